This design comes from an exercise in tuning for small area, a short achievable clock period and few clock cycles on the open sky130 flow, not from production work.
At most, simulation tests tie the RTL to the original design; equivalence was not proved.
Order is by start time. A run may have started before the one above it ended, and the first run may already hold edits.
Some runs may be left out. An edit can pass the tests and still lose a function that they never use.
Function not checked in runs 1 to 13, 22 to 24, 26 to 34, 36, 45 and 48: the RTL went through the layout flow alone.
Power and IR drop assume default switching activity.

## design.v

```verilog
module fir_single_chan (
  input clk,
  input rst,
  output logic [15:0] data_addr_rd_o,
  output logic [15:0] data_addr_wr_o,
  input  logic [15:0] data_din_i,
  output logic [15:0] data_dout_o,
  output logic        data_we_o,
  output logic        done_intr
);
logic [15:0] w[0:7];
always_ff @(posedge clk) begin
  w[0] <= data_din_i;
  for (int i = 1; i < 8; i++) w[i] <= w[i-1];
end
logic [16:0] pa, pb, pc, pd;
always_ff @(posedge clk) begin
  pa <= {w[0][15], w[0]} + {w[7][15], w[7]};
  pb <= {w[1][15], w[1]} + {w[6][15], w[6]};
  pc <= {w[2][15], w[2]} + {w[5][15], w[5]};
  pd <= {w[3][15], w[3]} + {w[4][15], w[4]};
end
logic [23:0] ea, eb, ec, ed, sum;
assign ea = {{7{pa[16]}}, pa};
assign eb = {{7{pb[16]}}, pb};
assign ec = {{7{pc[16]}}, pc};
assign ed = {{7{pd[16]}}, pd};
assign sum = (ea << 3) - ea + (eb << 4) + (eb << 3)
           + (ec << 5) + (ec << 3) + (ec << 1) + ec
           + (ed << 6) - (ed << 3) - ed;
always_ff @(posedge clk) data_dout_o <= sum[23:8];
logic start;
assign start = (data_addr_rd_o == 16'd11);
always_ff @(posedge clk) begin
  if (rst) begin
    data_addr_rd_o <= 16'd1;
    data_addr_wr_o <= 16'hffff;
    data_we_o <= 1'b0;
    done_intr <= 1'b0;
  end else begin
    data_addr_rd_o <= data_addr_rd_o + 16'd1;
    if (done_intr) begin
      data_we_o <= 1'b0;
    end else if (data_we_o | start) begin
      data_we_o <= 1'b1;
      data_addr_wr_o <= data_addr_wr_o + 16'd1;
      if (data_addr_wr_o == 16'hfffe) done_intr <= 1'b1;
    end
  end
end
endmodule
```

## run.sh

```bash
#!/bin/bash
# synth_recipe.tcl (not shown) runs the flow's synth.tcl, then flattens the netlist and writes it again
# the make line also repeats each setting of config.mk as NAME=value (left out here)
make -C /OpenROAD-flow-scripts/flow DESIGN_CONFIG=/design/flow/config.mk WORK_HOME=/design/flow/orfs CLKGATE_MAP_FILE= SYNTH_SCRIPT=/design/flow/synth_recipe.tcl finish
```

## config.mk

```make
export PLATFORM = sky130hd
export DESIGN_NAME = fir_single_chan
export DESIGN_NICKNAME = fir_single_chan
export VERILOG_FILES = /design/flow/design.v
export SDC_FILE = /design/flow/constraint.sdc
export NUM_CORES = 4
export LEC_CHECK = 0
export CAP_MARGIN = 20
export CORE_MARGIN = 2
export CORE_UTILIZATION = 40
export PLACE_DENSITY = 0.6
export SLEW_MARGIN = 20
```

## constraint.sdc

```tcl
create_clock -name core_clock -period 5.5 [get_ports {clk}]
set_input_delay 1.1000 -clock core_clock [delete_from_list [all_inputs] [get_ports {clk}]]
set_output_delay 1.1000 -clock core_clock [all_outputs]
set_load 0.01 [all_outputs]
```

==> metrics list, run 1 <==
- Post-Syn Area per Cell: 11.1 um2
* Worst-Margin Slew: 0.587 ns
- Antenna diode instance count: 0
- Minimum setup slack among reg-to-reg paths: 0.51 ns
* Count of pins over their slew limit: 0
* Proportion of layout cells with a drive suffix above 1: 4.37%
- Dominant register cell in the synthesized netlist: sky130_fd_sc_hd__dfxtp_1
- At the end of routability-driven placement, the weighted congestion stood at 0.841.
- Die footprint: 34800 um2
* Highest fanout seen on the critical path: 9
- In this design, the stage delay of the slowest critical-path cell is 0.63 ns.
- STA classifies the critical path endpoint as a register.
* Area growth from synthesis to layout: 15.2%
- The clock passes through at most 3 buffers.
- Count of buffers from port buffering: 67
- The count of nets left with antenna violations once routing finished came out at 0.
- Min Hold Slack: 0.352 ns
- The clock arrives with 0.0124 ns of skew.
- The number of global-route vias before repair is 8879.
- Max-cap violations in this run came to 0.
- Entering global routing, the biggest net connects 35 pins.
- Buffers added to address setup during post-CTS repair amount to 0.
- Walking the worst path, the cells encountered are inv_1 > fa_1 > inv_1 > fa_1 > inv_1 > fa_1 > fa_1 > inv_1 > fa_1 > inv_1 > ha_1 > and3_1 > a21oi_1 > o32ai_2 > nand4_1 > o211ai_1 > xnor2_1.
- Minimum clock period after layout: 4.99 ns
- Detail Placement HPWL: 20200 um
- Summed over its instances, the top area cell type makes up 37.0% of the synthesized netlist area.
- Hold violation total from the final report: 0
- After clock tree synthesis, the clock-pin slew on the worst setup and hold paths is 0.06 ns.
* Number of synthesized flops with an enable pin: 0
* Floorplan row count: 66
* Final WL: 24800 um
* First element of the critical path: pd[16]
- CTS H-tree lvls: 1
- Count of vias placed by the detailed router: 8227
- Counting every net in the synthesized netlist gives 1481.
- RSZ-0062 raised after global routing: false
- The run finished with no timing, DRC or antenna violations.
* CTS tree: yes
- Setup TNS: 0 ns
- The number of antenna violations at the first check in global routing came to 0.
* Cell with the largest stage delay on the worst path: sky130_fd_sc_hd__dfxtp_1
* Combined global-route utilization of all metal layers: 14.8%
- Post-DR wirelength/cell: 14.2 um
* Total global routing overflow: 0
- The final layout contains 1568 nets.
- Setup violations remaining at the end of the flow were counted as 0.
* CTS Hold Buffers Added: 0
- Placeable Area: 32700 um2
- Derived from the worst setup path, the maximum achievable clock frequency is 201 MHz.
- Number of clock sinks: 246
- After synthesis the cells add up to 13300 um2.
- Post-CTS repair changed the size of 0 cells.
- Cell taking the most area after synthesis: sky130_fd_sc_hd__dfxtp_1
* Data required time at the worst endpoint: 5.95 ns
- Clock buffers created by TritonCTS: 26
- The number of different library cells used by synthesis comes to 63.
* Yosys warning count: 2
* Drt initial violations: 279
* Clock latency on the worst-skew pair: 0.52 ns
- In this run the horizontal extent of the chip is 186 um.
* Most numerous cell types in the synthesized netlist: sky130_fd_sc_hd__dfxtp_1, sky130_fd_sc_hd__inv_1, sky130_fd_sc_hd__fa_1
* Most area-consuming cells after synthesis: sky130_fd_sc_hd__dfxtp_1, sky130_fd_sc_hd__fa_1, sky130_fd_sc_hd__ha_1
* Worst hold start: w[0][7]
- Clk Tree Root Cell: sky130_fd_sc_hd__clkbuf_16
- Detailed-route DRC error count: 0
- In this run the worst hold path is classified as register to register.
- For the worst setup path, the data arrival time is 5.43 ns.
* Count leader, synth: sky130_fd_sc_hd__dfxtp_1
- Synthesis handed over a netlist of 1201 instances.
- Via-to-Cell Ratio: 4.71
- Synthesis-stage register bit count: 246
- Slew HR: 60.8%
- Number of I/O pins: 68
- Fillcell total: 3047
* Wire length of the first global-routing pass: 42700 um
- Sequential elements use 37.0% of the synthesized area.
- STA classifies the critical path startpoint as a register.
- The first detailed-routing pass took 5 iterations.
- Share of flip-flops with an asynchronous set or reset: 0%
* Initial core utilization: 40.7%
* Launch instance of the worst register-to-register path: pd[16]
- By startpoint and endpoint, the worst setup path is classified as register to register.
- In the finished design, the share of the clock period the worst path needs comes to 90.6%.
* Die extent in y: 186 um
cell usage in the layout, fill, tap and decap left out, types with 8 or more instances in the layout:
cell | Yosys | layout
sky130_fd_sc_hd__xor2_1 | 28 | 28
sky130_fd_sc_hd__ha_1 | 106 | 106
sky130_fd_sc_hd__o21bai_1 | 11 | 11
sky130_fd_sc_hd__fa_1 | 156 | 156
sky130_fd_sc_hd__o211ai_1 | 8 | 8
sky130_fd_sc_hd__a21o_1 | 20 | 20
sky130_fd_sc_hd__nand2b_1 | 25 | 25
sky130_fd_sc_hd__nor2_1 | 53 | 53
sky130_fd_sc_hd__a21oi_1 | 62 | 62
sky130_fd_sc_hd__nor3_1 | 12 | 12
sky130_fd_sc_hd__a211oi_1 | 11 | 11
sky130_fd_sc_hd__inv_1 | 187 | 187
sky130_fd_sc_hd__and3_1 | 15 | 15
sky130_fd_sc_hd__o21a_1 | 10 | 10
sky130_fd_sc_hd__dfxtp_1 | 246 | 246
sky130_fd_sc_hd__xnor2_1 | 58 | 58
sky130_fd_sc_hd__o21ai_0 | 18 | 18
sky130_fd_sc_hd__nor2b_1 | 10 | 10
sky130_fd_sc_hd__or3_1 | 9 | 9
sky130_fd_sc_hd__nand3_1 | 25 | 25
sky130_fd_sc_hd__clkdlybuf4s50_1 | 0 | 66
sky130_fd_sc_hd__nand2_1 | 30 | 30
sky130_fd_sc_hd__o21ai_1 | 13 | 13
sky130_fd_sc_hd__clkbuf_16 | 0 | 27
sky130_fd_sc_hd__nand4_1 | 13 | 13
worst paths after layout:
check | to | depth (start not counted)
worst min-delay path | w[1][7] | 0
worst max-delay path | data_dout_o[15] | 17
worst max register to register | data_dout_o[15] | 17
worst min register to register | w[1][7] | 0
through the flow:
stage,instances,utilization [%],instance area (um2),setup WS [ns]
floorplan,1201,-,13300,0.592
global placement,1702,44.4,14500,0.637
detailed placement,1702,44.4,14500,0.489
CTS,1747,46.9,15400,0.488
global route,1747,46.9,15300,0.180
finish,1747,46.9,15300,0.515
worst max-delay path: cells and delay by family (launching register included):
kind                       cells  cell delay, ns
AOI/OAI and AO/OA              3            0.49
and+or+nand+nor                2            0.33
DFF                            1            0.63
xor gates and xnor gates       1            0.14
buffers and inverters          5            0.36
adders and majority gates      6            2.97
cell type report:
cell class                      instances  area (um2)  share of cell area [%]
Multi-Input combinational cell        759        7650                    49.8
Tap cell                              442         553                    3.60
Sequential cell                       246        4920                    32.1
Inverter                              187         702                    4.57
Clock inverter                          8        92.6                   0.603
Timing Repair Buffer                   68         673                    4.39
Clock buffer                           37         753                    4.91
sequential cells by signal, indices dropped and copies added (netlist names):
register / flops
data_we_o: 1
data_addr_rd_o: 16
w: 128
data_addr_wr_o: 16
pc: 17
data_dout_o: 16
pb: 17
pd: 17
pa: 17
done_intr: 1
logic make-up (layout without fill, tap and decap cells):
kind of cell / count (synthesis) / count (layout) / synth area share [%]
adder cells (fa/ha/maj): 262 / 262 / 33.4
flip-flops: 246 / 246 / 37.0
AND/OR/NAND/NOR: 216 / 216 / 8.71
buffers and inverters: 196 / 300 / 5.62
AO/OA/AOI/OAI: 194 / 194 / 9.58
XOR/XNOR: 86 / 86 / 5.65
multiplexers: 1 / 1 / 0.0751
layer usage:
metal | track usage (%) | part of all wire, %
met1 | 20.7 | 50
met2 | 23.8 | 44
met3 | 2.73 | 4.3
met4 | 3.51 | 1.6
met5 | 0 | 0
Power of run 1 is not shown: default switching activity piles up to over one toggle a cycle in this logic, so the estimate is an artifact.
==> inputs of run 2 (changes only) <==
--- a/design.v
+++ b/design.v
@@ -27,8 +27,11 @@
 assign ed = {{7{pd[16]}}, pd};
-assign sum = (ea << 3) - ea + (eb << 4) + (eb << 3)
-           + (ec << 5) + (ec << 3) + (ec << 1) + ec
-           + (ed << 6) - (ed << 3) - ed;
+logic [23:0] p, q;
+always_ff @(posedge clk) begin
+  p <= (ea << 3) - ea + (eb << 4) + (eb << 3);
+  q <= (ec << 5) + (ec << 3) + (ec << 1) + ec + (ed << 6) - (ed << 3) - ed;
+end
+assign sum = p + q;
 always_ff @(posedge clk) data_dout_o <= sum[23:8];
 logic start;
-assign start = (data_addr_rd_o == 16'd11);
+assign start = (data_addr_rd_o == 16'd12);
 always_ff @(posedge clk) begin
==> run 2 against run 1 <==
- still clean
- global-route usage is 0.81 points higher
- count of clock-buffer cells in the layout rose by 12
- non-clock buffer count unchanged
- worst setup slack improved by 0.13 ns
==> metrics list, run 2 <==
- Die footprint: 40400 um2 (was 34800 um2)
- Fillcell total: 3613 (was 3047)
- Net count, final: 1913 (was 1568)
* Share of flip-flops with an asynchronous set or reset: 0% (unchanged)
- Total global routing overflow: 0 (unchanged)
* MaxCap Viol Count: 0 (unchanged)
- Count of unique library cells instantiated by Yosys: 72 (was 63)
- Instance area at placement: 16800 um2 (was 14500 um2)
- The number of warning messages in the yosys log came to 2 (unchanged).
- Share of Yosys cell area claimed by the top area cell type: 37.8% (was 37.0%)
- Run status: finished clean (unchanged)
- The overall die height was 201 um (was 186 um).
- Sequential element share of the synthesized area: 37.8% (was 37.0%)
- The total length of routed wires came to 30700 um (was 24800 um).
- RSZ-0062 raised after global routing: false (unchanged)
* Post-DR wirelength/cell: 14.1 um (was 14.2 um)
- Width of the chip: 201 um (was 186 um)
* Most numerous cell types in the synthesized netlist: sky130_fd_sc_hd__dfxtp_1, sky130_fd_sc_hd__inv_1, sky130_fd_sc_hd__ha_1 (was sky130_fd_sc_hd__dfxtp_1, sky130_fd_sc_hd__inv_1, sky130_fd_sc_hd__fa_1)
* Number of flip-flops in the largest register: 128 (unchanged)
- Sort of element at the end of the critical path: register (unchanged)
* Area growth from synthesis to layout: 16.3% (was 15.2%)
- The largest family of logic cells by synthesized area is adder cells (unchanged).
- The slew at the pin closest to its max-slew limit is 0.719 ns (was 0.587 ns).
* Maximum clock frequency: 206 MHz (was 201 MHz)
- Post-Synthesis Net Count: 1819 (was 1481)
- Routed met1 length: 15200 um (was 12400 um)
- Synthesis-stage register bit count: 293 (was 246)
* Min Hold Slack: 0.351 ns (was 0.352 ns)
- Biggest registers after layout: w (128), q (24), p (23)
* Minimum clock period after layout: 4.85 ns (was 4.99 ns)
* Clock skew: 0.0315 ns (was 0.0124 ns)
- CTS tree: yes (unchanged)
- Leading cell type in the layout, fill and taps excluded: sky130_fd_sc_hd__dfxtp_1 (unchanged)
- The clock latency of the later-clocked register in the worst-skew pair is 0.53 ns (was 0.52 ns).
* Floorplan row count: 72 (was 66)
- The via count came to 10.5k (was 8227).
- Count of buffers from port buffering: 67 (unchanged)
- Synthesized-area fraction occupied by adder cells: 27.0% (was 33.4%)
- The category of the critical setup timing path is register to register (unchanged).
- The final count of pins violating max slew is 0 (unchanged).
- The count of flip-flops with a built-in enable after synthesis was 0 (unchanged).
- The post-cts gate resize count came to 0 (unchanged).
- Maximum number of pins on one net before global-route repair: 35 (unchanged)
- The average footprint of a synthesized cell is 10.1 um2 (was 11.1 um2).
- The starting density of the core came to 40.4% (was 40.7%).
- Combined global-route utilization of all metal layers: 15.6% (was 14.8%)
- Multiplexer area fraction after synthesis: 0.129% (was 0.0751%)
- The post-synthesis xor/xnor area fraction came to 6.65% (was 5.65%).
- Detailed-route DRC error count: 0 (unchanged)
- The post-route setup TNS is 0 ns (unchanged).
- The placeable core area was 38500 um2 (was 32700 um2).
- Proportion of layout cells with a drive suffix above 1: 4.41% (was 4.37%)
- Clk Tree Root Cell: sky130_fd_sc_hd__clkbuf_16 (unchanged)
- The iteration count of the initial detailed-routing pass is 5 (unchanged).
- Share of the core filled with cells: 47.0% (was 46.9%)
* Sort of element at the start of the critical path: register (unchanged)
- Number of clock sinks: 293 (was 246)
* Worst setup slack after layout: 0.649 ns (was 0.515 ns)
* Cell taking the most area after synthesis: sky130_fd_sc_hd__dfxtp_1 (unchanged)
* Initial antenna violation count: 3 (was 0)
- The number of setup buffers added after CTS came to 0 (unchanged).
- Count leader, synth: sky130_fd_sc_hd__dfxtp_1 (unchanged)
- The non-filler instance count after layout was 2172 (was 1747).
- The number of DRC markers in iteration 0 is 465 (was 279).
* Post-placement worst setup slack: 0.641 ns (was 0.489 ns)
- The share of the clock period used by the worst path was 88.2% (was 90.6%).
- The antenna violation net count after detailed routing came to 0 (unchanged).
* Final weighted congestion of routability-driven global placement: 0.847 (was 0.841)
- The quantity of hold-fixing buffers added after cts is 0 (unchanged).
* Number of buffers on the longest clock path: 3 (unchanged)
- Top Layer Used: met4 (unchanged)
-- run 2: cell count changes in the layout (fill, tap and decap cells not counted), sizes merged, moves of 10 or more --
cell / before / now
clkbuf: 37 / 49
o21ai: 33 / 55
nor3: 12 / 25
xnor2: 58 / 73
nor2: 54 / 85
xor2: 28 / 45
a21oi: 66 / 76
fa: 156 / 114
dfxtp: 246 / 293
nand2: 30 / 57
ha: 106 / 153
inv: 187 / 258
o21a: 10 / 20
a21o: 20 / 41
-- run 2: worst max-delay path, stage by stage (launching register included) --
cell	delay, ns
sky130_fd_sc_hd__dfxtp_1	0.33
sky130_fd_sc_hd__inv_1	0.10
sky130_fd_sc_hd__fa_1	0.54
sky130_fd_sc_hd__inv_1	0.05
sky130_fd_sc_hd__fa_1	0.53
sky130_fd_sc_hd__inv_1	0.05
sky130_fd_sc_hd__fa_1	0.53
sky130_fd_sc_hd__inv_1	0.04
sky130_fd_sc_hd__ha_1	0.27
sky130_fd_sc_hd__ha_1	0.16
sky130_fd_sc_hd__inv_1	0.05
sky130_fd_sc_hd__fa_1	0.39
sky130_fd_sc_hd__nor2b_1	0.18
sky130_fd_sc_hd__o31a_1	0.16
sky130_fd_sc_hd__o21ai_0	0.18
sky130_fd_sc_hd__a2111oi_2	0.51
sky130_fd_sc_hd__nor3_1	0.14
sky130_fd_sc_hd__o41ai_1	0.41
sky130_fd_sc_hd__xor2_1	0.10
-- run 2: worst paths after layout --
path	start	endpoint	slack, ns	depth (start not counted)
min	w[6][0]	w[7][0]	0.35	0
min reg2reg	w[6][0]	w[7][0]	0.35	0
max	pc[1]	q[22]	0.65	18
max reg2reg	pc[1]	q[22]	0.65	18
-- run 2: logic make-up after synthesis --
kind of cell             after synthesis
AO/OA/AOI/OAI                        296
XOR/XNOR                             118
adder cells (fa/ha/maj)              267
buffers and inverters                268
flip-flops                           293
multiplexers                           2
AND/OR/NAND/NOR                      290
-- run 2: final cells by class --
class	instances	area, um2	area share (%)
clock inverter	14	219	1.21
clock buffer	49	1030	5.70
tap	518	648	3.59
multi-input combinational	973	8660	48.0
sequential	293	5870	32.5
inverter	257	965	5.34
timing repair buffer	68	673	3.73
-- run 2: per-layer routing --
metal  vias to the layer above  track usage (%)
met4                         0             5.13
met5                         -                0
met2                       181             25.3
met1                      4918             21.2
met3                        58             2.50
li1                       5294                -
Power of run 2 is left out for the same reason.
==> inputs of run 3 (changes only) <==
--- a/config.mk
+++ b/config.mk
@@ -7,2 +7,3 @@
 export LEC_CHECK = 0
+export ABC_CLOCK_PERIOD_IN_PS = 2000
 export CAP_MARGIN = 20
@@ -11,2 +12,3 @@
 export PLACE_DENSITY = 0.6
+export SETUP_SLACK_MARGIN = 3.0
 export SLEW_MARGIN = 20
==> run 3 against run 2 <==
- maximum frequency increased by 13%
- design area increased by 7.2%
- area after synthesis is the same
- first-iteration DRC count is 4.9% lower
- flip-flop and latch count unchanged
- non-clock buffer count increased by 57
- register-to-register slack better by 0.55 ns
- worst setup slack better by 0.55 ns
- critical path depth shrank 2
- final cell count increased by 2.4%
- via count rose by 2.3%
- clock skew down 0.019 ns
- largest cell class unchanged
==> metrics list, run 3 <==
* Run status: finished clean (unchanged)
- The logic depth of the worst register-to-register path is 16 (was 18).
- Wire length of the first global-routing pass: 53000 um (was 51500 um)
* Stage delay of the slowest cell on the critical path: 0.55 ns (was 0.54 ns)
* Post-Syn Area per Cell: 10.1 um2 (unchanged)
- The number of warning messages in the yosys log is 2 (unchanged).
- The cell with the largest stage delay on the worst path is sky130_fd_sc_hd__fa_1 (unchanged).
* Maximum clock frequency: 233 MHz (was 206 MHz)
* MaxCap Viol Count: 0 (unchanged)
* Highest fanout seen on the critical path: 4 (was 3)
- The synthesized instance count came to 1534 (unchanged).
- The number of levels the H-tree was split into came to 2 (unchanged).
* Cell type group with the largest total delay on the critical path: adder cells (unchanged)
- The library cell occupying the most area in the post-synthesis netlist is sky130_fd_sc_hd__dfxtp_1 (unchanged).
* Post-DR wirelength/cell: 14.7 um (was 14.1 um)
- The port buffer count came to 67 (unchanged).
* Floorplan row count: 72 (unchanged)
- The critical hold path startpoint was w[1][3] (was w[6][0]).
* Levels on crit path: 16 (was 18)
- First element of the critical path: pc[6] (was pc[1])
- Die footprint: 40400 um2 (unchanged)
- Number of buffers and inverters on the critical path: 4 (was 5)
- Sort of element at the start of the critical path: register (unchanged)
- The endpoint type of the worst setup path was a register (unchanged).
- The clock tree buffer depth is 3 (unchanged).
- The count of flip-flops with a built-in enable after synthesis is 0 (unchanged).
- The flop-to-flop setup slack was 1.20 ns (was 0.65 ns).
- Path class of the lowest-slack min-delay path: register to register (unchanged)
- Proportion of layout cells with a drive suffix above 1: 19.3% (was 4.41%)
* Detailed-route DRC error count: 0 (unchanged)
- Share of Yosys cell area claimed by the top area cell type: 37.8% (unchanged)
- The number of buffers created by CTS is 34 (was 35).
- Crit-path cells: inv_2 > fa_1 > inv_2 > fa_1 > inv_1 > fa_2 > fa_1 > inv_2 > ha_4 > o21a_1 > o31a_1 > o21ai_4 > a2111oi_4 > nor3_2 > o41ai_2 > xor2_1 (was inv_1 > fa_1 > inv_1 > fa_1 > inv_1 > fa_1 > inv_1 > ha_1 > ha_1 > inv_1 > fa_1 > nor2b_1 > o31a_1 > o21ai_0 > a2111oi_2 > nor3_1 > o41ai_1 > xor2_1).
- Vias in the first global route: 11.0k (was 10.7k)
- The mean number of vias per cell came to 4.81 (about the same).
* Maximum number of pins on one net before global-route repair: 35 (unchanged)
* RSZ-0062 raised after global routing: true (was false)
- The worst path required time is 5.95 ns (was 5.89 ns).
- The commonest non-fill, non-tap cell in the layout is sky130_fd_sc_hd__dfxtp_1 (unchanged).
- The count of boundary I/O pins is 68 (unchanged).
- Fillcell total: 3494 (was 3613)
- The most repeated cell in the gate-level netlist after synthesis is sky130_fd_sc_hd__dfxtp_1 (unchanged).
* Critical path start-end classification: register to register (unchanged)
- The final critical delay including setup and external delays is 4.30 ns (was 4.85 ns).
- Combined global-route utilization of all metal layers: 16.1% (was 15.6%)
* Initial antenna violation count: 0 (was 3)
* Endpoint of the worst-slack reg-to-reg timing path: q[22] (unchanged)
* Worst Setup EP: q[22] (unchanged)
* Count of vias placed by the detailed router: 10.7k (was 10.5k)
* Area growth from synthesis to layout: 24.6% (was 16.3%)
- Post-Synthesis Net Count: 1819 (unchanged)
- Antenna diode instance count: 0 (unchanged)
- The worst flop-to-flop path startpoint was pc[6] (was pc[1]).
* Sequential element share of the synthesized area: 37.8% (unchanged)
* Setup-violating endpoint count in the final report: 0 (unchanged)
* Worst-Margin Slew: 0.629 ns (was 0.719 ns)
- Die extent in y: 201 um (unchanged)
- The setup clock skew after layout was 0.0122 ns (was 0.0315 ns).
* Clk Tree Root Cell: sky130_fd_sc_hd__clkbuf_16 (unchanged)
* Clock-pin transition on the worst setup and hold timing paths: 0.06 ns (about the same)
* Net count, final: 1969 (was 1913)
* Count of unique library cells instantiated by Yosys: 72 (unchanged)
- Initial core utilization: 40.4% (unchanged)
* Final WL: 32600 um (was 30700 um)
* Total global routing overflow: 0 (unchanged)
* Final weighted congestion of routability-driven global placement: 0.834 (was 0.847)
* Slew HR: 58.0% (was 51.8%)
* CTS Hold Buffers Added: 0 (unchanged)
- The final count of pins violating max slew is 0 (unchanged).
* Endpoint arrival time on the critical path: 4.74 ns (was 5.24 ns)
* Share of flip-flops with an asynchronous set or reset: 0% (unchanged)
run 3: cell counts after synthesis:
No cell type changed its count.
run 3: metrics by stage:
step	hold WS, ns	std cells	area [um2]	worst slack, ns	util (%)
final	0.351	2224	19400	1.20	50.3
after CTS	0.349	2200	18900	1.20	49.1
after floorplan	0.331	1534	15900	1.33	-
after global placement	0.340	2108	17200	1.16	44.7
after detailed placement	0.342	2108	17200	1.08	44.7
after global routing	0.354	2224	19400	1.04	50.3
run 3: layout make-up:
type | count | area [um2] | share of cell area [%]
flip-flops and latches | 293 | 5940 | 30.7
multi-input cells | 973 | 9590 | 49.5
clock inverters | 13 | 144 | 0.743
well taps | 518 | 648 | 3.35
inverters | 257 | 975 | 5.03
clock buffers | 45 | 973 | 5.03
repair buffers | 125 | 1100 | 5.67
run 3: worst min path at each step:
stage	endpoint	slack, ns	cells after the start
3_5_place_dp	w[7][15]	0.34	0
4_1_cts	w[4][0]	0.35	0
5_1_grt	w[4][0]	0.35	0
6_report	w[2][3]	0.35	0
2_1_floorplan	p[0]	0.33	0
3_3_place_gp	w[1][11]	0.34	0
run 3: layer usage:
| layer | part of all wire, % | GRT usage, % | vias up |
|---|---|---|---|
| met3 | 3.2 | 2.47 | 61 |
| met2 | 46 | 27.2 | 168 |
| li1 | - | - | 5402 |
| met5 | 0 | 0 | - |
| met1 | 48 | 20.9 | 5057 |
| met4 | 2.9 | 5.71 | 0 |
run 3: logic make-up (layout without fill, tap and decap cells):
kind of cell / after synthesis / after routing / synth area share (%)
flip-flops: 293 / 293 / 37.8
AND/OR/NAND/NOR: 290 / 290 / 9.24
buffers and inverters: 268 / 440 / 6.48
multiplexers: 2 / 2 / 0.129
AO/OA/AOI/OAI: 296 / 296 / 12.7
XOR/XNOR: 118 / 118 / 6.65
adder cells (fa/ha/maj): 267 / 267 / 27.0
run 3: what timing repair did:
item,CTS,global route
endpoints found under the setup margin,84,61
buffers inserted,34,24
cloned,0,0
pin swaps,63,62
endpoints found under the hold margin,0,0
gates resized for setup,133,77
Power of run 3 is left out for the same reason.
==> inputs of run 4 (changes only) <==
--- a/design.v
+++ b/design.v
@@ -27,11 +27,8 @@
 assign ed = {{7{pd[16]}}, pd};
-logic [23:0] p, q;
-always_ff @(posedge clk) begin
-  p <= (ea << 3) - ea + (eb << 4) + (eb << 3);
-  q <= (ec << 5) + (ec << 3) + (ec << 1) + ec + (ed << 6) - (ed << 3) - ed;
-end
-assign sum = p + q;
+assign sum = (ea << 3) - ea + (eb << 4) + (eb << 3)
+           + (ec << 5) + (ec << 3) + (ec << 1) + ec
+           + (ed << 6) - (ed << 3) - ed;
 always_ff @(posedge clk) data_dout_o <= sum[23:8];
 logic start;
-assign start = (data_addr_rd_o == 16'd12);
+assign start = (data_addr_rd_o == 16'd11);
 always_ff @(posedge clk) begin
==> run 4 against run 3 <==
- routed wire length down 20%
- die area down 14%
- clock skew up 0.0072 ns
- area after synthesis down 14%
- still clean
- hold slack worse by 0.0038 ns
- flip-flop and latch count down 47
- utilization down 1.2 points
- non-clock buffer count down 30
- final cell count down 20%
- sequential share of layout area up 0.51 points
==> metrics list, run 4 <==
- The hold violation total from the final report came to 0 (unchanged).
* Clock-pin transition on the worst setup and hold timing paths: 0.06 ns (about the same)
* Share of Yosys cell area claimed by the top area cell type: 37.0% (was 37.8%)
- The number of nets in the finished design came to 1596 (was 1969).
- Clock buffers created by TritonCTS: 27 (was 34)
- The clock tree buffer depth came to 3 (unchanged).
- The average footprint of a synthesized cell was 11.1 um2 (was 10.1 um2).
- The async set or reset register ratio after synthesis is 0% (unchanged).
* Register ranked first by flip-flop count: w (unchanged)
* Maximum number of pins on one net before global-route repair: 35 (unchanged)
* Proportion of layout cells with a drive suffix above 1: 15.4% (was 19.3%)
- Clock skew: 0.0194 ns (was 0.0122 ns)
- CTS H-tree lvls: 1 (was 2)
* Sequential element share of the synthesized area: 37.0% (was 37.8%)
* Total global routing overflow: 0 (unchanged)
* Final weighted congestion of routability-driven global placement: 0.821 (was 0.834)
- The number of antenna violations at the first check in global routing was 0 (unchanged).
- Run status: finished clean (unchanged)
- The tightest hold margin came to 0.347 ns (was 0.351 ns).
- Crit-path cells: inv_4 > fa_1 > inv_2 > fa_1 > fa_1 > fa_1 > fa_1 > ha_4 > buf_4 > a21o_1 > a211o_1 > a221oi_2 > o21bai_1 > a21oi_2 > xnor2_1 (was inv_2 > fa_1 > inv_2 > fa_1 > inv_1 > fa_2 > fa_1 > inv_2 > ha_4 > o21a_1 > o31a_1 > o21ai_4 > a2111oi_4 > nor3_2 > o41ai_2 > xor2_1).
- The final count of pins violating max slew was 0 (unchanged).
- The mean number of vias per cell is 4.72 (was 4.81).
* Endpoint arrival time on the critical path: 5.02 ns (was 4.74 ns)
* Post-Synthesis Net Count: 1481 (was 1819)
- Highest fanout seen on the critical path: 3 (was 4)
- Data required time at the worst endpoint: 5.96 ns (was 5.95 ns)
- Area growth from synthesis to layout: 20.5% (was 24.6%)
- Multiplexer area fraction after synthesis: 0.0751% (was 0.129%)
* Fillcell total: 2995 (was 3494)
- The aggregate global-route resource usage is 15.3% (was 16.1%).
* Drt initial violations: 362 (was 442)
* Dominant register cell in the synthesized netlist: sky130_fd_sc_hd__dfxtp_1 (unchanged)
* Final antenna-violating net count: 0 (unchanged)
* CTS tree: yes (unchanged)
* Count of vias placed by the detailed router: 8370 (was 10.7k)
- The estimated wirelength of the detail-placed design is 20600 um (was 25000 um).
* Number of optimization iterations in the first detailed-route pass: 6 (was 5)
- The placeable core area was 32700 um2 (was 38500 um2).
* Cell taking the most area after synthesis: sky130_fd_sc_hd__dfxtp_1 (unchanged)
* Vias in the first global route: 8964 (was 11.0k)
- The slew at the pin closest to its max-slew limit was 0.542 ns (was 0.629 ns).
- Floorplan row count: 66 (was 72)
- Most frequent cells in the layout: sky130_fd_sc_hd__dfxtp_1, sky130_fd_sc_hd__inv_1, sky130_fd_sc_hd__fa_1 (was sky130_fd_sc_hd__dfxtp_1, sky130_fd_sc_hd__inv_1, sky130_fd_sc_hd__ha_1).
* Path class of the lowest-slack min-delay path: register to register (unchanged)
- Xor-xnor portion of the synthesized cell area: 5.65% (was 6.65%)
- The number of flip-flops in the largest register came to 128 (unchanged).
- The worst slew slack as a fraction of its limit was 63.9% (was 58.0%).
- Most numerous cell types in the synthesized netlist: sky130_fd_sc_hd__dfxtp_1, sky130_fd_sc_hd__inv_1, sky130_fd_sc_hd__fa_1 (was sky130_fd_sc_hd__dfxtp_1, sky130_fd_sc_hd__inv_1, sky130_fd_sc_hd__ha_1).
* Antenna diode instance count: 0 (unchanged)
[run 4: cell count changes after synthesis, moves of 13 or more]
cell	before	now
sky130_fd_sc_hd__ha_1	153	106
sky130_fd_sc_hd__a21o_1	39	20
sky130_fd_sc_hd__fa_1	114	156
sky130_fd_sc_hd__nor2_1	84	53
sky130_fd_sc_hd__dfxtp_1	293	246
sky130_fd_sc_hd__xnor2_1	73	58
sky130_fd_sc_hd__o21ai_0	55	18
sky130_fd_sc_hd__nand2_1	57	30
sky130_fd_sc_hd__o21ai_1	0	13
sky130_fd_sc_hd__xor2_1	45	28
sky130_fd_sc_hd__a21oi_1	76	62
sky130_fd_sc_hd__inv_1	257	187
sky130_fd_sc_hd__nor3_1	25	12
[run 4: timing repair]
item | in CTS | in global routing
hold buffers | 0 | 0
buffers inserted | 18 | 10
resized for setup | 99 | 49
pin swaps | 41 | 35
endpoints found under the setup margin | 66 | 35
[run 4: per-stage QoR]
step	util [%]	setup WS [ns]	instances	cell area, um2
2_1_floorplan	-	1.05	1201	13500
3_3_place_gp	44.8	0.897	1701	14600
3_5_place_dp	44.8	0.858	1701	14600
4_1_cts	48.4	0.934	1765	15800
5_1_grt	49.1	0.723	1775	16100
6_report	49.1	0.931	1775	16100
[run 4: final cells by class]
class	instances	area, um2	share of cell area (%)
well taps	442	553	3.44
inverters	187	704	4.39
repair buffers	95	863	5.38
multi-input cells	759	7960	49.6
clock buffers	34	763	4.75
flip-flops and latches	246	5000	31.2
clock inverters	12	203	1.26
[run 4: worst paths after layout]
check | depth (start not counted) | end | slack, ns | start
worst max-delay path | 15 | data_dout_o[8] | 0.93 | pa[7]
worst min-delay path | 0 | w[2][8] | 0.35 | w[1][8]
worst max register to register | 15 | data_dout_o[8] | 0.93 | pa[7]
worst min register to register | 0 | w[2][8] | 0.35 | w[1][8]
[run 4: metal layers]
layer	up-vias	share of wire [%]	track usage, %
met2	148	45	25.3
met3	35	4.0	2.82
met5	-	0	0
li1	4181	-	-
met1	4006	49	21.0
met4	0	1.7	3.42
Power of run 4 is left out for the same reason.
==> inputs of run 5 (changes only) <==
==> design.v (replaced) <==
module fir_single_chan (
  input clk,
  input rst,
  output logic [15:0] data_addr_rd_o,
  output logic [15:0] data_addr_wr_o,
  input  logic [15:0] data_din_i,
  output logic [15:0] data_dout_o,
  output logic        data_we_o,
  output logic        done_intr
);
logic [23:0] xs;
assign xs = {{8{data_din_i[15]}}, data_din_i};
logic [17:0] m3;
logic [18:0] m5, m7;
always_ff @(posedge clk) begin
  m3 <= 18'(xs + (xs << 1));
  m5 <= 19'(xs + (xs << 2));
  m7 <= 19'((xs << 3) - xs);
end
logic [23:0] e3, e5, e7, t7, t24, t43, t55;
assign e3 = {{6{m3[17]}}, m3};
assign e5 = {{5{m5[18]}}, m5};
assign e7 = {{5{m7[18]}}, m7};
assign t7  = e7;
assign t24 = e3 << 3;
assign t43 = (e5 << 3) + e3;
assign t55 = (e3 << 4) + e7;
logic [18:0] q7;
logic [20:0] q6;
logic [22:0] q5;
logic [23:0] q4, q3, q2, q1;
always_ff @(posedge clk) begin
  q7 <= m7;
  q6 <= 21'({{5{q7[18]}}, q7} + t24);
  q5 <= 23'({{3{q6[20]}}, q6} + t43);
  q4 <= {q5[22], q5} + t55;
  q3 <= q4 + t55;
  q2 <= q3 + t43;
  q1 <= q2 + t24;
end
logic [23:0] sum;
assign sum = q1 + t7;
always_ff @(posedge clk) data_dout_o <= sum[23:8];
logic start;
assign start = (data_addr_rd_o == 16'd10);
always_ff @(posedge clk) begin
  if (rst) begin
    data_addr_rd_o <= 16'd1;
    data_addr_wr_o <= 16'hffff;
    data_we_o <= 1'b0;
    done_intr <= 1'b0;
  end else begin
    data_addr_rd_o <= data_addr_rd_o + 16'd1;
    if (done_intr) begin
      data_we_o <= 1'b0;
    end else if (data_we_o | start) begin
      data_we_o <= 1'b1;
      data_addr_wr_o <= data_addr_wr_o + 16'd1;
      if (data_addr_wr_o == 16'hfffe) done_intr <= 1'b1;
    end
  end
end
endmodule
==> run 5 against run 4 <==
- design area up 43%
- still clean
- die area up 22%
- non-clock buffer count up 159
- first-iteration DRC count up 110%
- area after synthesis up 22%
- clock skew down 0.0018 ns
- routed wire length up 75%
- count of clock-buffer cells in the layout up 14
==> metrics list, run 5 <==
- The share of the clock period used by the worst path came to 70.0% (was 83.1%).
- Most numerous cell types in the synthesized netlist: sky130_fd_sc_hd__dfxtp_1, sky130_fd_sc_hd__ha_1, sky130_fd_sc_hd__a21oi_1 (was sky130_fd_sc_hd__dfxtp_1, sky130_fd_sc_hd__inv_1, sky130_fd_sc_hd__fa_1).
* Die extent in y: 206 um (was 186 um)
- Number of I/O pins: 68 (unchanged)
- The family of cells with the greatest summed delay on the critical path is compound AO/OA/AOI/OAI gates (was adder cells).
* Clock-pin transition on the worst setup and hold timing paths: 0.06 ns (about the same)
- The logic depth of the worst register-to-register path came to 15 (unchanged).
* Path class of the lowest-slack min-delay path: register to register (unchanged)
- RSZ-0062 raised after global routing: true (unchanged).
- The aggregate global-route resource usage was 20.9% (was 15.3%).
- Setup TNS: 0 ns (unchanged)
- The fraction of post-synthesis cell area in the top cell type by area was 32.1% (was 37.0%).
- The area occupied by registers was 5270 um2 (was 5000 um2).
- The number of antenna cells inserted is 0 (unchanged).
- Initial antenna violation count: 1 (was 0)
- The category of the critical setup timing path is register to register (unchanged).
- The number of synthesized register bits was 261 (was 246).
- Most frequent cells in the layout: sky130_fd_sc_hd__dfxtp_1, sky130_fd_sc_hd__ha_1, sky130_fd_sc_hd__buf_4 (was sky130_fd_sc_hd__dfxtp_1, sky130_fd_sc_hd__inv_1, sky130_fd_sc_hd__fa_1).
* Clk Tree Root Cell: sky130_fd_sc_hd__clkbuf_16 (unchanged)
* Net count, final: 2329 (was 1596)
- The die width was 206 um (was 186 um).
* Count of vias placed by the detailed router: 14.1k (was 8370)
- Dominant combinational cell family by area after synthesis: compound AO/OA/AOI/OAI gates (was adder cells)
* Levels on crit path: 15 (unchanged)
- Clock latency on the worst-skew pair: 0.55 ns (was 0.54 ns)
- Run status: finished clean (unchanged)
- The antenna violation net count after detailed routing came to 0 (unchanged).
- Hold violation total from the final report: 0 (unchanged)
- The portion of netlist area occupied by mux cells came to 0.246% (was 0.0751%).
- Synthesized-area fraction occupied by adder cells: 19.4% (was 33.4%)
- The post-synthesis compound-gate area fraction is 20.3% (was 9.58%).
- Detail Placement HPWL: 31000 um (was 20600 um)
* Dominant register cell in the synthesized netlist: sky130_fd_sc_hd__dfxtp_1 (unchanged)
- CTS Hold Buffers Added: 0 (unchanged)
- Detailed-route DRC error count: 0 (unchanged)
- The data arrival time of the critical path was 4.32 ns (was 5.02 ns).
- Leading cell type in the layout, fill and taps excluded: sky130_fd_sc_hd__dfxtp_1 (unchanged)
- Setup-violating endpoint count in the final report: 0 (unchanged)
- Worst-Margin Slew: 0.697 ns (was 0.542 ns)
- Wire length of the first global-routing pass: 71000 um (was 43800 um)
* Minimum clock period after layout: 3.85 ns (was 4.57 ns)
- The starting density of the core came to 40.7% (about the same).
- The post-synthesis xor/xnor area fraction is 10.7% (was 5.65%).
* CTS tree: yes (unchanged)
- The share of post-route cells with drive strength above 1 came to 33.3% (was 15.4%).
* Most area-consuming cells after synthesis: sky130_fd_sc_hd__dfxtp_1, sky130_fd_sc_hd__ha_1, sky130_fd_sc_hd__xnor2_1 (was sky130_fd_sc_hd__dfxtp_1, sky130_fd_sc_hd__fa_1, sky130_fd_sc_hd__ha_1)
- The tightest hold margin came to 0.325 ns (was 0.347 ns).
- Number of buffers on the longest clock path: 3 (unchanged)
* Number of synthesized flops with an enable pin: 0 (unchanged)
-- run 5: layout make-up --
class | instances | area share, %
multi-input combinational | 1420 | 57.7
sequential | 261 | 22.9
timing repair buffer | 254 | 9.65
clock buffer | 48 | 4.41
tap | 525 | 2.86
inverter | 93 | 1.58
clock inverter | 14 | 0.844
-- run 5: per-stage QoR --
stage	instance area [um2]	worst slack (ns)	utilization, %
after floorplan	16600	1.84	-
after global placement	17900	1.47	44.8
after detailed placement	17900	1.38	44.8
after CTS	21800	1.71	54.4
after global routing	23000	1.50	57.4
final	23000	1.65	57.4
-- run 5: cell families (layout without fill, tap and decap cells) --
family	Yosys count	in the layout
AOI/OAI and AO/OA	488	488
DFF	261	261
xor gates and xnor gates	198	198
buffers and inverters	104	409
and+or+nand+nor	483	483
adders and majority gates	247	247
muxes	4	4
-- run 5: path summary, 6_finish.rpt --
kind / slack, ns / endpoint / start
worst min-delay path: 0.32 / q1[1] / q2[1]
worst max-delay path: 1.65 / q4[23] / m7[8]
worst min register to register: 0.32 / q1[1] / q2[1]
worst max register to register: 1.65 / q4[23] / m7[8]
-- run 5: repair_timing --
| item | 4_1_cts | 5_1_grt |
|---|---|---|
| gates cloned | 0 | 0 |
| gates resized for setup | 422 | 162 |
| pin swaps | 235 | 184 |
| setup buffers | 127 | 60 |
| setup endpoints to repair | 163 | 123 |
-- run 5: routing by layer --
| metal | vias up | routed length (um) | GRT usage (%) | share of wire (%) |
|---|---|---|---|---|
| met1 | 6769 | 20900 | 26.4 | 46 |
| met2 | 289 | 21800 | 36.9 | 48 |
| met5 | - | 10 | 0 | 0.022 |
| met3 | 87 | 1620 | 2.61 | 3.6 |
| li1 | 6981 | - | - | - |
| met4 | 2 | 1230 | 6.48 | 2.7 |
Power of run 5 is not shown: the default activity estimate is doubtful for this run.
==> inputs of run 6 (changes only) <==
--- a/config.mk
+++ b/config.mk
@@ -7,3 +7,3 @@
 export LEC_CHECK = 0
-export ABC_CLOCK_PERIOD_IN_PS = 2000
+export ABC_CLOCK_PERIOD_IN_PS = 1500
 export CAP_MARGIN = 20
@@ -12,3 +12,3 @@
 export PLACE_DENSITY = 0.6
-export SETUP_SLACK_MARGIN = 3.0
+export SETUP_SLACK_MARGIN = 3.2
 export SLEW_MARGIN = 20
==> run 6 against run 5 <==
- global-route usage increased by 0.12 points
- die area unchanged
- count of clock-buffer cells in the layout fell by 9
- non-clock buffer count is 36 higher
- register-to-register slack got worse by 0.04 ns
- worst setup slack worse by 0.041 ns
- utilization up 1.2 points
- critical path depth increased by 2
- final cell count rose by 1.1%
- synthesized cell count stayed put
- via count rose by 0.61%
- highest routed layer is now met4
==> metrics list, run 6 <==
- The category of the critical setup timing path was register to register (unchanged).
* Endpoint arrival time on the critical path: 4.39 ns (was 4.32 ns)
- The total standard cell area after synthesis was 16300 um2 (unchanged).
* Most area-consuming cells after synthesis: sky130_fd_sc_hd__dfxtp_1, sky130_fd_sc_hd__ha_1, sky130_fd_sc_hd__xnor2_1 (unchanged)
- Cell taking the most area after synthesis: sky130_fd_sc_hd__dfxtp_1 (unchanged)
- Cell type group with the largest total delay on the critical path: compound AO/OA/AOI/OAI gates (unchanged)
- Count of pins over their slew limit: 0 (unchanged)
- The final setup violation count came to 0 (unchanged).
- Number of cells on the worst reg-to-reg path: 17 (was 15)
* Post-Syn Area per Cell: 9.13 um2 (unchanged)
- The share of the clock period used by the worst path is 70.8% (was 70.0%).
- Post-synthesis compound-gate area fraction: 20.3% (unchanged)
- The adder and majority cell fraction of the synthesized area is 19.4% (unchanged).
- The combined buffer and inverter count along the critical path is 0 (unchanged).
- Maximum clock frequency: 257 MHz (was 260 MHz)
- The kind of path behind the tightest hold check is register to register (unchanged).
- Cell with the largest stage delay on the worst path: sky130_fd_sc_hd__or4b_1 (unchanged)
- Initial antenna violation count: 0 (was 1)
- Via-to-Cell Ratio: 5.38 (was 5.40)
- Area used by multi-input combinational logic: 13400 um2 (was 13300 um2)
- The post-detailed-route wirelength per cell came to 17.4 um (about the same).
* Share of Yosys cell area claimed by the top area cell type: 32.1% (unchanged)
- The setup clock skew after layout is 0.0150 ns (was 0.0176 ns).
- Final weighted congestion of routability-driven global placement: 0.896 (was 0.847)
- The slew at the pin closest to its max-slew limit was 0.695 ns (was 0.697 ns).
- MaxCap Viol Count: 0 (unchanged)
- The commonest non-fill, non-tap cell in the layout is sky130_fd_sc_hd__dfxtp_1 (unchanged).
* Run status: finished clean (unchanged)
* Drt initial violations: 739 (was 752)
- The worst path required time is 6.00 ns (was 5.97 ns).
- Sort of element at the start of the critical path: register (unchanged)
- The clock latency of the later-clocked register in the worst-skew pair is 0.58 ns (was 0.55 ns).
- Wire length of the first global-routing pass: 71900 um (was 71000 um)
* Total global routing overflow: 0 (unchanged)
- Combined global-route utilization of all metal layers: 21.0% (was 20.9%)
* Count of vias placed by the detailed router: 14.2k (was 14.1k)
* Final antenna-violating net count: 0 (unchanged)
- Dominant combinational cell family by area after synthesis: compound AO/OA/AOI/OAI gates (unchanged)
- The floorplan die area is 42400 um2 (unchanged).
- The TritonCTS clock tree is yes (unchanged).
- Number of cells produced by synthesis: 1785 (unchanged)
- The number of sinks driven by the clock tree came to 261 (unchanged).
- CTS H-tree lvls: 1 (was 2)
- Most frequent cells in the layout: sky130_fd_sc_hd__dfxtp_1, sky130_fd_sc_hd__ha_1, sky130_fd_sc_hd__buf_4 (unchanged).
- Detail Placement HPWL: 30800 um (was 31000 um)
- Number of stages on the worst hold path: 0 (unchanged)
* Slew HR: 53.3% (was 53.1%)
- Proportion of layout cells with a drive suffix above 1: 36.7% (was 33.3%)
- The die width was 206 um (unchanged).
* Count of buffers from port buffering: 67 (unchanged)
- Setup TNS: 0 ns (unchanged)
- RSZ-0062 raised after global routing: true (unchanged)
- Number of optimization iterations in the first detailed-route pass: 5 (was 7)
- Antenna diode instance count: 0 (unchanged)
- The count of boundary I/O pins came to 68 (unchanged).
- Synthesis-stage register bit count: 261 (unchanged)
- The portion of netlist area occupied by mux cells is 0.246% (unchanged).
- Crit-path cells: ha_4 > a21o_1 > a21oi_2 > or2_4 > a21boi_4 > o21a_4 > o31ai_4 > nor2b_4 > xnor2_2 > ha_4 > and3_4 > and3_4 > and3_4 > a22oi_2 > a2111oi_2 > or4b_1 > o21ai_1 (was ha_4 > a2111oi_4 > a21boi_2 > o21a_2 > o31ai_4 > nor2b_4 > xnor2_2 > ha_4 > and3_4 > and3_4 > and3_4 > a22oi_2 > a2111oi_2 > or4b_1 > o21ai_1)
- The placeable core area came to 40000 um2 (unchanged).
- Sequential element share of the synthesized area: 32.1% (unchanged)
- Most used cell, CP: sky130_fd_sc_hd__and3_4 (unchanged)
- The starting density of the core was 40.7% (unchanged).
- The number of placement rows was 73 (unchanged).
- Most numerous cell types in the synthesized netlist: sky130_fd_sc_hd__dfxtp_1, sky130_fd_sc_hd__ha_1, sky130_fd_sc_hd__a21oi_1 (unchanged)
* Stage delay of the slowest cell on the critical path: 0.49 ns (was 0.47 ns)
* Post-Synth Simple-Gate Area: 14.9% (unchanged)
- The count of unresolved DRC violations after routing came to 0 (unchanged).
- The number of warning messages in the yosys log was 1 (unchanged).
- Hold violation total from the final report: 0 (unchanged)
- The endpoint type of the worst setup path is a register (unchanged).
- The post-synth net total came to 2050 (unchanged).
[run 6: cell counts after synthesis]
No cell type changed its count.
[run 6: worst paths after layout]
path / startpoint / endpoint / slack (ns)
max: m7[1] / q4[23] / 1.61
min: q2[0] / q1[0] / 0.33
max reg2reg: m7[1] / q4[23] / 1.61
min reg2reg: q2[0] / q1[0] / 0.33
[run 6: area by class of cell]
| type | count | area share [%] |
|---|---|---|
| clock buffer | 39 | 3.69 |
| clock inverter | 16 | 1.13 |
| inverter | 93 | 1.55 |
| multi-input combinational | 1420 | 57.0 |
| sequential | 261 | 22.7 |
| tap | 525 | 2.80 |
| timing repair buffer | 290 | 11.1 |
[run 6: repair_timing]
action                                 in CTS  in global routing
gates resized for setup                   535                203
pin swaps                                 256                193
buffers inserted                          158                 65
setup endpoints to repair                 189                176
endpoints found under the hold margin       0                  0
[run 6: cells by family after synthesis]
logic type | Yosys count
compound gates | 488
mux | 4
simple gates | 483
buf+inv | 104
xor+xnor | 198
fa+ha+maj | 247
flops | 261
[run 6: metrics by stage]
stage | utilization (%) | instance area, um2 | hold slack [ns] | cells | setup WS, ns
floorplan | - | 16700 | 0.310 | 1785 | 1.84
global placement | 44.9 | 17900 | 0.311 | 2366 | 1.46
detailed placement | 44.9 | 17900 | 0.315 | 2366 | 1.41
CTS | 55.2 | 22100 | 0.329 | 2579 | 1.70
global route | 58.6 | 23500 | 0.334 | 2644 | 1.41
finish | 58.6 | 23500 | 0.326 | 2644 | 1.61
[run 6: routing by layer]
| metal | global-route usage, % | up-vias | share of wire [%] |
|---|---|---|---|
| met5 | 0 | - | 0 |
| met4 | 6.35 | 0 | 2.5 |
| met3 | 2.17 | 80 | 3.3 |
| met2 | 36.8 | 281 | 48 |
| met1 | 27.2 | 6799 | 46 |
| li1 | - | 7054 | - |
Power of run 6 is not shown: the default activity estimate is doubtful for this run.
==> run 7: too many edits to list; what changed since run 6 <==
design.v: 63 -> 667 lines; modules unchanged: 0
  fir_single_chan: edited, 63 -> 667 lines, not shown
--- a/config.mk
+++ b/config.mk
@@ -7,3 +7,2 @@
 export LEC_CHECK = 0
-export ABC_CLOCK_PERIOD_IN_PS = 1500
 export CAP_MARGIN = 20
@@ -12,3 +11,2 @@
 export PLACE_DENSITY = 0.6
-export SETUP_SLACK_MARGIN = 3.2
 export SLEW_MARGIN = 20
==> run 7 against run 6 <==
- still clean on timing, DRC and antenna
- flip-flop and latch count grew 54
- register-to-register slack gained 1.0 ns
- area after synthesis shrank 9.3%
- routed wire length shrank 39%
- worst setup slack gained 1.0 ns
- global-route usage shrank 5.9 points
- clock skew grew 0.015 ns
- design area shrank 27%
- critical endpoint is now data_dout_o[15]
- synthesized cell count shrank 26%
- largest cell class unchanged
- die area shrank 9.2%
- critical path depth shrank 9
==> metrics list, run 7 <==
* Dominant register cell in the synthesized netlist: sky130_fd_sc_hd__dfxtp_1 (unchanged)
- Min Hold Slack: 0.353 ns (was 0.326 ns)
- Yosys warning count: 2 (was 1)
* Leading cell type in the layout, fill and taps excluded: sky130_fd_sc_hd__dfxtp_1 (unchanged)
- Maximum number of pins on one net before global-route repair: 35 (unchanged)
- Area used by sequential logic in the layout: 6310 um2 (was 5330 um2)
* Period utilisation layout: 52.3% (was 70.8%)
- CTS Hold Buffers Added: 0 (unchanged)
* Synthesis-stage register bit count: 315 (was 261)
* MaxCap Viol Count: 0 (unchanged)
* CTS tree: yes (unchanged)
- Data required time at the worst endpoint: 5.90 ns (was 6.00 ns)
- The post-synthesis xor/xnor area fraction is 5.04% (was 10.7%).
* Number of cells on the worst reg-to-reg path: 8 (was 17)
- The clock tree buffer depth is 3 (unchanged).
- Sort of element at the start of the critical path: register (unchanged)
* Final weighted congestion of routability-driven global placement: 0.911 (was 0.896)
* Synthesized-area fraction occupied by adder cells: 28.7% (was 19.4%)
- Combined global-route utilization of all metal layers: 15.1% (was 21.0%)
- Worst setup slack after layout: 2.62 ns (was 1.61 ns)
- Count of pins over their slew limit: 0 (unchanged)
- The largest family of logic cells by synthesized area is adder cells (was compound AO/OA/AOI/OAI gates).
* Initial antenna violation count: 0 (unchanged)
- The overall die height is 196 um (was 206 um).
- Layout clock buffer count: 42 (was 39)
- The sequential portion of the cell area came to 36.6% (was 22.7%).
- The portion of netlist area occupied by mux cells was 0.136% (was 0.246%).
- Multi-input combinational cell count: 779 (was 1420)
- The iteration count of the initial detailed-routing pass came to 5 (unchanged).
- Drt initial violations: 339 (was 739)
- The count of flip-flops with a built-in enable after synthesis is 0 (unchanged).
- The footprint of the multi-input gates came to 7620 um2 (was 13400 um2).
- Clock latency on the worst-skew pair: 0.52 ns (was 0.58 ns)
* Cell type group with the largest total delay on the critical path: adder cells (was compound AO/OA/AOI/OAI gates)
- Cell taking the most area after synthesis: sky130_fd_sc_hd__dfxtp_1 (unchanged)
- The endpoint type of the worst setup path was a register (unchanged).
- Slew HR: 63.1% (was 53.3%)
- The number of tapcells was 468 (was 525).
- The largest cell class by area was multi-input gates (unchanged).
- Routed length on met3: 1090 um (was 1520 um)
- Run status: finished clean (unchanged).
- The worst flop-to-flop path startpoint was r316 (was m7[1]).
* Final antenna-violating net count: 0 (unchanged)
* Post-Synth Simple-Gate Area: 8.22% (was 14.9%)
* Most area-consuming cells after synthesis: sky130_fd_sc_hd__dfxtp_1, sky130_fd_sc_hd__fa_1, sky130_fd_sc_hd__ha_1 (was sky130_fd_sc_hd__dfxtp_1, sky130_fd_sc_hd__ha_1, sky130_fd_sc_hd__xnor2_1)
- Top Layer Used: met4 (unchanged)
* Minimum setup slack among reg-to-reg paths: 2.62 ns (was 1.61 ns)
- The final setup violation count was 0 (unchanged).
- Path class of the lowest-slack min-delay path: register to register (unchanged)
-- run 7: cell types whose count changed after synthesis, moves of 28 or more --
cell                      delta
sky130_fd_sc_hd__a21o_1     -44
sky130_fd_sc_hd__a21oi_1    -88
sky130_fd_sc_hd__dfxtp_1    +54
sky130_fd_sc_hd__fa_1      +135
sky130_fd_sc_hd__ha_1      -130
sky130_fd_sc_hd__inv_1     +116
sky130_fd_sc_hd__nand2_1    -42
sky130_fd_sc_hd__nor2_1     -87
sky130_fd_sc_hd__nor3_1     -32
sky130_fd_sc_hd__o21ai_0    -28
sky130_fd_sc_hd__xnor2_1    -87
-- run 7: how the worst max path moves through the flow --
stage	cells past startpoint	from	end	slack [ns]
final	8	r316	data_dout_o[15]	2.62
after global routing	8	r316	data_dout_o[15]	2.41
after CTS	8	r319	data_dout_o[15]	2.61
after detailed placement	8	r319	data_dout_o[15]	2.63
after global placement	8	r319	data_dout_o[15]	2.67
after floorplan	7	A[6]	r292	2.93
-- run 7: kinds of logic (layout without fill, tap and decap cells) --
logic type      after synthesis  count (layout)
flops                       315             315
fa+ha+maj                   252             252
simple gates                231             231
xor+xnor                     85              85
compound gates              209             209
buf+inv                     222             336
mux                           2               2
-- run 7: metal layers --
metal | up-vias | global-route usage, %
met5 | - | 0
met4 | 0 | 4.60
met1 | 4266 | 20.4
li1 | 4497 | -
met3 | 40 | 2.25
met2 | 191 | 25.1
-- run 7: power by group --
| group | total (mW) | internal [mW] | switching [mW] | leakage (nW) |
|---|---|---|---|---|
| Combinational | 5.13 | 2.29 | 2.84 | 4.50 |
| Clock | 2.55 | 1.62 | 0.929 | 0.613 |
| Sequential | 3.18 | 2.89 | 0.296 | 2.65 |
-- run 7: worst register-to-register path, stage by stage (launching register included) --
cell	delay [ns]
sky130_fd_sc_hd__dfxtp_1	0.32
sky130_fd_sc_hd__fa_1	0.47
sky130_fd_sc_hd__ha_1	0.48
sky130_fd_sc_hd__nand4_1	0.17
sky130_fd_sc_hd__nor4_1	0.38
sky130_fd_sc_hd__o211ai_1	0.29
sky130_fd_sc_hd__a21oi_1	0.32
sky130_fd_sc_hd__o221ai_1	0.19
sky130_fd_sc_hd__xnor2_1	0.16
==> inputs of run 8 (changes only) <==
--- a/config.mk
+++ b/config.mk
@@ -11,2 +11,3 @@
 export PLACE_DENSITY = 0.6
+export SETUP_SLACK_MARGIN = 2.5
 export SLEW_MARGIN = 20
==> run 8 against run 7 <==
- final cell count unchanged
- worst setup slack better by 0.078 ns
- flip-flop and latch count unchanged
- power increased by 0.21%
- first-iteration DRC count decreased by 2.9%
- clock power about the same
- sequential power barely moved
- synthesized cell count unchanged
- die area unchanged
- sequential share of layout area barely moved
- critical path depth unchanged
- largest power group unchanged
- highest routed layer unchanged
==> metrics list, run 8 <==
- The number of nets in the finished design was 1677 (unchanged).
- The synthesized instance count was 1316 (unchanged).
- Detail Placement HPWL: 22500 um (unchanged)
* Sequential element share of the synthesized area: 42.7% (unchanged)
- Number of synthesized flops with an enable pin: 0 (unchanged)
- Most area-consuming cells after synthesis: sky130_fd_sc_hd__dfxtp_1, sky130_fd_sc_hd__fa_1, sky130_fd_sc_hd__ha_1 (unchanged)
- Die footprint: 38500 um2 (unchanged)
- CTS tree: yes (unchanged)
- The clock edge transition at the registers on the reported setup and hold paths is 0.06 ns (about the same).
* Count of vias placed by the detailed router: 9020 (was 8994)
- The biggest fanout along the worst timing path came to 10 (unchanged).
- The kind of path behind the tightest hold check was register to register (unchanged).
* Met3 Resource Use GR: 2.25% (unchanged)
* Critical path start-end classification: register to register (unchanged)
- Routed length on met3: 1090 um (about the same)
- Synthesized-area fraction occupied by adder cells: 28.7% (unchanged)
- Synthesis-stage register bit count: 315 (unchanged)
- Met2 wire len: 12900 um (about the same)
* Psw: 4.08 mW (was 4.07 mW)
- The number of global-route vias before repair was 9256 (unchanged).
- Area used by sequential logic in the layout: 6310 um2 (unchanged)
- The die width is 196 um (unchanged).
- Non-clock buffer count: 67 (unchanged)
* Sort of element at the end of the critical path: register (unchanged)
- Detailed-route DRC error count: 0 (unchanged)
- Hold violation total from the final report: 0 (unchanged)
* Post-Synthesis Net Count: 1586 (unchanged)
* Internal portion of total power: 6.80 mW (was 6.79 mW)
- Run status: finished clean (unchanged)
- The worst path required time is 5.92 ns (was 5.90 ns).
- The post-synthesis xor/xnor area fraction came to 5.04% (unchanged).
- The met2 demand-to-capacity share in global routing came to 25.1% (unchanged).
- RSZ-0062 raised after global routing: false (unchanged).
- The depth of the worst hold-timing path is 0 (unchanged).
* Initial core utilization: 40.4% (unchanged)
- The most flop-heavy register was w (unchanged).
- The antenna violation net count after detailed routing was 0 (unchanged).
- The number of antenna violations at the first check in global routing is 0 (unchanged).
- Endpoint of the worst-slack reg-to-reg timing path: data_dout_o[13] (was data_dout_o[15])
* Sort of element at the start of the critical path: register (unchanged)
* Setup Fix Bufs, Post-CTS: 0 (unchanged)
- The most repeated cell in the gate-level netlist after synthesis is sky130_fd_sc_hd__dfxtp_1 (unchanged).
- Final WL: 28300 um (was 28200 um)
* Leading cell type in the layout, fill and taps excluded: sky130_fd_sc_hd__dfxtp_1 (unchanged)
* Worst hold start: w[1][15] (unchanged)
- Tap cells: 468 (unchanged)
* Cell taking the most area after synthesis: sky130_fd_sc_hd__dfxtp_1 (unchanged)
- The worst flop-to-flop path startpoint was r316 (unchanged).
- The final critical delay including setup and external delays was 2.80 ns (was 2.88 ns).
- The number of fill cells came to 3309 (was 3313).
- Worst-Margin Slew: 0.553 ns (was 0.540 ns)
- Min Hold Slack: 0.353 ns (about the same)
- Setup-violating endpoint count in the final report: 0 (unchanged)
- Clock buffers and inverters, area share: 7.39% (was 7.40%)
- The switching portion of total power was 37.5% (about the same).
* Post-Synth Simple-Gate Area: 8.22% (unchanged)
- The logic depth of the worst register-to-register path came to 8 (unchanged).
* Worst hold path endpoint: w[2][15] (unchanged)
* Number of flip-flops in the largest register: 128 (unchanged)
- The number of maximum-capacitance violations is 0 (unchanged).
- The largest family of logic cells by synthesized area was adder cells (unchanged).
- Setup TNS: 0 ns (unchanged)
* Area growth from synthesis to layout: 16.8% (was 16.7%)
- The count of boundary I/O pins is 68 (unchanged).
- Clock buffers created by TritonCTS: 35 (unchanged)
- The async set or reset register ratio after synthesis is 0% (unchanged).
- Busiest layer in global routing: met2 (unchanged)
- Most numerous cell types in the synthesized netlist: sky130_fd_sc_hd__dfxtp_1, sky130_fd_sc_hd__inv_1, sky130_fd_sc_hd__fa_1 (unchanged)
- The number of levels the H-tree was split into came to 2 (unchanged).
* Non-Clock Buffer Area Fraction: 3.86% (about the same)
- The prevailing post-synth register cell is sky130_fd_sc_hd__dfxtp_1 (unchanged).
==> run 8: cell counts after synthesis <==
Identical to the previous run, type by type.
==> run 8: timing repair <==
item                       in CTS  in global routing
hold buffers                    0                  0
gates resized for setup         0                  3
setup endpoints to repair       0                  3
==> run 8: per-stage QoR <==
| step | util, % | std cells | setup WS (ns) | cell area, um2 |
|---|---|---|---|---|
| 5_1_grt | 47.2 | 1898 | 2.51 | 17200 |
| 3_5_place_dp | 43.7 | 1838 | 2.63 | 16000 |
| 3_3_place_gp | 43.7 | 1838 | 2.67 | 16000 |
| 4_1_cts | 47.2 | 1898 | 2.61 | 17200 |
| 2_1_floorplan | - | 1316 | 2.93 | 14800 |
| 6_report | 47.2 | 1898 | 2.70 | 17200 |
==> run 8: logic make-up (layout without fill, tap and decap cells) <==
family / Yosys count / in the layout
flops: 315 / 315
fa+ha+maj: 252 / 252
simple gates: 231 / 231
buf+inv: 222 / 336
compound gates: 209 / 209
xor+xnor: 85 / 85
mux: 2 / 2
==> run 8: power by group through the flow <==
stage          Combinational [mW]  Sequential [mW]  Clock (mW)
2_1_floorplan                3.95             3.19           0
3_3_place_gp                 5.10             3.23           0
3_5_place_dp                 5.22             3.25           0
4_1_cts                      5.23             3.20        2.61
5_1_grt                      6.09             3.24        2.70
6_report                     5.15             3.18        2.55
==> run 8: worst max-delay path: stages (launching register included) <==
cell and delay (ns):
sky130_fd_sc_hd__dfxtp_1 0.32, sky130_fd_sc_hd__fa_1 0.54, sky130_fd_sc_hd__ha_2 0.33, sky130_fd_sc_hd__a2111oi_0 0.45, sky130_fd_sc_hd__a2111oi_1 0.14, sky130_fd_sc_hd__a21oi_2 0.24
sky130_fd_sc_hd__a21boi_1 0.12, sky130_fd_sc_hd__or4b_1 0.48, sky130_fd_sc_hd__o311ai_1 0.09
==> run 8: worst max-delay path by stage <==
| stage | start | endpoint | slack [ns] | cells after the start |
|---|---|---|---|---|
| 6_report | r316 | data_dout_o[13] | 2.70 | 8 |
| 5_1_grt | r316 | data_dout_o[13] | 2.51 | 8 |
| 4_1_cts | r319 | data_dout_o[15] | 2.61 | 8 |
| 3_5_place_dp | r319 | data_dout_o[15] | 2.63 | 8 |
| 3_3_place_gp | r319 | data_dout_o[15] | 2.67 | 8 |
| 2_1_floorplan | A[6] | r292 | 2.93 | 7 |
==> inputs of run 9 (changes only) <==
==> flow/run.sh (new file) <==
#!/bin/bash
# Own layout flow: the standard ORFS flow (standard.sh, standard synthesis), with the
# ports buffered by plain buffers instead of the delay cells buffer_ports picks by default,
# and sizing not held to the cells' footprints. Each tool's output goes to a log here.
set -uo pipefail
bash standard.sh \
  'BUFFER_PORTS_ARGS=-buffer_cell sky130_fd_sc_hd__buf_4' \
  MATCH_CELL_FOOTPRINT=0 \
  finish > flow_make.log 2>&1
status=$?
cp -r orfs/logs flow_logs 2>/dev/null || true
exit $status
==> standard.sh (new file) <==
#!/bin/bash
# synth_recipe.tcl (not shown) runs the flow's synth.tcl, then flattens the netlist and writes it again
# the make line also repeats each setting of config.mk as NAME=value (left out here)
make -C /OpenROAD-flow-scripts/flow DESIGN_CONFIG=/design/flow/config.mk WORK_HOME=/design/flow/orfs CLKGATE_MAP_FILE= SYNTH_SCRIPT=/design/flow/synth_recipe.tcl "${@:-finish}"
--- a/config.mk
+++ b/config.mk
@@ -11,3 +11,2 @@
 export PLACE_DENSITY = 0.6
-export SETUP_SLACK_MARGIN = 2.5
 export SLEW_MARGIN = 20
removed: run.sh
==> run 9 against run 8 <==
- non-clock buffer count unchanged
- design area down 1.5%
- final cell count up 0.21%
- utilization down 0.69 points
- critical endpoint is now data_dout_o[15]
- highest routed layer unchanged
==> metrics list, run 9 <==
* Run status: finished clean (unchanged)
- Net count, final: 1677 (unchanged)
- The TritonCTS clock tree is yes (unchanged).
- The number of buffers created by CTS came to 35 (unchanged).
- Floorplan row count: 70 (unchanged)
- Leading cell type in the layout, fill and taps excluded: sky130_fd_sc_hd__dfxtp_1 (unchanged)
* Count of unique library cells instantiated by Yosys: 66 (unchanged)
- MaxCap Viol Count: 0 (unchanged)
- The estimated wirelength of the detail-placed design is 22700 um (was 22500 um).
* Number of I/O pins: 68 (unchanged)
- Count leader, synth: sky130_fd_sc_hd__dfxtp_1 (unchanged)
* Placeable Area: 36500 um2 (unchanged)
- RSZ-0062 raised after global routing: false (unchanged)
- The number of global-route vias before repair came to 9431 (was 9256).
- Slew HR: 64.1% (was 63.0%)
* Minimum clock period after layout: 2.85 ns (was 2.80 ns)
* Count of buffers from port buffering: 67 (unchanged)
- The cell total after placement came to 1838 (unchanged).
* Worst setup slack after layout: 2.65 ns (was 2.70 ns)
- PostCTS Resize Cnt: 0 (unchanged)
- Setup Fix Bufs, Post-CTS: 0 (unchanged)
- The count of flip-flops with a built-in enable after synthesis came to 0 (unchanged).
- Min Hold Slack: 0.353 ns (about the same)
- The clock tree buffer depth was 3 (unchanged).
- The part of the power in combinational logic was 48.2% (was 47.3%).
* Cell taking the most area after synthesis: sky130_fd_sc_hd__dfxtp_1 (unchanged)
* Maximum clock frequency: 351 MHz (was 357 MHz)
- Psw: 4.12 mW (was 4.08 mW)
- The delay of the slowest critical-path stage came to 0.49 ns (was 0.54 ns).
- The sequential share of power is 29.8% (was 29.2%).
* Filler-free cell count of the finished design: 1902 (was 1898)
* Die footprint: 38500 um2 (unchanged)
- The quantity of hold-fixing buffers added after cts is 0 (unchanged).
- The via count is 8999 (was 9020).
- Most numerous cell types in the synthesized netlist: sky130_fd_sc_hd__dfxtp_1, sky130_fd_sc_hd__inv_1, sky130_fd_sc_hd__fa_1 (unchanged)
- The synthesized instance count was 1316 (unchanged).
- The number of synthesized register bits came to 315 (unchanged).
* Critical path start-end classification: register to register (unchanged)
- The share of the clock period used by the worst path was 51.9% (was 50.9%).
- The post-synth net total was 1586 (unchanged).
* Maximum number of pins on one net before global-route repair: 35 (unchanged)
* Wire length of the first global-routing pass: 47300 um (was 46600 um)
- Antenna diode instance count: 0 (unchanged)
* Drt initial violations: 376 (was 329)
- CTS H-tree lvls: 2 (unchanged)
- The async set or reset register ratio after synthesis is 0% (unchanged).
* Detailed-route DRC error count: 0 (unchanged)
* Number of clock sinks: 315 (unchanged)
* Hold violation total from the final report: 0 (unchanged)
- The total standard cell area after synthesis came to 14800 um2 (unchanged).
- Sort of element at the end of the critical path: register (unchanged)
- The total grt overflow was 0 (unchanged).
- Final WL: 28600 um (was 28300 um)
* Clock skew: 0.0283 ns (was 0.0296 ns)
* Initial core utilization: 40.4% (unchanged)
* Setup TNS: 0 ns (unchanged)
* Yosys warning count: 2 (unchanged)
- Clock-pin transition on the worst setup and hold timing paths: 0.06 ns (about the same)
* Setup-violating endpoint count in the final report: 0 (unchanged)
- Number of optimization iterations in the first detailed-route pass: 5 (unchanged)
- The clock latency of the later-clocked register in the worst-skew pair came to 0.53 ns (was 0.52 ns).
- Proportion of layout cells with a drive suffix above 1: 10.5% (was 5.73%)
- The data arrival time of the critical path is 3.26 ns (was 3.22 ns).
* Internal portion of total power: 6.56 mW (was 6.80 mW)
* Worst-Margin Slew: 0.525 ns (was 0.553 ns)
- Most frequent cells in the layout: sky130_fd_sc_hd__dfxtp_1, sky130_fd_sc_hd__inv_1, sky130_fd_sc_hd__fa_1 (unchanged).
- Register ranked first by flip-flop count: w (unchanged)
- The post-detailed-route wirelength per cell was 15.1 um (was 14.9 um).
* Share of total power in the clock network: 22.0% (was 23.4%)
- Crit-path cells: fa_1 > ha_1 > nand4_1 > nor4_1 > o211ai_1 > a21oi_1 > o221ai_1 > xnor2_1 (was fa_1 > ha_2 > a2111oi_0 > a2111oi_1 > a21oi_2 > a21boi_1 > or4b_1 > o311ai_1)
- Via-to-Cell Ratio: 4.73 (was 4.75)
-- run 9: metrics by stage --
step / instance area, um2 / util [%]
finish: 17000 / 46.5
global route: 17000 / 46.5
CTS: 17000 / 46.5
detailed placement: 15800 / 43.3
global placement: 15800 / 43.3
floorplan: 14800 / -
-- run 9: critical path, delay by kind of cell, from the launching register on --
family	cells	cell delay (ns)
AOI/OAI and AO/OA	3	0.77
xor gates and xnor gates	1	0.14
adders and majority gates	2	0.96
DFF	1	0.31
and+or+nand+nor	2	0.56
-- run 9: final cells by class --
cell class	instances	area, um2
Clock buffer	47	1040
Clock inverter	17	154
Fill cell	3311	19500
Inverter	209	785
Multi-Input combinational cell	779	7620
Sequential cell	315	6310
Tap cell	468	586
Timing Repair Buffer	67	503
-- run 9: cells by family (layout without fill, tap and decap cells) --
logic type | after synthesis | after routing | share of synthesized area, %
flops | 315 | 315 | 42.7
fa+ha+maj | 252 | 252 | 28.7
xor+xnor | 85 | 85 | 5.04
mux | 2 | 2 | 0.136
simple gates | 231 | 231 | 8.22
buf+inv | 222 | 340 | 5.70
compound gates | 209 | 209 | 9.49
-- run 9: final timing paths --
path              depth (start not counted)     from  slack, ns               to
hold reg to reg                           0  w[1][6]       0.35          w[2][6]
hold / removal                            0  w[1][6]       0.35          w[2][6]
setup / recovery                          8     r319       2.65  data_dout_o[15]
setup reg to reg                          8     r319       2.65  data_dout_o[15]
-- run 9: routing by layer --
| layer | wire length (um) | GRT usage (%) |
|---|---|---|
| met1 | 14000 | 20.8 |
| met2 | 12700 | 25.1 |
| met3 | 1130 | 2.30 |
| met4 | 825 | 5.27 |
| met5 | 0 | 0 |
-- run 9: power by group through the flow --
stage / sequential, mW / combinational, mW / clock [mW]
2_1_floorplan: 3.19 / 3.95 / 0
3_3_place_gp: 3.23 / 5.08 / 0
3_5_place_dp: 3.24 / 5.23 / 0
4_1_cts: 3.19 / 5.23 / 2.41
5_1_grt: 3.24 / 6.05 / 2.50
6_report: 3.18 / 5.15 / 2.35
==> inputs of run 10 (changes only) <==
--- a/config.mk
+++ b/config.mk
@@ -11,2 +11,3 @@
 export PLACE_DENSITY = 0.6
+export SETUP_SLACK_MARGIN = 3.3
 export SLEW_MARGIN = 20
==> run 10 against run 9 <==
- still clean on timing, DRC and antenna
- final cell count rose by 1.7%
- utilization rose by 2.7 points
- die area did not move
- design area rose by 5.8%
- hold slack got worse by 0.00054 ns
- flip-flop and latch count did not move
- via count rose by 2.0%
- first-iteration DRC count fell by 19%
- synthesized cell count did not move
- critical path type unchanged
==> metrics list, run 10 <==
* Run status: finished clean (unchanged)
* Post-Synthesis Net Count: 1586 (unchanged)
- The final count of pins violating max slew is 0 (unchanged).
- CTS H-tree lvls: 2 (unchanged)
- The via count is 9178 (was 8999).
- The area overhead of the layout relative to synthesis came to 21.8% (was 15.1%).
* Worst Setup EP: data_dout_o[15] (unchanged)
- The library cell occupying the most area in the post-synthesis netlist is sky130_fd_sc_hd__dfxtp_1 (unchanged).
- Final WL: 29600 um (was 28600 um)
- RSZ-0062 raised after global routing: true (was false).
- Synthesis-stage register bit count: 315 (unchanged)
- The commonest non-fill, non-tap cell in the layout was sky130_fd_sc_hd__dfxtp_1 (unchanged).
* Post-DR wirelength/cell: 15.3 um (was 15.1 um)
* Number of cells on the worst reg-to-reg path: 9 (was 8)
- Wire length of the first global-routing pass: 48700 um (was 47300 um)
- The fraction of post-synthesis cell area in the top cell type by area is 42.7% (unchanged).
* Most numerous cell types in the synthesized netlist: sky130_fd_sc_hd__dfxtp_1, sky130_fd_sc_hd__inv_1, sky130_fd_sc_hd__fa_1 (unchanged)
- The count of distinct cell types in the synthesized netlist came to 66 (unchanged).
- Total global routing overflow: 0 (unchanged)
- The biggest fanout along the worst timing path came to 7 (was 9).
- The post-placement setup slack is 2.61 ns (was 2.65 ns).
- Proportion of layout cells with a drive suffix above 1: 25.8% (was 10.5%)
- Path class of the lowest-slack min-delay path: register to register (unchanged)
- The data arrival time of the critical path was 3.09 ns (was 3.26 ns).
- Endpoint of the worst-slack reg-to-reg timing path: data_dout_o[15] (unchanged)
- Launch instance of the worst register-to-register path: r322 (was r319)
- Most frequent cells in the layout: sky130_fd_sc_hd__dfxtp_1, sky130_fd_sc_hd__inv_1, sky130_fd_sc_hd__fa_1 (unchanged).
* Worst setup slack after layout: 2.80 ns (was 2.65 ns)
- Sort of element at the start of the critical path: register (unchanged)
* Post-Syn Area per Cell: 11.2 um2 (unchanged)
- The share of the core filled with cells in the final layout was 49.2% (was 46.5%).
- Detailed-route DRC error count: 0 (unchanged)
* Register ranked first by flip-flop count: w (unchanged)
- The number of antenna cells inserted came to 0 (unchanged).
- Die extent in y: 196 um (unchanged)
- The slew at the pin closest to its max-slew limit was 0.540 ns (was 0.525 ns).
- The clock latency of the later-clocked register in the worst-skew pair came to 0.52 ns (was 0.53 ns).
- The hold violation total from the final report came to 0 (unchanged).
- The setup clock skew after layout came to 0.0275 ns (was 0.0283 ns).
- Placeable Area: 36500 um2 (unchanged)
* Number of flip-flops in the largest register: 128 (unchanged)
* Most area-consuming cells after synthesis: sky130_fd_sc_hd__dfxtp_1, sky130_fd_sc_hd__fa_1, sky130_fd_sc_hd__ha_1 (unchanged)
- First element of the critical path: r322 (was r319)
- The category of the critical setup timing path is register to register (unchanged).
- The number of antenna violations at the first check in global routing came to 0 (unchanged).
- The clock tree buffer depth came to 3 (unchanged).
- The most repeated cell in the gate-level netlist after synthesis is sky130_fd_sc_hd__dfxtp_1 (unchanged).
- The share of the clock period used by the worst path came to 49.0% (was 51.9%).
* Final weighted congestion of routability-driven global placement: 0.871 (was 0.894)
- The number of nets in the finished design is 1710 (was 1677).
- Maximum number of pins on one net before global-route repair: 35 (unchanged)
- The port buffer count was 67 (unchanged).
* Dominant register cell in the synthesized netlist: sky130_fd_sc_hd__dfxtp_1 (unchanged)
- Mapped cell area: 14800 um2 (unchanged)
- The root buffer cell is sky130_fd_sc_hd__clkbuf_16 (unchanged).
- The post-route setup TNS was 0 ns (unchanged).
- The post-place instance area is 16000 um2 (was 15800 um2).
- The number of global-route vias before repair is 9731 (was 9431).
- The post-route cell area is 18000 um2 (was 17000 um2).
- The floorplan die area was 38500 um2 (unchanged).
* Minimum setup slack among reg-to-reg paths: 2.80 ns (was 2.65 ns)
- The TritonCTS clock tree is yes (unchanged).
- The die width is 196 um (unchanged).
* Combined global-route utilization of all metal layers: 15.8% (was 15.3%)
- The number of placement rows was 70 (unchanged).
* Drt initial violations: 303 (was 376)
* Number of cells produced by synthesis: 1316 (unchanged)
- The worst slew slack as a fraction of its limit was 63.1% (was 64.1%).
* Number of synthesized flops with an enable pin: 0 (unchanged)
- The estimated wirelength of the detail-placed design was 22900 um (was 22700 um).
- Setup-violating endpoint count in the final report: 0 (unchanged)
[run 10: cell counts after synthesis]
Identical to the previous run, type by type.
[run 10: final cells by class]
| type | instances | area (um2) |
|---|---|---|
| fillers | 3252 | 18500 |
| multi-input cells | 779 | 8210 |
| flip-flops and latches | 315 | 6430 |
| clock buffers | 49 | 1000 |
| inverters | 209 | 787 |
| repair buffers | 99 | 751 |
| well taps | 468 | 586 |
| clock inverters | 16 | 230 |
[run 10: what timing repair did]
item / in CTS / in global routing
hold buffers: 0 / 0
setup endpoints to repair: 76 / 90
setup buffers: 23 / 9
resized for setup: 97 / 65
pin swaps: 64 / 50
[run 10: cell families after synthesis]
logic type / share of synthesized area [%]
multiplexers: 0.136
buffers and inverters: 5.70
AO/OA/AOI/OAI: 9.49
XOR/XNOR: 5.04
AND/OR/NAND/NOR: 8.22
adder cells (fa/ha/maj): 28.7
flip-flops: 42.7
[run 10: worst min path at each step]
stage          startpoint       end  depth (start not counted)  slack, ns
2_1_floorplan       D[16]      r340                          0       0.33
3_3_place_gp      w[4][0]   w[5][0]                          0       0.34
6_report         w[0][10]  w[1][10]                          0       0.35
4_1_cts          w[0][10]  w[1][10]                          0       0.36
5_1_grt           w[6][7]   w[7][7]                          0       0.36
3_5_place_dp      w[2][5]   w[3][5]                          0       0.34
[run 10: stage by stage]
| step | hold WS [ns] | cells |
|---|---|---|
| after floorplan | 0.331 | 1316 |
| after global placement | 0.340 | 1838 |
| after detailed placement | 0.343 | 1838 |
| after CTS | 0.356 | 1926 |
| after global routing | 0.360 | 1935 |
| final | 0.352 | 1935 |
[run 10: critical path, cell delays in order (launching register included)]
cell and delay [ns]:
sky130_fd_sc_hd__dfxtp_1 0.31, sky130_fd_sc_hd__fa_1 0.48, sky130_fd_sc_hd__ha_2 0.42, sky130_fd_sc_hd__nand4_1 0.14
sky130_fd_sc_hd__nor4_2 0.31, sky130_fd_sc_hd__o211ai_1 0.25, sky130_fd_sc_hd__buf_4 0.21, sky130_fd_sc_hd__a21oi_2 0.15
sky130_fd_sc_hd__o221ai_1 0.16, sky130_fd_sc_hd__xnor2_1 0.15
[run 10: layer usage]
metal	vias to the layer above	wire length, um	GRT usage, %
met4	0	630	4.69
met2	174	13800	26.5
li1	4560	-	-
met1	4403	14200	21.2
met3	41	958	2.25
met5	-	0	0
Power of run 10 is not shown: the default activity estimate is doubtful for this run.
--- run 11: outline of the changes from run 10 ---
design.v: 667 -> 385 lines; modules unchanged: 0
  fir_single_chan: edited, 667 -> 385 lines, shown in part
==> module fir_single_chan, changes in run 11, first 65 of 992 lines <==
@@ -10,641 +10,359 @@
 );
-logic [15:0] w[0:7];
+logic [15:0] x1;
+logic [16:0] s0, s1, s2;
 always_ff @(posedge clk) begin
-  w[0] <= data_din_i;
-  for (int i = 1; i < 8; i++) w[i] <= w[i-1];
+  x1 <= data_din_i;
+  s0 <= {data_din_i[15], data_din_i} + {x1[15], x1};
+  s1 <= s0;
+  s2 <= s1;
 end
-logic [16:0] A, B, C, D;
+logic [18:0] v[0:4];
 always_ff @(posedge clk) begin
-  A <= {w[0][15], w[0]} + {w[7][15], w[7]};
-  B <= {w[1][15], w[1]} + {w[6][15], w[6]};
-  C <= {w[2][15], w[2]} + {w[5][15], w[5]};
-  D <= {w[3][15], w[3]} + {w[4][15], w[4]};
+  v[0] <= {{2{s0[16]}}, s0} + {{2{s1[16]}}, s1} + {{2{s2[16]}}, s2};
+  for (int i = 1; i < 5; i++) v[i] <= v[i-1];
 end
-logic s1, c2;
-logic s3, c4;
-logic s5, c6;
-logic s7, c8;
-logic s9, c10;
-logic s11, c12;
-logic s13, c14;
-logic s15, c16;
-logic s17, c18;
-logic s19, c20;
-logic s21, c22;
-logic s23, c24;
-logic s25, c26;
-logic s27, c28;
-logic s29, c30;
-logic s31, c32;
-logic s33, c34;
-logic s35, c36;
-logic s37, c38;
-logic s39, c40;
-logic s41, c42;
-logic s43, c44;
-logic s45, c46;
-logic s47, c48;
-logic s49, c50;
-logic s51, c52;
-logic s53, c54;
-logic s55, c56;
-logic s57, c58;
-logic s59, c60;
-logic s61, c62;
-logic s63, c64;
-logic s65, c66;
-logic s67, c68;
-logic s69, c70;
-logic s71, c72;
-logic s73, c74;
-logic s75, c76;
-logic s77, c78;
-logic s79, c80;
-logic s81, c82;
-logic s83, c84;
--- a/config.mk
+++ b/config.mk
@@ -11,3 +11,2 @@
 export PLACE_DENSITY = 0.6
-export SETUP_SLACK_MARGIN = 3.3
 export SLEW_MARGIN = 20
==> run 11 against run 10 <==
- still clean
- design area is 17% lower
- first-iteration DRC count is 27% lower
- hold slack worse by 0.029 ns
- register-to-register slack worse by 0.31 ns
- die area is 13% lower
- area after synthesis is 13% lower
- critical path type unchanged
- critical endpoint is now v[0][18]
==> metrics list, run 11 <==
- Sort of element at the end of the critical path: register (unchanged)
- The setup clock skew after layout was 0.00795 ns (was 0.0275 ns).
- Vias in the first global route: 7678 (was 9731)
- Count of buffers from port buffering: 67 (unchanged)
- RSZ-0062 raised after global routing: false (was true)
- Endpoint arrival time on the critical path: 3.46 ns (was 3.09 ns)
- CTS tree: yes (unchanged)
- Antenna diode instance count: 0 (unchanged)
- The number of warning messages in the yosys log came to 2 (unchanged).
- The biggest fanout along the worst timing path is 3 (was 7).
- The count of boundary I/O pins came to 68 (unchanged).
- The number of DRC markers in iteration 0 is 221 (was 303).
- Cell with the largest stage delay on the worst path: sky130_fd_sc_hd__fa_1 (unchanged)
* Count of pins over their slew limit: 0 (unchanged)
* Floorplan row count: 65 (was 70)
- The worst slew slack as a fraction of its limit was 62.9% (was 63.1%).
- The most repeated cell in the gate-level netlist after synthesis is sky130_fd_sc_hd__dfxtp_1 (unchanged).
- CTS Hold Buffers Added: 0 (unchanged)
* Width of the chip: 183 um (was 196 um)
- The number of antenna violations at the first check in global routing was 0 (unchanged).
* Final WL: 20400 um (was 29600 um)
* Detail Placement HPWL: 15500 um (was 22900 um)
* Number of cells produced by synthesis: 1138 (was 1316)
* Fillcell total: 2886 (was 3252)
* Area growth from synthesis to layout: 16.2% (was 21.8%)
- Placeable Area: 31600 um2 (was 36500 um2)
- Clock-pin transition on the worst setup and hold timing paths: 0.06 ns (about the same)
- Critical path start-end classification: register to register (unchanged)
* Number of buffers and inverters on the critical path: 0 (was 1)
- Crit-path cells: fa_1 > ha_1 > a211o_1 > a21oi_2 > o21ai_2 > a221oi_2 > a21oi_1 > o41a_1 > a221oi_2 (was fa_1 > ha_2 > nand4_1 > nor4_2 > o211ai_1 > buf_4 > a21oi_2 > o221ai_1 > xnor2_1).
- MaxCap Viol Count: 0 (unchanged)
* Met3 Resource Use GR: 2.24% (was 2.25%)
- Most frequent cells in the layout: sky130_fd_sc_hd__dfxtp_1, sky130_fd_sc_hd__inv_1, sky130_fd_sc_hd__ha_1 (was sky130_fd_sc_hd__dfxtp_1, sky130_fd_sc_hd__inv_1, sky130_fd_sc_hd__fa_1)
- Count of unique library cells instantiated by Yosys: 64 (was 66)
- The global-route track usage on met1 was 17.3% (was 21.2%).
- Combined global-route utilization of all metal layers: 12.5% (was 15.8%)
- Biggest registers after layout: v (95), pa (20), pb (20)
- Worst-Margin Slew: 0.553 ns (was 0.540 ns)
* Number of synthesized flops with an enable pin: 0 (unchanged)
- The worst path required time was 5.96 ns (was 5.89 ns).
* Cell taking the most area after synthesis: sky130_fd_sc_hd__dfxtp_1 (unchanged)
- The commonest non-fill, non-tap cell in the layout is sky130_fd_sc_hd__dfxtp_1 (unchanged).
- The number of levels the H-tree was split into is 1 (was 2).
- Share of Yosys cell area claimed by the top area cell type: 46.5% (was 42.7%)
* Setup-violating endpoint count in the final report: 0 (unchanged)
* Post-Syn Area per Cell: 11.3 um2 (was 11.2 um2)
* Minimum setup slack among reg-to-reg paths: 2.49 ns (was 2.80 ns)
- The post-synth net total was 1352 (was 1586).
- The clock tree buffer depth was 3 (unchanged).
- Most used cell, CP: sky130_fd_sc_hd__a221oi_2
- Proportion of layout cells with a drive suffix above 1: 10.7% (was 25.8%)
* Busiest layer in global routing: met2 (unchanged)
- The iteration count of the initial detailed-routing pass is 4 (unchanged).
- Minimum clock period after layout: 3.01 ns (was 2.70 ns)
- Share of flip-flops with an asynchronous set or reset: 0% (unchanged)
- The met2 demand-to-capacity share in global routing is 20.1% (was 26.5%).
- Run status: finished clean (unchanged)
- The hold violation total from the final report was 0 (unchanged).
- Period utilisation layout: 54.7% (was 49.0%)
- The final RePlAce weighted congestion was 0.833 (was 0.871).
- The family of cells with the greatest summed delay on the critical path is compound AO/OA/AOI/OAI gates (was adder cells).
- The number of flip-flops in the largest register is 95 (was 128).
* Placed Cells incl. Taps: 1600 (was 1838)
- The number of sinks driven by the clock tree came to 299 (was 315).
- Sort of element at the start of the critical path: register (unchanged)
- Setup TNS: 0 ns (unchanged)
* Die extent in y: 183 um (was 196 um)
- Detailed-route DRC error count: 0 (unchanged)
- Setup Fix Bufs, Post-CTS: 0 (was 23)
- Count of vias placed by the detailed router: 7759 (was 9178)
- The number of synthesized register bits is 299 (was 315).
==> run 11: cell types whose count changed after synthesis, sizes merged, moves of 8 or more <==
cell	change
nand4	-8
inv	-79
fa	-53
o21a	+10
dfxtp	-16
nor2	+13
nand2	-10
==> run 11: worst paths after layout <==
check / start / cells after the start / to
worst min register to register: v[2][8] / 0 / v[3][8]
worst max-delay path: s0[2] / 9 / v[0][18]
worst max register to register: s0[2] / 9 / v[0][18]
worst min-delay path: v[2][8] / 0 / v[3][8]
==> run 11: logic make-up after synthesis <==
kind of cell	synth area share (%)
xor+xnor	6.39
simple gates	8.10
buf+inv	4.00
compound gates	10.5
fa+ha+maj	24.4
flops	46.5
mux	0.0777
==> run 11: per-layer routing <==
metal  vias up  part of all wire, %
met5         -                    0
met4         0                  2.4
li1       4011                    -
met2       114                   43
met3        31                  3.8
met1      3603                   51
==> run 11: per-stage QoR <==
| stage | hold WS, ns | util (%) | area [um2] | setup slack [ns] |
|---|---|---|---|---|
| after global routing | 0.328 | 47.3 | 15000 | 2.31 |
| after CTS | 0.321 | 47.3 | 15000 | 2.47 |
| after detailed placement | 0.312 | 43.8 | 13900 | 1.98 |
| after global placement | 0.310 | 43.8 | 13900 | 1.99 |
| after floorplan | 0.310 | - | 12900 | 2.38 |
| final | 0.324 | 47.3 | 15000 | 2.49 |
==> run 11: final cells by class <==
type | count | area (um2) | area share [%]
Tap cell | 402 | 503 | 3.36
Clock buffer | 43 | 921 | 6.15
Inverter | 130 | 488 | 3.26
Timing Repair Buffer | 67 | 503 | 3.36
Sequential cell | 299 | 5990 | 40.0
Multi-Input combinational cell | 702 | 6370 | 42.6
Clock inverter | 15 | 193 | 1.29
Power of run 11 is not shown: the default activity estimate is doubtful for this run.
==> inputs of run 12 (changes only) <==
--- a/config.mk
+++ b/config.mk
@@ -11,2 +11,3 @@
 export PLACE_DENSITY = 0.6
+export SETUP_SLACK_MARGIN = 3.0
 export SLEW_MARGIN = 20
==> run 12 against run 11 <==
- still clean
- first-iteration DRC count increased by 32%
- flip-flop and latch count unchanged
- global-route usage rose by 0.64 points
- worst setup slack improved by 0.16 ns
- via count increased by 1.3%
- critical path depth stayed put
- register-to-register slack better by 0.16 ns
- final cell count is 1.1% higher
- maximum frequency increased by 5.6%
- hold slack improved by 0.00063 ns
- critical path type unchanged
- largest cell class unchanged
==> metrics list, run 12 <==
- Critical path start-end classification: register to register (unchanged)
* Count of vias placed by the detailed router: 7862 (was 7759)
* Number of I/O pins: 68 (unchanged)
- Sort of element at the start of the critical path: register (unchanged)
- Setup TNS: 0 ns (unchanged)
- The cell with the largest stage delay on the worst path is sky130_fd_sc_hd__fa_2 (was sky130_fd_sc_hd__fa_1).
- The share of post-route cells with drive strength above 1 was 16.5% (was 10.7%).
- Share of the core filled with cells: 48.9% (was 47.3%)
* Final weighted congestion of routability-driven global placement: 0.783 (was 0.833)
- Count of unique library cells instantiated by Yosys: 64 (unchanged)
- Endpoint arrival time on the critical path: 3.25 ns (was 3.46 ns)
- Total global routing overflow: 0 (unchanged)
- Number of synthesized flops with an enable pin: 0 (unchanged)
* Share of flip-flops with an asynchronous set or reset: 0% (unchanged)
* Run status: finished clean (unchanged)
- The area overhead of the layout relative to synthesis was 20.1% (was 16.2%).
- Post-DR wirelength/cell: 12.8 um (was 12.3 um)
* Number of buffers on the longest clock path: 3 (unchanged)
- The delay of the slowest critical-path stage is 0.60 ns (was 0.54 ns).
* Maximum number of pins on one net before global-route repair: 35 (unchanged)
- Min Hold Slack: 0.324 ns (about the same)
* Leading cell type in the layout, fill and taps excluded: sky130_fd_sc_hd__dfxtp_1 (unchanged)
- The port buffer count was 67 (unchanged).
* Setup-violating endpoint count in the final report: 0 (unchanged)
- CTS H-tree lvls: 2 (was 1)
- Share of Yosys cell area claimed by the top area cell type: 46.5% (unchanged)
- Clock buffers created by TritonCTS: 34 (was 31)
* Period utilisation layout: 51.7% (was 54.7%)
* Path class of the lowest-slack min-delay path: register to register (unchanged)
- Clock latency on the worst-skew pair: 0.52 ns (was 0.55 ns)
* Detail Placement HPWL: 15900 um (was 15500 um)
- Biggest registers after layout: v (95), pa (20), pb (20) (unchanged)
- The number of DRC markers in iteration 0 is 291 (was 221).
- Most area-consuming cells after synthesis: sky130_fd_sc_hd__dfxtp_1, sky130_fd_sc_hd__fa_1, sky130_fd_sc_hd__ha_1 (unchanged).
- Final WL: 21400 um (was 20400 um)
- The peak clock frequency supported by timing was 351 MHz (was 333 MHz).
- Minimum clock period after layout: 2.85 ns (was 3.01 ns)
- The endpoint type of the worst setup path is a register (unchanged).
- Fillcell total: 2842 (was 2886)
* Hold violation total from the final report: 0 (unchanged)
* Initial core utilization: 40.7% (unchanged)
- The number of nets in the finished design came to 1464 (was 1445).
- The placeable core area is 31600 um2 (unchanged).
- The average footprint of a synthesized cell is 11.3 um2 (unchanged).
- Combined global-route utilization of all metal layers: 13.1% (was 12.5%)
* Count of pins over their slew limit: 0 (unchanged)
- The TritonCTS clock tree was yes (unchanged).
* Worst setup slack after layout: 2.65 ns (was 2.49 ns)
- Clock skew: 0.0280 ns (was 0.00795 ns)
* Mapped cell area: 12900 um2 (unchanged)
- The library cell occupying the most area in the post-synthesis netlist was sky130_fd_sc_hd__dfxtp_1 (unchanged).
- The number of maximum-capacitance violations came to 0 (unchanged).
- Die footprint: 33600 um2 (unchanged)
- The worst path required time came to 5.91 ns (was 5.96 ns).
- The prevailing post-synth register cell is sky130_fd_sc_hd__dfxtp_1 (unchanged).
- Slew HR: 66.9% (was 62.9%)
- Worst-Margin Slew: 0.493 ns (was 0.553 ns)
- Number of cells produced by synthesis: 1138 (unchanged)
- Count leader, synth: sky130_fd_sc_hd__dfxtp_1 (unchanged)
* RSZ-0062 raised after global routing: true (was false)
- Via-to-Cell Ratio: 4.69 (was 4.68)
- The number of global-route vias before repair was 7913 (was 7678).
* Register ranked first by flip-flop count: v (unchanged)
- Floorplan row count: 65 (unchanged)
- The quantity of hold-fixing buffers added after cts was 0 (unchanged).
- Clk Tree Root Cell: sky130_fd_sc_hd__clkbuf_16 (unchanged)
- Most frequent cells in the layout: sky130_fd_sc_hd__dfxtp_1, sky130_fd_sc_hd__inv_1, sky130_fd_sc_hd__ha_1 (unchanged)
- Most numerous cell types in the synthesized netlist: sky130_fd_sc_hd__dfxtp_1, sky130_fd_sc_hd__inv_1, sky130_fd_sc_hd__ha_1 (unchanged)
- Post-placement worst setup slack: 2.30 ns (was 1.98 ns)
- The sequential element share of the synthesized area was 46.5% (unchanged).
* Number of flip-flops in the largest register: 95 (unchanged)
==> run 12: cell count changes in the layout (fill, tap and decap cells not counted), sizes merged <==
cell	before	now
inv	132	130
clkinv	5	10
bufinv	4	3
buf	67	83
clkbuf	43	44
clkinvlp	4	3
==> run 12: path summary, 6_finish.rpt <==
path | slack [ns] | from | cells past startpoint | end
worst max-delay path | 2.65 | s2[2] | 9 | v[0][18]
worst min-delay path | 0.32 | v[2][13] | 0 | v[3][13]
worst max register to register | 2.65 | s2[2] | 9 | v[0][18]
worst min register to register | 0.32 | v[2][13] | 0 | v[3][13]
==> run 12: cells by family after synthesis <==
group | count (synthesis) | share of synthesized area (%)
compound gates | 204 | 10.5
mux | 1 | 0.0777
flops | 299 | 46.5
xor+xnor | 94 | 6.39
fa+ha+maj | 196 | 24.4
simple gates | 207 | 8.10
buf+inv | 137 | 4.00
==> run 12: layout make-up <==
cell class	instances	area, um2	area share (%)
Clock buffer	44	970	6.27
Clock inverter	16	189	1.22
Inverter	130	488	3.16
Multi-Input combinational cell	702	6680	43.2
Sequential cell	299	6000	38.8
Tap cell	402	503	3.25
Timing Repair Buffer	83	631	4.08
==> run 12: per-stage QoR <==
step,area (um2),std cells
after floorplan,13000,1138
after global placement,14000,1600
after detailed placement,14000,1600
after CTS,15300,1668
after global routing,15500,1676
final,15500,1676
==> run 12: metal layers <==
layer / share of wire [%] / wire length (um) / vias to the layer above / track usage, %
li1: - / - / 4054 / -
met1: 49 / 10500 / 3649 / 17.9
met2: 45 / 9550 / 116 / 21.1
met3: 4.0 / 860 / 43 / 2.46
met4: 2.4 / 512 / 0 / 4.22
met5: 0 / 0 / - / 0
==> run 12: repair_timing <==
action	in CTS	in global routing
endpoints found under the setup margin	13	23
endpoints found under the hold margin	0	0
pin swaps	19	20
gates resized for setup	23	25
setup buffers	8	8
gates cloned	0	0
==> run 12: worst max-delay path: cells and delay by family (launching register included) <==
family	cells	cell delay (ns)
AO/OA/AOI/OAI	7	1.62
flip-flops	1	0.32
adder cells (fa/ha/maj)	2	0.80
Power of run 12 is not shown: default switching activity piles up to over one toggle a cycle in this logic, so the estimate is an artifact.
==> inputs of run 13 (changes only) <==
--- a/config.mk
+++ b/config.mk
@@ -11,3 +11,3 @@
 export PLACE_DENSITY = 0.6
-export SETUP_SLACK_MARGIN = 3.0
+export SETUP_SLACK_MARGIN = 3.2
 export SLEW_MARGIN = 20
==> run 13 against run 12 <==
- critical endpoint unchanged
- still clean
- count of clock-buffer cells in the layout up 1
- area after synthesis unchanged
- maximum frequency down 2.8%
- worst setup slack worse by 0.083 ns
- final cell count up 1.8%
- highest routed layer unchanged
- utilization up 1.8 points
==> metrics list, run 13 <==
* Final weighted congestion of routability-driven global placement: 0.805 (was 0.783)
- The synthesized instance count is 1138 (unchanged).
- Share of Yosys cell area claimed by the top area cell type: 46.5% (unchanged)
- Vias in the first global route: 8223 (was 7913)
- Maximum number of pins on one net before global-route repair: 35 (unchanged)
* Number of synthesized flops with an enable pin: 0 (unchanged)
- Proportion of layout cells with a drive suffix above 1: 20.9% (was 16.5%)
- The hold violation total from the final report was 0 (unchanged).
- The async set or reset register ratio after synthesis was 0% (unchanged).
- Drt initial violations: 308 (was 291)
* Setup TNS: 0 ns (unchanged)
* Count leader, synth: sky130_fd_sc_hd__dfxtp_1 (unchanged)
* Number of clock sinks: 299 (unchanged)
- Count of unique library cells instantiated by Yosys: 64 (unchanged)
- The prevailing post-synth register cell is sky130_fd_sc_hd__dfxtp_1 (unchanged).
- Most numerous cell types in the synthesized netlist: sky130_fd_sc_hd__dfxtp_1, sky130_fd_sc_hd__inv_1, sky130_fd_sc_hd__ha_1 (unchanged).
- Run status: finished clean (unchanged)
* Initial antenna violation count: 0 (unchanged)
- Worst-Margin Slew: 0.480 ns (was 0.493 ns)
- Final WL: 22300 um (was 21400 um)
* Number of I/O pins: 68 (unchanged)
- Endpoint arrival time on the critical path: 3.34 ns (was 3.25 ns)
* Post-Synthesis Net Count: 1352 (unchanged)
- The floorplan die area is 33600 um2 (unchanged).
- The die width was 183 um (unchanged).
- Mapped cell area: 12900 um2 (unchanged)
- Via-to-Cell Ratio: 4.70 (was 4.69)
- The number of synthesized register bits came to 299 (unchanged).
- Clock latency on the worst-skew pair: 0.51 ns (was 0.52 ns)
* Sequential element share of the synthesized area: 46.5% (unchanged)
- The TritonCTS clock tree is yes (unchanged).
* Total global routing overflow: 0 (unchanged)
- Cell with the largest stage delay on the worst path: sky130_fd_sc_hd__fa_1 (was sky130_fd_sc_hd__fa_2)
- Cell taking the most area after synthesis: sky130_fd_sc_hd__dfxtp_1 (unchanged)
* RSZ-0062 raised after global routing: true (unchanged)
- Most area-consuming cells after synthesis: sky130_fd_sc_hd__dfxtp_1, sky130_fd_sc_hd__fa_1, sky130_fd_sc_hd__ha_1 (unchanged)
* Stage delay of the slowest cell on the critical path: 0.52 ns (was 0.60 ns)
- Highest fanout seen on the critical path: 2 (unchanged)
* Number of optimization iterations in the first detailed-route pass: 4 (unchanged)
* Leading cell type in the layout, fill and taps excluded: sky130_fd_sc_hd__dfxtp_1 (unchanged)
- Floorplan row count: 65 (unchanged)
- The number of flip-flops in the largest register came to 95 (unchanged).
- The worst slew slack as a fraction of its limit came to 67.7% (was 66.9%).
- Clock-pin transition on the worst setup and hold timing paths: 0.06 ns (about the same)
- Critical path start-end classification: register to register (unchanged)
* Most frequent cells in the layout: sky130_fd_sc_hd__dfxtp_1, sky130_fd_sc_hd__inv_1, sky130_fd_sc_hd__buf_4 (was sky130_fd_sc_hd__dfxtp_1, sky130_fd_sc_hd__inv_1, sky130_fd_sc_hd__ha_1)
- Net count, final: 1492 (was 1464)
- Detail Placement HPWL: 15800 um (was 15900 um)
- The root buffer cell is sky130_fd_sc_hd__clkbuf_16 (unchanged).
- Minimum clock period after layout: 2.93 ns (was 2.85 ns)
- The final setup violation count was 0 (unchanged).
* Yosys warning count: 2 (unchanged)
* Number of buffers on the longest clock path: 3 (unchanged)
* Sort of element at the end of the critical path: register (unchanged)
* CTS H-tree lvls: 2 (unchanged)
- Share of the core filled with cells: 50.6% (was 48.9%)
- Post-DR wirelength/cell: 13.1 um (was 12.8 um)
- Path class of the lowest-slack min-delay path: register to register (unchanged)
* Register ranked first by flip-flop count: v (unchanged)
* Die extent in y: 183 um (unchanged)
* Detailed-route DRC error count: 0 (unchanged)
* Number of buffers and inverters on the critical path: 0 (unchanged)
- Sort of element at the start of the critical path: register (unchanged)
- The number of fill cells was 2775 (was 2842).
- The number of buffers created by CTS was 34 (unchanged).
* MaxCap Viol Count: 0 (unchanged)
- CTS Hold Buffers Added: 0 (unchanged)
- Biggest registers after layout: v (95), pa (20), pb (20) (unchanged).
- Placeable Area: 31600 um2 (unchanged)
* Maximum clock frequency: 341 MHz (was 351 MHz)
- Final antenna-violating net count: 0 (unchanged)
-- run 13: cell counts after synthesis --
Identical to the previous run, type by type.
-- run 13: timing repair --
item | 4_1_cts | 5_1_grt
setup buffers | 22 | 22
setup endpoints to repair | 29 | 47
hold endpoints to repair | 0 | 0
resized for setup | 35 | 65
pin swaps | 34 | 58
-- run 13: kinds of logic after synthesis --
group | Yosys count | share of synthesized area [%]
muxes | 1 | 0.0777
buffers and inverters | 137 | 4.00
adders and majority gates | 196 | 24.4
xor gates and xnor gates | 94 | 6.39
DFF | 299 | 46.5
AOI/OAI and AO/OA | 204 | 10.5
and+or+nand+nor | 207 | 8.10
-- run 13: stage by stage --
step | cell area (um2) | hold slack, ns | setup slack, ns | instances
6_report | 16000 | 0.312 | 2.57 | 1706
4_1_cts | 15500 | 0.309 | 2.60 | 1684
3_5_place_dp | 14000 | 0.312 | 2.33 | 1600
5_1_grt | 16000 | 0.327 | 2.52 | 1706
3_3_place_gp | 14000 | 0.311 | 2.32 | 1600
2_1_floorplan | 13000 | 0.310 | 2.61 | 1138
-- run 13: final timing paths --
kind	startpoint	to	slack [ns]	cells past startpoint
worst max-delay path	s2[2]	v[0][18]	2.57	9
worst min-delay path	v[2][13]	v[3][13]	0.31	0
worst max register to register	s2[2]	v[0][18]	2.57	9
worst min register to register	v[2][13]	v[3][13]	0.31	0
-- run 13: worst register-to-register path: cells and delay by family, from the launching register on --
| family | cells | cell delay, ns |
|---|---|---|
| AOI/OAI and AO/OA | 7 | 1.67 |
| adders and majority gates | 2 | 0.85 |
| DFF | 1 | 0.32 |
-- run 13: metal layers --
| layer | GRT usage (%) | routed length [um] |
|---|---|---|
| met1 | 17.6 | 10700 |
| met2 | 22.5 | 10300 |
| met4 | 3.97 | 377 |
| met5 | 0 | 0 |
| met3 | 2.64 | 880 |
-- run 13: cell type report --
| cell class | instances | area [um2] | share of cell area (%) |
|---|---|---|---|
| Clock buffer | 45 | 963 | 6.01 |
| Timing Repair Buffer | 111 | 882 | 5.51 |
| Sequential cell | 299 | 6010 | 37.5 |
| Clock inverter | 17 | 244 | 1.52 |
| Multi-Input combinational cell | 702 | 6930 | 43.3 |
| Tap cell | 402 | 503 | 3.14 |
| Inverter | 130 | 488 | 3.05 |
Power of run 13 is left out for the same reason.
==> inputs of run 14 (changes only) <==
--- a/design.v
+++ b/design.v
@@ -10,13 +10,15 @@
 );
-logic [15:0] x1;
-logic [16:0] s0, s1, s2;
+logic [15:0] x0, x1;
+logic [16:0] s0, s1;
 always_ff @(posedge clk) begin
-  x1 <= data_din_i;
-  s0 <= {data_din_i[15], data_din_i} + {x1[15], x1};
+  x0 <= data_din_i;
+  x1 <= x0;
+  s0 <= {x0[15], x0} + {x1[15], x1};
   s1 <= s0;
-  s2 <= s1;
 end
+logic [17:0] p;
 logic [18:0] v[0:4];
 always_ff @(posedge clk) begin
-  v[0] <= {{2{s0[16]}}, s0} + {{2{s1[16]}}, s1} + {{2{s2[16]}}, s2};
+  p <= {s0[16], s0} + {s1[16], s1};
+  v[0] <= {{2{s0[16]}}, s0} + {p[17], p};
   for (int i = 1; i < 5; i++) v[i] <= v[i-1];
@@ -366,3 +368,3 @@
 logic start;
-assign start = (data_addr_rd_o == 16'd13);
+assign start = (data_addr_rd_o == 16'd14);
 always_ff @(posedge clk) begin
--- a/config.mk
+++ b/config.mk
@@ -11,3 +11,3 @@
 export PLACE_DENSITY = 0.6
-export SETUP_SLACK_MARGIN = 3.2
+export SETUP_SLACK_MARGIN = 3.0
 export SLEW_MARGIN = 20
==> run 14 against run 13 <==
- final cell count rose by 10%
- die area rose by 8.4%
- synthesized cell count rose by 15%
- register-to-register slack improved by 0.47 ns
- still clean on timing, DRC and antenna
- routed wire length rose by 4.2%
- critical path depth fell by 1
- maximum frequency rose by 19%
==> metrics list, run 14 <==
- Biggest registers after layout: v (95), pa (20), pb (20) (unchanged)
- The post-detailed-route wirelength per cell came to 12.3 um (was 13.1 um).
- Die footprint: 36500 um2 (was 33600 um2)
- The setup clock skew after layout is 0.0201 ns (was 0.0254 ns).
- The area overhead of the layout relative to synthesis came to 17.0% (was 24.5%).
* Minimum setup slack among reg-to-reg paths: 3.04 ns (was 2.57 ns)
- PostCTS Resize Cnt: 2 (was 35)
* Path class of the lowest-slack min-delay path: register to register (unchanged)
- Worst hold path endpoint: v[3][5] (was v[3][13])
* Via-to-Cell Ratio: 4.68 (was 4.70)
- RSZ-0062 raised after global routing: true (unchanged).
- The slew at the pin closest to its max-slew limit came to 0.570 ns (was 0.480 ns).
- The placeable core area was 34500 um2 (was 31600 um2).
- Initial core utilization: 40.6% (was 40.7%)
- Maximum number of pins on one net before global-route repair: 35 (unchanged)
- The count of unresolved DRC violations after routing came to 0 (unchanged).
- The number of levels the H-tree was split into came to 2 (unchanged).
* Busiest layer in global routing: met2 (unchanged)
* Stage delay of the slowest cell on the critical path: 0.51 ns (was 0.52 ns)
- Dominant register cell in the synthesized netlist: sky130_fd_sc_hd__dfxtp_1 (unchanged)
- The total grt overflow is 0 (unchanged).
* Most frequent cells in the layout: sky130_fd_sc_hd__dfxtp_1, sky130_fd_sc_hd__inv_1, sky130_fd_sc_hd__ha_1 (was sky130_fd_sc_hd__dfxtp_1, sky130_fd_sc_hd__inv_1, sky130_fd_sc_hd__buf_4)
- The number of warning messages in the yosys log was 2 (unchanged).
- Final antenna-violating net count: 0 (unchanged)
- Crit-path cells: ha_1 > a21o_1 > a21oi_2 > o21ai_0 > a31oi_2 > o21ai_0 > mux2i_1 > or4_1 (was fa_1 > ha_1 > a211o_1 > a21oi_2 > o21ai_2 > a221oi_2 > a21oi_2 > o41a_1 > a221oi_2)
- The sum of routed wire segments on met1 was 11400 um (was 10700 um).
- Most numerous cell types in the synthesized netlist: sky130_fd_sc_hd__dfxtp_1, sky130_fd_sc_hd__inv_1, sky130_fd_sc_hd__ha_1 (unchanged)
- Period utilisation layout: 44.7% (was 53.2%)
- Cell taking the most area after synthesis: sky130_fd_sc_hd__dfxtp_1 (unchanged)
- The number of synthesized register bits was 316 (was 299).
- The overall die height came to 191 um (was 183 um).
* Hold violation total from the final report: 0 (unchanged)
- Minimum clock period after layout: 2.46 ns (was 2.93 ns)
* Clock-pin transition on the worst setup and hold timing paths: 0.06 ns (about the same)
* Net count, final: 1616 (was 1492)
- Most used cell, CP: sky130_fd_sc_hd__o21ai_0
* MaxCap Viol Count: 0 (unchanged)
- The critical hold path startpoint is v[2][5] (was v[2][13]).
- The clock latency of the later-clocked register in the worst-skew pair came to 0.53 ns (was 0.51 ns).
* Run status: finished clean (unchanged)
- Count of vias placed by the detailed router: 8796 (was 8016)
- Proportion of layout cells with a drive suffix above 1: 11.6% (was 20.9%)
- Count leader, synth: sky130_fd_sc_hd__dfxtp_1 (unchanged)
* Sort of element at the end of the critical path: register (unchanged)
- The number of antenna violations at the first check in global routing came to 0 (unchanged).
* Mapped cell area: 14000 um2 (was 12900 um2)
- The worst flop-to-flop path startpoint is v[3][1] (was s2[2]).
* Vias in the first global route: 8808 (was 8223)
- Number of buffers on the longest clock path: 3 (unchanged)
run 14: cell types whose count changed after synthesis, moves of 16 or more:
| cell | previous run | this run |
|---|---|---|
| sky130_fd_sc_hd__o21ai_0 | 18 | 54 |
| sky130_fd_sc_hd__inv_1 | 129 | 160 |
| sky130_fd_sc_hd__o21ai_1 | 20 | 1 |
| sky130_fd_sc_hd__ha_1 | 104 | 122 |
| sky130_fd_sc_hd__dfxtp_1 | 299 | 316 |
| sky130_fd_sc_hd__fa_1 | 92 | 76 |
run 14: stage by stage:
step | cell area, um2 | setup slack (ns) | util, % | std cells | hold slack, ns
after global placement | 15000 | 2.85 | 43.5 | 1814 | 0.310
after floorplan | 14000 | 3.15 | - | 1304 | 0.310
after CTS | 16300 | 2.93 | 47.2 | 1879 | 0.325
after detailed placement | 15000 | 2.80 | 43.5 | 1814 | 0.312
after global routing | 16400 | 2.90 | 47.5 | 1881 | 0.327
final | 16400 | 3.04 | 47.5 | 1881 | 0.325
run 14: cells by family (layout without fill, tap and decap cells):
group / after synthesis / count (layout) / synth area share (%)
AOI/OAI and AO/OA: 258 / 258 / 12.1
xor gates and xnor gates: 108 / 108 / 6.77
buffers and inverters: 172 / 294 / 4.67
DFF: 316 / 316 / 45.2
and+or+nand+nor: 249 / 249 / 9.24
muxes: 3 / 3 / 0.215
adders and majority gates: 198 / 198 / 21.8
run 14: worst max-delay path by stage:
stage                        end  cells after the start  startpoint
after floorplan           pb[15]                      8     v[3][1]
after global placement    pb[15]                      8     v[3][1]
after detailed placement  pb[15]                      8     v[3][1]
after CTS                 pb[15]                      8     v[3][1]
after global routing      pb[15]                      8     v[3][1]
final                     pb[15]                      8     v[3][1]
run 14: critical path, delay by kind of cell (launching register included):
family          cells  cell delay [ns]
fa+ha+maj           1             0.29
compound gates      5             1.04
mux                 1             0.14
simple gates        1             0.51
flops               1             0.35
run 14: final cells by class:
| type | count | area, um2 | area share [%] |
|---|---|---|---|
| clock buffers | 49 | 1050 | 6.44 |
| clock inverters | 16 | 190 | 1.16 |
| inverters | 160 | 601 | 3.67 |
| multi-input cells | 816 | 7090 | 43.4 |
| flip-flops and latches | 316 | 6330 | 38.7 |
| well taps | 455 | 569 | 3.48 |
| repair buffers | 69 | 518 | 3.17 |
Testbench counts for the RTL of run 14, summed over its fixed seeds: cycles 262,200.
Power of run 14 is not shown: the default activity estimate is doubtful for this run.
==> inputs of run 15 (changes only) <==
--- a/config.mk
+++ b/config.mk
@@ -11,3 +11,3 @@
 export PLACE_DENSITY = 0.6
-export SETUP_SLACK_MARGIN = 3.0
+export SETUP_SLACK_MARGIN = 3.2
 export SLEW_MARGIN = 20
==> run 15 against run 14 <==
- die area is the same
- via count grew 0.82%
- non-clock buffer count grew 18
==> metrics list, run 15 <==
* Endpoint of the worst-slack reg-to-reg timing path: cs_r192 (was pb[15])
- The root buffer cell is sky130_fd_sc_hd__clkbuf_16 (unchanged).
- Most frequent cells in the layout: sky130_fd_sc_hd__dfxtp_1, sky130_fd_sc_hd__inv_1, sky130_fd_sc_hd__ha_1 (unchanged).
- The endpoint type of the worst setup path was a register (unchanged).
- RSZ-0062 raised after global routing: true (unchanged)
- Final WL: 23500 um (was 23200 um)
- The uppermost metal layer occupied by signal nets is met4 (unchanged).
- The number of antenna violations at the first check in global routing came to 0 (unchanged).
- Fillcell total: 3132 (was 3192)
- The clock edge transition at the registers on the reported setup and hold paths came to 0.06 ns (about the same).
* Clock skew: 0.00787 ns (was 0.0201 ns)
* CTS H-tree lvls: 2 (unchanged)
- Area used by multi-input combinational logic: 7290 um2 (was 7090 um2)
- The type of origin of the critical path is a register (unchanged).
* Worst-Margin Slew: 0.389 ns (was 0.570 ns)
* Routed met1 length: 11500 um (was 11400 um)
- The count of unresolved DRC violations after routing came to 0 (unchanged).
* Area used by sequential logic in the layout: 6340 um2 (was 6330 um2)
- The count of distinct cell types in the synthesized netlist is 63 (unchanged).
- The depth of the worst hold-timing path came to 0 (unchanged).
- Share of Yosys cell area claimed by the top area cell type: 45.2% (unchanged)
- The cell repeated most along the worst path is sky130_fd_sc_hd__fa_1 (was sky130_fd_sc_hd__o21ai_0).
* Number of flip-flops in the largest register: 95 (unchanged)
- Post-Syn Area per Cell: 10.7 um2 (unchanged)
- Post-DR wirelength/cell: 12.4 um (was 12.3 um)
* Run status: finished clean (unchanged)
* Area growth from synthesis to layout: 18.9% (was 17.0%)
- The clock tree buffer depth came to 3 (unchanged).
- Slew HR: 73.4% (was 61.6%)
- Most numerous cell types in the synthesized netlist: sky130_fd_sc_hd__dfxtp_1, sky130_fd_sc_hd__inv_1, sky130_fd_sc_hd__ha_1 (unchanged)
* Setup TNS: 0 ns (unchanged)
- Critical path start-end classification: register to register (unchanged)
- The global-route wire length before repair came to 39600 um (was 39500 um).
* Proportion of layout cells with a drive suffix above 1: 15.3% (was 11.6%)
- The TritonCTS clock tree was yes (unchanged).
- The worst setup path endpoint is cs_r192 (was pb[15]).
* Crit-path cells: inv_4 > ha_4 > inv_1 > fa_1 > inv_2 > fa_1 > fa_1 (was ha_1 > a21o_1 > a21oi_2 > o21ai_0 > a31oi_2 > o21ai_0 > mux2i_1 > or4_1)
* Count of pins over their slew limit: 0 (unchanged)
- Busiest layer in global routing: met2 (unchanged)
- Cell taking the most area after synthesis: sky130_fd_sc_hd__dfxtp_1 (unchanged)
* Detail Placement HPWL: 17400 um (about the same)
- Worst hold start: v[2][13] (was v[2][5])
- Post-Synthesis Net Count: 1520 (unchanged)
* Levels on crit path: 7 (was 8)
- Clock latency on the worst-skew pair: 0.50 ns (was 0.53 ns)
* Dominant register cell in the synthesized netlist: sky130_fd_sc_hd__dfxtp_1 (unchanged)
- The count of flip-flops with a built-in enable after synthesis was 0 (unchanged).
- The peak clock frequency supported by timing was 441 MHz (was 407 MHz).
- Path class of the lowest-slack min-delay path: register to register (unchanged)
- Stage delay of the slowest cell on the critical path: 0.54 ns (was 0.51 ns)
- Number of cells produced by synthesis: 1304 (unchanged)
- The quantity of hold-fixing buffers added after cts came to 0 (unchanged).
- Clock buffers created by TritonCTS: 35 (was 37)
- The met2 demand-to-capacity share in global routing is 21.5% (was 21.2%).
- Synthesis-stage register bit count: 316 (unchanged)
- The final critical delay including setup and external delays was 2.27 ns (was 2.46 ns).
- Highest fanout seen on the critical path: 2 (was 5)
- Mapped cell area: 14000 um2 (unchanged)
- Hold violation total from the final report: 0 (unchanged)
- Number of clock sinks: 316 (unchanged)
- Count leader, synth: sky130_fd_sc_hd__dfxtp_1 (unchanged)
* Share of flip-flops with an asynchronous set or reset: 0% (unchanged)
- Launch instance of the worst register-to-register path: pa[18] (was v[3][1])
* Worst hold path endpoint: v[3][13] (was v[3][5])
* Die extent in y: 191 um (unchanged)
- Minimum setup slack among reg-to-reg paths: 3.23 ns (was 3.04 ns)
* Register ranked first by flip-flop count: v (unchanged)
- Biggest registers after layout: v (95), pa (20), pb (20) (unchanged).
- Final antenna-violating net count: 0 (unchanged)
* Number of cells on the worst reg-to-reg path: 7 (was 8)
- Total global routing overflow: 0 (unchanged)
==> run 15: changes by cell type in the layout (fill, tap and decap cells not counted), moves of 4 or more <==
cell,change
sky130_fd_sc_hd__clkbuf_8,+5
sky130_fd_sc_hd__a21oi_1,-4
sky130_fd_sc_hd__buf_4,+18
sky130_fd_sc_hd__ha_4,+5
sky130_fd_sc_hd__dfxtp_2,+7
sky130_fd_sc_hd__dfxtp_1,-8
sky130_fd_sc_hd__ha_1,-6
sky130_fd_sc_hd__o21ai_0,-7
sky130_fd_sc_hd__o21ai_1,+5
sky130_fd_sc_hd__a21oi_2,+4
==> run 15: logic make-up (layout without fill, tap and decap cells) <==
kind of cell | count (synthesis) | count (layout) | share of synthesized area [%]
buffers and inverters | 172 | 309 | 4.67
muxes | 3 | 3 | 0.215
xor gates and xnor gates | 108 | 108 | 6.77
adders and majority gates | 198 | 198 | 21.8
DFF | 316 | 316 | 45.2
and+or+nand+nor | 249 | 249 | 9.24
AOI/OAI and AO/OA | 258 | 258 | 12.1
==> run 15: stage by stage <==
stage	util, %	setup WS (ns)	cells	hold WS, ns	instance area, um2
after floorplan	-	3.23	1304	0.310	14000
after global placement	43.6	3.01	1814	0.310	15000
after detailed placement	43.6	2.94	1814	0.312	15000
after CTS	47.3	3.16	1881	0.326	16300
after global routing	48.2	3.12	1896	0.329	16600
final	48.2	3.23	1896	0.325	16600
==> run 15: cell type report <==
class	count	share of cell area (%)
Clock inverter	8	0.542
Multi-Input combinational cell	816	43.9
Inverter	160	3.63
Timing Repair Buffer	87	3.93
Sequential cell	316	38.1
Clock buffer	54	6.49
Tap cell	455	3.42
==> run 15: timing repair <==
item	in CTS	in global routing
setup endpoints to repair	35	45
pin swaps	11	37
buffers inserted	5	15
resized for setup	27	55
==> run 15: worst register-to-register path, stage by stage (launching register included) <==
cell and delay, ns:
sky130_fd_sc_hd__dfxtp_2 0.34, sky130_fd_sc_hd__inv_4 0.05, sky130_fd_sc_hd__ha_4 0.25, sky130_fd_sc_hd__inv_1 0.04, sky130_fd_sc_hd__fa_1 0.49, sky130_fd_sc_hd__inv_2 0.04, sky130_fd_sc_hd__fa_1 0.54, sky130_fd_sc_hd__fa_1 0.40
Power of run 15 is not shown: the default activity estimate is doubtful for this run.
==> inputs of run 16 (changes only) <==
--- a/config.mk
+++ b/config.mk
@@ -10,2 +10,5 @@
 export CORE_UTILIZATION = 40
+export CTS_BUF_LIST = sky130_fd_sc_hd__clkbuf_16
+export CTS_CLUSTER_DIAMETER = 120
+export CTS_CLUSTER_SIZE = 30
 export PLACE_DENSITY = 0.6
==> run 16 against run 15 <==
- register-to-register slack worse by 0.04 ns
- via count fell by 2.1%
- non-clock buffer count increased by 4
- maximum frequency is 1.6% lower
- first-iteration DRC count is 26% lower
- flip-flop and latch count did not move
- sequential share of layout area grew 1.7 points
- die area stayed put
- worst setup slack got worse by 0.036 ns
- global-route usage down 0.34 points
- routed wire length is 2.2% lower
- critical path depth is the same
==> metrics list, run 16 <==
- Run status: finished clean (unchanged).
* Clock-pin transition on the worst setup and hold timing paths: 0.11 ns (was 0.06 ns)
- The type of origin of the critical path is a register (unchanged).
* Maximum clock frequency: 434 MHz (was 441 MHz)
* Leading cell type in the layout, fill and taps excluded: sky130_fd_sc_hd__dfxtp_1 (unchanged)
- The number of flip-flops in the largest register was 95 (unchanged).
- Hold violation total from the final report: 0 (unchanged)
- The total length of routed wires is 23000 um (was 23500 um).
- Data required time at the worst endpoint: 5.88 ns (was 5.87 ns)
* CTS tree: yes (unchanged)
- Filler-free cell count of the finished design: 1855 (was 1896)
- Sequential element share of the synthesized area: 45.2% (unchanged)
- The post-route setup TNS is 0 ns (unchanged).
- The kind of path behind the tightest hold check is register to register (unchanged).
- The worst slew slack as a fraction of its limit was 73.2% (was 73.4%).
- Share of Yosys cell area claimed by the top area cell type: 45.2% (unchanged)
- Count of unique library cells instantiated by Yosys: 63 (unchanged)
- The slew at the pin closest to its max-slew limit came to 0.391 ns (was 0.389 ns).
- The data arrival time of the critical path was 2.68 ns (was 2.64 ns).
* Cell with the largest stage delay on the worst path: sky130_fd_sc_hd__fa_1 (unchanged)
- MaxCap Viol Count: 0 (unchanged)
- The final RePlAce weighted congestion is 0.806 (unchanged).
- The post-detailed-route wirelength per cell is 12.4 um (about the same).
* Fillcell total: 3205 (was 3132)
- The count of flip-flops with a built-in enable after synthesis came to 0 (unchanged).
- Highest fanout seen on the critical path: 2 (unchanged)
* Wire length of the first global-routing pass: 38800 um (was 39600 um)
- Critical path start-end classification: register to register (unchanged)
- The final count of pins violating max slew was 0 (unchanged).
- The number of nets in the finished design was 1615 (was 1632).
- Dominant register cell in the synthesized netlist: sky130_fd_sc_hd__dfxtp_1 (unchanged)
- Initial core utilization: 40.6% (unchanged)
- The endpoint type of the worst setup path is a register (unchanged).
- Most area-consuming cells after synthesis: sky130_fd_sc_hd__dfxtp_1, sky130_fd_sc_hd__ha_1, sky130_fd_sc_hd__fa_1 (unchanged).
* Die extent in y: 191 um (unchanged)
* Stage delay of the slowest cell on the critical path: 0.54 ns (about the same)
- Share of the core filled with cells: 46.3% (was 48.2%)
- The die width came to 191 um (unchanged).
- Post-Synthesis Net Count: 1520 (unchanged)
- The aggregate global-route resource usage is 12.7% (was 13.0%).
- Maximum number of pins on one net before global-route repair: 35 (unchanged)
* Placed Cells incl. Taps: 1814 (unchanged)
* Most used cell, CP: sky130_fd_sc_hd__fa_1 (unchanged)
* Clock skew: 0.0200 ns (was 0.00787 ns)
- Post-Syn Area per Cell: 10.7 um2 (unchanged)
* Die footprint: 36500 um2 (unchanged)
* Number of I/O pins: 68 (unchanged)
* Detailed-route DRC error count: 0 (unchanged)
* Min Hold Slack: 0.333 ns (was 0.325 ns)
- Biggest registers after layout: v (95), pa (20), pb (20) (unchanged).
* Area growth from synthesis to layout: 14.0% (was 18.9%)
* Number of buffers on the longest clock path: 3 (unchanged)
- Yosys warning count: 2 (unchanged)
* Via-to-Cell Ratio: 4.68 (about the same)
* CTS H-tree lvls: 1 (was 2)
- The share of the clock period used by the worst path was 41.9% (was 41.2%).
* Clock buffers created by TritonCTS: 14 (was 35)
- The share of post-route cells with drive strength above 1 is 14.0% (was 15.3%).
* Antenna diode instance count: 0 (unchanged)
- Most numerous cell types in the synthesized netlist: sky130_fd_sc_hd__dfxtp_1, sky130_fd_sc_hd__inv_1, sky130_fd_sc_hd__ha_1 (unchanged).
- The root buffer cell was sky130_fd_sc_hd__clkbuf_16 (unchanged).
- Count of buffers from port buffering: 67 (unchanged)
* Number of cells produced by synthesis: 1304 (unchanged)
* Count of vias placed by the detailed router: 8678 (was 8868)
- The most repeated cell in the gate-level netlist after synthesis is sky130_fd_sc_hd__dfxtp_1 (unchanged).
* Synthesis-stage register bit count: 316 (unchanged)
- Final antenna-violating net count: 0 (unchanged)
- Drt initial violations: 303 (was 412)
* Detail Placement HPWL: 17400 um (unchanged)
- The number of sinks driven by the clock tree is 316 (unchanged).
- The number of global-route vias before repair was 8556 (was 8787).
run 16: path summary, 6_finish.rpt:
kind         startpoint        to  slack, ns  cells past startpoint
min reg2reg    v[2][12]  v[3][12]       0.33                      0
max reg2reg      pa[18]   cs_r192       3.20                      7
max              pa[18]   cs_r192       3.20                      7
min            v[2][12]  v[3][12]       0.33                      0
run 16: kinds of logic after synthesis:
kind of cell               share of synthesized area (%)
muxes                                              0.215
buffers and inverters                               4.67
and+or+nand+nor                                     9.24
DFF                                                 45.2
AOI/OAI and AO/OA                                   12.1
xor gates and xnor gates                            6.77
adders and majority gates                           21.8
run 16: worst max-delay path, delay by kind of cell (launching register included):
kind	cells	cell delay, ns
adder cells (fa/ha/maj)	4	1.71
buffers and inverters	3	0.13
flip-flops	1	0.35
run 16: layout make-up:
cell class,instances,area [um2],area share (%)
Clock inverter,2,41.3,0.259
Timing Repair Buffer,91,683,4.29
Multi-Input combinational cell,816,7320,45.9
Sequential cell,316,6350,39.9
Tap cell,455,569,3.57
Inverter,160,603,3.78
Clock buffer,15,375,2.35
run 16: per-stage QoR:
stage / area, um2 / worst slack [ns]
final: 15900 / 3.20
after global placement: 15000 / 3.01
after global routing: 15900 / 3.12
after detailed placement: 15000 / 2.94
after CTS: 15600 / 3.16
after floorplan: 14000 / 3.23
run 16: routing by layer:
metal  global-route usage, %  vias up  routed length [um]
met1                    17.3     3965               11600
li1                        -     4580                   -
met3                    1.89       24                 692
met5                       0        -                   0
met2                    21.3      109               10300
met4                    3.04        0                 368
run 16: what timing repair did:
item	4_1_cts	5_1_grt
pin swaps	11	41
setup endpoints to repair	36	48
buffers inserted	6	18
hold buffers	0	0
gates resized for setup	30	71
Power of run 16 is not shown: the default activity estimate is doubtful for this run.
==> inputs of run 17 (changes only) <==
--- a/config.mk
+++ b/config.mk
@@ -11,4 +11,4 @@
 export CTS_BUF_LIST = sky130_fd_sc_hd__clkbuf_16
-export CTS_CLUSTER_DIAMETER = 120
-export CTS_CLUSTER_SIZE = 30
+export CTS_CLUSTER_DIAMETER = 100
+export CTS_CLUSTER_SIZE = 22
 export PLACE_DENSITY = 0.6
==> run 17 against run 16 <==
- register-to-register slack improved by 0.04 ns
- largest cell class unchanged
- hold slack got worse by 0.0091 ns
- non-clock buffer count shrank 1
- critical path type is now register to output port
- design area up 0.15%
- die area did not move
- worst setup slack improved by 0.028 ns
- maximum frequency up 1.2%
- critical endpoint is now data_addr_rd_o[4]
- global-route usage hardly changed
==> metrics list, run 17 <==
- The largest net degree at the start of global routing is 35 (unchanged).
* Final weighted congestion of routability-driven global placement: 0.806 (unchanged)
- The total length of routed wires came to 23100 um (was 23000 um).
- Clock latency on the worst-skew pair: 0.51 ns (about the same)
* Wire length of the first global-routing pass: 38800 um (about the same)
* Via-to-Cell Ratio: 4.69 (was 4.68)
- The total standard cell area after synthesis is 14000 um2 (unchanged).
* Detail Placement HPWL: 17400 um (unchanged)
* Hold violation total from the final report: 0 (unchanged)
- The starting density of the core came to 40.6% (unchanged).
* Number of clock sinks: 316 (unchanged)
- The family of cells with the greatest summed delay on the critical path is flip-flops (was adder cells).
- The count of flip-flops with a built-in enable after synthesis came to 0 (unchanged).
- The library cell occupying the most area in the post-synthesis netlist was sky130_fd_sc_hd__dfxtp_1 (unchanged).
* Placeable Area: 34500 um2 (unchanged)
- Most numerous cell types in the synthesized netlist: sky130_fd_sc_hd__dfxtp_1, sky130_fd_sc_hd__inv_1, sky130_fd_sc_hd__ha_1 (unchanged)
- Highest fanout seen on the critical path: 7 (was 2)
* Count of pins over their slew limit: 0 (unchanged)
* Share of flip-flops with an asynchronous set or reset: 0% (unchanged)
* Area growth from synthesis to layout: 14.2% (was 14.0%)
* Number of optimization iterations in the first detailed-route pass: 4 (unchanged)
* Die footprint: 36500 um2 (unchanged)
* Count of vias placed by the detailed router: 8703 (was 8678)
* Period utilisation layout: 41.4% (was 41.9%)
- Post-Syn Area per Cell: 10.7 um2 (unchanged)
- Stage delay of the slowest cell on the critical path: 0.49 ns (was 0.54 ns)
* Met2 wire len: 10300 um (about the same)
- The most repeated cell in the gate-level netlist after synthesis was sky130_fd_sc_hd__dfxtp_1 (unchanged).
- The antenna violation net count after detailed routing came to 0 (unchanged).
- Vias in the first global route: 8580 (was 8556)
- Top Layer Used: met4 (unchanged)
* Drt initial violations: 346 (was 303)
- Critical path start-end classification: register to output port (was register to register)
- Count of buffers from port buffering: 67 (unchanged)
* Setup-violating endpoint count in the final report: 0 (unchanged)
* Number of cells produced by synthesis: 1304 (unchanged)
- The worst path required time came to 4.40 ns (was 5.88 ns).
* Total global routing overflow: 0 (unchanged)
- The quantity of hold-fixing buffers added after cts came to 0 (unchanged).
- The aggregate global-route resource usage was 12.7% (about the same).
* Number of buffers and inverters on the critical path: 1 (was 3)
- Most frequent cells in the layout: sky130_fd_sc_hd__dfxtp_1, sky130_fd_sc_hd__inv_1, sky130_fd_sc_hd__ha_1 (unchanged).
- The root buffer cell was sky130_fd_sc_hd__clkbuf_16 (unchanged).
- The TritonCTS clock tree is yes (unchanged).
* Count of unique library cells instantiated by Yosys: 63 (unchanged)
- The final critical delay including setup and external delays is 2.27 ns (was 2.30 ns).
- Floorplan row count: 68 (unchanged)
* Yosys warning count: 2 (unchanged)
- The cell with the largest stage delay on the worst path was sky130_fd_sc_hd__dfxtp_1 (was sky130_fd_sc_hd__fa_1).
- Setup TNS: 0 ns (unchanged)
* Routed length on met3: 605 um (was 692 um)
- Slew HR: 73.2% (about the same)
* Proportion of layout cells with a drive suffix above 1: 13.8% (was 14.0%)
* RSZ-0062 raised after global routing: true (unchanged)
- Crit-path cells: buf_4 (was inv_4 > ha_4 > inv_1 > fa_2 > inv_2 > fa_1 > fa_1)
- Sort of element at the start of the critical path: register (unchanged)
- Run status: finished clean (unchanged)
- The number of buffers created by CTS is 18 (was 14).
- Maximum clock frequency: 440 MHz (was 434 MHz)
- The slew at the pin closest to its max-slew limit came to 0.391 ns (about the same).
- Number of I/O pins: 68 (unchanged)
- Fillcell total: 3189 (was 3205)
- Antenna diode instance count: 0 (unchanged)
- Leading cell type in the layout, fill and taps excluded: sky130_fd_sc_hd__dfxtp_1 (unchanged)
- Synthesis-stage register bit count: 316 (unchanged)
- Most area-consuming cells after synthesis: sky130_fd_sc_hd__dfxtp_1, sky130_fd_sc_hd__ha_1, sky130_fd_sc_hd__fa_1 (unchanged)
* Post-Synthesis Net Count: 1520 (unchanged)
- The number of levels the H-tree was split into came to 1 (unchanged).
* Number of buffers on the longest clock path: 3 (unchanged)
* Width of the chip: 191 um (unchanged)
- Sort of element at the end of the critical path: output port (was register)
==> run 17: per-layer routing <==
| layer | vias to the layer above | track usage (%) |
|---|---|---|
| met4 | 0 | 3.25 |
| met2 | 109 | 21.4 |
| met1 | 3981 | 17.1 |
| met5 | - | 0 |
| met3 | 31 | 1.71 |
| li1 | 4582 | - |
==> run 17: layout make-up <==
type	count	area, um2	share of cell area (%)
multi-input combinational	816	7280	45.6
sequential	316	6340	39.7
timing repair buffer	90	676	4.23
inverter	160	603	3.78
tap	455	569	3.57
clock buffer	19	475	2.98
clock inverter	1	16.3	0.102
==> run 17: repair_timing <==
action,4_1_cts,5_1_grt
endpoints found under the setup margin,35,47
pin swaps,11,43
resized for setup,29,62
setup buffers,5,18
==> run 17: through the flow <==
step	util [%]	std cells	instance area, um2	worst slack, ns	hold slack (ns)
global route	46.3	1857	16000	3.11	0.334
detailed placement	43.6	1814	15000	2.94	0.312
global placement	43.6	1814	15000	3.01	0.310
CTS	45.4	1839	15600	3.16	0.332
floorplan	-	1304	14000	3.23	0.310
finish	46.3	1857	16000	3.23	0.324
==> run 17: logic make-up after synthesis <==
logic type                 after synthesis  synth area share [%]
DFF                                    316                  45.2
AOI/OAI and AO/OA                      258                  12.1
and+or+nand+nor                        249                  9.24
adders and majority gates              198                  21.8
buffers and inverters                  172                  4.67
xor gates and xnor gates               108                  6.77
muxes                                    3                 0.215
==> run 17: path summary, 6_finish.rpt <==
| kind | cells past startpoint | to | slack (ns) | start |
|---|---|---|---|---|
| setup / recovery | 1 | data_addr_rd_o[4] | 3.23 | data_addr_rd_o[4] |
| hold / removal | 0 | v[3][15] | 0.32 | v[2][15] |
| setup reg to reg | 7 | cs_r192 | 3.24 | pa[18] |
| hold reg to reg | 0 | v[3][15] | 0.32 | v[2][15] |
Power of run 17 is not shown: the default activity estimate is doubtful for this run.
==> inputs of run 18 (changes only) <==
--- a/config.mk
+++ b/config.mk
@@ -14,3 +14,3 @@
 export PLACE_DENSITY = 0.6
-export SETUP_SLACK_MARGIN = 3.2
+export SETUP_SLACK_MARGIN = 3.4
 export SLEW_MARGIN = 20
==> run 18 against run 17 <==
- synthesized cell count unchanged
- first-iteration DRC count increased by 7.5%
- maximum frequency increased by 0.42%
- die area unchanged
- clock skew decreased by 0.0049 ns
- via count increased by 5.3%
==> metrics list, run 18 <==
- Slew HR: 73.6% (was 73.2%)
- The worst path required time came to 5.89 ns (was 4.40 ns).
- The prevailing post-synth register cell is sky130_fd_sc_hd__dfxtp_1 (unchanged).
- Routed met1 length: 11900 um (was 11600 um)
- Sort of element at the end of the critical path: register (was output port)
- Yosys warning count: 2 (unchanged)
- Routed length on met3: 754 um (was 605 um)
* Total global routing overflow: 0 (unchanged)
- The count of unresolved DRC violations after routing came to 0 (unchanged).
* Count leader, synth: sky130_fd_sc_hd__dfxtp_1 (unchanged)
- The post-route setup TNS is 0 ns (unchanged).
- Endpoint arrival time on the critical path: 2.65 ns (was 1.17 ns)
* Combined global-route utilization of all metal layers: 13.8% (was 12.7%)
* Maximum number of pins on one net before global-route repair: 35 (unchanged)
- The starting density of the core is 40.6% (unchanged).
- The worst flop-to-flop path startpoint was pa[18] (unchanged).
* MaxCap Viol Count: 0 (unchanged)
- The setup clock skew after layout was 0.0170 ns (was 0.0219 ns).
- Number of optimization iterations in the first detailed-route pass: 5 (was 4)
- The met2 routed wirelength came to 12000 um (was 10300 um).
- Number of I/O pins: 68 (unchanged)
- The post-detailed-route wirelength per cell was 13.0 um (was 12.4 um).
- The kind of path behind the tightest hold check is register to register (unchanged).
* Most numerous cell types in the synthesized netlist: sky130_fd_sc_hd__dfxtp_1, sky130_fd_sc_hd__inv_1, sky130_fd_sc_hd__ha_1 (unchanged)
* Setup-violating endpoint count in the final report: 0 (unchanged)
- Met1 Track Usage GR: 18.4% (was 17.1%)
* Endpoint of the worst-slack reg-to-reg timing path: cs_r192 (unchanged)
- Run status: finished clean (unchanged).
- Most area-consuming cells after synthesis: sky130_fd_sc_hd__dfxtp_1, sky130_fd_sc_hd__ha_1, sky130_fd_sc_hd__fa_1 (unchanged).
- Minimum setup slack among reg-to-reg paths: 3.23 ns (was 3.24 ns)
* Worst Setup EP: cs_r192 (was data_addr_rd_o[4])
- Number of cells on the worst reg-to-reg path: 7 (unchanged)
- The number of nets in the finished design came to 1695 (was 1618).
- The number of sinks driven by the clock tree was 316 (unchanged).
- The share of the clock period used by the worst path came to 41.2% (was 41.4%).
* Floorplan row count: 68 (unchanged)
* Busiest layer in global routing: met2 (unchanged)
- Number of cells produced by synthesis: 1304 (unchanged)
* GRT met2 Usage: 23.6% (was 21.4%)
* RSZ-0062 raised after global routing: true (unchanged)
- Synthesis-stage register bit count: 316 (unchanged)
* Number of buffers on the longest clock path: 3 (unchanged)
* Proportion of layout cells with a drive suffix above 1: 29.7% (was 13.8%)
- The global-route wire length before repair came to 41900 um (was 38800 um).
- The clock edge transition at the registers on the reported setup and hold paths was 0.09 ns (was 0.08 ns).
- Initial antenna violation count: 0 (unchanged)
- Number of synthesized flops with an enable pin: 0 (unchanged)
* Clock latency on the worst-skew pair: 0.51 ns (about the same)
- The hold violation total from the final report is 0 (unchanged).
* CTS tree: yes (unchanged)
- The uppermost metal layer occupied by signal nets was met4 (unchanged).
* Leading cell type in the layout, fill and taps excluded: sky130_fd_sc_hd__dfxtp_1 (unchanged)
* Most frequent cells in the layout: sky130_fd_sc_hd__dfxtp_1, sky130_fd_sc_hd__inv_1, sky130_fd_sc_hd__buf_4 (was sky130_fd_sc_hd__dfxtp_1, sky130_fd_sc_hd__inv_1, sky130_fd_sc_hd__ha_1)
* Area growth from synthesis to layout: 24.6% (was 14.2%)
- The total standard cell area after synthesis was 14000 um2 (unchanged).
- The root buffer cell was sky130_fd_sc_hd__clkbuf_16 (unchanged).
- Count of vias placed by the detailed router: 9168 (was 8703)
* Count of unique library cells instantiated by Yosys: 63 (unchanged)
* Via-to-Cell Ratio: 4.74 (was 4.69)
- Antenna diode instance count: 0 (unchanged)
* Clock buffers created by TritonCTS: 18 (unchanged)
* Post-Synthesis Net Count: 1520 (unchanged)
- The startpoint of the most critical setup path was pa[18] (was data_addr_rd_o[4]).
- The final count of pins violating max slew was 0 (unchanged).
* Sort of element at the start of the critical path: register (unchanged)
- The total length of routed wires is 25200 um (was 23100 um).
- Biggest registers after layout: v (95), pa (20), pb (20) (unchanged)
- Maximum clock frequency: 441 MHz (was 440 MHz)
- The overall die height was 191 um (unchanged).
- The sequential element share of the synthesized area is 45.2% (unchanged).
* Width of the chip: 191 um (unchanged)
[run 18: cell counts after synthesis]
Identical to the previous run, type by type.
[run 18: area by class of cell]
cell class	count	area (um2)	area share [%]
timing repair buffer	167	1440	8.25
clock buffer	19	475	2.73
inverter	160	601	3.45
tap	455	569	3.27
sequential	316	6530	37.5
multi-input combinational	816	7790	44.7
clock inverter	2	21.3	0.122
[run 18: worst max-delay path, cell delays in order, from the launching register on]
cell,delay (ns)
sky130_fd_sc_hd__dfxtp_2,0.33
sky130_fd_sc_hd__inv_2,0.05
sky130_fd_sc_hd__ha_4,0.25
sky130_fd_sc_hd__inv_2,0.03
sky130_fd_sc_hd__fa_2,0.52
sky130_fd_sc_hd__inv_2,0.04
sky130_fd_sc_hd__fa_2,0.52
sky130_fd_sc_hd__fa_2,0.42
[run 18: worst min-delay path by stage]
stage	start	to	slack (ns)	depth (start not counted)
floorplan	v[2][1]	v[3][1]	0.31	0
global placement	v[2][17]	v[3][17]	0.31	0
detailed placement	v[2][13]	v[3][13]	0.31	0
CTS	v[2][2]	v[3][2]	0.33	0
global route	v[2][2]	v[3][2]	0.32	0
finish	v[2][2]	v[3][2]	0.33	0
[run 18: cells by family (layout without fill, tap and decap cells)]
group | count (synthesis) | after routing | synth area share [%]
DFF | 316 | 316 | 45.2
AOI/OAI and AO/OA | 258 | 258 | 12.1
buffers and inverters | 172 | 348 | 4.67
muxes | 3 | 3 | 0.215
xor gates and xnor gates | 108 | 108 | 6.77
and+or+nand+nor | 249 | 249 | 9.24
adders and majority gates | 198 | 198 | 21.8
[run 18: metrics by stage]
| step | setup slack, ns | instance area [um2] | hold slack (ns) | util (%) | cells |
|---|---|---|---|---|---|
| floorplan | 3.33 | 14000 | 0.310 | - | 1304 |
| global placement | 2.98 | 15100 | 0.310 | 43.7 | 1814 |
| detailed placement | 2.95 | 15100 | 0.312 | 43.7 | 1814 |
| CTS | 3.28 | 16800 | 0.328 | 48.6 | 1910 |
| global route | 3.18 | 17400 | 0.325 | 50.6 | 1935 |
| finish | 3.23 | 17400 | 0.328 | 50.6 | 1935 |
[run 18: repair_timing]
item                       4_1_cts  5_1_grt
setup endpoints to repair      111      101
pin swaps                       77       93
resized for setup              221      128
buffers inserted                75       25
Power of run 18 is not shown: the default activity estimate is doubtful for this run.
==> inputs of run 19 (changes only) <==
--- a/config.mk
+++ b/config.mk
@@ -14,3 +14,3 @@
 export PLACE_DENSITY = 0.6
-export SETUP_SLACK_MARGIN = 3.4
+export SETUP_SLACK_MARGIN = 3.6
 export SLEW_MARGIN = 20
==> run 19 against run 18 <==
- die area is the same
- maximum frequency shrank 0.98%
- critical path depth is the same
- critical endpoint unchanged
==> metrics list, run 19 <==
- Initial antenna violation count: 1 (was 0)
- The post-route cell area is 18500 um2 (was 17400 um2).
- The estimated wirelength of the detail-placed design came to 17800 um (was 17700 um).
- The count of flip-flops with a built-in enable after synthesis is 0 (unchanged).
- The final RePlAce weighted congestion was 0.784 (was 0.798).
- Endpoint arrival time on the critical path: 2.68 ns (was 2.65 ns)
- The slew at the pin closest to its max-slew limit was 0.485 ns (was 0.387 ns).
- Clock buffers created by TritonCTS: 18 (unchanged)
- The clock edge transition at the registers on the reported setup and hold paths is 0.09 ns (about the same).
* Met3 Resource Use GR: 1.84% (was 1.89%)
* Clock skew: 0.0122 ns (was 0.0170 ns)
- The kind of path behind the tightest hold check was register to register (unchanged).
- The number of warning messages in the yosys log is 2 (unchanged).
* Floorplan row count: 68 (unchanged)
* Share of Yosys cell area claimed by the top area cell type: 45.2% (unchanged)
- Filler-free cell count of the finished design: 1977 (was 1935)
- The hold violation total from the final report was 0 (unchanged).
* Number of flip-flops in the largest register: 95 (unchanged)
- The number of synthesized register bits was 316 (unchanged).
* Number of buffers on the longest clock path: 3 (unchanged)
* Final WL: 26300 um (was 25200 um)
- Combined global-route utilization of all metal layers: 14.3% (was 13.8%)
- Wire length of the first global-routing pass: 43200 um (was 41900 um)
- Die footprint: 36500 um2 (unchanged)
- Cell with the largest stage delay on the worst path: sky130_fd_sc_hd__fa_2 (unchanged)
- Number of cells produced by synthesis: 1304 (unchanged)
- Cell taking the most area after synthesis: sky130_fd_sc_hd__dfxtp_1 (unchanged)
* Period utilisation layout: 41.6% (was 41.2%)
- The endpoint type of the worst setup path is a register (unchanged).
- Final antenna-violating net count: 0 (unchanged)
- Number of optimization iterations in the first detailed-route pass: 4 (was 5)
* Most numerous cell types in the synthesized netlist: sky130_fd_sc_hd__dfxtp_1, sky130_fd_sc_hd__inv_1, sky130_fd_sc_hd__ha_1 (unchanged)
- The commonest non-fill, non-tap cell in the layout was sky130_fd_sc_hd__dfxtp_1 (unchanged).
* Post-DR wirelength/cell: 13.3 um (was 13.0 um)
* Mapped cell area: 14000 um2 (unchanged)
- The number of levels the H-tree was split into was 1 (unchanged).
* Vias in the first global route: 9401 (was 9088)
- Clk Tree Root Cell: sky130_fd_sc_hd__clkbuf_16 (unchanged)
* Data required time at the worst endpoint: 5.90 ns (was 5.89 ns)
- Register ranked first by flip-flop count: v (unchanged)
- The cell total after placement was 1814 (unchanged).
* Count of unique library cells instantiated by Yosys: 63 (unchanged)
* Count of vias placed by the detailed router: 9373 (was 9168)
- Area growth from synthesis to layout: 32.4% (was 24.6%)
- Via-to-Cell Ratio: 4.74 (about the same)
- The post-synth net total came to 1520 (unchanged).
* Busiest layer in global routing: met2 (unchanged)
- Most area-consuming cells after synthesis: sky130_fd_sc_hd__dfxtp_1, sky130_fd_sc_hd__ha_1, sky130_fd_sc_hd__fa_1 (unchanged).
- The number of antenna cells inserted was 0 (unchanged).
- The count of unresolved DRC violations after routing is 0 (unchanged).
* Number of clock sinks: 316 (unchanged)
- Count leader, synth: sky130_fd_sc_hd__dfxtp_1 (unchanged)
- Run status: finished clean (unchanged).
- MaxCap Viol Count: 0 (unchanged)
* Number of I/O pins: 68 (unchanged)
- Placeable Area: 34500 um2 (unchanged)
- The category of the critical setup timing path was register to register (unchanged).
- The type of origin of the critical path is a register (unchanged).
* Most used cell, CP: sky130_fd_sc_hd__fa_2
- Share of flip-flops with an asynchronous set or reset: 0% (unchanged)
- Proportion of layout cells with a drive suffix above 1: 39.2% (was 29.7%)
- Min Hold Slack: 0.322 ns (was 0.328 ns)
- The worst slew slack as a fraction of its limit came to 66.8% (was 73.6%).
- Highest fanout seen on the critical path: 2 (unchanged)
* Fillcell total: 2961 (was 3122)
* Post-Syn Area per Cell: 10.7 um2 (unchanged)
- The peak clock frequency supported by timing came to 437 MHz (was 441 MHz).
* Drt initial violations: 334 (was 372)
* RSZ-0062 raised after global routing: true (unchanged)
* Count of buffers from port buffering: 67 (unchanged)
- The delay of the slowest critical-path stage is 0.52 ns (about the same).
[run 19: cell counts after synthesis]
Identical to the previous run, type by type.
[run 19: final timing paths]
check                               from        to  slack, ns  cells after the start
worst min register to register  v[2][18]  v[3][18]       0.32                      0
worst max register to register    pa[18]   cs_r192       3.21                      7
worst min-delay path            v[2][18]  v[3][18]       0.32                      0
worst max-delay path              pa[18]   cs_r192       3.21                      7
[run 19: final cells by class]
type                    count  area [um2]  area share [%]
inverters                 160         606            3.27
multi-input cells         816        8320            44.9
repair buffers            208        1920            10.4
clock inverters             3        23.8           0.128
flip-flops and latches    316        6600            35.7
clock buffers              19         475            2.57
well taps                 455         569            3.07
[run 19: kinds of logic (layout without fill, tap and decap cells)]
logic type | count (synthesis) | count (layout) | share of synthesized area [%]
simple gates | 249 | 249 | 9.24
fa+ha+maj | 198 | 198 | 21.8
flops | 316 | 316 | 45.2
mux | 3 | 3 | 0.215
compound gates | 258 | 258 | 12.1
xor+xnor | 108 | 108 | 6.77
buf+inv | 172 | 390 | 4.67
[run 19: stage by stage]
step,utilization [%],worst slack (ns)
floorplan,-,3.33
global placement,44.6,3.14
detailed placement,44.6,3.13
CTS,50.9,3.26
global route,53.7,3.14
finish,53.7,3.21
[run 19: metal layers]
layer,routed length [um],vias up
met5,12,-
met2,12800,116
met1,12300,4409
li1,-,4806
met4,573,2
met3,691,40
[run 19: worst max-delay path: cells and delay by family, from the launching register on]
| family | cells | cell delay, ns |
|---|---|---|
| flip-flops | 1 | 0.35 |
| buffers and inverters | 3 | 0.11 |
| adder cells (fa/ha/maj) | 4 | 1.71 |
[run 19: what timing repair did]
| action | 4_1_cts | 5_1_grt |
|---|---|---|
| resized for setup | 259 | 168 |
| buffers inserted | 105 | 36 |
| endpoints found under the setup margin | 147 | 161 |
| pin swaps | 117 | 107 |
Power of run 19 is not shown: the default activity estimate is doubtful for this run.
==> inputs of run 20 (changes only) <==
--- a/config.mk
+++ b/config.mk
@@ -14,3 +14,4 @@
 export PLACE_DENSITY = 0.6
-export SETUP_SLACK_MARGIN = 3.6
+export SETUP_SLACK_MARGIN = 3.3
 export SLEW_MARGIN = 20
+export TNS_END_PERCENT = 0
==> run 20 against run 19 <==
- still clean on timing, DRC and antenna
- register-to-register slack improved by 0.04 ns
- synthesized cell count did not move
- sequential share of layout area rose by 4.3 points
- maximum frequency is 1.9% higher
- utilization is 7.7 points lower
- hold slack better by 0.0057 ns
- die area unchanged
- first-iteration DRC count is 6.3% higher
- critical path depth shrank 1
- global-route usage fell by 1.3 points
- non-clock buffer count decreased by 126
- critical path type unchanged
==> metrics list, run 20 <==
- The family of cells with the greatest summed delay on the critical path is adder cells (unchanged).
- Final weighted congestion of routability-driven global placement: 0.800 (was 0.784)
- The count of flip-flops with a built-in enable after synthesis was 0 (unchanged).
* Biggest registers after layout: v (95), pa (20), pb (20) (unchanged)
- The number of global-route vias before repair came to 8584 (was 9401).
- The number of antenna cells inserted was 0 (unchanged).
- Mapped cell area: 14000 um2 (unchanged)
* Post-Syn Area per Cell: 10.7 um2 (unchanged)
* Floorplan row count: 68 (unchanged)
* Count of unique library cells instantiated by Yosys: 63 (unchanged)
* Final WL: 23000 um (was 26300 um)
- Routed length on met3: 665 um (was 691 um)
- Min Hold Slack: 0.328 ns (was 0.322 ns)
* Maximum number of pins on one net before global-route repair: 35 (unchanged)
- The estimated wirelength of the detail-placed design is 17700 um (was 17800 um).
- Area growth from synthesis to layout: 13.5% (was 32.4%)
* Worst hold start: v[2][8] (was v[2][18])
- Register ranked first by flip-flop count: v (unchanged)
- The post-synth net total is 1520 (unchanged).
* Count of buffers from port buffering: 67 (unchanged)
- The placeable core area was 34500 um2 (unchanged).
- The number of DRC markers in iteration 0 is 355 (was 334).
- MaxCap Viol Count: 0 (unchanged)
- Number of buffers and inverters on the critical path: 3 (unchanged)
- Minimum clock period after layout: 2.25 ns (was 2.29 ns)
* Post-DR wirelength/cell: 12.5 um (was 13.3 um)
- The endpoint type of the worst setup path was a register (unchanged).
* Number of flip-flops in the largest register: 95 (unchanged)
- Sort of element at the start of the critical path: register (unchanged)
- The worst flop-to-flop path startpoint is pa[12] (was pa[18]).
- Maximum clock frequency: 445 MHz (was 437 MHz)
* Cell with the largest stage delay on the worst path: sky130_fd_sc_hd__fa_1 (was sky130_fd_sc_hd__fa_2)
- Setup-violating endpoint count in the final report: 0 (unchanged)
- Clock buffers created by TritonCTS: 18 (unchanged)
- Count leader, synth: sky130_fd_sc_hd__dfxtp_1 (unchanged)
* Count of vias placed by the detailed router: 8745 (was 9373)
* Width of the chip: 191 um (unchanged)
- The iteration count of the initial detailed-routing pass is 4 (unchanged).
- The biggest fanout along the worst timing path is 2 (unchanged).
- The sequential element share of the synthesized area was 45.2% (unchanged).
- The setup clock skew after layout came to 0.0147 ns (was 0.0122 ns).
- The clock tree buffer depth was 3 (unchanged).
- Run status: finished clean (unchanged).
- The TritonCTS clock tree is yes (unchanged).
* Final antenna-violating net count: 0 (unchanged)
- CTS H-tree lvls: 1 (unchanged)
- The sum of routed wire segments on met1 came to 11300 um (was 12300 um).
- Initial antenna violation count: 0 (was 1)
- Dominant register cell in the synthesized netlist: sky130_fd_sc_hd__dfxtp_1 (unchanged)
- Worst-Margin Slew: 0.544 ns (was 0.485 ns)
- Most frequent cells in the layout: sky130_fd_sc_hd__dfxtp_1, sky130_fd_sc_hd__inv_1, sky130_fd_sc_hd__ha_1 (was sky130_fd_sc_hd__dfxtp_1, sky130_fd_sc_hd__inv_1, sky130_fd_sc_hd__buf_4).
- The clock edge transition at the registers on the reported setup and hold paths came to 0.09 ns (about the same).
- Slew HR: 62.8% (was 66.8%)
- Initial core utilization: 40.6% (unchanged)
- The category of the critical setup timing path is register to register (unchanged).
- Path class of the lowest-slack min-delay path: register to register (unchanged)
- The global-route wire length before repair was 39300 um (was 43200 um).
- The share of post-route cells with drive strength above 1 was 12.6% (was 39.2%).
* Net count, final: 1610 (was 1736)
- The number of sinks driven by the clock tree is 316 (unchanged).
- Hold violation total from the final report: 0 (unchanged)
- The met2 routed wirelength was 10500 um (was 12800 um).
- Die footprint: 36500 um2 (unchanged)
- The root buffer cell is sky130_fd_sc_hd__clkbuf_16 (unchanged).
- The overall die height is 191 um (unchanged).
- Number of cells produced by synthesis: 1304 (unchanged)
* Most numerous cell types in the synthesized netlist: sky130_fd_sc_hd__dfxtp_1, sky130_fd_sc_hd__inv_1, sky130_fd_sc_hd__ha_1 (unchanged)
- Data required time at the worst endpoint: 5.89 ns (was 5.90 ns)
* RSZ-0062 raised after global routing: true (unchanged)
- Detailed-route DRC error count: 0 (unchanged)
* Period utilisation layout: 40.8% (was 41.6%)
-- run 20: changes by cell type in the layout (fill, tap and decap cells not counted), moves of 26 or more --
cell	previous run	this run
sky130_fd_sc_hd__buf_4	117	82
sky130_fd_sc_hd__buf_6	89	0
sky130_fd_sc_hd__dfxtp_1	195	305
sky130_fd_sc_hd__dfxtp_2	71	10
sky130_fd_sc_hd__dfxtp_4	50	1
sky130_fd_sc_hd__ha_1	84	117
sky130_fd_sc_hd__ha_4	28	2
sky130_fd_sc_hd__inv_1	125	159
sky130_fd_sc_hd__inv_2	35	1
-- run 20: layout make-up --
type	instances	area, um2
Fill cell	3261	18600
Multi-Input combinational cell	816	7240
Clock inverter	1	16.3
Tap cell	455	569
Sequential cell	316	6340
Clock buffer	19	475
Inverter	160	601
Timing Repair Buffer	82	616
-- run 20: final timing paths --
check | endpoint | slack, ns | cells past startpoint
setup / recovery | cs_r180 | 3.25 | 6
hold / removal | v[3][8] | 0.33 | 0
setup reg to reg | cs_r180 | 3.25 | 6
hold reg to reg | v[3][8] | 0.33 | 0
-- run 20: logic make-up after synthesis --
kind of cell,share of synthesized area (%)
xor+xnor,6.77
mux,0.215
buf+inv,4.67
fa+ha+maj,21.8
simple gates,9.24
compound gates,12.1
flops,45.2
-- run 20: through the flow --
stage	utilization, %	cell area [um2]	cells	setup WS (ns)
finish	46.0	15900	1849	3.25
global route	46.0	15900	1849	3.15
CTS	45.4	15600	1838	3.19
detailed placement	43.6	15000	1814	2.98
global placement	43.6	15000	1814	3.02
floorplan	-	14000	1304	3.28
-- run 20: repair_timing --
| item | CTS | global route |
|---|---|---|
| pin swaps | 9 | 33 |
| buffers inserted | 4 | 11 |
| setup endpoints to repair | 64 | 99 |
| gates resized for setup | 23 | 52 |
| hold buffers | 0 | 0 |
-- run 20: metal layers --
metal  vias up  global-route usage, %
met2       111                   21.7
met3        33                   1.84
met4         0                   3.28
met1      4034                   17.5
met5         -                      0
li1       4567                      -
Power of run 20 is left out: the tool's default activity adds up to more than one toggle a clock period on the data nets, which glitch-free logic cannot reach.
==> inputs of run 21 (changes only) <==
--- a/config.mk
+++ b/config.mk
@@ -14,3 +14,3 @@
 export PLACE_DENSITY = 0.6
-export SETUP_SLACK_MARGIN = 3.3
+export SETUP_SLACK_MARGIN = 3.5
 export SLEW_MARGIN = 20
==> run 21 against run 20 <==
- final cell count rose by 0.32%
- area after synthesis did not move
- utilization rose by 0.20 points
- flip-flop and latch count did not move
- sequential share of layout area fell by 0.089 points
- still clean
- worst setup slack got worse by 0.0061 ns
- via count fell by 0.14%
- synthesized cell count did not move
- design area rose by 0.44%
==> metrics list, run 21 <==
- The count of distinct cell types in the synthesized netlist came to 63 (unchanged).
* Drt initial violations: 359 (was 355)
- The port buffer count is 67 (unchanged).
- Count of vias placed by the detailed router: 8733 (was 8745)
- Clock-pin transition on the worst setup and hold timing paths: 0.09 ns (about the same)
- Cell area after layout: 15900 um2 (about the same)
* Count of pins over their slew limit: 0 (unchanged)
- Number of synthesized flops with an enable pin: 0 (unchanged)
- The number of placement rows came to 68 (unchanged).
- The worst path required time came to 5.90 ns (was 5.89 ns).
* Width of the chip: 191 um (unchanged)
* Fillcell total: 3229 (was 3261)
- The setup clock skew after layout was 0.0189 ns (was 0.0147 ns).
- The sequential element share of the synthesized area is 45.2% (unchanged).
- The largest net degree at the start of global routing is 35 (unchanged).
- Sort of element at the end of the critical path: register (unchanged)
- The total standard cell area after synthesis came to 14000 um2 (unchanged).
- The number of antenna cells inserted came to 0 (unchanged).
- The starting density of the core came to 40.6% (unchanged).
* Dominant combinational cell family by area after synthesis: adder cells (unchanged)
- The final RePlAce weighted congestion was 0.801 (was 0.800).
- The adder and majority cell fraction of the synthesized area is 21.8% (unchanged).
- Setup-violating endpoint count in the final report: 0 (unchanged)
- The quantity of hold-fixing buffers added after cts was 0 (unchanged).
* Biggest registers after layout: v (95), pa (20), pb (20) (unchanged)
- The number of flip-flops in the largest register came to 95 (unchanged).
- The number of warning messages in the yosys log came to 2 (unchanged).
* Maximum clock frequency: 444 MHz (was 445 MHz)
* Multiplexer area fraction after synthesis: 0.215% (unchanged)
* Number of clock sinks: 316 (unchanged)
- Post-Synth Simple-Gate Area: 9.24% (unchanged)
- RSZ-0062 raised after global routing: true (unchanged).
* Run status: finished clean (unchanged)
* Proportion of layout cells with a drive suffix above 1: 13.6% (was 12.6%)
- The most flop-heavy register was v (unchanged).
* Count leader, synth: sky130_fd_sc_hd__dfxtp_1 (unchanged)
- The root buffer cell was sky130_fd_sc_hd__clkbuf_16 (unchanged).
* Combined global-route utilization of all metal layers: 13.0% (was 12.9%)
- Period utilisation layout: 40.9% (was 40.8%)
- Vias in the first global route: 8614 (was 8584)
- The final critical delay including setup and external delays came to 2.25 ns (about the same).
- Post-DR wirelength/cell: 12.6 um (was 12.5 um)
- The antenna violation net count after detailed routing came to 0 (unchanged).
- CTS H-tree lvls: 1 (unchanged)
- The floorplan die area came to 36500 um2 (unchanged).
- Number of cells produced by synthesis: 1304 (unchanged)
* Final WL: 23400 um (was 23000 um)
- Detailed-route DRC error count: 0 (unchanged)
* Clock buffers created by TritonCTS: 18 (unchanged)
- Share of flip-flops with an asynchronous set or reset: 0% (unchanged)
- The count of boundary I/O pins is 68 (unchanged).
- The tightest hold margin is 0.328 ns (about the same).
- Synthesis-stage register bit count: 316 (unchanged)
- Detail Placement HPWL: 17500 um (was 17700 um)
* MaxCap Viol Count: 0 (unchanged)
- Critical path start-end classification: register to register (unchanged)
* Post-Synthesis Net Count: 1520 (unchanged)
- Wire length of the first global-routing pass: 39400 um (was 39300 um)
- Most area-consuming cells after synthesis: sky130_fd_sc_hd__dfxtp_1, sky130_fd_sc_hd__ha_1, sky130_fd_sc_hd__fa_1 (unchanged).
- Area growth from synthesis to layout: 14.0% (was 13.5%)
- The flop-to-flop setup slack is 3.25 ns (about the same).
* Placeable Area: 34500 um2 (unchanged)
- Die extent in y: 191 um (unchanged)
* Number of buffers on the longest clock path: 3 (unchanged)
- Share of Yosys cell area claimed by the top area cell type: 45.2% (unchanged)
- Most frequent cells in the layout: sky130_fd_sc_hd__dfxtp_1, sky130_fd_sc_hd__inv_1, sky130_fd_sc_hd__ha_1 (unchanged)
* Cell taking the most area after synthesis: sky130_fd_sc_hd__dfxtp_1 (unchanged)
- The hold violation total from the final report is 0 (unchanged).
* Path class of the lowest-slack min-delay path: register to register (unchanged)
- The post-place instance area was 15000 um2 (about the same).
* CTS tree: yes (unchanged)
==> run 21: path summary, 6_finish.rpt <==
| path | end | cells past startpoint | start |
|---|---|---|---|
| hold reg to reg | v[3][5] | 0 | v[2][5] |
| setup reg to reg | v[0][16] | 10 | s0[0] |
| hold / removal | v[3][5] | 0 | v[2][5] |
| setup / recovery | v[0][16] | 10 | s0[0] |
==> run 21: cell type report <==
type | instances | area (um2) | area share (%)
repair buffers | 88 | 661 | 4.15
well taps | 455 | 569 | 3.57
clock inverters | 1 | 16.3 | 0.102
clock buffers | 19 | 475 | 2.98
flip-flops and latches | 316 | 6360 | 39.9
inverters | 160 | 601 | 3.77
multi-input cells | 816 | 7250 | 45.5
==> run 21: through the flow <==
stage	util (%)	worst slack, ns	instances
after floorplan	-	3.33	1304
after global placement	43.6	3.00	1814
after detailed placement	43.6	2.99	1814
after CTS	45.8	3.26	1849
after global routing	46.2	3.15	1855
final	46.2	3.25	1855
==> run 21: logic make-up (layout without fill, tap and decap cells) <==
family,Yosys count,count (layout)
AOI/OAI and AO/OA,258,258
and+or+nand+nor,249,249
buffers and inverters,172,268
adders and majority gates,198,198
xor gates and xnor gates,108,108
muxes,3,3
DFF,316,316
==> run 21: worst max-delay path, stage by stage (launching register included) <==
cell	delay [ns]
sky130_fd_sc_hd__dfxtp_4	0.37
sky130_fd_sc_hd__ha_4	0.13
sky130_fd_sc_hd__inv_2	0.04
sky130_fd_sc_hd__fa_2	0.39
sky130_fd_sc_hd__nor2b_4	0.16
sky130_fd_sc_hd__o31ai_4	0.09
sky130_fd_sc_hd__a211oi_2	0.28
sky130_fd_sc_hd__o31a_1	0.29
sky130_fd_sc_hd__a41o_1	0.21
sky130_fd_sc_hd__a21oi_2	0.06
sky130_fd_sc_hd__xnor2_1	0.12
==> run 21: timing repair <==
| action | CTS | global route |
|---|---|---|
| resized for setup | 40 | 35 |
| pin swaps | 17 | 26 |
| endpoints found under the setup margin | 150 | 160 |
| buffers inserted | 15 | 6 |
==> run 21: per-layer routing <==
| layer | wire length (um) | vias to the layer above | track usage [%] |
|---|---|---|---|
| met1 | 11500 | 4010 | 17.8 |
| met2 | 10600 | 113 | 21.3 |
| met3 | 697 | 33 | 1.87 |
| li1 | - | 4577 | - |
| met5 | 0 | - | 0 |
| met4 | 530 | 0 | 3.55 |
Power of run 21 is not shown: the default activity estimate is doubtful for this run.
--- run 22: outline of the changes from run 21 ---
design.v: 387 -> 1978 lines; modules unchanged: 0
  fir_single_chan: edited, 387 -> 1978 lines, not shown
--- a/config.mk
+++ b/config.mk
@@ -14,4 +14,3 @@
 export PLACE_DENSITY = 0.6
-export SETUP_SLACK_MARGIN = 3.5
+export SETUP_SLACK_MARGIN = 3.2
 export SLEW_MARGIN = 20
-export TNS_END_PERCENT = 0
==> run 22 against run 21 <==
- sequential share of layout area up 0.18 points
- utilization down 0.18 points
- area after synthesis down 0.75%
==> metrics list, run 22 <==
* Biggest registers after layout: v (95), ra (24), rb (23) (was v (95), pa (20), pb (20))
* Run status: finished clean (unchanged)
* Met1 Track Usage GR: 17.1% (was 17.8%)
- Sort of element at the end of the critical path: register (unchanged)
- Setup TNS: 0 ns (unchanged)
- The hold violation total from the final report came to 0 (unchanged).
- The final count of pins violating max slew came to 0 (unchanged).
- The post-placement setup slack came to 2.88 ns (was 2.99 ns).
* Share of flip-flops with an asynchronous set or reset: 0% (unchanged)
- CTS H-tree lvls: 1 (unchanged)
- Count of buffers from port buffering: 67 (unchanged)
- Wire length of the first global-routing pass: 38900 um (was 39400 um)
- Net count, final: 1605 (was 1616)
* MaxCap Viol Count: 0 (unchanged)
* Number of clock sinks: 316 (unchanged)
- Count of unique library cells instantiated by Yosys: 71 (was 63)
- The number of global-route vias before repair is 8495 (was 8614).
- Most frequent cells in the layout: sky130_fd_sc_hd__dfxtp_1, sky130_fd_sc_hd__inv_1, sky130_fd_sc_hd__ha_1 (unchanged).
- The minimum setup slack in the final design is 3.05 ns (was 3.25 ns).
* Number of optimization iterations in the first detailed-route pass: 5 (was 4)
- The kind of path behind the tightest hold check was register to register (unchanged).
- The share of post-route cells with drive strength above 1 came to 13.1% (was 13.6%).
- The estimated wirelength of the detail-placed design is 17300 um (was 17500 um).
- The most flop-heavy register is v (unchanged).
- The number of antenna violations at the first check in global routing came to 0 (unchanged).
* Data required time at the worst endpoint: 5.90 ns (about the same)
- Sequential element share of the synthesized area: 45.6% (was 45.2%)
- The worst slew slack as a fraction of its limit is 70.9% (was 70.8%).
* Via-to-Cell Ratio: 4.76 (was 4.71)
- The final setup violation count is 0 (unchanged).
* Cell taking the most area after synthesis: sky130_fd_sc_hd__dfxtp_1 (unchanged)
* Endpoint arrival time on the critical path: 2.85 ns (was 2.65 ns)
- The final critical delay including setup and external delays came to 2.45 ns (was 2.25 ns).
- The share of the clock period used by the worst path was 44.5% (was 40.9%).
* Sort of element at the start of the critical path: register (unchanged)
* Post-Syn Area per Cell: 10.8 um2 (was 10.7 um2)
* Number of I/O pins: 68 (unchanged)
- Number of flip-flops in the largest register: 95 (unchanged)
- Share of the core filled with cells: 46.1% (was 46.2%)
- Final weighted congestion of routability-driven global placement: 0.825 (was 0.801)
- Maximum clock frequency: 409 MHz (was 444 MHz)
- The starting density of the core came to 40.4% (was 40.6%).
- Most numerous cell types in the synthesized netlist: sky130_fd_sc_hd__dfxtp_1, sky130_fd_sc_hd__inv_1, sky130_fd_sc_hd__ha_1 (unchanged).
* Post-Synthesis Net Count: 1503 (was 1520)
- The biggest fanout along the worst timing path is 4 (unchanged).
- The clock tree buffer depth is 3 (unchanged).
* Area growth from synthesis to layout: 14.1% (was 14.0%)
* Count of vias placed by the detailed router: 8779 (was 8733)
* Dominant register cell in the synthesized netlist: sky130_fd_sc_hd__dfxtp_1 (unchanged)
- Met3 Resource Use GR: 1.73% (was 1.87%)
- Clock latency on the worst-skew pair: 0.51 ns (about the same)
* Clock buffers created by TritonCTS: 18 (unchanged)
* Post-DR wirelength/cell: 12.4 um (was 12.6 um)
- Worst-Margin Slew: 0.425 ns (was 0.434 ns)
- The number of fill cells was 3241 (was 3229).
* Maximum number of pins on one net before global-route repair: 35 (unchanged)
- Placeable Area: 34400 um2 (was 34500 um2)
* RSZ-0062 raised after global routing: true (unchanged)
- The count of flip-flops with a built-in enable after synthesis came to 0 (unchanged).
* Clk Tree Root Cell: sky130_fd_sc_hd__clkbuf_16 (unchanged)
- The tightest hold margin came to 0.323 ns (was 0.328 ns).
- The overall die height came to 190 um (was 191 um).
- The number of antenna cells inserted came to 0 (unchanged).
- Final WL: 23000 um (was 23400 um)
* Share of Yosys cell area claimed by the top area cell type: 45.6% (was 45.2%)
* Total global routing overflow: 0 (unchanged)
- Busiest layer in global routing: met2 (unchanged)
- The category of the critical setup timing path is register to register (unchanged).
- The number of DRC markers in iteration 0 was 370 (was 359).
* Mapped cell area: 13900 um2 (was 14000 um2)
- The count of unresolved DRC violations after routing was 0 (unchanged).
==> run 22: area by class of cell <==
class | instances | area share (%)
clock buffers | 19 | 3.00
clock inverters | 2 | 0.134
inverters | 155 | 3.68
multi-input cells | 810 | 45.3
flip-flops and latches | 316 | 40.1
well taps | 455 | 3.60
repair buffers | 88 | 4.17
==> run 22: kinds of logic (layout without fill, tap and decap cells) <==
logic type,Yosys count,after routing,share of synthesized area [%]
AO/OA/AOI/OAI,235,235,11.2
AND/OR/NAND/NOR,266,266,9.82
flip-flops,316,316,45.6
buffers and inverters,161,264,4.36
adder cells (fa/ha/maj),198,198,22.0
multiplexers,2,2,0.153
XOR/XNOR,109,109,6.88
==> run 22: metal layers <==
layer	vias to the layer above	wire [um]	part of all wire, %
li1	4543	-	-
met1	4078	11300	49
met2	128	10400	45
met3	30	683	3.0
met4	0	557	2.4
met5	-	0	0
==> run 22: worst paths after layout <==
path              depth (start not counted)  startpoint  slack [ns]  endpoint
setup / recovery                          9     v[1][0]        3.05    pb[16]
setup reg to reg                          9     v[1][0]        3.05    pb[16]
hold / removal                            0     v[2][1]        0.32   v[3][1]
hold reg to reg                           0     v[2][1]        0.32   v[3][1]
==> run 22: metrics by stage <==
stage | cell area, um2 | cells
floorplan | 13900 | 1287
CTS | 15600 | 1832
finish | 15800 | 1845
detailed placement | 14900 | 1803
global route | 15800 | 1845
global placement | 14900 | 1803
==> run 22: what timing repair did <==
| item | in CTS | in global routing |
|---|---|---|
| resized for setup | 33 | 32 |
| hold buffers | 0 | 0 |
| endpoints found under the setup margin | 23 | 33 |
| buffers inserted | 8 | 13 |
| pin swaps | 25 | 37 |
| endpoints found under the hold margin | 0 | 0 |
==> run 22: worst max-delay path, cell delays in order (launching register included) <==
cell and delay, ns:
sky130_fd_sc_hd__dfxtp_2 0.34, sky130_fd_sc_hd__ha_4 0.17, sky130_fd_sc_hd__fa_2 0.36, sky130_fd_sc_hd__a21o_1 0.20, sky130_fd_sc_hd__a221o_1 0.37, sky130_fd_sc_hd__o221ai_2 0.28, sky130_fd_sc_hd__a21oi_2 0.10, sky130_fd_sc_hd__o211ai_1 0.30
sky130_fd_sc_hd__buf_4 0.18, sky130_fd_sc_hd__xnor2_2 0.05
Power of run 22 is not shown: the default activity estimate is doubtful for this run.
--- run 23: outline of the changes from run 22 ---
design.v: 1978 -> 1477 lines; modules unchanged: 0
  fir_single_chan: edited, 1978 -> 1477 lines, not shown
==> run 23 against run 22 <==
- worst setup slack worse by 0.078 ns
- register-to-register slack got worse by 0.08 ns
- critical endpoint is now pa[16]
- flip-flop and latch count unchanged
- largest cell class unchanged
- critical path depth rose by 3
- routed wire length decreased by 12%
- hold slack gained 0.0073 ns
- highest routed layer unchanged
- first-iteration DRC count is 51% lower
- design area increased by 0.12%
- still clean on timing, DRC and antenna
==> metrics list, run 23 <==
- Worst Setup EP: pa[16] (was pb[16])
- The count of plain and timing-repair buffers in the layout was 126 (was 88).
* Share of Yosys cell area claimed by the top area cell type: 48.2% (was 45.6%)
- The worst flop-to-flop path startpoint is v[0][0] (was v[1][0]).
- The port buffer count was 67 (unchanged).
- Cell class with the largest area share: multi-input gates (unchanged)
- Fraction of standard cell area in multi-input logic: 42.2% (was 45.3%)
* Initial core utilization: 40.5% (was 40.4%)
- Seq_cells: 316 (unchanged)
- Critical path start-end classification: register to register (unchanged)
- Proportion of layout cells with a drive suffix above 1: 21.9% (was 13.1%)
- Biggest registers after layout: v (95), ra (24), rb (23) (unchanged)
- The total grt overflow is 0 (unchanged).
* Count leader, synth: sky130_fd_sc_hd__dfxtp_1 (unchanged)
- First element of the critical path: v[0][0] (was v[1][0])
- Clock latency on the worst-skew pair: 0.50 ns (was 0.51 ns)
- The footprint of the multi-input gates is 6690 um2 (was 7180 um2).
- Most area-consuming cells after synthesis: sky130_fd_sc_hd__dfxtp_1, sky130_fd_sc_hd__fa_1, sky130_fd_sc_hd__ha_1 (was sky130_fd_sc_hd__dfxtp_1, sky130_fd_sc_hd__ha_1, sky130_fd_sc_hd__fa_1)
- The total standard cell area after synthesis was 13100 um2 (was 13900 um2).
- Worst hold path endpoint: v[3][7] (was v[3][1])
- The prevailing post-synth register cell is sky130_fd_sc_hd__dfxtp_1 (unchanged).
- Endpoint arrival time on the critical path: 2.93 ns (was 2.85 ns)
- The iteration count of the initial detailed-routing pass came to 4 (was 5).
- The average footprint of a synthesized cell is 11.4 um2 (was 10.8 um2).
- The commonest non-fill, non-tap cell in the layout is sky130_fd_sc_hd__dfxtp_1 (unchanged).
* Detailed-route DRC error count: 0 (unchanged)
- Layout clock buffer count: 19 (unchanged)
* Share of flip-flops with an asynchronous set or reset: 0% (unchanged)
* CTS tree: yes (unchanged)
- Die extent in y: 185 um (was 190 um)
* Clock-pin transition on the worst setup and hold timing paths: 0.08 ns (was 0.09 ns)
- CTS H-tree lvls: 1 (unchanged)
- Most numerous cell types in the synthesized netlist: sky130_fd_sc_hd__dfxtp_1, sky130_fd_sc_hd__inv_1, sky130_fd_sc_hd__ha_1 (unchanged)
- The layout buffering overhead excluding clock cells came to 6.18% (was 4.17%).
- Setup-violating endpoint count in the final report: 0 (unchanged)
- The peak clock frequency supported by timing was 396 MHz (was 409 MHz).
- Number of clock sinks: 316 (unchanged)
- Maximum number of pins on one net before global-route repair: 35 (unchanged)
* Number of non-clock inverters: 204 (was 155)
* Number of flip-flops in the largest register: 95 (unchanged)
* Count of vias placed by the detailed router: 7639 (was 8779)
* Post-DR wirelength/cell: 11.6 um (was 12.4 um)
- Tap cells: 442 (was 455)
- Number of buffers on the longest clock path: 3 (unchanged)
- Setup TNS: 0 ns (unchanged)
- Fillcell total: 2917 (was 3241)
- Worst-Margin Slew: 0.495 ns (was 0.425 ns)
- Number of cells produced by synthesis: 1151 (was 1287)
- Register ranked first by flip-flop count: v (unchanged)
- Die footprint: 34300 um2 (was 36200 um2)
- Run status: finished clean (unchanged)
* Hold violation total from the final report: 0 (unchanged)
- Width of the chip: 185 um (was 190 um)
- Net count, final: 1525 (was 1605)
- The number of maximum-capacitance violations came to 0 (unchanged).
- Sort of element at the start of the critical path: register (unchanged)
* Detail Placement HPWL: 14500 um (was 17300 um)
- Highest fanout seen on the critical path: 3 (was 4)
* Combined global-route utilization of all metal layers: 12.0% (was 12.8%)
- Wire length of the first global-routing pass: 34300 um (was 38900 um)
- Yosys warning count: 2 (unchanged)
- Number of synthesized flops with an enable pin: 0 (unchanged)
* Slew HR: 66.7% (was 70.9%)
* Clock skew: 0.00981 ns (was 0.0108 ns)
* Path class of the lowest-slack min-delay path: register to register (unchanged)
* Synthesis-stage register bit count: 316 (unchanged)
- The post-synth net total came to 1383 (was 1503).
* Sort of element at the end of the critical path: register (unchanged)
- The antenna violation net count after detailed routing came to 0 (unchanged).
- Count of pins over their slew limit: 0 (unchanged)
* Clock buffers and inverters, area share: 3.13% (was 3.14%)
## run 23: cell types whose count changed after synthesis, moves of 9 or more
cell,before,now
sky130_fd_sc_hd__o21ai_0,49,31
sky130_fd_sc_hd__inv_1,155,204
sky130_fd_sc_hd__xnor2_1,72,50
sky130_fd_sc_hd__nor3_1,25,9
sky130_fd_sc_hd__nor2_1,73,53
sky130_fd_sc_hd__o21bai_1,18,9
sky130_fd_sc_hd__a21oi_1,67,39
sky130_fd_sc_hd__fa_1,76,98
## run 23: worst max-delay path, stage by stage (launching register included)
cell                      delay, ns
sky130_fd_sc_hd__dfxtp_2       0.36
sky130_fd_sc_hd__ha_4          0.13
sky130_fd_sc_hd__inv_2         0.03
sky130_fd_sc_hd__fa_2          0.36
sky130_fd_sc_hd__nor2b_2       0.14
sky130_fd_sc_hd__o211a_1       0.18
sky130_fd_sc_hd__o21ai_2       0.07
sky130_fd_sc_hd__o21ai_2       0.17
sky130_fd_sc_hd__nand2_2       0.08
sky130_fd_sc_hd__o31ai_4       0.31
sky130_fd_sc_hd__nor2_2        0.06
sky130_fd_sc_hd__fa_2          0.51
sky130_fd_sc_hd__inv_1         0.03
## run 23: routing by layer
layer | up-vias | wire length, um | global-route usage [%]
li1 | 3955 | - | -
met1 | 3554 | 9800 | 16.0
met2 | 101 | 9160 | 20.3
met3 | 29 | 797 | 2.14
met4 | 0 | 434 | 3.02
met5 | - | 0 | 0
## run 23: metrics by stage
stage	area, um2	setup WS [ns]	util, %	hold slack (ns)	cells
final	15800	2.98	48.8	0.330	1737
after global routing	15800	2.86	48.8	0.334	1737
after CTS	15300	2.85	47.2	0.329	1715
after detailed placement	14300	2.71	44.1	0.312	1656
after global placement	14300	2.78	44.1	0.311	1656
after floorplan	13300	3.00	-	0.310	1151
## run 23: logic make-up (layout without fill, tap and decap cells)
kind of cell             Yosys count  in the layout  share of synthesized area (%)
AO/OA/AOI/OAI                    136            136                           6.79
XOR/XNOR                          87             87                           5.80
adder cells (fa/ha/maj)          214            214                           26.0
buffers and inverters            208            352                           5.96
flip-flops                       316            316                           48.2
AND/OR/NAND/NOR                  190            190                           7.26
## run 23: repair_timing
item | in CTS | in global routing
gates resized for setup | 62 | 73
pin swaps | 45 | 49
hold buffers | 0 | 0
setup endpoints to repair | 44 | 47
setup buffers | 37 | 22
Power of run 23 is not shown: the default activity estimate is doubtful for this run.
==> inputs of run 24 (changes only) <==
==> design.v (replaced) <==
module fir_single_chan (
  input clk,
  input rst,
  output logic [15:0] data_addr_rd_o,
  output logic [15:0] data_addr_wr_o,
  input  logic [15:0] data_din_i,
  output logic [15:0] data_dout_o,
  output logic        data_we_o,
  output logic        done_intr
);
logic [15:0] x1;
logic [16:0] s0, s1;
always_ff @(posedge clk) begin
  x1 <= data_din_i;
  s0 <= {data_din_i[15], data_din_i} + {x1[15], x1};
  s1 <= s0;
end
logic [17:0] p;
logic [18:0] v[0:4];
always_ff @(posedge clk) begin
  p <= {s0[16], s0} + {s1[16], s1};
  v[0] <= {{2{s0[16]}}, s0} + {p[17], p};
  for (int i = 1; i < 5; i++) v[i] <= v[i-1];
end
logic [19:0] pa, pb;
logic [18:0] pc;
always_ff @(posedge clk) begin
  pa <= {v[0][18], v[0]} + {v[4][18], v[4]};
  pb <= {v[1][18], v[1]} + {v[3][18], v[3]};
end
assign pc = v[3];   
logic cs_s1, cs_c2;
logic cs_s3, cs_c4;
logic cs_s5, cs_c6;
logic cs_s7, cs_c8;
logic cs_s9, cs_c10;
logic cs_s11, cs_c12;
logic cs_s13, cs_c14;
logic cs_s15, cs_c16;
logic cs_s17, cs_c18;
logic cs_s19, cs_c20;
logic cs_s21, cs_c22;
logic cs_s23, cs_c24;
logic cs_s25, cs_c26;
logic cs_s27, cs_c28;
logic cs_s29, cs_c30;
logic cs_s31, cs_c32;
logic cs_s33, cs_c34;
logic cs_s35, cs_c36;
logic cs_s37, cs_c38;
logic cs_s39, cs_c40;
logic cs_s41, cs_c42;
logic cs_s43, cs_c44;
logic cs_s45, cs_c46;
logic cs_s47, cs_c48;
logic cs_s49, cs_c50;
logic cs_s51, cs_c52;
logic cs_s53, cs_c54;
logic cs_s55, cs_c56;
logic cs_s57, cs_c58;
logic cs_s59, cs_c60;
logic cs_s61, cs_c62;
logic cs_s63, cs_c64;
logic cs_s65, cs_c66;
logic cs_s67, cs_c68;
logic cs_s69, cs_c70;
logic cs_s71, cs_c72;
logic cs_s73, cs_c74;
logic cs_s75, cs_c76;
logic cs_s77, cs_c78;
logic cs_s79, cs_c80;
logic cs_s81, cs_c82;
logic cs_s83, cs_c84;
logic cs_s85, cs_c86;
logic cs_s87, cs_c88;
logic cs_s89, cs_c90;
logic cs_s91, cs_c92;
logic cs_s93, cs_c94;
logic cs_s95, cs_c96;
logic cs_s97, cs_c98;
logic cs_s99, cs_c100;
logic cs_s101, cs_c102;
logic cs_s103, cs_c104;
logic cs_s105, cs_c106;
logic cs_s107, cs_c108;
logic cs_s109, cs_c110;
logic cs_s111, cs_c112;
logic cs_s113, cs_c114;
logic cs_s115, cs_c116;
logic cs_s117, cs_c118;
logic cs_s119, cs_c120;
logic cs_s121, cs_c122;
logic cs_s123, cs_c124;
logic cs_s125, cs_c126;
logic cs_s127, cs_c128;
logic cs_s129, cs_c130;
logic cs_s131, cs_c132;
logic cs_s133, cs_c134;
logic cs_s135, cs_c136;
logic cs_s137, cs_c138;
logic cs_s139, cs_c140;
logic cs_s141, cs_c142;
logic cs_s143, cs_c144;
logic cs_s145, cs_c146;
logic cs_s147, cs_c148;
logic cs_s149, cs_c150;
logic cs_s151, cs_c152;
logic cs_s153, cs_c154;
logic cs_s155, cs_c156;
logic cs_r157;
logic cs_r158;
logic cs_r159;
logic cs_r160;
logic cs_r161;
logic cs_r162;
logic cs_r163;
logic cs_r164;
logic cs_r165;
logic cs_r166;
logic cs_r167;
logic cs_r168;
logic cs_r169;
logic cs_r170;
logic cs_r171;
logic cs_r172;
logic cs_r173;
logic cs_r174;
logic cs_r175;
logic cs_r176;
logic cs_r177;
logic cs_r178;
logic cs_r179;
logic cs_r180;
logic cs_r181;
logic cs_r182;
logic cs_r183;
logic cs_r184;
logic cs_r185;
logic cs_r186;
logic cs_r187;
logic cs_r188;
logic cs_r189;
logic cs_r190;
logic cs_r191;
logic cs_r192;
logic cs_r193;
logic cs_r194;
logic cs_r195;
logic cs_r196;
logic cs_r197;
logic cs_r198;
logic cs_r199;
logic cs_r200;
logic cs_r201;
logic cs_r202;
logic cs_r203;
assign cs_s1 = pa[15] ^ ~pa[18];
assign cs_c2 = pa[15] & ~pa[18];
assign cs_s3 = pa[0] ^ ~pa[3] ^ pb[0];
assign cs_c4 = (pa[0] & ~pa[3]) | (pa[0] & pb[0]) | (~pa[3] & pb[0]);
assign cs_s5 = pa[1] ^ ~pa[4] ^ pb[1];
assign cs_c6 = (pa[1] & ~pa[4]) | (pa[1] & pb[1]) | (~pa[4] & pb[1]);
assign cs_s7 = pb[3] ^ pc[1];
assign cs_c8 = pb[3] & pc[1];
assign cs_s9 = pa[2] ^ ~pa[5] ^ pb[2];
assign cs_c10 = (pa[2] & ~pa[5]) | (pa[2] & pb[2]) | (~pa[5] & pb[2]);
assign cs_s11 = pb[4] ^ pc[2] ^ pc[5];
assign cs_c12 = (pb[4] & pc[2]) | (pb[4] & pc[5]) | (pc[2] & pc[5]);
assign cs_s13 = pa[3] ^ ~pa[6] ^ pb[3];
assign cs_c14 = (pa[3] & ~pa[6]) | (pa[3] & pb[3]) | (~pa[6] & pb[3]);
assign cs_s15 = pb[5] ^ pc[3] ^ pc[6];
assign cs_c16 = (pb[5] & pc[3]) | (pb[5] & pc[6]) | (pc[3] & pc[6]);
assign cs_s17 = pa[4] ^ ~pa[7] ^ pb[4];
assign cs_c18 = (pa[4] & ~pa[7]) | (pa[4] & pb[4]) | (~pa[7] & pb[4]);
assign cs_s19 = pb[6] ^ pc[4] ^ pc[7];
assign cs_c20 = (pb[6] & pc[4]) | (pb[6] & pc[7]) | (pc[4] & pc[7]);
assign cs_s21 = pa[5] ^ ~pa[8] ^ pb[5];
assign cs_c22 = (pa[5] & ~pa[8]) | (pa[5] & pb[5]) | (~pa[8] & pb[5]);
assign cs_s23 = pb[7] ^ pc[5] ^ pc[8];
assign cs_c24 = (pb[7] & pc[5]) | (pb[7] & pc[8]) | (pc[5] & pc[8]);
assign cs_s25 = pa[6] ^ ~pa[9] ^ pb[6];
assign cs_c26 = (pa[6] & ~pa[9]) | (pa[6] & pb[6]) | (~pa[9] & pb[6]);
assign cs_s27 = pb[8] ^ pc[6] ^ pc[9];
assign cs_c28 = (pb[8] & pc[6]) | (pb[8] & pc[9]) | (pc[6] & pc[9]);
assign cs_s29 = pa[7] ^ ~pa[10] ^ pb[7];
assign cs_c30 = (pa[7] & ~pa[10]) | (pa[7] & pb[7]) | (~pa[10] & pb[7]);
assign cs_s31 = pb[9] ^ pc[7] ^ pc[10];
assign cs_c32 = (pb[9] & pc[7]) | (pb[9] & pc[10]) | (pc[7] & pc[10]);
assign cs_s33 = pa[8] ^ ~pa[11] ^ pb[8];
assign cs_c34 = (pa[8] & ~pa[11]) | (pa[8] & pb[8]) | (~pa[11] & pb[8]);
assign cs_s35 = pb[10] ^ pc[8] ^ pc[11];
assign cs_c36 = (pb[10] & pc[8]) | (pb[10] & pc[11]) | (pc[8] & pc[11]);
assign cs_s37 = pa[9] ^ ~pa[12] ^ pb[9];
assign cs_c38 = (pa[9] & ~pa[12]) | (pa[9] & pb[9]) | (~pa[12] & pb[9]);
assign cs_s39 = pb[11] ^ pc[9] ^ pc[12];
assign cs_c40 = (pb[11] & pc[9]) | (pb[11] & pc[12]) | (pc[9] & pc[12]);
assign cs_s41 = pa[10] ^ ~pa[13] ^ pb[10];
assign cs_c42 = (pa[10] & ~pa[13]) | (pa[10] & pb[10]) | (~pa[13] & pb[10]);
assign cs_s43 = pb[12] ^ pc[10] ^ pc[13];
assign cs_c44 = (pb[12] & pc[10]) | (pb[12] & pc[13]) | (pc[10] & pc[13]);
assign cs_s45 = pa[11] ^ ~pa[14] ^ pb[11];
assign cs_c46 = (pa[11] & ~pa[14]) | (pa[11] & pb[11]) | (~pa[14] & pb[11]);
assign cs_s47 = pb[13] ^ pc[11] ^ pc[14];
assign cs_c48 = (pb[13] & pc[11]) | (pb[13] & pc[14]) | (pc[11] & pc[14]);
assign cs_s49 = pa[12] ^ ~pa[15] ^ pb[12];
assign cs_c50 = (pa[12] & ~pa[15]) | (pa[12] & pb[12]) | (~pa[15] & pb[12]);
assign cs_s51 = pb[14] ^ pc[12] ^ pc[15];
assign cs_c52 = (pb[14] & pc[12]) | (pb[14] & pc[15]) | (pc[12] & pc[15]);
assign cs_s53 = pa[13] ^ ~pa[16] ^ pb[13];
assign cs_c54 = (pa[13] & ~pa[16]) | (pa[13] & pb[13]) | (~pa[16] & pb[13]);
assign cs_s55 = pb[15] ^ pc[13] ^ pc[16];
assign cs_c56 = (pb[15] & pc[13]) | (pb[15] & pc[16]) | (pc[13] & pc[16]);
assign cs_s57 = pa[14] ^ ~pa[17] ^ pb[14];
assign cs_c58 = (pa[14] & ~pa[17]) | (pa[14] & pb[14]) | (~pa[17] & pb[14]);
assign cs_s59 = pb[16] ^ pc[14] ^ pc[17];
assign cs_c60 = (pb[16] & pc[14]) | (pb[16] & pc[17]) | (pc[14] & pc[17]);
assign cs_s61 = cs_s1 ^ pb[15] ^ pb[17];
assign cs_c62 = (cs_s1 & pb[15]) | (cs_s1 & pb[17]) | (pb[15] & pb[17]);
assign cs_s63 = pc[15] ^ ~pc[18] ^ 1'b1;
assign cs_c64 = (pc[15] & ~pc[18]) | (pc[15] & 1'b1) | (~pc[18] & 1'b1);
assign cs_s65 = pa[16] ^ pa[19] ^ pb[16];
assign cs_c66 = (pa[16] & pa[19]) | (pa[16] & pb[16]) | (pa[19] & pb[16]);
assign cs_s67 = pb[18] ^ pc[16] ^ cs_c2;
assign cs_c68 = (pb[18] & pc[16]) | (pb[18] & cs_c2) | (pc[16] & cs_c2);
assign cs_s69 = pa[17] ^ pb[17] ^ ~pb[19];
assign cs_c70 = (pa[17] & pb[17]) | (pa[17] & ~pb[19]) | (pb[17] & ~pb[19]);
assign cs_s71 = cs_s3 ^ pb[2];
assign cs_c72 = cs_s3 & pb[2];
assign cs_s73 = cs_s5 ^ cs_s7 ^ pc[4];
assign cs_c74 = (cs_s5 & cs_s7) | (cs_s5 & pc[4]) | (cs_s7 & pc[4]);
assign cs_s75 = cs_s9 ^ cs_s11 ^ cs_c6;
assign cs_c76 = (cs_s9 & cs_s11) | (cs_s9 & cs_c6) | (cs_s11 & cs_c6);
assign cs_s77 = cs_s13 ^ cs_s15 ^ cs_c10;
assign cs_c78 = (cs_s13 & cs_s15) | (cs_s13 & cs_c10) | (cs_s15 & cs_c10);
assign cs_s79 = cs_s17 ^ cs_s19 ^ cs_c14;
assign cs_c80 = (cs_s17 & cs_s19) | (cs_s17 & cs_c14) | (cs_s19 & cs_c14);
assign cs_s81 = cs_s21 ^ cs_s23 ^ cs_c18;
assign cs_c82 = (cs_s21 & cs_s23) | (cs_s21 & cs_c18) | (cs_s23 & cs_c18);
assign cs_s83 = cs_s25 ^ cs_s27 ^ cs_c22;
assign cs_c84 = (cs_s25 & cs_s27) | (cs_s25 & cs_c22) | (cs_s27 & cs_c22);
assign cs_s85 = cs_s29 ^ cs_s31 ^ cs_c26;
assign cs_c86 = (cs_s29 & cs_s31) | (cs_s29 & cs_c26) | (cs_s31 & cs_c26);
assign cs_s87 = cs_s33 ^ cs_s35 ^ cs_c30;
assign cs_c88 = (cs_s33 & cs_s35) | (cs_s33 & cs_c30) | (cs_s35 & cs_c30);
assign cs_s89 = cs_s37 ^ cs_s39 ^ cs_c34;
assign cs_c90 = (cs_s37 & cs_s39) | (cs_s37 & cs_c34) | (cs_s39 & cs_c34);
assign cs_s91 = cs_s41 ^ cs_s43 ^ cs_c38;
assign cs_c92 = (cs_s41 & cs_s43) | (cs_s41 & cs_c38) | (cs_s43 & cs_c38);
assign cs_s93 = cs_s45 ^ cs_s47 ^ cs_c42;
assign cs_c94 = (cs_s45 & cs_s47) | (cs_s45 & cs_c42) | (cs_s47 & cs_c42);
assign cs_s95 = cs_s49 ^ cs_s51 ^ cs_c46;
assign cs_c96 = (cs_s49 & cs_s51) | (cs_s49 & cs_c46) | (cs_s51 & cs_c46);
assign cs_s97 = cs_s53 ^ cs_s55 ^ cs_c50;
assign cs_c98 = (cs_s53 & cs_s55) | (cs_s53 & cs_c50) | (cs_s55 & cs_c50);
assign cs_s99 = cs_s57 ^ cs_s59 ^ cs_c54;
assign cs_c100 = (cs_s57 & cs_s59) | (cs_s57 & cs_c54) | (cs_s59 & cs_c54);
assign cs_s101 = cs_s61 ^ cs_s63 ^ cs_c58;
assign cs_c102 = (cs_s61 & cs_s63) | (cs_s61 & cs_c58) | (cs_s63 & cs_c58);
assign cs_s103 = cs_s65 ^ cs_s67 ^ cs_c62;
assign cs_c104 = (cs_s65 & cs_s67) | (cs_s65 & cs_c62) | (cs_s67 & cs_c62);
assign cs_s105 = cs_s69 ^ pc[17] ^ cs_c66;
assign cs_c106 = (cs_s69 & pc[17]) | (cs_s69 & cs_c66) | (pc[17] & cs_c66);
assign cs_s107 = pa[18] ^ pb[18] ^ ~pc[18];
assign cs_c108 = (pa[18] & pb[18]) | (pa[18] & ~pc[18]) | (pb[18] & ~pc[18]);
assign cs_s109 = ~pa[19] ^ ~pb[19];
assign cs_c110 = ~pa[19] & ~pb[19];
assign cs_s111 = ~pa[0] ^ pc[0];
assign cs_c112 = ~pa[0] & pc[0];
assign cs_s113 = ~pa[1] ^ pb[0] ^ pc[1];
assign cs_c114 = (~pa[1] & pb[0]) | (~pa[1] & pc[1]) | (pb[0] & pc[1]);
assign cs_s115 = ~pa[2] ^ pb[1] ^ pc[2];
assign cs_c116 = (~pa[2] & pb[1]) | (~pa[2] & pc[2]) | (pb[1] & pc[2]);
assign cs_s117 = cs_s71 ^ pc[0] ^ pc[3];
assign cs_c118 = (cs_s71 & pc[0]) | (cs_s71 & pc[3]) | (pc[0] & pc[3]);
assign cs_s119 = cs_s73 ^ cs_c4 ^ cs_c72;
assign cs_c120 = (cs_s73 & cs_c4) | (cs_s73 & cs_c72) | (cs_c4 & cs_c72);
assign cs_s121 = cs_s75 ^ cs_c8 ^ cs_c74;
assign cs_c122 = (cs_s75 & cs_c8) | (cs_s75 & cs_c74) | (cs_c8 & cs_c74);
assign cs_s123 = cs_s77 ^ cs_c12 ^ cs_c76;
assign cs_c124 = (cs_s77 & cs_c12) | (cs_s77 & cs_c76) | (cs_c12 & cs_c76);
assign cs_s125 = cs_s79 ^ cs_c16 ^ cs_c78;
assign cs_c126 = (cs_s79 & cs_c16) | (cs_s79 & cs_c78) | (cs_c16 & cs_c78);
assign cs_s127 = cs_s81 ^ cs_c20 ^ cs_c80;
assign cs_c128 = (cs_s81 & cs_c20) | (cs_s81 & cs_c80) | (cs_c20 & cs_c80);
assign cs_s129 = cs_s83 ^ cs_c24 ^ cs_c82;
assign cs_c130 = (cs_s83 & cs_c24) | (cs_s83 & cs_c82) | (cs_c24 & cs_c82);
assign cs_s131 = cs_s85 ^ cs_c28 ^ cs_c84;
assign cs_c132 = (cs_s85 & cs_c28) | (cs_s85 & cs_c84) | (cs_c28 & cs_c84);
assign cs_s133 = cs_s87 ^ cs_c32 ^ cs_c86;
assign cs_c134 = (cs_s87 & cs_c32) | (cs_s87 & cs_c86) | (cs_c32 & cs_c86);
assign cs_s135 = cs_s89 ^ cs_c36 ^ cs_c88;
assign cs_c136 = (cs_s89 & cs_c36) | (cs_s89 & cs_c88) | (cs_c36 & cs_c88);
assign cs_s137 = cs_s91 ^ cs_c40 ^ cs_c90;
assign cs_c138 = (cs_s91 & cs_c40) | (cs_s91 & cs_c90) | (cs_c40 & cs_c90);
assign cs_s139 = cs_s93 ^ cs_c44 ^ cs_c92;
assign cs_c140 = (cs_s93 & cs_c44) | (cs_s93 & cs_c92) | (cs_c44 & cs_c92);
assign cs_s141 = cs_s95 ^ cs_c48 ^ cs_c94;
assign cs_c142 = (cs_s95 & cs_c48) | (cs_s95 & cs_c94) | (cs_c48 & cs_c94);
assign cs_s143 = cs_s97 ^ cs_c52 ^ cs_c96;
assign cs_c144 = (cs_s97 & cs_c52) | (cs_s97 & cs_c96) | (cs_c52 & cs_c96);
assign cs_s145 = cs_s99 ^ cs_c56 ^ cs_c98;
assign cs_c146 = (cs_s99 & cs_c56) | (cs_s99 & cs_c98) | (cs_c56 & cs_c98);
assign cs_s147 = cs_s101 ^ cs_c60 ^ cs_c100;
assign cs_c148 = (cs_s101 & cs_c60) | (cs_s101 & cs_c100) | (cs_c60 & cs_c100);
assign cs_s149 = cs_s103 ^ cs_c64 ^ cs_c102;
assign cs_c150 = (cs_s103 & cs_c64) | (cs_s103 & cs_c102) | (cs_c64 & cs_c102);
assign cs_s151 = cs_s105 ^ cs_c68 ^ cs_c104;
assign cs_c152 = (cs_s105 & cs_c68) | (cs_s105 & cs_c104) | (cs_c68 & cs_c104);
assign cs_s153 = cs_s107 ^ cs_c70 ^ cs_c106;
assign cs_c154 = (cs_s107 & cs_c70) | (cs_s107 & cs_c106) | (cs_c70 & cs_c106);
assign cs_s155 = cs_s109 ^ 1'b1 ^ cs_c108;
assign cs_c156 = (cs_s109 & 1'b1) | (cs_s109 & cs_c108) | (1'b1 & cs_c108);
always_ff @(posedge clk) begin
  cs_r157 <= cs_s111;
  cs_r158 <= cs_s113;
  cs_r159 <= cs_c112;
  cs_r160 <= cs_s115;
  cs_r161 <= cs_c114;
  cs_r162 <= cs_s117;
  cs_r163 <= cs_c116;
  cs_r164 <= cs_s119;
  cs_r165 <= cs_c118;
  cs_r166 <= cs_s121;
  cs_r167 <= cs_c120;
  cs_r168 <= cs_s123;
  cs_r169 <= cs_c122;
  cs_r170 <= cs_s125;
  cs_r171 <= cs_c124;
  cs_r172 <= cs_s127;
  cs_r173 <= cs_c126;
  cs_r174 <= cs_s129;
  cs_r175 <= cs_c128;
  cs_r176 <= cs_s131;
  cs_r177 <= cs_c130;
  cs_r178 <= cs_s133;
  cs_r179 <= cs_c132;
  cs_r180 <= cs_s135;
  cs_r181 <= cs_c134;
  cs_r182 <= cs_s137;
  cs_r183 <= cs_c136;
  cs_r184 <= cs_s139;
  cs_r185 <= cs_c138;
  cs_r186 <= cs_s141;
  cs_r187 <= cs_c140;
  cs_r188 <= cs_s143;
  cs_r189 <= cs_c142;
  cs_r190 <= cs_s145;
  cs_r191 <= cs_c144;
  cs_r192 <= cs_s147;
  cs_r193 <= cs_c146;
  cs_r194 <= cs_s149;
  cs_r195 <= cs_c148;
  cs_r196 <= cs_s151;
  cs_r197 <= cs_c150;
  cs_r198 <= cs_s153;
  cs_r199 <= cs_c152;
  cs_r200 <= cs_s155;
  cs_r201 <= cs_c154;
  cs_r202 <= cs_c110;
  cs_r203 <= cs_c156;
end
logic [23:0] sum_a, sum_b, sum;
assign sum_a = {cs_r202, cs_r200, cs_r198, cs_r196, cs_r194, cs_r192, cs_r190, cs_r188, cs_r186, cs_r184, cs_r182, cs_r180, cs_r178, cs_r176, cs_r174, cs_r172, cs_r170, cs_r168, cs_r166, cs_r164, cs_r162, cs_r160, cs_r158, cs_r157};
assign sum_b = {cs_r203, cs_r201, cs_r199, cs_r197, cs_r195, cs_r193, cs_r191, cs_r189, cs_r187, cs_r185, cs_r183, cs_r181, cs_r179, cs_r177, cs_r175, cs_r173, cs_r171, cs_r169, cs_r167, cs_r165, cs_r163, cs_r161, cs_r159, 1'b1};
assign sum = sum_a + sum_b;
always_ff @(posedge clk) data_dout_o <= sum[23:8];
logic start;
assign start = (data_addr_rd_o == 16'd13);
always_ff @(posedge clk) begin
  if (rst) begin
    data_addr_rd_o <= 16'd1;
    data_addr_wr_o <= 16'hffff;
    data_we_o <= 1'b0;
    done_intr <= 1'b0;
  end else begin
    data_addr_rd_o <= data_addr_rd_o + 16'd1;
    if (done_intr) begin
      data_we_o <= 1'b0;
    end else if (data_we_o | start) begin
      data_we_o <= 1'b1;
      data_addr_wr_o <= data_addr_wr_o + 16'd1;
      if (data_addr_wr_o == 16'hfffe) done_intr <= 1'b1;
    end
  end
end
endmodule
==> run 24 against run 23 <==
- via count up 15%
- area after synthesis up 3.9%
- routed wire length up 16%
- clock skew up 0.0047 ns
- first-iteration DRC count up 120%
- non-clock buffer count down 23
- still clean
- synthesized cell count up 12%
- critical path type unchanged
- design area up 0.15%
==> metrics list, run 24 <==
* Share of flip-flops with an asynchronous set or reset: 0% (unchanged)
* Count of unique library cells instantiated by Yosys: 57 (was 53)
- Initial antenna violation count: 0 (unchanged)
* Highest fanout seen on the critical path: 2 (was 3)
* Slew HR: 69.9% (was 66.7%)
- CTS Hold Buffers Added: 0 (unchanged)
- The kind of path behind the tightest hold check is register to register (unchanged).
- The data arrival time of the critical path was 2.90 ns (was 2.93 ns).
- Biggest registers after layout: v (95), pa (20), pb (20) (was v (95), ra (24), rb (23))
- The floorplan die area was 35600 um2 (was 34300 um2).
- Post-DR wirelength/cell: 12.6 um (was 11.6 um)
* Clk Tree Root Cell: sky130_fd_sc_hd__clkbuf_16 (unchanged)
* Number of clock sinks: 300 (was 316)
- The TritonCTS clock tree was yes (unchanged).
- Most area-consuming cells after synthesis: sky130_fd_sc_hd__dfxtp_1, sky130_fd_sc_hd__ha_1, sky130_fd_sc_hd__fa_1 (was sky130_fd_sc_hd__dfxtp_1, sky130_fd_sc_hd__fa_1, sky130_fd_sc_hd__ha_1).
* Initial core utilization: 40.7% (was 40.5%)
- Most frequent cells in the layout: sky130_fd_sc_hd__dfxtp_1, sky130_fd_sc_hd__inv_1, sky130_fd_sc_hd__ha_1 (was sky130_fd_sc_hd__dfxtp_1, sky130_fd_sc_hd__inv_1, sky130_fd_sc_hd__buf_4).
- Critical path start-end classification: register to register (unchanged)
- Drt initial violations: 411 (was 183)
- Net count, final: 1620 (was 1525)
* Sequential element share of the synthesized area: 44.0% (was 48.2%)
- The share of the core filled with cells in the final layout is 47.3% (was 48.8%).
- The total length of routed wires is 23400 um (was 20200 um).
* Run status: finished clean (unchanged)
- The endpoint type of the worst setup path was a register (unchanged).
- The final RePlAce weighted congestion is 0.841 (was 0.788).
- Count of pins over their slew limit: 0 (unchanged)
- Number of cells produced by synthesis: 1292 (was 1151)
- Total global routing overflow: 0 (unchanged)
* Clock latency on the worst-skew pair: 0.50 ns (about the same)
* CTS H-tree lvls: 1 (unchanged)
- The aggregate global-route resource usage is 13.0% (was 12.0%).
- The number of warning messages in the yosys log came to 2 (unchanged).
* Clock skew: 0.0145 ns (was 0.00981 ns)
- Final antenna-violating net count: 0 (unchanged)
- The count of flip-flops with a built-in enable after synthesis came to 0 (unchanged).
- The post-cts gate resize count came to 30 (was 62).
* Maximum clock frequency: 407 MHz (was 396 MHz)
- Setup-violating endpoint count in the final report: 0 (unchanged)
- Worst-Margin Slew: 0.449 ns (was 0.495 ns)
* Via-to-Cell Ratio: 4.75 (was 4.40)
* Floorplan row count: 67 (was 66)
- Post-Syn Area per Cell: 10.6 um2 (was 11.4 um2)
* Clock-pin transition on the worst setup and hold timing paths: 0.09 ns (was 0.08 ns)
* Minimum clock period after layout: 2.46 ns (was 2.52 ns)
* Detail Placement HPWL: 17300 um (was 14500 um)
- The most repeated cell in the gate-level netlist after synthesis is sky130_fd_sc_hd__dfxtp_1 (unchanged).
- Number of optimization iterations in the first detailed-route pass: 5 (was 4)
- Share of Yosys cell area claimed by the top area cell type: 44.0% (was 48.2%)
- The number of maximum-capacitance violations is 0 (unchanged).
* Mapped cell area: 13600 um2 (was 13100 um2)
* Leading cell type in the layout, fill and taps excluded: sky130_fd_sc_hd__dfxtp_1 (unchanged)
- Number of I/O pins: 68 (unchanged)
- Setup Fix Bufs, Post-CTS: 26 (was 37)
* Cell taking the most area after synthesis: sky130_fd_sc_hd__dfxtp_1 (unchanged)
- Register ranked first by flip-flop count: v (unchanged)
- The clock tree buffer depth was 3 (unchanged).
- Width of the chip: 189 um (was 185 um)
- Dominant register cell in the synthesized netlist: sky130_fd_sc_hd__dfxtp_1 (unchanged)
- Synthesis-stage register bit count: 300 (was 316)
- The post-synth net total was 1508 (was 1383).
- Die extent in y: 189 um (was 185 um)
* Count of vias placed by the detailed router: 8792 (was 7639)
- Maximum number of pins on one net before global-route repair: 35 (unchanged)
- The worst path required time is 5.94 ns (was 5.90 ns).
* Proportion of layout cells with a drive suffix above 1: 16.2% (was 21.9%)
- Area growth from synthesis to layout: 16.4% (was 20.7%)
- The hold violation total from the final report was 0 (unchanged).
* Most numerous cell types in the synthesized netlist: sky130_fd_sc_hd__dfxtp_1, sky130_fd_sc_hd__inv_1, sky130_fd_sc_hd__ha_1 (unchanged)
- The number of global-route vias before repair came to 8623 (was 7723).
- Detailed-route DRC error count: 0 (unchanged)
## run 24: kinds of logic after synthesis
group	after synthesis	share of synthesized area [%]
buf+inv	167	4.60
mux	2	0.147
simple gates	242	8.89
xor+xnor	106	6.81
compound gates	277	13.2
flops	300	44.0
fa+ha+maj	198	22.3
## run 24: path summary, 6_finish.rpt
kind                            slack (ns)  cells after the start    start  endpoint
worst max register to register        3.04                     16  v[3][0]     pb[6]
worst max-delay path                  3.04                     16  v[3][0]     pb[6]
worst min register to register        0.32                      0  v[2][9]   v[3][9]
worst min-delay path                  0.32                      0  v[2][9]   v[3][9]
## run 24: worst max-delay path, cell delays in order (launching register included)
cell and delay, ns:
sky130_fd_sc_hd__dfxtp_4 0.36, sky130_fd_sc_hd__ha_4 0.16, sky130_fd_sc_hd__fa_2 0.39, sky130_fd_sc_hd__a211oi_2 0.24, sky130_fd_sc_hd__buf_4 0.16, sky130_fd_sc_hd__buf_6 0.08
sky130_fd_sc_hd__buf_6 0.08, sky130_fd_sc_hd__buf_4 0.09, sky130_fd_sc_hd__buf_4 0.09, sky130_fd_sc_hd__buf_4 0.09, sky130_fd_sc_hd__buf_6 0.08, sky130_fd_sc_hd__buf_6 0.08
sky130_fd_sc_hd__buf_6 0.08, sky130_fd_sc_hd__buf_6 0.08, sky130_fd_sc_hd__o21bai_4 0.07, sky130_fd_sc_hd__a21oi_2 0.15, sky130_fd_sc_hd__xnor2_1 0.12
## run 24: stage by stage
stage	hold WS (ns)	instance area (um2)	setup slack, ns	std cells
final	0.321	15900	3.04	1852
after detailed placement	0.312	14800	2.35	1797
after global routing	0.338	15900	2.97	1852
after global placement	0.310	14800	2.37	1797
after CTS	0.325	15500	2.99	1842
after floorplan	0.310	13800	2.65	1292
## run 24: area by class of cell
cell class,instances,area (um2)
fillers,3124,17700
multi-input cells,825,7450
flip-flops and latches,300,6030
repair buffers,103,803
inverters,157,589
well taps,448,561
clock buffers,17,425
clock inverters,2,12.5
## run 24: metal layers
layer / track usage (%) / vias to the layer above / wire [um]
met4: 3.31 / 0 / 510
met1: 17.3 / 4077 / 11400
met5: 0 / - / 0
met2: 22.3 / 113 / 10800
met3: 1.64 / 31 / 620
li1: - / 4571 / -
Power of run 24 is not shown: the default activity estimate is doubtful for this run.
==> inputs of run 25 (changes only) <==
--- a/design.v
+++ b/design.v
@@ -10,7 +10,8 @@
 );
-logic [15:0] x1;
+logic [15:0] x0, x1;
 logic [16:0] s0, s1;
 always_ff @(posedge clk) begin
-  x1 <= data_din_i;
-  s0 <= {data_din_i[15], data_din_i} + {x1[15], x1};
+  x0 <= data_din_i;
+  x1 <= x0;
+  s0 <= {x0[15], x0} + {x1[15], x1};
   s1 <= s0;
@@ -367,3 +368,3 @@
 logic start;
-assign start = (data_addr_rd_o == 16'd13);
+assign start = (data_addr_rd_o == 16'd14);
 always_ff @(posedge clk) begin
--- a/config.mk
+++ b/config.mk
@@ -9,3 +9,3 @@
 export CORE_MARGIN = 2
-export CORE_UTILIZATION = 40
+export CORE_UTILIZATION = 60
 export CTS_BUF_LIST = sky130_fd_sc_hd__clkbuf_16
@@ -13,3 +13,3 @@
 export CTS_CLUSTER_SIZE = 22
-export PLACE_DENSITY = 0.6
+export PLACE_DENSITY = 0.75
 export SETUP_SLACK_MARGIN = 3.2
==> run 25 against run 24 <==
- first-iteration DRC count increased by 2.9%
- global-route usage up 5.8 points
- largest cell class unchanged
- still clean on timing, DRC and antenna
- critical endpoint is now data_dout_o[15]
- critical path depth is 8 lower
==> metrics list, run 25 <==
* Crit-path cells: ha_1 > a211oi_2 > o21a_1 > nor3_4 > o41ai_4 > o221ai_2 > a31oi_2 > xnor2_1 (was ha_4 > fa_2 > a211oi_2 > buf_4 > buf_6 > buf_6 > buf_4 > buf_4 > buf_4 > buf_6 > buf_6 > buf_6 > buf_6 > o21bai_4 > a21oi_2 > xnor2_1)
- The most flop-heavy register is v (unchanged).
- Setup TNS: 0 ns (unchanged)
* Count of pins over their slew limit: 0 (unchanged)
* Number of clock sinks: 316 (was 300)
* Number of flip-flops in the largest register: 95 (unchanged)
* Sort of element at the end of the critical path: register (unchanged)
- Yosys warning count: 2 (unchanged)
* Synthesis-stage register bit count: 316 (was 300)
- The number of placement rows was 55 (was 67).
- RSZ-0062 raised after global routing: true (unchanged)
- CTS tree: yes (unchanged)
- Drt initial violations: 423 (was 411)
- The area overhead of the layout relative to synthesis was 12.9% (was 16.4%).
* Cell taking the most area after synthesis: sky130_fd_sc_hd__dfxtp_1 (unchanged)
- The biggest fanout along the worst timing path came to 4 (was 2).
* Number of buffers and inverters on the critical path: 0 (was 10)
- Die extent in y: 157 um (was 189 um)
- The aggregate global-route resource usage is 18.8% (was 13.0%).
- Cell with the largest stage delay on the worst path: sky130_fd_sc_hd__o41ai_4 (was sky130_fd_sc_hd__fa_2)
* Number of synthesized flops with an enable pin: 0 (unchanged)
- Placeable Area: 22800 um2 (was 33500 um2)
- The final setup violation count came to 0 (unchanged).
- Proportion of layout cells with a drive suffix above 1: 13.5% (was 16.2%)
- The area occupied by registers came to 6350 um2 (was 6030 um2).
* Worst-Margin Slew: 0.633 ns (was 0.449 ns)
- Number of cells produced by synthesis: 1304 (was 1292)
- The number of buffers created by CTS is 18 (was 17).
- Endpoint arrival time on the critical path: 2.71 ns (was 2.90 ns)
- Sequential element share of the synthesized area: 45.2% (was 44.0%)
* Detailed-route DRC error count: 0 (unchanged)
* Slew HR: 57.4% (was 69.9%)
* Endpoint of the worst-slack reg-to-reg timing path: data_dout_o[15] (was pb[6])
* Number of cells on the worst reg-to-reg path: 8 (was 16)
- The average footprint of a synthesized cell is 10.7 um2 (was 10.6 um2).
- The clock edge transition at the registers on the reported setup and hold paths was 0.08 ns (was 0.09 ns).
- Detail Placement HPWL: 17000 um (was 17300 um)
* Vias in the first global route: 8803 (was 8623)
* Clock skew: 0.0149 ns (was 0.0145 ns)
* Stage delay of the slowest cell on the critical path: 0.50 ns (was 0.39 ns)
- The most repeated cell in the gate-level netlist after synthesis is sky130_fd_sc_hd__dfxtp_1 (unchanged).
- Run status: finished clean (unchanged)
* Number of stages on the worst hold path: 0 (unchanged)
- Cell type group with the largest total delay on the critical path: compound AO/OA/AOI/OAI gates (was buffers and inverters)
- The final RePlAce weighted congestion was 0.860 (was 0.841).
* Critical path start-end classification: register to register (unchanged)
* Fillcell total: 1643 (was 3124)
* Minimum clock period after layout: 2.28 ns (was 2.46 ns)
- Total global routing overflow: 0 (unchanged)
- The startpoint of the most critical setup path is cs_r158 (was v[3][0]).
- The async set or reset register ratio after synthesis came to 0% (unchanged).
* Via-to-Cell Ratio: 5.24 (was 4.75)
- The total standard cell area after synthesis was 14000 um2 (was 13600 um2).
- The type of origin of the critical path was a register (unchanged).
* Maximum clock frequency: 438 MHz (was 407 MHz)
- Antenna diode instance count: 0 (unchanged)
- Initial antenna violation count: 0 (unchanged)
- The commonest non-fill, non-tap cell in the layout is sky130_fd_sc_hd__dfxtp_1 (unchanged).
- The total stage count of the critical path was 8 (was 16).
- Clock latency on the worst-skew pair: 0.51 ns (was 0.50 ns)
- The post-detailed-route wirelength per cell was 13.4 um (was 12.6 um).
- The via count is 8991 (was 8792).
- Minimum setup slack among reg-to-reg paths: 3.22 ns (was 3.04 ns)
- Count of buffers from port buffering: 67 (unchanged)
* Path class of the lowest-slack min-delay path: register to register (unchanged)
- Post-Synthesis Net Count: 1520 (was 1508)
- MaxCap Viol Count: 0 (unchanged)
- Final antenna-violating net count: 0 (unchanged)
* Launch instance of the worst register-to-register path: cs_r158 (was v[3][0])
* Most area-consuming cells after synthesis: sky130_fd_sc_hd__dfxtp_1, sky130_fd_sc_hd__ha_1, sky130_fd_sc_hd__fa_1 (unchanged)
* Number of optimization iterations in the first detailed-route pass: 4 (was 5)
-- run 25: changes by cell type in the layout (fill, tap and decap cells not counted), sizes merged, moves of 9 or more --
cell    delta
buf       -12
a21oi     -21
dfxtp     +16
a211oi     -9
nor2      -13
-- run 25: what timing repair did --
item,4_1_cts,5_1_grt
setup buffers,8,16
resized for setup,29,59
setup endpoints to repair,34,46
pin swaps,14,36
-- run 25: cell families after synthesis --
| logic type | count (synthesis) | synth area share, % |
|---|---|---|
| and+or+nand+nor | 249 | 9.24 |
| muxes | 3 | 0.215 |
| buffers and inverters | 172 | 4.67 |
| AOI/OAI and AO/OA | 258 | 12.1 |
| adders and majority gates | 198 | 21.8 |
| xor gates and xnor gates | 108 | 6.77 |
| DFF | 316 | 45.2 |
-- run 25: routing by layer --
layer	up-vias	global-route usage [%]	routed length, um
met4	0	4.94	473
met5	-	0	0
li1	4586	-	-
met1	4255	23.5	10600
met2	114	34.3	11400
met3	36	2.19	569
-- run 25: worst min path at each step --
stage / from / endpoint / slack, ns
floorplan: v[2][0] / v[3][0] / 0.31
global placement: v[2][3] / v[3][3] / 0.31
detailed placement: v[2][6] / v[3][6] / 0.31
CTS: v[2][7] / v[3][7] / 0.33
global route: v[2][7] / v[3][7] / 0.33
finish: v[2][14] / v[3][14] / 0.33
-- run 25: area by class of cell --
| cell class | count | area share [%] |
|---|---|---|
| inverter | 160 | 3.80 |
| sequential | 316 | 40.2 |
| timing repair buffer | 91 | 4.33 |
| multi-input combinational | 816 | 46.1 |
| tap | 313 | 2.48 |
| clock buffer | 19 | 3.01 |
| clock inverter | 1 | 0.103 |
-- run 25: stage by stage --
step / hold WS, ns / util, % / std cells / cell area, um2 / setup WS, ns
after floorplan: 0.310 / - / 1304 / 14000 / 3.23
after global placement: 0.310 / 65.1 / 1672 / 14800 / 3.01
after detailed placement: 0.312 / 65.1 / 1672 / 14800 / 2.90
after CTS: 0.332 / 68.0 / 1700 / 15500 / 3.15
after global routing: 0.333 / 69.3 / 1716 / 15800 / 3.13
final: 0.329 / 69.3 / 1716 / 15800 / 3.22
Testbench counts for the RTL of run 25, summed over its fixed seeds: cycles 262,200.
Power of run 25 is not shown: default switching activity piles up to over one toggle a cycle in this logic, so the estimate is an artifact.
==> inputs of run 26 (changes only) <==
--- a/design.v
+++ b/design.v
@@ -368,3 +368,3 @@
 logic start;
-assign start = (data_addr_rd_o == 16'd14);
+assign start = (data_addr_rd_o[3:0] == 4'd14);
 always_ff @(posedge clk) begin
@@ -372,3 +372,3 @@
     data_addr_rd_o <= 16'd1;
-    data_addr_wr_o <= 16'hffff;
+    data_addr_wr_o <= 16'hfff2;
     data_we_o <= 1'b0;
@@ -377,2 +377,3 @@
     data_addr_rd_o <= data_addr_rd_o + 16'd1;
+    data_addr_wr_o <= data_addr_wr_o + 16'd1;
     if (done_intr) begin
@@ -381,4 +382,3 @@
       data_we_o <= 1'b1;
-      data_addr_wr_o <= data_addr_wr_o + 16'd1;
-      if (data_addr_wr_o == 16'hfffe) done_intr <= 1'b1;
+      if (data_we_o && data_addr_wr_o == 16'hfffe) done_intr <= 1'b1;
     end
--- a/config.mk
+++ b/config.mk
@@ -9,3 +9,3 @@
 export CORE_MARGIN = 2
-export CORE_UTILIZATION = 60
+export CORE_UTILIZATION = 40
 export CTS_BUF_LIST = sky130_fd_sc_hd__clkbuf_16
@@ -13,3 +13,3 @@
 export CTS_CLUSTER_SIZE = 22
-export PLACE_DENSITY = 0.75
+export PLACE_DENSITY = 0.6
 export SETUP_SLACK_MARGIN = 3.2
==> run 26 against run 25 <==
- still clean
- register-to-register slack worse by 0.05 ns
- critical path depth did not move
- final cell count up 7.2%
- synthesized cell count fell by 2.1%
- hold slack lost 0.0021 ns
- global-route usage decreased by 5.8 points
- die area up 47%
- largest cell class unchanged
==> metrics list, run 26 <==
* Number of synthesized flops with an enable pin: 0 (unchanged)
- The category of the critical setup timing path was register to register (unchanged).
- The post-synth net total was 1493 (was 1520).
- The TritonCTS clock tree was yes (unchanged).
* Share of flip-flops with an asynchronous set or reset: 0% (unchanged)
- Sort of element at the end of the critical path: register (unchanged)
- The estimated wirelength of the detail-placed design is 17300 um (was 17000 um).
- Yosys warning count: 2 (unchanged)
* Total global routing overflow: 0 (unchanged)
- Highest fanout seen on the critical path: 4 (unchanged)
- Period utilisation layout: 42.4% (was 41.5%)
- The delay of the slowest critical-path stage is 0.53 ns (was 0.50 ns).
- The largest net degree at the start of global routing was 35 (unchanged).
- Most area-consuming cells after synthesis: sky130_fd_sc_hd__dfxtp_1, sky130_fd_sc_hd__ha_1, sky130_fd_sc_hd__fa_1 (unchanged).
* Minimum clock period after layout: 2.33 ns (was 2.28 ns)
* Dominant register cell in the synthesized netlist: sky130_fd_sc_hd__dfxtp_1 (unchanged)
- Number of flip-flops in the largest register: 95 (unchanged)
- The root buffer cell was sky130_fd_sc_hd__clkbuf_16 (unchanged).
- Count of buffers from port buffering: 67 (unchanged)
* Busiest layer in global routing: met2 (unchanged)
- Run status: finished clean (unchanged)
* Number of clock sinks: 316 (unchanged)
- The type of origin of the critical path is a register (unchanged).
- The clock tree buffer depth was 3 (unchanged).
* Cell taking the most area after synthesis: sky130_fd_sc_hd__dfxtp_1 (unchanged)
- The global routing usage on met3 was 2.14% (was 2.19%).
- Worst-Margin Slew: 0.483 ns (was 0.633 ns)
- Initial antenna violation count: 0 (unchanged)
* Slew HR: 67.0% (was 57.4%)
- Setup-violating endpoint count in the final report: 0 (unchanged)
* GRT met2 Usage: 21.1% (was 34.3%)
- The number of placement rows was 68 (was 55).
* CTS H-tree lvls: 1 (unchanged)
- The minimum setup slack in the final design came to 3.17 ns (was 3.22 ns).
- Die extent in y: 190 um (was 157 um)
- RSZ-0062 raised after global routing: true (unchanged).
* Clock buffers created by TritonCTS: 18 (unchanged)
* Maximum clock frequency: 429 MHz (was 438 MHz)
- The global-route track usage on met1 came to 18.0% (was 23.5%).
- The number of antenna cells inserted came to 0 (unchanged).
* Vias in the first global route: 8537 (was 8803)
* Die footprint: 36100 um2 (was 24500 um2)
- The iteration count of the initial detailed-routing pass is 5 (was 4).
- The post-placement setup slack came to 2.76 ns (was 2.90 ns).
- The area occupied by registers came to 6360 um2 (was 6350 um2).
* Net count, final: 1600 (was 1619)
* Detailed-route DRC error count: 0 (unchanged)
- The starting density of the core is 40.4% (was 61.4%).
- Path class of the lowest-slack min-delay path: register to register (unchanged)
* Count leader, synth: sky130_fd_sc_hd__dfxtp_1 (unchanged)
* Wire length of the first global-routing pass: 39400 um (was 38300 um)
- Width of the chip: 190 um (was 157 um)
- Area growth from synthesis to layout: 15.5% (was 12.9%)
- Leading cell type in the layout, fill and taps excluded: sky130_fd_sc_hd__dfxtp_1 (unchanged)
- Biggest registers after layout: v (95), pa (20), pb (20) (unchanged).
- Sequential element share of the synthesized area: 45.7% (was 45.2%)
- Mapped cell area: 13800 um2 (was 14000 um2)
- The synthesized instance count was 1277 (was 1304).
* Clock skew: 0.0107 ns (was 0.0149 ns)
* Final antenna-violating net count: 0 (unchanged)
* Placeable Area: 34300 um2 (was 22800 um2)
- Hold violation total from the final report: 0 (unchanged)
- Synthesis-stage register bit count: 316 (unchanged)
* Fillcell total: 3208 (was 1643)
- Crit-path cells: ha_4 > or4_4 > o2111ai_4 > nor3_2 > or3_4 > a41o_4 > a221oi_4 > xnor2_1 (was ha_1 > a211oi_2 > o21a_1 > nor3_4 > o41ai_4 > o221ai_2 > a31oi_2 > xnor2_1).
* Count of unique library cells instantiated by Yosys: 62 (was 63)
* Setup TNS: 0 ns (unchanged)
- Endpoint arrival time on the critical path: 2.78 ns (was 2.71 ns)
- The footprint of the multi-input gates was 7300 um2 (was 7270 um2).
* Combined global-route utilization of all metal layers: 13.0% (was 18.8%)
* Drt initial violations: 374 (was 423)
-- run 26: cell type report --
class	instances	share of cell area (%)
multi-input cells	802	45.6
flip-flops and latches	316	39.7
clock buffers	19	2.97
repair buffers	93	4.39
well taps	455	3.56
clock inverters	2	0.133
inverters	153	3.59
-- run 26: cell families (layout without fill, tap and decap cells) --
logic type	Yosys count	after routing	share of synthesized area, %
compound gates	244	244	11.8
flops	316	316	45.7
fa+ha+maj	198	198	22.0
mux	2	2	0.145
simple gates	250	250	9.24
buf+inv	159	267	4.31
xor+xnor	108	108	6.83
-- run 26: what timing repair did --
item / CTS / global route
hold endpoints to repair: 0 / 0
hold buffers: 0 / 0
setup buffers: 17 / 9
pin swaps: 31 / 45
endpoints found under the setup margin: 35 / 37
gates resized for setup: 54 / 53
-- run 26: worst paths after layout --
path	end	cells after the start	slack, ns	start
min reg2reg	v[3][7]	0	0.33	v[2][7]
min	v[3][7]	0	0.33	v[2][7]
max	data_dout_o[15]	8	3.17	cs_r168
max reg2reg	data_dout_o[15]	8	3.17	cs_r168
-- run 26: routing by layer --
metal / vias up / wire (um)
met2: 135 / 10400
met1: 4034 / 11500
met4: 0 / 519
li1: 4513 / -
met5: - / 0
met3: 39 / 804
-- run 26: stage by stage --
stage	util, %	hold WS (ns)	area, um2	std cells
floorplan	-	0.310	13900	1277
global placement	43.6	0.310	14900	1793
detailed placement	43.6	0.312	14900	1793
CTS	45.9	0.332	15700	1831
global route	46.7	0.330	16000	1840
finish	46.7	0.327	16000	1840
-- run 26: critical path, delay by kind of cell, from the launching register on --
| family | cells | cell delay (ns) |
|---|---|---|
| AOI/OAI and AO/OA | 3 | 0.62 |
| xor gates and xnor gates | 1 | 0.13 |
| DFF | 1 | 0.34 |
| and+or+nand+nor | 3 | 1.00 |
| adders and majority gates | 1 | 0.17 |
Power of run 26 is left out for the same reason.
==> inputs of run 27 (changes only) <==
==> design.v (replaced) <==
module fir_single_chan (
  input clk,
  input rst,
  output logic [15:0] data_addr_rd_o,
  output logic [15:0] data_addr_wr_o,
  input  logic [15:0] data_din_i,
  output logic [15:0] data_dout_o,
  output logic        data_we_o,
  output logic        done_intr
);
logic [15:0] x0, x1;
logic [16:0] s0, s1;
always_ff @(posedge clk) begin
  x0 <= data_din_i;
  x1 <= x0;
  s0 <= {x0[15], x0} + {x1[15], x1};
  s1 <= s0;
end
logic [17:0] p;
logic [18:0] v[0:4];
always_ff @(posedge clk) begin
  p <= {s0[16], s0} + {s1[16], s1};
  v[0] <= {{2{s0[16]}}, s0} + {p[17], p};
  for (int i = 1; i < 5; i++) v[i] <= v[i-1];
end
logic [19:0] pa, pb;
logic [18:0] pc;
always_ff @(posedge clk) begin
  pa <= {v[0][18], v[0]} + {v[4][18], v[4]};
  pb <= {v[1][18], v[1]} + {v[3][18], v[3]};
end
assign pc = v[3];   
logic cs_s1, cs_c2;
logic cs_s3, cs_c4;
logic cs_s5, cs_c6;
logic cs_s7, cs_c8;
logic cs_s9, cs_c10;
logic cs_s11, cs_c12;
logic cs_s13, cs_c14;
logic cs_s15, cs_c16;
logic cs_s17, cs_c18;
logic cs_s19, cs_c20;
logic cs_s21, cs_c22;
logic cs_s23, cs_c24;
logic cs_s25, cs_c26;
logic cs_s27, cs_c28;
logic cs_s29, cs_c30;
logic cs_s31, cs_c32;
logic cs_s33, cs_c34;
logic cs_s35, cs_c36;
logic cs_s37, cs_c38;
logic cs_s39, cs_c40;
logic cs_s41, cs_c42;
logic cs_s43, cs_c44;
logic cs_s45, cs_c46;
logic cs_s47, cs_c48;
logic cs_s49, cs_c50;
logic cs_s51, cs_c52;
logic cs_s53, cs_c54;
logic cs_s55, cs_c56;
logic cs_s57, cs_c58;
logic cs_s59, cs_c60;
logic cs_s61, cs_c62;
logic cs_s63, cs_c64;
logic cs_s65, cs_c66;
logic cs_s67, cs_c68;
logic cs_s69, cs_c70;
logic cs_s71, cs_c72;
logic cs_s73, cs_c74;
logic cs_s75, cs_c76;
logic cs_s77, cs_c78;
logic cs_s79, cs_c80;
logic cs_s81, cs_c82;
logic cs_s83, cs_c84;
logic cs_s85, cs_c86;
logic cs_s87, cs_c88;
logic cs_s89, cs_c90;
logic cs_s91, cs_c92;
logic cs_s93, cs_c94;
logic cs_s95, cs_c96;
logic cs_s97, cs_c98;
logic cs_s99, cs_c100;
logic cs_s101, cs_c102;
logic cs_s103, cs_c104;
logic cs_s105, cs_c106;
logic cs_s107, cs_c108;
logic cs_s109, cs_c110;
logic cs_s111, cs_c112;
logic cs_s113, cs_c114;
logic cs_s115, cs_c116;
logic cs_s117, cs_c118;
logic cs_s119, cs_c120;
logic cs_s121, cs_c122;
logic cs_s123, cs_c124;
logic cs_s125, cs_c126;
logic cs_s127, cs_c128;
logic cs_s129, cs_c130;
logic cs_s131, cs_c132;
logic cs_s133, cs_c134;
logic cs_s135, cs_c136;
logic cs_s137, cs_c138;
logic cs_s139, cs_c140;
logic cs_s141, cs_c142;
logic cs_s143, cs_c144;
logic cs_s145, cs_c146;
logic cs_s147, cs_c148;
logic cs_s149, cs_c150;
logic cs_s151, cs_c152;
logic cs_s153, cs_c154;
logic cs_r155;
logic cs_r156;
logic cs_r157;
logic cs_r158;
logic cs_r159;
logic cs_r160;
logic cs_r161;
logic cs_r162;
logic cs_r163;
logic cs_r164;
logic cs_r165;
logic cs_r166;
logic cs_r167;
logic cs_r168;
logic cs_r169;
logic cs_r170;
logic cs_r171;
logic cs_r172;
logic cs_r173;
logic cs_r174;
logic cs_r175;
logic cs_r176;
logic cs_r177;
logic cs_r178;
logic cs_r179;
logic cs_r180;
logic cs_r181;
logic cs_r182;
logic cs_r183;
logic cs_r184;
logic cs_r185;
logic cs_r186;
logic cs_r187;
logic cs_r188;
logic cs_r189;
logic cs_r190;
logic cs_r191;
logic cs_r192;
logic cs_r193;
logic cs_r194;
logic cs_r195;
logic cs_r196;
logic cs_r197;
logic cs_r198;
logic cs_r199;
logic cs_r200;
logic cs_r201;
assign cs_s1 = pa[0] ^ ~pa[3] ^ pb[0];
assign cs_c2 = (pa[0] & ~pa[3]) | (pa[0] & pb[0]) | (~pa[3] & pb[0]);
assign cs_s3 = pa[1] ^ ~pa[4] ^ pb[1];
assign cs_c4 = (pa[1] & ~pa[4]) | (pa[1] & pb[1]) | (~pa[4] & pb[1]);
assign cs_s5 = pb[3] ^ pc[1];
assign cs_c6 = pb[3] & pc[1];
assign cs_s7 = pa[2] ^ ~pa[5] ^ pb[2];
assign cs_c8 = (pa[2] & ~pa[5]) | (pa[2] & pb[2]) | (~pa[5] & pb[2]);
assign cs_s9 = pb[4] ^ pc[2] ^ pc[5];
assign cs_c10 = (pb[4] & pc[2]) | (pb[4] & pc[5]) | (pc[2] & pc[5]);
assign cs_s11 = pa[3] ^ ~pa[6] ^ pb[3];
assign cs_c12 = (pa[3] & ~pa[6]) | (pa[3] & pb[3]) | (~pa[6] & pb[3]);
assign cs_s13 = pb[5] ^ pc[3] ^ pc[6];
assign cs_c14 = (pb[5] & pc[3]) | (pb[5] & pc[6]) | (pc[3] & pc[6]);
assign cs_s15 = pa[4] ^ ~pa[7] ^ pb[4];
assign cs_c16 = (pa[4] & ~pa[7]) | (pa[4] & pb[4]) | (~pa[7] & pb[4]);
assign cs_s17 = pb[6] ^ pc[4] ^ pc[7];
assign cs_c18 = (pb[6] & pc[4]) | (pb[6] & pc[7]) | (pc[4] & pc[7]);
assign cs_s19 = pa[5] ^ ~pa[8] ^ pb[5];
assign cs_c20 = (pa[5] & ~pa[8]) | (pa[5] & pb[5]) | (~pa[8] & pb[5]);
assign cs_s21 = pb[7] ^ pc[5] ^ pc[8];
assign cs_c22 = (pb[7] & pc[5]) | (pb[7] & pc[8]) | (pc[5] & pc[8]);
assign cs_s23 = pa[6] ^ ~pa[9] ^ pb[6];
assign cs_c24 = (pa[6] & ~pa[9]) | (pa[6] & pb[6]) | (~pa[9] & pb[6]);
assign cs_s25 = pb[8] ^ pc[6] ^ pc[9];
assign cs_c26 = (pb[8] & pc[6]) | (pb[8] & pc[9]) | (pc[6] & pc[9]);
assign cs_s27 = pa[7] ^ ~pa[10] ^ pb[7];
assign cs_c28 = (pa[7] & ~pa[10]) | (pa[7] & pb[7]) | (~pa[10] & pb[7]);
assign cs_s29 = pb[9] ^ pc[7] ^ pc[10];
assign cs_c30 = (pb[9] & pc[7]) | (pb[9] & pc[10]) | (pc[7] & pc[10]);
assign cs_s31 = pa[8] ^ ~pa[11] ^ pb[8];
assign cs_c32 = (pa[8] & ~pa[11]) | (pa[8] & pb[8]) | (~pa[11] & pb[8]);
assign cs_s33 = pb[10] ^ pc[8] ^ pc[11];
assign cs_c34 = (pb[10] & pc[8]) | (pb[10] & pc[11]) | (pc[8] & pc[11]);
assign cs_s35 = pa[9] ^ ~pa[12] ^ pb[9];
assign cs_c36 = (pa[9] & ~pa[12]) | (pa[9] & pb[9]) | (~pa[12] & pb[9]);
assign cs_s37 = pb[11] ^ pc[9] ^ pc[12];
assign cs_c38 = (pb[11] & pc[9]) | (pb[11] & pc[12]) | (pc[9] & pc[12]);
assign cs_s39 = pa[10] ^ ~pa[13] ^ pb[10];
assign cs_c40 = (pa[10] & ~pa[13]) | (pa[10] & pb[10]) | (~pa[13] & pb[10]);
assign cs_s41 = pb[12] ^ pc[10] ^ pc[13];
assign cs_c42 = (pb[12] & pc[10]) | (pb[12] & pc[13]) | (pc[10] & pc[13]);
assign cs_s43 = pa[11] ^ ~pa[14] ^ pb[11];
assign cs_c44 = (pa[11] & ~pa[14]) | (pa[11] & pb[11]) | (~pa[14] & pb[11]);
assign cs_s45 = pb[13] ^ pc[11] ^ pc[14];
assign cs_c46 = (pb[13] & pc[11]) | (pb[13] & pc[14]) | (pc[11] & pc[14]);
assign cs_s47 = pa[12] ^ ~pa[15] ^ pb[12];
assign cs_c48 = (pa[12] & ~pa[15]) | (pa[12] & pb[12]) | (~pa[15] & pb[12]);
assign cs_s49 = pb[14] ^ pc[12] ^ pc[15];
assign cs_c50 = (pb[14] & pc[12]) | (pb[14] & pc[15]) | (pc[12] & pc[15]);
assign cs_s51 = pa[13] ^ ~pa[16] ^ pb[13];
assign cs_c52 = (pa[13] & ~pa[16]) | (pa[13] & pb[13]) | (~pa[16] & pb[13]);
assign cs_s53 = pb[15] ^ pc[13] ^ pc[16];
assign cs_c54 = (pb[15] & pc[13]) | (pb[15] & pc[16]) | (pc[13] & pc[16]);
assign cs_s55 = pa[14] ^ ~pa[17] ^ pb[14];
assign cs_c56 = (pa[14] & ~pa[17]) | (pa[14] & pb[14]) | (~pa[17] & pb[14]);
assign cs_s57 = pb[16] ^ pc[14] ^ pc[17];
assign cs_c58 = (pb[16] & pc[14]) | (pb[16] & pc[17]) | (pc[14] & pc[17]);
assign cs_s59 = pa[15] ^ ~pa[18] ^ pb[15];
assign cs_c60 = (pa[15] & ~pa[18]) | (pa[15] & pb[15]) | (~pa[18] & pb[15]);
assign cs_s61 = pb[17] ^ pc[15] ^ pc[18];
assign cs_c62 = (pb[17] & pc[15]) | (pb[17] & pc[18]) | (pc[15] & pc[18]);
assign cs_s63 = pa[16] ^ pa[19] ^ pb[16];
assign cs_c64 = (pa[16] & pa[19]) | (pa[16] & pb[16]) | (pa[19] & pb[16]);
assign cs_s65 = pb[18] ^ pc[16] ^ ~pc[18];
assign cs_c66 = (pb[18] & pc[16]) | (pb[18] & ~pc[18]) | (pc[16] & ~pc[18]);
assign cs_s67 = pa[17] ^ pb[17] ^ ~pb[19];
assign cs_c68 = (pa[17] & pb[17]) | (pa[17] & ~pb[19]) | (pb[17] & ~pb[19]);
assign cs_s69 = cs_s1 ^ pb[2];
assign cs_c70 = cs_s1 & pb[2];
assign cs_s71 = cs_s3 ^ cs_s5 ^ pc[4];
assign cs_c72 = (cs_s3 & cs_s5) | (cs_s3 & pc[4]) | (cs_s5 & pc[4]);
assign cs_s73 = cs_s7 ^ cs_s9 ^ cs_c4;
assign cs_c74 = (cs_s7 & cs_s9) | (cs_s7 & cs_c4) | (cs_s9 & cs_c4);
assign cs_s75 = cs_s11 ^ cs_s13 ^ cs_c8;
assign cs_c76 = (cs_s11 & cs_s13) | (cs_s11 & cs_c8) | (cs_s13 & cs_c8);
assign cs_s77 = cs_s15 ^ cs_s17 ^ cs_c12;
assign cs_c78 = (cs_s15 & cs_s17) | (cs_s15 & cs_c12) | (cs_s17 & cs_c12);
assign cs_s79 = cs_s19 ^ cs_s21 ^ cs_c16;
assign cs_c80 = (cs_s19 & cs_s21) | (cs_s19 & cs_c16) | (cs_s21 & cs_c16);
assign cs_s81 = cs_s23 ^ cs_s25 ^ cs_c20;
assign cs_c82 = (cs_s23 & cs_s25) | (cs_s23 & cs_c20) | (cs_s25 & cs_c20);
assign cs_s83 = cs_s27 ^ cs_s29 ^ cs_c24;
assign cs_c84 = (cs_s27 & cs_s29) | (cs_s27 & cs_c24) | (cs_s29 & cs_c24);
assign cs_s85 = cs_s31 ^ cs_s33 ^ cs_c28;
assign cs_c86 = (cs_s31 & cs_s33) | (cs_s31 & cs_c28) | (cs_s33 & cs_c28);
assign cs_s87 = cs_s35 ^ cs_s37 ^ cs_c32;
assign cs_c88 = (cs_s35 & cs_s37) | (cs_s35 & cs_c32) | (cs_s37 & cs_c32);
assign cs_s89 = cs_s39 ^ cs_s41 ^ cs_c36;
assign cs_c90 = (cs_s39 & cs_s41) | (cs_s39 & cs_c36) | (cs_s41 & cs_c36);
assign cs_s91 = cs_s43 ^ cs_s45 ^ cs_c40;
assign cs_c92 = (cs_s43 & cs_s45) | (cs_s43 & cs_c40) | (cs_s45 & cs_c40);
assign cs_s93 = cs_s47 ^ cs_s49 ^ cs_c44;
assign cs_c94 = (cs_s47 & cs_s49) | (cs_s47 & cs_c44) | (cs_s49 & cs_c44);
assign cs_s95 = cs_s51 ^ cs_s53 ^ cs_c48;
assign cs_c96 = (cs_s51 & cs_s53) | (cs_s51 & cs_c48) | (cs_s53 & cs_c48);
assign cs_s97 = cs_s55 ^ cs_s57 ^ cs_c52;
assign cs_c98 = (cs_s55 & cs_s57) | (cs_s55 & cs_c52) | (cs_s57 & cs_c52);
assign cs_s99 = cs_s59 ^ cs_s61 ^ cs_c56;
assign cs_c100 = (cs_s59 & cs_s61) | (cs_s59 & cs_c56) | (cs_s61 & cs_c56);
assign cs_s101 = cs_s63 ^ cs_s65 ^ cs_c60;
assign cs_c102 = (cs_s63 & cs_s65) | (cs_s63 & cs_c60) | (cs_s65 & cs_c60);
assign cs_s103 = cs_s67 ^ pc[17] ^ cs_c64;
assign cs_c104 = (cs_s67 & pc[17]) | (cs_s67 & cs_c64) | (pc[17] & cs_c64);
assign cs_s105 = pa[18] ^ pb[18] ^ ~pc[18];
assign cs_c106 = (pa[18] & pb[18]) | (pa[18] & ~pc[18]) | (pb[18] & ~pc[18]);
assign cs_s107 = ~pa[19] ^ ~pb[19];
assign cs_c108 = ~pa[19] & ~pb[19];
assign cs_s109 = ~pa[0] ^ pc[0];
assign cs_c110 = ~pa[0] & pc[0];
assign cs_s111 = ~pa[1] ^ pb[0] ^ pc[1];
assign cs_c112 = (~pa[1] & pb[0]) | (~pa[1] & pc[1]) | (pb[0] & pc[1]);
assign cs_s113 = ~pa[2] ^ pb[1] ^ pc[2];
assign cs_c114 = (~pa[2] & pb[1]) | (~pa[2] & pc[2]) | (pb[1] & pc[2]);
assign cs_s115 = cs_s69 ^ pc[0] ^ pc[3];
assign cs_c116 = (cs_s69 & pc[0]) | (cs_s69 & pc[3]) | (pc[0] & pc[3]);
assign cs_s117 = cs_s71 ^ cs_c2 ^ cs_c70;
assign cs_c118 = (cs_s71 & cs_c2) | (cs_s71 & cs_c70) | (cs_c2 & cs_c70);
assign cs_s119 = cs_s73 ^ cs_c6 ^ cs_c72;
assign cs_c120 = (cs_s73 & cs_c6) | (cs_s73 & cs_c72) | (cs_c6 & cs_c72);
assign cs_s121 = cs_s75 ^ cs_c10 ^ cs_c74;
assign cs_c122 = (cs_s75 & cs_c10) | (cs_s75 & cs_c74) | (cs_c10 & cs_c74);
assign cs_s123 = cs_s77 ^ cs_c14 ^ cs_c76;
assign cs_c124 = (cs_s77 & cs_c14) | (cs_s77 & cs_c76) | (cs_c14 & cs_c76);
assign cs_s125 = cs_s79 ^ cs_c18 ^ cs_c78;
assign cs_c126 = (cs_s79 & cs_c18) | (cs_s79 & cs_c78) | (cs_c18 & cs_c78);
assign cs_s127 = cs_s81 ^ cs_c22 ^ cs_c80;
assign cs_c128 = (cs_s81 & cs_c22) | (cs_s81 & cs_c80) | (cs_c22 & cs_c80);
assign cs_s129 = cs_s83 ^ cs_c26 ^ cs_c82;
assign cs_c130 = (cs_s83 & cs_c26) | (cs_s83 & cs_c82) | (cs_c26 & cs_c82);
assign cs_s131 = cs_s85 ^ cs_c30 ^ cs_c84;
assign cs_c132 = (cs_s85 & cs_c30) | (cs_s85 & cs_c84) | (cs_c30 & cs_c84);
assign cs_s133 = cs_s87 ^ cs_c34 ^ cs_c86;
assign cs_c134 = (cs_s87 & cs_c34) | (cs_s87 & cs_c86) | (cs_c34 & cs_c86);
assign cs_s135 = cs_s89 ^ cs_c38 ^ cs_c88;
assign cs_c136 = (cs_s89 & cs_c38) | (cs_s89 & cs_c88) | (cs_c38 & cs_c88);
assign cs_s137 = cs_s91 ^ cs_c42 ^ cs_c90;
assign cs_c138 = (cs_s91 & cs_c42) | (cs_s91 & cs_c90) | (cs_c42 & cs_c90);
assign cs_s139 = cs_s93 ^ cs_c46 ^ cs_c92;
assign cs_c140 = (cs_s93 & cs_c46) | (cs_s93 & cs_c92) | (cs_c46 & cs_c92);
assign cs_s141 = cs_s95 ^ cs_c50 ^ cs_c94;
assign cs_c142 = (cs_s95 & cs_c50) | (cs_s95 & cs_c94) | (cs_c50 & cs_c94);
assign cs_s143 = cs_s97 ^ cs_c54 ^ cs_c96;
assign cs_c144 = (cs_s97 & cs_c54) | (cs_s97 & cs_c96) | (cs_c54 & cs_c96);
assign cs_s145 = cs_s99 ^ cs_c58 ^ cs_c98;
assign cs_c146 = (cs_s99 & cs_c58) | (cs_s99 & cs_c98) | (cs_c58 & cs_c98);
assign cs_s147 = cs_s101 ^ cs_c62 ^ cs_c100;
assign cs_c148 = (cs_s101 & cs_c62) | (cs_s101 & cs_c100) | (cs_c62 & cs_c100);
assign cs_s149 = cs_s103 ^ cs_c66 ^ cs_c102;
assign cs_c150 = (cs_s103 & cs_c66) | (cs_s103 & cs_c102) | (cs_c66 & cs_c102);
assign cs_s151 = cs_s105 ^ cs_c68 ^ cs_c104;
assign cs_c152 = (cs_s105 & cs_c68) | (cs_s105 & cs_c104) | (cs_c68 & cs_c104);
assign cs_s153 = cs_s107 ^ 1'b1 ^ cs_c106;
assign cs_c154 = (cs_s107 & 1'b1) | (cs_s107 & cs_c106) | (1'b1 & cs_c106);
always_ff @(posedge clk) begin
  cs_r155 <= cs_s109;
  cs_r156 <= cs_s111;
  cs_r157 <= cs_c110;
  cs_r158 <= cs_s113;
  cs_r159 <= cs_c112;
  cs_r160 <= cs_s115;
  cs_r161 <= cs_c114;
  cs_r162 <= cs_s117;
  cs_r163 <= cs_c116;
  cs_r164 <= cs_s119;
  cs_r165 <= cs_c118;
  cs_r166 <= cs_s121;
  cs_r167 <= cs_c120;
  cs_r168 <= cs_s123;
  cs_r169 <= cs_c122;
  cs_r170 <= cs_s125;
  cs_r171 <= cs_c124;
  cs_r172 <= cs_s127;
  cs_r173 <= cs_c126;
  cs_r174 <= cs_s129;
  cs_r175 <= cs_c128;
  cs_r176 <= cs_s131;
  cs_r177 <= cs_c130;
  cs_r178 <= cs_s133;
  cs_r179 <= cs_c132;
  cs_r180 <= cs_s135;
  cs_r181 <= cs_c134;
  cs_r182 <= cs_s137;
  cs_r183 <= cs_c136;
  cs_r184 <= cs_s139;
  cs_r185 <= cs_c138;
  cs_r186 <= cs_s141;
  cs_r187 <= cs_c140;
  cs_r188 <= cs_s143;
  cs_r189 <= cs_c142;
  cs_r190 <= cs_s145;
  cs_r191 <= cs_c144;
  cs_r192 <= cs_s147;
  cs_r193 <= cs_c146;
  cs_r194 <= cs_s149;
  cs_r195 <= cs_c148;
  cs_r196 <= cs_s151;
  cs_r197 <= cs_c150;
  cs_r198 <= cs_s153;
  cs_r199 <= cs_c152;
  cs_r200 <= cs_c108;
  cs_r201 <= cs_c154;
end
logic [23:0] sum_a, sum_b, sum;
assign sum_a = {cs_r200, cs_r198, cs_r196, cs_r194, cs_r192, cs_r190, cs_r188, cs_r186, cs_r184, cs_r182, cs_r180, cs_r178, cs_r176, cs_r174, cs_r172, cs_r170, cs_r168, cs_r166, cs_r164, cs_r162, cs_r160, cs_r158, cs_r156, cs_r155};
assign sum_b = {cs_r201, cs_r199, cs_r197, cs_r195, cs_r193, cs_r191, cs_r189, cs_r187, cs_r185, cs_r183, cs_r181, cs_r179, cs_r177, cs_r175, cs_r173, cs_r171, cs_r169, cs_r167, cs_r165, cs_r163, cs_r161, cs_r159, cs_r157, 1'b1};
assign sum = sum_a + sum_b;
always_ff @(posedge clk) data_dout_o <= sum[23:8];
logic start;
assign start = (data_addr_rd_o[3:0] == 4'd14);
always_ff @(posedge clk) begin
  if (rst) begin
    data_addr_rd_o <= 16'd1;
    data_addr_wr_o <= 16'hfff2;
    data_we_o <= 1'b0;
    done_intr <= 1'b0;
  end else begin
    data_addr_rd_o <= data_addr_rd_o + 16'd1;
    data_addr_wr_o <= data_addr_wr_o + 16'd1;
    if (done_intr) begin
      data_we_o <= 1'b0;
    end else if (data_we_o | start) begin
      data_we_o <= 1'b1;
      if (data_we_o && data_addr_wr_o == 16'hfffe) done_intr <= 1'b1;
    end
  end
end
endmodule
==> run 27 against run 26 <==
- critical path type unchanged
- count of clock-buffer cells in the layout is the same
- design area decreased by 0.32%
- critical path depth up 1
- still clean on timing, DRC and antenna
- sequential share of layout area increased by 0.073 points
- global-route usage decreased by 0.11 points
==> metrics list, run 27 <==
- The number of antenna violations at the first check in global routing was 0 (unchanged).
- Mapped cell area: 13900 um2 (was 13800 um2)
* Run status: finished clean (unchanged)
- The most repeated cell in the gate-level netlist after synthesis is sky130_fd_sc_hd__dfxtp_1 (unchanged).
* CTS Hold Buffers Added: 0 (unchanged)
* Net count, final: 1612 (was 1600)
- Min Hold Slack: 0.329 ns (was 0.327 ns)
- CTS tree: yes (unchanged)
- The total grt overflow is 0 (unchanged).
- The estimated wirelength of the detail-placed design is 17500 um (was 17300 um).
* Clk Tree Root Cell: sky130_fd_sc_hd__clkbuf_16 (unchanged)
* Endpoint arrival time on the critical path: 2.74 ns (was 2.78 ns)
* Number of cells produced by synthesis: 1295 (was 1277)
* Detailed-route DRC error count: 0 (unchanged)
* Wire length of the first global-routing pass: 39200 um (was 39400 um)
* Post-Synthesis Net Count: 1510 (was 1493)
* Count of vias placed by the detailed router: 8792 (was 8721)
* Placeable Area: 34400 um2 (was 34300 um2)
- Filler-free cell count of the finished design: 1853 (was 1840)
* Cell taking the most area after synthesis: sky130_fd_sc_hd__dfxtp_1 (unchanged)
* Die footprint: 36300 um2 (was 36100 um2)
- Critical path start-end classification: register to register (unchanged)
- Area growth from synthesis to layout: 14.6% (was 15.5%)
- Most area-consuming cells after synthesis: sky130_fd_sc_hd__dfxtp_1, sky130_fd_sc_hd__fa_1, sky130_fd_sc_hd__ha_1 (was sky130_fd_sc_hd__dfxtp_1, sky130_fd_sc_hd__ha_1, sky130_fd_sc_hd__fa_1).
- Worst setup slack after layout: 3.18 ns (was 3.17 ns)
- Initial core utilization: 40.5% (was 40.4%)
- Synthesis-stage register bit count: 316 (unchanged)
* Final weighted congestion of routability-driven global placement: 0.836 (was 0.832)
- Final WL: 23300 um (about the same)
* Via-to-Cell Ratio: 4.74 (about the same)
* Biggest registers after layout: v (95), pa (20), pb (20) (unchanged)
- The share of post-route cells with drive strength above 1 came to 13.9% (was 15.9%).
* Share of Yosys cell area claimed by the top area cell type: 45.5% (was 45.7%)
- The clock edge transition at the registers on the reported setup and hold paths is 0.09 ns (about the same).
- The count of flip-flops with a built-in enable after synthesis came to 0 (unchanged).
- Count of unique library cells instantiated by Yosys: 66 (was 62)
- The post-route setup TNS is 0 ns (unchanged).
- The count of boundary I/O pins came to 68 (unchanged).
* CTS H-tree lvls: 1 (unchanged)
* Antenna diode instance count: 0 (unchanged)
- The number of buffers created by CTS is 18 (unchanged).
- The final setup violation count is 0 (unchanged).
* Sequential element share of the synthesized area: 45.5% (was 45.7%)
- Post-placement worst setup slack: 2.89 ns (was 2.76 ns)
* Count of buffers from port buffering: 67 (unchanged)
* Final antenna-violating net count: 0 (unchanged)
- The iteration count of the initial detailed-routing pass was 5 (unchanged).
- The final count of pins violating max slew came to 0 (unchanged).
- The setup clock skew after layout is 0.0213 ns (was 0.0107 ns).
- The number of flip-flops in the largest register came to 95 (unchanged).
* Number of buffers on the longest clock path: 3 (unchanged)
* Highest fanout seen on the critical path: 3 (was 4)
- The final critical delay including setup and external delays came to 2.32 ns (was 2.33 ns).
- Maximum clock frequency: 432 MHz (was 429 MHz)
- Most numerous cell types in the synthesized netlist: sky130_fd_sc_hd__dfxtp_1, sky130_fd_sc_hd__inv_1, sky130_fd_sc_hd__ha_1 (unchanged)
* Leading cell type in the layout, fill and taps excluded: sky130_fd_sc_hd__dfxtp_1 (unchanged)
- The hold violation total from the final report is 0 (unchanged).
* Vias in the first global route: 8596 (was 8537)
- The die width was 191 um (was 190 um).
- Fillcell total: 3259 (was 3208)
* Sort of element at the end of the critical path: register (unchanged)
- Combined global-route utilization of all metal layers: 12.9% (was 13.0%)
* Drt initial violations: 305 (was 374)
* Post-Syn Area per Cell: 10.7 um2 (was 10.8 um2)
* Post-DR wirelength/cell: 12.6 um (about the same)
* Die extent in y: 191 um (was 190 um)
* Yosys warning count: 2 (unchanged)
* Share of flip-flops with an asynchronous set or reset: 0% (unchanged)
* Floorplan row count: 68 (unchanged)
* Worst-Margin Slew: 0.544 ns (was 0.483 ns)
- Sort of element at the start of the critical path: register (unchanged)
[run 27: cell families after synthesis]
group	Yosys count	share of synthesized area, %
XOR/XNOR	108	6.80
AO/OA/AOI/OAI	271	13.1
buffers and inverters	172	4.64
flip-flops	316	45.5
adder cells (fa/ha/maj)	197	21.9
AND/OR/NAND/NOR	231	8.11
[run 27: repair_timing]
action / 4_1_cts / 5_1_grt
buffers inserted: 8 / 15
gates resized for setup: 34 / 49
cloned: 0 / 0
pin swaps: 16 / 40
endpoints found under the setup margin: 26 / 34
[run 27: critical path, stage by stage (launching register included)]
cell and delay, ns:
sky130_fd_sc_hd__dfxtp_2 0.33, sky130_fd_sc_hd__ha_2 0.20, sky130_fd_sc_hd__fa_2 0.40, sky130_fd_sc_hd__a211oi_4 0.29, sky130_fd_sc_hd__o21ai_2 0.12, sky130_fd_sc_hd__a31oi_4 0.26, sky130_fd_sc_hd__o21ai_2 0.09, sky130_fd_sc_hd__a31o_2 0.28
sky130_fd_sc_hd__a21oi_2 0.14, sky130_fd_sc_hd__xnor2_1 0.13
[run 27: metal layers]
layer	vias up	global-route usage, %	part of all wire (%)
li1	4545	-	-
met1	4079	17.2	49
met2	135	21.7	45
met3	33	2.01	3.4
met4	0	3.19	2.3
met5	-	0	0
[run 27: layout make-up]
cell class                 count  area [um2]  area share, %
timing repair buffer          90         676           4.24
clock inverter                 2        20.0          0.126
sequential                   316        6350           39.8
tap                          455         569           3.57
clock buffer                  19         475           2.98
multi-input combinational    807        7240           45.4
inverter                     164         616           3.86
[run 27: worst paths after layout]
kind	startpoint	slack, ns	cells after the start	end
setup / recovery	v[0][0]	3.18	9	pa[16]
hold / removal	v[2][13]	0.33	0	v[3][13]
hold reg to reg	v[2][13]	0.33	0	v[3][13]
setup reg to reg	v[0][0]	3.18	9	pa[16]
[run 27: per-stage QoR]
step / utilization, % / instance area, um2
2_1_floorplan: - / 13900
3_3_place_gp: 43.6 / 15000
3_5_place_dp: 43.6 / 15000
4_1_cts: 45.5 / 15600
5_1_grt: 46.4 / 15900
6_report: 46.4 / 15900
Power of run 27 is left out for the same reason.
==> inputs of run 28 (changes only) <==
--- a/config.mk
+++ b/config.mk
@@ -14,3 +14,3 @@
 export PLACE_DENSITY = 0.6
-export SETUP_SLACK_MARGIN = 3.2
+export SETUP_SLACK_MARGIN = 3.4
 export SLEW_MARGIN = 20
==> run 28 against run 27 <==
- largest cell class unchanged
- via count is 3.8% higher
- routed wire length is 6.6% higher
- sequential share of layout area is 1.9 points lower
- area after synthesis stayed put
- synthesized cell count stayed put
- critical endpoint is now s0[4]
- worst setup slack better by 0.074 ns
- count of clock-buffer cells in the layout stayed put
==> metrics list, run 28 <==
- Critical path start-end classification: register to register (unchanged)
* Synthesis-stage register bit count: 316 (unchanged)
* Met2 wire len: 11500 um (was 10500 um)
* Period utilisation layout: 40.8% (was 42.1%)
- Yosys warning count: 2 (unchanged)
- The number of global-route vias before repair was 9052 (was 8596).
* Most area-consuming cells after synthesis: sky130_fd_sc_hd__dfxtp_1, sky130_fd_sc_hd__fa_1, sky130_fd_sc_hd__ha_1 (unchanged)
* Clk Tree Root Cell: sky130_fd_sc_hd__clkbuf_16 (unchanged)
* Sort of element at the start of the critical path: register (unchanged)
- The final critical delay including setup and external delays came to 2.24 ns (was 2.32 ns).
- The number of DRC markers in iteration 0 came to 354 (was 305).
- Cell type group with the largest total delay on the critical path: buffers and inverters (was compound AO/OA/AOI/OAI gates)
- The number of maximum-capacitance violations came to 0 (unchanged).
* Most frequent cells in the layout: sky130_fd_sc_hd__dfxtp_1, sky130_fd_sc_hd__inv_1, sky130_fd_sc_hd__buf_4 (was sky130_fd_sc_hd__dfxtp_1, sky130_fd_sc_hd__inv_1, sky130_fd_sc_hd__ha_1)
* Worst-Margin Slew: 0.604 ns (was 0.544 ns)
- Final WL: 24800 um (was 23300 um)
* Routed met1 length: 11900 um (was 11400 um)
* CTS Hold Buffers Added: 0 (unchanged)
- The startpoint of the most critical setup path is x0[0] (was v[0][0]).
* Clock-pin transition on the worst setup and hold timing paths: 0.08 ns (was 0.09 ns)
- The count of boundary I/O pins was 68 (unchanged).
- The aggregate global-route resource usage was 13.5% (was 12.9%).
- Die footprint: 36300 um2 (unchanged)
- The antenna violation net count after detailed routing was 0 (unchanged).
- The async set or reset register ratio after synthesis came to 0% (unchanged).
- Leading cell type in the layout, fill and taps excluded: sky130_fd_sc_hd__dfxtp_1 (unchanged)
* Clock latency on the worst-skew pair: 0.51 ns (was 0.52 ns)
- The die width came to 191 um (unchanged).
- Hold violation total from the final report: 0 (unchanged)
* Launch instance of the worst register-to-register path: x0[0] (was v[0][0])
* Proportion of layout cells with a drive suffix above 1: 28.7% (was 13.9%)
- Area used by sequential logic in the layout: 6510 um2 (was 6350 um2)
* Run status: finished clean (unchanged)
- The kind of path behind the tightest hold check is register to register (unchanged).
* Clock buffers created by TritonCTS: 18 (unchanged)
- Count of pins over their slew limit: 0 (unchanged)
- The peak clock frequency supported by timing was 446 MHz (was 432 MHz).
- The sequential element share of the synthesized area came to 45.5% (unchanged).
- Slew HR: 58.7% (was 62.8%)
- Top Layer Used: met4 (unchanged)
- The count of distinct cell types in the synthesized netlist was 66 (unchanged).
* Most numerous cell types in the synthesized netlist: sky130_fd_sc_hd__dfxtp_1, sky130_fd_sc_hd__inv_1, sky130_fd_sc_hd__ha_1 (unchanged)
- The count of unresolved DRC violations after routing was 0 (unchanged).
- Area growth from synthesis to layout: 23.5% (was 14.6%)
- Levels on crit path: 15 (was 9)
- The endpoint type of the worst setup path is a register (unchanged).
- The placeable core area is 34400 um2 (unchanged).
* Detail Placement HPWL: 17700 um (was 17500 um)
- Cell taking the most area after synthesis: sky130_fd_sc_hd__dfxtp_1 (unchanged)
- Cell with the largest stage delay on the worst path: sky130_fd_sc_hd__dfxtp_2 (was sky130_fd_sc_hd__fa_2)
- Maximum number of pins on one net before global-route repair: 35 (unchanged)
- Clock skew: 0.0166 ns (was 0.0213 ns)
* Minimum setup slack among reg-to-reg paths: 3.26 ns (was 3.18 ns)
* Biggest registers after layout: v (95), pa (20), pb (20) (unchanged)
* Setup-violating endpoint count in the final report: 0 (unchanged)
* Worst hold start: v[2][8] (was v[2][13])
- Count of buffers from port buffering: 67 (unchanged)
- The number of nets in the finished design is 1681 (was 1612).
- Die extent in y: 191 um (unchanged)
- The number of antenna violations at the first check in global routing came to 0 (unchanged).
- Register ranked first by flip-flop count: v (unchanged)
* Post-DR wirelength/cell: 12.9 um (was 12.6 um)
- The biggest fanout along the worst timing path is 2 (was 3).
* Post-Syn Area per Cell: 10.7 um2 (unchanged)
- Number of buffers and inverters on the critical path: 10 (was 0)
- Crit-path cells: ha_4 > fa_2 > a21o_1 > a21oi_2 > buf_4 > buf_4 > buf_4 > buf_4 > buf_4 > buf_6 > buf_6 > buf_6 > buf_6 > buf_6 > xnor2_2 (was ha_2 > fa_2 > a211oi_4 > o21ai_2 > a31oi_4 > o21ai_2 > a31o_2 > a21oi_2 > xnor2_1)
- Number of optimization iterations in the first detailed-route pass: 5 (unchanged)
- Initial core utilization: 40.5% (unchanged)
- Post-Synthesis Net Count: 1510 (unchanged)
- Mapped cell area: 13900 um2 (unchanged)
* Antenna diode instance count: 0 (unchanged)
==> run 28: layout make-up <==
cell class                      count  share of cell area (%)
Multi-Input combinational cell    807                    44.4
Timing Repair Buffer              159                    7.92
Inverter                          164                    3.58
Clock buffer                       19                    2.77
Tap cell                          455                    3.31
Sequential cell                   316                    37.9
Clock inverter                      2                   0.117
==> run 28: metrics by stage <==
| stage | hold WS, ns | cell area [um2] | setup WS, ns | util [%] | std cells |
|---|---|---|---|---|---|
| 4_1_cts | 0.330 | 16500 | 3.19 | 48.0 | 1896 |
| 3_3_place_gp | 0.310 | 15000 | 3.11 | 43.8 | 1809 |
| 3_5_place_dp | 0.312 | 15000 | 3.02 | 43.8 | 1809 |
| 2_1_floorplan | 0.310 | 14000 | 3.30 | - | 1295 |
| 6_report | 0.327 | 17200 | 3.26 | 50.0 | 1922 |
| 5_1_grt | 0.334 | 17200 | 3.15 | 50.0 | 1922 |
==> run 28: kinds of logic (layout without fill, tap and decap cells) <==
| logic type | Yosys count | in the layout | synth area share, % |
|---|---|---|---|
| and+or+nand+nor | 231 | 231 | 8.11 |
| xor gates and xnor gates | 108 | 108 | 6.80 |
| DFF | 316 | 316 | 45.5 |
| adders and majority gates | 197 | 197 | 21.9 |
| AOI/OAI and AO/OA | 271 | 271 | 13.1 |
| buffers and inverters | 172 | 344 | 4.64 |
==> run 28: worst min-delay path by stage <==
stage | endpoint | cells after the start
after floorplan | v[3][0] | 0
after global placement | v[3][1] | 0
after detailed placement | v[3][0] | 0
after CTS | v[3][0] | 0
after global routing | v[3][10] | 0
final | v[3][8] | 0
==> run 28: routing by layer <==
metal	GRT usage, %	vias up
met5	0	-
met4	3.97	0
met3	1.69	45
met2	23.0	126
met1	17.8	4253
li1	-	4705
==> run 28: what timing repair did <==
| action | CTS | global route |
|---|---|---|
| setup endpoints to repair | 104 | 100 |
| pin swaps | 65 | 72 |
| setup buffers | 66 | 26 |
| gates resized for setup | 190 | 116 |
| gates cloned | 0 | 0 |
Power of run 28 is not shown: the default activity estimate is doubtful for this run.
--- run 29: outline of the changes from run 28 ---
design.v: 384 -> 1975 lines; modules unchanged: 0
  fir_single_chan: edited, 384 -> 1975 lines, not shown
--- a/config.mk
+++ b/config.mk
@@ -14,3 +14,4 @@
 export PLACE_DENSITY = 0.6
-export SETUP_SLACK_MARGIN = 3.4
+export SETUP_SLACK_MARGIN = 3.5
 export SLEW_MARGIN = 20
+export TNS_END_PERCENT = 0
==> run 29 against run 28 <==
- hold slack about the same
- first-iteration DRC count decreased by 24%
- design area decreased by 9.8%
- critical endpoint is now pa[18]
- largest cell class unchanged
- still clean
==> metrics list, run 29 <==
- The number of levels the H-tree was split into was 1 (unchanged).
- The layout buffering overhead excluding clock cells is 3.44% (was 7.92%).
* Share of flip-flops with an asynchronous set or reset: 0% (unchanged)
- Count of buffers from port buffering: 67 (unchanged)
- Crit-path cells: ha_4 > fa_2 > a211o_4 > a2111oi_4 > o31ai_4 > a21oi_2 > a311oi_1 > xor2_1 (was ha_4 > fa_2 > a21o_1 > a21oi_2 > buf_4 > buf_4 > buf_4 > buf_4 > buf_4 > buf_6 > buf_6 > buf_6 > buf_6 > buf_6 > xnor2_2).
- Biggest registers after layout: v (95), ra (24), rb (23) (was v (95), pa (20), pb (20)).
- Post-Syn Area per Cell: 10.9 um2 (was 10.7 um2)
* Wire length of the first global-routing pass: 37600 um (was 40800 um)
* Placed Cells incl. Taps: 1782 (was 1809)
* Initial core utilization: 40.4% (was 40.5%)
- Filler-free cell count of the finished design: 1807 (was 1922)
- Placeable Area: 34300 um2 (was 34400 um2)
- Total global routing overflow: 0 (unchanged)
- Yosys warning count: 2 (unchanged)
- The total standard cell area after synthesis is 13800 um2 (was 13900 um2).
- The critical hold path startpoint is v[2][12] (was v[2][8]).
- The number of synthesized register bits is 316 (unchanged).
- The most flop-heavy register is v (unchanged).
* Number of optimization iterations in the first detailed-route pass: 6 (was 5)
- Number of buffers on the longest clock path: 3 (unchanged)
- Antenna diode instance count: 0 (unchanged)
- Sequential element share of the synthesized area: 45.7% (was 45.5%)
- Period utilisation layout: 44.2% (was 40.8%)
* Path class of the lowest-slack min-delay path: register to register (unchanged)
- The prevailing post-synth register cell is sky130_fd_sc_hd__dfxtp_1 (unchanged).
- Non-clock buffer count: 71 (was 159)
- The area overhead of the layout relative to synthesis was 12.0% (was 23.5%).
- Share of Yosys cell area claimed by the top area cell type: 45.7% (was 45.5%)
- Run status: finished clean (unchanged).
- Detailed-route DRC error count: 0 (unchanged)
* Maximum number of pins on one net before global-route repair: 35 (unchanged)
* Area used by multi-input combinational logic: 7000 um2 (was 7630 um2)
- The share of post-route cells with drive strength above 1 is 10.4% (was 28.7%).
* Drt initial violations: 268 (was 354)
- The synthesized instance count was 1268 (was 1295).
- Most numerous cell types in the synthesized netlist: sky130_fd_sc_hd__dfxtp_1, sky130_fd_sc_hd__inv_1, sky130_fd_sc_hd__ha_1 (unchanged).
- RSZ-0062 raised after global routing: true (unchanged).
- The category of the critical setup timing path is register to register (unchanged).
- Die extent in y: 190 um (was 191 um)
- Fraction of standard cell area in multi-input logic: 45.2% (was 44.4%)
- Final weighted congestion of routability-driven global placement: 0.789 (was 0.884)
- The family of cells with the greatest summed delay on the critical path was compound AO/OA/AOI/OAI gates (was buffers and inverters).
- Clock latency on the worst-skew pair: 0.51 ns (about the same)
- Die footprint: 36100 um2 (was 36300 um2)
- Final antenna-violating net count: 0 (unchanged)
* Post-Synthesis Net Count: 1483 (was 1510)
- The count of distinct cell types in the synthesized netlist is 74 (was 66).
* CTS tree: yes (unchanged)
- First element of the critical path: v[4][0] (was x0[0])
* Tap cells: 455 (unchanged)
- The worst slew slack as a fraction of its limit was 65.5% (was 58.7%).
- The root buffer cell is sky130_fd_sc_hd__clkbuf_16 (unchanged).
- Floorplan row count: 68 (unchanged)
- Sort of element at the end of the critical path: register (unchanged)
- Combined global-route utilization of all metal layers: 12.4% (was 13.5%)
- Clock buffers created by TritonCTS: 18 (unchanged)
* Hold violation total from the final report: 0 (unchanged)
- The number of global-route vias before repair was 8227 (was 9052).
- The setup clock skew after layout came to 0.00915 ns (was 0.0166 ns).
- The minimum setup slack in the final design is 3.07 ns (was 3.26 ns).
- The count of flip-flops with a built-in enable after synthesis is 0 (unchanged).
* Highest fanout seen on the critical path: 3 (was 2)
* Cell with the largest stage delay on the worst path: sky130_fd_sc_hd__a2111oi_4 (was sky130_fd_sc_hd__dfxtp_2)
- Area used by sequential logic in the layout: 6330 um2 (was 6510 um2)
- The count of clock-net buffers in the final layout came to 19 (unchanged).
* Final WL: 22000 um (was 24800 um)
- Most frequent cells in the layout: sky130_fd_sc_hd__dfxtp_1, sky130_fd_sc_hd__inv_1, sky130_fd_sc_hd__ha_1 (was sky130_fd_sc_hd__dfxtp_1, sky130_fd_sc_hd__inv_1, sky130_fd_sc_hd__buf_4)
* Number of non-clock inverters: 152 (was 164)
- Post-placement worst setup slack: 2.94 ns (was 3.02 ns)
* Post-DR wirelength/cell: 12.2 um (was 12.9 um)
- The via count is 8448 (was 9129).
-- run 29: cell types whose count changed after synthesis, moves of 5 or more --
| cell | change |
|---|---|
| sky130_fd_sc_hd__a21oi_1 | -19 |
| sky130_fd_sc_hd__inv_1 | -12 |
| sky130_fd_sc_hd__nor3_1 | +10 |
| sky130_fd_sc_hd__a211oi_1 | +6 |
| sky130_fd_sc_hd__a31oi_1 | +6 |
| sky130_fd_sc_hd__nor2b_1 | -6 |
| sky130_fd_sc_hd__o211ai_1 | -6 |
| sky130_fd_sc_hd__o31ai_1 | -6 |
| sky130_fd_sc_hd__xor2_1 | +6 |
| sky130_fd_sc_hd__a2111oi_0 | -5 |
| sky130_fd_sc_hd__and3_1 | +5 |
| sky130_fd_sc_hd__nand2b_1 | -5 |
| sky130_fd_sc_hd__o21ai_0 | -5 |
| sky130_fd_sc_hd__or3_1 | +5 |
-- run 29: what timing repair did --
item	CTS	global route
resized for setup	11	12
hold endpoints to repair	0	0
pin swaps	3	9
hold buffers	0	0
setup buffers	2	2
setup endpoints to repair	133	146
cloned	0	0
-- run 29: per-layer routing --
| layer | up-vias | GRT usage [%] | wire length (um) |
|---|---|---|---|
| met1 | 3892 | 17.1 | 11100 |
| met2 | 92 | 20.5 | 9830 |
| met3 | 30 | 1.62 | 623 |
| met5 | - | 0 | 0 |
| li1 | 4434 | - | - |
| met4 | 0 | 3.37 | 470 |
-- run 29: worst paths after layout --
check             depth (start not counted)  slack [ns]       end
setup / recovery                          8        3.07    pa[18]
hold / removal                            0        0.33  v[3][12]
setup reg to reg                          8        3.07    pa[18]
hold reg to reg                           0        0.33  v[3][12]
-- run 29: logic make-up after synthesis --
kind of cell	share of synthesized area [%]
and+or+nand+nor	8.45
AOI/OAI and AO/OA	12.3
buffers and inverters	4.47
adders and majority gates	22.0
xor gates and xnor gates	7.03
muxes	0.0814
DFF	45.7
-- run 29: per-stage QoR --
stage / hold slack, ns / instance area, um2
finish: 0.327 / 15500
global route: 0.334 / 15500
CTS: 0.326 / 15400
detailed placement: 0.312 / 14900
global placement: 0.310 / 14900
floorplan: 0.310 / 13900
Power of run 29 is not shown: default switching activity piles up to over one toggle a cycle in this logic, so the estimate is an artifact.
## Run 30: large edit since run 29, in outline
design.v: 1975 -> 1474 lines; modules unchanged: 0
  fir_single_chan: edited, 1975 -> 1474 lines, not shown
==> run 30 against run 29 <==
- still clean
- die area down 5.1%
- final cell count down 6.9%
- flip-flop and latch count unchanged
- first-iteration DRC count down 26%
- synthesized cell count down 9.6%
- global-route usage down 0.77 points
- sequential share of layout area up 1.7 points
- worst setup slack worse by 0.17 ns
- critical path type unchanged
- highest routed layer unchanged
==> metrics list, run 30 <==
- The category of the critical setup timing path was register to register (unchanged).
- Crit-path cells: ha_1 > inv_1 > fa_2 > nor2b_1 > o21ai_1 > a211o_1 > nand2_2 > o21ai_2 > a2111oi_4 > or3_1 > fa_2 (was ha_4 > fa_2 > a211o_4 > a2111oi_4 > o31ai_4 > a21oi_2 > a311oi_1 > xor2_1)
* Run status: finished clean (unchanged)
- Stage delay of the slowest cell on the critical path: 0.42 ns (about the same)
- The antenna violation net count after detailed routing was 0 (unchanged).
* Sort of element at the start of the critical path: register (unchanged)
* Mapped cell area: 13100 um2 (was 13800 um2)
* Data required time at the worst endpoint: 5.88 ns (was 5.89 ns)
- The number of buffers created by CTS came to 18 (unchanged).
- Count of vias placed by the detailed router: 7251 (was 8448)
- The count of boundary I/O pins was 68 (unchanged).
- Count of unique library cells instantiated by Yosys: 53 (was 74)
- The kind of path behind the tightest hold check is register to register (unchanged).
* Count of pins over their slew limit: 0 (unchanged)
- The die width was 185 um (was 190 um).
- The data arrival time of the critical path is 2.99 ns (was 2.82 ns).
- The floorplan die area was 34300 um2 (was 36100 um2).
- The number of antenna violations at the first check in global routing was 0 (unchanged).
* Count leader, synth: sky130_fd_sc_hd__dfxtp_1 (unchanged)
* Setup-violating endpoint count in the final report: 0 (unchanged)
- The mean number of vias per cell is 4.31 (was 4.68).
- The combined buffer and inverter count along the critical path was 1 (was 0).
- Period utilisation layout: 47.4% (was 44.2%)
- Cell taking the most area after synthesis: sky130_fd_sc_hd__dfxtp_1 (unchanged)
- Cell type group with the largest total delay on the critical path: adder cells (was compound AO/OA/AOI/OAI gates)
- The starting density of the core is 40.4% (about the same).
* Clock latency on the worst-skew pair: 0.51 ns (about the same)
- Most frequent cells in the layout: sky130_fd_sc_hd__dfxtp_1, sky130_fd_sc_hd__inv_1, sky130_fd_sc_hd__ha_1 (unchanged).
- The endpoint type of the worst setup path is a register (unchanged).
* Setup TNS: 0 ns (unchanged)
- RSZ-0062 raised after global routing: true (unchanged).
- Cell with the largest stage delay on the worst path: sky130_fd_sc_hd__fa_2 (was sky130_fd_sc_hd__a2111oi_4)
- The root buffer cell is sky130_fd_sc_hd__clkbuf_16 (unchanged).
- The biggest fanout along the worst timing path is 3 (unchanged).
- The commonest non-fill, non-tap cell in the layout was sky130_fd_sc_hd__dfxtp_1 (unchanged).
- The total length of routed wires is 19000 um (was 22000 um).
- Vias in the first global route: 7373 (was 8227)
* Most numerous cell types in the synthesized netlist: sky130_fd_sc_hd__dfxtp_1, sky130_fd_sc_hd__inv_1, sky130_fd_sc_hd__ha_1 (unchanged)
- Combined global-route utilization of all metal layers: 11.6% (was 12.4%)
- Total global routing overflow: 0 (unchanged)
* Most area-consuming cells after synthesis: sky130_fd_sc_hd__dfxtp_1, sky130_fd_sc_hd__fa_1, sky130_fd_sc_hd__ha_1 (unchanged)
- The met3 layer wire length in the routed design came to 776 um (was 623 um).
- Antenna diode instance count: 0 (unchanged)
* Dominant register cell in the synthesized netlist: sky130_fd_sc_hd__dfxtp_1 (unchanged)
- Met2 wire len: 8250 um (was 9830 um)
- Floorplan row count: 66 (was 68)
- The number of maximum-capacitance violations is 0 (unchanged).
* Net count, final: 1469 (was 1566)
- Share of flip-flops with an asynchronous set or reset: 0% (unchanged)
* Minimum clock period after layout: 2.61 ns (was 2.43 ns)
- Sequential element share of the synthesized area: 48.2% (was 45.7%)
- Biggest registers after layout: v (95), ra (24), rb (23) (unchanged).
* Yosys warning count: 2 (unchanged)
- The number of fill cells was 3001 (was 3195).
- The sum of routed wire segments on met1 is 9570 um (was 11100 um).
* Hold violation total from the final report: 0 (unchanged)
- Die extent in y: 185 um (was 190 um)
- Number of cells produced by synthesis: 1146 (was 1268)
- Most used cell, CP: sky130_fd_sc_hd__fa_2
- Final weighted congestion of routability-driven global placement: 0.778 (was 0.789)
- The number of sinks driven by the clock tree came to 316 (unchanged).
* Maximum number of pins on one net before global-route repair: 35 (unchanged)
* Area growth from synthesis to layout: 13.5% (was 12.0%)
* Share of Yosys cell area claimed by the top area cell type: 48.2% (was 45.7%)
* CTS tree: yes (unchanged)
- The port buffer count was 67 (unchanged).
- Placeable Area: 32500 um2 (was 34300 um2)
* CTS Hold Buffers Added: 0 (unchanged)
- The setup clock skew after layout is 0.0140 ns (was 0.00915 ns).
- Maximum clock frequency: 384 MHz (was 411 MHz)
* Post-Syn Area per Cell: 11.4 um2 (was 10.9 um2)
==> run 30: metrics by stage <==
| step | cell area (um2) | hold WS (ns) | util (%) | instances | setup WS [ns] |
|---|---|---|---|---|---|
| finish | 14900 | 0.323 | 45.9 | 1682 | 2.89 |
| global route | 14900 | 0.334 | 45.9 | 1682 | 2.73 |
| CTS | 14900 | 0.331 | 45.8 | 1680 | 2.89 |
| detailed placement | 14200 | 0.312 | 43.8 | 1652 | 2.61 |
| global placement | 14200 | 0.310 | 43.8 | 1652 | 2.68 |
| floorplan | 13200 | 0.310 | - | 1146 | 2.98 |
==> run 30: cell families after synthesis <==
family	share of synthesized area [%]
xor gates and xnor gates	5.68
AOI/OAI and AO/OA	7.14
and+or+nand+nor	7.03
muxes	0.0763
adders and majority gates	26.0
DFF	48.2
buffers and inverters	5.87
==> run 30: cell type report <==
cell class / count / area [um2] / share of cell area, %
clock buffers: 19 / 475 / 3.19
clock inverters: 3 / 20.0 / 0.134
inverters: 202 / 758 / 5.09
multi-input cells: 625 / 6190 / 41.6
flip-flops and latches: 316 / 6330 / 42.5
well taps: 442 / 553 / 3.71
repair buffers: 75 / 563 / 3.78
==> run 30: path summary, 6_finish.rpt <==
check | endpoint | slack, ns | cells past startpoint | startpoint
worst min register to register | v[3][7] | 0.32 | 0 | v[2][7]
worst max register to register | v[0][16] | 2.89 | 11 | s0[0]
worst max-delay path | v[0][16] | 2.89 | 11 | s0[0]
worst min-delay path | v[3][7] | 0.32 | 0 | v[2][7]
==> run 30: metal layers <==
layer / track usage [%] / vias up
li1: - / 3824
met3: 2.36 / 23
met5: 0 / -
met1: 15.6 / 3316
met2: 19.3 / 88
met4: 2.79 / 0
==> run 30: what timing repair did <==
action,4_1_cts,5_1_grt
gates cloned,0,0
pin swaps,20,8
endpoints found under the setup margin,145,162
gates resized for setup,25,5
setup buffers,6,2
Power of run 30 is not shown: the default activity estimate is doubtful for this run.
==> inputs of run 31 (changes only) <==
==> design.v: back to that of run 29 <==
--- a/config.mk
+++ b/config.mk
@@ -14,4 +14,3 @@
 export PLACE_DENSITY = 0.6
-export SETUP_SLACK_MARGIN = 3.5
+export SETUP_SLACK_MARGIN = 3.3
 export SLEW_MARGIN = 20
-export TNS_END_PERCENT = 0
==> run 31 against run 30 <==
- utilization increased by 1.3 points
- critical path depth decreased by 3
- area after synthesis increased by 5.5%
- register-to-register slack improved by 0.22 ns
- via count increased by 19%
- design area increased by 8.7%
- first-iteration DRC count increased by 53%
- worst setup slack improved by 0.22 ns
- final cell count increased by 9.1%
- clock skew about the same
- critical path type unchanged
- critical endpoint is now pa[18]
==> metrics list, run 31 <==
- Run status: finished clean (unchanged).
- Post-Synthesis Net Count: 1483 (was 1377)
* Post-Syn Area per Cell: 10.9 um2 (was 11.4 um2)
* Number of cells produced by synthesis: 1268 (was 1146)
* Die footprint: 36100 um2 (was 34300 um2)
- The iteration count of the initial detailed-routing pass was 4 (unchanged).
* Critical path start-end classification: register to register (unchanged)
- The async set or reset register ratio after synthesis came to 0% (unchanged).
- RSZ-0062 raised after global routing: true (unchanged).
- The port buffer count came to 67 (unchanged).
- Path class of the lowest-slack min-delay path: register to register (unchanged)
- The worst slew slack as a fraction of its limit was 68.0% (was 59.2%).
* Instance area at placement: 14900 um2 (was 14200 um2)
- Number of cells on the worst reg-to-reg path: 8 (was 11)
* Final WL: 23200 um (was 19000 um)
- The global-route wire length before repair is 38900 um (was 33200 um).
* Setup TNS: 0 ns (unchanged)
- The post-placement setup slack came to 2.91 ns (was 2.61 ns).
- The final setup violation count was 0 (unchanged).
- Drt initial violations: 305 (was 199)
- The root buffer cell is sky130_fd_sc_hd__clkbuf_16 (unchanged).
* Crit-path cells: ha_4 > fa_2 > a211o_4 > a2111oi_4 > o31ai_4 > a21oi_2 > a311oi_2 > xor2_1 (was ha_1 > inv_1 > fa_2 > nor2b_1 > o21ai_1 > a211o_1 > nand2_2 > o21ai_2 > a2111oi_4 > or3_1 > fa_2)
* Number of clock sinks: 316 (unchanged)
* Most frequent cells in the layout: sky130_fd_sc_hd__dfxtp_1, sky130_fd_sc_hd__inv_1, sky130_fd_sc_hd__ha_1 (unchanged)
* Most numerous cell types in the synthesized netlist: sky130_fd_sc_hd__dfxtp_1, sky130_fd_sc_hd__inv_1, sky130_fd_sc_hd__ha_1 (unchanged)
* Combined global-route utilization of all metal layers: 12.8% (was 11.6%)
- Biggest registers after layout: v (95), ra (24), rb (23) (unchanged)
- Number of synthesized flops with an enable pin: 0 (unchanged)
- The count of unresolved DRC violations after routing was 0 (unchanged).
- The fraction of post-synthesis cell area in the top cell type by area was 45.7% (was 48.2%).
* Area growth from synthesis to layout: 17.0% (was 13.5%)
* Number of buffers on the longest clock path: 3 (unchanged)
- CTS tree: yes (unchanged)
- The flop-to-flop setup slack is 3.12 ns (was 2.89 ns).
- The type of origin of the critical path was a register (unchanged).
- Maximum clock frequency: 420 MHz (was 384 MHz)
- Width of the chip: 190 um (was 185 um)
* Detail Placement HPWL: 17100 um (was 14700 um)
- The most repeated cell in the gate-level netlist after synthesis was sky130_fd_sc_hd__dfxtp_1 (unchanged).
- The tightest hold margin is 0.326 ns (was 0.323 ns).
* Most area-consuming cells after synthesis: sky130_fd_sc_hd__dfxtp_1, sky130_fd_sc_hd__fa_1, sky130_fd_sc_hd__ha_1 (unchanged)
- CTS Hold Buffers Added: 0 (unchanged)
- The number of fill cells is 3146 (was 3001).
* Clock skew: 0.0141 ns (was 0.0140 ns)
- Clock latency on the worst-skew pair: 0.51 ns (about the same)
- Antenna diode instance count: 0 (unchanged)
* Placeable Area: 34300 um2 (was 32500 um2)
- The total stage count of the critical path came to 8 (was 11).
- Stage delay of the slowest cell on the critical path: 0.45 ns (was 0.42 ns)
* Number of buffers and inverters on the critical path: 0 (was 1)
- Worst-Margin Slew: 0.475 ns (was 0.597 ns)
* Data required time at the worst endpoint: 5.90 ns (was 5.88 ns)
- Cell with the largest stage delay on the worst path: sky130_fd_sc_hd__a2111oi_4 (was sky130_fd_sc_hd__fa_2)
- The biggest fanout along the worst timing path came to 3 (unchanged).
* Cell type group with the largest total delay on the critical path: compound AO/OA/AOI/OAI gates (was adder cells)
* MaxCap Viol Count: 0 (unchanged)
- Sort of element at the end of the critical path: register (unchanged)
* Minimum clock period after layout: 2.38 ns (was 2.61 ns)
- Worst setup slack after layout: 3.12 ns (was 2.89 ns)
* Sequential element share of the synthesized area: 45.7% (was 48.2%)
- Count of vias placed by the detailed router: 8660 (was 7251)
* Number of I/O pins: 68 (unchanged)
- The post-detailed-route wirelength per cell is 12.7 um (was 11.3 um).
- The most flop-heavy register is v (unchanged).
- The final count of pins violating max slew came to 0 (unchanged).
* Final antenna-violating net count: 0 (unchanged)
- The share of post-route cells with drive strength above 1 was 18.6% (was 11.1%).
- Share of the core filled with cells: 47.2% (was 45.9%)
- The number of warning messages in the yosys log was 2 (unchanged).
- Synthesis-stage register bit count: 316 (unchanged)
- The footprint of the multi-input gates was 7410 um2 (was 6190 um2).
[run 31: cell types whose count changed in the layout (fill, tap and decap cells not counted), moves of 10 or more]
| cell | before | now |
|---|---|---|
| sky130_fd_sc_hd__a21oi_2 | 2 | 15 |
| sky130_fd_sc_hd__dfxtp_2 | 4 | 37 |
| sky130_fd_sc_hd__a21o_1 | 21 | 34 |
| sky130_fd_sc_hd__xnor2_1 | 48 | 64 |
| sky130_fd_sc_hd__buf_4 | 75 | 96 |
| sky130_fd_sc_hd__ha_4 | 0 | 12 |
| sky130_fd_sc_hd__nor3_1 | 10 | 24 |
| sky130_fd_sc_hd__a21oi_1 | 32 | 50 |
| sky130_fd_sc_hd__nand2_1 | 33 | 44 |
| sky130_fd_sc_hd__o21bai_1 | 8 | 18 |
| sky130_fd_sc_hd__inv_1 | 203 | 151 |
| sky130_fd_sc_hd__dfxtp_1 | 312 | 272 |
| sky130_fd_sc_hd__and3_1 | 7 | 17 |
| sky130_fd_sc_hd__fa_1 | 92 | 72 |
[run 31: per-layer routing]
metal	track usage (%)	up-vias	share of wire, %
met5	0	-	0
met4	3.25	0	1.9
met2	21.5	87	46
li1	-	4483	-
met3	1.73	25	2.4
met1	17.4	4065	50
[run 31: logic make-up after synthesis]
logic type	Yosys count	synth area share (%)
AOI/OAI and AO/OA	247	12.3
xor gates and xnor gates	111	7.03
adders and majority gates	197	22.0
buffers and inverters	160	4.47
DFF	316	45.7
muxes	1	0.0814
and+or+nand+nor	236	8.45
[run 31: final timing paths]
check / start / end
setup / recovery: v[0][0] / pa[18]
hold / removal: v[2][1] / v[3][1]
setup reg to reg: v[0][0] / pa[18]
hold reg to reg: v[2][1] / v[3][1]
[run 31: area by class of cell]
cell class                 count  area share, %
clock buffer                  19           2.94
clock inverter                 3          0.124
inverter                     152           3.53
multi-input combinational    792           45.8
sequential                   316           39.5
tap                          455           3.52
timing repair buffer          98           4.59
[run 31: repair_timing]
action	CTS	global route
pin swaps	29	41
cloned	0	0
endpoints found under the setup margin	55	57
gates resized for setup	68	76
buffers inserted	24	7
Power of run 31 is left out: the tool's default activity adds up to more than one toggle a clock period on the data nets, which glitch-free logic cannot reach.
==> inputs of run 32 (changes only) <==
--- a/config.mk
+++ b/config.mk
@@ -14,3 +14,4 @@
 export PLACE_DENSITY = 0.6
-export SETUP_SLACK_MARGIN = 3.3
+export SETUP_SLACK_MARGIN = 3.4
 export SLEW_MARGIN = 20
+export TNS_END_PERCENT = 40
==> run 32 against run 31 <==
- still clean
- via count up 1.9%
- design area increased by 2.2%
- non-clock buffer count increased by 18
- routed wire length up 1.9%
- critical path depth unchanged
- worst setup slack better by 0.033 ns
- first-iteration DRC count is 23% higher
- global-route usage up 0.13 points
- critical endpoint unchanged
==> metrics list, run 32 <==
- Total global routing overflow: 0 (unchanged)
* Dominant register cell in the synthesized netlist: sky130_fd_sc_hd__dfxtp_1 (unchanged)
* Instance area at placement: 14900 um2 (about the same)
- Biggest registers after layout: v (95), ra (24), rb (23) (unchanged).
- The category of the critical setup timing path is register to register (unchanged).
- The iteration count of the initial detailed-routing pass came to 4 (unchanged).
* Most area-consuming cells after synthesis: sky130_fd_sc_hd__dfxtp_1, sky130_fd_sc_hd__fa_1, sky130_fd_sc_hd__ha_1 (unchanged)
- The setup clock skew after layout is 0.0121 ns (was 0.0141 ns).
- Most frequent cells in the layout: sky130_fd_sc_hd__dfxtp_1, sky130_fd_sc_hd__inv_1, sky130_fd_sc_hd__ha_1 (unchanged).
* Wire length of the first global-routing pass: 39100 um (was 38900 um)
- GRT met2 Usage: 21.8% (was 21.5%)
* Area growth from synthesis to layout: 19.5% (was 17.0%)
* Register ranked first by flip-flop count: v (unchanged)
- The number of sinks driven by the clock tree came to 316 (unchanged).
- The worst path required time is 5.89 ns (was 5.90 ns).
- Clock-pin transition on the worst setup and hold timing paths: 0.08 ns (was 0.09 ns)
- The flop-to-flop setup slack is 3.15 ns (was 3.12 ns).
- Share of Yosys cell area claimed by the top area cell type: 45.7% (unchanged)
* Sort of element at the end of the critical path: register (unchanged)
- Count of vias placed by the detailed router: 8823 (was 8660)
* Post-Syn Area per Cell: 10.9 um2 (unchanged)
* Worst hold start: v[2][7] (was v[2][1])
- The largest net degree at the start of global routing was 35 (unchanged).
- The type of origin of the critical path is a register (unchanged).
* Highest fanout seen on the critical path: 3 (unchanged)
- Yosys warning count: 2 (unchanged)
* Synthesis-stage register bit count: 316 (unchanged)
- The mean number of vias per cell came to 4.76 (was 4.72).
- The slew at the pin closest to its max-slew limit is 0.536 ns (was 0.475 ns).
- The number of flip-flops in the largest register is 95 (unchanged).
- Path class of the lowest-slack min-delay path: register to register (unchanged)
- Most numerous cell types in the synthesized netlist: sky130_fd_sc_hd__dfxtp_1, sky130_fd_sc_hd__inv_1, sky130_fd_sc_hd__ha_1 (unchanged)
- The share of post-route cells with drive strength above 1 came to 20.4% (was 18.6%).
- Busiest layer in global routing: met2 (unchanged)
- The port buffer count is 67 (unchanged).
* CTS H-tree lvls: 1 (unchanged)
* First element of the critical path: v[0][0] (unchanged)
- The global-route track usage on met1 came to 17.4% (about the same).
- The most repeated cell in the gate-level netlist after synthesis is sky130_fd_sc_hd__dfxtp_1 (unchanged).
- The aggregate global-route resource usage was 12.9% (was 12.8%).
* Number of cells produced by synthesis: 1268 (unchanged)
- Number of synthesized flops with an enable pin: 0 (unchanged)
* Worst Setup EP: pa[18] (unchanged)
- RSZ-0062 raised after global routing: true (unchanged).
- Launch instance of the worst register-to-register path: v[0][0] (unchanged)
- Count of pins over their slew limit: 0 (unchanged)
- The commonest non-fill, non-tap cell in the layout is sky130_fd_sc_hd__dfxtp_1 (unchanged).
- MaxCap Viol Count: 0 (unchanged)
- Placed Cells incl. Taps: 1782 (unchanged)
* Placeable Area: 34300 um2 (unchanged)
- Cell area after layout: 16500 um2 (was 16200 um2)
- Post-DR wirelength/cell: 12.8 um (was 12.7 um)
* Final antenna-violating net count: 0 (unchanged)
- Minimum clock period after layout: 2.35 ns (was 2.38 ns)
* Drt initial violations: 374 (was 305)
* Initial antenna violation count: 0 (unchanged)
- The estimated wirelength of the detail-placed design came to 17100 um (about the same).
* Detailed-route DRC error count: 0 (unchanged)
- Die extent in y: 190 um (unchanged)
* Period utilisation layout: 42.7% (was 43.3%)
* Vias in the first global route: 8586 (was 8521)
- Run status: finished clean (unchanged)
* Post-Synthesis Net Count: 1483 (unchanged)
- The count of distinct cell types in the synthesized netlist was 74 (unchanged).
- Net count, final: 1611 (was 1593)
* Clock buffers created by TritonCTS: 18 (unchanged)
- The worst slew slack as a fraction of its limit is 63.9% (was 68.0%).
* Antenna diode instance count: 0 (unchanged)
- The total standard cell area after synthesis is 13800 um2 (unchanged).
* Number of cells on the worst reg-to-reg path: 8 (unchanged)
* Maximum clock frequency: 426 MHz (was 420 MHz)
[run 32: cell counts after synthesis]
No cell type changed its count.
[run 32: metrics by stage]
stage | hold slack (ns) | worst slack [ns] | util, %
2_1_floorplan | 0.310 | 3.29 | -
6_report | 0.326 | 3.15 | 48.2
5_1_grt | 0.331 | 3.08 | 48.2
3_3_place_gp | 0.310 | 2.95 | 43.5
3_5_place_dp | 0.313 | 2.88 | 43.5
4_1_cts | 0.327 | 3.16 | 46.8
[run 32: worst min-delay path by stage]
stage               endpoint  slack, ns  depth (start not counted)
CTS                  v[3][7]       0.33                          0
global placement     v[3][7]       0.31                          0
floorplan            v[3][0]       0.31                          0
global route         v[3][1]       0.33                          0
finish               v[3][7]       0.33                          0
detailed placement  v[3][11]       0.31                          0
[run 32: routing by layer]
| metal | wire length [um] | part of all wire, % |
|---|---|---|
| met5 | 0 | 0 |
| met4 | 641 | 2.7 |
| met3 | 606 | 2.6 |
| met2 | 11000 | 46 |
| met1 | 11500 | 48 |
[run 32: kinds of logic after synthesis]
kind of cell / Yosys count / synth area share (%)
DFF: 316 / 45.7
AOI/OAI and AO/OA: 247 / 12.3
and+or+nand+nor: 236 / 8.45
adders and majority gates: 197 / 22.0
buffers and inverters: 160 / 4.47
xor gates and xnor gates: 111 / 7.03
muxes: 1 / 0.0814
[run 32: layout make-up]
cell class | instances | area, um2
fillers | 3114 | 17800
multi-input cells | 792 | 7510
flip-flops and latches | 316 | 6430
repair buffers | 116 | 935
inverters | 152 | 571
well taps | 455 | 569
clock buffers | 19 | 475
clock inverters | 2 | 41.3
[run 32: what timing repair did]
action / CTS / global route
gates resized for setup: 99 / 83
hold buffers: 0 / 0
pin swaps: 48 / 52
setup buffers: 23 / 26
setup endpoints to repair: 88 / 101
[run 32: worst max-delay path, cell delays in order (launching register included)]
cell and delay [ns]:
sky130_fd_sc_hd__dfxtp_2 0.34, sky130_fd_sc_hd__ha_4 0.16, sky130_fd_sc_hd__fa_2 0.35, sky130_fd_sc_hd__a211o_4 0.35
sky130_fd_sc_hd__a2111oi_4 0.39, sky130_fd_sc_hd__o31ai_4 0.12, sky130_fd_sc_hd__a21oi_2 0.22, sky130_fd_sc_hd__a311oi_2 0.13
sky130_fd_sc_hd__xor2_1 0.17
Power of run 32 is left out for the same reason.
==> inputs of run 33 (changes only) <==
==> design.v: back to that of run 27 <==
==> flow/run.sh (replaced) <==
#!/bin/bash
# Own layout flow: the standard ORFS flow (standard.sh, standard synthesis), with the
# ports buffered by plain buffers (buf_2 on inputs, buf_4 on outputs) instead of the delay
# cells buffer_ports picks by default, and sizing not held to the cells' footprints.
# Each tool's output goes to a log here.
set -uo pipefail
here=$(pwd)
bash standard.sh \
  "PRE_GLOBAL_PLACE_TCL=$here/flow/pre_gpl.tcl" \
  'BUFFER_PORTS_ARGS=-outputs -buffer_cell sky130_fd_sc_hd__buf_4' \
  MATCH_CELL_FOOTPRINT=0 \
  finish > flow_make.log 2>&1
status=$?
cp -r orfs/logs flow_logs 2>/dev/null || true
exit $status
==> flow/pre_gpl.tcl (new file) <==
# Buffer the input ports with small buffers before the standard buffer_ports call,
# which BUFFER_PORTS_ARGS limits to the outputs.
buffer_ports -inputs -buffer_cell sky130_fd_sc_hd__buf_2
--- a/config.mk
+++ b/config.mk
@@ -14,4 +14,3 @@
 export PLACE_DENSITY = 0.6
-export SETUP_SLACK_MARGIN = 3.4
+export SETUP_SLACK_MARGIN = 3.2
 export SLEW_MARGIN = 20
-export TNS_END_PERCENT = 40
==> run 33 against run 32 <==
- via count shrank 0.24%
- hold slack lost 0.0089 ns
- utilization shrank 2.2 points
- clock skew grew 0.0019 ns
- non-clock buffer count shrank 42
- maximum frequency grew 0.22%
- design area shrank 4.3%
- synthesized cell count grew 2.1%
==> metrics list, run 33 <==
- The TritonCTS clock tree was yes (unchanged).
- The global-route wire length before repair is 40000 um (was 39100 um).
* Synthesis-stage register bit count: 316 (unchanged)
- The number of antenna violations at the first check in global routing came to 0 (unchanged).
- The most repeated cell in the gate-level netlist after synthesis is sky130_fd_sc_hd__dfxtp_1 (unchanged).
* Net count, final: 1596 (was 1611)
* Dominant register cell in the synthesized netlist: sky130_fd_sc_hd__dfxtp_1 (unchanged)
* Maximum number of pins on one net before global-route repair: 35 (unchanged)
- Worst hold start: v[2][16] (was v[2][7])
* Filler-free cell count of the finished design: 1837 (was 1852)
* Die footprint: 36300 um2 (was 36100 um2)
* Most numerous cell types in the synthesized netlist: sky130_fd_sc_hd__dfxtp_1, sky130_fd_sc_hd__inv_1, sky130_fd_sc_hd__ha_1 (unchanged)
- Biggest registers after layout: v (95), pa (20), pb (20) (was v (95), ra (24), rb (23))
- Initial core utilization: 40.5% (was 40.4%)
* Detailed-route DRC error count: 0 (unchanged)
* CTS H-tree lvls: 1 (unchanged)
- Setup-violating endpoint count in the final report: 0 (unchanged)
* Maximum clock frequency: 427 MHz (was 426 MHz)
- Via-to-Cell Ratio: 4.79 (was 4.76)
- Placed Cells incl. Taps: 1792 (was 1782)
- Total global routing overflow: 0 (unchanged)
- Number of I/O pins: 68 (unchanged)
* Worst hold path endpoint: v[3][16] (was v[3][7])
* Die extent in y: 191 um (was 190 um)
- Endpoint arrival time on the critical path: 2.77 ns (was 2.74 ns)
- Sequential element share of the synthesized area: 45.5% (was 45.7%)
* MaxCap Viol Count: 0 (unchanged)
- The synthesized instance count is 1295 (was 1268).
- The area occupied by registers is 6340 um2 (was 6430 um2).
- The category of the critical setup timing path is register to register (unchanged).
- Share of flip-flops with an asynchronous set or reset: 0% (unchanged)
* Setup TNS: 0 ns (unchanged)
- Post-Syn Area per Cell: 10.7 um2 (was 10.9 um2)
- The delay of the slowest critical-path stage was 0.42 ns (was 0.39 ns).
- The antenna violation net count after detailed routing came to 0 (unchanged).
- The number of sinks driven by the clock tree came to 316 (unchanged).
* Worst-Margin Slew: 0.537 ns (was 0.536 ns)
- The share of the clock period used by the worst path came to 42.6% (was 42.7%).
- The count of flip-flops with a built-in enable after synthesis is 0 (unchanged).
- The number of fill cells is 3238 (was 3114).
- Most area-consuming cells after synthesis: sky130_fd_sc_hd__dfxtp_1, sky130_fd_sc_hd__fa_1, sky130_fd_sc_hd__ha_1 (unchanged).
- Vias in the first global route: 8664 (was 8586)
- Count of vias placed by the detailed router: 8802 (was 8823)
* Sort of element at the start of the critical path: register (unchanged)
- The number of warning messages in the yosys log is 2 (unchanged).
- Leading cell type in the layout, fill and taps excluded: sky130_fd_sc_hd__dfxtp_1 (unchanged)
* Slew HR: 63.3% (was 63.9%)
- Proportion of layout cells with a drive suffix above 1: 13.0% (was 20.4%)
- Number of buffers on the longest clock path: 3 (unchanged)
- The worst flop-to-flop path startpoint is x0[0] (was v[0][0]).
- Hold violation total from the final report: 0 (unchanged)
- Highest fanout seen on the critical path: 2 (was 3)
- Antenna diode instance count: 0 (unchanged)
- Combined global-route utilization of all metal layers: 13.2% (was 12.9%)
- The combined buffer and inverter count along the critical path came to 0 (unchanged).
* Number of optimization iterations in the first detailed-route pass: 5 (was 4)
* Post-DR wirelength/cell: 12.8 um (about the same)
* Count of pins over their slew limit: 0 (unchanged)
- Most frequent cells in the layout: sky130_fd_sc_hd__dfxtp_1, sky130_fd_sc_hd__inv_1, sky130_fd_sc_hd__ha_1 (unchanged)
- Run status: finished clean (unchanged)
- Clock buffers created by TritonCTS: 18 (unchanged)
- The number of placement rows is 68 (unchanged).
- The clock edge transition at the registers on the reported setup and hold paths is 0.09 ns (was 0.08 ns).
- The clock latency of the later-clocked register in the worst-skew pair was 0.51 ns (about the same).
* Count of buffers from port buffering: 67 (unchanged)
- Path class of the lowest-slack min-delay path: register to register (unchanged)
- Cell taking the most area after synthesis: sky130_fd_sc_hd__dfxtp_1 (unchanged)
- Width of the chip: 191 um (was 190 um)
- Area used by multi-input combinational logic: 7240 um2 (was 7510 um2)
* Register ranked first by flip-flop count: v (unchanged)
- Data required time at the worst endpoint: 5.92 ns (was 5.89 ns)
## run 33: worst max-delay path by stage
| stage | end | cells after the start |
|---|---|---|
| 2_1_floorplan | s0[14] | 9 |
| 3_3_place_gp | pa[16] | 9 |
| 3_5_place_dp | pa[16] | 9 |
| 4_1_cts | pa[16] | 9 |
| 5_1_grt | p[14] | 10 |
| 6_report | s0[14] | 9 |
## run 33: cells by family (layout without fill, tap and decap cells)
logic type      after synthesis  after routing  share of synthesized area, %
flops                       316            316                          45.5
xor+xnor                    108            108                          6.80
fa+ha+maj                   197            197                          21.9
buf+inv                     172            259                          4.64
simple gates                231            231                          8.11
compound gates              271            271                          13.1
## run 33: what timing repair did
action                     CTS  global route
setup endpoints to repair   25            32
pin swaps                   23            45
buffers inserted            13            11
hold buffers                 0             0
resized for setup           33            46
hold endpoints to repair     0             0
## run 33: final cells by class
cell class / instances / share of cell area [%]
Multi-Input combinational cell: 807 / 45.8
Timing Repair Buffer: 74 / 3.51
Inverter: 164 / 3.89
Clock inverter: 2 / 0.119
Clock buffer: 19 / 3.00
Sequential cell: 316 / 40.1
Tap cell: 455 / 3.60
## run 33: metal layers
layer	GRT usage, %	vias up	part of all wire (%)
li1	-	4536	-
met1	17.9	4096	49
met2	22.2	135	45
met3	1.86	35	3.1
met4	3.19	0	2.3
met5	0	-	0
## run 33: per-stage QoR
| stage | hold WS [ns] | area (um2) | worst slack, ns | utilization (%) |
|---|---|---|---|---|
| after floorplan | 0.310 | 13900 | 3.21 | - |
| after global placement | 0.310 | 14800 | 2.94 | 43.2 |
| after detailed placement | 0.312 | 14800 | 2.91 | 43.2 |
| after CTS | 0.320 | 15500 | 3.16 | 45.2 |
| after global routing | 0.317 | 15800 | 3.05 | 46.0 |
| final | 0.317 | 15800 | 3.16 | 46.0 |
Power of run 33 is left out for the same reason.
==> inputs of run 34 (changes only) <==
==> flow/run.sh (replaced) <==
#!/bin/bash
# Own layout flow: the standard ORFS flow (standard.sh, standard synthesis), with the
# ports buffered by plain buffers instead of the delay cells buffer_ports picks by default,
# and sizing not held to the cells' footprints. Each tool's output goes to a log here.
set -uo pipefail
bash standard.sh \
  'BUFFER_PORTS_ARGS=-buffer_cell sky130_fd_sc_hd__buf_4' \
  MATCH_CELL_FOOTPRINT=0 \
  finish > flow_make.log 2>&1
status=$?
cp -r orfs/logs flow_logs 2>/dev/null || true
exit $status
--- a/config.mk
+++ b/config.mk
@@ -10,5 +10,5 @@
 export CORE_UTILIZATION = 40
-export CTS_BUF_LIST = sky130_fd_sc_hd__clkbuf_16
-export CTS_CLUSTER_DIAMETER = 100
-export CTS_CLUSTER_SIZE = 22
+export CTS_BUF_LIST = sky130_fd_sc_hd__clkbuf_8
+export CTS_CLUSTER_DIAMETER = 80
+export CTS_CLUSTER_SIZE = 16
 export PLACE_DENSITY = 0.6
removed: flow/pre_gpl.tcl
==> run 34 against run 33 <==
- worst setup slack improved by 0.035 ns
- flip-flop and latch count did not move
- utilization barely moved
- hold slack gained 0.014 ns
- design area hardly changed
- maximum frequency increased by 1.5%
- via count grew 0.35%
- non-clock buffer count increased by 16
- critical path type unchanged
- largest cell class unchanged
==> metrics list, run 34 <==
* Number of clock sinks: 316 (unchanged)
* Data required time at the worst endpoint: 5.98 ns (was 5.92 ns)
- Most numerous cell types in the synthesized netlist: sky130_fd_sc_hd__dfxtp_1, sky130_fd_sc_hd__inv_1, sky130_fd_sc_hd__ha_1 (unchanged)
- The setup clock skew after layout is 0.0317 ns (was 0.0139 ns).
- The depth of the worst hold-timing path was 0 (unchanged).
* Clock-pin transition on the worst setup and hold timing paths: 0.10 ns (was 0.09 ns)
- Run status: finished clean (unchanged).
- The number of warning messages in the yosys log came to 2 (unchanged).
- The family of cells with the greatest summed delay on the critical path was compound AO/OA/AOI/OAI gates (unchanged).
- Number of cells produced by synthesis: 1295 (unchanged)
* Final weighted congestion of routability-driven global placement: 0.836 (was 0.839)
- Floorplan row count: 68 (unchanged)
- Clock buffers created by TritonCTS: 23 (was 18)
- The portion of netlist area occupied by mux cells was 0% (unchanged).
- Detailed-route DRC error count: 0 (unchanged)
- Maximum number of pins on one net before global-route repair: 35 (unchanged)
* Clk Tree Root Cell: sky130_fd_sc_hd__clkbuf_8 (was sky130_fd_sc_hd__clkbuf_16)
* Slew HR: 61.6% (was 63.3%)
- Die footprint: 36300 um2 (unchanged)
- The number of global-route vias before repair came to 8607 (was 8664).
- The die width was 191 um (unchanged).
- Biggest registers after layout: v (95), pa (20), pb (20) (unchanged).
- Most area-consuming cells after synthesis: sky130_fd_sc_hd__dfxtp_1, sky130_fd_sc_hd__fa_1, sky130_fd_sc_hd__ha_1 (unchanged)
- Crit-path cells: ha_2 > fa_2 > a211oi_4 > o21ai_2 > a31oi_4 > o21ai_2 > a31o_2 > a21oi_2 > xnor2_1 (was ha_4 > fa_2 > a21o_1 > a21oi_2 > o21bai_2 > a2111oi_4 > nor2_2 > a221oi_2 > xnor2_1)
* Clock latency on the worst-skew pair: 0.57 ns (was 0.51 ns)
- Final antenna-violating net count: 0 (unchanged)
- Mapped cell area: 13900 um2 (unchanged)
- Placeable Area: 34400 um2 (unchanged)
- The TritonCTS clock tree was yes (unchanged).
- The number of antenna cells inserted came to 0 (unchanged).
* Count of buffers from port buffering: 67 (unchanged)
- The count of flip-flops with a built-in enable after synthesis came to 0 (unchanged).
- The cell with the largest stage delay on the worst path is sky130_fd_sc_hd__fa_2 (was sky130_fd_sc_hd__a2111oi_4).
* Wire length of the first global-routing pass: 39400 um (was 40000 um)
- The sequential element share of the synthesized area came to 45.5% (unchanged).
* Count of vias placed by the detailed router: 8833 (was 8802)
* Post-Syn Area per Cell: 10.7 um2 (unchanged)
* Count of pins over their slew limit: 0 (unchanged)
* Register ranked first by flip-flop count: v (unchanged)
* Number of optimization iterations in the first detailed-route pass: 4 (was 5)
* Sort of element at the end of the critical path: register (unchanged)
* Drt initial violations: 351 (was 334)
* Initial antenna violation count: 0 (unchanged)
* Sort of element at the start of the critical path: register (unchanged)
* MaxCap Viol Count: 0 (unchanged)
- Total global routing overflow: 0 (unchanged)
* Final WL: 23400 um (was 23500 um)
* Most used cell, CP: sky130_fd_sc_hd__o21ai_2
- Levels on crit path: 9 (unchanged)
* Leading cell type in the layout, fill and taps excluded: sky130_fd_sc_hd__dfxtp_1 (unchanged)
- Net count, final: 1617 (was 1596)
* RSZ-0062 raised after global routing: true (unchanged)
- Synthesis-stage register bit count: 316 (unchanged)
- Most frequent cells in the layout: sky130_fd_sc_hd__dfxtp_1, sky130_fd_sc_hd__inv_1, sky130_fd_sc_hd__ha_1 (unchanged).
- The footprint of the multi-input gates came to 7250 um2 (was 7240 um2).
* Post-synthesis compound-gate area fraction: 13.1% (unchanged)
- The overall die height was 191 um (unchanged).
- The area occupied by registers was 6360 um2 (was 6340 um2).
- Setup TNS: 0 ns (unchanged)
- The final setup violation count came to 0 (unchanged).
- Dominant register cell in the synthesized netlist: sky130_fd_sc_hd__dfxtp_1 (unchanged)
- The peak clock frequency supported by timing is 433 MHz (was 427 MHz).
* Number of flip-flops in the largest register: 95 (unchanged)
- The quantity of hold-fixing buffers added after cts was 0 (unchanged).
- The data arrival time of the critical path came to 2.79 ns (was 2.77 ns).
- Fillcell total: 3282 (was 3238)
- The post-synthesis xor/xnor area fraction came to 6.80% (unchanged).
* Worst-Margin Slew: 0.561 ns (was 0.537 ns)
- The estimated wirelength of the detail-placed design came to 17500 um (about the same).
- The most repeated cell in the gate-level netlist after synthesis is sky130_fd_sc_hd__dfxtp_1 (unchanged).
* Share of flip-flops with an asynchronous set or reset: 0% (unchanged)
[run 34: kinds of logic after synthesis]
logic type               Yosys count
XOR/XNOR                         108
flip-flops                       316
adder cells (fa/ha/maj)          197
AND/OR/NAND/NOR                  231
AO/OA/AOI/OAI                    271
buffers and inverters            172
[run 34: area by class of cell]
class | count | share of cell area [%]
Sequential cell | 316 | 40.3
Clock buffer | 24 | 2.09
Timing Repair Buffer | 90 | 4.27
Inverter | 164 | 3.89
Tap cell | 455 | 3.60
Clock inverter | 2 | 0.0475
Multi-Input combinational cell | 807 | 45.8
[run 34: per-stage QoR]
step	util [%]	instances	hold slack [ns]	instance area (um2)	setup slack [ns]
floorplan	-	1295	0.310	13900	3.21
global placement	43.6	1809	0.310	15000	2.94
detailed placement	43.6	1809	0.312	15000	2.89
CTS	45.1	1843	0.332	15500	3.13
global route	46.0	1858	0.338	15800	3.06
finish	46.0	1858	0.331	15800	3.19
[run 34: path summary, 6_finish.rpt]
kind              startpoint        to  slack (ns)
setup / recovery     v[0][0]    pa[16]        3.19
hold / removal      v[2][10]  v[3][10]        0.33
hold reg to reg     v[2][10]  v[3][10]        0.33
setup reg to reg     v[0][0]    pa[16]        3.19
[run 34: timing repair]
action,CTS,global route
setup buffers,8,15
setup endpoints to repair,36,37
pin swaps,17,37
gates resized for setup,48,49
[run 34: worst reg2reg max path: cells and delay by family, from the launching register on]
| kind | cells | cell delay (ns) |
|---|---|---|
| flip-flops | 1 | 0.34 |
| XOR/XNOR | 1 | 0.12 |
| adder cells (fa/ha/maj) | 2 | 0.60 |
| AO/OA/AOI/OAI | 6 | 1.17 |
[run 34: routing by layer]
layer / GRT usage (%) / routed length, um / share of wire [%] / vias to the layer above
met5: 0 / 0 / 0 / -
met4: 3.61 / 598 / 2.6 / 0
met3: 2.08 / 819 / 3.5 / 38
met2: 21.6 / 10600 / 45 / 132
met1: 17.4 / 11500 / 49 / 4109
li1: - / - / - / 4554
Power of run 34 is left out for the same reason.
==> inputs of run 35 (changes only) <==
==> design.v: back to that of run 14 <==
--- a/config.mk
+++ b/config.mk
@@ -10,5 +10,6 @@
 export CORE_UTILIZATION = 40
-export CTS_BUF_LIST = sky130_fd_sc_hd__clkbuf_8
-export CTS_CLUSTER_DIAMETER = 80
-export CTS_CLUSTER_SIZE = 16
+export CTS_BUF_LIST = sky130_fd_sc_hd__clkbuf_16
+export CTS_CLUSTER_DIAMETER = 100
+export CTS_CLUSTER_SIZE = 22
+export GPL_TIMING_DRIVEN = 1
 export PLACE_DENSITY = 0.6
==> run 35 against run 34 <==
- synthesized cell count increased by 0.69%
- worst setup slack improved by 0.033 ns
- count of clock-buffer cells in the layout decreased by 5
- non-clock buffer count unchanged
- critical path depth decreased by 8
- design area increased by 0.98%
- sequential share of layout area decreased by 0.52 points
- still clean on timing, DRC and antenna
==> metrics list, run 35 <==
* Number of optimization iterations in the first detailed-route pass: 4 (unchanged)
- The number of flip-flops in the largest register came to 95 (unchanged).
* Die extent in y: 191 um (about the same)
* Number of stages on the worst hold path: 0 (unchanged)
* Mapped cell area: 14000 um2 (was 13900 um2)
* Maximum clock frequency: 440 MHz (was 433 MHz)
- The category of the critical setup timing path is register to output port (was register to register).
* Share of the core filled with cells: 46.3% (was 46.0%)
* Clock skew: 0.0219 ns (was 0.0317 ns)
- Slew HR: 73.2% (was 61.6%)
* Drt initial violations: 346 (was 351)
* Stage delay of the slowest cell on the critical path: 0.49 ns (was 0.40 ns)
* Detail Placement HPWL: 17400 um (was 17500 um)
- The endpoint type of the worst setup path is an output port (was register).
- Wire length of the first global-routing pass: 38800 um (was 39400 um)
- Net count, final: 1618 (was 1617)
- Number of buffers and inverters on the critical path: 1 (was 0)
* Clock latency on the worst-skew pair: 0.51 ns (was 0.57 ns)
- Cell taking the most area after synthesis: sky130_fd_sc_hd__dfxtp_1 (unchanged)
* Path class of the lowest-slack min-delay path: register to register (unchanged)
- The slew at the pin closest to its max-slew limit came to 0.391 ns (was 0.561 ns).
* Die footprint: 36500 um2 (was 36300 um2)
- The type of origin of the critical path is a register (unchanged).
- Number of clock sinks: 316 (unchanged)
* Levels on crit path: 1 (was 9)
* Worst setup slack after layout: 3.23 ns (was 3.19 ns)
- Count of pins over their slew limit: 0 (unchanged)
- The port buffer count is 67 (unchanged).
- The hold violation total from the final report came to 0 (unchanged).
- Vias in the first global route: 8580 (was 8607)
- The aggregate global-route resource usage is 12.7% (was 13.0%).
- Area growth from synthesis to layout: 14.2% (was 13.6%)
- The number of maximum-capacitance violations was 0 (unchanged).
- Count of vias placed by the detailed router: 8703 (was 8833)
* Count of unique library cells instantiated by Yosys: 63 (was 66)
- Maximum number of pins on one net before global-route repair: 35 (unchanged)
- The placeable core area was 34500 um2 (was 34400 um2).
- The logic depth of the worst register-to-register path was 7 (was 9).
* Post-DR wirelength/cell: 12.4 um (was 12.6 um)
- Share of Yosys cell area claimed by the top area cell type: 45.2% (was 45.5%)
- The synthesized instance count is 1304 (was 1295).
- The total length of routed wires came to 23100 um (was 23400 um).
- RSZ-0062 raised after global routing: true (unchanged)
* Proportion of layout cells with a drive suffix above 1: 13.8% (was 15.3%)
- The number of antenna violations at the first check in global routing was 0 (unchanged).
* Setup TNS: 0 ns (unchanged)
* Number of I/O pins: 68 (unchanged)
- The antenna violation net count after detailed routing was 0 (unchanged).
- The commonest non-fill, non-tap cell in the layout was sky130_fd_sc_hd__dfxtp_1 (unchanged).
- The post-route cell area was 16000 um2 (was 15800 um2).
- Most numerous cell types in the synthesized netlist: sky130_fd_sc_hd__dfxtp_1, sky130_fd_sc_hd__inv_1, sky130_fd_sc_hd__ha_1 (unchanged).
- The tightest hold margin is 0.324 ns (was 0.331 ns).
* Antenna diode instance count: 0 (unchanged)
- The number of placement rows was 68 (unchanged).
- The async set or reset register ratio after synthesis came to 0% (unchanged).
- Number of synthesized flops with an enable pin: 0 (unchanged)
- Sequential element share of the synthesized area: 45.2% (was 45.5%)
* Crit-path cells: buf_4 (was ha_2 > fa_2 > a211oi_4 > o21ai_2 > a31oi_4 > o21ai_2 > a31o_2 > a21oi_2 > xnor2_1)
* Synthesis-stage register bit count: 316 (unchanged)
- The number of warning messages in the yosys log came to 2 (unchanged).
* Clock-pin transition on the worst setup and hold timing paths: 0.08 ns (was 0.10 ns)
- The TritonCTS clock tree is yes (unchanged).
* CTS H-tree lvls: 1 (unchanged)
* Run status: finished clean (unchanged)
- Most frequent cells in the layout: sky130_fd_sc_hd__dfxtp_1, sky130_fd_sc_hd__inv_1, sky130_fd_sc_hd__ha_1 (unchanged)
- Dominant register cell in the synthesized netlist: sky130_fd_sc_hd__dfxtp_1 (unchanged)
- Via-to-Cell Ratio: 4.69 (was 4.75)
- The cell total after placement came to 1814 (was 1809).
- Initial core utilization: 40.6% (was 40.5%)
- Period utilisation layout: 41.4% (was 42.0%)
* Post-Synthesis Net Count: 1520 (was 1510)
run 35: changes by cell type after synthesis, moves of 5 or more:
cell                       delta
sky130_fd_sc_hd__a21o_1       +5
sky130_fd_sc_hd__a21oi_1     -17
sky130_fd_sc_hd__a31oi_1      +7
sky130_fd_sc_hd__nand2_1      -5
sky130_fd_sc_hd__nor2_1       -5
sky130_fd_sc_hd__nor3_1       +8
sky130_fd_sc_hd__o21a_1      +12
sky130_fd_sc_hd__o21ai_0     +12
sky130_fd_sc_hd__o21ai_1      -5
sky130_fd_sc_hd__o21bai_1     -7
sky130_fd_sc_hd__or3_1        +7
run 35: repair_timing:
action,CTS,global route
pin swaps,11,43
resized for setup,29,62
endpoints found under the setup margin,35,47
setup buffers,5,18
run 35: layer usage:
| metal | vias to the layer above | track usage [%] | share of wire [%] |
|---|---|---|---|
| li1 | 4582 | - | - |
| met1 | 3981 | 17.1 | 50 |
| met2 | 109 | 21.4 | 45 |
| met3 | 31 | 1.71 | 2.6 |
| met4 | 0 | 3.25 | 2.3 |
| met5 | - | 0 | 0 |
run 35: worst paths after layout:
kind / slack [ns] / end / startpoint
max: 3.23 / data_addr_rd_o[4] / data_addr_rd_o[4]
min reg2reg: 0.32 / v[3][15] / v[2][15]
max reg2reg: 3.24 / cs_r192 / pa[18]
min: 0.32 / v[3][15] / v[2][15]
run 35: layout make-up:
| class | instances | area, um2 |
|---|---|---|
| fill | 3189 | 18500 |
| multi-input combinational | 816 | 7280 |
| clock buffer | 19 | 475 |
| clock inverter | 1 | 16.3 |
| timing repair buffer | 90 | 676 |
| sequential | 316 | 6340 |
| inverter | 160 | 603 |
| tap | 455 | 569 |
run 35: logic make-up (layout without fill, tap and decap cells):
logic type / Yosys count / after routing / share of synthesized area (%)
flops: 316 / 316 / 45.2
compound gates: 258 / 258 / 12.1
simple gates: 249 / 249 / 9.24
fa+ha+maj: 198 / 198 / 21.8
buf+inv: 172 / 270 / 4.67
xor+xnor: 108 / 108 / 6.77
mux: 3 / 3 / 0.215
Testbench counts for the RTL of run 35, summed over its fixed seeds: cycles 262,200.
Power of run 35 is not shown: the default activity estimate is doubtful for this run.
==> inputs of run 36 (changes only) <==
==> design.v: back to that of run 27 <==
--- a/config.mk
+++ b/config.mk
@@ -10,5 +10,5 @@
 export CORE_UTILIZATION = 40
-export CTS_BUF_LIST = sky130_fd_sc_hd__clkbuf_16
-export CTS_CLUSTER_DIAMETER = 100
-export CTS_CLUSTER_SIZE = 22
+export CTS_BUF_LIST = sky130_fd_sc_hd__clkbuf_8
+export CTS_CLUSTER_DIAMETER = 80
+export CTS_CLUSTER_SIZE = 16
 export GPL_TIMING_DRIVEN = 1
==> run 36 against run 35 <==
- still clean on timing, DRC and antenna
- sequential share of layout area up 0.52 points
- count of clock-buffer cells in the layout is 5 higher
- maximum frequency shrank 1.4%
- critical path depth up 8
- global-route usage grew 0.26 points
- routed wire length is 1.5% higher
- utilization down 0.34 points
- via count rose by 1.5%
- final cell count is essentially flat
- critical path type is now register to register
- critical endpoint is now pa[16]
- highest routed layer unchanged
==> metrics list, run 36 <==
- Run status: finished clean (unchanged)
- The commonest non-fill, non-tap cell in the layout is sky130_fd_sc_hd__dfxtp_1 (unchanged).
- Final antenna-violating net count: 0 (unchanged)
- Count of unique library cells instantiated by Yosys: 66 (was 63)
- The most repeated cell in the gate-level netlist after synthesis was sky130_fd_sc_hd__dfxtp_1 (unchanged).
- The number of synthesized register bits came to 316 (unchanged).
- Clk Tree Root Cell: sky130_fd_sc_hd__clkbuf_8 (was sky130_fd_sc_hd__clkbuf_16)
- Sort of element at the start of the critical path: register (unchanged)
- Vias in the first global route: 8607 (was 8580)
- Width of the chip: 191 um (about the same)
- The iteration count of the initial detailed-routing pass was 4 (unchanged).
- The slew at the pin closest to its max-slew limit was 0.561 ns (was 0.391 ns).
- The number of placement rows came to 68 (unchanged).
- The floorplan die area came to 36300 um2 (was 36500 um2).
* Number of clock sinks: 316 (unchanged)
* Initial core utilization: 40.5% (was 40.6%)
- CTS tree: yes (unchanged)
* Number of I/O pins: 68 (unchanged)
- The category of the critical setup timing path was register to register (was register to output port).
* CTS H-tree lvls: 1 (unchanged)
- The final RePlAce weighted congestion is 0.836 (was 0.806).
- The prevailing post-synth register cell is sky130_fd_sc_hd__dfxtp_1 (unchanged).
- Placeable Area: 34400 um2 (was 34500 um2)
* Maximum number of pins on one net before global-route repair: 35 (unchanged)
- The number of antenna violations at the first check in global routing is 0 (unchanged).
- Post-Syn Area per Cell: 10.7 um2 (about the same)
* Worst Setup EP: pa[16] (was data_addr_rd_o[4])
* Wire length of the first global-routing pass: 39400 um (was 38800 um)
- Share of Yosys cell area claimed by the top area cell type: 45.5% (was 45.2%)
- RSZ-0062 raised after global routing: true (unchanged)
- The share of post-route cells with drive strength above 1 came to 15.3% (was 13.8%).
- The post-detailed-route wirelength per cell is 12.6 um (was 12.4 um).
- MaxCap Viol Count: 0 (unchanged)
- The terminus of the critical flop-to-flop path is pa[16] (was cs_r192).
- The count of unresolved DRC violations after routing came to 0 (unchanged).
- Detail Placement HPWL: 17500 um (was 17400 um)
- Post-Synthesis Net Count: 1510 (was 1520)
- Minimum setup slack among reg-to-reg paths: 3.19 ns (was 3.24 ns)
* Slew HR: 61.6% (was 73.2%)
- CTS Hold Buffers Added: 0 (unchanged)
- Path class of the lowest-slack min-delay path: register to register (unchanged)
* Drt initial violations: 351 (was 346)
- Biggest registers after layout: v (95), pa (20), pb (20) (unchanged).
- The biggest fanout along the worst timing path came to 3 (was 7).
- The number of warning messages in the yosys log is 2 (unchanged).
* Net count, final: 1617 (was 1618)
* Area growth from synthesis to layout: 13.6% (was 14.2%)
- The endpoint type of the worst setup path was a register (was output port).
- The footprint of the multi-input gates came to 7250 um2 (was 7280 um2).
- Mapped cell area: 13900 um2 (was 14000 um2)
- The cell total after placement came to 1809 (was 1814).
- The combined buffer and inverter count along the critical path is 0 (was 1).
- Count of buffers from port buffering: 67 (unchanged)
- Count of pins over their slew limit: 0 (unchanged)
* Combined global-route utilization of all metal layers: 13.0% (was 12.7%)
* Minimum clock period after layout: 2.31 ns (was 2.27 ns)
- Crit-path cells: ha_2 > fa_2 > a211oi_4 > o21ai_2 > a31oi_4 > o21ai_2 > a31o_2 > a21oi_2 > xnor2_1 (was buf_4)
* Launch instance of the worst register-to-register path: v[0][0] (was pa[18])
- Most numerous cell types in the synthesized netlist: sky130_fd_sc_hd__dfxtp_1, sky130_fd_sc_hd__inv_1, sky130_fd_sc_hd__ha_1 (unchanged).
- Clock buffers created by TritonCTS: 23 (was 18)
* Cell with the largest stage delay on the worst path: sky130_fd_sc_hd__fa_2 (was sky130_fd_sc_hd__dfxtp_1)
* Clock latency on the worst-skew pair: 0.57 ns (was 0.51 ns)
* Count of vias placed by the detailed router: 8833 (was 8703)
- The final setup violation count is 0 (unchanged).
- The area occupied by registers was 6360 um2 (was 6340 um2).
- The share of the core filled with cells in the final layout is 46.0% (was 46.3%).
- The sequential element share of the synthesized area is 45.5% (was 45.2%).
* Share of flip-flops with an asynchronous set or reset: 0% (unchanged)
- Period utilisation layout: 42.0% (was 41.4%)
- The total stage count of the critical path came to 9 (was 1).
- The library cell occupying the most area in the post-synthesis netlist is sky130_fd_sc_hd__dfxtp_1 (unchanged).
-- run 36: cell types whose count changed after synthesis, sizes merged, moves of 5 or more --
cell and delta:
o21ai -6, nor3 -8, a31oi -6, o21bai +7, o21a -12, a2111oi +5, or3 -7, a21oi +20
-- run 36: worst register-to-register path: cells and delay by family, from the launching register on --
| family | cells | cell delay [ns] |
|---|---|---|
| flops | 1 | 0.34 |
| compound gates | 6 | 1.17 |
| fa+ha+maj | 2 | 0.60 |
| xor+xnor | 1 | 0.12 |
-- run 36: layout make-up --
cell class	count	share of cell area (%)
Sequential cell	316	40.3
Inverter	164	3.89
Tap cell	455	3.60
Timing Repair Buffer	90	4.27
Multi-Input combinational cell	807	45.8
Clock inverter	2	0.0475
Clock buffer	24	2.09
-- run 36: what timing repair did --
action | CTS | global route
pin swaps | 17 | 37
resized for setup | 48 | 49
cloned | 0 | 0
buffers inserted | 8 | 15
setup endpoints to repair | 36 | 37
-- run 36: cells by family after synthesis --
group	share of synthesized area (%)
AOI/OAI and AO/OA	13.1
xor gates and xnor gates	6.80
adders and majority gates	21.9
buffers and inverters	4.64
DFF	45.5
and+or+nand+nor	8.11
-- run 36: through the flow --
step	hold WS [ns]	setup WS [ns]	instance area, um2
floorplan	0.310	3.21	13900
global placement	0.310	2.94	15000
detailed placement	0.312	2.89	15000
CTS	0.332	3.13	15500
global route	0.338	3.06	15800
finish	0.331	3.19	15800
-- run 36: worst min-delay path by stage --
stage / from / end / slack [ns]
6_report: v[2][10] / v[3][10] / 0.33
5_1_grt: v[2][10] / v[3][10] / 0.34
4_1_cts: v[2][1] / v[3][1] / 0.33
3_5_place_dp: v[2][18] / v[3][18] / 0.31
3_3_place_gp: v[2][1] / v[3][1] / 0.31
2_1_floorplan: v[2][0] / v[3][0] / 0.31
-- run 36: per-layer routing --
metal | GRT usage (%) | share of wire, % | vias to the layer above
met5 | 0 | 0 | -
met1 | 17.4 | 49 | 4109
met3 | 2.08 | 3.5 | 38
met4 | 3.61 | 2.6 | 0
met2 | 21.6 | 45 | 132
li1 | - | - | 4554
Power of run 36 is left out: the tool's default activity adds up to more than one toggle a clock period on the data nets, which glitch-free logic cannot reach.
==> run 37: too many edits to list; what changed since run 36 <==
design.v: 384 -> 390 lines; modules unchanged: 0
  fir_single_chan: edited, 384 -> 390 lines, not shown
--- a/config.mk
+++ b/config.mk
@@ -13,3 +13,2 @@
 export CTS_CLUSTER_SIZE = 16
-export GPL_TIMING_DRIVEN = 1
 export PLACE_DENSITY = 0.6
==> run 37 against run 36 <==
- register-to-register slack better by 0.04 ns
- via count shrank 12%
- non-clock buffer count decreased by 12
- critical path depth unchanged
- hold slack hardly changed
- worst setup slack gained 0.036 ns
- final cell count shrank 9.3%
- clock skew fell by 0.0098 ns
- synthesized cell count fell by 12%
- critical path type unchanged
- highest routed layer unchanged
==> metrics list, run 37 <==
- The global-route track usage on met1 came to 16.8% (was 17.4%).
* Drt initial violations: 229 (was 351)
* Count of pins over their slew limit: 0 (unchanged)
- The port buffer count is 67 (unchanged).
- The number of nets in the finished design is 1455 (was 1617).
* Data required time at the worst endpoint: 6.01 ns (was 5.98 ns)
* Run status: finished clean (unchanged)
* Register ranked first by flip-flop count: v (unchanged)
- Sort of element at the start of the critical path: register (unchanged)
- The terminus of the critical flop-to-flop path is pb[16] (was pa[16]).
- The area overhead of the layout relative to synthesis was 13.5% (was 13.6%).
- The placeable core area came to 32400 um2 (was 34400 um2).
* Number of synthesized flops with an enable pin: 0 (unchanged)
* Clock latency on the worst-skew pair: 0.56 ns (was 0.57 ns)
- The number of sinks driven by the clock tree was 315 (was 316).
- The async set or reset register ratio after synthesis is 0% (unchanged).
* Met3 Resource Use GR: 2.50% (was 2.08%)
* Proportion of layout cells with a drive suffix above 1: 14.3% (was 15.3%)
- Share of Yosys cell area claimed by the top area cell type: 48.2% (was 45.5%)
- Vias in the first global route: 8030 (was 8607)
- Number of cells produced by synthesis: 1146 (was 1295)
- RSZ-0062 raised after global routing: true (unchanged)
- Cell taking the most area after synthesis: sky130_fd_sc_hd__dfxtp_1 (unchanged)
* MaxCap Viol Count: 0 (unchanged)
- The biggest fanout along the worst timing path was 4 (was 3).
- Most numerous cell types in the synthesized netlist: sky130_fd_sc_hd__dfxtp_1, sky130_fd_sc_hd__inv_1, sky130_fd_sc_hd__fa_1 (was sky130_fd_sc_hd__dfxtp_1, sky130_fd_sc_hd__inv_1, sky130_fd_sc_hd__ha_1).
* Sequential element share of the synthesized area: 48.2% (was 45.5%)
- Sort of element at the end of the critical path: register (unchanged)
- Placed Cells incl. Taps: 1649 (was 1809)
* Die extent in y: 185 um (was 191 um)
* Clock-pin transition on the worst setup and hold timing paths: 0.10 ns (about the same)
* First element of the critical path: v[3][0] (was v[0][0])
- Maximum number of pins on one net before global-route repair: 35 (unchanged)
- Number of buffers on the longest clock path: 3 (unchanged)
* Clock skew: 0.0219 ns (was 0.0317 ns)
- The total standard cell area after synthesis was 13100 um2 (was 13900 um2).
- The flop-to-flop setup slack was 3.23 ns (was 3.19 ns).
- The final RePlAce weighted congestion was 0.874 (was 0.836).
- Width of the chip: 185 um (was 191 um)
* Detail Placement HPWL: 16400 um (was 17500 um)
- Critical path start-end classification: register to register (unchanged)
- The root buffer cell is sky130_fd_sc_hd__clkbuf_8 (unchanged).
- Leading cell type in the layout, fill and taps excluded: sky130_fd_sc_hd__dfxtp_1 (unchanged)
- The post-route setup TNS is 0 ns (unchanged).
- The number of antenna cells inserted was 0 (unchanged).
* Minimum clock period after layout: 2.27 ns (was 2.31 ns)
- CTS H-tree lvls: 1 (unchanged)
- The mean number of vias per cell came to 4.59 (was 4.75).
* Path class of the lowest-slack min-delay path: register to register (unchanged)
- Detailed-route DRC error count: 0 (unchanged)
* Maximum clock frequency: 440 MHz (was 433 MHz)
* Total global routing overflow: 0 (unchanged)
* Combined global-route utilization of all metal layers: 13.0% (about the same)
- Dominant register cell in the synthesized netlist: sky130_fd_sc_hd__dfxtp_1 (unchanged)
- Worst-Margin Slew: 0.618 ns (was 0.561 ns)
- The logic depth of the worst register-to-register path is 9 (unchanged).
* Count of unique library cells instantiated by Yosys: 67 (was 66)
- Die footprint: 34200 um2 (was 36300 um2)
* Synthesis-stage register bit count: 315 (was 316)
- Number of I/O pins: 68 (unchanged)
* Count leader, synth: sky130_fd_sc_hd__dfxtp_1 (unchanged)
* Worst Setup EP: pb[16] (was pa[16])
- Biggest registers after layout: v (95), ra (24), rb (23) (was v (95), pa (20), pb (20)).
- Final WL: 21700 um (was 23400 um)
- The number of warning messages in the yosys log came to 2 (unchanged).
- Post-DR wirelength/cell: 12.9 um (was 12.6 um)
- The worst flop-to-flop path startpoint is v[3][0] (was v[0][0]).
* Routed length on met3: 924 um (was 819 um)
- The most used routing layer in global routing was met2 (unchanged).
* Hold violation total from the final report: 0 (unchanged)
- GRT met2 Usage: 22.3% (was 21.6%)
[run 37: what timing repair did]
action / 4_1_cts / 5_1_grt
hold buffers: 0 / 0
setup buffers: 4 / 7
setup endpoints to repair: 25 / 33
pin swaps: 6 / 21
endpoints found under the hold margin: 0 / 0
gates resized for setup: 27 / 48
[run 37: cell type report]
class,count,area [um2]
clock buffer,24,330
clock inverter,2,12.5
fill,3033,17500
inverter,158,593
multi-input combinational,667,6440
sequential,315,6330
tap,442,553
timing repair buffer,78,589
[run 37: cells by family (layout without fill, tap and decap cells)]
logic type               count (synthesis)  after routing  share of synthesized area [%]
AO/OA/AOI/OAI                          193            193                           9.74
AND/OR/NAND/NOR                        201            201                           7.58
flip-flops                             315            315                           48.2
multiplexers                             1              1                         0.0765
buffers and inverters                  164            262                           4.71
XOR/XNOR                                78             78                           5.22
adder cells (fa/ha/maj)                194            194                           24.5
[run 37: metrics by stage]
stage	hold slack, ns	setup WS, ns	util, %	cell area (um2)
after floorplan	0.310	3.22	-	13100
after global placement	0.310	3.03	43.6	14100
after detailed placement	0.312	2.97	43.6	14100
after CTS	0.334	3.17	45.1	14600
after global routing	0.338	3.14	45.9	14800
final	0.332	3.23	45.9	14800
[run 37: worst min path at each step]
| stage | startpoint | to | slack [ns] | cells after the start |
|---|---|---|---|---|
| after detailed placement | v[2][12] | v[3][12] | 0.31 | 0 |
| after global placement | v[2][10] | v[3][10] | 0.31 | 0 |
| final | v[2][1] | v[3][1] | 0.33 | 0 |
| after CTS | v[2][12] | v[3][12] | 0.33 | 0 |
| after floorplan | v[2][0] | v[3][0] | 0.31 | 0 |
| after global routing | v[2][15] | v[3][15] | 0.34 | 0 |
[run 37: critical path: stages, from the launching register on]
cell and delay (ns):
sky130_fd_sc_hd__dfxtp_2 0.36, sky130_fd_sc_hd__ha_2 0.21, sky130_fd_sc_hd__fa_2 0.35, sky130_fd_sc_hd__a21o_1 0.19
sky130_fd_sc_hd__a21oi_2 0.16, sky130_fd_sc_hd__nand2b_4 0.16, sky130_fd_sc_hd__a21bo_4 0.15, sky130_fd_sc_hd__a31oi_4 0.11
sky130_fd_sc_hd__or4_1 0.43, sky130_fd_sc_hd__nand4_1 0.09
Testbench counts for the RTL of run 37, summed over its fixed seeds: cycles 262,196.
Power of run 37 is not shown: the default activity estimate is doubtful for this run.
==> inputs of run 38 (changes only) <==
--- a/config.mk
+++ b/config.mk
@@ -10,5 +10,5 @@
 export CORE_UTILIZATION = 40
-export CTS_BUF_LIST = sky130_fd_sc_hd__clkbuf_8
-export CTS_CLUSTER_DIAMETER = 80
-export CTS_CLUSTER_SIZE = 16
+export CTS_BUF_LIST = sky130_fd_sc_hd__clkbuf_16
+export CTS_CLUSTER_DIAMETER = 100
+export CTS_CLUSTER_SIZE = 22
 export PLACE_DENSITY = 0.6
==> run 38 against run 37 <==
- area after synthesis unchanged
- flip-flop and latch count unchanged
- first-iteration DRC count increased by 18%
- highest routed layer unchanged
- worst setup slack improved by 0.0078 ns
- register-to-register slack about the same
- count of clock-buffer cells in the layout decreased by 5
==> metrics list, run 38 <==
* Mapped cell area: 13100 um2 (unchanged)
- The area overhead of the layout relative to synthesis is 14.7% (was 13.5%).
- The fraction of post-synthesis cell area in the top cell type by area was 48.2% (unchanged).
* Floorplan row count: 66 (unchanged)
* CTS Hold Buffers Added: 0 (unchanged)
- Clock buffers created by TritonCTS: 18 (was 23)
* Setup-violating endpoint count in the final report: 0 (unchanged)
- Most frequent cells in the layout: sky130_fd_sc_hd__dfxtp_1, sky130_fd_sc_hd__inv_1, sky130_fd_sc_hd__fa_1 (unchanged)
- Net count, final: 1450 (was 1455)
- The data arrival time of the critical path came to 2.71 ns (was 2.78 ns).
- The count of unresolved DRC violations after routing came to 0 (unchanged).
- The sequential element share of the synthesized area is 48.2% (unchanged).
* Hold violation total from the final report: 0 (unchanged)
- Minimum setup slack among reg-to-reg paths: 3.24 ns (was 3.23 ns)
- The count of distinct cell types in the synthesized netlist came to 67 (unchanged).
- Levels on crit path: 9 (unchanged)
* Register ranked first by flip-flop count: v (unchanged)
* Multiplexer area fraction after synthesis: 0.0765% (unchanged)
- The type of origin of the critical path is a register (unchanged).
- Number of I/O pins: 68 (unchanged)
* Vias in the first global route: 7977 (was 8030)
- The family of cells with the greatest summed delay on the critical path is simple AND/OR/NAND/NOR gates (unchanged).
- Die footprint: 34200 um2 (unchanged)
- Crit-path cells: ha_2 > fa_2 > a21o_1 > a21oi_2 > nand2b_4 > a21bo_4 > a31oi_4 > or4_1 > nand4_1 (unchanged).
* Post-Syn Area per Cell: 11.4 um2 (unchanged)
- The startpoint of the most critical setup path is v[3][0] (unchanged).
- Leading cell type in the layout, fill and taps excluded: sky130_fd_sc_hd__dfxtp_1 (unchanged)
- Worst Setup EP: pb[16] (unchanged)
- Post-placement worst setup slack: 2.97 ns (unchanged)
- Routed length on met3: 1010 um (was 924 um)
- Dominant combinational cell family by area after synthesis: adder cells (unchanged)
- The cell total after placement was 1649 (unchanged).
- The delay of the slowest critical-path stage was 0.43 ns (about the same).
- Count of buffers from port buffering: 67 (unchanged)
* Clk Tree Root Cell: sky130_fd_sc_hd__clkbuf_16 (was sky130_fd_sc_hd__clkbuf_8)
* Period utilisation layout: 41.2% (was 41.3%)
- Fillcell total: 3013 (was 3033)
- The met2 routed wirelength is 9900 um (was 10000 um).
- The async set or reset register ratio after synthesis is 0% (unchanged).
* Count of vias placed by the detailed router: 7720 (was 7746)
* Endpoint of the worst-slack reg-to-reg timing path: pb[16] (unchanged)
- The worst path required time came to 5.95 ns (was 6.01 ns).
- Highest fanout seen on the critical path: 4 (unchanged)
* Final WL: 21500 um (was 21700 um)
- The share of post-route cells with drive strength above 1 was 13.2% (was 14.3%).
- The number of flip-flops in the largest register was 95 (unchanged).
* CTS tree: yes (unchanged)
- Cell with the largest stage delay on the worst path: sky130_fd_sc_hd__or4_1 (unchanged)
* Worst setup slack after layout: 3.24 ns (was 3.23 ns)
- The logic depth of the worst register-to-register path was 9 (unchanged).
* Xor-xnor portion of the synthesized cell area: 5.22% (unchanged)
- The iteration count of the initial detailed-routing pass was 4 (unchanged).
- The clock tree buffer depth is 3 (unchanged).
- The setup clock skew after layout was 0.0156 ns (was 0.0219 ns).
* Most numerous cell types in the synthesized netlist: sky130_fd_sc_hd__dfxtp_1, sky130_fd_sc_hd__inv_1, sky130_fd_sc_hd__fa_1 (unchanged)
- Routed met1 length: 10200 um (about the same)
- The worst flop-to-flop path startpoint is v[3][0] (unchanged).
* Critical path start-end classification: register to register (unchanged)
* RSZ-0062 raised after global routing: true (unchanged)
* Post-Synthesis Net Count: 1358 (unchanged)
- Wire length of the first global-routing pass: 36700 um (was 36800 um)
* Width of the chip: 185 um (unchanged)
- Setup TNS: 0 ns (unchanged)
* Final antenna-violating net count: 0 (unchanged)
- The endpoint type of the worst setup path is a register (unchanged).
- The number of synthesized register bits is 315 (unchanged).
- Count of pins over their slew limit: 0 (unchanged)
* Slew HR: 60.7% (was 58.7%)
- The aggregate global-route resource usage is 13.0% (about the same).
- Final weighted congestion of routability-driven global placement: 0.874 (unchanged)
- Run status: finished clean (unchanged)
## run 38: cell counts after synthesis
Identical to the previous run, type by type.
## run 38: logic make-up (layout without fill, tap and decap cells)
logic type / after synthesis / count (layout)
and+or+nand+nor: 201 / 201
xor gates and xnor gates: 78 / 78
muxes: 1 / 1
DFF: 315 / 315
adders and majority gates: 194 / 194
buffers and inverters: 164 / 256
AOI/OAI and AO/OA: 193 / 193
## run 38: per-stage QoR
step / util [%] / area (um2)
global route: 46.4 / 15000
detailed placement: 43.6 / 14100
finish: 46.4 / 15000
CTS: 45.5 / 14700
global placement: 43.6 / 14100
floorplan: - / 13100
## run 38: per-layer routing
| layer | GRT usage, % | up-vias |
|---|---|---|
| li1 | - | 3932 |
| met1 | 16.9 | 3637 |
| met2 | 22.2 | 122 |
| met3 | 2.71 | 29 |
| met4 | 3.05 | 0 |
| met5 | 0 | - |
## run 38: worst min-delay path by stage
stage	startpoint	endpoint	slack [ns]	cells after the start
floorplan	v[2][0]	v[3][0]	0.31	0
global placement	v[2][10]	v[3][10]	0.31	0
detailed placement	v[2][12]	v[3][12]	0.31	0
CTS	v[2][11]	v[3][11]	0.33	0
global route	v[2][11]	v[3][11]	0.33	0
finish	v[2][11]	v[3][11]	0.33	0
## run 38: cell type report
cell class	count	share of cell area [%]
clock buffers	19	3.17
clock inverters	1	0.108
inverters	158	3.95
multi-input cells	667	43.0
flip-flops and latches	315	42.1
well taps	442	3.68
repair buffers	78	3.93
## run 38: worst reg2reg max path: cells and delay by family, from the launching register on
kind	cells	cell delay, ns
DFF	1	0.35
adders and majority gates	2	0.56
AOI/OAI and AO/OA	4	0.61
and+or+nand+nor	3	0.68
## run 38: repair_timing
action                                  CTS  global route
gates resized for setup                  22            43
buffers inserted                          4             7
pin swaps                                 6            20
hold endpoints to repair                  0             0
endpoints found under the setup margin   21            28
Power of run 38 is not shown: the default activity estimate is doubtful for this run.
==> inputs of run 39 (changes only) <==
--- a/config.mk
+++ b/config.mk
@@ -14,3 +14,3 @@
 export PLACE_DENSITY = 0.6
-export SETUP_SLACK_MARGIN = 3.2
+export SETUP_SLACK_MARGIN = 3.3
 export SLEW_MARGIN = 20
==> run 39 against run 38 <==
- still clean on timing, DRC and antenna
- utilization up 0.83 points
- hold slack worse by 0.0034 ns
- sequential share of layout area down 0.38 points
- final cell count up 1.0%
- critical path depth unchanged
- maximum frequency up 1.7%
- via count up 0.83%
- die area unchanged
- non-clock buffer count up 17
- flip-flop and latch count unchanged
- critical path type unchanged
- critical endpoint is now pa[18]
==> metrics list, run 39 <==
* Detailed-route DRC error count: 0 (unchanged)
* Area used by sequential logic in the layout: 6380 um2 (was 6320 um2)
* Vias in the first global route: 7989 (was 7977)
- The mean number of vias per cell is 4.59 (was 4.60).
- Die extent in y: 185 um (unchanged)
- Data required time at the worst endpoint: 5.88 ns (was 5.95 ns)
* Combined global-route utilization of all metal layers: 13.3% (was 13.0%)
- Post-Synthesis Net Count: 1358 (unchanged)
* Initial core utilization: 40.4% (unchanged)
* Drt initial violations: 239 (was 270)
- The peak clock frequency supported by timing is 449 MHz (was 442 MHz).
- Clock skew: 0.0114 ns (was 0.0156 ns)
* Worst hold start: v[2][17] (was v[2][11])
* Share of Yosys cell area claimed by the top area cell type: 48.2% (unchanged)
* Yosys warning count: 2 (unchanged)
* Share of flip-flops with an asynchronous set or reset: 0% (unchanged)
- The global-route track usage on met1 came to 17.8% (was 16.9%).
* Wire length of the first global-routing pass: 37600 um (was 36700 um)
- The antenna violation net count after detailed routing is 0 (unchanged).
* Number of cells produced by synthesis: 1146 (unchanged)
- Busiest layer in global routing: met2 (unchanged)
- The flop-to-flop setup slack came to 3.27 ns (was 3.24 ns).
- Count leader, synth: sky130_fd_sc_hd__dfxtp_1 (unchanged)
* Total global routing overflow: 0 (unchanged)
* CTS tree: yes (unchanged)
* Most numerous cell types in the synthesized netlist: sky130_fd_sc_hd__dfxtp_1, sky130_fd_sc_hd__inv_1, sky130_fd_sc_hd__fa_1 (unchanged)
- The final count of pins violating max slew is 0 (unchanged).
* Highest fanout seen on the critical path: 4 (unchanged)
* Area used by multi-input combinational logic: 6550 um2 (was 6460 um2)
* Area growth from synthesis to layout: 16.8% (was 14.7%)
- Count of buffers from port buffering: 67 (unchanged)
* Slew HR: 59.2% (was 60.7%)
- The number of maximum-capacitance violations was 0 (unchanged).
- Run status: finished clean (unchanged)
* Most frequent cells in the layout: sky130_fd_sc_hd__dfxtp_1, sky130_fd_sc_hd__inv_1, sky130_fd_sc_hd__fa_1 (unchanged)
- Number of optimization iterations in the first detailed-route pass: 5 (was 4)
- The clock tree buffer depth came to 3 (unchanged).
- The estimated wirelength of the detail-placed design came to 16300 um (was 16400 um).
* Register ranked first by flip-flop count: v (unchanged)
- The library cell occupying the most area in the post-synthesis netlist is sky130_fd_sc_hd__dfxtp_1 (unchanged).
- The post-detailed-route wirelength per cell is 13.0 um (was 12.8 um).
- Count of unique library cells instantiated by Yosys: 67 (unchanged)
* Met3 Resource Use GR: 2.38% (was 2.71%)
- Final weighted congestion of routability-driven global placement: 0.865 (was 0.874)
- The type of origin of the critical path is a register (unchanged).
- Most area-consuming cells after synthesis: sky130_fd_sc_hd__dfxtp_1, sky130_fd_sc_hd__fa_1, sky130_fd_sc_hd__ha_1 (unchanged).
- The number of flip-flops in the largest register is 95 (unchanged).
- Worst-Margin Slew: 0.610 ns (was 0.588 ns)
- Biggest registers after layout: v (95), ra (24), rb (23) (unchanged)
- Number of I/O pins: 68 (unchanged)
- The post-route setup TNS came to 0 ns (unchanged).
- The number of sinks driven by the clock tree was 315 (unchanged).
- Clock buffers created by TritonCTS: 18 (unchanged)
* Fillcell total: 2970 (was 3013)
* Endpoint arrival time on the critical path: 2.61 ns (was 2.71 ns)
- The total standard cell area after synthesis was 13100 um2 (unchanged).
- Net count, final: 1467 (was 1450)
- The via count came to 7784 (was 7720).
- The hold violation total from the final report was 0 (unchanged).
- Period utilisation layout: 40.5% (was 41.2%)
- The placeable core area came to 32400 um2 (unchanged).
- RSZ-0062 raised after global routing: true (unchanged).
- GRT met2 Usage: 22.4% (was 22.2%)
- The number of placement rows came to 66 (unchanged).
- Antenna diode instance count: 0 (unchanged)
- Maximum number of pins on one net before global-route repair: 35 (unchanged)
* Path class of the lowest-slack min-delay path: register to register (unchanged)
- Width of the chip: 185 um (unchanged)
- The final setup violation count was 0 (unchanged).
- The sequential element share of the synthesized area is 48.2% (unchanged).
- The endpoint type of the worst setup path was a register (unchanged).
-- run 39: what timing repair did --
action | 4_1_cts | 5_1_grt
hold buffers | 0 | 0
setup endpoints to repair | 39 | 64
gates resized for setup | 57 | 66
setup buffers | 18 | 10
endpoints found under the hold margin | 0 | 0
pin swaps | 35 | 35
-- run 39: critical path: stages, from the launching register on --
cell	delay [ns]
sky130_fd_sc_hd__dfxtp_2	0.34
sky130_fd_sc_hd__ha_4	0.16
sky130_fd_sc_hd__fa_2	0.36
sky130_fd_sc_hd__a21o_1	0.17
sky130_fd_sc_hd__a21oi_2	0.16
sky130_fd_sc_hd__o21ai_2	0.10
sky130_fd_sc_hd__a31o_4	0.26
sky130_fd_sc_hd__o211ai_1	0.25
sky130_fd_sc_hd__a31oi_1	0.15
sky130_fd_sc_hd__xor2_1	0.17
-- run 39: metal layers --
layer | part of all wire (%) | up-vias
met4 | 2.1 | 0
met2 | 46 | 134
met1 | 48 | 3660
met3 | 4.3 | 26
met5 | 0 | -
li1 | - | 3964
-- run 39: cells by family (layout without fill, tap and decap cells) --
| group | after synthesis | in the layout | synth area share [%] |
|---|---|---|---|
| AOI/OAI and AO/OA | 193 | 193 | 9.74 |
| DFF | 315 | 315 | 48.2 |
| adders and majority gates | 194 | 194 | 24.5 |
| and+or+nand+nor | 201 | 201 | 7.58 |
| buffers and inverters | 164 | 273 | 4.71 |
| xor gates and xnor gates | 78 | 78 | 5.22 |
| muxes | 1 | 1 | 0.0765 |
-- run 39: worst paths after layout --
path         endpoint  depth (start not counted)
min reg2reg  v[3][17]                          0
min          v[3][17]                          0
max reg2reg    pa[18]                          9
max            pa[18]                          9
-- run 39: layout make-up --
| class | instances | area share (%) |
|---|---|---|
| multi-input combinational | 667 | 42.8 |
| inverter | 158 | 3.91 |
| clock inverter | 1 | 0.106 |
| tap | 442 | 3.62 |
| timing repair buffer | 95 | 4.67 |
| clock buffer | 19 | 3.11 |
| sequential | 315 | 41.7 |
-- run 39: through the flow --
step                cells  util, %  worst slack (ns)  hold WS, ns  area, um2
floorplan            1146        -              3.28        0.310      13100
global placement     1649     43.7              3.05        0.310      14100
detailed placement   1649     43.7              3.00        0.312      14100
CTS                  1687     46.3              3.24        0.327      15000
global route         1697     47.2              3.18        0.333      15300
finish               1697     47.2              3.27        0.322      15300
Power of run 39 is not shown: the default activity estimate is doubtful for this run.
==> inputs of run 40 (changes only) <==
--- a/config.mk
+++ b/config.mk
@@ -14,3 +14,3 @@
 export PLACE_DENSITY = 0.6
-export SETUP_SLACK_MARGIN = 3.3
+export SETUP_SLACK_MARGIN = 3.5
 export SLEW_MARGIN = 20
==> run 40 against run 39 <==
- routed wire length up 6.9%
- worst setup slack better by 0.00077 ns
- utilization up 4.1 points
- clock skew down 0.0016 ns
- largest cell class unchanged
- via count up 5.1%
- first-iteration DRC count up 67%
- highest routed layer unchanged
- critical path depth unchanged
- die area unchanged
- global-route usage up 0.42 points
==> metrics list, run 40 <==
- Share of the core filled with cells: 51.3% (was 47.2%)
- The endpoint type of the worst setup path was a register (unchanged).
- Critical path start-end classification: register to register (unchanged)
- The average footprint of a synthesized cell was 11.4 um2 (unchanged).
- Count of vias placed by the detailed router: 8178 (was 7784)
- The antenna violation net count after detailed routing was 0 (unchanged).
- The count of boundary I/O pins was 68 (unchanged).
* Post-placement worst setup slack: 3.10 ns (was 3.00 ns)
- Detailed-route DRC error count: 0 (unchanged)
- The number of DRC markers in iteration 0 is 399 (was 239).
- Most frequent cells in the layout: sky130_fd_sc_hd__dfxtp_1, sky130_fd_sc_hd__inv_1, sky130_fd_sc_hd__buf_4 (was sky130_fd_sc_hd__dfxtp_1, sky130_fd_sc_hd__inv_1, sky130_fd_sc_hd__fa_1)
- The logic depth of the worst register-to-register path is 9 (unchanged).
* Clock-pin transition on the worst setup and hold timing paths: 0.09 ns (about the same)
- Floorplan row count: 66 (unchanged)
- Worst setup slack after layout: 3.28 ns (was 3.27 ns)
- Number of stages on the worst hold path: 0 (unchanged)
- The number of antenna violations at the first check in global routing was 0 (unchanged).
- Post-Synthesis Net Count: 1358 (unchanged)
- Slew HR: 61.4% (was 59.2%)
- Post-synthesis compound-gate area fraction: 9.74% (unchanged)
- CTS Hold Buffers Added: 0 (unchanged)
- The setup clock skew after layout was 0.00986 ns (was 0.0114 ns).
- Most area-consuming cells after synthesis: sky130_fd_sc_hd__dfxtp_1, sky130_fd_sc_hd__fa_1, sky130_fd_sc_hd__ha_1 (unchanged).
- Post-DR wirelength/cell: 13.3 um (was 13.0 um)
- The hold violation total from the final report came to 0 (unchanged).
- The terminating pin of the worst hold path was v[3][6] (was v[3][17]).
- Cell area after layout: 16600 um2 (was 15300 um2)
* Placed Cells incl. Taps: 1649 (unchanged)
- Biggest registers after layout: v (95), ra (24), rb (23) (unchanged).
- Initial core utilization: 40.4% (unchanged)
- The aggregate global-route resource usage came to 13.7% (was 13.3%).
- The peak clock frequency supported by timing was 449 MHz (about the same).
- Dominant combinational cell family by area after synthesis: adder cells (unchanged)
- The synthesized instance count came to 1146 (unchanged).
- Number of optimization iterations in the first detailed-route pass: 4 (was 5)
* Met1 Track Usage GR: 18.8% (was 17.8%)
- Routed length on met3: 777 um (was 936 um)
* GRT met2 Usage: 22.9% (was 22.4%)
- The number of sinks driven by the clock tree is 315 (unchanged).
* Clk Tree Root Cell: sky130_fd_sc_hd__clkbuf_16 (unchanged)
- The async set or reset register ratio after synthesis came to 0% (unchanged).
- Net count, final: 1540 (was 1467)
- Endpoint of the worst-slack reg-to-reg timing path: pa[16] (was pa[18])
- CTS tree: yes (unchanged)
- The uppermost metal layer occupied by signal nets is met4 (unchanged).
* Via-to-Cell Ratio: 4.62 (was 4.59)
* Multiplexer area fraction after synthesis: 0.0765% (unchanged)
- The prevailing post-synth register cell was sky130_fd_sc_hd__dfxtp_1 (unchanged).
- The count of flip-flops with a built-in enable after synthesis is 0 (unchanged).
* Synthesized-area fraction occupied by adder cells: 24.5% (unchanged)
- Count of pins over their slew limit: 0 (unchanged)
- Width of the chip: 185 um (unchanged)
- Share of Yosys cell area claimed by the top area cell type: 48.2% (unchanged)
- Endpoint arrival time on the critical path: 2.65 ns (was 2.61 ns)
- Run status: finished clean (unchanged)
- The area overhead of the layout relative to synthesis was 26.9% (was 16.8%).
- The number of levels the H-tree was split into came to 1 (unchanged).
- The share of the clock period used by the worst path is 40.5% (about the same).
- Met2 wire len: 10900 um (was 10000 um)
- Path class of the lowest-slack min-delay path: register to register (unchanged)
- Die footprint: 34200 um2 (unchanged)
* Clock latency on the worst-skew pair: 0.51 ns (was 0.50 ns)
- The share of post-route cells with drive strength above 1 is 34.5% (was 19.2%).
- Maximum number of pins on one net before global-route repair: 35 (unchanged)
- The estimated wirelength of the detail-placed design is 16200 um (was 16300 um).
* Synthesis-stage register bit count: 315 (unchanged)
- The sequential element share of the synthesized area is 48.2% (unchanged).
* Clock buffers created by TritonCTS: 18 (unchanged)
- Count of buffers from port buffering: 67 (unchanged)
- Post-Synth Simple-Gate Area: 7.58% (unchanged)
- RSZ-0062 raised after global routing: true (unchanged).
## run 40: changes by cell type in the layout (fill, tap and decap cells not counted), moves of 8 or more
| cell | change |
|---|---|
| sky130_fd_sc_hd__inv_1 | -18 |
| sky130_fd_sc_hd__o21ai_2 | +8 |
| sky130_fd_sc_hd__ha_1 | -8 |
| sky130_fd_sc_hd__fa_2 | +22 |
| sky130_fd_sc_hd__fa_1 | -22 |
| sky130_fd_sc_hd__dfxtp_2 | +38 |
| sky130_fd_sc_hd__o21ai_0 | -9 |
| sky130_fd_sc_hd__dfxtp_1 | -62 |
| sky130_fd_sc_hd__a21oi_1 | -10 |
| sky130_fd_sc_hd__inv_2 | +19 |
| sky130_fd_sc_hd__buf_6 | +67 |
| sky130_fd_sc_hd__dfxtp_4 | +24 |
## run 40: logic make-up (layout without fill, tap and decap cells)
logic type,count (synthesis),in the layout
AOI/OAI and AO/OA,193,193
xor gates and xnor gates,78,78
adders and majority gates,194,194
buffers and inverters,164,348
DFF,315,315
muxes,1,1
and+or+nand+nor,201,201
## run 40: area by class of cell
class,instances,area (um2),area share (%)
Clock buffer,19,475,2.86
Clock inverter,3,22.5,0.136
Inverter,158,598,3.60
Multi-Input combinational cell,667,6920,41.7
Sequential cell,315,6510,39.2
Tap cell,442,553,3.33
Timing Repair Buffer,168,1510,9.11
## run 40: what timing repair did
action | in CTS | in global routing
setup endpoints to repair | 123 | 119
pin swaps | 112 | 74
buffers inserted | 76 | 25
gates resized for setup | 217 | 87
## run 40: worst max path at each step
stage,cells past startpoint,endpoint,start
after floorplan,5,va[15],data_din_i[15]
after global placement,6,va[15],data_din_i[15]
after detailed placement,6,va[15],data_din_i[15]
after CTS,9,pb[16],v[3][0]
after global routing,9,pa[16],v[4][0]
final,9,pa[16],v[0][0]
## run 40: critical path, cell delays in order, from the launching register on
cell                      delay [ns]
sky130_fd_sc_hd__dfxtp_2        0.34
sky130_fd_sc_hd__ha_4           0.17
sky130_fd_sc_hd__fa_2           0.36
sky130_fd_sc_hd__a21o_1         0.17
sky130_fd_sc_hd__a21oi_2        0.16
sky130_fd_sc_hd__o21ai_2        0.10
sky130_fd_sc_hd__a31o_4         0.26
sky130_fd_sc_hd__a221o_1        0.32
sky130_fd_sc_hd__a21oi_2        0.15
sky130_fd_sc_hd__xnor2_1        0.12
Power of run 40 is not shown: the default activity estimate is doubtful for this run.
==> inputs of run 41 (changes only) <==
==> flow/run.sh (replaced) <==
#!/bin/bash
# Own layout flow: the standard ORFS flow (standard.sh, standard synthesis), with the
# ports buffered by plain buffers (buf_1 on inputs, buf_2 on outputs) instead of the delay
# cells buffer_ports picks by default, and sizing not held to the cells' footprints.
# Each tool's output goes to a log here.
set -uo pipefail
here=$(pwd)
bash standard.sh \
  "PRE_GLOBAL_PLACE_TCL=$here/flow/pre_gpl.tcl" \
  'BUFFER_PORTS_ARGS=-outputs -buffer_cell sky130_fd_sc_hd__buf_2' \
  MATCH_CELL_FOOTPRINT=0 \
  finish > flow_make.log 2>&1
status=$?
cp -r orfs/logs flow_logs 2>/dev/null || true
exit $status
==> flow/pre_gpl.tcl (new file) <==
# Buffer the input ports with small buffers before the standard buffer_ports call,
# which BUFFER_PORTS_ARGS limits to the outputs.
buffer_ports -inputs -buffer_cell sky130_fd_sc_hd__buf_1
--- a/config.mk
+++ b/config.mk
@@ -10,7 +10,7 @@
 export CORE_UTILIZATION = 40
-export CTS_BUF_LIST = sky130_fd_sc_hd__clkbuf_16
-export CTS_CLUSTER_DIAMETER = 100
-export CTS_CLUSTER_SIZE = 22
+export CTS_BUF_LIST = sky130_fd_sc_hd__clkbuf_8
+export CTS_CLUSTER_DIAMETER = 80
+export CTS_CLUSTER_SIZE = 16
 export PLACE_DENSITY = 0.6
-export SETUP_SLACK_MARGIN = 3.5
+export SETUP_SLACK_MARGIN = 3.2
 export SLEW_MARGIN = 20
==> run 41 against run 40 <==
- non-clock buffer count is 108 lower
- clock skew is 0.0064 ns higher
- count of clock-buffer cells in the layout is 4 higher
- via count is 6.5% lower
- critical path type unchanged
- utilization is 6.6 points lower
==> metrics list, run 41 <==
- The iteration count of the initial detailed-routing pass was 4 (unchanged).
* PostCTS Resize Cnt: 24 (was 217)
* Endpoint arrival time on the critical path: 2.68 ns (was 2.65 ns)
* Setup TNS: 0 ns (unchanged)
- The total length of routed wires came to 21300 um (was 23500 um).
- Count of unique library cells instantiated by Yosys: 67 (unchanged)
* Count of vias placed by the detailed router: 7648 (was 8178)
- The clock tree buffer depth is 3 (unchanged).
- The hold violation total from the final report was 0 (unchanged).
- The total grt overflow came to 0 (unchanged).
- Count of pins over their slew limit: 0 (unchanged)
- Sort of element at the start of the critical path: register (unchanged)
- MaxCap Viol Count: 0 (unchanged)
- Wire length of the first global-routing pass: 36100 um (was 38500 um)
* Biggest registers after layout: v (95), ra (24), rb (23) (unchanged)
* Die footprint: 34200 um2 (unchanged)
- The number of warning messages in the yosys log is 2 (unchanged).
- Net count, final: 1437 (was 1540)
* Worst-Margin Slew: 0.578 ns (about the same)
- The mean number of vias per cell came to 4.59 (was 4.62).
* Number of I/O pins: 68 (unchanged)
* Detail Placement HPWL: 16100 um (was 16200 um)
* Highest fanout seen on the critical path: 4 (unchanged)
- Most frequent cells in the layout: sky130_fd_sc_hd__dfxtp_1, sky130_fd_sc_hd__inv_1, sky130_fd_sc_hd__fa_1 (was sky130_fd_sc_hd__dfxtp_1, sky130_fd_sc_hd__inv_1, sky130_fd_sc_hd__buf_4).
* CTS tree: yes (unchanged)
* Setup Fix Bufs, Post-CTS: 7 (was 76)
- The final critical delay including setup and external delays came to 2.25 ns (was 2.22 ns).
* Endpoint of the worst-slack reg-to-reg timing path: pb[19] (was pa[16])
- The prevailing post-synth register cell was sky130_fd_sc_hd__dfxtp_1 (unchanged).
* Drt initial violations: 261 (was 399)
* Post-Synthesis Net Count: 1358 (unchanged)
* Filler-free cell count of the finished design: 1666 (was 1772)
- RSZ-0062 raised after global routing: true (unchanged)
- The cell total after placement is 1632 (was 1649).
- Number of flip-flops in the largest register: 95 (unchanged)
- Most area-consuming cells after synthesis: sky130_fd_sc_hd__dfxtp_1, sky130_fd_sc_hd__fa_1, sky130_fd_sc_hd__ha_1 (unchanged).
- Most numerous cell types in the synthesized netlist: sky130_fd_sc_hd__dfxtp_1, sky130_fd_sc_hd__inv_1, sky130_fd_sc_hd__fa_1 (unchanged).
- The number of sinks driven by the clock tree was 315 (unchanged).
* Clock latency on the worst-skew pair: 0.55 ns (was 0.51 ns)
- The flop-to-flop setup slack came to 3.25 ns (was 3.28 ns).
- Clk Tree Root Cell: sky130_fd_sc_hd__clkbuf_8 (was sky130_fd_sc_hd__clkbuf_16)
- The sequential element share of the synthesized area is 48.2% (unchanged).
- The quantity of hold-fixing buffers added after cts was 0 (unchanged).
- The share of post-route cells with drive strength above 1 came to 11.7% (was 34.5%).
- Share of Yosys cell area claimed by the top area cell type: 48.2% (unchanged)
- The peak clock frequency supported by timing was 443 MHz (was 449 MHz).
- Share of flip-flops with an asynchronous set or reset: 0% (unchanged)
* Number of cells on the worst reg-to-reg path: 8 (was 9)
- Share of the core filled with cells: 44.7% (was 51.3%)
* Vias in the first global route: 7718 (was 8227)
* First element of the critical path: v[3][4] (was v[0][0])
- The endpoint type of the worst setup path is a register (unchanged).
- Number of cells produced by synthesis: 1146 (unchanged)
- Die extent in y: 185 um (unchanged)
- Data required time at the worst endpoint: 5.92 ns (was 5.93 ns)
* Leading cell type in the layout, fill and taps excluded: sky130_fd_sc_hd__dfxtp_1 (unchanged)
- Register ranked first by flip-flop count: v (unchanged)
- Instance area at placement: 13900 um2 (was 14300 um2)
- Number of synthesized flops with an enable pin: 0 (unchanged)
- Path class of the lowest-slack min-delay path: register to register (unchanged)
* Combined global-route utilization of all metal layers: 12.9% (was 13.7%)
- Slew HR: 61.4% (about the same)
- Maximum number of pins on one net before global-route repair: 35 (unchanged)
- Cell taking the most area after synthesis: sky130_fd_sc_hd__dfxtp_1 (unchanged)
- Antenna diode instance count: 0 (unchanged)
- The count of unresolved DRC violations after routing came to 0 (unchanged).
- Area growth from synthesis to layout: 10.7% (was 26.9%)
* Post-DR wirelength/cell: 12.8 um (was 13.3 um)
- Width of the chip: 185 um (unchanged)
* Floorplan row count: 66 (unchanged)
* Run status: finished clean (unchanged)
[run 41: cell count changes in the layout (fill, tap and decap cells not counted), moves of 50 or more]
cell                      delta
sky130_fd_sc_hd__dfxtp_1   +101
sky130_fd_sc_hd__buf_2      +50
sky130_fd_sc_hd__buf_4      -91
sky130_fd_sc_hd__buf_6      -67
sky130_fd_sc_hd__dfxtp_2    -75
[run 41: area by class of cell]
class | instances | area (um2)
Fill cell | 3022 | 17900
Clock inverter | 1 | 7.51
Sequential cell | 315 | 6320
Clock buffer | 23 | 317
Timing Repair Buffer | 60 | 325
Inverter | 158 | 593
Tap cell | 442 | 553
Multi-Input combinational cell | 667 | 6360
[run 41: logic make-up (layout without fill, tap and decap cells)]
group | after synthesis | in the layout | share of synthesized area (%)
AOI/OAI and AO/OA | 193 | 193 | 9.74
xor gates and xnor gates | 78 | 78 | 5.22
adders and majority gates | 194 | 194 | 24.5
buffers and inverters | 164 | 242 | 4.71
DFF | 315 | 315 | 48.2
muxes | 1 | 1 | 0.0765
and+or+nand+nor | 201 | 201 | 7.58
[run 41: per-layer routing]
metal	GRT usage, %	wire [um]	vias to the layer above	share of wire (%)
met5	0	0	-	0
met4	2.98	447	0	2.1
met3	3.03	1130	25	5.3
met2	21.6	9500	139	45
met1	16.8	10200	3571	48
li1	-	-	3913	-
[run 41: worst min path at each step]
stage	endpoint	slack [ns]	cells past startpoint
3_5_place_dp	v[3][0]	0.31	0
5_1_grt	v[3][6]	0.33	0
2_1_floorplan	v[3][0]	0.31	0
6_report	v[3][6]	0.33	0
4_1_cts	v[3][6]	0.31	0
3_3_place_gp	v[3][18]	0.31	0
[run 41: critical path, cell delays in order, from the launching register on]
cell and delay (ns):
sky130_fd_sc_hd__dfxtp_1 0.40, sky130_fd_sc_hd__ha_1 0.44, sky130_fd_sc_hd__o21ai_0 0.15, sky130_fd_sc_hd__a21oi_1 0.22, sky130_fd_sc_hd__nand2_1 0.14, sky130_fd_sc_hd__o21ai_2 0.18
sky130_fd_sc_hd__a21oi_1 0.14, sky130_fd_sc_hd__nor4_2 0.32, sky130_fd_sc_hd__o22ai_1 0.12
[run 41: per-stage QoR]
stage	hold WS, ns	setup WS (ns)
global placement	0.310	3.03
CTS	0.313	3.16
detailed placement	0.312	2.95
finish	0.328	3.25
global route	0.329	3.11
floorplan	0.310	3.22
Power of run 41 is not shown: default switching activity piles up to over one toggle a cycle in this logic, so the estimate is an artifact.
==> inputs of run 42 (changes only) <==
==> flow/run.sh (replaced) <==
#!/bin/bash
# Own layout flow: the standard ORFS flow (standard.sh, standard synthesis), with the
# ports buffered by plain buffers instead of the delay cells buffer_ports picks by default,
# and sizing not held to the cells' footprints. Each tool's output goes to a log here.
set -uo pipefail
bash standard.sh \
  'BUFFER_PORTS_ARGS=-buffer_cell sky130_fd_sc_hd__buf_4' \
  MATCH_CELL_FOOTPRINT=0 \
  finish > flow_make.log 2>&1
status=$?
cp -r orfs/logs flow_logs 2>/dev/null || true
exit $status
--- a/config.mk
+++ b/config.mk
@@ -9,7 +9,7 @@
 export CORE_MARGIN = 2
-export CORE_UTILIZATION = 40
-export CTS_BUF_LIST = sky130_fd_sc_hd__clkbuf_8
-export CTS_CLUSTER_DIAMETER = 80
-export CTS_CLUSTER_SIZE = 16
-export PLACE_DENSITY = 0.6
+export CORE_UTILIZATION = 55
+export CTS_BUF_LIST = sky130_fd_sc_hd__clkbuf_16
+export CTS_CLUSTER_DIAMETER = 100
+export CTS_CLUSTER_SIZE = 22
+export PLACE_DENSITY = 0.7
 export SETUP_SLACK_MARGIN = 3.2
removed: flow/pre_gpl.tcl
==> run 42 against run 41 <==
- clock skew up 0.00056 ns
- worst setup slack worse by 0.047 ns
- count of clock-buffer cells in the layout down 4
- critical path depth up 2
- hold slack better by 0.0010 ns
- utilization up 19 points
- global-route usage up 4.8 points
- area after synthesis unchanged
- design area up 3.1%
- final cell count down 6.2%
- critical path type unchanged
==> metrics list, run 42 <==
- Run status: finished clean (unchanged)
* Count of unique library cells instantiated by Yosys: 67 (unchanged)
- The post-synthesis compound-gate area fraction came to 9.74% (unchanged).
* Final antenna-violating net count: 0 (unchanged)
- Post-Synthesis Net Count: 1358 (unchanged)
- The share of post-route cells with drive strength above 1 is 14.2% (was 11.7%).
* Number of cells produced by synthesis: 1146 (unchanged)
* Synthesis-stage register bit count: 315 (unchanged)
- The post-synthesis xor/xnor area fraction was 5.22% (unchanged).
* Number of buffers on the longest clock path: 3 (unchanged)
* Clock latency on the worst-skew pair: 0.51 ns (was 0.55 ns)
- The number of placement rows was 56 (was 66).
- Final WL: 21500 um (was 21300 um)
- Sequential element share of the synthesized area: 48.2% (unchanged)
* Cell taking the most area after synthesis: sky130_fd_sc_hd__dfxtp_1 (unchanged)
- Setup TNS: 0 ns (unchanged)
* Maximum number of pins on one net before global-route repair: 35 (unchanged)
* Number of stages on the worst hold path: 0 (unchanged)
* Number of cells on the worst reg-to-reg path: 10 (was 8)
- Critical path start-end classification: register to register (unchanged)
* Vias in the first global route: 7950 (was 7718)
- Sort of element at the end of the critical path: register (unchanged)
* Initial core utilization: 55.9% (was 40.4%)
- The number of fill cells is 1902 (was 3022).
- CTS Hold Buffers Added: 0 (unchanged)
- The final setup violation count came to 0 (unchanged).
- The iteration count of the initial detailed-routing pass is 4 (unchanged).
- Most numerous cell types in the synthesized netlist: sky130_fd_sc_hd__dfxtp_1, sky130_fd_sc_hd__inv_1, sky130_fd_sc_hd__fa_1 (unchanged)
* Post-Syn Area per Cell: 11.4 um2 (unchanged)
- The delay of the slowest critical-path stage was 0.36 ns (was 0.44 ns).
* Count of buffers from port buffering: 67 (unchanged)
* Yosys warning count: 2 (unchanged)
- Period utilisation layout: 41.8% (was 41.0%)
- Antenna diode instance count: 0 (unchanged)
* Placeable Area: 23400 um2 (was 32400 um2)
* Minimum clock period after layout: 2.30 ns (was 2.25 ns)
- The fraction of post-synthesis cell area in the top cell type by area came to 48.2% (unchanged).
* Die footprint: 25000 um2 (was 34200 um2)
- The area overhead of the layout relative to synthesis was 14.1% (was 10.7%).
- The root buffer cell is sky130_fd_sc_hd__clkbuf_16 (was sky130_fd_sc_hd__clkbuf_8).
- The biggest fanout along the worst timing path came to 3 (was 4).
- Hold violation total from the final report: 0 (unchanged)
* Detailed-route DRC error count: 0 (unchanged)
- Clock buffers created by TritonCTS: 18 (was 23)
- Area used by multi-input combinational logic: 6480 um2 (was 6360 um2)
- Number of flip-flops in the largest register: 95 (unchanged)
- The setup clock skew after layout was 0.0168 ns (was 0.0163 ns).
* Number of I/O pins: 68 (unchanged)
* Sort of element at the start of the critical path: register (unchanged)
- Die extent in y: 158 um (was 185 um)
- Path class of the lowest-slack min-delay path: register to register (unchanged)
- The prevailing post-synth register cell is sky130_fd_sc_hd__dfxtp_1 (unchanged).
- Most area-consuming cells after synthesis: sky130_fd_sc_hd__dfxtp_1, sky130_fd_sc_hd__fa_1, sky130_fd_sc_hd__ha_1 (unchanged).
- The area share of and/or/nand/nor cells after synthesis came to 7.58% (unchanged).
- Slew HR: 57.8% (was 61.4%)
- Filler-free cell count of the finished design: 1562 (was 1666)
- The minimum setup slack in the final design came to 3.20 ns (was 3.25 ns).
- RSZ-0062 raised after global routing: true (unchanged)
* MaxCap Viol Count: 0 (unchanged)
- The number of DRC markers in iteration 0 was 315 (was 261).
- The slew at the pin closest to its max-slew limit was 0.631 ns (was 0.578 ns).
- The die width is 158 um (was 185 um).
* Count leader, synth: sky130_fd_sc_hd__dfxtp_1 (unchanged)
* CTS H-tree lvls: 1 (unchanged)
- Most frequent cells in the layout: sky130_fd_sc_hd__dfxtp_1, sky130_fd_sc_hd__inv_1, sky130_fd_sc_hd__fa_1 (unchanged)
* Biggest registers after layout: v (95), ra (24), rb (23) (unchanged)
- The number of antenna violations at the first check in global routing was 0 (unchanged).
- The tightest hold margin is 0.330 ns (was 0.328 ns).
- Wire length of the first global-routing pass: 36000 um (was 36100 um)
* Area used by sequential logic in the layout: 6320 um2 (unchanged)
- Synthesized-area fraction occupied by adder cells: 24.5% (unchanged)
-- run 42: cell counts after synthesis --
No cell type changed its count.
-- run 42: layer usage --
layer | vias up | GRT usage [%] | part of all wire, %
li1 | 3943 | - | -
met1 | 3752 | 23.8 | 47
met2 | 125 | 29.9 | 47
met3 | 39 | 2.44 | 3.1
met4 | 0 | 5.19 | 2.6
met5 | - | 0 | 0
-- run 42: metrics by stage --
step	area, um2	util, %
finish	14900	63.8
global route	14900	63.8
CTS	14600	62.3
detailed placement	14000	59.7
global placement	14000	59.7
floorplan	13100	-
-- run 42: final timing paths --
| path | startpoint | to | slack, ns |
|---|---|---|---|
| min | v[2][0] | v[3][0] | 0.33 |
| min reg2reg | v[2][0] | v[3][0] | 0.33 |
| max reg2reg | v[0][0] | pa[18] | 3.20 |
| max | v[0][0] | pa[18] | 3.20 |
-- run 42: cells by family (layout without fill, tap and decap cells) --
kind of cell	count (synthesis)	count (layout)
DFF	315	315
buffers and inverters	164	261
and+or+nand+nor	201	201
AOI/OAI and AO/OA	193	193
muxes	1	1
adders and majority gates	194	194
xor gates and xnor gates	78	78
-- run 42: layout make-up --
cell class              count  area share, %
repair buffers             83           4.23
inverters                 158           3.97
multi-input cells         667           43.5
clock buffers              19           3.19
flip-flops and latches    315           42.4
well taps                 319           2.68
clock inverters             1          0.109
-- run 42: worst max-delay path: cells and delay by family, from the launching register on --
kind            cells  cell delay (ns)
buf+inv             1             0.12
fa+ha+maj           2             0.52
xor+xnor            1             0.17
compound gates      6             1.04
flops               1             0.34
-- run 42: timing repair --
item                                    CTS  global route
endpoints found under the setup margin   22            32
buffers inserted                          7             9
resized for setup                        19            55
pin swaps                                 5            35
Power of run 42 is left out for the same reason.
==> inputs of run 43 (changes only) <==
--- a/flow/run.sh
+++ b/flow/run.sh
@@ -6,3 +6,3 @@
 bash standard.sh \
-  'BUFFER_PORTS_ARGS=-buffer_cell sky130_fd_sc_hd__buf_4' \
+  'BUFFER_PORTS_ARGS=-buffer_cell sky130_fd_sc_hd__buf_2' \
   MATCH_CELL_FOOTPRINT=0 \
--- a/config.mk
+++ b/config.mk
@@ -9,3 +9,3 @@
 export CORE_MARGIN = 2
-export CORE_UTILIZATION = 55
+export CORE_UTILIZATION = 40
 export CTS_BUF_LIST = sky130_fd_sc_hd__clkbuf_16
@@ -13,3 +13,3 @@
 export CTS_CLUSTER_SIZE = 22
-export PLACE_DENSITY = 0.7
+export PLACE_DENSITY = 0.6
 export SETUP_SLACK_MARGIN = 3.2
==> run 43 against run 42 <==
- utilization decreased by 18 points
- critical path depth down 1
- via count fell by 1.3%
- flip-flop and latch count stayed put
- highest routed layer unchanged
- critical endpoint is now pb[16]
- count of clock-buffer cells in the layout shrank 1
- die area is 36% higher
- still clean on timing, DRC and antenna
- hold slack worse by 0.0014 ns
- non-clock buffer count fell by 4
==> metrics list, run 43 <==
- Most numerous cell types in the synthesized netlist: sky130_fd_sc_hd__dfxtp_1, sky130_fd_sc_hd__inv_1, sky130_fd_sc_hd__fa_1 (unchanged)
- The peak clock frequency supported by timing came to 446 MHz (was 434 MHz).
* Number of cells on the worst reg-to-reg path: 9 (was 10)
- Antenna diode instance count: 0 (unchanged)
* Sequential element share of the synthesized area: 48.2% (unchanged)
- Critical path start-end classification: register to register (unchanged)
- Number of clock sinks: 315 (unchanged)
* Launch instance of the worst register-to-register path: v[3][0] (was v[0][0])
- MaxCap Viol Count: 0 (unchanged)
* Setup TNS: 0 ns (unchanged)
- The post-place instance area came to 13900 um2 (was 14000 um2).
* Number of I/O pins: 68 (unchanged)
* Clock skew: 0.0182 ns (was 0.0168 ns)
- The kind of path behind the tightest hold check is register to register (unchanged).
- The estimated wirelength of the detail-placed design came to 16300 um (was 15900 um).
- Most area-consuming cells after synthesis: sky130_fd_sc_hd__dfxtp_1, sky130_fd_sc_hd__fa_1, sky130_fd_sc_hd__ha_1 (unchanged)
* Count leader, synth: sky130_fd_sc_hd__dfxtp_1 (unchanged)
- The number of DRC markers in iteration 0 came to 217 (was 315).
- Share of flip-flops with an asynchronous set or reset: 0% (unchanged)
- The number of antenna violations at the first check in global routing came to 0 (unchanged).
* Data required time at the worst endpoint: 5.94 ns (was 5.91 ns)
- Minimum clock period after layout: 2.24 ns (was 2.30 ns)
- Placeable Area: 32400 um2 (was 23400 um2)
* Share of the core filled with cells: 45.8% (was 63.8%)
* Endpoint arrival time on the critical path: 2.69 ns (was 2.71 ns)
- The TritonCTS clock tree is yes (unchanged).
- Total global routing overflow: 0 (unchanged)
- The number of nets in the finished design came to 1451 (was 1455).
* Number of cells produced by synthesis: 1146 (unchanged)
- Combined global-route utilization of all metal layers: 13.1% (was 17.7%)
* Minimum setup slack among reg-to-reg paths: 3.26 ns (was 3.20 ns)
- Number of synthesized flops with an enable pin: 0 (unchanged)
- Post-Synthesis Net Count: 1358 (unchanged)
- The post-detailed-route wirelength per cell was 12.8 um (was 13.7 um).
- The most flop-heavy register was v (unchanged).
* Sort of element at the start of the critical path: register (unchanged)
- Count of unique library cells instantiated by Yosys: 67 (unchanged)
- The number of flip-flops in the largest register is 95 (unchanged).
- Proportion of layout cells with a drive suffix above 1: 14.0% (was 14.2%)
- Clock latency on the worst-skew pair: 0.52 ns (was 0.51 ns)
* Worst hold start: x3[0] (was v[2][0])
- The number of buffers created by CTS is 18 (unchanged).
- The fraction of post-synthesis cell area in the top cell type by area was 48.2% (unchanged).
* Worst setup slack after layout: 3.26 ns (was 3.20 ns)
* Count of pins over their slew limit: 0 (unchanged)
* Run status: finished clean (unchanged)
- Width of the chip: 185 um (was 158 um)
- The final setup violation count is 0 (unchanged).
- The clock edge transition at the registers on the reported setup and hold paths is 0.09 ns (was 0.08 ns).
* Final weighted congestion of routability-driven global placement: 0.859 (was 0.856)
* Initial core utilization: 40.4% (was 55.9%)
* CTS Hold Buffers Added: 0 (unchanged)
- The hold violation total from the final report was 0 (unchanged).
- Vias in the first global route: 7816 (was 7950)
- The cell total after placement is 1649 (was 1526).
- The total length of routed wires is 21400 um (was 21500 um).
- The root buffer cell was sky130_fd_sc_hd__clkbuf_16 (unchanged).
* Worst-Margin Slew: 0.562 ns (was 0.631 ns)
* Highest fanout seen on the critical path: 4 (was 3)
- The area overhead of the layout relative to synthesis came to 13.3% (was 14.1%).
* Cell area after layout: 14800 um2 (was 14900 um2)
* Synthesis-stage register bit count: 315 (unchanged)
- Wire length of the first global-routing pass: 36900 um (was 36000 um)
- RSZ-0062 raised after global routing: true (unchanged).
- The depth of the worst hold-timing path came to 0 (unchanged).
- Filler-free cell count of the finished design: 1681 (was 1562)
* Cell taking the most area after synthesis: sky130_fd_sc_hd__dfxtp_1 (unchanged)
* Die extent in y: 185 um (was 158 um)
* Period utilisation layout: 40.8% (was 41.8%)
- The clock tree buffer depth came to 3 (unchanged).
- The total standard cell area after synthesis came to 13100 um2 (unchanged).
## run 43: cell counts after synthesis
Identical to the previous run, type by type.
## run 43: worst max-delay path by stage
stage / slack (ns) / cells after the start / startpoint / to
2_1_floorplan: 3.22 / 9 / v[0][0] / pa[16]
3_3_place_gp: 3.03 / 9 / v[3][0] / pb[16]
3_5_place_dp: 2.99 / 9 / v[3][0] / pb[16]
4_1_cts: 3.18 / 5 / v[3][13] / pb[16]
5_1_grt: 3.15 / 10 / x1[0] / v[0][16]
6_report: 3.26 / 9 / v[3][0] / pb[16]
## run 43: logic make-up after synthesis
| logic type | share of synthesized area [%] |
|---|---|
| AOI/OAI and AO/OA | 9.74 |
| xor gates and xnor gates | 5.22 |
| adders and majority gates | 24.5 |
| buffers and inverters | 4.71 |
| DFF | 48.2 |
| muxes | 0.0765 |
| and+or+nand+nor | 7.58 |
## run 43: critical path, cell delays in order (launching register included)
cell	delay (ns)
sky130_fd_sc_hd__dfxtp_4	0.36
sky130_fd_sc_hd__ha_4	0.17
sky130_fd_sc_hd__fa_2	0.35
sky130_fd_sc_hd__a21o_1	0.18
sky130_fd_sc_hd__a21oi_2	0.14
sky130_fd_sc_hd__nand2b_4	0.16
sky130_fd_sc_hd__a21bo_4	0.15
sky130_fd_sc_hd__a31oi_4	0.11
sky130_fd_sc_hd__or4_1	0.49
sky130_fd_sc_hd__nand4_1	0.08
## run 43: layer usage
layer  wire length, um  share of wire [%]  GRT usage [%]  vias to the layer above
met3               901                4.2           2.34                       28
met1             10400                 48           17.7                     3646
met5                 0                  0              0                        -
met4               491                2.3           3.52                        0
li1                  -                  -              -                     3942
met2              9700                 45           21.7                      138
## run 43: what timing repair did
action,4_1_cts,5_1_grt
gates resized for setup,23,47
hold endpoints to repair,0,0
pin swaps,6,31
setup buffers,2,10
setup endpoints to repair,20,30
## run 43: area by class of cell
cell class / instances / area [um2]
Clock buffer: 18 / 450
Timing Repair Buffer: 79 / 425
Sequential cell: 315 / 6330
Fill cell: 3047 / 17500
Clock inverter: 2 / 32.5
Tap cell: 442 / 553
Inverter: 158 / 593
Multi-Input combinational cell: 667 / 6440
Power of run 43 is not shown: the default activity estimate is doubtful for this run.
==> inputs of run 44 (changes only) <==
--- a/config.mk
+++ b/config.mk
@@ -10,5 +10,5 @@
 export CORE_UTILIZATION = 40
-export CTS_BUF_LIST = sky130_fd_sc_hd__clkbuf_16
-export CTS_CLUSTER_DIAMETER = 100
-export CTS_CLUSTER_SIZE = 22
+export CTS_BUF_LIST = sky130_fd_sc_hd__clkbuf_8
+export CTS_CLUSTER_DIAMETER = 80
+export CTS_CLUSTER_SIZE = 16
 export PLACE_DENSITY = 0.6
==> run 44 against run 43 <==
- final cell count rose by 0.48%
- sequential share of layout area rose by 0.26 points
- via count about the same
- maximum frequency increased by 0.87%
- critical path type unchanged
==> metrics list, run 44 <==
- Run status: finished clean (unchanged).
* Wire length of the first global-routing pass: 37000 um (was 36900 um)
* Width of the chip: 185 um (unchanged)
* Initial antenna violation count: 0 (unchanged)
* Most area-consuming cells after synthesis: sky130_fd_sc_hd__dfxtp_1, sky130_fd_sc_hd__fa_1, sky130_fd_sc_hd__ha_1 (unchanged)
- Sequential element share of the synthesized area: 48.2% (unchanged)
- Maximum clock frequency: 450 MHz (was 446 MHz)
- The starting density of the core came to 40.4% (unchanged).
- The combined buffer and inverter count along the critical path came to 0 (unchanged).
* Worst hold path endpoint: v[3][1] (was vb[0])
- Period utilisation layout: 40.4% (was 40.8%)
- The setup clock skew after layout was 0.0175 ns (was 0.0182 ns).
- Net count, final: 1458 (was 1451)
* Minimum clock period after layout: 2.22 ns (was 2.24 ns)
* Cell with the largest stage delay on the worst path: sky130_fd_sc_hd__or4_1 (unchanged)
* Post-Syn Area per Cell: 11.4 um2 (unchanged)
- The largest net degree at the start of global routing was 35 (unchanged).
- Endpoint arrival time on the critical path: 2.72 ns (was 2.69 ns)
* Total global routing overflow: 0 (unchanged)
- Min Hold Slack: 0.331 ns (was 0.328 ns)
- Launch instance of the worst register-to-register path: v[3][0] (unchanged)
* Minimum setup slack among reg-to-reg paths: 3.28 ns (was 3.26 ns)
- The number of buffers created by CTS was 23 (was 18).
- Clk Tree Root Cell: sky130_fd_sc_hd__clkbuf_8 (was sky130_fd_sc_hd__clkbuf_16)
* Synthesis-stage register bit count: 315 (unchanged)
- The number of antenna cells inserted is 0 (unchanged).
- Sort of element at the end of the critical path: register (unchanged)
- Hold violation total from the final report: 0 (unchanged)
- The count of boundary I/O pins came to 68 (unchanged).
* Cell type group with the largest total delay on the critical path: simple AND/OR/NAND/NOR gates (unchanged)
- The area overhead of the layout relative to synthesis was 12.9% (was 13.3%).
- The post-detailed-route wirelength per cell is 12.8 um (about the same).
- Number of synthesized flops with an enable pin: 0 (unchanged)
- The number of global-route vias before repair is 7835 (was 7816).
- The final count of pins violating max slew was 0 (unchanged).
- The prevailing post-synth register cell is sky130_fd_sc_hd__dfxtp_1 (unchanged).
- Share of flip-flops with an asynchronous set or reset: 0% (unchanged)
- The number of maximum-capacitance violations is 0 (unchanged).
- The logic depth of the worst register-to-register path is 9 (unchanged).
- The area occupied by registers was 6340 um2 (was 6330 um2).
- Critical path start-end classification: register to register (unchanged)
- Detail Placement HPWL: 16300 um (unchanged)
- The type of origin of the critical path was a register (unchanged).
* First element of the critical path: v[3][0] (unchanged)
* Biggest registers after layout: v (95), ra (24), rb (23) (unchanged)
* Number of cells produced by synthesis: 1146 (unchanged)
* CTS tree: yes (unchanged)
- Clock-pin transition on the worst setup and hold timing paths: 0.10 ns (was 0.09 ns)
- Leading cell type in the layout, fill and taps excluded: sky130_fd_sc_hd__dfxtp_1 (unchanged)
* Area used by multi-input combinational logic: 6480 um2 (was 6440 um2)
* Final antenna-violating net count: 0 (unchanged)
- The floorplan die area was 34200 um2 (unchanged).
- The non-filler instance count after layout came to 1689 (was 1681).
- The mean number of vias per cell is 4.59 (was 4.61).
* Stage delay of the slowest cell on the critical path: 0.41 ns (was 0.49 ns)
- The overall die height came to 185 um (unchanged).
* Number of optimization iterations in the first detailed-route pass: 4 (unchanged)
- Crit-path cells: ha_4 > fa_2 > a21o_1 > a21oi_2 > nand2b_4 > a21bo_4 > a31oi_4 > or4_1 > nand4_1 (unchanged)
- The depth of the worst hold-timing path was 0 (unchanged).
- The aggregate global-route resource usage came to 13.1% (about the same).
- The final setup violation count is 0 (unchanged).
- The worst slew slack as a fraction of its limit is 62.3% (was 62.1%).
* Yosys warning count: 2 (unchanged)
- Count of vias placed by the detailed router: 7757 (was 7754)
- Most numerous cell types in the synthesized netlist: sky130_fd_sc_hd__dfxtp_1, sky130_fd_sc_hd__inv_1, sky130_fd_sc_hd__fa_1 (unchanged)
* Drt initial violations: 212 (was 217)
- The worst path required time was 6.00 ns (was 5.94 ns).
* Detailed-route DRC error count: 0 (unchanged)
- The critical hold path startpoint is v[2][1] (was x3[0]).
* Placeable Area: 32400 um2 (unchanged)
- The clock latency of the later-clocked register in the worst-skew pair came to 0.55 ns (was 0.52 ns).
[run 44: stage by stage]
step	worst slack (ns)	area, um2
floorplan	3.22	13100
global placement	3.03	13900
detailed placement	2.99	13900
CTS	3.18	14500
global route	3.18	14800
finish	3.28	14800
[run 44: final cells by class]
class	count	share of cell area, %
multi-input cells	667	43.9
flip-flops and latches	315	43.0
inverters	158	4.02
well taps	442	3.74
repair buffers	81	2.98
clock buffers	23	2.14
clock inverters	3	0.280
[run 44: layer usage]
| metal | global-route usage [%] | wire (um) | vias to the layer above | part of all wire (%) |
|---|---|---|---|---|
| met4 | 3.40 | 470 | 0 | 2.2 |
| met3 | 2.54 | 950 | 35 | 4.4 |
| met5 | 0 | 0 | - | 0 |
| met1 | 17.7 | 10400 | 3631 | 48 |
| met2 | 21.6 | 9770 | 136 | 45 |
| li1 | - | - | 3955 | - |
[run 44: logic make-up after synthesis]
| logic type | Yosys count | synth area share [%] |
|---|---|---|
| adders and majority gates | 194 | 24.5 |
| DFF | 315 | 48.2 |
| and+or+nand+nor | 201 | 7.58 |
| muxes | 1 | 0.0765 |
| xor gates and xnor gates | 78 | 5.22 |
| AOI/OAI and AO/OA | 193 | 9.74 |
| buffers and inverters | 164 | 4.71 |
[run 44: what timing repair did]
| action | 4_1_cts | 5_1_grt |
|---|---|---|
| pin swaps | 8 | 29 |
| endpoints found under the setup margin | 24 | 42 |
| buffers inserted | 3 | 11 |
| gates resized for setup | 26 | 59 |
| hold endpoints to repair | 0 | 0 |
[run 44: worst max path at each step]
stage | to | slack [ns] | depth (start not counted)
6_report | pb[16] | 3.28 | 9
5_1_grt | v[0][16] | 3.18 | 10
4_1_cts | pb[16] | 3.18 | 9
3_5_place_dp | pb[16] | 2.99 | 9
3_3_place_gp | pb[16] | 3.03 | 9
2_1_floorplan | pa[16] | 3.22 | 9
Power of run 44 is not shown: the default activity estimate is doubtful for this run.
--- run 45: outline of the changes from run 44 ---
design.v: 390 -> 1129 lines; modules unchanged: 0
  fir_single_chan: edited, 390 -> 1129 lines, not shown
==> run 45 against run 44 <==
- still clean on timing, DRC and antenna
- first-iteration DRC count shrank 8.0%
- final cell count fell by 11%
- design area fell by 2.9%
- utilization is 0.15 points higher
- sequential share of layout area increased by 1.3 points
- register-to-register slack worse by 0.18 ns
- global-route usage shrank 1.4 points
==> metrics list, run 45 <==
* Period utilisation layout: 43.7% (was 40.4%)
- The category of the critical setup timing path was register to register (unchanged).
* Placeable Area: 31300 um2 (was 32400 um2)
* Count of buffers from port buffering: 67 (unchanged)
* Detailed-route DRC error count: 0 (unchanged)
- Most area-consuming cells after synthesis: sky130_fd_sc_hd__dfxtp_1, sky130_fd_sc_hd__fa_1, sky130_fd_sc_hd__ha_1 (unchanged)
* Combined global-route utilization of all metal layers: 11.7% (was 13.1%)
- The most repeated cell in the gate-level netlist after synthesis was sky130_fd_sc_hd__dfxtp_1 (unchanged).
* Worst-Margin Slew: 0.552 ns (was 0.560 ns)
- The starting density of the core was 40.3% (was 40.4%).
* Post-Syn Area per Cell: 12.8 um2 (was 11.4 um2)
- Share of Yosys cell area claimed by the top area cell type: 50.0% (was 48.2%)
- Initial antenna violation count: 0 (unchanged)
- Final WL: 18400 um (was 21600 um)
- Run status: finished clean (unchanged)
- Multiplexer area fraction after synthesis: 0% (was 0.0765%)
* Post-DR wirelength/cell: 12.2 um (was 12.8 um)
* Minimum clock period after layout: 2.40 ns (was 2.22 ns)
* Dominant register cell in the synthesized netlist: sky130_fd_sc_hd__dfxtp_1 (unchanged)
- The endpoint type of the worst setup path was a register (unchanged).
* Leading cell type in the layout, fill and taps excluded: sky130_fd_sc_hd__dfxtp_1 (unchanged)
* Setup-violating endpoint count in the final report: 0 (unchanged)
* Most frequent cells in the layout: sky130_fd_sc_hd__dfxtp_1, sky130_fd_sc_hd__inv_1, sky130_fd_sc_hd__fa_1 (unchanged)
- Register ranked first by flip-flop count: v (unchanged)
- The number of fill cells is 2786 (was 3073).
- The clock latency of the later-clocked register in the worst-skew pair is 0.55 ns (about the same).
* Clock-pin transition on the worst setup and hold timing paths: 0.10 ns (about the same)
- Number of clock sinks: 315 (unchanged)
- The number of global-route vias before repair came to 7071 (was 7835).
- Setup TNS: 0 ns (unchanged)
* Post-synthesis compound-gate area fraction: 5.13% (was 9.74%)
- Synthesized-area fraction occupied by adder cells: 30.5% (was 24.5%)
- Die footprint: 33000 um2 (was 34200 um2)
- The mean number of vias per cell came to 4.38 (was 4.59).
- Antenna diode instance count: 0 (unchanged)
* Final antenna-violating net count: 0 (unchanged)
- MaxCap Viol Count: 0 (unchanged)
- Width of the chip: 182 um (was 185 um)
- The hold violation total from the final report is 0 (unchanged).
- Final weighted congestion of routability-driven global placement: 0.784 (was 0.859)
- The number of DRC markers in iteration 0 was 195 (was 212).
* Clock skew: 0.0141 ns (was 0.0175 ns)
- Yosys warning count: 2 (unchanged)
* Placed Cells incl. Taps: 1453 (was 1649)
- The count of boundary I/O pins came to 68 (unchanged).
- Highest fanout seen on the critical path: 4 (unchanged)
- CTS H-tree lvls: 1 (unchanged)
* Count of unique library cells instantiated by Yosys: 51 (was 67)
- Endpoint arrival time on the critical path: 2.83 ns (was 2.72 ns)
- Post-Synthesis Net Count: 1230 (was 1358)
* Total global routing overflow: 0 (unchanged)
- The post-synthesis xor/xnor area fraction was 3.54% (was 5.22%).
- Synthesis-stage register bit count: 315 (unchanged)
- Number of synthesized flops with an enable pin: 0 (unchanged)
- The type of origin of the critical path is a register (unchanged).
- Wire length of the first global-routing pass: 32500 um (was 37000 um)
- Clock buffers created by TritonCTS: 23 (unchanged)
- The post-place instance area was 13500 um2 (was 13900 um2).
- The cell with the largest stage delay on the worst path is sky130_fd_sc_hd__fa_1 (was sky130_fd_sc_hd__or4_1).
- The post-route cell area came to 14300 um2 (was 14800 um2).
- Die extent in y: 182 um (was 185 um)
* Cell taking the most area after synthesis: sky130_fd_sc_hd__dfxtp_1 (unchanged)
* Path class of the lowest-slack min-delay path: register to register (unchanged)
* Cell type group with the largest total delay on the critical path: adder cells (was simple AND/OR/NAND/NOR gates)
* Area used by multi-input combinational logic: 6030 um2 (was 6480 um2)
- Number of buffers and inverters on the critical path: 1 (was 0)
- RSZ-0062 raised after global routing: true (unchanged).
- The non-filler instance count after layout came to 1500 (was 1689).
- Floorplan row count: 65 (was 66)
* Clk Tree Root Cell: sky130_fd_sc_hd__clkbuf_8 (unchanged)
* Crit-path cells: ha_4 > inv_2 > fa_2 > nor2b_4 > a221oi_4 > o31a_1 > nand3b_4 > o311ai_4 > fa_1 (was ha_4 > fa_2 > a21o_1 > a21oi_2 > nand2b_4 > a21bo_4 > a31oi_4 > or4_1 > nand4_1)
## run 45: cell count changes in the layout (fill, tap and decap cells not counted), sizes merged, moves of 10 or more
| cell | before | now |
|---|---|---|
| and3 | 12 | 2 |
| a21oi | 65 | 32 |
| nand3 | 26 | 10 |
| xnor2 | 41 | 17 |
| a21o | 18 | 7 |
| fa | 103 | 139 |
| o21ai | 44 | 27 |
| nor2 | 58 | 32 |
## run 45: through the flow
step,utilization [%],worst slack [ns],hold slack (ns)
after detailed placement,43.0,2.86,0.312
after CTS,45.1,3.01,0.328
after floorplan,-,3.18,0.310
after global routing,45.8,3.00,0.336
after global placement,43.0,2.92,0.310
final,45.8,3.10,0.327
## run 45: path summary, 6_finish.rpt
path | start | end | cells after the start
max reg2reg | v[0][0] | pa[14] | 9
max | v[0][0] | pa[14] | 9
min | v[2][4] | v[3][4] | 0
min reg2reg | v[2][4] | v[3][4] | 0
## run 45: repair_timing
action                                 in CTS  in global routing
cloned                                      0                  0
buffers inserted                           13                  9
endpoints found under the hold margin       0                  0
hold buffers                                0                  0
resized for setup                          64                 42
pin swaps                                  32                 23
setup endpoints to repair                  35                 43
## run 45: layout make-up
cell class	instances	area share [%]
clock buffer	23	2.21
inverter	160	4.19
tap	402	3.51
multi-input combinational	509	42.1
clock inverter	2	0.105
sequential	315	44.3
timing repair buffer	89	3.60
## run 45: cell families after synthesis
group	count (synthesis)
AND/OR/NAND/NOR	136
XOR/XNOR	51
AO/OA/AOI/OAI	98
buffers and inverters	164
adder cells (fa/ha/maj)	224
flip-flops	315
## run 45: metal layers
| metal | global-route usage [%] | wire length (um) | vias up |
|---|---|---|---|
| met3 | 2.63 | 1020 | 23 |
| met5 | 0 | 0 | - |
| met1 | 16.1 | 8970 | 3123 |
| met4 | 2.93 | 289 | 0 |
| li1 | - | - | 3326 |
| met2 | 18.9 | 8080 | 102 |
Power of run 45 is not shown: the default activity estimate is doubtful for this run.
## Run 46: large edit since run 45, in outline
design.v: 1129 -> 1591 lines; modules unchanged: 0
  fir_single_chan: edited, 1129 -> 1591 lines, not shown
==> run 46 against run 45 <==
- via count up 11%
- flip-flop and latch count unchanged
- synthesized cell count up 12%
- non-clock buffer count down 7
- sequential share of layout area down 0.076 points
- utilization shrank 0.33 points
- design area about the same
- hold slack got worse by 0.025 ns
- die area increased by 1.6%
- clock skew rose by 0.027 ns
- maximum frequency up 8.4%
- critical path type is now register to output port
==> metrics list, run 46 <==
- Path class of the lowest-slack min-delay path: register to register (unchanged)
* Minimum setup slack among reg-to-reg paths: 3.29 ns (was 3.10 ns)
- Count leader, synth: sky130_fd_sc_hd__dfxtp_1 (unchanged)
- Area used by multi-input combinational logic: 6100 um2 (was 6030 um2)
* MaxCap Viol Count: 0 (unchanged)
- The cell total after placement is 1570 (was 1453).
- The hold violation total from the final report was 0 (unchanged).
* Multiplexer area fraction after synthesis: 0% (unchanged)
- The number of antenna cells inserted was 0 (unchanged).
- The critical hold path startpoint is v[2][7] (was v[2][4]).
* Sequential element share of the synthesized area: 49.2% (was 50.0%)
- Setup-violating endpoint count in the final report: 0 (unchanged)
- Number of buffers on the longest clock path: 3 (unchanged)
- The via count is 7275 (was 6574).
- Final antenna-violating net count: 0 (unchanged)
- The most flop-heavy register was v (unchanged).
- Stage delay of the slowest cell on the critical path: 0.41 ns (was 0.44 ns)
* Maximum clock frequency: 451 MHz (was 416 MHz)
* Worst hold path endpoint: v[3][7] (was v[3][4])
- The count of flip-flops with a built-in enable after synthesis was 0 (unchanged).
- Post-Synth Simple-Gate Area: 6.48% (was 5.94%)
- Clock latency on the worst-skew pair: 0.57 ns (was 0.55 ns)
- The largest family of logic cells by synthesized area was adder cells (unchanged).
* Post-Syn Area per Cell: 11.6 um2 (was 12.8 um2)
- The endpoint type of the worst setup path is an output port (was register).
- Clock buffers created by TritonCTS: 23 (unchanged)
* Vias in the first global route: 7399 (was 7071)
- Initial antenna violation count: 0 (unchanged)
- Most area-consuming cells after synthesis: sky130_fd_sc_hd__dfxtp_1, sky130_fd_sc_hd__fa_1, sky130_fd_sc_hd__ha_1 (unchanged).
- The total grt overflow came to 0 (unchanged).
* Number of clock sinks: 315 (unchanged)
* Most frequent cells in the layout: sky130_fd_sc_hd__dfxtp_1, sky130_fd_sc_hd__inv_1, sky130_fd_sc_hd__fa_1 (unchanged)
- Net count, final: 1420 (was 1340)
- Detail Placement HPWL: 15200 um (was 14000 um)
* Cell with the largest stage delay on the worst path: sky130_fd_sc_hd__dfxtp_1 (was sky130_fd_sc_hd__fa_1)
- The tightest hold margin came to 0.302 ns (was 0.327 ns).
- Slew HR: 62.2% (was 63.2%)
- The global-route wire length before repair was 34200 um (was 32500 um).
* Clock skew: 0.0407 ns (was 0.0141 ns)
- Number of optimization iterations in the first detailed-route pass: 4 (unchanged)
* Biggest registers after layout: v (95), ra (24), rb (23) (unchanged)
- The terminus of the critical flop-to-flop path is pb[17] (was pa[14]).
* Leading cell type in the layout, fill and taps excluded: sky130_fd_sc_hd__dfxtp_1 (unchanged)
* Post-DR wirelength/cell: 12.4 um (was 12.2 um)
- CTS H-tree lvls: 1 (unchanged)
* Number of cells on the worst reg-to-reg path: 9 (unchanged)
* Run status: finished clean (unchanged)
- Detailed-route DRC error count: 0 (unchanged)
- Share of Yosys cell area claimed by the top area cell type: 49.2% (was 50.0%)
* Die extent in y: 183 um (was 182 um)
* Count of pins over their slew limit: 0 (unchanged)
- Number of flip-flops in the largest register: 95 (unchanged)
* Minimum clock period after layout: 2.22 ns (was 2.40 ns)
- The post-route setup TNS came to 0 ns (unchanged).
* Floorplan row count: 65 (unchanged)
- Fillcell total: 2990 (was 2786)
- The worst path required time was 4.40 ns (was 5.93 ns).
- Post-synthesis compound-gate area fraction: 8.33% (was 5.13%)
- Most numerous cell types in the synthesized netlist: sky130_fd_sc_hd__dfxtp_1, sky130_fd_sc_hd__inv_1, sky130_fd_sc_hd__fa_1 (unchanged).
- Filler-free cell count of the finished design: 1611 (was 1500)
* Sort of element at the start of the critical path: register (unchanged)
- The area occupied by registers came to 6340 um2 (was 6350 um2).
- The number of warning messages in the yosys log came to 2 (unchanged).
- Final WL: 20000 um (was 18400 um)
- Post-Synthesis Net Count: 1318 (was 1230)
* Worst-Margin Slew: 0.563 ns (was 0.552 ns)
* Xor-xnor portion of the synthesized cell area: 6.08% (was 3.54%)
* Area growth from synthesis to layout: 11.9% (was 13.6%)
* Synthesis-stage register bit count: 315 (unchanged)
- Period utilisation layout: 40.3% (was 43.7%)
- The family of cells with the greatest summed delay on the critical path is flip-flops (was adder cells).
## run 46: cell types whose count changed in the layout (fill, tap and decap cells not counted), moves of 15 or more
cell / before / now
sky130_fd_sc_hd__fa_1: 123 / 100
sky130_fd_sc_hd__a21oi_1: 27 / 47
sky130_fd_sc_hd__a21o_1: 7 / 27
sky130_fd_sc_hd__nand3_1: 10 / 25
sky130_fd_sc_hd__xnor2_1: 16 / 53
## run 46: worst max path at each step
stage                  startpoint            endpoint  slack (ns)  cells after the start
5_1_grt                   v[1][0]              pb[18]        3.14                     10
3_5_place_dp                ra[1]     data_dout_o[11]        2.90                      9
6_report       data_addr_wr_o[10]  data_addr_wr_o[10]        3.28                      1
3_3_place_gp              v[3][0]              pb[18]        2.95                     10
4_1_cts                   v[3][0]              pb[18]        3.18                     10
2_1_floorplan             v[3][0]              pb[18]        3.21                     10
## run 46: logic make-up after synthesis
kind of cell	after synthesis
flip-flops	315
adder cells (fa/ha/maj)	194
AO/OA/AOI/OAI	171
buffers and inverters	167
XOR/XNOR	89
AND/OR/NAND/NOR	170
## run 46: what timing repair did
item                                    CTS  global route
endpoints found under the setup margin   18            28
buffers inserted                          6             9
gates cloned                              0             0
resized for setup                        31            44
hold buffers                              0             0
pin swaps                                15            29
## run 46: stage by stage
step / area [um2] / utilization [%]
after floorplan: 12800 / -
after global placement: 13600 / 43.2
after global routing: 14300 / 45.5
after detailed placement: 13600 / 43.2
final: 14300 / 45.5
after CTS: 14100 / 44.7
## run 46: final cells by class
cell class / instances / share of cell area, %
Clock buffer: 24 / 2.30
Clock inverter: 2 / 0.0872
Inverter: 162 / 4.24
Multi-Input combinational cell: 624 / 42.5
Sequential cell: 315 / 44.2
Tap cell: 402 / 3.51
Timing Repair Buffer: 82 / 3.12
## run 46: layer usage
metal / global-route usage, % / up-vias / wire length [um]
li1: - / 3754 / -
met1: 17.9 / 3369 / 10200
met2: 19.1 / 121 / 8460
met3: 2.12 / 31 / 955
met4: 3.17 / 0 / 403
met5: 0 / - / 0
Testbench counts for the RTL of run 46, summed over its fixed seeds: cycles 262,196.
Power of run 46 is not shown: default switching activity piles up to over one toggle a cycle in this logic, so the estimate is an artifact.
==> inputs of run 47 (changes only) <==
--- a/config.mk
+++ b/config.mk
@@ -14,3 +14,3 @@
 export PLACE_DENSITY = 0.6
-export SETUP_SLACK_MARGIN = 3.2
+export SETUP_SLACK_MARGIN = 3.3
 export SLEW_MARGIN = 20
==> run 47 against run 46 <==
- non-clock buffer count grew 30
- final cell count grew 1.9%
- routed wire length grew 3.4%
- synthesized cell count is the same
- clock skew shrank 0.026 ns
- worst setup slack gained 0.0086 ns
- area after synthesis is the same
- die area is the same
- sequential share of layout area shrank 0.81 points
==> metrics list, run 47 <==
- The clock edge transition at the registers on the reported setup and hold paths was 0.10 ns (about the same).
* Detailed-route DRC error count: 0 (unchanged)
- Sort of element at the start of the critical path: register (unchanged)
* Width of the chip: 183 um (unchanged)
- Clock latency on the worst-skew pair: 0.55 ns (was 0.57 ns)
* Cell area after layout: 14800 um2 (was 14300 um2)
* Clock skew: 0.0148 ns (was 0.0407 ns)
* Fillcell total: 2928 (was 2990)
* Most frequent cells in the layout: sky130_fd_sc_hd__dfxtp_1, sky130_fd_sc_hd__inv_1, sky130_fd_sc_hd__fa_1 (unchanged)
* Most area-consuming cells after synthesis: sky130_fd_sc_hd__dfxtp_1, sky130_fd_sc_hd__fa_1, sky130_fd_sc_hd__ha_1 (unchanged)
- The area overhead of the layout relative to synthesis was 15.5% (was 11.9%).
- Minimum clock period after layout: 2.21 ns (was 2.22 ns)
* Instance area at placement: 13700 um2 (was 13600 um2)
- The count of distinct cell types in the synthesized netlist was 47 (unchanged).
- Maximum number of pins on one net before global-route repair: 35 (unchanged)
- The TritonCTS clock tree is yes (unchanged).
* Endpoint arrival time on the critical path: 2.66 ns (was 1.12 ns)
- Total global routing overflow: 0 (unchanged)
- Cell taking the most area after synthesis: sky130_fd_sc_hd__dfxtp_1 (unchanged)
- The final count of pins violating max slew was 0 (unchanged).
- The average footprint of a synthesized cell came to 11.6 um2 (unchanged).
* Critical path start-end classification: register to register (was register to output port)
- The port buffer count came to 67 (unchanged).
- The number of synthesized register bits is 315 (unchanged).
* Register ranked first by flip-flop count: v (unchanged)
- The slew at the pin closest to its max-slew limit is 0.595 ns (was 0.563 ns).
* Detail Placement HPWL: 15300 um (was 15200 um)
- Die extent in y: 183 um (unchanged)
- Wire length of the first global-routing pass: 35100 um (was 34200 um)
- Minimum setup slack among reg-to-reg paths: 3.29 ns (about the same)
- Number of optimization iterations in the first detailed-route pass: 4 (unchanged)
* Drt initial violations: 216 (was 264)
- The number of sinks driven by the clock tree came to 315 (unchanged).
* Leading cell type in the layout, fill and taps excluded: sky130_fd_sc_hd__dfxtp_1 (unchanged)
- Post-DR wirelength/cell: 12.6 um (was 12.4 um)
- Number of buffers on the longest clock path: 3 (unchanged)
* Number of buffers and inverters on the critical path: 0 (was 1)
- Clock buffers created by TritonCTS: 23 (unchanged)
* Floorplan row count: 65 (unchanged)
- The startpoint of the most critical setup path is v[3][0] (was data_addr_wr_o[10]).
- Initial core utilization: 40.6% (unchanged)
- The number of antenna cells inserted was 0 (unchanged).
- The async set or reset register ratio after synthesis came to 0% (unchanged).
* Post-Synthesis Net Count: 1318 (unchanged)
- The number of antenna violations at the first check in global routing is 0 (unchanged).
- The endpoint type of the worst setup path is a register (was output port).
- Final weighted congestion of routability-driven global placement: 0.796 (was 0.824)
* Setup-violating endpoint count in the final report: 0 (unchanged)
- Number of flip-flops in the largest register: 95 (unchanged)
- The quantity of hold-fixing buffers added after cts came to 0 (unchanged).
- The family of cells with the greatest summed delay on the critical path is compound AO/OA/AOI/OAI gates (was flip-flops).
- The share of post-route cells with drive strength above 1 was 21.5% (was 15.1%).
- Number of I/O pins: 68 (unchanged)
- The share of the clock period used by the worst path is 40.1% (was 40.3%).
- The total length of routed wires was 20700 um (was 20000 um).
- Filler-free cell count of the finished design: 1642 (was 1611)
* Placed Cells incl. Taps: 1570 (unchanged)
- Most numerous cell types in the synthesized netlist: sky130_fd_sc_hd__dfxtp_1, sky130_fd_sc_hd__inv_1, sky130_fd_sc_hd__fa_1 (unchanged).
- Stage delay of the slowest cell on the critical path: 0.36 ns (was 0.41 ns)
* Maximum clock frequency: 453 MHz (was 451 MHz)
- The worst slew slack as a fraction of its limit came to 60.0% (was 62.2%).
- Die footprint: 33500 um2 (unchanged)
- The prevailing post-synth register cell was sky130_fd_sc_hd__dfxtp_1 (unchanged).
- Sequential element share of the synthesized area: 49.2% (unchanged)
* Worst Setup EP: pb[18] (was data_addr_wr_o[10])
* Final antenna-violating net count: 0 (unchanged)
- Path class of the lowest-slack min-delay path: register to register (unchanged)
- The depth of the worst hold-timing path was 0 (unchanged).
- The total stage count of the critical path is 10 (was 1).
* Run status: finished clean (unchanged)
- Placeable Area: 31600 um2 (unchanged)
[run 47: cell counts after synthesis]
Identical to the previous run, type by type.
[run 47: cell type report]
cell class	count	area (um2)	area share, %
Tap cell	402	503	3.40
Inverter	162	613	4.14
Multi-Input combinational cell	624	6200	41.9
Clock buffer	24	330	2.23
Timing Repair Buffer	112	709	4.79
Clock inverter	3	16.3	0.110
Sequential cell	315	6420	43.4
[run 47: kinds of logic (layout without fill, tap and decap cells)]
kind of cell	Yosys count	count (layout)	synth area share, %
flip-flops	315	315	49.2
adder cells (fa/ha/maj)	194	194	25.0
AO/OA/AOI/OAI	171	171	8.33
AND/OR/NAND/NOR	170	170	6.48
buffers and inverters	167	301	4.95
XOR/XNOR	89	89	6.08
[run 47: routing by layer]
| metal | GRT usage (%) | part of all wire (%) | wire length [um] | vias to the layer above |
|---|---|---|---|---|
| li1 | - | - | - | 3821 |
| met1 | 18.0 | 51 | 10600 | 3450 |
| met2 | 20.0 | 43 | 8870 | 87 |
| met3 | 2.10 | 3.4 | 707 | 31 |
| met4 | 3.26 | 2.3 | 476 | 0 |
| met5 | 0 | 0 | 0 | - |
[run 47: worst min path at each step]
| stage | end | slack [ns] | startpoint |
|---|---|---|---|
| 2_1_floorplan | v[3][8] | 0.31 | v[2][8] |
| 3_3_place_gp | v[3][3] | 0.31 | v[2][3] |
| 3_5_place_dp | v[3][8] | 0.31 | v[2][8] |
| 4_1_cts | v[3][7] | 0.32 | v[2][7] |
| 5_1_grt | v[3][6] | 0.33 | v[2][6] |
| 6_report | v[3][7] | 0.32 | v[2][7] |
[run 47: repair_timing]
item	4_1_cts	5_1_grt
setup buffers	28	17
pin swaps	26	38
gates resized for setup	86	62
setup endpoints to repair	57	44
hold endpoints to repair	0	0
[run 47: through the flow]
stage | hold WS (ns) | util [%] | setup WS (ns)
2_1_floorplan | 0.309 | - | 3.26
3_3_place_gp | 0.311 | 43.4 | 3.01
3_5_place_dp | 0.312 | 43.4 | 2.94
4_1_cts | 0.321 | 45.8 | 3.21
5_1_grt | 0.326 | 46.9 | 3.16
6_report | 0.318 | 46.9 | 3.29
Power of run 47 is not shown: the default activity estimate is doubtful for this run.
==> inputs of run 48 (changes only) <==
--- a/design.v
+++ b/design.v
@@ -1570,2 +1570,232 @@
 assign sum[23] = sum_p0_23 ^ sum_g5_22;
+logic [15:0] rd_next;
+logic rd_next_a1_1;
+assign rd_next_a1_1 = data_addr_rd_o[1] & data_addr_rd_o[0];
+logic rd_next_a1_2;
+assign rd_next_a1_2 = data_addr_rd_o[2] & data_addr_rd_o[1];
+logic rd_next_a1_3;
+assign rd_next_a1_3 = data_addr_rd_o[3] & data_addr_rd_o[2];
+logic rd_next_a1_4;
+assign rd_next_a1_4 = data_addr_rd_o[4] & data_addr_rd_o[3];
+logic rd_next_a1_5;
+assign rd_next_a1_5 = data_addr_rd_o[5] & data_addr_rd_o[4];
+logic rd_next_a1_6;
+assign rd_next_a1_6 = data_addr_rd_o[6] & data_addr_rd_o[5];
+logic rd_next_a1_7;
+assign rd_next_a1_7 = data_addr_rd_o[7] & data_addr_rd_o[6];
+logic rd_next_a1_8;
+assign rd_next_a1_8 = data_addr_rd_o[8] & data_addr_rd_o[7];
+logic rd_next_a1_9;
+assign rd_next_a1_9 = data_addr_rd_o[9] & data_addr_rd_o[8];
+logic rd_next_a1_10;
+assign rd_next_a1_10 = data_addr_rd_o[10] & data_addr_rd_o[9];
+logic rd_next_a1_11;
+assign rd_next_a1_11 = data_addr_rd_o[11] & data_addr_rd_o[10];
+logic rd_next_a1_12;
+assign rd_next_a1_12 = data_addr_rd_o[12] & data_addr_rd_o[11];
+logic rd_next_a1_13;
+assign rd_next_a1_13 = data_addr_rd_o[13] & data_addr_rd_o[12];
+logic rd_next_a1_14;
+assign rd_next_a1_14 = data_addr_rd_o[14] & data_addr_rd_o[13];
+logic rd_next_a1_15;
+assign rd_next_a1_15 = data_addr_rd_o[15] & data_addr_rd_o[14];
+logic rd_next_a2_2;
+assign rd_next_a2_2 = rd_next_a1_2 & data_addr_rd_o[0];
+logic rd_next_a2_3;
+assign rd_next_a2_3 = rd_next_a1_3 & rd_next_a1_1;
+logic rd_next_a2_4;
+assign rd_next_a2_4 = rd_next_a1_4 & rd_next_a1_2;
+logic rd_next_a2_5;
+assign rd_next_a2_5 = rd_next_a1_5 & rd_next_a1_3;
+logic rd_next_a2_6;
+assign rd_next_a2_6 = rd_next_a1_6 & rd_next_a1_4;
+logic rd_next_a2_7;
+assign rd_next_a2_7 = rd_next_a1_7 & rd_next_a1_5;
+logic rd_next_a2_8;
+assign rd_next_a2_8 = rd_next_a1_8 & rd_next_a1_6;
+logic rd_next_a2_9;
+assign rd_next_a2_9 = rd_next_a1_9 & rd_next_a1_7;
+logic rd_next_a2_10;
+assign rd_next_a2_10 = rd_next_a1_10 & rd_next_a1_8;
+logic rd_next_a2_11;
+assign rd_next_a2_11 = rd_next_a1_11 & rd_next_a1_9;
+logic rd_next_a2_12;
+assign rd_next_a2_12 = rd_next_a1_12 & rd_next_a1_10;
+logic rd_next_a2_13;
+assign rd_next_a2_13 = rd_next_a1_13 & rd_next_a1_11;
+logic rd_next_a2_14;
+assign rd_next_a2_14 = rd_next_a1_14 & rd_next_a1_12;
+logic rd_next_a2_15;
+assign rd_next_a2_15 = rd_next_a1_15 & rd_next_a1_13;
+logic rd_next_a3_4;
+assign rd_next_a3_4 = rd_next_a2_4 & data_addr_rd_o[0];
+logic rd_next_a3_5;
+assign rd_next_a3_5 = rd_next_a2_5 & rd_next_a1_1;
+logic rd_next_a3_6;
+assign rd_next_a3_6 = rd_next_a2_6 & rd_next_a2_2;
+logic rd_next_a3_7;
+assign rd_next_a3_7 = rd_next_a2_7 & rd_next_a2_3;
+logic rd_next_a3_8;
+assign rd_next_a3_8 = rd_next_a2_8 & rd_next_a2_4;
+logic rd_next_a3_9;
+assign rd_next_a3_9 = rd_next_a2_9 & rd_next_a2_5;
+logic rd_next_a3_10;
+assign rd_next_a3_10 = rd_next_a2_10 & rd_next_a2_6;
+logic rd_next_a3_11;
+assign rd_next_a3_11 = rd_next_a2_11 & rd_next_a2_7;
+logic rd_next_a3_12;
+assign rd_next_a3_12 = rd_next_a2_12 & rd_next_a2_8;
+logic rd_next_a3_13;
+assign rd_next_a3_13 = rd_next_a2_13 & rd_next_a2_9;
+logic rd_next_a3_14;
+assign rd_next_a3_14 = rd_next_a2_14 & rd_next_a2_10;
+logic rd_next_a3_15;
+assign rd_next_a3_15 = rd_next_a2_15 & rd_next_a2_11;
+logic rd_next_a4_8;
+assign rd_next_a4_8 = rd_next_a3_8 & data_addr_rd_o[0];
+logic rd_next_a4_9;
+assign rd_next_a4_9 = rd_next_a3_9 & rd_next_a1_1;
+logic rd_next_a4_10;
+assign rd_next_a4_10 = rd_next_a3_10 & rd_next_a2_2;
+logic rd_next_a4_11;
+assign rd_next_a4_11 = rd_next_a3_11 & rd_next_a2_3;
+logic rd_next_a4_12;
+assign rd_next_a4_12 = rd_next_a3_12 & rd_next_a3_4;
+logic rd_next_a4_13;
+assign rd_next_a4_13 = rd_next_a3_13 & rd_next_a3_5;
+logic rd_next_a4_14;
+assign rd_next_a4_14 = rd_next_a3_14 & rd_next_a3_6;
+logic rd_next_a4_15;
+assign rd_next_a4_15 = rd_next_a3_15 & rd_next_a3_7;
+assign rd_next[0] = ~data_addr_rd_o[0];
+assign rd_next[1] = data_addr_rd_o[1] ^ data_addr_rd_o[0];
+assign rd_next[2] = data_addr_rd_o[2] ^ rd_next_a1_1;
+assign rd_next[3] = data_addr_rd_o[3] ^ rd_next_a2_2;
+assign rd_next[4] = data_addr_rd_o[4] ^ rd_next_a2_3;
+assign rd_next[5] = data_addr_rd_o[5] ^ rd_next_a3_4;
+assign rd_next[6] = data_addr_rd_o[6] ^ rd_next_a3_5;
+assign rd_next[7] = data_addr_rd_o[7] ^ rd_next_a3_6;
+assign rd_next[8] = data_addr_rd_o[8] ^ rd_next_a3_7;
+assign rd_next[9] = data_addr_rd_o[9] ^ rd_next_a4_8;
+assign rd_next[10] = data_addr_rd_o[10] ^ rd_next_a4_9;
+assign rd_next[11] = data_addr_rd_o[11] ^ rd_next_a4_10;
+assign rd_next[12] = data_addr_rd_o[12] ^ rd_next_a4_11;
+assign rd_next[13] = data_addr_rd_o[13] ^ rd_next_a4_12;
+assign rd_next[14] = data_addr_rd_o[14] ^ rd_next_a4_13;
+assign rd_next[15] = data_addr_rd_o[15] ^ rd_next_a4_14;
+logic [15:0] wr_next;
+logic wr_next_a1_1;
+assign wr_next_a1_1 = data_addr_wr_o[1] & data_addr_wr_o[0];
+logic wr_next_a1_2;
+assign wr_next_a1_2 = data_addr_wr_o[2] & data_addr_wr_o[1];
+logic wr_next_a1_3;
+assign wr_next_a1_3 = data_addr_wr_o[3] & data_addr_wr_o[2];
+logic wr_next_a1_4;
+assign wr_next_a1_4 = data_addr_wr_o[4] & data_addr_wr_o[3];
+logic wr_next_a1_5;
+assign wr_next_a1_5 = data_addr_wr_o[5] & data_addr_wr_o[4];
+logic wr_next_a1_6;
+assign wr_next_a1_6 = data_addr_wr_o[6] & data_addr_wr_o[5];
+logic wr_next_a1_7;
+assign wr_next_a1_7 = data_addr_wr_o[7] & data_addr_wr_o[6];
+logic wr_next_a1_8;
+assign wr_next_a1_8 = data_addr_wr_o[8] & data_addr_wr_o[7];
+logic wr_next_a1_9;
+assign wr_next_a1_9 = data_addr_wr_o[9] & data_addr_wr_o[8];
+logic wr_next_a1_10;
+assign wr_next_a1_10 = data_addr_wr_o[10] & data_addr_wr_o[9];
+logic wr_next_a1_11;
+assign wr_next_a1_11 = data_addr_wr_o[11] & data_addr_wr_o[10];
+logic wr_next_a1_12;
+assign wr_next_a1_12 = data_addr_wr_o[12] & data_addr_wr_o[11];
+logic wr_next_a1_13;
+assign wr_next_a1_13 = data_addr_wr_o[13] & data_addr_wr_o[12];
+logic wr_next_a1_14;
+assign wr_next_a1_14 = data_addr_wr_o[14] & data_addr_wr_o[13];
+logic wr_next_a1_15;
+assign wr_next_a1_15 = data_addr_wr_o[15] & data_addr_wr_o[14];
+logic wr_next_a2_2;
+assign wr_next_a2_2 = wr_next_a1_2 & data_addr_wr_o[0];
+logic wr_next_a2_3;
+assign wr_next_a2_3 = wr_next_a1_3 & wr_next_a1_1;
+logic wr_next_a2_4;
+assign wr_next_a2_4 = wr_next_a1_4 & wr_next_a1_2;
+logic wr_next_a2_5;
+assign wr_next_a2_5 = wr_next_a1_5 & wr_next_a1_3;
+logic wr_next_a2_6;
+assign wr_next_a2_6 = wr_next_a1_6 & wr_next_a1_4;
+logic wr_next_a2_7;
+assign wr_next_a2_7 = wr_next_a1_7 & wr_next_a1_5;
+logic wr_next_a2_8;
+assign wr_next_a2_8 = wr_next_a1_8 & wr_next_a1_6;
+logic wr_next_a2_9;
+assign wr_next_a2_9 = wr_next_a1_9 & wr_next_a1_7;
+logic wr_next_a2_10;
+assign wr_next_a2_10 = wr_next_a1_10 & wr_next_a1_8;
+logic wr_next_a2_11;
+assign wr_next_a2_11 = wr_next_a1_11 & wr_next_a1_9;
+logic wr_next_a2_12;
+assign wr_next_a2_12 = wr_next_a1_12 & wr_next_a1_10;
+logic wr_next_a2_13;
+assign wr_next_a2_13 = wr_next_a1_13 & wr_next_a1_11;
+logic wr_next_a2_14;
+assign wr_next_a2_14 = wr_next_a1_14 & wr_next_a1_12;
+logic wr_next_a2_15;
+assign wr_next_a2_15 = wr_next_a1_15 & wr_next_a1_13;
+logic wr_next_a3_4;
+assign wr_next_a3_4 = wr_next_a2_4 & data_addr_wr_o[0];
+logic wr_next_a3_5;
+assign wr_next_a3_5 = wr_next_a2_5 & wr_next_a1_1;
+logic wr_next_a3_6;
+assign wr_next_a3_6 = wr_next_a2_6 & wr_next_a2_2;
+logic wr_next_a3_7;
+assign wr_next_a3_7 = wr_next_a2_7 & wr_next_a2_3;
+logic wr_next_a3_8;
+assign wr_next_a3_8 = wr_next_a2_8 & wr_next_a2_4;
+logic wr_next_a3_9;
+assign wr_next_a3_9 = wr_next_a2_9 & wr_next_a2_5;
+logic wr_next_a3_10;
+assign wr_next_a3_10 = wr_next_a2_10 & wr_next_a2_6;
+logic wr_next_a3_11;
+assign wr_next_a3_11 = wr_next_a2_11 & wr_next_a2_7;
+logic wr_next_a3_12;
+assign wr_next_a3_12 = wr_next_a2_12 & wr_next_a2_8;
+logic wr_next_a3_13;
+assign wr_next_a3_13 = wr_next_a2_13 & wr_next_a2_9;
+logic wr_next_a3_14;
+assign wr_next_a3_14 = wr_next_a2_14 & wr_next_a2_10;
+logic wr_next_a3_15;
+assign wr_next_a3_15 = wr_next_a2_15 & wr_next_a2_11;
+logic wr_next_a4_8;
+assign wr_next_a4_8 = wr_next_a3_8 & data_addr_wr_o[0];
+logic wr_next_a4_9;
+assign wr_next_a4_9 = wr_next_a3_9 & wr_next_a1_1;
+logic wr_next_a4_10;
+assign wr_next_a4_10 = wr_next_a3_10 & wr_next_a2_2;
+logic wr_next_a4_11;
+assign wr_next_a4_11 = wr_next_a3_11 & wr_next_a2_3;
+logic wr_next_a4_12;
+assign wr_next_a4_12 = wr_next_a3_12 & wr_next_a3_4;
+logic wr_next_a4_13;
+assign wr_next_a4_13 = wr_next_a3_13 & wr_next_a3_5;
+logic wr_next_a4_14;
+assign wr_next_a4_14 = wr_next_a3_14 & wr_next_a3_6;
+logic wr_next_a4_15;
+assign wr_next_a4_15 = wr_next_a3_15 & wr_next_a3_7;
+assign wr_next[0] = ~data_addr_wr_o[0];
+assign wr_next[1] = data_addr_wr_o[1] ^ data_addr_wr_o[0];
+assign wr_next[2] = data_addr_wr_o[2] ^ wr_next_a1_1;
+assign wr_next[3] = data_addr_wr_o[3] ^ wr_next_a2_2;
+assign wr_next[4] = data_addr_wr_o[4] ^ wr_next_a2_3;
+assign wr_next[5] = data_addr_wr_o[5] ^ wr_next_a3_4;
+assign wr_next[6] = data_addr_wr_o[6] ^ wr_next_a3_5;
+assign wr_next[7] = data_addr_wr_o[7] ^ wr_next_a3_6;
+assign wr_next[8] = data_addr_wr_o[8] ^ wr_next_a3_7;
+assign wr_next[9] = data_addr_wr_o[9] ^ wr_next_a4_8;
+assign wr_next[10] = data_addr_wr_o[10] ^ wr_next_a4_9;
+assign wr_next[11] = data_addr_wr_o[11] ^ wr_next_a4_10;
+assign wr_next[12] = data_addr_wr_o[12] ^ wr_next_a4_11;
+assign wr_next[13] = data_addr_wr_o[13] ^ wr_next_a4_12;
+assign wr_next[14] = data_addr_wr_o[14] ^ wr_next_a4_13;
+assign wr_next[15] = data_addr_wr_o[15] ^ wr_next_a4_14;
 always_ff @(posedge clk) data_dout_o <= sum[23:8];
@@ -1580,4 +1810,4 @@
   end else begin
-    data_addr_rd_o <= data_addr_rd_o + 16'd1;
-    data_addr_wr_o <= data_addr_wr_o + 16'd1;
+    data_addr_rd_o <= rd_next;
+    data_addr_wr_o <= wr_next;
     if (done_intr) begin
--- a/config.mk
+++ b/config.mk
@@ -14,3 +14,3 @@
 export PLACE_DENSITY = 0.6
-export SETUP_SLACK_MARGIN = 3.3
+export SETUP_SLACK_MARGIN = 3.2
 export SLEW_MARGIN = 20
==> run 48 against run 47 <==
- via count increased by 7.9%
- highest routed layer unchanged
- flip-flop and latch count unchanged
- clock skew is 0.0022 ns lower
- design area rose by 0.83%
- utilization decreased by 1.0 points
==> metrics list, run 48 <==
* Number of buffers and inverters on the critical path: 1 (was 0)
- Setup-violating endpoint count in the final report: 0 (unchanged)
* Clock buffers created by TritonCTS: 23 (unchanged)
- The number of levels the H-tree was split into came to 1 (unchanged).
* Post-Synthesis Net Count: 1391 (was 1318)
- The number of sinks driven by the clock tree came to 315 (unchanged).
- Highest fanout seen on the critical path: 3 (unchanged)
- The via count is 7972 (was 7389).
* Post-placement worst setup slack: 2.87 ns (was 2.94 ns)
- The type of origin of the critical path is a register (unchanged).
- The count of flip-flops with a built-in enable after synthesis was 0 (unchanged).
* Endpoint of the worst-slack reg-to-reg timing path: pb[16] (was pb[18])
* Number of flip-flops in the largest register: 95 (unchanged)
- The root buffer cell is sky130_fd_sc_hd__clkbuf_8 (unchanged).
- The peak clock frequency supported by timing is 421 MHz (was 453 MHz).
- Launch instance of the worst register-to-register path: v[3][0] (unchanged)
* Minimum clock period after layout: 2.38 ns (was 2.21 ns)
* Number of optimization iterations in the first detailed-route pass: 5 (was 4)
- Worst-Margin Slew: 0.576 ns (was 0.595 ns)
- The total standard cell area after synthesis came to 13200 um2 (was 12800 um2).
- Vias in the first global route: 7970 (was 7610)
- Number of buffers on the longest clock path: 3 (unchanged)
- The number of antenna cells inserted is 0 (unchanged).
* Maximum number of pins on one net before global-route repair: 35 (unchanged)
* Yosys warning count: 2 (unchanged)
- Leading cell type in the layout, fill and taps excluded: sky130_fd_sc_hd__dfxtp_1 (unchanged)
* Area growth from synthesis to layout: 12.7% (was 15.5%)
* Final WL: 22200 um (was 20700 um)
- Number of cells produced by synthesis: 1179 (was 1106)
- The cell with the largest stage delay on the worst path is sky130_fd_sc_hd__a2111oi_4 (was sky130_fd_sc_hd__fa_2).
- Initial antenna violation count: 0 (unchanged)
- The setup clock skew after layout is 0.0125 ns (was 0.0148 ns).
- Initial core utilization: 40.7% (was 40.6%)
- The async set or reset register ratio after synthesis is 0% (unchanged).
- Post-Syn Area per Cell: 11.2 um2 (was 11.6 um2)
- Post-DR wirelength/cell: 12.9 um (was 12.6 um)
* Die footprint: 34600 um2 (was 33500 um2)
- Count of unique library cells instantiated by Yosys: 58 (was 47)
- First element of the critical path: v[3][0] (unchanged)
- Share of Yosys cell area claimed by the top area cell type: 47.6% (was 49.2%)
- The total stage count of the critical path is 10 (unchanged).
* Sort of element at the end of the critical path: register (unchanged)
- The overall die height was 186 um (was 183 um).
- The count of unresolved DRC violations after routing was 0 (unchanged).
* Register ranked first by flip-flop count: v (unchanged)
- Most numerous cell types in the synthesized netlist: sky130_fd_sc_hd__dfxtp_1, sky130_fd_sc_hd__inv_1, sky130_fd_sc_hd__fa_1 (unchanged)
- Wire length of the first global-routing pass: 37200 um (was 35100 um)
* Cell taking the most area after synthesis: sky130_fd_sc_hd__dfxtp_1 (unchanged)
- Cell type group with the largest total delay on the critical path: compound AO/OA/AOI/OAI gates (unchanged)
* Most frequent cells in the layout: sky130_fd_sc_hd__dfxtp_1, sky130_fd_sc_hd__inv_1, sky130_fd_sc_hd__fa_1 (unchanged)
- The category of the critical setup timing path was register to register (unchanged).
- The mean number of vias per cell is 4.61 (was 4.50).
* Synthesis-stage register bit count: 315 (unchanged)
- Run status: finished clean (unchanged)
* Count leader, synth: sky130_fd_sc_hd__dfxtp_1 (unchanged)
* Detail Placement HPWL: 16800 um (was 15300 um)
- The worst path required time is 5.98 ns (was 5.95 ns).
- The number of maximum-capacitance violations is 0 (unchanged).
* Count of buffers from port buffering: 67 (unchanged)
* Number of I/O pins: 68 (unchanged)
- The number of nets in the finished design was 1497 (was 1450).
- The quantity of hold-fixing buffers added after cts was 0 (unchanged).
* Most area-consuming cells after synthesis: sky130_fd_sc_hd__dfxtp_1, sky130_fd_sc_hd__fa_1, sky130_fd_sc_hd__ha_1 (unchanged)
- Clock-pin transition on the worst setup and hold timing paths: 0.09 ns (was 0.10 ns)
- The share of post-route cells with drive strength above 1 is 15.4% (was 21.5%).
* Floorplan row count: 66 (was 65)
* Worst setup slack after layout: 3.12 ns (was 3.29 ns)
* Dominant register cell in the synthesized netlist: sky130_fd_sc_hd__dfxtp_1 (unchanged)
* RSZ-0062 raised after global routing: true (unchanged)
- Hold violation total from the final report: 0 (unchanged)
* Period utilisation layout: 43.2% (was 40.1%)
-- run 48: cell count changes after synthesis, sizes merged, moves of 5 or more --
| cell | previous run | this run |
|---|---|---|
| nand2 | 34 | 52 |
| nor2 | 44 | 58 |
| clkbuf | 3 | 13 |
| or3 | 1 | 11 |
| xnor2 | 53 | 46 |
| inv | 162 | 156 |
| nor2b | 6 | 12 |
| nor3 | 16 | 10 |
| a21o | 27 | 32 |
| o31ai | 4 | 9 |
| xor2 | 36 | 31 |
-- run 48: worst min-delay path by stage --
stage	startpoint	cells past startpoint	endpoint	slack [ns]
floorplan	v[2][4]	0	v[3][4]	0.31
global placement	v[2][11]	0	v[3][11]	0.31
detailed placement	v[2][15]	0	v[3][15]	0.31
CTS	v[2][6]	0	v[3][6]	0.33
global route	v[2][3]	0	v[3][3]	0.33
finish	v[2][14]	0	v[3][14]	0.33
-- run 48: cell families (layout without fill, tap and decap cells) --
group                    Yosys count  count (layout)  synth area share, %
AND/OR/NAND/NOR                  222             222                 8.27
adder cells (fa/ha/maj)          194             194                 24.2
multiplexers                       2               2                0.151
XOR/XNOR                          77              77                 5.09
flip-flops                       315             315                 47.6
buffers and inverters            169             276                 4.79
AO/OA/AOI/OAI                    200             200                 9.89
-- run 48: per-stage QoR --
| stage | utilization, % | area, um2 | hold slack (ns) |
|---|---|---|---|
| final | 45.9 | 14900 | 0.326 |
| after detailed placement | 43.4 | 14100 | 0.312 |
| after global placement | 43.4 | 14100 | 0.310 |
| after CTS | 45.3 | 14700 | 0.330 |
| after floorplan | - | 13300 | 0.310 |
| after global routing | 45.9 | 14900 | 0.334 |
-- run 48: metal layers --
metal,vias up,share of wire (%),global-route usage (%)
li1,4078,-,-
met1,3739,50,18.3
met2,122,44,21.4
met3,33,3.3,2.07
met4,0,2.4,3.34
met5,-,0,0
-- run 48: what timing repair did --
action	CTS	global route
endpoints found under the hold margin	0	0
pin swaps	26	25
buffers inserted	18	9
endpoints found under the setup margin	29	34
resized for setup	43	37
-- run 48: layout make-up --
class                      instances  area [um2]
inverter                         156         586
tap                              442         553
timing repair buffer              94         542
clock buffer                      23         317
fill                            3094       17600
sequential                       315        6350
multi-input combinational        695        6560
clock inverter                     3        12.5
Power of run 48 is left out: the tool's default activity adds up to more than one toggle a clock period on the data nets, which glitch-free logic cannot reach.
==> inputs of run 49 (changes only) <==
==> design.v: back to that of run 46 <==
--- a/config.mk
+++ b/config.mk
@@ -13,3 +13,3 @@
 export CTS_CLUSTER_SIZE = 16
-export PLACE_DENSITY = 0.6
+export PLACE_DENSITY = 0.7
 export SETUP_SLACK_MARGIN = 3.2
==> run 49 against run 48 <==
- count of clock-buffer cells in the layout stayed put
- routed wire length decreased by 6.6%
- register-to-register slack barely moved
- die area is 3.1% lower
- highest routed layer unchanged
- worst setup slack lost 0.0097 ns
- hold slack worse by 0.0035 ns
- first-iteration DRC count unchanged
- still clean
- via count fell by 5.0%
- area after synthesis down 3.2%
- maximum frequency decreased by 0.41%
- largest cell class is now flip-flops and latches
==> metrics list, run 49 <==
- Stage delay of the slowest cell on the critical path: 0.41 ns (was 0.37 ns)
- Worst-Margin Slew: 0.549 ns (was 0.576 ns)
- The final RePlAce weighted congestion came to 0.857 (was 0.806).
- The number of synthesized register bits was 315 (unchanged).
- Clock buffers created by TritonCTS: 23 (unchanged)
- Number of buffers and inverters on the critical path: 5 (was 1)
- RSZ-0062 raised after global routing: true (unchanged).
- The port buffer count came to 67 (unchanged).
- Maximum number of pins on one net before global-route repair: 35 (unchanged)
* Number of flip-flops in the largest register: 95 (unchanged)
- Maximum clock frequency: 419 MHz (was 421 MHz)
- The count of distinct cell types in the synthesized netlist is 47 (was 58).
- Biggest registers after layout: v (95), ra (24), rb (23) (unchanged)
* Setup-violating endpoint count in the final report: 0 (unchanged)
- Final antenna-violating net count: 0 (unchanged)
* Clock skew: 0.0111 ns (was 0.0125 ns)
* Cell taking the most area after synthesis: sky130_fd_sc_hd__dfxtp_1 (unchanged)
* CTS H-tree lvls: 1 (unchanged)
- The final count of pins violating max slew is 0 (unchanged).
- The kind of path behind the tightest hold check is register to register (unchanged).
- Run status: finished clean (unchanged)
- The iteration count of the initial detailed-routing pass is 4 (was 5).
* Cell with the largest stage delay on the worst path: sky130_fd_sc_hd__fa_2 (was sky130_fd_sc_hd__a2111oi_4)
* Post-Syn Area per Cell: 11.6 um2 (was 11.2 um2)
* Minimum clock period after layout: 2.38 ns (about the same)
* Floorplan row count: 65 (was 66)
* Post-placement worst setup slack: 2.88 ns (was 2.87 ns)
* Highest fanout seen on the critical path: 2 (was 3)
- Sort of element at the end of the critical path: register (unchanged)
- The most repeated cell in the gate-level netlist after synthesis was sky130_fd_sc_hd__dfxtp_1 (unchanged).
* Die footprint: 33500 um2 (was 34600 um2)
- Vias in the first global route: 7753 (was 7970)
* Clock latency on the worst-skew pair: 0.55 ns (about the same)
- The family of cells with the greatest summed delay on the critical path is compound AO/OA/AOI/OAI gates (unchanged).
- Antenna diode instance count: 0 (unchanged)
- Cell area after layout: 14600 um2 (was 14900 um2)
- Most area-consuming cells after synthesis: sky130_fd_sc_hd__dfxtp_1, sky130_fd_sc_hd__fa_1, sky130_fd_sc_hd__ha_1 (unchanged)
- Critical path start-end classification: register to register (unchanged)
* Drt initial violations: 311 (unchanged)
- Mapped cell area: 12800 um2 (was 13200 um2)
- Clk Tree Root Cell: sky130_fd_sc_hd__clkbuf_8 (unchanged)
* Dominant register cell in the synthesized netlist: sky130_fd_sc_hd__dfxtp_1 (unchanged)
- Most used cell, CP: sky130_fd_sc_hd__buf_6
- Most frequent cells in the layout: sky130_fd_sc_hd__dfxtp_1, sky130_fd_sc_hd__inv_1, sky130_fd_sc_hd__fa_1 (unchanged)
* Min Hold Slack: 0.322 ns (was 0.326 ns)
- The flop-to-flop setup slack came to 3.12 ns (about the same).
* Share of Yosys cell area claimed by the top area cell type: 49.2% (was 47.6%)
- The starting density of the core was 40.6% (was 40.7%).
- Most numerous cell types in the synthesized netlist: sky130_fd_sc_hd__dfxtp_1, sky130_fd_sc_hd__inv_1, sky130_fd_sc_hd__fa_1 (unchanged)
## run 49: cell count changes in the layout (fill, tap and decap cells not counted), moves of 6 or more
| cell | change |
|---|---|
| sky130_fd_sc_hd__a21oi_1 | -14 |
| sky130_fd_sc_hd__a21oi_2 | +9 |
| sky130_fd_sc_hd__nand2_1 | -18 |
| sky130_fd_sc_hd__nor2_1 | -14 |
| sky130_fd_sc_hd__nor3_1 | +6 |
| sky130_fd_sc_hd__o21ai_0 | -8 |
| sky130_fd_sc_hd__or3_1 | -11 |
| sky130_fd_sc_hd__xnor2_1 | +6 |
## run 49: kinds of logic (layout without fill, tap and decap cells)
family,Yosys count,in the layout,share of synthesized area [%]
compound gates,171,171,8.33
xor+xnor,89,89,6.08
fa+ha+maj,194,194,25.0
buf+inv,167,285,4.95
flops,315,315,49.2
simple gates,170,170,6.48
## run 49: area by class of cell
class,instances,area [um2],share of cell area (%)
inverter,162,608,4.18
multi-input combinational,624,6150,42.3
sequential,315,6360,43.7
tap,402,503,3.46
clock inverter,3,41.3,0.284
timing repair buffer,97,576,3.96
clock buffer,23,317,2.18
## run 49: metal layers
| metal | wire, um | vias up | global-route usage (%) |
|---|---|---|---|
| met5 | 0 | - | 0 |
| li1 | - | 3796 | - |
| met3 | 896 | 44 | 2.16 |
| met2 | 9150 | 152 | 20.3 |
| met1 | 10100 | 3581 | 17.2 |
| met4 | 587 | 0 | 3.84 |
## run 49: worst max-delay path by stage
stage / from / to / slack, ns / depth (start not counted)
finish: v[3][0] / pb[10] / 3.12 / 13
global route: v[1][0] / pb[10] / 3.02 / 13
CTS: v[3][0] / pb[18] / 3.17 / 10
detailed placement: v[3][0] / pb[18] / 2.88 / 10
global placement: v[3][0] / pb[18] / 2.95 / 10
floorplan: v[3][0] / pb[18] / 3.21 / 10
## run 49: metrics by stage
step	utilization, %	cells
after global routing	46.1	1626
after CTS	45.1	1609
after global placement	43.2	1570
final	46.1	1626
after floorplan	-	1106
after detailed placement	43.2	1570
## run 49: repair_timing
item / CTS / global route
pin swaps: 17 / 43
buffers inserted: 13 / 17
gates resized for setup: 43 / 55
cloned: 0 / 0
endpoints found under the setup margin: 25 / 30
Testbench counts for the RTL of run 49, summed over its fixed seeds: cycles 262,196.
Power of run 49 is left out for the same reason.
==> inputs of run 50 (changes only) <==
==> flow/run.sh (replaced) <==
#!/bin/bash
# Own layout flow: the standard ORFS flow (standard.sh), with
#  - the ports buffered by plain buf_2 buffers instead of the delay cells buffer_ports picks,
#  - sizing not held to the cells' footprints,
#  - the slow four- and five-input AND-OR/OR-AND and wide gates added to the platform's
#    don't-use list (flow/dont_use_slow.txt), so synthesis and repair build the adders from
#    simpler, faster gates. The platform's own list is repeated from flow/dont_use_platform.txt
#    because a command-line setting replaces it.
# Registers are untouched: the synthesis is ORFS's, through the standard flow's synth_recipe.tcl.
# Each tool's output goes to a log here.
set -uo pipefail
here=$(pwd)
dont_use="$(cat "$here/flow/dont_use_platform.txt") $(cat "$here/flow/dont_use_slow.txt")"
bash standard.sh \
  'BUFFER_PORTS_ARGS=-buffer_cell sky130_fd_sc_hd__buf_2' \
  MATCH_CELL_FOOTPRINT=0 \
  "DONT_USE_CELLS=$dont_use" \
  finish > flow_make.log 2>&1
status=$?
cp -r orfs/logs flow_logs 2>/dev/null || true
exit $status
==> flow/dont_use_platform.txt (new file) <==
sky130_fd_sc_hd__probe_p_8 sky130_fd_sc_hd__probec_p_8 sky130_fd_sc_hd__lpflow_bleeder_1 sky130_fd_sc_hd__lpflow_clkbufkapwr_1 sky130_fd_sc_hd__lpflow_clkbufkapwr_16 sky130_fd_sc_hd__lpflow_clkbufkapwr_2 sky130_fd_sc_hd__lpflow_clkbufkapwr_4 sky130_fd_sc_hd__lpflow_clkbufkapwr_8 sky130_fd_sc_hd__lpflow_clkinvkapwr_1 sky130_fd_sc_hd__lpflow_clkinvkapwr_16 sky130_fd_sc_hd__lpflow_clkinvkapwr_2 sky130_fd_sc_hd__lpflow_clkinvkapwr_4 sky130_fd_sc_hd__lpflow_clkinvkapwr_8 sky130_fd_sc_hd__lpflow_decapkapwr_12 sky130_fd_sc_hd__lpflow_decapkapwr_3 sky130_fd_sc_hd__lpflow_decapkapwr_4 sky130_fd_sc_hd__lpflow_decapkapwr_6 sky130_fd_sc_hd__lpflow_decapkapwr_8 sky130_fd_sc_hd__lpflow_inputiso0n_1 sky130_fd_sc_hd__lpflow_inputiso0p_1 sky130_fd_sc_hd__lpflow_inputiso1n_1 sky130_fd_sc_hd__lpflow_inputiso1p_1 sky130_fd_sc_hd__lpflow_inputisolatch_1 sky130_fd_sc_hd__lpflow_isobufsrc_1 sky130_fd_sc_hd__lpflow_isobufsrc_16 sky130_fd_sc_hd__lpflow_isobufsrc_2 sky130_fd_sc_hd__lpflow_isobufsrc_4 sky130_fd_sc_hd__lpflow_isobufsrc_8 sky130_fd_sc_hd__lpflow_isobufsrckapwr_16 sky130_fd_sc_hd__lpflow_lsbuf_lh_hl_isowell_tap_1 sky130_fd_sc_hd__lpflow_lsbuf_lh_hl_isowell_tap_2 sky130_fd_sc_hd__lpflow_lsbuf_lh_hl_isowell_tap_4 sky130_fd_sc_hd__lpflow_lsbuf_lh_isowell_4 sky130_fd_sc_hd__lpflow_lsbuf_lh_isowell_tap_1 sky130_fd_sc_hd__lpflow_lsbuf_lh_isowell_tap_2 sky130_fd_sc_hd__lpflow_lsbuf_lh_isowell_tap_4 sky130_fd_sc_hd__fill_1 sky130_fd_sc_hd__fill_2 sky130_fd_sc_hd__fill_4 sky130_fd_sc_hd__fill_8
==> flow/dont_use_slow.txt (new file) <==
sky130_fd_sc_hd__a2111o_* sky130_fd_sc_hd__a2111oi_* sky130_fd_sc_hd__o2111a_* sky130_fd_sc_hd__o2111ai_* sky130_fd_sc_hd__a311o_* sky130_fd_sc_hd__a311oi_* sky130_fd_sc_hd__o311a_* sky130_fd_sc_hd__o311ai_* sky130_fd_sc_hd__a41o_* sky130_fd_sc_hd__a41oi_* sky130_fd_sc_hd__o41a_* sky130_fd_sc_hd__o41ai_* sky130_fd_sc_hd__a221o_* sky130_fd_sc_hd__a221oi_* sky130_fd_sc_hd__o221a_* sky130_fd_sc_hd__o221ai_* sky130_fd_sc_hd__a222oi_* sky130_fd_sc_hd__a32o_* sky130_fd_sc_hd__a32oi_* sky130_fd_sc_hd__o32a_* sky130_fd_sc_hd__o32ai_* sky130_fd_sc_hd__or4_* sky130_fd_sc_hd__and4_* sky130_fd_sc_hd__nor4_* sky130_fd_sc_hd__nand4_* sky130_fd_sc_hd__or4b_* sky130_fd_sc_hd__and4b_* sky130_fd_sc_hd__or4bb_* sky130_fd_sc_hd__and4bb_* sky130_fd_sc_hd__nor4b_* sky130_fd_sc_hd__nand4b_* sky130_fd_sc_hd__nand4bb_* sky130_fd_sc_hd__nor4bb_*
--- a/config.mk
+++ b/config.mk
@@ -13,3 +13,3 @@
 export CTS_CLUSTER_SIZE = 16
-export PLACE_DENSITY = 0.7
+export PLACE_DENSITY = 0.6
 export SETUP_SLACK_MARGIN = 3.2
==> run 50 against run 49 <==
- area after synthesis rose by 2.1%
- global-route usage fell by 0.069 points
- maximum frequency rose by 7.2%
- still clean
- clock skew rose by 0.0098 ns
- critical path depth fell by 4
- first-iteration DRC count fell by 12%
==> metrics list, run 50 <==
* Run status: finished clean (unchanged)
- Net count, final: 1461 (was 1435)
* Data required time at the worst endpoint: 5.96 ns (was 5.93 ns)
- Most frequent cells in the layout: sky130_fd_sc_hd__dfxtp_1, sky130_fd_sc_hd__inv_1, sky130_fd_sc_hd__fa_1 (unchanged)
- Total global routing overflow: 0 (unchanged)
* Antenna diode instance count: 0 (unchanged)
- Vias in the first global route: 7520 (was 7753)
- Post-DR wirelength/cell: 12.1 um (was 12.8 um)
- The floorplan die area is 34200 um2 (was 33500 um2).
- The delay of the slowest critical-path stage is 0.34 ns (was 0.41 ns).
* Path class of the lowest-slack min-delay path: register to register (unchanged)
* CTS Hold Buffers Added: 0 (unchanged)
* Fillcell total: 3119 (was 2840)
- The share of the clock period used by the worst path is 40.4% (was 43.4%).
- Share of flip-flops with an asynchronous set or reset: 0% (unchanged)
- The number of buffers created by CTS came to 23 (unchanged).
* Post-Synthesis Net Count: 1372 (was 1318)
- The average footprint of a synthesized cell was 11.3 um2 (was 11.6 um2).
* Count of buffers from port buffering: 67 (unchanged)
- Most area-consuming cells after synthesis: sky130_fd_sc_hd__dfxtp_1, sky130_fd_sc_hd__fa_1, sky130_fd_sc_hd__ha_1 (unchanged).
* Maximum clock frequency: 450 MHz (was 419 MHz)
- The setup clock skew after layout came to 0.0208 ns (was 0.0111 ns).
- The area overhead of the layout relative to synthesis is 10.1% (was 13.5%).
- Slew HR: 57.7% (was 63.1%)
- The mean number of vias per cell is 4.46 (was 4.66).
- Critical path start-end classification: register to register (unchanged)
* Count of vias placed by the detailed router: 7549 (was 7573)
* CTS tree: yes (unchanged)
- Area used by multi-input combinational logic: 6210 um2 (was 6150 um2)
* Number of I/O pins: 68 (unchanged)
- The terminus of the critical flop-to-flop path is pa[18] (was pb[10]).
- Most numerous cell types in the synthesized netlist: sky130_fd_sc_hd__dfxtp_1, sky130_fd_sc_hd__inv_1, sky130_fd_sc_hd__fa_1 (unchanged)
* Proportion of layout cells with a drive suffix above 1: 11.3% (was 16.9%)
- The count of flip-flops with a built-in enable after synthesis was 0 (unchanged).
- The startpoint of the most critical setup path is v[0][0] (was v[3][0]).
- Count leader, synth: sky130_fd_sc_hd__dfxtp_1 (unchanged)
- The cell repeated most along the worst path is sky130_fd_sc_hd__a21o_1 (was sky130_fd_sc_hd__buf_6).
- The count of distinct cell types in the synthesized netlist is 41 (was 47).
- Sequential element share of the synthesized area: 48.2% (was 49.2%)
* Hold violation total from the final report: 0 (unchanged)
- Detailed-route DRC error count: 0 (unchanged)
- Setup-violating endpoint count in the final report: 0 (unchanged)
- The iteration count of the initial detailed-routing pass is 4 (unchanged).
- Initial core utilization: 40.4% (was 40.6%)
* Cell with the largest stage delay on the worst path: sky130_fd_sc_hd__fa_2 (unchanged)
- Maximum number of pins on one net before global-route repair: 35 (unchanged)
* Dominant register cell in the synthesized netlist: sky130_fd_sc_hd__dfxtp_1 (unchanged)
* Combined global-route utilization of all metal layers: 12.4% (was 12.5%)
* Count of pins over their slew limit: 0 (unchanged)
- The number of sinks driven by the clock tree came to 315 (unchanged).
* Final WL: 20400 um (was 20800 um)
- Minimum setup slack among reg-to-reg paths: 3.28 ns (was 3.12 ns)
* Worst Setup EP: pa[18] (was pb[10])
- RSZ-0062 raised after global routing: true (unchanged).
* Highest fanout seen on the critical path: 3 (was 2)
- The overall die height is 185 um (was 183 um).
* Worst-Margin Slew: 0.630 ns (was 0.549 ns)
* Width of the chip: 185 um (was 183 um)
- The number of antenna violations at the first check in global routing was 0 (unchanged).
- Number of buffers on the longest clock path: 3 (unchanged)
- Launch instance of the worst register-to-register path: v[0][0] (was v[3][0])
- The data arrival time of the critical path was 2.69 ns (was 2.82 ns).
* Crit-path cells: ha_2 > fa_2 > a21o_1 > a21oi_2 > o21bai_1 > a21o_1 > a21o_1 > a211o_1 > xor2_1 (was ha_4 > fa_2 > a21oi_4 > o21ai_2 > a21oi_2 > o211ai_1 > a31oi_1 > buf_4 > buf_6 > buf_6 > buf_6 > buf_6 > xnor2_2)
- The number of synthesized register bits came to 315 (unchanged).
- Floorplan row count: 66 (was 65)
* Wire length of the first global-routing pass: 35000 um (about the same)
* Sort of element at the start of the critical path: register (unchanged)
* CTS H-tree lvls: 1 (unchanged)
- The number of maximum-capacitance violations is 0 (unchanged).
- Area used by sequential logic in the layout: 6330 um2 (was 6360 um2)
* Number of cells produced by synthesis: 1160 (was 1106)
[run 50: how the worst min path moves through the flow]
stage	cells after the start	start	endpoint
after floorplan	0	v[2][0]	v[3][0]
after global placement	0	v[2][7]	v[3][7]
after detailed placement	0	v[2][12]	v[3][12]
after CTS	0	v[2][12]	v[3][12]
after global routing	0	v[2][12]	v[3][12]
final	0	v[2][12]	v[3][12]
[run 50: cells by family after synthesis]
group           share of synthesized area, %
compound gates                          9.08
xor+xnor                                5.62
fa+ha+maj                               24.5
buf+inv                                 4.88
flops                                   48.2
mux                                   0.0765
simple gates                            7.69
[run 50: per-stage QoR]
step / setup slack (ns) / cells / util [%] / hold WS, ns / cell area, um2
6_report: 3.28 / 1692 / 44.5 / 0.322 / 14400
5_1_grt: 3.13 / 1692 / 44.5 / 0.339 / 14400
4_1_cts: 3.20 / 1692 / 44.4 / 0.328 / 14400
3_5_place_dp: 2.97 / 1662 / 43.1 / 0.312 / 13900
3_3_place_gp: 3.04 / 1662 / 43.1 / 0.310 / 13900
2_1_floorplan: 3.26 / 1160 / - / 0.310 / 13100
[run 50: what timing repair did]
item / in CTS / in global routing
endpoints found under the hold margin: 0 / 0
setup buffers: 4 / 0
endpoints found under the setup margin: 15 / 24
gates resized for setup: 17 / 21
pin swaps: 7 / 5
[run 50: layer usage]
layer	global-route usage, %	up-vias	share of wire, %	wire length [um]
li1	-	3902	-	-
met1	17.3	3502	51	10400
met2	20.0	111	43	8710
met3	2.30	34	4.2	851
met4	3.21	0	2.2	440
met5	0	-	0	0
[run 50: layout make-up]
cell class	instances	area share (%)
sequential	315	43.9
tap	442	3.84
timing repair buffer	71	2.54
clock buffer	24	2.29
inverter	163	4.25
multi-input combinational	675	43.1
clock inverter	2	0.0868
[run 50: critical path, delay by kind of cell (launching register included)]
| kind | cells | cell delay, ns |
|---|---|---|
| AOI/OAI and AO/OA | 6 | 1.12 |
| xor gates and xnor gates | 1 | 0.14 |
| adders and majority gates | 2 | 0.53 |
| DFF | 1 | 0.33 |
Power of run 50 is not shown: the default activity estimate is doubtful for this run.
==> inputs of run 51 (changes only) <==
==> design.v: back to that of run 37 <==
==> run 51 against run 50 <==
- still clean
- synthesized cell count is 0.43% higher
- area after synthesis is 0.36% higher
- critical path depth is 1 higher
==> metrics list, run 51 <==
* Hold violation total from the final report: 0 (unchanged)
* Most frequent cells in the layout: sky130_fd_sc_hd__dfxtp_1, sky130_fd_sc_hd__inv_1, sky130_fd_sc_hd__fa_1 (unchanged)
- The estimated wirelength of the detail-placed design came to 16100 um (was 15800 um).
- Path class of the lowest-slack min-delay path: register to register (unchanged)
* Die extent in y: 185 um (about the same)
- The final count of pins violating max slew was 0 (unchanged).
* Number of buffers on the longest clock path: 3 (unchanged)
* Width of the chip: 185 um (about the same)
- The area occupied by registers was 6330 um2 (about the same).
- Clock skew: 0.0218 ns (was 0.0208 ns)
- The post-placement setup slack came to 2.99 ns (was 2.97 ns).
* Setup-violating endpoint count in the final report: 0 (unchanged)
- The number of warning messages in the yosys log is 2 (unchanged).
* Period utilisation layout: 41.3% (was 40.4%)
- The commonest non-fill, non-tap cell in the layout is sky130_fd_sc_hd__dfxtp_1 (unchanged).
* Worst-Margin Slew: 0.555 ns (was 0.630 ns)
- The total standard cell area after synthesis is 13100 um2 (about the same).
- The global-route wire length before repair came to 34800 um (was 35000 um).
- Most area-consuming cells after synthesis: sky130_fd_sc_hd__dfxtp_1, sky130_fd_sc_hd__fa_1, sky130_fd_sc_hd__ha_1 (unchanged).
* Run status: finished clean (unchanged)
* Initial core utilization: 40.5% (was 40.4%)
* Critical path start-end classification: register to register (unchanged)
* Total global routing overflow: 0 (unchanged)
* Busiest layer in global routing: met2 (unchanged)
* CTS tree: yes (unchanged)
* Post-Syn Area per Cell: 11.3 um2 (about the same)
- The clock edge transition at the registers on the reported setup and hold paths was 0.09 ns (was 0.10 ns).
* Minimum clock period after layout: 2.27 ns (was 2.22 ns)
- Placeable Area: 32500 um2 (was 32400 um2)
- The number of nets in the finished design is 1470 (was 1461).
- The global routing usage on met3 is 1.93% (was 2.30%).
* Number of optimization iterations in the first detailed-route pass: 4 (unchanged)
- The mean number of vias per cell is 4.49 (was 4.46).
* Post-DR wirelength/cell: 12.3 um (was 12.1 um)
- Drt initial violations: 400 (was 273)
- Number of clock sinks: 315 (unchanged)
- Share of flip-flops with an asynchronous set or reset: 0% (unchanged)
- Number of flip-flops in the largest register: 95 (unchanged)
- The number of antenna cells inserted was 0 (unchanged).
- The most flop-heavy register was v (unchanged).
- The minimum setup slack in the final design is 3.23 ns (was 3.28 ns).
* Dominant register cell in the synthesized netlist: sky130_fd_sc_hd__dfxtp_1 (unchanged)
- The endpoint type of the worst setup path is a register (unchanged).
- Die footprint: 34300 um2 (was 34200 um2)
- Share of Yosys cell area claimed by the top area cell type: 48.0% (was 48.2%)
- Data required time at the worst endpoint: 5.93 ns (was 5.96 ns)
* Clock buffers created by TritonCTS: 23 (unchanged)
- The sequential element share of the synthesized area was 48.0% (was 48.2%).
* Number of cells produced by synthesis: 1165 (was 1160)
- The port buffer count came to 67 (unchanged).
- Area used by multi-input combinational logic: 6340 um2 (was 6210 um2)
- Number of I/O pins: 68 (unchanged)
- The quantity of hold-fixing buffers added after cts came to 0 (unchanged).
- Final weighted congestion of routability-driven global placement: 0.869 (was 0.792)
- The type of origin of the critical path is a register (unchanged).
- The number of maximum-capacitance violations came to 0 (unchanged).
* GRT met2 Usage: 19.4% (was 20.0%)
- The post-place instance area came to 14000 um2 (was 13900 um2).
* Slew HR: 63.0% (was 57.7%)
- Final WL: 20900 um (was 20400 um)
* Clk Tree Root Cell: sky130_fd_sc_hd__clkbuf_8 (unchanged)
- Maximum number of pins on one net before global-route repair: 35 (unchanged)
- The biggest fanout along the worst timing path is 3 (unchanged).
* Floorplan row count: 66 (unchanged)
- Met1 Track Usage GR: 17.4% (was 17.3%)
- Proportion of layout cells with a drive suffix above 1: 12.5% (was 11.3%)
- Count leader, synth: sky130_fd_sc_hd__dfxtp_1 (unchanged)
* Clock latency on the worst-skew pair: 0.56 ns (about the same)
- The via count came to 7639 (was 7549).
- The number of global-route vias before repair came to 7619 (was 7520).
- The number of fill cells was 3033 (was 3119).
-- run 51: path summary, 6_finish.rpt --
path         startpoint        to  slack, ns  cells after the start
max               x1[0]  v[0][16]       3.23                     10
min            v[2][16]  v[3][16]       0.33                      0
max reg2reg       x1[0]  v[0][16]       3.23                     10
min reg2reg    v[2][16]  v[3][16]       0.33                      0
-- run 51: timing repair --
item,CTS,global route
resized for setup,9,33
gates cloned,0,0
setup endpoints to repair,12,26
setup buffers,3,4
pin swaps,7,19
-- run 51: logic make-up (layout without fill, tap and decap cells) --
group | Yosys count | after routing | share of synthesized area [%]
AND/OR/NAND/NOR | 207 | 207 | 7.45
XOR/XNOR | 82 | 82 | 5.47
flip-flops | 315 | 315 | 48.0
multiplexers | 2 | 2 | 0.152
buffers and inverters | 162 | 257 | 4.63
adder cells (fa/ha/maj) | 194 | 194 | 24.4
AO/OA/AOI/OAI | 203 | 203 | 9.91
-- run 51: final cells by class --
| class | instances | area share, % |
|---|---|---|
| Timing Repair Buffer | 74 | 2.67 |
| Sequential cell | 315 | 43.5 |
| Clock inverter | 4 | 0.164 |
| Inverter | 156 | 4.03 |
| Tap cell | 442 | 3.80 |
| Multi-Input combinational cell | 688 | 43.6 |
| Clock buffer | 23 | 2.18 |
-- run 51: worst max-delay path: stages (launching register included) --
cell	delay (ns)
sky130_fd_sc_hd__dfxtp_2	0.35
sky130_fd_sc_hd__ha_4	0.16
sky130_fd_sc_hd__inv_2	0.05
sky130_fd_sc_hd__fa_2	0.22
sky130_fd_sc_hd__nor2b_2	0.05
sky130_fd_sc_hd__o31a_1	0.35
sky130_fd_sc_hd__o31ai_4	0.29
sky130_fd_sc_hd__a21oi_2	0.12
sky130_fd_sc_hd__a211oi_2	0.29
sky130_fd_sc_hd__a21oi_1	0.13
sky130_fd_sc_hd__xor2_1	0.15
-- run 51: per-stage QoR --
step	util [%]	instances
floorplan	-	1165
global placement	43.1	1668
detailed placement	43.1	1668
CTS	44.4	1698
global route	44.8	1702
finish	44.8	1702
-- run 51: per-layer routing --
metal	share of wire (%)	routed length, um	up-vias
li1	-	-	3963
met1	51	10600	3513
met2	42	8820	118
met3	4.3	895	45
met4	2.7	562	0
met5	0	0	-
Testbench counts for the RTL of run 51, summed over its fixed seeds: cycles 262,196.
Power of run 51 is left out: the tool's default activity adds up to more than one toggle a clock period on the data nets, which glitch-free logic cannot reach.
==> inputs of run 52 (changes only) <==
==> design.v: back to that of run 46 <==
--- a/config.mk
+++ b/config.mk
@@ -14,3 +14,3 @@
 export PLACE_DENSITY = 0.6
-export SETUP_SLACK_MARGIN = 3.2
+export SETUP_SLACK_MARGIN = 3.3
 export SLEW_MARGIN = 20
==> run 52 against run 51 <==
- design area grew 3.4%
- routed wire length grew 1.5%
- worst setup slack gained 0.050 ns
- die area shrank 0.36%
- clock skew grew 0.0036 ns
- maximum frequency grew 2.2%
- via count grew 1.2%
- first-iteration DRC count shrank 28%
- critical path type unchanged
- largest cell class is now flip-flops and latches
- highest routed layer unchanged
==> metrics list, run 52 <==
- The antenna violation net count after detailed routing was 0 (unchanged).
- The TritonCTS clock tree is yes (unchanged).
- Final WL: 21200 um (was 20900 um)
- Count of buffers from port buffering: 67 (unchanged)
* Post-synthesis compound-gate area fraction: 9.08% (was 9.91%)
- Worst-Margin Slew: 0.686 ns (was 0.555 ns)
- The clock edge transition at the registers on the reported setup and hold paths came to 0.10 ns (was 0.09 ns).
- The most flop-heavy register is v (unchanged).
- Period utilisation layout: 40.4% (was 41.3%)
* Yosys warning count: 2 (unchanged)
* GRT met2 Usage: 21.7% (was 19.4%)
* Minimum clock period after layout: 2.22 ns (was 2.27 ns)
- The post-synth net total was 1372 (was 1377).
- Placeable Area: 32400 um2 (was 32500 um2)
* Detail Placement HPWL: 15900 um (was 16100 um)
- Clock buffers created by TritonCTS: 23 (unchanged)
- The synthesized instance count came to 1160 (was 1165).
- The library cell occupying the most area in the post-synthesis netlist is sky130_fd_sc_hd__dfxtp_1 (unchanged).
* Most used cell, CP: sky130_fd_sc_hd__a21o_1
* Area growth from synthesis to layout: 14.8% (was 10.7%)
- The logic depth of the worst register-to-register path is 9 (was 10).
* Count of unique library cells instantiated by Yosys: 41 (was 45)
- The number of DRC markers in iteration 0 came to 287 (was 400).
- Run status: finished clean (unchanged).
* RSZ-0062 raised after global routing: true (unchanged)
- The worst slew slack as a fraction of its limit is 53.9% (was 63.0%).
* Share of Yosys cell area claimed by the top area cell type: 48.2% (was 48.0%)
- The number of nets in the finished design was 1499 (was 1470).
- The global-route wire length before repair is 36000 um (was 34800 um).
- Synthesis-stage register bit count: 315 (unchanged)
- The peak clock frequency supported by timing was 450 MHz (was 440 MHz).
- The biggest fanout along the worst timing path came to 3 (unchanged).
- The number of placement rows was 66 (unchanged).
* Number of I/O pins: 68 (unchanged)
- Initial core utilization: 40.4% (was 40.5%)
- Endpoint arrival time on the critical path: 2.67 ns (was 2.70 ns)
- CTS Hold Buffers Added: 0 (unchanged)
- Proportion of layout cells with a drive suffix above 1: 17.6% (was 12.5%)
- The total grt overflow is 0 (unchanged).
* Dominant combinational cell family by area after synthesis: adder cells (unchanged)
- Dominant register cell in the synthesized netlist: sky130_fd_sc_hd__dfxtp_1 (unchanged)
- Count of vias placed by the detailed router: 7727 (was 7639)
- Number of optimization iterations in the first detailed-route pass: 4 (unchanged)
- The average footprint of a synthesized cell came to 11.3 um2 (about the same).
* Detailed-route DRC error count: 0 (unchanged)
* Die extent in y: 185 um (about the same)
- Most area-consuming cells after synthesis: sky130_fd_sc_hd__dfxtp_1, sky130_fd_sc_hd__fa_1, sky130_fd_sc_hd__ha_1 (unchanged).
- Busiest layer in global routing: met2 (unchanged)
* Number of flip-flops in the largest register: 95 (unchanged)
- The number of sinks driven by the clock tree is 315 (unchanged).
* Number of synthesized flops with an enable pin: 0 (unchanged)
- The aggregate global-route resource usage is 12.8% (was 12.3%).
- Maximum number of pins on one net before global-route repair: 35 (unchanged)
- The floorplan die area was 34200 um2 (was 34300 um2).
- Most numerous cell types in the synthesized netlist: sky130_fd_sc_hd__dfxtp_1, sky130_fd_sc_hd__inv_1, sky130_fd_sc_hd__fa_1 (unchanged).
- The cell with the largest stage delay on the worst path is sky130_fd_sc_hd__dfxtp_2 (unchanged).
- The most repeated cell in the gate-level netlist after synthesis is sky130_fd_sc_hd__dfxtp_1 (unchanged).
* Final weighted congestion of routability-driven global placement: 0.797 (was 0.869)
- Biggest registers after layout: v (95), ra (24), rb (23) (unchanged)
- The hold violation total from the final report came to 0 (unchanged).
* Multiplexer area fraction after synthesis: 0.0765% (was 0.152%)
- Met3 Resource Use GR: 2.10% (was 1.93%)
- Via-to-Cell Ratio: 4.47 (was 4.49)
- Sort of element at the start of the critical path: register (unchanged)
- The endpoint type of the worst setup path is a register (unchanged).
- The category of the critical setup timing path was register to register (unchanged).
- Number of buffers on the longest clock path: 3 (unchanged)
* Stage delay of the slowest cell on the critical path: 0.35 ns (about the same)
- Path class of the lowest-slack min-delay path: register to register (unchanged)
- Clock latency on the worst-skew pair: 0.57 ns (was 0.56 ns)
- Sequential element share of the synthesized area: 48.2% (was 48.0%)
==> run 52: cell count changes after synthesis, sizes merged, moves of 6 or more <==
| cell | before | now |
|---|---|---|
| a211oi | 11 | 5 |
| a21o | 23 | 30 |
| inv | 156 | 163 |
| nand2 | 53 | 40 |
| nor2 | 55 | 62 |
| nor2b | 8 | 14 |
| o21ai | 46 | 29 |
| xor2 | 28 | 35 |
==> run 52: cell type report <==
| cell class | count | area (um2) |
|---|---|---|
| fillers | 3055 | 17300 |
| flip-flops and latches | 315 | 6390 |
| multi-input cells | 675 | 6380 |
| repair buffers | 109 | 751 |
| inverters | 163 | 612 |
| well taps | 442 | 553 |
| clock buffers | 24 | 330 |
| clock inverters | 2 | 16.3 |
==> run 52: worst paths after layout <==
check / startpoint / to / slack (ns)
min reg2reg: v[2][8] / v[3][8] / 0.33
min: v[2][8] / v[3][8] / 0.33
max reg2reg: v[0][0] / pa[18] / 3.28
max: v[0][0] / pa[18] / 3.28
==> run 52: cells by family after synthesis <==
logic type / after synthesis
xor+xnor: 84
mux: 1
flops: 315
fa+ha+maj: 194
simple gates: 208
compound gates: 188
buf+inv: 170
==> run 52: through the flow <==
step	cell area, um2	cells	utilization (%)	setup slack (ns)	hold slack (ns)
3_3_place_gp	14000	1662	43.1	3.03	0.310
2_1_floorplan	13100	1160	-	3.26	0.310
3_5_place_dp	14000	1662	43.1	2.98	0.312
6_report	15000	1730	46.4	3.28	0.325
5_1_grt	15000	1730	46.4	3.16	0.317
4_1_cts	14700	1715	45.3	3.23	0.323
==> run 52: what timing repair did <==
action | in CTS | in global routing
endpoints found under the setup margin | 49 | 42
buffers inserted | 27 | 15
resized for setup | 70 | 52
pin swaps | 14 | 28
==> run 52: critical path, delay by kind of cell, from the launching register on <==
| family | cells | cell delay (ns) |
|---|---|---|
| fa+ha+maj | 2 | 0.50 |
| compound gates | 6 | 1.13 |
| xor+xnor | 1 | 0.14 |
| flops | 1 | 0.35 |
==> run 52: layer usage <==
layer	routed length [um]	vias to the layer above	share of wire, %
met5	0	-	0
met4	438	0	2.1
met3	862	29	4.1
met2	9500	114	45
met1	10400	3598	49
li1	-	3986	-
Testbench counts for the RTL of run 52, summed over its fixed seeds: cycles 262,196.
Power of run 52 is not shown: the default activity estimate is doubtful for this run.
==> inputs of run 53 (changes only) <==
--- a/config.mk
+++ b/config.mk
@@ -14,3 +14,3 @@
 export PLACE_DENSITY = 0.6
-export SETUP_SLACK_MARGIN = 3.3
+export SETUP_SLACK_MARGIN = 3.5
 export SLEW_MARGIN = 20
==> run 53 against run 52 <==
- area after synthesis is the same
- critical endpoint is now v[0][14]
- non-clock buffer count grew 29
- design area grew 5.5%
- largest cell class is now multi-input gates
- die area is the same
- worst setup slack lost 0.0025 ns
- hold slack lost 0.017 ns
- synthesized cell count is the same
- first-iteration DRC count grew 24%
- via count grew 2.7%
- utilization grew 2.6 points
- global-route usage grew 0.70 points
==> metrics list, run 53 <==
- The final count of pins violating max slew came to 0 (unchanged).
* Count of vias placed by the detailed router: 7932 (was 7727)
- Synthesized-area fraction occupied by adder cells: 24.5% (unchanged)
- Vias in the first global route: 8193 (was 7800)
- Detail Placement HPWL: 15900 um (about the same)
- The total standard cell area after synthesis is 13100 um2 (unchanged).
* Most frequent cells in the layout: sky130_fd_sc_hd__dfxtp_1, sky130_fd_sc_hd__inv_1, sky130_fd_sc_hd__fa_1 (unchanged)
* Endpoint arrival time on the critical path: 2.71 ns (was 2.67 ns)
- The biggest fanout along the worst timing path was 2 (was 3).
- Sort of element at the end of the critical path: register (unchanged)
* Period utilisation layout: 40.4% (about the same)
- Number of optimization iterations in the first detailed-route pass: 4 (unchanged)
* Initial antenna violation count: 0 (unchanged)
- Share of flip-flops with an asynchronous set or reset: 0% (unchanged)
* Number of cells on the worst reg-to-reg path: 11 (was 9)
* Share of Yosys cell area claimed by the top area cell type: 48.2% (unchanged)
- Clock latency on the worst-skew pair: 0.57 ns (about the same)
* Count of buffers from port buffering: 67 (unchanged)
- Synthesis-stage register bit count: 315 (unchanged)
- Number of clock sinks: 315 (unchanged)
- Drt initial violations: 355 (was 287)
- The worst path required time was 5.98 ns (was 5.95 ns).
* Number of I/O pins: 68 (unchanged)
- Die footprint: 34200 um2 (unchanged)
* Initial core utilization: 40.4% (unchanged)
- Number of buffers on the longest clock path: 3 (unchanged)
- The global-route wire length before repair was 37800 um (was 36000 um).
- The flop-to-flop setup slack was 3.28 ns (about the same).
- Multiplexer area fraction after synthesis: 0.0765% (unchanged)
- Proportion of layout cells with a drive suffix above 1: 29.5% (was 17.6%)
* Setup TNS: 0 ns (unchanged)
- The number of warning messages in the yosys log came to 2 (unchanged).
- Register ranked first by flip-flop count: v (unchanged)
- The number of antenna cells inserted was 0 (unchanged).
- The clock edge transition at the registers on the reported setup and hold paths came to 0.11 ns (was 0.10 ns).
* Biggest registers after layout: v (95), ra (24), rb (23) (unchanged)
- The number of placement rows came to 66 (unchanged).
* First element of the critical path: vb[0] (was v[0][0])
* Cell taking the most area after synthesis: sky130_fd_sc_hd__dfxtp_1 (unchanged)
- Count of unique library cells instantiated by Yosys: 41 (unchanged)
- Combined global-route utilization of all metal layers: 13.5% (was 12.8%)
- The count of flip-flops with a built-in enable after synthesis is 0 (unchanged).
* Worst Setup EP: v[0][14] (was pa[18])
- The slew at the pin closest to its max-slew limit is 0.564 ns (was 0.686 ns).
- The prevailing post-synth register cell is sky130_fd_sc_hd__dfxtp_1 (unchanged).
- The hold violation total from the final report came to 0 (unchanged).
- PostCTS Resize Cnt: 199 (was 70)
- The count of unresolved DRC violations after routing came to 0 (unchanged).
- Most area-consuming cells after synthesis: sky130_fd_sc_hd__dfxtp_1, sky130_fd_sc_hd__fa_1, sky130_fd_sc_hd__ha_1 (unchanged)
- Final WL: 22400 um (was 21200 um)
* Number of cells produced by synthesis: 1160 (unchanged)
* Final weighted congestion of routability-driven global placement: 0.820 (was 0.797)
- Post-placement worst setup slack: 3.14 ns (was 2.98 ns)
* Count leader, synth: sky130_fd_sc_hd__dfxtp_1 (unchanged)
* Sort of element at the start of the critical path: register (unchanged)
* CTS H-tree lvls: 1 (unchanged)
- The largest family of logic cells by synthesized area is adder cells (unchanged).
- Clock buffers created by TritonCTS: 23 (unchanged)
- Critical path start-end classification: register to register (unchanged)
- Most numerous cell types in the synthesized netlist: sky130_fd_sc_hd__dfxtp_1, sky130_fd_sc_hd__inv_1, sky130_fd_sc_hd__fa_1 (unchanged)
- Run status: finished clean (unchanged)
* Leading cell type in the layout, fill and taps excluded: sky130_fd_sc_hd__dfxtp_1 (unchanged)
- The average footprint of a synthesized cell came to 11.3 um2 (unchanged).
- The final critical delay including setup and external delays came to 2.22 ns (about the same).
* Final antenna-violating net count: 0 (unchanged)
* Width of the chip: 185 um (unchanged)
- The kind of path behind the tightest hold check was register to register (unchanged).
- Total global routing overflow: 0 (unchanged)
- Die extent in y: 185 um (unchanged)
- The post-synth net total is 1372 (unchanged).
- MaxCap Viol Count: 0 (unchanged)
-- run 53: cell counts after synthesis --
No cell type changed its count.
-- run 53: worst min path at each step --
stage / to / cells past startpoint / slack, ns / from
after CTS: v[3][12] / 0 / 0.32 / v[2][12]
after global routing: v[3][12] / 0 / 0.31 / v[2][12]
final: v[3][12] / 0 / 0.31 / v[2][12]
after detailed placement: v[3][4] / 0 / 0.31 / v[2][4]
after global placement: v[3][0] / 0 / 0.31 / v[2][0]
after floorplan: v[3][16] / 0 / 0.31 / v[2][16]
-- run 53: metal layers --
layer | share of wire [%] | vias to the layer above | track usage [%]
li1 | - | 4049 | -
met1 | 48 | 3724 | 17.9
met2 | 45 | 116 | 22.5
met3 | 4.1 | 43 | 2.30
met4 | 2.7 | 0 | 4.16
met5 | 0 | - | 0
-- run 53: critical path: stages, from the launching register on --
cell and delay, ns:
sky130_fd_sc_hd__dfxtp_2 0.35, sky130_fd_sc_hd__ha_4 0.16, sky130_fd_sc_hd__inv_2 0.05, sky130_fd_sc_hd__fa_2 0.21
sky130_fd_sc_hd__nor2b_1 0.05, sky130_fd_sc_hd__o21a_1 0.18, sky130_fd_sc_hd__o21ai_2 0.19, sky130_fd_sc_hd__a211oi_2 0.13
sky130_fd_sc_hd__buf_4 0.16, sky130_fd_sc_hd__or3_1 0.34, sky130_fd_sc_hd__a31oi_1 0.20, sky130_fd_sc_hd__xnor2_1 0.14
-- run 53: layout make-up --
cell class | instances | area share [%]
clock buffers | 23 | 2.00
clock inverters | 3 | 0.260
flip-flops and latches | 315 | 40.8
inverters | 163 | 3.86
multi-input cells | 675 | 42.6
well taps | 442 | 3.49
repair buffers | 138 | 6.96
-- run 53: logic make-up (layout without fill, tap and decap cells) --
family                   after synthesis  count (layout)
adder cells (fa/ha/maj)              194             194
XOR/XNOR                              84              84
flip-flops                           315             315
buffers and inverters                170             327
multiplexers                           1               1
AND/OR/NAND/NOR                      208             208
AO/OA/AOI/OAI                        188             188
-- run 53: stage by stage --
step | instances | hold slack [ns] | area [um2] | utilization (%)
floorplan | 1160 | 0.310 | 13200 | -
global placement | 1662 | 0.310 | 14000 | 43.3
detailed placement | 1662 | 0.312 | 14000 | 43.3
CTS | 1740 | 0.317 | 15400 | 47.6
global route | 1759 | 0.311 | 15900 | 49.0
finish | 1759 | 0.308 | 15900 | 49.0
Power of run 53 is not shown: the default activity estimate is doubtful for this run.
==> inputs of run 54 (changes only) <==
==> flow/run.sh (replaced) <==
#!/bin/bash
# Own layout flow: the standard ORFS flow (standard.sh, standard synthesis), with the
# ports buffered by plain buffers instead of the delay cells buffer_ports picks by default,
# and sizing not held to the cells' footprints. Each tool's output goes to a log here.
set -uo pipefail
bash standard.sh \
  'BUFFER_PORTS_ARGS=-buffer_cell sky130_fd_sc_hd__buf_2' \
  MATCH_CELL_FOOTPRINT=0 \
  finish > flow_make.log 2>&1
status=$?
cp -r orfs/logs flow_logs 2>/dev/null || true
exit $status
--- a/config.mk
+++ b/config.mk
@@ -14,3 +14,3 @@
 export PLACE_DENSITY = 0.6
-export SETUP_SLACK_MARGIN = 3.5
+export SETUP_SLACK_MARGIN = 3.25
 export SLEW_MARGIN = 20
removed: flow/dont_use_platform.txt
removed: flow/dont_use_slow.txt
==> run 54 against run 53 <==
- still clean on timing, DRC and antenna
- final cell count is 8.0% lower
- sequential share of layout area is 3.1 points higher
- clock skew is 0.0090 ns lower
- worst setup slack worse by 0.082 ns
- routed wire length is 9.4% lower
- hold slack better by 0.0079 ns
- via count is 7.1% lower
- maximum frequency is 3.6% lower
- non-clock buffer count is 48 lower
- utilization is 3.0 points lower
- largest cell class is now flip-flops and latches
==> metrics list, run 54 <==
* Post-DR wirelength/cell: 12.5 um (was 12.7 um)
* Maximum number of pins on one net before global-route repair: 35 (unchanged)
- In this design, the critical path's most frequently occurring cell is sky130_fd_sc_hd__o21ai_2.
- The total grt overflow is 0 (unchanged).
* Count of buffers from port buffering: 67 (unchanged)
- Run status: finished clean (unchanged)
* Detailed-route DRC error count: 0 (unchanged)
- Number of optimization iterations in the first detailed-route pass: 4 (unchanged)
- Antenna diode instance count: 0 (unchanged)
- The combined buffer and inverter count along the critical path is 0 (was 2).
- The overall die height is 183 um (was 185 um).
- The number of warning messages in the yosys log was 2 (unchanged).
- Net count, final: 1428 (was 1528)
* Drt initial violations: 310 (was 355)
* Sort of element at the start of the critical path: register (unchanged)
* Clock skew: 0.0153 ns (was 0.0243 ns)
* Maximum clock frequency: 434 MHz (was 450 MHz)
* Detail Placement HPWL: 15200 um (was 15900 um)
- Cell with the largest stage delay on the worst path: sky130_fd_sc_hd__fa_2 (was sky130_fd_sc_hd__dfxtp_2)
- Synthesis-stage register bit count: 315 (unchanged)
- The placeable core area was 31600 um2 (was 32400 um2).
* Area growth from synthesis to layout: 13.1% (was 21.2%)
* Width of the chip: 183 um (was 185 um)
- Crit-path cells: ha_4 > fa_2 > a21oi_4 > o21ai_2 > a21oi_2 > o211ai_1 > a31oi_2 > o21ai_2 > a311oi_2 > xnor2_1 (was ha_4 > inv_2 > fa_2 > nor2b_1 > o21a_1 > o21ai_2 > a211oi_2 > buf_4 > or3_1 > a31oi_1 > xnor2_1)
* Endpoint arrival time on the critical path: 2.75 ns (was 2.71 ns)
- MaxCap Viol Count: 0 (unchanged)
* Period utilisation layout: 41.9% (was 40.4%)
- Placed Cells incl. Taps: 1570 (was 1662)
* Cell taking the most area after synthesis: sky130_fd_sc_hd__dfxtp_1 (unchanged)
- Sort of element at the end of the critical path: register (unchanged)
- Final antenna-violating net count: 0 (unchanged)
- The minimum setup slack in the final design is 3.19 ns (was 3.28 ns).
* Launch instance of the worst register-to-register path: v[3][0] (was vb[0])
* Proportion of layout cells with a drive suffix above 1: 17.9% (was 29.5%)
- The logic depth of the worst register-to-register path came to 10 (was 11).
- The number of buffers created by CTS came to 23 (unchanged).
- Slew HR: 62.7% (was 62.4%)
* RSZ-0062 raised after global routing: true (unchanged)
- The prevailing post-synth register cell is sky130_fd_sc_hd__dfxtp_1 (unchanged).
- Hold violation total from the final report: 0 (unchanged)
- The slew at the pin closest to its max-slew limit was 0.560 ns (was 0.564 ns).
- The sequential element share of the synthesized area came to 49.2% (was 48.2%).
* Final weighted congestion of routability-driven global placement: 0.791 (was 0.820)
* Most frequent cells in the layout: sky130_fd_sc_hd__dfxtp_1, sky130_fd_sc_hd__inv_1, sky130_fd_sc_hd__fa_1 (unchanged)
* Minimum setup slack among reg-to-reg paths: 3.19 ns (was 3.28 ns)
* Count leader, synth: sky130_fd_sc_hd__dfxtp_1 (unchanged)
- Most area-consuming cells after synthesis: sky130_fd_sc_hd__dfxtp_1, sky130_fd_sc_hd__fa_1, sky130_fd_sc_hd__ha_1 (unchanged)
- The TritonCTS clock tree is yes (unchanged).
- The count of boundary I/O pins was 68 (unchanged).
- Share of flip-flops with an asynchronous set or reset: 0% (unchanged)
- Leading cell type in the layout, fill and taps excluded: sky130_fd_sc_hd__dfxtp_1 (unchanged)
* Post-Synthesis Net Count: 1318 (was 1372)
* Floorplan row count: 65 (was 66)
- CTS Hold Buffers Added: 0 (unchanged)
- The non-filler instance count after layout is 1618 (was 1759).
- Setup TNS: 0 ns (unchanged)
- The root buffer cell was sky130_fd_sc_hd__clkbuf_8 (unchanged).
- Die footprint: 33500 um2 (was 34200 um2)
- Number of flip-flops in the largest register: 95 (unchanged)
* Share of Yosys cell area claimed by the top area cell type: 49.2% (was 48.2%)
- Count of vias placed by the detailed router: 7366 (was 7932)
- Number of stages on the worst hold path: 0 (unchanged)
- The total standard cell area after synthesis came to 12800 um2 (was 13100 um2).
* CTS H-tree lvls: 1 (unchanged)
- The count of distinct cell types in the synthesized netlist came to 47 (was 41).
- Endpoint of the worst-slack reg-to-reg timing path: pb[18] (was v[0][14])
* Number of synthesized flops with an enable pin: 0 (unchanged)
- Biggest registers after layout: v (95), ra (24), rb (23) (unchanged)
* Worst hold start: v[2][4] (was v[2][12])
- Combined global-route utilization of all metal layers: 12.5% (was 13.5%)
- Highest fanout seen on the critical path: 3 (was 2)
run 54: cell count changes after synthesis, sizes merged, moves of 5 or more:
cell	before	now
nor2	62	44
nor2b	14	6
a21oi	70	64
nand2	40	34
nand3	31	25
nand4	0	6
o21bai	18	12
and3	16	11
run 54: logic make-up after synthesis:
family / synth area share, %
buf+inv: 4.95
flops: 49.2
compound gates: 8.33
xor+xnor: 6.08
fa+ha+maj: 25.0
simple gates: 6.48
run 54: final cells by class:
type	instances	area (um2)
fill	2984	17100
sequential	315	6370
multi-input combinational	624	6180
inverter	162	608
timing repair buffer	90	508
tap	402	503
clock buffer	23	317
clock inverter	2	15.0
run 54: how the worst max path moves through the flow:
stage | endpoint | cells past startpoint | slack (ns) | startpoint
after detailed placement | data_dout_o[11] | 9 | 2.91 | ra[1]
final | pb[18] | 10 | 3.19 | v[3][0]
after global routing | pb[18] | 10 | 3.07 | v[3][0]
after floorplan | pb[18] | 10 | 3.21 | v[3][0]
after CTS | pb[18] | 10 | 3.17 | v[3][0]
after global placement | pb[18] | 10 | 2.95 | v[3][0]
run 54: worst reg2reg max path, delay by kind of cell (launching register included):
kind / cells / cell delay, ns
XOR/XNOR: 1 / 0.10
adder cells (fa/ha/maj): 2 / 0.52
flip-flops: 1 / 0.35
AO/OA/AOI/OAI: 7 / 1.23
run 54: layer usage:
layer	routed length [um]	GRT usage (%)
met3	766	2.07
met2	8770	19.9
met5	0	0
met1	10300	17.9
met4	415	3.07
run 54: through the flow:
step,hold WS [ns],instance area [um2]
2_1_floorplan,0.310,12800
3_3_place_gp,0.310,13600
3_5_place_dp,0.312,13600
4_1_cts,0.316,14200
5_1_grt,0.321,14500
6_report,0.316,14500
run 54: timing repair:
item | in CTS | in global routing
setup endpoints to repair | 36 | 35
gates resized for setup | 64 | 50
pin swaps | 26 | 35
buffers inserted | 12 | 11
Power of run 54 is left out: the tool's default activity adds up to more than one toggle a clock period on the data nets, which glitch-free logic cannot reach.
==> inputs of run 55 (changes only) <==
--- a/config.mk
+++ b/config.mk
@@ -10,7 +10,7 @@
 export CORE_UTILIZATION = 40
-export CTS_BUF_LIST = sky130_fd_sc_hd__clkbuf_8
-export CTS_CLUSTER_DIAMETER = 80
-export CTS_CLUSTER_SIZE = 16
+export CTS_BUF_LIST = sky130_fd_sc_hd__clkbuf_16
+export CTS_CLUSTER_DIAMETER = 100
+export CTS_CLUSTER_SIZE = 22
 export PLACE_DENSITY = 0.6
-export SETUP_SLACK_MARGIN = 3.25
+export SETUP_SLACK_MARGIN = 3.2
 export SLEW_MARGIN = 20
==> run 55 against run 54 <==
- via count shrank 1.5%
- critical endpoint is now data_addr_rd_o[2]
- synthesized cell count did not move
- first-iteration DRC count shrank 23%
- highest routed layer unchanged
==> metrics list, run 55 <==
- The root buffer cell is sky130_fd_sc_hd__clkbuf_16 (was sky130_fd_sc_hd__clkbuf_8).
- Floorplan row count: 65 (unchanged)
- The worst flop-to-flop path startpoint was v[3][7] (was v[3][0]).
* Register ranked first by flip-flop count: v (unchanged)
- Post-Synth Simple-Gate Area: 6.48% (unchanged)
- Clock latency on the worst-skew pair: 0.51 ns (was 0.55 ns)
- The type of origin of the critical path was a register (unchanged).
* Area used by multi-input combinational logic: 6120 um2 (was 6180 um2)
- The number of nets in the finished design is 1420 (was 1428).
- Number of cells on the worst reg-to-reg path: 8 (was 10)
* Share of Yosys cell area claimed by the top area cell type: 49.2% (unchanged)
- Dominant combinational cell family by area after synthesis: adder cells (unchanged)
- The share of post-route cells with drive strength above 1 was 14.6% (was 17.9%).
* Most area-consuming cells after synthesis: sky130_fd_sc_hd__dfxtp_1, sky130_fd_sc_hd__fa_1, sky130_fd_sc_hd__ha_1 (unchanged)
- Count leader, synth: sky130_fd_sc_hd__dfxtp_1 (unchanged)
- Die footprint: 33500 um2 (unchanged)
* Number of flip-flops in the largest register: 95 (unchanged)
* Sequential element share of the synthesized area: 49.2% (unchanged)
* Initial core utilization: 40.6% (unchanged)
* Share of flip-flops with an asynchronous set or reset: 0% (unchanged)
* Combined global-route utilization of all metal layers: 12.4% (was 12.5%)
- Count of pins over their slew limit: 0 (unchanged)
- CTS Hold Buffers Added: 0 (unchanged)
- The post-detailed-route wirelength per cell was 12.4 um (was 12.5 um).
- The total length of routed wires is 20000 um (was 20300 um).
- Number of buffers on the longest clock path: 3 (unchanged)
* Minimum setup slack among reg-to-reg paths: 3.27 ns (was 3.19 ns)
- The estimated wirelength of the detail-placed design came to 15200 um (about the same).
* Hold violation total from the final report: 0 (unchanged)
- The synthesized instance count is 1106 (unchanged).
- Number of optimization iterations in the first detailed-route pass: 4 (unchanged)
- The commonest non-fill, non-tap cell in the layout is sky130_fd_sc_hd__dfxtp_1 (unchanged).
- The area overhead of the layout relative to synthesis was 13.3% (was 13.1%).
- Xor-xnor portion of the synthesized cell area: 6.08% (unchanged)
* Post-Syn Area per Cell: 11.6 um2 (unchanged)
- The delay of the slowest critical-path stage is 0.44 ns (was 0.36 ns).
- The final RePlAce weighted congestion was 0.824 (was 0.791).
- The total grt overflow came to 0 (unchanged).
- MaxCap Viol Count: 0 (unchanged)
* Dominant register cell in the synthesized netlist: sky130_fd_sc_hd__dfxtp_1 (unchanged)
- The placeable core area was 31600 um2 (unchanged).
- Path class of the lowest-slack min-delay path: register to register (unchanged)
- The number of antenna violations at the first check in global routing is 0 (unchanged).
- Final antenna-violating net count: 0 (unchanged)
- Maximum clock frequency: 449 MHz (was 434 MHz)
* Minimum clock period after layout: 2.23 ns (was 2.31 ns)
* Post-synthesis compound-gate area fraction: 8.33% (unchanged)
* Area used by sequential logic in the layout: 6330 um2 (was 6370 um2)
- The number of DRC markers in iteration 0 came to 238 (was 310).
* Most frequent cells in the layout: sky130_fd_sc_hd__dfxtp_1, sky130_fd_sc_hd__inv_1, sky130_fd_sc_hd__fa_1 (unchanged)
- The number of synthesized register bits is 315 (unchanged).
- Number of buffers and inverters on the critical path: 1 (was 0)
- Setup-violating endpoint count in the final report: 0 (unchanged)
- The category of the critical setup timing path was register to output port (was register to register).
- The count of flip-flops with a built-in enable after synthesis came to 0 (unchanged).
* RSZ-0062 raised after global routing: true (unchanged)
* Vias in the first global route: 7429 (was 7445)
- The overall die height is 183 um (unchanged).
- Cell type group with the largest total delay on the critical path: flip-flops (was compound AO/OA/AOI/OAI gates)
- The TritonCTS clock tree was yes (unchanged).
- Number of clock sinks: 315 (unchanged)
* Run status: finished clean (unchanged)
- The worst slew slack as a fraction of its limit was 62.2% (was 62.7%).
* Clock-pin transition on the worst setup and hold timing paths: 0.09 ns (was 0.10 ns)
- Worst-Margin Slew: 0.562 ns (was 0.560 ns)
- The largest net degree at the start of global routing was 35 (unchanged).
- The count of unresolved DRC violations after routing was 0 (unchanged).
- Endpoint of the worst-slack reg-to-reg timing path: pb[19] (was pb[18])
- Multiplexer area fraction after synthesis: 0% (unchanged)
* Width of the chip: 183 um (unchanged)
* Cell with the largest stage delay on the worst path: sky130_fd_sc_hd__dfxtp_1 (was sky130_fd_sc_hd__fa_2)
[run 55: changes by cell type in the layout (fill, tap and decap cells not counted), sizes merged]
| cell | delta |
|---|---|
| buf | -3 |
| clkinvlp | -1 |
| inv | +1 |
| clkbuf | -5 |
| clkinv | +1 |
[run 55: through the flow]
step	instance area [um2]	hold slack, ns	setup WS [ns]	cells
2_1_floorplan	12800	0.310	3.21	1106
3_3_place_gp	13600	0.310	2.95	1570
3_5_place_dp	13600	0.312	2.90	1570
4_1_cts	14300	0.321	3.15	1601
5_1_grt	14500	0.336	3.12	1611
6_report	14500	0.324	3.27	1611
[run 55: repair_timing]
item	4_1_cts	5_1_grt
gates resized for setup	32	38
buffers inserted	10	10
pin swaps	17	33
setup endpoints to repair	23	19
[run 55: final cells by class]
type / instances / share of cell area [%]
Timing Repair Buffer: 87 / 3.34
Tap cell: 402 / 3.46
Clock inverter: 3 / 0.241
Multi-Input combinational cell: 624 / 42.1
Inverter: 162 / 4.19
Sequential cell: 315 / 43.6
Clock buffer: 18 / 3.10
[run 55: cells by family (layout without fill, tap and decap cells)]
kind of cell,count (synthesis),after routing
AO/OA/AOI/OAI,171,171
XOR/XNOR,89,89
buffers and inverters,167,270
adder cells (fa/ha/maj),194,194
flip-flops,315,315
AND/OR/NAND/NOR,170,170
[run 55: worst max path at each step]
stage	to	startpoint	slack [ns]	cells past startpoint
2_1_floorplan	pb[18]	v[3][0]	3.21	10
3_3_place_gp	pb[18]	v[3][0]	2.95	10
3_5_place_dp	data_dout_o[11]	ra[1]	2.90	9
4_1_cts	pb[18]	v[3][0]	3.15	10
5_1_grt	v[0][16]	x1[0]	3.12	11
6_report	data_addr_rd_o[2]	data_addr_rd_o[2]	3.27	1
[run 55: layer usage]
metal,track usage [%],part of all wire [%]
met4,3.10,2.2
met1,17.7,51
met2,19.8,43
met5,0,0
met3,1.89,3.8
Power of run 55 is left out for the same reason.
==> inputs of run 56 (changes only) <==
==> config.mk (replaced) <==
export PLATFORM = sky130hd
export DESIGN_NAME = fir_single_chan
export DESIGN_NICKNAME = fir_single_chan
export VERILOG_FILES = /design/flow/design.v
export SDC_FILE = /design/flow/constraint.sdc
export NUM_CORES = 4
export LEC_CHECK = 0
export CAP_MARGIN = 10
export CORE_MARGIN = 2
export CORE_UTILIZATION = 40
export CTS_BUF_LIST = sky130_fd_sc_hd__clkbuf_8
export CTS_CLUSTER_DIAMETER = 80
export CTS_CLUSTER_SIZE = 16
export PLACE_DENSITY = 0.6
export SETUP_SLACK_MARGIN = 3.2
export SLEW_MARGIN = 10
==> run 56 against run 55 <==
- sequential share of layout area is 0.65 points higher
- maximum frequency is 0.51% higher
- count of clock-buffer cells in the layout is 6 higher
- via count is 0.25% higher
- worst setup slack better by 0.011 ns
- final cell count stayed put
- critical path depth stayed put
- hold slack worse by 0.022 ns
- register-to-register slack better by 0.02 ns
- routed wire length is 0.22% lower
- synthesized cell count stayed put
- clock skew is 0.026 ns higher
- critical path type unchanged
- highest routed layer unchanged
==> metrics list, run 56 <==
- The worst flop-to-flop path startpoint is v[3][8] (was v[3][7]).
- Antenna diode instance count: 0 (unchanged)
- Drt initial violations: 264 (was 238)
* Biggest registers after layout: v (95), ra (24), rb (23) (unchanged)
- Sort of element at the start of the critical path: register (unchanged)
- Mapped cell area: 12800 um2 (unchanged)
- Count of pins over their slew limit: 0 (unchanged)
- The sequential element share of the synthesized area was 49.2% (unchanged).
- Minimum clock period after layout: 2.22 ns (was 2.23 ns)
- Clock latency on the worst-skew pair: 0.57 ns (was 0.51 ns)
* Crit-path cells: buf_2 (unchanged)
- Hold violation total from the final report: 0 (unchanged)
- The biggest fanout along the worst timing path was 6 (unchanged).
* Clock buffers created by TritonCTS: 23 (was 18)
* Most numerous cell types in the synthesized netlist: sky130_fd_sc_hd__dfxtp_1, sky130_fd_sc_hd__inv_1, sky130_fd_sc_hd__fa_1 (unchanged)
* Synthesis-stage register bit count: 315 (unchanged)
- Number of flip-flops in the largest register: 95 (unchanged)
- Wire length of the first global-routing pass: 34200 um (was 34500 um)
- Stage delay of the slowest cell on the critical path: 0.41 ns (was 0.44 ns)
- RSZ-0062 raised after global routing: true (unchanged).
- The largest net degree at the start of global routing was 35 (unchanged).
* Run status: finished clean (unchanged)
* Number of cells produced by synthesis: 1106 (unchanged)
- Final antenna-violating net count: 0 (unchanged)
- Final WL: 20000 um (about the same)
* Setup-violating endpoint count in the final report: 0 (unchanged)
- Number of cells on the worst reg-to-reg path: 9 (was 8)
- The most flop-heavy register is v (unchanged).
- Count leader, synth: sky130_fd_sc_hd__dfxtp_1 (unchanged)
- The post-placement setup slack is 2.90 ns (unchanged).
- First element of the critical path: data_addr_wr_o[10] (was data_addr_rd_o[2])
- Cell type group with the largest total delay on the critical path: flip-flops (unchanged)
- The starting density of the core is 40.6% (unchanged).
- The fraction of post-synthesis cell area in the top cell type by area was 49.2% (unchanged).
- The data arrival time of the critical path was 1.12 ns (was 1.13 ns).
- Yosys warning count: 2 (unchanged)
- Worst setup slack after layout: 3.28 ns (was 3.27 ns)
- The cell with the largest stage delay on the worst path is sky130_fd_sc_hd__dfxtp_1 (unchanged).
- The total grt overflow came to 0 (unchanged).
* Vias in the first global route: 7399 (was 7429)
* Filler-free cell count of the finished design: 1611 (unchanged)
- MaxCap Viol Count: 0 (unchanged)
- The area overhead of the layout relative to synthesis was 11.9% (was 13.3%).
- CTS H-tree lvls: 1 (unchanged)
- Net count, final: 1420 (unchanged)
- Fillcell total: 2990 (was 2957)
* Placed Cells incl. Taps: 1570 (unchanged)
* Maximum clock frequency: 451 MHz (was 449 MHz)
- Cell taking the most area after synthesis: sky130_fd_sc_hd__dfxtp_1 (unchanged)
- Die extent in y: 183 um (unchanged)
- The quantity of hold-fixing buffers added after cts was 0 (unchanged).
* Data required time at the worst endpoint: 4.40 ns (about the same)
* Number of optimization iterations in the first detailed-route pass: 4 (unchanged)
* Slew HR: 62.2% (about the same)
* Endpoint of the worst-slack reg-to-reg timing path: pb[17] (was pb[19])
- Critical path start-end classification: register to output port (unchanged)
- Die footprint: 33500 um2 (unchanged)
- Worst-Margin Slew: 0.563 ns (was 0.562 ns)
* Most frequent cells in the layout: sky130_fd_sc_hd__dfxtp_1, sky130_fd_sc_hd__inv_1, sky130_fd_sc_hd__fa_1 (unchanged)
- Number of clock sinks: 315 (unchanged)
- Width of the chip: 183 um (unchanged)
* Count of vias placed by the detailed router: 7275 (was 7257)
- The aggregate global-route resource usage is 12.3% (was 12.4%).
* Minimum setup slack among reg-to-reg paths: 3.29 ns (was 3.27 ns)
* Count of unique library cells instantiated by Yosys: 47 (unchanged)
- Detail Placement HPWL: 15200 um (unchanged)
- The share of the clock period used by the worst path was 40.3% (was 40.5%).
- The footprint of the multi-input gates is 6100 um2 (was 6120 um2).
- The post-route setup TNS was 0 ns (unchanged).
- The TritonCTS clock tree is yes (unchanged).
- Most area-consuming cells after synthesis: sky130_fd_sc_hd__dfxtp_1, sky130_fd_sc_hd__fa_1, sky130_fd_sc_hd__ha_1 (unchanged).
run 56: cell count changes in the layout (fill, tap and decap cells not counted), sizes merged:
cell,before,now
inv,163,162
clkbuf,18,24
buf,87,82
run 56: final cells by class:
type                    count  area share (%)
repair buffers             82            3.12
well taps                 402            3.51
multi-input cells         624            42.5
inverters                 162            4.24
clock inverters             2          0.0872
flip-flops and latches    315            44.2
clock buffers              24            2.30
run 56: worst min-delay path by stage:
| stage | startpoint | endpoint | cells after the start |
|---|---|---|---|
| global placement | v[2][8] | v[3][8] | 0 |
| CTS | v[2][7] | v[3][7] | 0 |
| floorplan | v[2][0] | v[3][0] | 0 |
| detailed placement | v[2][6] | v[3][6] | 0 |
| global route | v[2][7] | v[3][7] | 0 |
| finish | v[2][7] | v[3][7] | 0 |
run 56: logic make-up after synthesis:
group	Yosys count	synth area share [%]
DFF	315	49.2
adders and majority gates	194	25.0
xor gates and xnor gates	89	6.08
and+or+nand+nor	170	6.48
buffers and inverters	167	4.95
AOI/OAI and AO/OA	171	8.33
run 56: metrics by stage:
step / util [%] / area, um2 / hold WS (ns)
final: 45.5 / 14300 / 0.302
after global routing: 45.5 / 14300 / 0.328
after CTS: 44.7 / 14100 / 0.307
after detailed placement: 43.2 / 13600 / 0.312
after global placement: 43.2 / 13600 / 0.310
after floorplan: - / 12800 / 0.310
run 56: repair_timing:
item	4_1_cts	5_1_grt
pin swaps	15	29
buffers inserted	6	9
resized for setup	31	44
endpoints found under the setup margin	18	28
run 56: metal layers:
metal	track usage [%]	wire, um	vias to the layer above
li1	-	-	3754
met1	17.9	10200	3369
met2	19.1	8460	121
met3	2.12	955	31
met4	3.17	403	0
met5	0	0	-
Power of run 56 is left out for the same reason.

[what the ideal ports hide]
How much do the figures lean on ideal ports? The routed layouts below were timed once more, with nothing changed but the port constraints.
Step 1 sets driving cells, clkbuf_16 on the clock port and buf_2 on the other inputs (assumed; they add their load-dependent delay and slew).
Step 2 adds t to the input delays and takes it off the output delays; t is the mean of the earliest and latest rising clock arrival at the registers after step 1. Input paths then give back, and output paths get back, about the clock's delay inside the block.
Slacks: no drivers / after step 1 / after step 2; pairs: no drivers / after step 1.
run	t (ns)	setup slack, ns	worst data-port slew with drivers (ns)
run 1	0.566	0.515 / 0.515 / 0.515	0.05
run 2	0.566	0.649 / 0.649 / 0.649	0.04
run 3	0.564	1.201 / 1.201 / 1.201	0.05
run 4	0.579	0.931 / 0.931 / 0.931	0.05
run 5	0.591	1.648 / 1.648 / 1.648	0.06
run 6	0.623	1.607 / 1.607 / 1.607	0.08
run 7	0.557	2.622 / 2.622 / 2.622	0.03
run 8	0.556	2.700 / 2.700 / 2.700	0.03
run 9	0.565	2.647 / 2.647 / 2.647	0.03
run 10	0.553	2.802 / 2.802 / 2.802	0.04
run 11	0.595	2.494 / 2.494 / 1.924	0.05
run 12	0.551	2.654 / 2.654 / 2.339	0.05
run 13	0.548	2.571 / 2.571 / 2.364	0.06
run 14	0.559	3.041 / 3.041 / 3.041	0.04
run 15	0.545	3.233 / 3.188 / 3.233	0.03
run 16	0.544	3.197 / 3.197 / 3.197	0.03
run 17	0.550	3.225 / 3.175 / 3.238	0.03
run 18	0.557	3.235 / 3.235 / 3.235	0.03
run 19	0.552	3.212 / 3.212 / 3.212	0.03
run 20	0.550	3.255 / 3.219 / 3.255	0.03
run 21	0.550	3.249 / 3.249 / 3.249	0.03
run 22	0.554	3.054 / 3.054 / 3.054	0.05
run 23	0.542	2.976 / 2.976 / 2.976	0.04
run 24	0.544	3.042 / 3.042 / 2.537	0.04
run 25	0.544	3.215 / 3.215 / 3.215	0.03
run 26	0.554	3.167 / 3.167 / 3.167	0.04
run 27	0.555	3.184 / 3.184 / 3.184	0.03
run 28	0.554	3.258 / 3.258 / 3.258	0.03
run 29	0.551	3.067 / 3.067 / 3.067	0.03
run 30	0.548	2.894 / 2.894 / 2.894	0.04
run 31	0.548	3.119 / 3.119 / 3.119	0.03
run 32	0.552	3.152 / 3.152 / 3.152	0.04
run 33	0.552	3.157 / 3.157 / 3.157	0.56
run 34	0.599	3.193 / 3.193 / 3.193	0.03
run 35	0.550	3.225 / 3.175 / 3.238	0.03
run 36	0.599	3.193 / 3.193 / 3.193	0.03
run 37	0.593	3.229 / 3.218 / 3.107	0.05
run 38	0.542	3.237 / 3.232 / 3.128	0.05
run 39	0.540	3.274 / 3.274 / 3.117	0.04
run 40	0.544	3.275 / 3.275 / 3.119	0.03
run 41	0.585	3.245 / 3.221 / 3.184	0.56
run 42	0.550	3.198 / 3.198 / 3.134	0.05
run 43	0.552	3.257 / 3.225 / 3.116	0.05
run 44	0.583	3.277 / 3.238 / 3.112	0.05
run 45	0.583	3.098 / 3.098 / 3.098	0.05
run 46	0.597	3.283 / 3.238 / 3.144	0.05
run 47	0.592	3.292 / 3.292 / 3.085	0.04
run 48	0.595	3.125 / 3.125 / 3.125	0.05
run 49	0.588	3.115 / 3.115 / 3.115	0.05
run 50	0.597	3.275 / 3.236 / 3.125	0.04
run 51	0.593	3.228 / 3.228 / 3.144	0.03
run 52	0.600	3.278 / 3.278 / 3.115	0.04
run 53	0.598	3.276 / 3.276 / 3.136	0.04
run 54	0.585	3.194 / 3.194 / 3.125	0.04
run 55	0.558	3.272 / 3.220 / 3.137	0.04
run 56	0.597	3.283 / 3.238 / 3.144	0.05
After both steps setup and hold are still met in every run listed. The setup slack of run 11, which loses most, moves by 0.000 ns with the drivers and by -0.570 ns with both steps.
